This design comes from an exercise in tuning for small area on the open sky130 flow, not from production work.
At most, simulation tests tie the RTL to the original design; equivalence was not proved.
Runs are listed by start time; runs that overlapped did not see each other's results, and the first one shown may already differ from the original design.
Some runs may be left out. An edit can pass the tests and still lose a function that they never use.
No functional check of the RTL was part of run 12.
No driver is modelled on the clock port, so clocking that relies on it looks cheaper here than on a real chip.
No activity file was given, so power comes from the tool's default toggle rates.

[flow/config.mk]
export PLATFORM = sky130hd
export DESIGN_NAME = URATE
export DESIGN_NICKNAME = URATE
export VERILOG_FILES = /design/flow/design.v
export SDC_FILE = /design/flow/constraint.sdc
export NUM_CORES = 4
export LEC_CHECK = 0
export CAP_MARGIN = 20
export CORE_MARGIN = 2
export CORE_UTILIZATION = 40
export SLEW_MARGIN = 20
[flow/constraint.sdc]
create_clock -name core_clock -period 14.0 [get_ports {clk}]
set_input_delay 2.8000 -clock core_clock [delete_from_list [all_inputs] [get_ports {clk}]]
set_output_delay 2.8000 -clock core_clock [all_outputs]
set_load 0.01 [all_outputs]
[flow/design.v]
module URATE (
    input clk,
    input rst,
    input signed [15:0] in,
    output signed [15:0] out
);
reg [4:0] cnt;
reg [15:0] x0, x1, x2, x3;
reg [30:0] r0;
reg [28:0] r1;
reg [25:0] r2;
reg [22:0] r3;
reg [20:0] r4;
wire smp = (cnt == 5'd19);    
wire [15:0] s3 = smp ? in : x3;    
reg k0d0a;
reg k0d0b;
reg k0d0n;
reg k0d1a;
reg k0d1b;
reg k0d1n;
reg k1d0a;
reg k1d0b;
reg k1d0n;
reg k1d1a;
reg k1d1b;
reg k1d1n;
reg k2d0a;
reg k2d0b;
reg k2d0n;
reg k2d1a;
reg k2d1b;
reg k2d1n;
reg k3d0a;
reg k3d0b;
reg k3d0n;
reg k3d1a;
reg k3d1n;
reg kc0;
reg kc1;
reg kc2;
reg kc3;
always @* begin
	k0d0a = 1'b0;
	k0d0b = 1'b0;
	k0d0n = 1'b0;
	k0d1a = 1'b0;
	k0d1b = 1'b0;
	k0d1n = 1'b0;
	k1d0a = 1'b0;
	k1d0b = 1'b0;
	k1d0n = 1'b0;
	k1d1a = 1'b0;
	k1d1b = 1'b0;
	k1d1n = 1'b0;
	k2d0a = 1'b0;
	k2d0b = 1'b0;
	k2d0n = 1'b0;
	k2d1a = 1'b0;
	k2d1b = 1'b0;
	k2d1n = 1'b0;
	k3d0a = 1'b0;
	k3d0b = 1'b0;
	k3d0n = 1'b0;
	k3d1a = 1'b0;
	k3d1n = 1'b0;
	kc0 = 1'b0;
	kc1 = 1'b0;
	kc2 = 1'b0;
	kc3 = 1'b0;
	case (cnt)
	5'd0: begin
		k0d0a = 1'b1;
		k0d0n = 1'b1;
		k1d0b = 1'b1;
		k1d0n = 1'b1;
		k1d1a = 1'b1;
		k1d1n = 1'b1;
		k2d0a = 1'b1;
		k2d1a = 1'b1;
		k2d1n = 1'b1;
		k3d0b = 1'b1;
		k3d1a = 1'b1;
		kc1 = 1'b1;
		kc3 = 1'b1;
	end
	5'd1: begin
		k1d1a = 1'b1;
		k2d0b = 1'b1;
		k2d0n = 1'b1;
		k3d0a = 1'b1;
		k3d1a = 1'b1;
		k3d1n = 1'b1;
		kc0 = 1'b1;
		kc2 = 1'b1;
	end
	5'd2: begin
		k0d0a = 1'b1;
		k1d0a = 1'b1;
		k2d0a = 1'b1;
		k2d0n = 1'b1;
		k3d0a = 1'b1;
		k3d0n = 1'b1;
		kc1 = 1'b1;
	end
	5'd3: begin
		k0d0a = 1'b1;
		k0d0n = 1'b1;
		k0d1a = 1'b1;
		k1d0b = 1'b1;
		k2d1a = 1'b1;
		k2d1n = 1'b1;
		kc0 = 1'b1;
		kc2 = 1'b1;
	end
	5'd4: begin
		k0d0b = 1'b1;
		k0d0n = 1'b1;
		k0d1a = 1'b1;
		k0d1n = 1'b1;
		k1d0a = 1'b1;
		k1d0n = 1'b1;
		k1d1a = 1'b1;
		k2d0b = 1'b1;
		k2d1a = 1'b1;
		k3d0a = 1'b1;
		kc1 = 1'b1;
		kc2 = 1'b1;
	end
	5'd5: begin
		k0d0a = 1'b1;
		k0d0n = 1'b1;
		k0d1b = 1'b1;
		k1d0b = 1'b1;
		k1d1a = 1'b1;
		k2d1a = 1'b1;
		k2d1n = 1'b1;
		k3d0a = 1'b1;
		k3d0n = 1'b1;
		kc1 = 1'b1;
		kc2 = 1'b1;
	end
	5'd6: begin
		k0d0b = 1'b1;
		k0d0n = 1'b1;
		k1d0a = 1'b1;
		k2d0a = 1'b1;
		k2d0n = 1'b1;
		k2d1a = 1'b1;
		kc1 = 1'b1;
	end
	5'd7: begin
		k0d0a = 1'b1;
		k0d1a = 1'b1;
		k0d1n = 1'b1;
		k1d0a = 1'b1;
		k1d1b = 1'b1;
		k2d1a = 1'b1;
		kc2 = 1'b1;
	end
	5'd8: begin
		k0d0b = 1'b1;
		k0d1a = 1'b1;
		k1d0a = 1'b1;
		k1d1a = 1'b1;
		k1d1n = 1'b1;
		k2d0b = 1'b1;
		k2d0n = 1'b1;
		kc0 = 1'b1;
		kc2 = 1'b1;
	end
	5'd9: begin
		k0d1a = 1'b1;
		k0d1n = 1'b1;
		k1d0a = 1'b1;
		k1d1b = 1'b1;
		k2d0a = 1'b1;
		k2d0n = 1'b1;
		k2d1b = 1'b1;
		kc0 = 1'b1;
		kc2 = 1'b1;
	end
	5'd10: begin
		k1d0a = 1'b1;
		k2d0a = 1'b1;
		k2d1a = 1'b1;
		k2d1n = 1'b1;
		kc2 = 1'b1;
	end
	5'd11: begin
		k0d0a = 1'b1;
		k0d0n = 1'b1;
		k2d0b = 1'b1;
		k2d1a = 1'b1;
		kc0 = 1'b1;
	end
	5'd12: begin
		k0d0a = 1'b1;
		k2d0a = 1'b1;
		k2d0n = 1'b1;
		kc0 = 1'b1;
	end
	5'd13: begin
		k0d0b = 1'b1;
		k0d0n = 1'b1;
		k0d1a = 1'b1;
		k0d1n = 1'b1;
		k2d0a = 1'b1;
		kc0 = 1'b1;
		kc2 = 1'b1;
	end
	5'd14: begin
		k0d0a = 1'b1;
		k0d0n = 1'b1;
		k0d1a = 1'b1;
		k1d0a = 1'b1;
		k1d0n = 1'b1;
		kc1 = 1'b1;
	end
	5'd15: begin
		k0d0a = 1'b1;
		k0d1b = 1'b1;
		k0d1n = 1'b1;
		k1d0a = 1'b1;
		k1d0n = 1'b1;
		k1d1b = 1'b1;
		k1d1n = 1'b1;
		k2d1a = 1'b1;
		kc0 = 1'b1;
		kc3 = 1'b1;
	end
	5'd16: begin
		k0d0b = 1'b1;
		k1d0a = 1'b1;
		k1d0n = 1'b1;
		k1d1a = 1'b1;
		k2d0b = 1'b1;
		k2d0n = 1'b1;
		k2d1a = 1'b1;
		k2d1n = 1'b1;
		kc1 = 1'b1;
		kc2 = 1'b1;
	end
	5'd17: begin
		k0d1a = 1'b1;
		k0d1n = 1'b1;
		k1d0a = 1'b1;
		k1d0n = 1'b1;
		k1d1b = 1'b1;
		k1d1n = 1'b1;
		k2d0a = 1'b1;
		k2d0n = 1'b1;
		k2d1a = 1'b1;
		kc1 = 1'b1;
		kc3 = 1'b1;
	end
	5'd18: begin
		k0d0a = 1'b1;
		k0d1a = 1'b1;
		k0d1n = 1'b1;
		k1d0a = 1'b1;
		k1d0n = 1'b1;
		k2d0b = 1'b1;
		kc0 = 1'b1;
		kc2 = 1'b1;
	end
	5'd19: begin
		k0d1a = 1'b1;
		k1d0b = 1'b1;
		k1d0n = 1'b1;
		k1d1a = 1'b1;
		k1d1n = 1'b1;
		k2d0a = 1'b1;
		k2d1b = 1'b1;
		k2d1n = 1'b1;
		k3d0a = 1'b1;
		kc0 = 1'b1;
		kc3 = 1'b1;
	end
	default: ;
	endcase
end
wire k0d0_0 = ((k0d0a & x0[0])) ^ k0d0n;
wire k0d0_1 = ((k0d0a & x0[1]) | (k0d0b & x0[0])) ^ k0d0n;
wire k0d0_2 = ((k0d0a & x0[2]) | (k0d0b & x0[1])) ^ k0d0n;
wire k0d0_3 = ((k0d0a & x0[3]) | (k0d0b & x0[2])) ^ k0d0n;
wire k0d0_4 = ((k0d0a & x0[4]) | (k0d0b & x0[3])) ^ k0d0n;
wire k0d0_5 = ((k0d0a & x0[5]) | (k0d0b & x0[4])) ^ k0d0n;
wire k0d0_6 = ((k0d0a & x0[6]) | (k0d0b & x0[5])) ^ k0d0n;
wire k0d0_7 = ((k0d0a & x0[7]) | (k0d0b & x0[6])) ^ k0d0n;
wire k0d0_8 = ((k0d0a & x0[8]) | (k0d0b & x0[7])) ^ k0d0n;
wire k0d0_9 = ((k0d0a & x0[9]) | (k0d0b & x0[8])) ^ k0d0n;
wire k0d0_10 = ((k0d0a & x0[10]) | (k0d0b & x0[9])) ^ k0d0n;
wire k0d0_11 = ((k0d0a & x0[11]) | (k0d0b & x0[10])) ^ k0d0n;
wire k0d0_12 = ((k0d0a & x0[12]) | (k0d0b & x0[11])) ^ k0d0n;
wire k0d0_13 = ((k0d0a & x0[13]) | (k0d0b & x0[12])) ^ k0d0n;
wire k0d0_14 = ((k0d0a & x0[14]) | (k0d0b & x0[13])) ^ k0d0n;
wire k0d0_15 = ((k0d0a & x0[15]) | (k0d0b & x0[14])) ^ k0d0n;
wire k0d0_16 = ~(((k0d0a & x0[15]) | (k0d0b & x0[15])) ^ k0d0n);
wire k0d1_0 = ((k0d1a & x0[0])) ^ k0d1n;
wire k0d1_1 = ((k0d1a & x0[1]) | (k0d1b & x0[0])) ^ k0d1n;
wire k0d1_2 = ((k0d1a & x0[2]) | (k0d1b & x0[1])) ^ k0d1n;
wire k0d1_3 = ((k0d1a & x0[3]) | (k0d1b & x0[2])) ^ k0d1n;
wire k0d1_4 = ((k0d1a & x0[4]) | (k0d1b & x0[3])) ^ k0d1n;
wire k0d1_5 = ((k0d1a & x0[5]) | (k0d1b & x0[4])) ^ k0d1n;
wire k0d1_6 = ((k0d1a & x0[6]) | (k0d1b & x0[5])) ^ k0d1n;
wire k0d1_7 = ((k0d1a & x0[7]) | (k0d1b & x0[6])) ^ k0d1n;
wire k0d1_8 = ((k0d1a & x0[8]) | (k0d1b & x0[7])) ^ k0d1n;
wire k0d1_9 = ((k0d1a & x0[9]) | (k0d1b & x0[8])) ^ k0d1n;
wire k0d1_10 = ((k0d1a & x0[10]) | (k0d1b & x0[9])) ^ k0d1n;
wire k0d1_11 = ((k0d1a & x0[11]) | (k0d1b & x0[10])) ^ k0d1n;
wire k0d1_12 = ((k0d1a & x0[12]) | (k0d1b & x0[11])) ^ k0d1n;
wire k0d1_13 = ((k0d1a & x0[13]) | (k0d1b & x0[12])) ^ k0d1n;
wire k0d1_14 = ((k0d1a & x0[14]) | (k0d1b & x0[13])) ^ k0d1n;
wire k0d1_15 = ((k0d1a & x0[15]) | (k0d1b & x0[14])) ^ k0d1n;
wire k0d1_16 = ~(((k0d1a & x0[15]) | (k0d1b & x0[15])) ^ k0d1n);
wire k1d0_0 = ((k1d0a & x1[0])) ^ k1d0n;
wire k1d0_1 = ((k1d0a & x1[1]) | (k1d0b & x1[0])) ^ k1d0n;
wire k1d0_2 = ((k1d0a & x1[2]) | (k1d0b & x1[1])) ^ k1d0n;
wire k1d0_3 = ((k1d0a & x1[3]) | (k1d0b & x1[2])) ^ k1d0n;
wire k1d0_4 = ((k1d0a & x1[4]) | (k1d0b & x1[3])) ^ k1d0n;
wire k1d0_5 = ((k1d0a & x1[5]) | (k1d0b & x1[4])) ^ k1d0n;
wire k1d0_6 = ((k1d0a & x1[6]) | (k1d0b & x1[5])) ^ k1d0n;
wire k1d0_7 = ((k1d0a & x1[7]) | (k1d0b & x1[6])) ^ k1d0n;
wire k1d0_8 = ((k1d0a & x1[8]) | (k1d0b & x1[7])) ^ k1d0n;
wire k1d0_9 = ((k1d0a & x1[9]) | (k1d0b & x1[8])) ^ k1d0n;
wire k1d0_10 = ((k1d0a & x1[10]) | (k1d0b & x1[9])) ^ k1d0n;
wire k1d0_11 = ((k1d0a & x1[11]) | (k1d0b & x1[10])) ^ k1d0n;
wire k1d0_12 = ((k1d0a & x1[12]) | (k1d0b & x1[11])) ^ k1d0n;
wire k1d0_13 = ((k1d0a & x1[13]) | (k1d0b & x1[12])) ^ k1d0n;
wire k1d0_14 = ((k1d0a & x1[14]) | (k1d0b & x1[13])) ^ k1d0n;
wire k1d0_15 = ((k1d0a & x1[15]) | (k1d0b & x1[14])) ^ k1d0n;
wire k1d0_16 = ~(((k1d0a & x1[15]) | (k1d0b & x1[15])) ^ k1d0n);
wire k1d1_0 = ((k1d1a & x1[0])) ^ k1d1n;
wire k1d1_1 = ((k1d1a & x1[1]) | (k1d1b & x1[0])) ^ k1d1n;
wire k1d1_2 = ((k1d1a & x1[2]) | (k1d1b & x1[1])) ^ k1d1n;
wire k1d1_3 = ((k1d1a & x1[3]) | (k1d1b & x1[2])) ^ k1d1n;
wire k1d1_4 = ((k1d1a & x1[4]) | (k1d1b & x1[3])) ^ k1d1n;
wire k1d1_5 = ((k1d1a & x1[5]) | (k1d1b & x1[4])) ^ k1d1n;
wire k1d1_6 = ((k1d1a & x1[6]) | (k1d1b & x1[5])) ^ k1d1n;
wire k1d1_7 = ((k1d1a & x1[7]) | (k1d1b & x1[6])) ^ k1d1n;
wire k1d1_8 = ((k1d1a & x1[8]) | (k1d1b & x1[7])) ^ k1d1n;
wire k1d1_9 = ((k1d1a & x1[9]) | (k1d1b & x1[8])) ^ k1d1n;
wire k1d1_10 = ((k1d1a & x1[10]) | (k1d1b & x1[9])) ^ k1d1n;
wire k1d1_11 = ((k1d1a & x1[11]) | (k1d1b & x1[10])) ^ k1d1n;
wire k1d1_12 = ((k1d1a & x1[12]) | (k1d1b & x1[11])) ^ k1d1n;
wire k1d1_13 = ((k1d1a & x1[13]) | (k1d1b & x1[12])) ^ k1d1n;
wire k1d1_14 = ((k1d1a & x1[14]) | (k1d1b & x1[13])) ^ k1d1n;
wire k1d1_15 = ((k1d1a & x1[15]) | (k1d1b & x1[14])) ^ k1d1n;
wire k1d1_16 = ~(((k1d1a & x1[15]) | (k1d1b & x1[15])) ^ k1d1n);
wire k2d0_0 = ((k2d0a & x2[0])) ^ k2d0n;
wire k2d0_1 = ((k2d0a & x2[1]) | (k2d0b & x2[0])) ^ k2d0n;
wire k2d0_2 = ((k2d0a & x2[2]) | (k2d0b & x2[1])) ^ k2d0n;
wire k2d0_3 = ((k2d0a & x2[3]) | (k2d0b & x2[2])) ^ k2d0n;
wire k2d0_4 = ((k2d0a & x2[4]) | (k2d0b & x2[3])) ^ k2d0n;
wire k2d0_5 = ((k2d0a & x2[5]) | (k2d0b & x2[4])) ^ k2d0n;
wire k2d0_6 = ((k2d0a & x2[6]) | (k2d0b & x2[5])) ^ k2d0n;
wire k2d0_7 = ((k2d0a & x2[7]) | (k2d0b & x2[6])) ^ k2d0n;
wire k2d0_8 = ((k2d0a & x2[8]) | (k2d0b & x2[7])) ^ k2d0n;
wire k2d0_9 = ((k2d0a & x2[9]) | (k2d0b & x2[8])) ^ k2d0n;
wire k2d0_10 = ((k2d0a & x2[10]) | (k2d0b & x2[9])) ^ k2d0n;
wire k2d0_11 = ((k2d0a & x2[11]) | (k2d0b & x2[10])) ^ k2d0n;
wire k2d0_12 = ((k2d0a & x2[12]) | (k2d0b & x2[11])) ^ k2d0n;
wire k2d0_13 = ((k2d0a & x2[13]) | (k2d0b & x2[12])) ^ k2d0n;
wire k2d0_14 = ((k2d0a & x2[14]) | (k2d0b & x2[13])) ^ k2d0n;
wire k2d0_15 = ((k2d0a & x2[15]) | (k2d0b & x2[14])) ^ k2d0n;
wire k2d0_16 = ~(((k2d0a & x2[15]) | (k2d0b & x2[15])) ^ k2d0n);
wire k2d1_0 = ((k2d1a & x2[0])) ^ k2d1n;
wire k2d1_1 = ((k2d1a & x2[1]) | (k2d1b & x2[0])) ^ k2d1n;
wire k2d1_2 = ((k2d1a & x2[2]) | (k2d1b & x2[1])) ^ k2d1n;
wire k2d1_3 = ((k2d1a & x2[3]) | (k2d1b & x2[2])) ^ k2d1n;
wire k2d1_4 = ((k2d1a & x2[4]) | (k2d1b & x2[3])) ^ k2d1n;
wire k2d1_5 = ((k2d1a & x2[5]) | (k2d1b & x2[4])) ^ k2d1n;
wire k2d1_6 = ((k2d1a & x2[6]) | (k2d1b & x2[5])) ^ k2d1n;
wire k2d1_7 = ((k2d1a & x2[7]) | (k2d1b & x2[6])) ^ k2d1n;
wire k2d1_8 = ((k2d1a & x2[8]) | (k2d1b & x2[7])) ^ k2d1n;
wire k2d1_9 = ((k2d1a & x2[9]) | (k2d1b & x2[8])) ^ k2d1n;
wire k2d1_10 = ((k2d1a & x2[10]) | (k2d1b & x2[9])) ^ k2d1n;
wire k2d1_11 = ((k2d1a & x2[11]) | (k2d1b & x2[10])) ^ k2d1n;
wire k2d1_12 = ((k2d1a & x2[12]) | (k2d1b & x2[11])) ^ k2d1n;
wire k2d1_13 = ((k2d1a & x2[13]) | (k2d1b & x2[12])) ^ k2d1n;
wire k2d1_14 = ((k2d1a & x2[14]) | (k2d1b & x2[13])) ^ k2d1n;
wire k2d1_15 = ((k2d1a & x2[15]) | (k2d1b & x2[14])) ^ k2d1n;
wire k2d1_16 = ~(((k2d1a & x2[15]) | (k2d1b & x2[15])) ^ k2d1n);
wire k3d0_0 = ((k3d0a & s3[0])) ^ k3d0n;
wire k3d0_1 = ((k3d0a & s3[1]) | (k3d0b & s3[0])) ^ k3d0n;
wire k3d0_2 = ((k3d0a & s3[2]) | (k3d0b & s3[1])) ^ k3d0n;
wire k3d0_3 = ((k3d0a & s3[3]) | (k3d0b & s3[2])) ^ k3d0n;
wire k3d0_4 = ((k3d0a & s3[4]) | (k3d0b & s3[3])) ^ k3d0n;
wire k3d0_5 = ((k3d0a & s3[5]) | (k3d0b & s3[4])) ^ k3d0n;
wire k3d0_6 = ((k3d0a & s3[6]) | (k3d0b & s3[5])) ^ k3d0n;
wire k3d0_7 = ((k3d0a & s3[7]) | (k3d0b & s3[6])) ^ k3d0n;
wire k3d0_8 = ((k3d0a & s3[8]) | (k3d0b & s3[7])) ^ k3d0n;
wire k3d0_9 = ((k3d0a & s3[9]) | (k3d0b & s3[8])) ^ k3d0n;
wire k3d0_10 = ((k3d0a & s3[10]) | (k3d0b & s3[9])) ^ k3d0n;
wire k3d0_11 = ((k3d0a & s3[11]) | (k3d0b & s3[10])) ^ k3d0n;
wire k3d0_12 = ((k3d0a & s3[12]) | (k3d0b & s3[11])) ^ k3d0n;
wire k3d0_13 = ((k3d0a & s3[13]) | (k3d0b & s3[12])) ^ k3d0n;
wire k3d0_14 = ((k3d0a & s3[14]) | (k3d0b & s3[13])) ^ k3d0n;
wire k3d0_15 = ((k3d0a & s3[15]) | (k3d0b & s3[14])) ^ k3d0n;
wire k3d0_16 = ~(((k3d0a & s3[15]) | (k3d0b & s3[15])) ^ k3d0n);
wire k3d1_0 = ((k3d1a & s3[0])) ^ k3d1n;
wire k3d1_1 = ((k3d1a & s3[1])) ^ k3d1n;
wire k3d1_2 = ((k3d1a & s3[2])) ^ k3d1n;
wire k3d1_3 = ((k3d1a & s3[3])) ^ k3d1n;
wire k3d1_4 = ((k3d1a & s3[4])) ^ k3d1n;
wire k3d1_5 = ((k3d1a & s3[5])) ^ k3d1n;
wire k3d1_6 = ((k3d1a & s3[6])) ^ k3d1n;
wire k3d1_7 = ((k3d1a & s3[7])) ^ k3d1n;
wire k3d1_8 = ((k3d1a & s3[8])) ^ k3d1n;
wire k3d1_9 = ((k3d1a & s3[9])) ^ k3d1n;
wire k3d1_10 = ((k3d1a & s3[10])) ^ k3d1n;
wire k3d1_11 = ((k3d1a & s3[11])) ^ k3d1n;
wire k3d1_12 = ((k3d1a & s3[12])) ^ k3d1n;
wire k3d1_13 = ((k3d1a & s3[13])) ^ k3d1n;
wire k3d1_14 = ((k3d1a & s3[14])) ^ k3d1n;
wire k3d1_15 = ((k3d1a & s3[15])) ^ k3d1n;
wire k3d1_16 = ~(((k3d1a & s3[15])) ^ k3d1n);
wire fs_1 = r4[0] ^ k0d0_0 ^ k1d0_0;
wire fc_2 = (r4[0] & k0d0_0) | (r4[0] & k1d0_0) | (k0d0_0 & k1d0_0);
wire fs_3 = k2d0_0 ^ k3d0_0 ^ kc0;
wire fc_4 = (k2d0_0 & k3d0_0) | (k2d0_0 & kc0) | (k3d0_0 & kc0);
wire fs_5 = r4[1] ^ k0d0_1 ^ k1d0_1;
wire fc_6 = (r4[1] & k0d0_1) | (r4[1] & k1d0_1) | (k0d0_1 & k1d0_1);
wire fs_7 = k2d0_1 ^ k3d0_1 ^ kc1;
wire fc_8 = (k2d0_1 & k3d0_1) | (k2d0_1 & kc1) | (k3d0_1 & kc1);
wire fs_9 = r4[2] ^ k0d0_2 ^ k0d1_0;
wire fc_10 = (r4[2] & k0d0_2) | (r4[2] & k0d1_0) | (k0d0_2 & k0d1_0);
wire fs_11 = k1d0_2 ^ k1d1_0 ^ k2d0_2;
wire fc_12 = (k1d0_2 & k1d1_0) | (k1d0_2 & k2d0_2) | (k1d1_0 & k2d0_2);
wire fs_13 = k2d1_0 ^ k3d0_2 ^ k3d1_0;
wire fc_14 = (k2d1_0 & k3d0_2) | (k2d1_0 & k3d1_0) | (k3d0_2 & k3d1_0);
wire fs_15 = r4[3] ^ k0d0_3 ^ k0d1_1;
wire fc_16 = (r4[3] & k0d0_3) | (r4[3] & k0d1_1) | (k0d0_3 & k0d1_1);
wire fs_17 = k1d0_3 ^ k1d1_1 ^ k2d0_3;
wire fc_18 = (k1d0_3 & k1d1_1) | (k1d0_3 & k2d0_3) | (k1d1_1 & k2d0_3);
wire fs_19 = k2d1_1 ^ k3d0_3 ^ k3d1_1;
wire fc_20 = (k2d1_1 & k3d0_3) | (k2d1_1 & k3d1_1) | (k3d0_3 & k3d1_1);
wire fs_21 = r4[4] ^ k0d0_4 ^ k0d1_2;
wire fc_22 = (r4[4] & k0d0_4) | (r4[4] & k0d1_2) | (k0d0_4 & k0d1_2);
wire fs_23 = k1d0_4 ^ k1d1_2 ^ k2d0_4;
wire fc_24 = (k1d0_4 & k1d1_2) | (k1d0_4 & k2d0_4) | (k1d1_2 & k2d0_4);
wire fs_25 = k2d1_2 ^ k3d0_4 ^ k3d1_2;
wire fc_26 = (k2d1_2 & k3d0_4) | (k2d1_2 & k3d1_2) | (k3d0_4 & k3d1_2);
wire fs_27 = r4[5] ^ k0d0_5 ^ k0d1_3;
wire fc_28 = (r4[5] & k0d0_5) | (r4[5] & k0d1_3) | (k0d0_5 & k0d1_3);
wire fs_29 = k1d0_5 ^ k1d1_3 ^ k2d0_5;
wire fc_30 = (k1d0_5 & k1d1_3) | (k1d0_5 & k2d0_5) | (k1d1_3 & k2d0_5);
wire fs_31 = k2d1_3 ^ k3d0_5 ^ k3d1_3;
wire fc_32 = (k2d1_3 & k3d0_5) | (k2d1_3 & k3d1_3) | (k3d0_5 & k3d1_3);
wire fs_33 = r4[6] ^ k0d0_6 ^ k0d1_4;
wire fc_34 = (r4[6] & k0d0_6) | (r4[6] & k0d1_4) | (k0d0_6 & k0d1_4);
wire fs_35 = k1d0_6 ^ k1d1_4 ^ k2d0_6;
wire fc_36 = (k1d0_6 & k1d1_4) | (k1d0_6 & k2d0_6) | (k1d1_4 & k2d0_6);
wire fs_37 = k2d1_4 ^ k3d0_6 ^ k3d1_4;
wire fc_38 = (k2d1_4 & k3d0_6) | (k2d1_4 & k3d1_4) | (k3d0_6 & k3d1_4);
wire fs_39 = r4[7] ^ k0d0_7 ^ k0d1_5;
wire fc_40 = (r4[7] & k0d0_7) | (r4[7] & k0d1_5) | (k0d0_7 & k0d1_5);
wire fs_41 = k1d0_7 ^ k1d1_5 ^ k2d0_7;
wire fc_42 = (k1d0_7 & k1d1_5) | (k1d0_7 & k2d0_7) | (k1d1_5 & k2d0_7);
wire fs_43 = k2d1_5 ^ k3d0_7 ^ k3d1_5;
wire fc_44 = (k2d1_5 & k3d0_7) | (k2d1_5 & k3d1_5) | (k3d0_7 & k3d1_5);
wire fs_45 = r4[8] ^ k0d0_8 ^ k0d1_6;
wire fc_46 = (r4[8] & k0d0_8) | (r4[8] & k0d1_6) | (k0d0_8 & k0d1_6);
wire fs_47 = k1d0_8 ^ k1d1_6 ^ k2d0_8;
wire fc_48 = (k1d0_8 & k1d1_6) | (k1d0_8 & k2d0_8) | (k1d1_6 & k2d0_8);
wire fs_49 = k2d1_6 ^ k3d0_8 ^ k3d1_6;
wire fc_50 = (k2d1_6 & k3d0_8) | (k2d1_6 & k3d1_6) | (k3d0_8 & k3d1_6);
wire fs_51 = r4[9] ^ k0d0_9 ^ k0d1_7;
wire fc_52 = (r4[9] & k0d0_9) | (r4[9] & k0d1_7) | (k0d0_9 & k0d1_7);
wire fs_53 = k1d0_9 ^ k1d1_7 ^ k2d0_9;
wire fc_54 = (k1d0_9 & k1d1_7) | (k1d0_9 & k2d0_9) | (k1d1_7 & k2d0_9);
wire fs_55 = k2d1_7 ^ k3d0_9 ^ k3d1_7;
wire fc_56 = (k2d1_7 & k3d0_9) | (k2d1_7 & k3d1_7) | (k3d0_9 & k3d1_7);
wire fs_57 = r4[10] ^ k0d0_10 ^ k0d1_8;
wire fc_58 = (r4[10] & k0d0_10) | (r4[10] & k0d1_8) | (k0d0_10 & k0d1_8);
wire fs_59 = k1d0_10 ^ k1d1_8 ^ k2d0_10;
wire fc_60 = (k1d0_10 & k1d1_8) | (k1d0_10 & k2d0_10) | (k1d1_8 & k2d0_10);
wire fs_61 = k2d1_8 ^ k3d0_10 ^ k3d1_8;
wire fc_62 = (k2d1_8 & k3d0_10) | (k2d1_8 & k3d1_8) | (k3d0_10 & k3d1_8);
wire fs_63 = r4[11] ^ k0d0_11 ^ k0d1_9;
wire fc_64 = (r4[11] & k0d0_11) | (r4[11] & k0d1_9) | (k0d0_11 & k0d1_9);
wire fs_65 = k1d0_11 ^ k1d1_9 ^ k2d0_11;
wire fc_66 = (k1d0_11 & k1d1_9) | (k1d0_11 & k2d0_11) | (k1d1_9 & k2d0_11);
wire fs_67 = k2d1_9 ^ k3d0_11 ^ k3d1_9;
wire fc_68 = (k2d1_9 & k3d0_11) | (k2d1_9 & k3d1_9) | (k3d0_11 & k3d1_9);
wire fs_69 = r4[12] ^ k0d0_12 ^ k0d1_10;
wire fc_70 = (r4[12] & k0d0_12) | (r4[12] & k0d1_10) | (k0d0_12 & k0d1_10);
wire fs_71 = k1d0_12 ^ k1d1_10 ^ k2d0_12;
wire fc_72 = (k1d0_12 & k1d1_10) | (k1d0_12 & k2d0_12) | (k1d1_10 & k2d0_12);
wire fs_73 = k2d1_10 ^ k3d0_12 ^ k3d1_10;
wire fc_74 = (k2d1_10 & k3d0_12) | (k2d1_10 & k3d1_10) | (k3d0_12 & k3d1_10);
wire fs_75 = r4[13] ^ k0d0_13 ^ k0d1_11;
wire fc_76 = (r4[13] & k0d0_13) | (r4[13] & k0d1_11) | (k0d0_13 & k0d1_11);
wire fs_77 = k1d0_13 ^ k1d1_11 ^ k2d0_13;
wire fc_78 = (k1d0_13 & k1d1_11) | (k1d0_13 & k2d0_13) | (k1d1_11 & k2d0_13);
wire fs_79 = k2d1_11 ^ k3d0_13 ^ k3d1_11;
wire fc_80 = (k2d1_11 & k3d0_13) | (k2d1_11 & k3d1_11) | (k3d0_13 & k3d1_11);
wire fs_81 = r4[14] ^ k0d0_14 ^ k0d1_12;
wire fc_82 = (r4[14] & k0d0_14) | (r4[14] & k0d1_12) | (k0d0_14 & k0d1_12);
wire fs_83 = k1d0_14 ^ k1d1_12 ^ k2d0_14;
wire fc_84 = (k1d0_14 & k1d1_12) | (k1d0_14 & k2d0_14) | (k1d1_12 & k2d0_14);
wire fs_85 = k2d1_12 ^ k3d0_14 ^ k3d1_12;
wire fc_86 = (k2d1_12 & k3d0_14) | (k2d1_12 & k3d1_12) | (k3d0_14 & k3d1_12);
wire fs_87 = r4[15] ^ k0d0_15 ^ k0d1_13;
wire fc_88 = (r4[15] & k0d0_15) | (r4[15] & k0d1_13) | (k0d0_15 & k0d1_13);
wire fs_89 = k1d0_15 ^ k1d1_13 ^ k2d0_15;
wire fc_90 = (k1d0_15 & k1d1_13) | (k1d0_15 & k2d0_15) | (k1d1_13 & k2d0_15);
wire fs_91 = k2d1_13 ^ k3d0_15 ^ k3d1_13;
wire fc_92 = (k2d1_13 & k3d0_15) | (k2d1_13 & k3d1_13) | (k3d0_15 & k3d1_13);
wire fs_93 = r4[16] ^ k0d0_16 ^ k0d1_14;
wire fc_94 = (r4[16] & k0d0_16) | (r4[16] & k0d1_14) | (k0d0_16 & k0d1_14);
wire fs_95 = k1d0_16 ^ k1d1_14 ^ k2d0_16;
wire fc_96 = (k1d0_16 & k1d1_14) | (k1d0_16 & k2d0_16) | (k1d1_14 & k2d0_16);
wire fs_97 = k2d1_14 ^ k3d0_16 ^ k3d1_14;
wire fc_98 = (k2d1_14 & k3d0_16) | (k2d1_14 & k3d1_14) | (k3d0_16 & k3d1_14);
wire fs_99 = r4[17] ^ k0d1_15 ^ k1d1_15;
wire fc_100 = (r4[17] & k0d1_15) | (r4[17] & k1d1_15) | (k0d1_15 & k1d1_15);
wire fs_101 = r4[18] ^ k0d1_16 ^ k1d1_16;
wire fc_102 = (r4[18] & k0d1_16) | (r4[18] & k1d1_16) | (k0d1_16 & k1d1_16);
wire fs_103 = k2d1_16 ^ k3d1_16 ^ 1'b1;
wire fc_104 = (k2d1_16 & k3d1_16) | (k2d1_16 & 1'b1) | (k3d1_16 & 1'b1);
wire fs_105 = fc_2 ^ fc_4 ^ fs_5;
wire fc_106 = (fc_2 & fc_4) | (fc_2 & fs_5) | (fc_4 & fs_5);
wire fs_107 = fc_6 ^ fc_8 ^ fs_9;
wire fc_108 = (fc_6 & fc_8) | (fc_6 & fs_9) | (fc_8 & fs_9);
wire fs_109 = fs_11 ^ fs_13 ^ kc2;
wire fc_110 = (fs_11 & fs_13) | (fs_11 & kc2) | (fs_13 & kc2);
wire fs_111 = fc_10 ^ fc_12 ^ fc_14;
wire fc_112 = (fc_10 & fc_12) | (fc_10 & fc_14) | (fc_12 & fc_14);
wire fs_113 = fs_15 ^ fs_17 ^ fs_19;
wire fc_114 = (fs_15 & fs_17) | (fs_15 & fs_19) | (fs_17 & fs_19);
wire fs_115 = fc_16 ^ fc_18 ^ fc_20;
wire fc_116 = (fc_16 & fc_18) | (fc_16 & fc_20) | (fc_18 & fc_20);
wire fs_117 = fs_21 ^ fs_23 ^ fs_25;
wire fc_118 = (fs_21 & fs_23) | (fs_21 & fs_25) | (fs_23 & fs_25);
wire fs_119 = fc_22 ^ fc_24 ^ fc_26;
wire fc_120 = (fc_22 & fc_24) | (fc_22 & fc_26) | (fc_24 & fc_26);
wire fs_121 = fs_27 ^ fs_29 ^ fs_31;
wire fc_122 = (fs_27 & fs_29) | (fs_27 & fs_31) | (fs_29 & fs_31);
wire fs_123 = fc_28 ^ fc_30 ^ fc_32;
wire fc_124 = (fc_28 & fc_30) | (fc_28 & fc_32) | (fc_30 & fc_32);
wire fs_125 = fs_33 ^ fs_35 ^ fs_37;
wire fc_126 = (fs_33 & fs_35) | (fs_33 & fs_37) | (fs_35 & fs_37);
wire fs_127 = fc_34 ^ fc_36 ^ fc_38;
wire fc_128 = (fc_34 & fc_36) | (fc_34 & fc_38) | (fc_36 & fc_38);
wire fs_129 = fs_39 ^ fs_41 ^ fs_43;
wire fc_130 = (fs_39 & fs_41) | (fs_39 & fs_43) | (fs_41 & fs_43);
wire fs_131 = fc_40 ^ fc_42 ^ fc_44;
wire fc_132 = (fc_40 & fc_42) | (fc_40 & fc_44) | (fc_42 & fc_44);
wire fs_133 = fs_45 ^ fs_47 ^ fs_49;
wire fc_134 = (fs_45 & fs_47) | (fs_45 & fs_49) | (fs_47 & fs_49);
wire fs_135 = fc_46 ^ fc_48 ^ fc_50;
wire fc_136 = (fc_46 & fc_48) | (fc_46 & fc_50) | (fc_48 & fc_50);
wire fs_137 = fs_51 ^ fs_53 ^ fs_55;
wire fc_138 = (fs_51 & fs_53) | (fs_51 & fs_55) | (fs_53 & fs_55);
wire fs_139 = fc_52 ^ fc_54 ^ fc_56;
wire fc_140 = (fc_52 & fc_54) | (fc_52 & fc_56) | (fc_54 & fc_56);
wire fs_141 = fs_57 ^ fs_59 ^ fs_61;
wire fc_142 = (fs_57 & fs_59) | (fs_57 & fs_61) | (fs_59 & fs_61);
wire fs_143 = fc_58 ^ fc_60 ^ fc_62;
wire fc_144 = (fc_58 & fc_60) | (fc_58 & fc_62) | (fc_60 & fc_62);
wire fs_145 = fs_63 ^ fs_65 ^ fs_67;
wire fc_146 = (fs_63 & fs_65) | (fs_63 & fs_67) | (fs_65 & fs_67);
wire fs_147 = fc_64 ^ fc_66 ^ fc_68;
wire fc_148 = (fc_64 & fc_66) | (fc_64 & fc_68) | (fc_66 & fc_68);
wire fs_149 = fs_69 ^ fs_71 ^ fs_73;
wire fc_150 = (fs_69 & fs_71) | (fs_69 & fs_73) | (fs_71 & fs_73);
wire fs_151 = fc_70 ^ fc_72 ^ fc_74;
wire fc_152 = (fc_70 & fc_72) | (fc_70 & fc_74) | (fc_72 & fc_74);
wire fs_153 = fs_75 ^ fs_77 ^ fs_79;
wire fc_154 = (fs_75 & fs_77) | (fs_75 & fs_79) | (fs_77 & fs_79);
wire fs_155 = fc_76 ^ fc_78 ^ fc_80;
wire fc_156 = (fc_76 & fc_78) | (fc_76 & fc_80) | (fc_78 & fc_80);
wire fs_157 = fs_81 ^ fs_83 ^ fs_85;
wire fc_158 = (fs_81 & fs_83) | (fs_81 & fs_85) | (fs_83 & fs_85);
wire fs_159 = fc_82 ^ fc_84 ^ fc_86;
wire fc_160 = (fc_82 & fc_84) | (fc_82 & fc_86) | (fc_84 & fc_86);
wire fs_161 = fs_87 ^ fs_89 ^ fs_91;
wire fc_162 = (fs_87 & fs_89) | (fs_87 & fs_91) | (fs_89 & fs_91);
wire fs_163 = fc_88 ^ fc_90 ^ fc_92;
wire fc_164 = (fc_88 & fc_90) | (fc_88 & fc_92) | (fc_90 & fc_92);
wire fs_165 = fs_93 ^ fs_95 ^ fs_97;
wire fc_166 = (fs_93 & fs_95) | (fs_93 & fs_97) | (fs_95 & fs_97);
wire fs_167 = fc_94 ^ fc_96 ^ fc_98;
wire fc_168 = (fc_94 & fc_96) | (fc_94 & fc_98) | (fc_96 & fc_98);
wire fs_169 = fs_99 ^ k2d1_15 ^ k3d1_15;
wire fc_170 = (fs_99 & k2d1_15) | (fs_99 & k3d1_15) | (k2d1_15 & k3d1_15);
wire fs_171 = fc_100 ^ fs_101 ^ fs_103;
wire fc_172 = (fc_100 & fs_101) | (fc_100 & fs_103) | (fs_101 & fs_103);
wire fs_173 = fc_102 ^ fc_104 ^ r4[19];
wire fc_174 = (fc_102 & fc_104) | (fc_102 & r4[19]) | (fc_104 & r4[19]);
wire fs_175 = fc_106 ^ fs_107 ^ fs_109;
wire fc_176 = (fc_106 & fs_107) | (fc_106 & fs_109) | (fs_107 & fs_109);
wire fs_177 = fc_108 ^ fc_110 ^ fs_111;
wire fc_178 = (fc_108 & fc_110) | (fc_108 & fs_111) | (fc_110 & fs_111);
wire fs_179 = fc_112 ^ fc_114 ^ fs_115;
wire fc_180 = (fc_112 & fc_114) | (fc_112 & fs_115) | (fc_114 & fs_115);
wire fs_181 = fc_116 ^ fc_118 ^ fs_119;
wire fc_182 = (fc_116 & fc_118) | (fc_116 & fs_119) | (fc_118 & fs_119);
wire fs_183 = fc_120 ^ fc_122 ^ fs_123;
wire fc_184 = (fc_120 & fc_122) | (fc_120 & fs_123) | (fc_122 & fs_123);
wire fs_185 = fc_124 ^ fc_126 ^ fs_127;
wire fc_186 = (fc_124 & fc_126) | (fc_124 & fs_127) | (fc_126 & fs_127);
wire fs_187 = fc_128 ^ fc_130 ^ fs_131;
wire fc_188 = (fc_128 & fc_130) | (fc_128 & fs_131) | (fc_130 & fs_131);
wire fs_189 = fc_132 ^ fc_134 ^ fs_135;
wire fc_190 = (fc_132 & fc_134) | (fc_132 & fs_135) | (fc_134 & fs_135);
wire fs_191 = fc_136 ^ fc_138 ^ fs_139;
wire fc_192 = (fc_136 & fc_138) | (fc_136 & fs_139) | (fc_138 & fs_139);
wire fs_193 = fc_140 ^ fc_142 ^ fs_143;
wire fc_194 = (fc_140 & fc_142) | (fc_140 & fs_143) | (fc_142 & fs_143);
wire fs_195 = fc_144 ^ fc_146 ^ fs_147;
wire fc_196 = (fc_144 & fc_146) | (fc_144 & fs_147) | (fc_146 & fs_147);
wire fs_197 = fc_148 ^ fc_150 ^ fs_151;
wire fc_198 = (fc_148 & fc_150) | (fc_148 & fs_151) | (fc_150 & fs_151);
wire fs_199 = fc_152 ^ fc_154 ^ fs_155;
wire fc_200 = (fc_152 & fc_154) | (fc_152 & fs_155) | (fc_154 & fs_155);
wire fs_201 = fc_156 ^ fc_158 ^ fs_159;
wire fc_202 = (fc_156 & fc_158) | (fc_156 & fs_159) | (fc_158 & fs_159);
wire fs_203 = fc_160 ^ fc_162 ^ fs_163;
wire fc_204 = (fc_160 & fc_162) | (fc_160 & fs_163) | (fc_162 & fs_163);
wire fs_205 = fc_164 ^ fc_166 ^ fs_167;
wire fc_206 = (fc_164 & fc_166) | (fc_164 & fs_167) | (fc_166 & fs_167);
wire fs_207 = fc_168 ^ fc_170 ^ fs_171;
wire fc_208 = (fc_168 & fc_170) | (fc_168 & fs_171) | (fc_170 & fs_171);
wire fs_209 = fc_172 ^ fs_173 ^ 1'b1;
wire fc_210 = (fc_172 & fs_173) | (fc_172 & 1'b1) | (fs_173 & 1'b1);
wire fs_211 = fc_176 ^ fs_177 ^ fs_113;
wire fc_212 = (fc_176 & fs_177) | (fc_176 & fs_113) | (fs_177 & fs_113);
wire fs_213 = fc_178 ^ fs_179 ^ fs_117;
wire fc_214 = (fc_178 & fs_179) | (fc_178 & fs_117) | (fs_179 & fs_117);
wire fs_215 = fc_180 ^ fs_181 ^ fs_121;
wire fc_216 = (fc_180 & fs_181) | (fc_180 & fs_121) | (fs_181 & fs_121);
wire fs_217 = fc_182 ^ fs_183 ^ fs_125;
wire fc_218 = (fc_182 & fs_183) | (fc_182 & fs_125) | (fs_183 & fs_125);
wire fs_219 = fc_184 ^ fs_185 ^ fs_129;
wire fc_220 = (fc_184 & fs_185) | (fc_184 & fs_129) | (fs_185 & fs_129);
wire fs_221 = fc_186 ^ fs_187 ^ fs_133;
wire fc_222 = (fc_186 & fs_187) | (fc_186 & fs_133) | (fs_187 & fs_133);
wire fs_223 = fc_188 ^ fs_189 ^ fs_137;
wire fc_224 = (fc_188 & fs_189) | (fc_188 & fs_137) | (fs_189 & fs_137);
wire fs_225 = fc_190 ^ fs_191 ^ fs_141;
wire fc_226 = (fc_190 & fs_191) | (fc_190 & fs_141) | (fs_191 & fs_141);
wire fs_227 = fc_192 ^ fs_193 ^ fs_145;
wire fc_228 = (fc_192 & fs_193) | (fc_192 & fs_145) | (fs_193 & fs_145);
wire fs_229 = fc_194 ^ fs_195 ^ fs_149;
wire fc_230 = (fc_194 & fs_195) | (fc_194 & fs_149) | (fs_195 & fs_149);
wire fs_231 = fc_196 ^ fs_197 ^ fs_153;
wire fc_232 = (fc_196 & fs_197) | (fc_196 & fs_153) | (fs_197 & fs_153);
wire fs_233 = fc_198 ^ fs_199 ^ fs_157;
wire fc_234 = (fc_198 & fs_199) | (fc_198 & fs_157) | (fs_199 & fs_157);
wire fs_235 = fc_200 ^ fs_201 ^ fs_161;
wire fc_236 = (fc_200 & fs_201) | (fc_200 & fs_161) | (fs_201 & fs_161);
wire fs_237 = fc_202 ^ fs_203 ^ fs_165;
wire fc_238 = (fc_202 & fs_203) | (fc_202 & fs_165) | (fs_203 & fs_165);
wire fs_239 = fc_204 ^ fs_205 ^ fs_169;
wire fc_240 = (fc_204 & fs_205) | (fc_204 & fs_169) | (fs_205 & fs_169);
wire fs_241 = fc_210 ^ fc_174 ^ r4[20];
wire fc_242 = (fc_210 & fc_174) | (fc_210 & r4[20]) | (fc_174 & r4[20]);
wire fs_243 = fc_240 ^ fc_206 ^ fs_207;
wire fc_244 = (fc_240 & fc_206) | (fc_240 & fs_207) | (fc_206 & fs_207);
wire fs_245 = fc_244 ^ fc_208 ^ fs_209;
wire fc_246 = (fc_244 & fc_208) | (fc_244 & fs_209) | (fc_208 & fs_209);
wire fc_247 = fs_1 & fs_3;
wire fc_248 = (fs_105 & fs_7) | (fs_105 & fc_247) | (fs_7 & fc_247);
wire fc_249 = fs_175 & fc_248;
wire fc_250 = (fs_211 & kc3) | (fs_211 & fc_249) | (kc3 & fc_249);
wire fc_251 = (fc_212 & fs_213) | (fc_212 & fc_250) | (fs_213 & fc_250);
wire fc_252 = (fc_214 & fs_215) | (fc_214 & fc_251) | (fs_215 & fc_251);
wire fc_253 = (fc_216 & fs_217) | (fc_216 & fc_252) | (fs_217 & fc_252);
wire fc_254 = (fc_218 & fs_219) | (fc_218 & fc_253) | (fs_219 & fc_253);
wire fc_255 = (fc_220 & fs_221) | (fc_220 & fc_254) | (fs_221 & fc_254);
wire fc_256 = (fc_222 & fs_223) | (fc_222 & fc_255) | (fs_223 & fc_255);
wire fc_257 = (fc_224 & fs_225) | (fc_224 & fc_256) | (fs_225 & fc_256);
wire fc_258 = (fc_226 & fs_227) | (fc_226 & fc_257) | (fs_227 & fc_257);
wire fc_259 = (fc_228 & fs_229) | (fc_228 & fc_258) | (fs_229 & fc_258);
wire fc_260 = (fc_230 & fs_231) | (fc_230 & fc_259) | (fs_231 & fc_259);
wire fc_261 = (fc_232 & fs_233) | (fc_232 & fc_260) | (fs_233 & fc_260);
wire fc_262 = (fc_234 & fs_235) | (fc_234 & fc_261) | (fs_235 & fc_261);
wire fc_263 = (fc_236 & fs_237) | (fc_236 & fc_262) | (fs_237 & fc_262);
wire fc_264 = (fc_238 & fs_239) | (fc_238 & fc_263) | (fs_239 & fc_263);
wire fc_265 = fs_243 & fc_264;
wire fc_266 = fs_245 & fc_265;
wire [20:0] nx4 = {(fc_246 ^ fs_241 ^ fc_266), (fs_245 ^ fc_265), (fs_243 ^ fc_264), (fc_238 ^ fs_239 ^ fc_263), (fc_236 ^ fs_237 ^ fc_262), (fc_234 ^ fs_235 ^ fc_261), (fc_232 ^ fs_233 ^ fc_260), (fc_230 ^ fs_231 ^ fc_259), (fc_228 ^ fs_229 ^ fc_258), (fc_226 ^ fs_227 ^ fc_257), (fc_224 ^ fs_225 ^ fc_256), (fc_222 ^ fs_223 ^ fc_255), (fc_220 ^ fs_221 ^ fc_254), (fc_218 ^ fs_219 ^ fc_253), (fc_216 ^ fs_217 ^ fc_252), (fc_214 ^ fs_215 ^ fc_251), (fc_212 ^ fs_213 ^ fc_250), (fs_211 ^ kc3 ^ fc_249), (fs_175 ^ fc_248), (fs_105 ^ fs_7 ^ fc_247), (fs_1 ^ fs_3)};
wire fc_267 = r0[0] & r1[0];
wire fc_268 = (r0[1] & r1[1]) | (r0[1] & fc_267) | (r1[1] & fc_267);
wire fc_269 = (r0[2] & r1[2]) | (r0[2] & fc_268) | (r1[2] & fc_268);
wire fc_270 = (r0[3] & r1[3]) | (r0[3] & fc_269) | (r1[3] & fc_269);
wire fc_271 = (r0[4] & r1[4]) | (r0[4] & fc_270) | (r1[4] & fc_270);
wire fc_272 = (r0[5] & r1[5]) | (r0[5] & fc_271) | (r1[5] & fc_271);
wire fc_273 = (r0[6] & r1[6]) | (r0[6] & fc_272) | (r1[6] & fc_272);
wire fc_274 = (r0[7] & r1[7]) | (r0[7] & fc_273) | (r1[7] & fc_273);
wire fc_275 = (r0[8] & r1[8]) | (r0[8] & fc_274) | (r1[8] & fc_274);
wire fc_276 = (r0[9] & r1[9]) | (r0[9] & fc_275) | (r1[9] & fc_275);
wire fc_277 = (r0[10] & r1[10]) | (r0[10] & fc_276) | (r1[10] & fc_276);
wire fc_278 = (r0[11] & r1[11]) | (r0[11] & fc_277) | (r1[11] & fc_277);
wire fc_279 = (r0[12] & r1[12]) | (r0[12] & fc_278) | (r1[12] & fc_278);
wire fc_280 = (r0[13] & r1[13]) | (r0[13] & fc_279) | (r1[13] & fc_279);
wire fc_281 = (r0[14] & r1[14]) | (r0[14] & fc_280) | (r1[14] & fc_280);
wire fc_282 = (r0[15] & r1[15]) | (r0[15] & fc_281) | (r1[15] & fc_281);
wire fc_283 = (r0[16] & r1[16]) | (r0[16] & fc_282) | (r1[16] & fc_282);
wire fc_284 = (r0[17] & r1[17]) | (r0[17] & fc_283) | (r1[17] & fc_283);
wire fc_285 = (r0[18] & r1[18]) | (r0[18] & fc_284) | (r1[18] & fc_284);
wire fc_286 = (r0[19] & r1[19]) | (r0[19] & fc_285) | (r1[19] & fc_285);
wire fc_287 = (r0[20] & r1[20]) | (r0[20] & fc_286) | (r1[20] & fc_286);
wire fc_288 = (r0[21] & r1[21]) | (r0[21] & fc_287) | (r1[21] & fc_287);
wire fc_289 = (r0[22] & r1[22]) | (r0[22] & fc_288) | (r1[22] & fc_288);
wire fc_290 = (r0[23] & r1[23]) | (r0[23] & fc_289) | (r1[23] & fc_289);
wire fc_291 = (r0[24] & r1[24]) | (r0[24] & fc_290) | (r1[24] & fc_290);
wire fc_292 = (r0[25] & r1[25]) | (r0[25] & fc_291) | (r1[25] & fc_291);
wire fc_293 = (r0[26] & r1[26]) | (r0[26] & fc_292) | (r1[26] & fc_292);
wire fc_294 = (r0[27] & r1[27]) | (r0[27] & fc_293) | (r1[27] & fc_293);
wire fc_295 = (r0[28] & r1[28]) | (r0[28] & fc_294) | (r1[28] & fc_294);
wire fc_296 = (r0[29] & r1[28]) | (r0[29] & fc_295) | (r1[28] & fc_295);
wire [30:0] nx0 = {(r0[30] ^ r1[28] ^ fc_296), (r0[29] ^ r1[28] ^ fc_295), (r0[28] ^ r1[28] ^ fc_294), (r0[27] ^ r1[27] ^ fc_293), (r0[26] ^ r1[26] ^ fc_292), (r0[25] ^ r1[25] ^ fc_291), (r0[24] ^ r1[24] ^ fc_290), (r0[23] ^ r1[23] ^ fc_289), (r0[22] ^ r1[22] ^ fc_288), (r0[21] ^ r1[21] ^ fc_287), (r0[20] ^ r1[20] ^ fc_286), (r0[19] ^ r1[19] ^ fc_285), (r0[18] ^ r1[18] ^ fc_284), (r0[17] ^ r1[17] ^ fc_283), (r0[16] ^ r1[16] ^ fc_282), (r0[15] ^ r1[15] ^ fc_281), (r0[14] ^ r1[14] ^ fc_280), (r0[13] ^ r1[13] ^ fc_279), (r0[12] ^ r1[12] ^ fc_278), (r0[11] ^ r1[11] ^ fc_277), (r0[10] ^ r1[10] ^ fc_276), (r0[9] ^ r1[9] ^ fc_275), (r0[8] ^ r1[8] ^ fc_274), (r0[7] ^ r1[7] ^ fc_273), (r0[6] ^ r1[6] ^ fc_272), (r0[5] ^ r1[5] ^ fc_271), (r0[4] ^ r1[4] ^ fc_270), (r0[3] ^ r1[3] ^ fc_269), (r0[2] ^ r1[2] ^ fc_268), (r0[1] ^ r1[1] ^ fc_267), (r0[0] ^ r1[0])};
wire fc_297 = r1[0] & r2[0];
wire fc_298 = (r1[1] & r2[1]) | (r1[1] & fc_297) | (r2[1] & fc_297);
wire fc_299 = (r1[2] & r2[2]) | (r1[2] & fc_298) | (r2[2] & fc_298);
wire fc_300 = (r1[3] & r2[3]) | (r1[3] & fc_299) | (r2[3] & fc_299);
wire fc_301 = (r1[4] & r2[4]) | (r1[4] & fc_300) | (r2[4] & fc_300);
wire fc_302 = (r1[5] & r2[5]) | (r1[5] & fc_301) | (r2[5] & fc_301);
wire fc_303 = (r1[6] & r2[6]) | (r1[6] & fc_302) | (r2[6] & fc_302);
wire fc_304 = (r1[7] & r2[7]) | (r1[7] & fc_303) | (r2[7] & fc_303);
wire fc_305 = (r1[8] & r2[8]) | (r1[8] & fc_304) | (r2[8] & fc_304);
wire fc_306 = (r1[9] & r2[9]) | (r1[9] & fc_305) | (r2[9] & fc_305);
wire fc_307 = (r1[10] & r2[10]) | (r1[10] & fc_306) | (r2[10] & fc_306);
wire fc_308 = (r1[11] & r2[11]) | (r1[11] & fc_307) | (r2[11] & fc_307);
wire fc_309 = (r1[12] & r2[12]) | (r1[12] & fc_308) | (r2[12] & fc_308);
wire fc_310 = (r1[13] & r2[13]) | (r1[13] & fc_309) | (r2[13] & fc_309);
wire fc_311 = (r1[14] & r2[14]) | (r1[14] & fc_310) | (r2[14] & fc_310);
wire fc_312 = (r1[15] & r2[15]) | (r1[15] & fc_311) | (r2[15] & fc_311);
wire fc_313 = (r1[16] & r2[16]) | (r1[16] & fc_312) | (r2[16] & fc_312);
wire fc_314 = (r1[17] & r2[17]) | (r1[17] & fc_313) | (r2[17] & fc_313);
wire fc_315 = (r1[18] & r2[18]) | (r1[18] & fc_314) | (r2[18] & fc_314);
wire fc_316 = (r1[19] & r2[19]) | (r1[19] & fc_315) | (r2[19] & fc_315);
wire fc_317 = (r1[20] & r2[20]) | (r1[20] & fc_316) | (r2[20] & fc_316);
wire fc_318 = (r1[21] & r2[21]) | (r1[21] & fc_317) | (r2[21] & fc_317);
wire fc_319 = (r1[22] & r2[22]) | (r1[22] & fc_318) | (r2[22] & fc_318);
wire fc_320 = (r1[23] & r2[23]) | (r1[23] & fc_319) | (r2[23] & fc_319);
wire fc_321 = (r1[24] & r2[24]) | (r1[24] & fc_320) | (r2[24] & fc_320);
wire fc_322 = (r1[25] & r2[25]) | (r1[25] & fc_321) | (r2[25] & fc_321);
wire fc_323 = (r1[26] & r2[25]) | (r1[26] & fc_322) | (r2[25] & fc_322);
wire fc_324 = (r1[27] & r2[25]) | (r1[27] & fc_323) | (r2[25] & fc_323);
wire [28:0] nx1 = {(r1[28] ^ r2[25] ^ fc_324), (r1[27] ^ r2[25] ^ fc_323), (r1[26] ^ r2[25] ^ fc_322), (r1[25] ^ r2[25] ^ fc_321), (r1[24] ^ r2[24] ^ fc_320), (r1[23] ^ r2[23] ^ fc_319), (r1[22] ^ r2[22] ^ fc_318), (r1[21] ^ r2[21] ^ fc_317), (r1[20] ^ r2[20] ^ fc_316), (r1[19] ^ r2[19] ^ fc_315), (r1[18] ^ r2[18] ^ fc_314), (r1[17] ^ r2[17] ^ fc_313), (r1[16] ^ r2[16] ^ fc_312), (r1[15] ^ r2[15] ^ fc_311), (r1[14] ^ r2[14] ^ fc_310), (r1[13] ^ r2[13] ^ fc_309), (r1[12] ^ r2[12] ^ fc_308), (r1[11] ^ r2[11] ^ fc_307), (r1[10] ^ r2[10] ^ fc_306), (r1[9] ^ r2[9] ^ fc_305), (r1[8] ^ r2[8] ^ fc_304), (r1[7] ^ r2[7] ^ fc_303), (r1[6] ^ r2[6] ^ fc_302), (r1[5] ^ r2[5] ^ fc_301), (r1[4] ^ r2[4] ^ fc_300), (r1[3] ^ r2[3] ^ fc_299), (r1[2] ^ r2[2] ^ fc_298), (r1[1] ^ r2[1] ^ fc_297), (r1[0] ^ r2[0])};
wire fc_325 = r2[0] & r3[0];
wire fc_326 = (r2[1] & r3[1]) | (r2[1] & fc_325) | (r3[1] & fc_325);
wire fc_327 = (r2[2] & r3[2]) | (r2[2] & fc_326) | (r3[2] & fc_326);
wire fc_328 = (r2[3] & r3[3]) | (r2[3] & fc_327) | (r3[3] & fc_327);
wire fc_329 = (r2[4] & r3[4]) | (r2[4] & fc_328) | (r3[4] & fc_328);
wire fc_330 = (r2[5] & r3[5]) | (r2[5] & fc_329) | (r3[5] & fc_329);
wire fc_331 = (r2[6] & r3[6]) | (r2[6] & fc_330) | (r3[6] & fc_330);
wire fc_332 = (r2[7] & r3[7]) | (r2[7] & fc_331) | (r3[7] & fc_331);
wire fc_333 = (r2[8] & r3[8]) | (r2[8] & fc_332) | (r3[8] & fc_332);
wire fc_334 = (r2[9] & r3[9]) | (r2[9] & fc_333) | (r3[9] & fc_333);
wire fc_335 = (r2[10] & r3[10]) | (r2[10] & fc_334) | (r3[10] & fc_334);
wire fc_336 = (r2[11] & r3[11]) | (r2[11] & fc_335) | (r3[11] & fc_335);
wire fc_337 = (r2[12] & r3[12]) | (r2[12] & fc_336) | (r3[12] & fc_336);
wire fc_338 = (r2[13] & r3[13]) | (r2[13] & fc_337) | (r3[13] & fc_337);
wire fc_339 = (r2[14] & r3[14]) | (r2[14] & fc_338) | (r3[14] & fc_338);
wire fc_340 = (r2[15] & r3[15]) | (r2[15] & fc_339) | (r3[15] & fc_339);
wire fc_341 = (r2[16] & r3[16]) | (r2[16] & fc_340) | (r3[16] & fc_340);
wire fc_342 = (r2[17] & r3[17]) | (r2[17] & fc_341) | (r3[17] & fc_341);
wire fc_343 = (r2[18] & r3[18]) | (r2[18] & fc_342) | (r3[18] & fc_342);
wire fc_344 = (r2[19] & r3[19]) | (r2[19] & fc_343) | (r3[19] & fc_343);
wire fc_345 = (r2[20] & r3[20]) | (r2[20] & fc_344) | (r3[20] & fc_344);
wire fc_346 = (r2[21] & r3[21]) | (r2[21] & fc_345) | (r3[21] & fc_345);
wire fc_347 = (r2[22] & r3[22]) | (r2[22] & fc_346) | (r3[22] & fc_346);
wire fc_348 = (r2[23] & r3[22]) | (r2[23] & fc_347) | (r3[22] & fc_347);
wire fc_349 = (r2[24] & r3[22]) | (r2[24] & fc_348) | (r3[22] & fc_348);
wire [25:0] nx2 = {(r2[25] ^ r3[22] ^ fc_349), (r2[24] ^ r3[22] ^ fc_348), (r2[23] ^ r3[22] ^ fc_347), (r2[22] ^ r3[22] ^ fc_346), (r2[21] ^ r3[21] ^ fc_345), (r2[20] ^ r3[20] ^ fc_344), (r2[19] ^ r3[19] ^ fc_343), (r2[18] ^ r3[18] ^ fc_342), (r2[17] ^ r3[17] ^ fc_341), (r2[16] ^ r3[16] ^ fc_340), (r2[15] ^ r3[15] ^ fc_339), (r2[14] ^ r3[14] ^ fc_338), (r2[13] ^ r3[13] ^ fc_337), (r2[12] ^ r3[12] ^ fc_336), (r2[11] ^ r3[11] ^ fc_335), (r2[10] ^ r3[10] ^ fc_334), (r2[9] ^ r3[9] ^ fc_333), (r2[8] ^ r3[8] ^ fc_332), (r2[7] ^ r3[7] ^ fc_331), (r2[6] ^ r3[6] ^ fc_330), (r2[5] ^ r3[5] ^ fc_329), (r2[4] ^ r3[4] ^ fc_328), (r2[3] ^ r3[3] ^ fc_327), (r2[2] ^ r3[2] ^ fc_326), (r2[1] ^ r3[1] ^ fc_325), (r2[0] ^ r3[0])};
wire fc_350 = r3[0] & r4[0];
wire fc_351 = (r3[1] & r4[1]) | (r3[1] & fc_350) | (r4[1] & fc_350);
wire fc_352 = (r3[2] & r4[2]) | (r3[2] & fc_351) | (r4[2] & fc_351);
wire fc_353 = (r3[3] & r4[3]) | (r3[3] & fc_352) | (r4[3] & fc_352);
wire fc_354 = (r3[4] & r4[4]) | (r3[4] & fc_353) | (r4[4] & fc_353);
wire fc_355 = (r3[5] & r4[5]) | (r3[5] & fc_354) | (r4[5] & fc_354);
wire fc_356 = (r3[6] & r4[6]) | (r3[6] & fc_355) | (r4[6] & fc_355);
wire fc_357 = (r3[7] & r4[7]) | (r3[7] & fc_356) | (r4[7] & fc_356);
wire fc_358 = (r3[8] & r4[8]) | (r3[8] & fc_357) | (r4[8] & fc_357);
wire fc_359 = (r3[9] & r4[9]) | (r3[9] & fc_358) | (r4[9] & fc_358);
wire fc_360 = (r3[10] & r4[10]) | (r3[10] & fc_359) | (r4[10] & fc_359);
wire fc_361 = (r3[11] & r4[11]) | (r3[11] & fc_360) | (r4[11] & fc_360);
wire fc_362 = (r3[12] & r4[12]) | (r3[12] & fc_361) | (r4[12] & fc_361);
wire fc_363 = (r3[13] & r4[13]) | (r3[13] & fc_362) | (r4[13] & fc_362);
wire fc_364 = (r3[14] & r4[14]) | (r3[14] & fc_363) | (r4[14] & fc_363);
wire fc_365 = (r3[15] & r4[15]) | (r3[15] & fc_364) | (r4[15] & fc_364);
wire fc_366 = (r3[16] & r4[16]) | (r3[16] & fc_365) | (r4[16] & fc_365);
wire fc_367 = (r3[17] & r4[17]) | (r3[17] & fc_366) | (r4[17] & fc_366);
wire fc_368 = (r3[18] & r4[18]) | (r3[18] & fc_367) | (r4[18] & fc_367);
wire fc_369 = (r3[19] & r4[19]) | (r3[19] & fc_368) | (r4[19] & fc_368);
wire fc_370 = (r3[20] & r4[20]) | (r3[20] & fc_369) | (r4[20] & fc_369);
wire fc_371 = (r3[21] & r4[20]) | (r3[21] & fc_370) | (r4[20] & fc_370);
wire [22:0] nx3 = {(r3[22] ^ r4[20] ^ fc_371), (r3[21] ^ r4[20] ^ fc_370), (r3[20] ^ r4[20] ^ fc_369), (r3[19] ^ r4[19] ^ fc_368), (r3[18] ^ r4[18] ^ fc_367), (r3[17] ^ r4[17] ^ fc_366), (r3[16] ^ r4[16] ^ fc_365), (r3[15] ^ r4[15] ^ fc_364), (r3[14] ^ r4[14] ^ fc_363), (r3[13] ^ r4[13] ^ fc_362), (r3[12] ^ r4[12] ^ fc_361), (r3[11] ^ r4[11] ^ fc_360), (r3[10] ^ r4[10] ^ fc_359), (r3[9] ^ r4[9] ^ fc_358), (r3[8] ^ r4[8] ^ fc_357), (r3[7] ^ r4[7] ^ fc_356), (r3[6] ^ r4[6] ^ fc_355), (r3[5] ^ r4[5] ^ fc_354), (r3[4] ^ r4[4] ^ fc_353), (r3[3] ^ r4[3] ^ fc_352), (r3[2] ^ r4[2] ^ fc_351), (r3[1] ^ r4[1] ^ fc_350), (r3[0] ^ r4[0])};
always @(posedge clk or posedge rst) begin
	if (rst) begin
		cnt <= 5'd0;
		r0 <= 31'd0;
		r1 <= 29'd0;
		r2 <= 26'd0;
		r3 <= 23'd0;
		r4 <= 21'd0;
	end else begin
		cnt <= smp ? 5'd0 : cnt + 5'd1;
		r0 <= nx0;
		r1 <= nx1;
		r2 <= nx2;
		r3 <= nx3;
		r4 <= nx4;
	end
end
always @(posedge clk) begin
	if (smp | rst) begin
		x0 <= rst ? 16'd0 : in; x1 <= x0; x2 <= x1; x3 <= x2;
	end
end
assign out = r0[30:15];
endmodule
[flow/run.sh]
#!/bin/bash
# synth_recipe.tcl (not shown) runs the flow's synth.tcl, then flattens the netlist and writes it again
# the make line also repeats each setting of config.mk as NAME=value (left out here)
make -C /OpenROAD-flow-scripts/flow DESIGN_CONFIG=/design/flow/config.mk WORK_HOME=/design/flow/orfs CLKGATE_MAP_FILE= SYNTH_SCRIPT=/design/flow/synth_recipe.tcl finish
==> impl_metrics.csv, run 1 <==
group,metric,value,unit
worst_setup_path,cp.arrival,13480,ps
yosys,ys_ff_latch,199,
worst_hold_path,hp-class,"flop to flop",
power,power_leakage,6.54,nW
clock_tree,cts_resized,0,
sta,drv_slew,0,
grt,grt_usage,16.6,%
floorplan,rows,69,
clock_tree,cts_sinks,199,
yosys,synth_adder_area_share,34.0,%
drt,postRouteAntennaNets,0,
grt,grt_max_degree,74,
power,power_density,210,nW/um2
yosys,synth_compound_area_share,9.56,%
worst_setup_path,critPathBufInv,4,
sta,period_share,93.6,%
drt,via_per_inst,5.08,
sta,rsz0062_at_grt,"false",
cells_and_area,fin_util,44.3,%
cells_and_area,instances_no_fill,1593,
yosys,synth_flop_cell,"dfrtp_1",
clock_tree,htreeDepth,4,
clock_tree,post_cts_buffers,0,
worst_setup_path,cp_common_cell,"fa_1",
power,p_sw,1.35,mW
worst_setup_path,critPathCaptureType,"flop",
placed_design,place_inst,1561,
cells_and_area,nets,1391,
sta,finClkSkew,16.0,ps
sta,fin_tns_setup,0,ps
power,swShare,40.7,%
placed_design,place.gp.congestion,0.857,
grt,grt_antenna_before_repair,0,
clock_tree,cts_tree,"built",
yosys,synth_mux_area_share,1.38,%
yosys,ys_warn_count,1,
cells_and_area,syn2layout_area_growth,8.42,%
yosys,synthCells,1112,
floorplan,core,35700,um2
yosys,synth_top_family_by_area,"adder cells",
clock_tree,clock-root-buffer,"clkbuf_16",
cells_and_area,mostFrequentLayoutCells,"fa_1, inv_1, dfrtp_1",
worst_setup_path,critical_path_required,14370,ps
placed_design,detailed_place_hpwl,22800,um
floorplan,die_x,195,um
floorplan,fp.dieH,195,um
clock_tree,cts_hold_buffers,0,
sta,max_slew_margin,33.7,%
worst_setup_path,path_max_fanout,2,
sta,fin_crit,13100,ps
worst_setup_path,critPathKind,"primary input to flop",
sta,tightestPinTransition,994,ps
run,max-cap-violations,0,
grt,grt_pass1_vias,8609,
yosys,syn_area,14600,um2
clock_tree,numCtsBuffers,17,
floorplan,start_util,40.8,%
placed_design,io_buffers,33,
yosys,synthArstFlopShare,67.8,%
power,pwr-share-comb,50.3,%
power,p_clk_share,15.6,%
sta,max_freq,76.3,MHz
clock_tree,cts_buffer_depth,2,
yosys,synth.avg_cell_area,13.1,um2
drt,drc,0,
drt,postRouteWirelength,29200,um
drt,num_vias,8095,
status,status,"finished clean",
yosys,yosys.area_share.simple,3.52,%
grt,grt_pass1_wl,49500,um
cells_and_area,drive_above_1_share,7.95,%
floorplan,dieArea,38000,um2
yosys,synth_xor_area_share,8.04,%
power,p_int,1.97,mW
yosys,yosys.cell_types.count,52,
drt,dr.first_iter.drc_count,650,
clock_tree,clk_pin_slew,80,ps
drt,wl_per_cell,18.4,um
drt,drtPass1Iterations,8,
yosys,synth-edff-count,64,
cells_and_area,diodes,0,
yosys,yosysSeqAreaShare,36.3,%
worst_setup_path,crit_family,"adder cells",
sta,setup_viol,0,
cells_and_area,layout_commonest_cell,"fa_1",
power,seqPwrFrac,34.0,%
cells_and_area,final.fill_count,3303,
worst_setup_path,slowest_stage,"fa_1",
power,finalPower,3.31,mW
floorplan,io_pins,34,
worst_setup_path,crit_path_max_incr_delay,520,ps
grt,grt_overflow,0,
worst_setup_path,crit_path_start_kind,"primary input",
power,ir_drop,0.0916,mV
sta,report.final.hold_viol_count,0,
clock_tree,clock_latency,460,ps
[per-stage QoR]
step                      hold slack, ps  setup slack (ps)  area [um2]
after global placement               464               423       15200
after global routing                 526               455       15800
after floorplan                      447              1380       14600
final                                493               896       15800
after CTS                            492               833       15800
after detailed placement             476               371       15200
[path summary, 6_finish.rpt]
path | depth (start not counted) | slack [ps] | start | to
min in group asynchronous | 2 | 3320 | rst | r4[4]$_DFF_PP0_
max in group asynchronous | 3 | 9390 | rst | r1[21]$_DFF_PP0_
min | 1 | 490 | r0[0]$_DFF_PP0_ | r0[0]$_DFF_PP0_
min reg2reg | 1 | 490 | r0[0]$_DFF_PP0_ | r0[0]$_DFF_PP0_
max reg2reg | 34 | 1540 | cnt[2]$_DFF_PP0_ | r4[20]$_DFF_PP0_
max | 31 | 900 | in[1] | r4[20]$_DFF_PP0_
[routing by layer]
metal,routed length (um),vias up,track usage [%],part of all wire (%)
met5,0,-,0,0
met4,356,0,4.18,1.2
met3,1170,30,2.73,4.0
met2,13000,184,23.8,44
met1,14800,4265,26.3,50
li1,-,3616,-,-
[flip-flops by register name, indices dropped and copies added, names as in the netlist]
| signal | cells |
|---|---|
| cnt | 5 |
| r0 | 31 |
| r1 | 29 |
| r2 | 26 |
| r3 | 23 |
| r4 | 21 |
| x0 | 16 |
| x1 | 16 |
| x2 | 16 |
| x3 | 16 |
[cell usage after synthesis, types with 10 or more instances]
| cell type | count | share of area, % |
|---|---|---|
| ha_1 | 17 | 1.5 |
| nor2_1 | 10 | 0.26 |
| a22oi_1 | 81 | 4.2 |
| dfrtp_1 | 135 | 23 |
| a22oi_2 | 11 | 0.94 |
| and3_1 | 14 | 0.60 |
| inv_1 | 158 | 4.1 |
| buf_2 | 13 | 0.45 |
| buf_4 | 22 | 1.1 |
| buf_6 | 16 | 1.2 |
| a21oi_1 | 25 | 0.86 |
| clkbuf_1 | 11 | 0.28 |
| fa_1 | 237 | 33 |
| nor2b_1 | 22 | 0.94 |
| mux2i_1 | 19 | 1.3 |
| xnor2_1 | 125 | 7.5 |
| nand2_1 | 20 | 0.51 |
| o21ai_0 | 31 | 1.1 |
| o22ai_1 | 16 | 0.69 |
| edfxtp_1 | 64 | 13 |
[logic make-up after synthesis]
family,Yosys count
AOI/OAI and AO/OA,192
muxes,20
DFF,199
adders and majority gates,254
buffers and inverters,221
and+or+nand+nor,92
xor gates and xnor gates,134
[cell type report]
class | instances | area [um2] | share of cell area, %
inverter | 159 | 602 | 3.80
timing repair buffer | 50 | 458 | 2.90
clock buffer | 17 | 425 | 2.69
clock inverter | 15 | 193 | 1.22
multi-input combinational | 692 | 8260 | 52.2
tap | 461 | 577 | 3.65
sequential | 199 | 5300 | 33.5
[power by group through the flow]
stage	logic (mW)	registers, mW	clock network, mW
after detailed placement	1.72	1.15	0
final	1.67	1.13	0.518
after floorplan	1.28	1.10	0
after global placement	1.62	1.15	0
after global routing	2.02	1.18	0.556
after CTS	1.73	1.14	0.533
==> run 2, diff against run 1 <==
==> flow/design.v (replaced) <==
module URATE (
    input clk,
    input rst,
    input signed [15:0] in,
    output signed [15:0] out
);
reg [4:0] cnt;
reg [15:0] x0, x1, x2, x3;
reg [30:0] r0;
reg [28:0] r1;
reg [25:0] r2;
reg [22:0] r3;
reg [20:0] r4;
wire smp = (cnt == 5'd19);    
wire [15:0] s3 = smp ? in : x3;    
reg k0d0a;
reg k0d0b;
reg k0d0n;
reg k0d1a;
reg k0d1b;
reg k0d1n;
reg k1d0a;
reg k1d0b;
reg k1d0n;
reg k1d1a;
reg k1d1b;
reg k1d1n;
reg k2d0a;
reg k2d0b;
reg k2d0n;
reg k2d1a;
reg k2d1b;
reg k2d1n;
reg k3d0a;
reg k3d0b;
reg k3d0n;
reg k3d1a;
reg k3d1n;
reg kc0;
reg kc1;
reg kc2;
reg kc3;
always @* begin
	k0d0a = 1'b0;
	k0d0b = 1'b0;
	k0d0n = 1'b0;
	k0d1a = 1'b0;
	k0d1b = 1'b0;
	k0d1n = 1'b0;
	k1d0a = 1'b0;
	k1d0b = 1'b0;
	k1d0n = 1'b0;
	k1d1a = 1'b0;
	k1d1b = 1'b0;
	k1d1n = 1'b0;
	k2d0a = 1'b0;
	k2d0b = 1'b0;
	k2d0n = 1'b0;
	k2d1a = 1'b0;
	k2d1b = 1'b0;
	k2d1n = 1'b0;
	k3d0a = 1'b0;
	k3d0b = 1'b0;
	k3d0n = 1'b0;
	k3d1a = 1'b0;
	k3d1n = 1'b0;
	kc0 = 1'b0;
	kc1 = 1'b0;
	kc2 = 1'b0;
	kc3 = 1'b0;
	case (cnt)
	5'd0: begin
		k0d0a = 1'b1;
		k0d0n = 1'b1;
		k1d0b = 1'b1;
		k1d0n = 1'b1;
		k1d1a = 1'b1;
		k1d1n = 1'b1;
		k2d0a = 1'b1;
		k2d1a = 1'b1;
		k2d1n = 1'b1;
		k3d0b = 1'b1;
		k3d1a = 1'b1;
		kc1 = 1'b1;
		kc3 = 1'b1;
	end
	5'd1: begin
		k1d1a = 1'b1;
		k2d0b = 1'b1;
		k2d0n = 1'b1;
		k3d0a = 1'b1;
		k3d1a = 1'b1;
		k3d1n = 1'b1;
		kc0 = 1'b1;
		kc2 = 1'b1;
	end
	5'd2: begin
		k0d0a = 1'b1;
		k1d0a = 1'b1;
		k2d0a = 1'b1;
		k2d0n = 1'b1;
		k3d0a = 1'b1;
		k3d0n = 1'b1;
		kc1 = 1'b1;
	end
	5'd3: begin
		k0d0a = 1'b1;
		k0d0n = 1'b1;
		k0d1a = 1'b1;
		k1d0b = 1'b1;
		k2d1a = 1'b1;
		k2d1n = 1'b1;
		kc0 = 1'b1;
		kc2 = 1'b1;
	end
	5'd4: begin
		k0d0b = 1'b1;
		k0d0n = 1'b1;
		k0d1a = 1'b1;
		k0d1n = 1'b1;
		k1d0a = 1'b1;
		k1d0n = 1'b1;
		k1d1a = 1'b1;
		k2d0b = 1'b1;
		k2d1a = 1'b1;
		k3d0a = 1'b1;
		kc1 = 1'b1;
		kc2 = 1'b1;
	end
	5'd5: begin
		k0d0a = 1'b1;
		k0d0n = 1'b1;
		k0d1b = 1'b1;
		k1d0b = 1'b1;
		k1d1a = 1'b1;
		k2d1a = 1'b1;
		k2d1n = 1'b1;
		k3d0a = 1'b1;
		k3d0n = 1'b1;
		kc1 = 1'b1;
		kc2 = 1'b1;
	end
	5'd6: begin
		k0d0b = 1'b1;
		k0d0n = 1'b1;
		k1d0a = 1'b1;
		k2d0a = 1'b1;
		k2d0n = 1'b1;
		k2d1a = 1'b1;
		kc1 = 1'b1;
	end
	5'd7: begin
		k0d0a = 1'b1;
		k0d1a = 1'b1;
		k0d1n = 1'b1;
		k1d0a = 1'b1;
		k1d1b = 1'b1;
		k2d1a = 1'b1;
		kc2 = 1'b1;
	end
	5'd8: begin
		k0d0b = 1'b1;
		k0d1a = 1'b1;
		k1d0a = 1'b1;
		k1d1a = 1'b1;
		k1d1n = 1'b1;
		k2d0b = 1'b1;
		k2d0n = 1'b1;
		kc0 = 1'b1;
		kc2 = 1'b1;
	end
	5'd9: begin
		k0d1a = 1'b1;
		k0d1n = 1'b1;
		k1d0a = 1'b1;
		k1d1b = 1'b1;
		k2d0a = 1'b1;
		k2d0n = 1'b1;
		k2d1b = 1'b1;
		kc0 = 1'b1;
		kc2 = 1'b1;
	end
	5'd10: begin
		k1d0a = 1'b1;
		k2d0a = 1'b1;
		k2d1a = 1'b1;
		k2d1n = 1'b1;
		kc2 = 1'b1;
	end
	5'd11: begin
		k0d0a = 1'b1;
		k0d0n = 1'b1;
		k2d0b = 1'b1;
		k2d1a = 1'b1;
		kc0 = 1'b1;
	end
	5'd12: begin
		k0d0a = 1'b1;
		k2d0a = 1'b1;
		k2d0n = 1'b1;
		kc0 = 1'b1;
	end
	5'd13: begin
		k0d0b = 1'b1;
		k0d0n = 1'b1;
		k0d1a = 1'b1;
		k0d1n = 1'b1;
		k2d0a = 1'b1;
		kc0 = 1'b1;
		kc2 = 1'b1;
	end
	5'd14: begin
		k0d0a = 1'b1;
		k0d0n = 1'b1;
		k0d1a = 1'b1;
		k1d0a = 1'b1;
		k1d0n = 1'b1;
		kc1 = 1'b1;
	end
	5'd15: begin
		k0d0a = 1'b1;
		k0d1b = 1'b1;
		k0d1n = 1'b1;
		k1d0a = 1'b1;
		k1d0n = 1'b1;
		k1d1b = 1'b1;
		k1d1n = 1'b1;
		k2d1a = 1'b1;
		kc0 = 1'b1;
		kc3 = 1'b1;
	end
	5'd16: begin
		k0d0b = 1'b1;
		k1d0a = 1'b1;
		k1d0n = 1'b1;
		k1d1a = 1'b1;
		k2d0b = 1'b1;
		k2d0n = 1'b1;
		k2d1a = 1'b1;
		k2d1n = 1'b1;
		kc1 = 1'b1;
		kc2 = 1'b1;
	end
	5'd17: begin
		k0d1a = 1'b1;
		k0d1n = 1'b1;
		k1d0a = 1'b1;
		k1d0n = 1'b1;
		k1d1b = 1'b1;
		k1d1n = 1'b1;
		k2d0a = 1'b1;
		k2d0n = 1'b1;
		k2d1a = 1'b1;
		kc1 = 1'b1;
		kc3 = 1'b1;
	end
	5'd18: begin
		k0d0a = 1'b1;
		k0d1a = 1'b1;
		k0d1n = 1'b1;
		k1d0a = 1'b1;
		k1d0n = 1'b1;
		k2d0b = 1'b1;
		kc0 = 1'b1;
		kc2 = 1'b1;
	end
	5'd19: begin
		k0d1a = 1'b1;
		k1d0b = 1'b1;
		k1d0n = 1'b1;
		k1d1a = 1'b1;
		k1d1n = 1'b1;
		k2d0a = 1'b1;
		k2d1b = 1'b1;
		k2d1n = 1'b1;
		k3d0a = 1'b1;
		kc0 = 1'b1;
		kc3 = 1'b1;
	end
	default: ;
	endcase
end
wire k0d0_0 = ((k0d0a & x0[0])) ^ k0d0n;
wire k0d0_1 = ((k0d0a & x0[1]) | (k0d0b & x0[0])) ^ k0d0n;
wire k0d0_2 = ((k0d0a & x0[2]) | (k0d0b & x0[1])) ^ k0d0n;
wire k0d0_3 = ((k0d0a & x0[3]) | (k0d0b & x0[2])) ^ k0d0n;
wire k0d0_4 = ((k0d0a & x0[4]) | (k0d0b & x0[3])) ^ k0d0n;
wire k0d0_5 = ((k0d0a & x0[5]) | (k0d0b & x0[4])) ^ k0d0n;
wire k0d0_6 = ((k0d0a & x0[6]) | (k0d0b & x0[5])) ^ k0d0n;
wire k0d0_7 = ((k0d0a & x0[7]) | (k0d0b & x0[6])) ^ k0d0n;
wire k0d0_8 = ((k0d0a & x0[8]) | (k0d0b & x0[7])) ^ k0d0n;
wire k0d0_9 = ((k0d0a & x0[9]) | (k0d0b & x0[8])) ^ k0d0n;
wire k0d0_10 = ((k0d0a & x0[10]) | (k0d0b & x0[9])) ^ k0d0n;
wire k0d0_11 = ((k0d0a & x0[11]) | (k0d0b & x0[10])) ^ k0d0n;
wire k0d0_12 = ((k0d0a & x0[12]) | (k0d0b & x0[11])) ^ k0d0n;
wire k0d0_13 = ((k0d0a & x0[13]) | (k0d0b & x0[12])) ^ k0d0n;
wire k0d0_14 = ((k0d0a & x0[14]) | (k0d0b & x0[13])) ^ k0d0n;
wire k0d0_15 = ((k0d0a & x0[15]) | (k0d0b & x0[14])) ^ k0d0n;
wire k0d0_16 = ~(((k0d0a & x0[15]) | (k0d0b & x0[15])) ^ k0d0n);
wire k0d1_0 = ((k0d1a & x0[0])) ^ k0d1n;
wire k0d1_1 = ((k0d1a & x0[1]) | (k0d1b & x0[0])) ^ k0d1n;
wire k0d1_2 = ((k0d1a & x0[2]) | (k0d1b & x0[1])) ^ k0d1n;
wire k0d1_3 = ((k0d1a & x0[3]) | (k0d1b & x0[2])) ^ k0d1n;
wire k0d1_4 = ((k0d1a & x0[4]) | (k0d1b & x0[3])) ^ k0d1n;
wire k0d1_5 = ((k0d1a & x0[5]) | (k0d1b & x0[4])) ^ k0d1n;
wire k0d1_6 = ((k0d1a & x0[6]) | (k0d1b & x0[5])) ^ k0d1n;
wire k0d1_7 = ((k0d1a & x0[7]) | (k0d1b & x0[6])) ^ k0d1n;
wire k0d1_8 = ((k0d1a & x0[8]) | (k0d1b & x0[7])) ^ k0d1n;
wire k0d1_9 = ((k0d1a & x0[9]) | (k0d1b & x0[8])) ^ k0d1n;
wire k0d1_10 = ((k0d1a & x0[10]) | (k0d1b & x0[9])) ^ k0d1n;
wire k0d1_11 = ((k0d1a & x0[11]) | (k0d1b & x0[10])) ^ k0d1n;
wire k0d1_12 = ((k0d1a & x0[12]) | (k0d1b & x0[11])) ^ k0d1n;
wire k0d1_13 = ((k0d1a & x0[13]) | (k0d1b & x0[12])) ^ k0d1n;
wire k0d1_14 = ((k0d1a & x0[14]) | (k0d1b & x0[13])) ^ k0d1n;
wire k0d1_15 = ((k0d1a & x0[15]) | (k0d1b & x0[14])) ^ k0d1n;
wire k0d1_16 = ~(((k0d1a & x0[15]) | (k0d1b & x0[15])) ^ k0d1n);
wire k1d0_0 = ((k1d0a & x1[0])) ^ k1d0n;
wire k1d0_1 = ((k1d0a & x1[1]) | (k1d0b & x1[0])) ^ k1d0n;
wire k1d0_2 = ((k1d0a & x1[2]) | (k1d0b & x1[1])) ^ k1d0n;
wire k1d0_3 = ((k1d0a & x1[3]) | (k1d0b & x1[2])) ^ k1d0n;
wire k1d0_4 = ((k1d0a & x1[4]) | (k1d0b & x1[3])) ^ k1d0n;
wire k1d0_5 = ((k1d0a & x1[5]) | (k1d0b & x1[4])) ^ k1d0n;
wire k1d0_6 = ((k1d0a & x1[6]) | (k1d0b & x1[5])) ^ k1d0n;
wire k1d0_7 = ((k1d0a & x1[7]) | (k1d0b & x1[6])) ^ k1d0n;
wire k1d0_8 = ((k1d0a & x1[8]) | (k1d0b & x1[7])) ^ k1d0n;
wire k1d0_9 = ((k1d0a & x1[9]) | (k1d0b & x1[8])) ^ k1d0n;
wire k1d0_10 = ((k1d0a & x1[10]) | (k1d0b & x1[9])) ^ k1d0n;
wire k1d0_11 = ((k1d0a & x1[11]) | (k1d0b & x1[10])) ^ k1d0n;
wire k1d0_12 = ((k1d0a & x1[12]) | (k1d0b & x1[11])) ^ k1d0n;
wire k1d0_13 = ((k1d0a & x1[13]) | (k1d0b & x1[12])) ^ k1d0n;
wire k1d0_14 = ((k1d0a & x1[14]) | (k1d0b & x1[13])) ^ k1d0n;
wire k1d0_15 = ((k1d0a & x1[15]) | (k1d0b & x1[14])) ^ k1d0n;
wire k1d0_16 = ~(((k1d0a & x1[15]) | (k1d0b & x1[15])) ^ k1d0n);
wire k1d1_0 = ((k1d1a & x1[0])) ^ k1d1n;
wire k1d1_1 = ((k1d1a & x1[1]) | (k1d1b & x1[0])) ^ k1d1n;
wire k1d1_2 = ((k1d1a & x1[2]) | (k1d1b & x1[1])) ^ k1d1n;
wire k1d1_3 = ((k1d1a & x1[3]) | (k1d1b & x1[2])) ^ k1d1n;
wire k1d1_4 = ((k1d1a & x1[4]) | (k1d1b & x1[3])) ^ k1d1n;
wire k1d1_5 = ((k1d1a & x1[5]) | (k1d1b & x1[4])) ^ k1d1n;
wire k1d1_6 = ((k1d1a & x1[6]) | (k1d1b & x1[5])) ^ k1d1n;
wire k1d1_7 = ((k1d1a & x1[7]) | (k1d1b & x1[6])) ^ k1d1n;
wire k1d1_8 = ((k1d1a & x1[8]) | (k1d1b & x1[7])) ^ k1d1n;
wire k1d1_9 = ((k1d1a & x1[9]) | (k1d1b & x1[8])) ^ k1d1n;
wire k1d1_10 = ((k1d1a & x1[10]) | (k1d1b & x1[9])) ^ k1d1n;
wire k1d1_11 = ((k1d1a & x1[11]) | (k1d1b & x1[10])) ^ k1d1n;
wire k1d1_12 = ((k1d1a & x1[12]) | (k1d1b & x1[11])) ^ k1d1n;
wire k1d1_13 = ((k1d1a & x1[13]) | (k1d1b & x1[12])) ^ k1d1n;
wire k1d1_14 = ((k1d1a & x1[14]) | (k1d1b & x1[13])) ^ k1d1n;
wire k1d1_15 = ((k1d1a & x1[15]) | (k1d1b & x1[14])) ^ k1d1n;
wire k1d1_16 = ~(((k1d1a & x1[15]) | (k1d1b & x1[15])) ^ k1d1n);
wire k2d0_0 = ((k2d0a & x2[0])) ^ k2d0n;
wire k2d0_1 = ((k2d0a & x2[1]) | (k2d0b & x2[0])) ^ k2d0n;
wire k2d0_2 = ((k2d0a & x2[2]) | (k2d0b & x2[1])) ^ k2d0n;
wire k2d0_3 = ((k2d0a & x2[3]) | (k2d0b & x2[2])) ^ k2d0n;
wire k2d0_4 = ((k2d0a & x2[4]) | (k2d0b & x2[3])) ^ k2d0n;
wire k2d0_5 = ((k2d0a & x2[5]) | (k2d0b & x2[4])) ^ k2d0n;
wire k2d0_6 = ((k2d0a & x2[6]) | (k2d0b & x2[5])) ^ k2d0n;
wire k2d0_7 = ((k2d0a & x2[7]) | (k2d0b & x2[6])) ^ k2d0n;
wire k2d0_8 = ((k2d0a & x2[8]) | (k2d0b & x2[7])) ^ k2d0n;
wire k2d0_9 = ((k2d0a & x2[9]) | (k2d0b & x2[8])) ^ k2d0n;
wire k2d0_10 = ((k2d0a & x2[10]) | (k2d0b & x2[9])) ^ k2d0n;
wire k2d0_11 = ((k2d0a & x2[11]) | (k2d0b & x2[10])) ^ k2d0n;
wire k2d0_12 = ((k2d0a & x2[12]) | (k2d0b & x2[11])) ^ k2d0n;
wire k2d0_13 = ((k2d0a & x2[13]) | (k2d0b & x2[12])) ^ k2d0n;
wire k2d0_14 = ((k2d0a & x2[14]) | (k2d0b & x2[13])) ^ k2d0n;
wire k2d0_15 = ((k2d0a & x2[15]) | (k2d0b & x2[14])) ^ k2d0n;
wire k2d0_16 = ~(((k2d0a & x2[15]) | (k2d0b & x2[15])) ^ k2d0n);
wire k2d1_0 = ((k2d1a & x2[0])) ^ k2d1n;
wire k2d1_1 = ((k2d1a & x2[1]) | (k2d1b & x2[0])) ^ k2d1n;
wire k2d1_2 = ((k2d1a & x2[2]) | (k2d1b & x2[1])) ^ k2d1n;
wire k2d1_3 = ((k2d1a & x2[3]) | (k2d1b & x2[2])) ^ k2d1n;
wire k2d1_4 = ((k2d1a & x2[4]) | (k2d1b & x2[3])) ^ k2d1n;
wire k2d1_5 = ((k2d1a & x2[5]) | (k2d1b & x2[4])) ^ k2d1n;
wire k2d1_6 = ((k2d1a & x2[6]) | (k2d1b & x2[5])) ^ k2d1n;
wire k2d1_7 = ((k2d1a & x2[7]) | (k2d1b & x2[6])) ^ k2d1n;
wire k2d1_8 = ((k2d1a & x2[8]) | (k2d1b & x2[7])) ^ k2d1n;
wire k2d1_9 = ((k2d1a & x2[9]) | (k2d1b & x2[8])) ^ k2d1n;
wire k2d1_10 = ((k2d1a & x2[10]) | (k2d1b & x2[9])) ^ k2d1n;
wire k2d1_11 = ((k2d1a & x2[11]) | (k2d1b & x2[10])) ^ k2d1n;
wire k2d1_12 = ((k2d1a & x2[12]) | (k2d1b & x2[11])) ^ k2d1n;
wire k2d1_13 = ((k2d1a & x2[13]) | (k2d1b & x2[12])) ^ k2d1n;
wire k2d1_14 = ((k2d1a & x2[14]) | (k2d1b & x2[13])) ^ k2d1n;
wire k2d1_15 = ((k2d1a & x2[15]) | (k2d1b & x2[14])) ^ k2d1n;
wire k2d1_16 = ~(((k2d1a & x2[15]) | (k2d1b & x2[15])) ^ k2d1n);
wire k3d0_0 = ((k3d0a & s3[0])) ^ k3d0n;
wire k3d0_1 = ((k3d0a & s3[1]) | (k3d0b & s3[0])) ^ k3d0n;
wire k3d0_2 = ((k3d0a & s3[2]) | (k3d0b & s3[1])) ^ k3d0n;
wire k3d0_3 = ((k3d0a & s3[3]) | (k3d0b & s3[2])) ^ k3d0n;
wire k3d0_4 = ((k3d0a & s3[4]) | (k3d0b & s3[3])) ^ k3d0n;
wire k3d0_5 = ((k3d0a & s3[5]) | (k3d0b & s3[4])) ^ k3d0n;
wire k3d0_6 = ((k3d0a & s3[6]) | (k3d0b & s3[5])) ^ k3d0n;
wire k3d0_7 = ((k3d0a & s3[7]) | (k3d0b & s3[6])) ^ k3d0n;
wire k3d0_8 = ((k3d0a & s3[8]) | (k3d0b & s3[7])) ^ k3d0n;
wire k3d0_9 = ((k3d0a & s3[9]) | (k3d0b & s3[8])) ^ k3d0n;
wire k3d0_10 = ((k3d0a & s3[10]) | (k3d0b & s3[9])) ^ k3d0n;
wire k3d0_11 = ((k3d0a & s3[11]) | (k3d0b & s3[10])) ^ k3d0n;
wire k3d0_12 = ((k3d0a & s3[12]) | (k3d0b & s3[11])) ^ k3d0n;
wire k3d0_13 = ((k3d0a & s3[13]) | (k3d0b & s3[12])) ^ k3d0n;
wire k3d0_14 = ((k3d0a & s3[14]) | (k3d0b & s3[13])) ^ k3d0n;
wire k3d0_15 = ((k3d0a & s3[15]) | (k3d0b & s3[14])) ^ k3d0n;
wire k3d0_16 = ~(((k3d0a & s3[15]) | (k3d0b & s3[15])) ^ k3d0n);
wire k3d1_0 = ((k3d1a & s3[0])) ^ k3d1n;
wire k3d1_1 = ((k3d1a & s3[1])) ^ k3d1n;
wire k3d1_2 = ((k3d1a & s3[2])) ^ k3d1n;
wire k3d1_3 = ((k3d1a & s3[3])) ^ k3d1n;
wire k3d1_4 = ((k3d1a & s3[4])) ^ k3d1n;
wire k3d1_5 = ((k3d1a & s3[5])) ^ k3d1n;
wire k3d1_6 = ((k3d1a & s3[6])) ^ k3d1n;
wire k3d1_7 = ((k3d1a & s3[7])) ^ k3d1n;
wire k3d1_8 = ((k3d1a & s3[8])) ^ k3d1n;
wire k3d1_9 = ((k3d1a & s3[9])) ^ k3d1n;
wire k3d1_10 = ((k3d1a & s3[10])) ^ k3d1n;
wire k3d1_11 = ((k3d1a & s3[11])) ^ k3d1n;
wire k3d1_12 = ((k3d1a & s3[12])) ^ k3d1n;
wire k3d1_13 = ((k3d1a & s3[13])) ^ k3d1n;
wire k3d1_14 = ((k3d1a & s3[14])) ^ k3d1n;
wire k3d1_15 = ((k3d1a & s3[15])) ^ k3d1n;
wire k3d1_16 = ~(((k3d1a & s3[15])) ^ k3d1n);
wire fs_1, fc_2;
FA ufs_1 (.a(r4[0]), .b(k0d0_0), .c(k1d0_0), .s(fs_1), .co(fc_2));
wire fs_3, fc_4;
FA ufs_3 (.a(k2d0_0), .b(k3d0_0), .c(kc0), .s(fs_3), .co(fc_4));
wire fs_5, fc_6;
FA ufs_5 (.a(r4[1]), .b(k0d0_1), .c(k1d0_1), .s(fs_5), .co(fc_6));
wire fs_7, fc_8;
FA ufs_7 (.a(k2d0_1), .b(k3d0_1), .c(kc1), .s(fs_7), .co(fc_8));
wire fs_9, fc_10;
FA ufs_9 (.a(r4[2]), .b(k0d0_2), .c(k0d1_0), .s(fs_9), .co(fc_10));
wire fs_11, fc_12;
FA ufs_11 (.a(k1d0_2), .b(k1d1_0), .c(k2d0_2), .s(fs_11), .co(fc_12));
wire fs_13, fc_14;
FA ufs_13 (.a(k2d1_0), .b(k3d0_2), .c(k3d1_0), .s(fs_13), .co(fc_14));
wire fs_15, fc_16;
FA ufs_15 (.a(r4[3]), .b(k0d0_3), .c(k0d1_1), .s(fs_15), .co(fc_16));
wire fs_17, fc_18;
FA ufs_17 (.a(k1d0_3), .b(k1d1_1), .c(k2d0_3), .s(fs_17), .co(fc_18));
wire fs_19, fc_20;
FA ufs_19 (.a(k2d1_1), .b(k3d0_3), .c(k3d1_1), .s(fs_19), .co(fc_20));
wire fs_21, fc_22;
FA ufs_21 (.a(r4[4]), .b(k0d0_4), .c(k0d1_2), .s(fs_21), .co(fc_22));
wire fs_23, fc_24;
FA ufs_23 (.a(k1d0_4), .b(k1d1_2), .c(k2d0_4), .s(fs_23), .co(fc_24));
wire fs_25, fc_26;
FA ufs_25 (.a(k2d1_2), .b(k3d0_4), .c(k3d1_2), .s(fs_25), .co(fc_26));
wire fs_27, fc_28;
FA ufs_27 (.a(r4[5]), .b(k0d0_5), .c(k0d1_3), .s(fs_27), .co(fc_28));
wire fs_29, fc_30;
FA ufs_29 (.a(k1d0_5), .b(k1d1_3), .c(k2d0_5), .s(fs_29), .co(fc_30));
wire fs_31, fc_32;
FA ufs_31 (.a(k2d1_3), .b(k3d0_5), .c(k3d1_3), .s(fs_31), .co(fc_32));
wire fs_33, fc_34;
FA ufs_33 (.a(r4[6]), .b(k0d0_6), .c(k0d1_4), .s(fs_33), .co(fc_34));
wire fs_35, fc_36;
FA ufs_35 (.a(k1d0_6), .b(k1d1_4), .c(k2d0_6), .s(fs_35), .co(fc_36));
wire fs_37, fc_38;
FA ufs_37 (.a(k2d1_4), .b(k3d0_6), .c(k3d1_4), .s(fs_37), .co(fc_38));
wire fs_39, fc_40;
FA ufs_39 (.a(r4[7]), .b(k0d0_7), .c(k0d1_5), .s(fs_39), .co(fc_40));
wire fs_41, fc_42;
FA ufs_41 (.a(k1d0_7), .b(k1d1_5), .c(k2d0_7), .s(fs_41), .co(fc_42));
wire fs_43, fc_44;
FA ufs_43 (.a(k2d1_5), .b(k3d0_7), .c(k3d1_5), .s(fs_43), .co(fc_44));
wire fs_45, fc_46;
FA ufs_45 (.a(r4[8]), .b(k0d0_8), .c(k0d1_6), .s(fs_45), .co(fc_46));
wire fs_47, fc_48;
FA ufs_47 (.a(k1d0_8), .b(k1d1_6), .c(k2d0_8), .s(fs_47), .co(fc_48));
wire fs_49, fc_50;
FA ufs_49 (.a(k2d1_6), .b(k3d0_8), .c(k3d1_6), .s(fs_49), .co(fc_50));
wire fs_51, fc_52;
FA ufs_51 (.a(r4[9]), .b(k0d0_9), .c(k0d1_7), .s(fs_51), .co(fc_52));
wire fs_53, fc_54;
FA ufs_53 (.a(k1d0_9), .b(k1d1_7), .c(k2d0_9), .s(fs_53), .co(fc_54));
wire fs_55, fc_56;
FA ufs_55 (.a(k2d1_7), .b(k3d0_9), .c(k3d1_7), .s(fs_55), .co(fc_56));
wire fs_57, fc_58;
FA ufs_57 (.a(r4[10]), .b(k0d0_10), .c(k0d1_8), .s(fs_57), .co(fc_58));
wire fs_59, fc_60;
FA ufs_59 (.a(k1d0_10), .b(k1d1_8), .c(k2d0_10), .s(fs_59), .co(fc_60));
wire fs_61, fc_62;
FA ufs_61 (.a(k2d1_8), .b(k3d0_10), .c(k3d1_8), .s(fs_61), .co(fc_62));
wire fs_63, fc_64;
FA ufs_63 (.a(r4[11]), .b(k0d0_11), .c(k0d1_9), .s(fs_63), .co(fc_64));
wire fs_65, fc_66;
FA ufs_65 (.a(k1d0_11), .b(k1d1_9), .c(k2d0_11), .s(fs_65), .co(fc_66));
wire fs_67, fc_68;
FA ufs_67 (.a(k2d1_9), .b(k3d0_11), .c(k3d1_9), .s(fs_67), .co(fc_68));
wire fs_69, fc_70;
FA ufs_69 (.a(r4[12]), .b(k0d0_12), .c(k0d1_10), .s(fs_69), .co(fc_70));
wire fs_71, fc_72;
FA ufs_71 (.a(k1d0_12), .b(k1d1_10), .c(k2d0_12), .s(fs_71), .co(fc_72));
wire fs_73, fc_74;
FA ufs_73 (.a(k2d1_10), .b(k3d0_12), .c(k3d1_10), .s(fs_73), .co(fc_74));
wire fs_75, fc_76;
FA ufs_75 (.a(r4[13]), .b(k0d0_13), .c(k0d1_11), .s(fs_75), .co(fc_76));
wire fs_77, fc_78;
FA ufs_77 (.a(k1d0_13), .b(k1d1_11), .c(k2d0_13), .s(fs_77), .co(fc_78));
wire fs_79, fc_80;
FA ufs_79 (.a(k2d1_11), .b(k3d0_13), .c(k3d1_11), .s(fs_79), .co(fc_80));
wire fs_81, fc_82;
FA ufs_81 (.a(r4[14]), .b(k0d0_14), .c(k0d1_12), .s(fs_81), .co(fc_82));
wire fs_83, fc_84;
FA ufs_83 (.a(k1d0_14), .b(k1d1_12), .c(k2d0_14), .s(fs_83), .co(fc_84));
wire fs_85, fc_86;
FA ufs_85 (.a(k2d1_12), .b(k3d0_14), .c(k3d1_12), .s(fs_85), .co(fc_86));
wire fs_87, fc_88;
FA ufs_87 (.a(r4[15]), .b(k0d0_15), .c(k0d1_13), .s(fs_87), .co(fc_88));
wire fs_89, fc_90;
FA ufs_89 (.a(k1d0_15), .b(k1d1_13), .c(k2d0_15), .s(fs_89), .co(fc_90));
wire fs_91, fc_92;
FA ufs_91 (.a(k2d1_13), .b(k3d0_15), .c(k3d1_13), .s(fs_91), .co(fc_92));
wire fs_93, fc_94;
FA ufs_93 (.a(r4[16]), .b(k0d0_16), .c(k0d1_14), .s(fs_93), .co(fc_94));
wire fs_95, fc_96;
FA ufs_95 (.a(k1d0_16), .b(k1d1_14), .c(k2d0_16), .s(fs_95), .co(fc_96));
wire fs_97, fc_98;
FA ufs_97 (.a(k2d1_14), .b(k3d0_16), .c(k3d1_14), .s(fs_97), .co(fc_98));
wire fs_99, fc_100;
FA ufs_99 (.a(r4[17]), .b(k0d1_15), .c(k1d1_15), .s(fs_99), .co(fc_100));
wire fs_101, fc_102;
FA ufs_101 (.a(r4[18]), .b(k0d1_16), .c(k1d1_16), .s(fs_101), .co(fc_102));
wire fs_103, fc_104;
FA ufs_103 (.a(k2d1_16), .b(k3d1_16), .c(1'b1), .s(fs_103), .co(fc_104));
wire fs_105, fc_106;
FA ufs_105 (.a(fc_2), .b(fc_4), .c(fs_5), .s(fs_105), .co(fc_106));
wire fs_107, fc_108;
FA ufs_107 (.a(fc_6), .b(fc_8), .c(fs_9), .s(fs_107), .co(fc_108));
wire fs_109, fc_110;
FA ufs_109 (.a(fs_11), .b(fs_13), .c(kc2), .s(fs_109), .co(fc_110));
wire fs_111, fc_112;
FA ufs_111 (.a(fc_10), .b(fc_12), .c(fc_14), .s(fs_111), .co(fc_112));
wire fs_113, fc_114;
FA ufs_113 (.a(fs_15), .b(fs_17), .c(fs_19), .s(fs_113), .co(fc_114));
wire fs_115, fc_116;
FA ufs_115 (.a(fc_16), .b(fc_18), .c(fc_20), .s(fs_115), .co(fc_116));
wire fs_117, fc_118;
FA ufs_117 (.a(fs_21), .b(fs_23), .c(fs_25), .s(fs_117), .co(fc_118));
wire fs_119, fc_120;
FA ufs_119 (.a(fc_22), .b(fc_24), .c(fc_26), .s(fs_119), .co(fc_120));
wire fs_121, fc_122;
FA ufs_121 (.a(fs_27), .b(fs_29), .c(fs_31), .s(fs_121), .co(fc_122));
wire fs_123, fc_124;
FA ufs_123 (.a(fc_28), .b(fc_30), .c(fc_32), .s(fs_123), .co(fc_124));
wire fs_125, fc_126;
FA ufs_125 (.a(fs_33), .b(fs_35), .c(fs_37), .s(fs_125), .co(fc_126));
wire fs_127, fc_128;
FA ufs_127 (.a(fc_34), .b(fc_36), .c(fc_38), .s(fs_127), .co(fc_128));
wire fs_129, fc_130;
FA ufs_129 (.a(fs_39), .b(fs_41), .c(fs_43), .s(fs_129), .co(fc_130));
wire fs_131, fc_132;
FA ufs_131 (.a(fc_40), .b(fc_42), .c(fc_44), .s(fs_131), .co(fc_132));
wire fs_133, fc_134;
FA ufs_133 (.a(fs_45), .b(fs_47), .c(fs_49), .s(fs_133), .co(fc_134));
wire fs_135, fc_136;
FA ufs_135 (.a(fc_46), .b(fc_48), .c(fc_50), .s(fs_135), .co(fc_136));
wire fs_137, fc_138;
FA ufs_137 (.a(fs_51), .b(fs_53), .c(fs_55), .s(fs_137), .co(fc_138));
wire fs_139, fc_140;
FA ufs_139 (.a(fc_52), .b(fc_54), .c(fc_56), .s(fs_139), .co(fc_140));
wire fs_141, fc_142;
FA ufs_141 (.a(fs_57), .b(fs_59), .c(fs_61), .s(fs_141), .co(fc_142));
wire fs_143, fc_144;
FA ufs_143 (.a(fc_58), .b(fc_60), .c(fc_62), .s(fs_143), .co(fc_144));
wire fs_145, fc_146;
FA ufs_145 (.a(fs_63), .b(fs_65), .c(fs_67), .s(fs_145), .co(fc_146));
wire fs_147, fc_148;
FA ufs_147 (.a(fc_64), .b(fc_66), .c(fc_68), .s(fs_147), .co(fc_148));
wire fs_149, fc_150;
FA ufs_149 (.a(fs_69), .b(fs_71), .c(fs_73), .s(fs_149), .co(fc_150));
wire fs_151, fc_152;
FA ufs_151 (.a(fc_70), .b(fc_72), .c(fc_74), .s(fs_151), .co(fc_152));
wire fs_153, fc_154;
FA ufs_153 (.a(fs_75), .b(fs_77), .c(fs_79), .s(fs_153), .co(fc_154));
wire fs_155, fc_156;
FA ufs_155 (.a(fc_76), .b(fc_78), .c(fc_80), .s(fs_155), .co(fc_156));
wire fs_157, fc_158;
FA ufs_157 (.a(fs_81), .b(fs_83), .c(fs_85), .s(fs_157), .co(fc_158));
wire fs_159, fc_160;
FA ufs_159 (.a(fc_82), .b(fc_84), .c(fc_86), .s(fs_159), .co(fc_160));
wire fs_161, fc_162;
FA ufs_161 (.a(fs_87), .b(fs_89), .c(fs_91), .s(fs_161), .co(fc_162));
wire fs_163, fc_164;
FA ufs_163 (.a(fc_88), .b(fc_90), .c(fc_92), .s(fs_163), .co(fc_164));
wire fs_165, fc_166;
FA ufs_165 (.a(fs_93), .b(fs_95), .c(fs_97), .s(fs_165), .co(fc_166));
wire fs_167, fc_168;
FA ufs_167 (.a(fc_94), .b(fc_96), .c(fc_98), .s(fs_167), .co(fc_168));
wire fs_169, fc_170;
FA ufs_169 (.a(fs_99), .b(k2d1_15), .c(k3d1_15), .s(fs_169), .co(fc_170));
wire fs_171, fc_172;
FA ufs_171 (.a(fc_100), .b(fs_101), .c(fs_103), .s(fs_171), .co(fc_172));
wire fs_173, fc_174;
FA ufs_173 (.a(fc_102), .b(fc_104), .c(r4[19]), .s(fs_173), .co(fc_174));
wire fs_175, fc_176;
FA ufs_175 (.a(fc_106), .b(fs_107), .c(fs_109), .s(fs_175), .co(fc_176));
wire fs_177, fc_178;
FA ufs_177 (.a(fc_108), .b(fc_110), .c(fs_111), .s(fs_177), .co(fc_178));
wire fs_179, fc_180;
FA ufs_179 (.a(fc_112), .b(fc_114), .c(fs_115), .s(fs_179), .co(fc_180));
wire fs_181, fc_182;
FA ufs_181 (.a(fc_116), .b(fc_118), .c(fs_119), .s(fs_181), .co(fc_182));
wire fs_183, fc_184;
FA ufs_183 (.a(fc_120), .b(fc_122), .c(fs_123), .s(fs_183), .co(fc_184));
wire fs_185, fc_186;
FA ufs_185 (.a(fc_124), .b(fc_126), .c(fs_127), .s(fs_185), .co(fc_186));
wire fs_187, fc_188;
FA ufs_187 (.a(fc_128), .b(fc_130), .c(fs_131), .s(fs_187), .co(fc_188));
wire fs_189, fc_190;
FA ufs_189 (.a(fc_132), .b(fc_134), .c(fs_135), .s(fs_189), .co(fc_190));
wire fs_191, fc_192;
FA ufs_191 (.a(fc_136), .b(fc_138), .c(fs_139), .s(fs_191), .co(fc_192));
wire fs_193, fc_194;
FA ufs_193 (.a(fc_140), .b(fc_142), .c(fs_143), .s(fs_193), .co(fc_194));
wire fs_195, fc_196;
FA ufs_195 (.a(fc_144), .b(fc_146), .c(fs_147), .s(fs_195), .co(fc_196));
wire fs_197, fc_198;
FA ufs_197 (.a(fc_148), .b(fc_150), .c(fs_151), .s(fs_197), .co(fc_198));
wire fs_199, fc_200;
FA ufs_199 (.a(fc_152), .b(fc_154), .c(fs_155), .s(fs_199), .co(fc_200));
wire fs_201, fc_202;
FA ufs_201 (.a(fc_156), .b(fc_158), .c(fs_159), .s(fs_201), .co(fc_202));
wire fs_203, fc_204;
FA ufs_203 (.a(fc_160), .b(fc_162), .c(fs_163), .s(fs_203), .co(fc_204));
wire fs_205, fc_206;
FA ufs_205 (.a(fc_164), .b(fc_166), .c(fs_167), .s(fs_205), .co(fc_206));
wire fs_207, fc_208;
FA ufs_207 (.a(fc_168), .b(fc_170), .c(fs_171), .s(fs_207), .co(fc_208));
wire fs_209, fc_210;
FA ufs_209 (.a(fc_172), .b(fs_173), .c(1'b1), .s(fs_209), .co(fc_210));
wire fs_211, fc_212;
FA ufs_211 (.a(fc_176), .b(fs_177), .c(fs_113), .s(fs_211), .co(fc_212));
wire fs_213, fc_214;
FA ufs_213 (.a(fc_178), .b(fs_179), .c(fs_117), .s(fs_213), .co(fc_214));
wire fs_215, fc_216;
FA ufs_215 (.a(fc_180), .b(fs_181), .c(fs_121), .s(fs_215), .co(fc_216));
wire fs_217, fc_218;
FA ufs_217 (.a(fc_182), .b(fs_183), .c(fs_125), .s(fs_217), .co(fc_218));
wire fs_219, fc_220;
FA ufs_219 (.a(fc_184), .b(fs_185), .c(fs_129), .s(fs_219), .co(fc_220));
wire fs_221, fc_222;
FA ufs_221 (.a(fc_186), .b(fs_187), .c(fs_133), .s(fs_221), .co(fc_222));
wire fs_223, fc_224;
FA ufs_223 (.a(fc_188), .b(fs_189), .c(fs_137), .s(fs_223), .co(fc_224));
wire fs_225, fc_226;
FA ufs_225 (.a(fc_190), .b(fs_191), .c(fs_141), .s(fs_225), .co(fc_226));
wire fs_227, fc_228;
FA ufs_227 (.a(fc_192), .b(fs_193), .c(fs_145), .s(fs_227), .co(fc_228));
wire fs_229, fc_230;
FA ufs_229 (.a(fc_194), .b(fs_195), .c(fs_149), .s(fs_229), .co(fc_230));
wire fs_231, fc_232;
FA ufs_231 (.a(fc_196), .b(fs_197), .c(fs_153), .s(fs_231), .co(fc_232));
wire fs_233, fc_234;
FA ufs_233 (.a(fc_198), .b(fs_199), .c(fs_157), .s(fs_233), .co(fc_234));
wire fs_235, fc_236;
FA ufs_235 (.a(fc_200), .b(fs_201), .c(fs_161), .s(fs_235), .co(fc_236));
wire fs_237, fc_238;
FA ufs_237 (.a(fc_202), .b(fs_203), .c(fs_165), .s(fs_237), .co(fc_238));
wire fs_239, fc_240;
FA ufs_239 (.a(fc_204), .b(fs_205), .c(fs_169), .s(fs_239), .co(fc_240));
wire fs_241, fc_242;
FA ufs_241 (.a(fc_210), .b(fc_174), .c(r4[20]), .s(fs_241), .co(fc_242));
wire fs_243, fc_244;
FA ufs_243 (.a(fc_240), .b(fc_206), .c(fs_207), .s(fs_243), .co(fc_244));
wire fs_245, fc_246;
FA ufs_245 (.a(fc_244), .b(fc_208), .c(fs_209), .s(fs_245), .co(fc_246));
wire fs_247, fc_248;
HA ufs_247 (.a(fs_1), .b(fs_3), .s(fs_247), .co(fc_248));
wire fs_249, fc_250;
FA ufs_249 (.a(fs_105), .b(fs_7), .c(fc_248), .s(fs_249), .co(fc_250));
wire fs_251, fc_252;
HA ufs_251 (.a(fs_175), .b(fc_250), .s(fs_251), .co(fc_252));
wire fs_253, fc_254;
FA ufs_253 (.a(fs_211), .b(kc3), .c(fc_252), .s(fs_253), .co(fc_254));
wire fs_255, fc_256;
FA ufs_255 (.a(fc_212), .b(fs_213), .c(fc_254), .s(fs_255), .co(fc_256));
wire fs_257, fc_258;
FA ufs_257 (.a(fc_214), .b(fs_215), .c(fc_256), .s(fs_257), .co(fc_258));
wire fs_259, fc_260;
FA ufs_259 (.a(fc_216), .b(fs_217), .c(fc_258), .s(fs_259), .co(fc_260));
wire fs_261, fc_262;
FA ufs_261 (.a(fc_218), .b(fs_219), .c(fc_260), .s(fs_261), .co(fc_262));
wire fs_263, fc_264;
FA ufs_263 (.a(fc_220), .b(fs_221), .c(fc_262), .s(fs_263), .co(fc_264));
wire fs_265, fc_266;
FA ufs_265 (.a(fc_222), .b(fs_223), .c(fc_264), .s(fs_265), .co(fc_266));
wire fs_267, fc_268;
FA ufs_267 (.a(fc_224), .b(fs_225), .c(fc_266), .s(fs_267), .co(fc_268));
wire fs_269, fc_270;
FA ufs_269 (.a(fc_226), .b(fs_227), .c(fc_268), .s(fs_269), .co(fc_270));
wire fs_271, fc_272;
FA ufs_271 (.a(fc_228), .b(fs_229), .c(fc_270), .s(fs_271), .co(fc_272));
wire fs_273, fc_274;
FA ufs_273 (.a(fc_230), .b(fs_231), .c(fc_272), .s(fs_273), .co(fc_274));
wire fs_275, fc_276;
FA ufs_275 (.a(fc_232), .b(fs_233), .c(fc_274), .s(fs_275), .co(fc_276));
wire fs_277, fc_278;
FA ufs_277 (.a(fc_234), .b(fs_235), .c(fc_276), .s(fs_277), .co(fc_278));
wire fs_279, fc_280;
FA ufs_279 (.a(fc_236), .b(fs_237), .c(fc_278), .s(fs_279), .co(fc_280));
wire fs_281, fc_282;
FA ufs_281 (.a(fc_238), .b(fs_239), .c(fc_280), .s(fs_281), .co(fc_282));
wire fs_283, fc_284;
HA ufs_283 (.a(fs_243), .b(fc_282), .s(fs_283), .co(fc_284));
wire fs_285, fc_286;
HA ufs_285 (.a(fs_245), .b(fc_284), .s(fs_285), .co(fc_286));
wire [20:0] nx4 = {(fc_246 ^ fs_241 ^ fc_286), fs_285, fs_283, fs_281, fs_279, fs_277, fs_275, fs_273, fs_271, fs_269, fs_267, fs_265, fs_263, fs_261, fs_259, fs_257, fs_255, fs_253, fs_251, fs_249, fs_247};
wire fs_287, fc_288;
HA ufs_287 (.a(r0[0]), .b(r1[0]), .s(fs_287), .co(fc_288));
wire fs_289, fc_290;
FA ufs_289 (.a(r0[1]), .b(r1[1]), .c(fc_288), .s(fs_289), .co(fc_290));
wire fs_291, fc_292;
FA ufs_291 (.a(r0[2]), .b(r1[2]), .c(fc_290), .s(fs_291), .co(fc_292));
wire fs_293, fc_294;
FA ufs_293 (.a(r0[3]), .b(r1[3]), .c(fc_292), .s(fs_293), .co(fc_294));
wire fs_295, fc_296;
FA ufs_295 (.a(r0[4]), .b(r1[4]), .c(fc_294), .s(fs_295), .co(fc_296));
wire fs_297, fc_298;
FA ufs_297 (.a(r0[5]), .b(r1[5]), .c(fc_296), .s(fs_297), .co(fc_298));
wire fs_299, fc_300;
FA ufs_299 (.a(r0[6]), .b(r1[6]), .c(fc_298), .s(fs_299), .co(fc_300));
wire fs_301, fc_302;
FA ufs_301 (.a(r0[7]), .b(r1[7]), .c(fc_300), .s(fs_301), .co(fc_302));
wire fs_303, fc_304;
FA ufs_303 (.a(r0[8]), .b(r1[8]), .c(fc_302), .s(fs_303), .co(fc_304));
wire fs_305, fc_306;
FA ufs_305 (.a(r0[9]), .b(r1[9]), .c(fc_304), .s(fs_305), .co(fc_306));
wire fs_307, fc_308;
FA ufs_307 (.a(r0[10]), .b(r1[10]), .c(fc_306), .s(fs_307), .co(fc_308));
wire fs_309, fc_310;
FA ufs_309 (.a(r0[11]), .b(r1[11]), .c(fc_308), .s(fs_309), .co(fc_310));
wire fs_311, fc_312;
FA ufs_311 (.a(r0[12]), .b(r1[12]), .c(fc_310), .s(fs_311), .co(fc_312));
wire fs_313, fc_314;
FA ufs_313 (.a(r0[13]), .b(r1[13]), .c(fc_312), .s(fs_313), .co(fc_314));
wire fs_315, fc_316;
FA ufs_315 (.a(r0[14]), .b(r1[14]), .c(fc_314), .s(fs_315), .co(fc_316));
wire fs_317, fc_318;
FA ufs_317 (.a(r0[15]), .b(r1[15]), .c(fc_316), .s(fs_317), .co(fc_318));
wire fs_319, fc_320;
FA ufs_319 (.a(r0[16]), .b(r1[16]), .c(fc_318), .s(fs_319), .co(fc_320));
wire fs_321, fc_322;
FA ufs_321 (.a(r0[17]), .b(r1[17]), .c(fc_320), .s(fs_321), .co(fc_322));
wire fs_323, fc_324;
FA ufs_323 (.a(r0[18]), .b(r1[18]), .c(fc_322), .s(fs_323), .co(fc_324));
wire fs_325, fc_326;
FA ufs_325 (.a(r0[19]), .b(r1[19]), .c(fc_324), .s(fs_325), .co(fc_326));
wire fs_327, fc_328;
FA ufs_327 (.a(r0[20]), .b(r1[20]), .c(fc_326), .s(fs_327), .co(fc_328));
wire fs_329, fc_330;
FA ufs_329 (.a(r0[21]), .b(r1[21]), .c(fc_328), .s(fs_329), .co(fc_330));
wire fs_331, fc_332;
FA ufs_331 (.a(r0[22]), .b(r1[22]), .c(fc_330), .s(fs_331), .co(fc_332));
wire fs_333, fc_334;
FA ufs_333 (.a(r0[23]), .b(r1[23]), .c(fc_332), .s(fs_333), .co(fc_334));
wire fs_335, fc_336;
FA ufs_335 (.a(r0[24]), .b(r1[24]), .c(fc_334), .s(fs_335), .co(fc_336));
wire fs_337, fc_338;
FA ufs_337 (.a(r0[25]), .b(r1[25]), .c(fc_336), .s(fs_337), .co(fc_338));
wire fs_339, fc_340;
FA ufs_339 (.a(r0[26]), .b(r1[26]), .c(fc_338), .s(fs_339), .co(fc_340));
wire fs_341, fc_342;
FA ufs_341 (.a(r0[27]), .b(r1[27]), .c(fc_340), .s(fs_341), .co(fc_342));
wire fs_343, fc_344;
FA ufs_343 (.a(r0[28]), .b(r1[28]), .c(fc_342), .s(fs_343), .co(fc_344));
wire fs_345, fc_346;
FA ufs_345 (.a(r0[29]), .b(r1[28]), .c(fc_344), .s(fs_345), .co(fc_346));
wire [30:0] nx0 = {(r0[30] ^ r1[28] ^ fc_346), fs_345, fs_343, fs_341, fs_339, fs_337, fs_335, fs_333, fs_331, fs_329, fs_327, fs_325, fs_323, fs_321, fs_319, fs_317, fs_315, fs_313, fs_311, fs_309, fs_307, fs_305, fs_303, fs_301, fs_299, fs_297, fs_295, fs_293, fs_291, fs_289, fs_287};
wire fs_347, fc_348;
HA ufs_347 (.a(r1[0]), .b(r2[0]), .s(fs_347), .co(fc_348));
wire fs_349, fc_350;
FA ufs_349 (.a(r1[1]), .b(r2[1]), .c(fc_348), .s(fs_349), .co(fc_350));
wire fs_351, fc_352;
FA ufs_351 (.a(r1[2]), .b(r2[2]), .c(fc_350), .s(fs_351), .co(fc_352));
wire fs_353, fc_354;
FA ufs_353 (.a(r1[3]), .b(r2[3]), .c(fc_352), .s(fs_353), .co(fc_354));
wire fs_355, fc_356;
FA ufs_355 (.a(r1[4]), .b(r2[4]), .c(fc_354), .s(fs_355), .co(fc_356));
wire fs_357, fc_358;
FA ufs_357 (.a(r1[5]), .b(r2[5]), .c(fc_356), .s(fs_357), .co(fc_358));
wire fs_359, fc_360;
FA ufs_359 (.a(r1[6]), .b(r2[6]), .c(fc_358), .s(fs_359), .co(fc_360));
wire fs_361, fc_362;
FA ufs_361 (.a(r1[7]), .b(r2[7]), .c(fc_360), .s(fs_361), .co(fc_362));
wire fs_363, fc_364;
FA ufs_363 (.a(r1[8]), .b(r2[8]), .c(fc_362), .s(fs_363), .co(fc_364));
wire fs_365, fc_366;
FA ufs_365 (.a(r1[9]), .b(r2[9]), .c(fc_364), .s(fs_365), .co(fc_366));
wire fs_367, fc_368;
FA ufs_367 (.a(r1[10]), .b(r2[10]), .c(fc_366), .s(fs_367), .co(fc_368));
wire fs_369, fc_370;
FA ufs_369 (.a(r1[11]), .b(r2[11]), .c(fc_368), .s(fs_369), .co(fc_370));
wire fs_371, fc_372;
FA ufs_371 (.a(r1[12]), .b(r2[12]), .c(fc_370), .s(fs_371), .co(fc_372));
wire fs_373, fc_374;
FA ufs_373 (.a(r1[13]), .b(r2[13]), .c(fc_372), .s(fs_373), .co(fc_374));
wire fs_375, fc_376;
FA ufs_375 (.a(r1[14]), .b(r2[14]), .c(fc_374), .s(fs_375), .co(fc_376));
wire fs_377, fc_378;
FA ufs_377 (.a(r1[15]), .b(r2[15]), .c(fc_376), .s(fs_377), .co(fc_378));
wire fs_379, fc_380;
FA ufs_379 (.a(r1[16]), .b(r2[16]), .c(fc_378), .s(fs_379), .co(fc_380));
wire fs_381, fc_382;
FA ufs_381 (.a(r1[17]), .b(r2[17]), .c(fc_380), .s(fs_381), .co(fc_382));
wire fs_383, fc_384;
FA ufs_383 (.a(r1[18]), .b(r2[18]), .c(fc_382), .s(fs_383), .co(fc_384));
wire fs_385, fc_386;
FA ufs_385 (.a(r1[19]), .b(r2[19]), .c(fc_384), .s(fs_385), .co(fc_386));
wire fs_387, fc_388;
FA ufs_387 (.a(r1[20]), .b(r2[20]), .c(fc_386), .s(fs_387), .co(fc_388));
wire fs_389, fc_390;
FA ufs_389 (.a(r1[21]), .b(r2[21]), .c(fc_388), .s(fs_389), .co(fc_390));
wire fs_391, fc_392;
FA ufs_391 (.a(r1[22]), .b(r2[22]), .c(fc_390), .s(fs_391), .co(fc_392));
wire fs_393, fc_394;
FA ufs_393 (.a(r1[23]), .b(r2[23]), .c(fc_392), .s(fs_393), .co(fc_394));
wire fs_395, fc_396;
FA ufs_395 (.a(r1[24]), .b(r2[24]), .c(fc_394), .s(fs_395), .co(fc_396));
wire fs_397, fc_398;
FA ufs_397 (.a(r1[25]), .b(r2[25]), .c(fc_396), .s(fs_397), .co(fc_398));
wire fs_399, fc_400;
FA ufs_399 (.a(r1[26]), .b(r2[25]), .c(fc_398), .s(fs_399), .co(fc_400));
wire fs_401, fc_402;
FA ufs_401 (.a(r1[27]), .b(r2[25]), .c(fc_400), .s(fs_401), .co(fc_402));
wire [28:0] nx1 = {(r1[28] ^ r2[25] ^ fc_402), fs_401, fs_399, fs_397, fs_395, fs_393, fs_391, fs_389, fs_387, fs_385, fs_383, fs_381, fs_379, fs_377, fs_375, fs_373, fs_371, fs_369, fs_367, fs_365, fs_363, fs_361, fs_359, fs_357, fs_355, fs_353, fs_351, fs_349, fs_347};
wire fs_403, fc_404;
HA ufs_403 (.a(r2[0]), .b(r3[0]), .s(fs_403), .co(fc_404));
wire fs_405, fc_406;
FA ufs_405 (.a(r2[1]), .b(r3[1]), .c(fc_404), .s(fs_405), .co(fc_406));
wire fs_407, fc_408;
FA ufs_407 (.a(r2[2]), .b(r3[2]), .c(fc_406), .s(fs_407), .co(fc_408));
wire fs_409, fc_410;
FA ufs_409 (.a(r2[3]), .b(r3[3]), .c(fc_408), .s(fs_409), .co(fc_410));
wire fs_411, fc_412;
FA ufs_411 (.a(r2[4]), .b(r3[4]), .c(fc_410), .s(fs_411), .co(fc_412));
wire fs_413, fc_414;
FA ufs_413 (.a(r2[5]), .b(r3[5]), .c(fc_412), .s(fs_413), .co(fc_414));
wire fs_415, fc_416;
FA ufs_415 (.a(r2[6]), .b(r3[6]), .c(fc_414), .s(fs_415), .co(fc_416));
wire fs_417, fc_418;
FA ufs_417 (.a(r2[7]), .b(r3[7]), .c(fc_416), .s(fs_417), .co(fc_418));
wire fs_419, fc_420;
FA ufs_419 (.a(r2[8]), .b(r3[8]), .c(fc_418), .s(fs_419), .co(fc_420));
wire fs_421, fc_422;
FA ufs_421 (.a(r2[9]), .b(r3[9]), .c(fc_420), .s(fs_421), .co(fc_422));
wire fs_423, fc_424;
FA ufs_423 (.a(r2[10]), .b(r3[10]), .c(fc_422), .s(fs_423), .co(fc_424));
wire fs_425, fc_426;
FA ufs_425 (.a(r2[11]), .b(r3[11]), .c(fc_424), .s(fs_425), .co(fc_426));
wire fs_427, fc_428;
FA ufs_427 (.a(r2[12]), .b(r3[12]), .c(fc_426), .s(fs_427), .co(fc_428));
wire fs_429, fc_430;
FA ufs_429 (.a(r2[13]), .b(r3[13]), .c(fc_428), .s(fs_429), .co(fc_430));
wire fs_431, fc_432;
FA ufs_431 (.a(r2[14]), .b(r3[14]), .c(fc_430), .s(fs_431), .co(fc_432));
wire fs_433, fc_434;
FA ufs_433 (.a(r2[15]), .b(r3[15]), .c(fc_432), .s(fs_433), .co(fc_434));
wire fs_435, fc_436;
FA ufs_435 (.a(r2[16]), .b(r3[16]), .c(fc_434), .s(fs_435), .co(fc_436));
wire fs_437, fc_438;
FA ufs_437 (.a(r2[17]), .b(r3[17]), .c(fc_436), .s(fs_437), .co(fc_438));
wire fs_439, fc_440;
FA ufs_439 (.a(r2[18]), .b(r3[18]), .c(fc_438), .s(fs_439), .co(fc_440));
wire fs_441, fc_442;
FA ufs_441 (.a(r2[19]), .b(r3[19]), .c(fc_440), .s(fs_441), .co(fc_442));
wire fs_443, fc_444;
FA ufs_443 (.a(r2[20]), .b(r3[20]), .c(fc_442), .s(fs_443), .co(fc_444));
wire fs_445, fc_446;
FA ufs_445 (.a(r2[21]), .b(r3[21]), .c(fc_444), .s(fs_445), .co(fc_446));
wire fs_447, fc_448;
FA ufs_447 (.a(r2[22]), .b(r3[22]), .c(fc_446), .s(fs_447), .co(fc_448));
wire fs_449, fc_450;
FA ufs_449 (.a(r2[23]), .b(r3[22]), .c(fc_448), .s(fs_449), .co(fc_450));
wire fs_451, fc_452;
FA ufs_451 (.a(r2[24]), .b(r3[22]), .c(fc_450), .s(fs_451), .co(fc_452));
wire [25:0] nx2 = {(r2[25] ^ r3[22] ^ fc_452), fs_451, fs_449, fs_447, fs_445, fs_443, fs_441, fs_439, fs_437, fs_435, fs_433, fs_431, fs_429, fs_427, fs_425, fs_423, fs_421, fs_419, fs_417, fs_415, fs_413, fs_411, fs_409, fs_407, fs_405, fs_403};
wire fs_453, fc_454;
HA ufs_453 (.a(r3[0]), .b(r4[0]), .s(fs_453), .co(fc_454));
wire fs_455, fc_456;
FA ufs_455 (.a(r3[1]), .b(r4[1]), .c(fc_454), .s(fs_455), .co(fc_456));
wire fs_457, fc_458;
FA ufs_457 (.a(r3[2]), .b(r4[2]), .c(fc_456), .s(fs_457), .co(fc_458));
wire fs_459, fc_460;
FA ufs_459 (.a(r3[3]), .b(r4[3]), .c(fc_458), .s(fs_459), .co(fc_460));
wire fs_461, fc_462;
FA ufs_461 (.a(r3[4]), .b(r4[4]), .c(fc_460), .s(fs_461), .co(fc_462));
wire fs_463, fc_464;
FA ufs_463 (.a(r3[5]), .b(r4[5]), .c(fc_462), .s(fs_463), .co(fc_464));
wire fs_465, fc_466;
FA ufs_465 (.a(r3[6]), .b(r4[6]), .c(fc_464), .s(fs_465), .co(fc_466));
wire fs_467, fc_468;
FA ufs_467 (.a(r3[7]), .b(r4[7]), .c(fc_466), .s(fs_467), .co(fc_468));
wire fs_469, fc_470;
FA ufs_469 (.a(r3[8]), .b(r4[8]), .c(fc_468), .s(fs_469), .co(fc_470));
wire fs_471, fc_472;
FA ufs_471 (.a(r3[9]), .b(r4[9]), .c(fc_470), .s(fs_471), .co(fc_472));
wire fs_473, fc_474;
FA ufs_473 (.a(r3[10]), .b(r4[10]), .c(fc_472), .s(fs_473), .co(fc_474));
wire fs_475, fc_476;
FA ufs_475 (.a(r3[11]), .b(r4[11]), .c(fc_474), .s(fs_475), .co(fc_476));
wire fs_477, fc_478;
FA ufs_477 (.a(r3[12]), .b(r4[12]), .c(fc_476), .s(fs_477), .co(fc_478));
wire fs_479, fc_480;
FA ufs_479 (.a(r3[13]), .b(r4[13]), .c(fc_478), .s(fs_479), .co(fc_480));
wire fs_481, fc_482;
FA ufs_481 (.a(r3[14]), .b(r4[14]), .c(fc_480), .s(fs_481), .co(fc_482));
wire fs_483, fc_484;
FA ufs_483 (.a(r3[15]), .b(r4[15]), .c(fc_482), .s(fs_483), .co(fc_484));
wire fs_485, fc_486;
FA ufs_485 (.a(r3[16]), .b(r4[16]), .c(fc_484), .s(fs_485), .co(fc_486));
wire fs_487, fc_488;
FA ufs_487 (.a(r3[17]), .b(r4[17]), .c(fc_486), .s(fs_487), .co(fc_488));
wire fs_489, fc_490;
FA ufs_489 (.a(r3[18]), .b(r4[18]), .c(fc_488), .s(fs_489), .co(fc_490));
wire fs_491, fc_492;
FA ufs_491 (.a(r3[19]), .b(r4[19]), .c(fc_490), .s(fs_491), .co(fc_492));
wire fs_493, fc_494;
FA ufs_493 (.a(r3[20]), .b(r4[20]), .c(fc_492), .s(fs_493), .co(fc_494));
wire fs_495, fc_496;
FA ufs_495 (.a(r3[21]), .b(r4[20]), .c(fc_494), .s(fs_495), .co(fc_496));
wire [22:0] nx3 = {(r3[22] ^ r4[20] ^ fc_496), fs_495, fs_493, fs_491, fs_489, fs_487, fs_485, fs_483, fs_481, fs_479, fs_477, fs_475, fs_473, fs_471, fs_469, fs_467, fs_465, fs_463, fs_461, fs_459, fs_457, fs_455, fs_453};
always @(posedge clk or posedge rst) begin
	if (rst) begin
		cnt <= 5'd0;
		r0 <= 31'd0;
		r1 <= 29'd0;
		r2 <= 26'd0;
		r3 <= 23'd0;
		r4 <= 21'd0;
	end else begin
		cnt <= smp ? 5'd0 : cnt + 5'd1;
		r0 <= nx0;
		r1 <= nx1;
		r2 <= nx2;
		r3 <= nx3;
		r4 <= nx4;
	end
end
always @(posedge clk) begin
	if (smp | rst) begin
		x0 <= rst ? 16'd0 : in; x1 <= x0; x2 <= x1; x3 <= x2;
	end
end
assign out = r0[30:15];
endmodule
module FA (input a, input b, input c, output s, output co);
assign s = a ^ b ^ c;
assign co = (a & b) | (a & c) | (b & c);
endmodule
module HA (input a, input b, output s, output co);
assign s = a ^ b;
assign co = a & b;
endmodule
--- a/flow/config.mk
+++ b/flow/config.mk
@@ -9,3 +9,5 @@
 export CORE_MARGIN = 2
 export CORE_UTILIZATION = 40
 export SLEW_MARGIN = 20
+export SYNTH_HIERARCHICAL = 1
+export SYNTH_MINIMUM_KEEP_SIZE = 0
==> run 2 against run 1 <==
  * Critical endpoint is now r0[30]$_DFF_PP0_
  * Hold slack worse by 9.7 ps
  * Non-clock buffer count up 5
  * Register-to-register slack better by 140 ps
  * Clock skew down 2.3 ps
  * Highest routed layer unchanged
  * Still clean on timing, DRC and antenna
==> impl_metrics.csv, run 2 <==
group,metric,value,unit
status,status,"finished clean",
power,p_sw,1.24,mW
yosys,yosysMostFrequentCell,"fa_1",
yosys,yosys.area.top_type,"fa_1",
yosys,synthCells,975,
worst_setup_path,slowest_stage,"fa_1",
drt,num_vias,7821,
worst_setup_path,r2r_slack,1680,ps
cells_and_area,syn2layout_area_growth,8.43,%
worst_setup_path,critPathCaptureType,"flop",
placed_design,dp_slack,1410,ps
yosys,synth_mux_area_share,1.44,%
floorplan,core,35300,um2
cells_and_area,reg_top3,"r0: 31 flops, r1: 29 flops, r2: 26 flops",
worst_setup_path,r2r-start,"r1[0]$_DFF_PP0_",
yosys,synth-edff-count,64,
yosys,synth_adder_area_share,35.3,%
worst_setup_path,crit_path_max_incr_delay,420,ps
run,max-cap-violations,0,
cells_and_area,drive_above_1_share,9.65,%
power,ir_drop,0.111,mV
grt,grt_antenna_before_repair,0,
cells_and_area,layout_commonest_cell,"fa_1",
power,pwr-share-comb,48.8,%
sta,report.final.hold_viol_count,0,
grt,grt_overflow,0,
clock_tree,numCtsBuffers,17,
yosys,synth_compound_area_share,10.4,%
power,p_int,1.94,mW
worst_setup_path,startpoint,"r1[0]$_DFF_PP0_",
clock_tree,cts_tree,"built",
clock_tree,cts_hold_buffers,0,
drt,via_per_inst,5.37,
sta,rsz0062_at_grt,"false",
worst_setup_path,critPathKind,"flop to flop",
clock_tree,post_cts_buffers,0,
drt,wl_met2,14500,um
drt,highest_layer,"met4",
floorplan,fp.dieH,193,um
sta,finClkSkew,13.6,ps
sta,setup_viol,0,
drt,dr.first_iter.drc_count,647,
clock_tree,cts_sinks,199,
cells_and_area,mostFrequentLayoutCells,"fa_1, dfrtp_1, xor2_1",
clock_tree,htreeDepth,4,
sta,tightestPinTransition,1030,ps
power,power_leakage,5.97,nW
grt,grt_usage,18.3,%
placed_design,io_buffers,33,
worst_setup_path,critical_path_required,14330,ps
drt,wl_per_cell,21.4,um
worst_hold_path,hp-class,"flop to flop",
floorplan,rows,69,
yosys,synth_top_family_by_area,"adder cells",
worst_hold_path,hold_path.startpoint,"r0[0]$_DFF_PP0_",
floorplan,io_pins,34,
sta,fin_crit,12320,ps
yosys,synth_flop_cell,"dfrtp_1",
worst_setup_path,r2r-end,"r0[30]$_DFF_PP0_",
yosys,yosysSeqAreaShare,37.1,%
drt,wl_met3,1810,um
placed_design,place.gp.congestion,0.875,
yosys,yosys.cell_types.count,65,
power,p_clk_share,15.1,%
grt,grt_pass1_wl,50300,um
grt,grt_max_degree,83,
cells_and_area,nets,1259,
yosys,ys_warn_count,7,
clock_tree,cts_resized,0,
sta,layout_setup_ws,1680,ps
drt,drc,0,
grt,grt_pass1_vias,8427,
yosys,syn_area,14300,um2
yosys,synth_area_leaders,"fa_1, dfrtp_1, edfxtp_1",
yosys,synth_common_cells,"fa_1, dfrtp_1, xor2_1",
sta,max_slew_margin,31.6,%
yosys,yosys.area.top_type_share,33.7,%
floorplan,dieArea,37200,um2
power,seqPwrFrac,36.0,%
drt,postRouteAntennaNets,0,
sta,drv_slew,0,
power,power_density,205,nW/um2
clock_tree,cts_buffer_depth,2,
sta,period_share,88.0,%
clock_tree,clock-root-buffer,"clkbuf_16",
cells_and_area,largest_reg_flops,31,
yosys,ys_ff_latch,199,
yosys,synth_xor_area_share,8.28,%
sta,fin_tns_setup,0,ps
worst_setup_path,cp_common_cell,"fa_1",
cells_and_area,diodes,0,
placed_design,detailed_place_hpwl,22500,um
drt,postRouteWirelength,31100,um
power,swShare,39.1,%
drt,wl_met1,14000,um
worst_setup_path,rr_worst_depth,32,
clock_tree,clock_latency,460,ps
cells_and_area,final.fill_count,3102,
worst_setup_path,crit_path_start_kind,"flop",
worst_setup_path,path_max_fanout,2,
worst_setup_path,critPathCapture,"r0[30]$_DFF_PP0_",
yosys,synth.avg_cell_area,14.6,um2
yosys,yosys.area_share.simple,3.74,%
sta,max_freq,81.2,MHz
worst_setup_path,cp.arrival,12650,ps
yosys,synthArstFlopShare,67.8,%
cells_and_area,regMostFlops,"r0",
floorplan,die_x,193,um
drt,drtPass1Iterations,5,
floorplan,start_util,40.4,%
clock_tree,clk_pin_slew,70,ps
-- run 2: changes by cell type after synthesis, sizes merged, moves of 4 or more --
cell	previous run	this run
inv	159	6
and3	14	2
xor2	9	99
xnor2	125	35
or3	0	15
nand2	22	18
buf	51	60
a21oi	28	35
nand2b	9	5
-- run 2: critical path: cells and delay by family (launching register included) --
family	cells	cell delay, ps
adder cells (fa/ha/maj)	30	11570
flip-flops	1	390
XOR/XNOR	2	260
-- run 2: logic make-up after synthesis --
| family | after synthesis |
|---|---|
| buf+inv | 74 |
| simple gates | 90 |
| compound gates | 198 |
| mux | 20 |
| flops | 199 |
| xor+xnor | 134 |
| other cells | 1 |
| fa+ha+maj | 259 |
-- run 2: layout make-up --
cell class,instances,area [um2],area share [%]
multi-input combinational,703,8500,54.9
sequential,199,5300,34.3
tap,461,577,3.73
timing repair buffer,55,499,3.23
clock buffer,19,433,2.80
clock inverter,13,135,0.873
inverter,6,30.0,0.194
-- run 2: power by group through the flow --
| stage | registers, mW | clock network [mW] | logic [mW] |
|---|---|---|---|
| final | 1.15 | 0.481 | 1.55 |
| after global routing | 1.20 | 0.519 | 1.88 |
| after CTS | 1.16 | 0.499 | 1.62 |
| after detailed placement | 1.17 | 0 | 1.60 |
| after global placement | 1.16 | 0 | 1.51 |
| after floorplan | 1.10 | 0 | 1.21 |
-- run 2: worst min-delay path by stage --
| stage | cells past startpoint | to | slack (ps) |
|---|---|---|---|
| 3_3_place_gp | 1 | r0[0]$_DFF_PP0_ | 470 |
| 5_1_grt | 1 | r0[0]$_DFF_PP0_ | 510 |
| 6_report | 1 | r0[0]$_DFF_PP0_ | 480 |
| 3_5_place_dp | 1 | r0[0]$_DFF_PP0_ | 470 |
| 2_1_floorplan | 1 | r0[0]$_DFF_PP0_ | 460 |
| 4_1_cts | 1 | r0[0]$_DFF_PP0_ | 490 |
-- run 2: metrics by stage --
stage | hold WS, ps | area, um2 | total power, mW | std cells | utilization, %
floorplan | 456 | 14300 | 2.32 | 976 | -
global placement | 465 | 14900 | 2.67 | 1424 | 42.2
detailed placement | 471 | 14900 | 2.77 | 1424 | 42.2
CTS | 490 | 15500 | 3.28 | 1456 | 43.8
global route | 513 | 15500 | 3.60 | 1456 | 43.8
finish | 483 | 15500 | 3.18 | 1456 | 43.8
-- run 2: layer usage --
| metal | vias up | track usage [%] |
|---|---|---|
| li1 | 3364 | - |
| met1 | 4148 | 26.8 |
| met2 | 263 | 27.2 |
| met3 | 46 | 3.75 |
| met4 | 0 | 6.40 |
| met5 | - | 0 |
-- run 2: modules after synthesis (local to each module, per instance) --
module / flops+latches / area [um2]
FA: 0 / 20.0
URATE: 199 / 9370
HA: 0 / 12.5
==> run 3, diff against run 2 <==
--- a/flow/config.mk
+++ b/flow/config.mk
@@ -8,6 +8,8 @@
 export CAP_MARGIN = 20
 export CORE_MARGIN = 2
 export CORE_UTILIZATION = 40
+export CTS_BUF_LIST = sky130_fd_sc_hd__clkbuf_4 sky130_fd_sc_hd__clkbuf_8
+export CTS_CLUSTER_SIZE = 30
 export SLEW_MARGIN = 20
 export SYNTH_HIERARCHICAL = 1
 export SYNTH_MINIMUM_KEEP_SIZE = 0
==> run 3 against run 2 <==
  * Sequential power is essentially flat
  * Critical path depth did not move
  * Wire length decreased by 0.46%
  * Combinational power hardly changed
  * Hold slack better by 6.9 ps
  * Count of clock-buffer cells in the layout did not move
  * Total power fell by 3.9%
  * Non-clock buffer count stayed put
  * First-iteration DRC count increased by 13%
  * Worst setup slack improved by 14 ps
  * Register-to-register slack barely moved
  * Critical path type unchanged
  * Highest routed layer unchanged
==> impl_metrics.csv, run 3 <==
group,metric,value,unit
placed_design,io_buffers,33,
cells_and_area,seq_area,5300,um2
worst_setup_path,rr_worst_depth,32,
worst_setup_path,cp_common_cell,"fa_1",
yosys,ys_ff_latch,199,
sta,fin_crit,12300,ps
clock_tree,numCtsBuffers,17,
cells_and_area,reg_top3,"r0: 31 flops, r1: 29 flops, r2: 26 flops",
yosys,syn_area,14300,um2
cells_and_area,layout_commonest_cell,"fa_1",
yosys,synth_area_leaders,"fa_1, dfrtp_1, edfxtp_1",
worst_hold_path,hp-class,"flop to flop",
grt,grt_max_degree,83,
sta,report.final.hold_viol_count,0,
grt,grt_pass1_wl,50100,um
floorplan,io_pins,34,
drt,postRouteAntennaNets,0,
status,status,"finished clean",
sta,fin_tns_setup,0,ps
power,power_leakage,5.89,nW
clock_tree,cts_resized,0,
run,max-cap-violations,0,
drt,drtPass1Iterations,5,
sta,rsz0062_at_grt,"false",
grt,grt_antenna_before_repair,0,
drt,via_per_inst,5.38,
grt,grt_pass1_vias,8346,
sta,holdWs,490,ps
cells_and_area,finish.instance_area,15300,um2
floorplan,start_util,40.4,%
yosys,yosysMostFrequentCell,"fa_1",
cells_and_area,drive_above_1_share,9.85,%
cells_and_area,mostFrequentLayoutCells,"fa_1, dfrtp_1, xor2_1",
power,ir_drop,0.124,mV
floorplan,die_x,193,um
sta,setup_viol,0,
worst_setup_path,crit_path_max_incr_delay,410,ps
drt,postRouteWirelength,31000,um
sta,max_freq,81.3,MHz
floorplan,rows,69,
sta,max_slew_margin,32.3,%
floorplan,core,35300,um2
sta,drv_slew,0,
placed_design,detailed_place_hpwl,22500,um
drt,dr.first_iter.drc_count,732,
yosys,synth_flop_cell,"dfrtp_1",
floorplan,fp.dieH,193,um
worst_setup_path,critPathCaptureType,"flop",
floorplan,dieArea,37200,um2
drt,drc,0,
yosys,yosys.cell_types.count,65,
clock_tree,clock-root-buffer,"clkbuf_8",
drt,wl_per_cell,21.3,um
sta,period_share,87.9,%
clock_tree,htreeDepth,4,
yosys,synth_common_cells,"fa_1, dfrtp_1, xor2_1",
cells_and_area,multiInputGateArea,8500,um2
sta,tightestPinTransition,1010,ps
yosys,synth-edff-count,64,
cells_and_area,final.fill_count,3128,
worst_setup_path,crit_path_start_kind,"flop",
clock_tree,clk_pin_slew,100,ps
clock_tree,cts_tree,"built",
worst_setup_path,critical_path_required,14390,ps
placed_design,place.gp.congestion,0.875,
clock_tree,post_cts_buffers,0,
yosys,synthCells,975,
grt,grt_usage,18.3,%
worst_setup_path,critPathKind,"flop to flop",
grt,grt_overflow,0,
placed_design,dpl_cell_area,14900,um2
clock_tree,clock_latency,510,ps
cells_and_area,largest_reg_flops,31,
clock_tree,cts_sinks,199,
yosys,ys_warn_count,7,
clock_tree,cts_hold_buffers,0,
worst_hold_path,hold_depth,1,
worst_setup_path,cp.arrival,12690,ps
power,power_density,200,nW/um2
clock_tree,cts_buffer_depth,2,
yosys,yosys.area.top_type_share,33.7,%
worst_setup_path,slowest_stage,"fa_1",
yosys,yosys.area.top_type,"fa_1",
worst_setup_path,path_max_fanout,2,
cells_and_area,nets,1259,
sta,finClkSkew,18.3,ps
yosys,yosysSeqAreaShare,37.1,%
cells_and_area,syn2layout_area_growth,7.14,%
cells_and_area,diodes,0,
yosys,synthArstFlopShare,67.8,%
cells_and_area,regMostFlops,"r0",
yosys,synth.avg_cell_area,14.6,um2
drt,num_vias,7835,
-- run 3: power by group --
| part | internal, mW | total [mW] | switching [mW] |
|---|---|---|---|
| Clock | 0.136 | 0.364 | 0.228 |
| Sequential | 0.898 | 1.15 | 0.247 |
| Combinational | 0.796 | 1.54 | 0.748 |
| Total | 1.83 | 3.05 | 1.22 |
-- run 3: stage by stage --
stage	setup slack [ps]	util, %	power [mW]	cells
global route	1240	43.3	3.47	1456
CTS	1530	43.3	3.15	1456
global placement	1440	42.2	2.67	1424
floorplan	2070	-	2.32	976
detailed placement	1410	42.2	2.77	1424
finish	1700	43.3	3.05	1456
-- run 3: area by class of cell --
class                           instances  share of cell area [%]
Inverter                                6                   0.196
Sequential cell                       199                    34.7
Tap cell                              461                    3.77
Clock buffer                           19                    1.63
Multi-Input combinational cell        703                    55.6
Timing Repair Buffer                   55                    3.27
Clock inverter                         13                   0.884
-- run 3: modules after synthesis, one instance, submodules excluded --
module  cells inside  copies in the design
URATE            727                     1
FA                 1                   240
HA                 1                     8
-- run 3: critical path, delay by kind of cell, from the launching register on --
| family | cells | cell delay (ps) |
|---|---|---|
| adders and majority gates | 30 | 11540 |
| xor gates and xnor gates | 2 | 260 |
| DFF | 1 | 400 |
-- run 3: path summary, 6_finish.rpt --
check / from / endpoint / slack [ps]
setup / recovery: r1[0]$_DFF_PP0_ / r0[30]$_DFF_PP0_ / 1700
hold / removal: r0[0]$_DFF_PP0_ / r0[0]$_DFF_PP0_ / 490
setup reg to reg: r1[0]$_DFF_PP0_ / r0[30]$_DFF_PP0_ / 1700
hold reg to reg: r0[0]$_DFF_PP0_ / r0[0]$_DFF_PP0_ / 490
max in group asynchronous: rst / r4[0]$_DFF_PP0_ / 10030
min in group asynchronous: rst / r4[12]$_DFF_PP0_ / 2890
-- run 3: per-layer routing --
layer	GRT usage (%)	share of wire (%)	vias up
met5	0	0	-
met4	5.46	1.8	0
met3	3.69	5.6	35
met2	27.5	47	240
met1	26.8	45	4199
li1	-	-	3361
-- run 3: cells by family after synthesis --
group | after synthesis | share of synthesized area [%]
adders and majority gates | 259 | 35.3
DFF | 199 | 37.1
AOI/OAI and AO/OA | 198 | 10.4
xor gates and xnor gates | 134 | 8.28
and+or+nand+nor | 90 | 3.74
buffers and inverters | 74 | 3.69
muxes | 20 | 1.44
other | 1 | 0.0263
==> run 4, diff against run 3 <==
--- a/flow/config.mk
+++ b/flow/config.mk
@@ -9,7 +9,8 @@
 export CORE_MARGIN = 2
 export CORE_UTILIZATION = 40
 export CTS_BUF_LIST = sky130_fd_sc_hd__clkbuf_4 sky130_fd_sc_hd__clkbuf_8
-export CTS_CLUSTER_SIZE = 30
+export CTS_CLUSTER_DIAMETER = 200
+export CTS_CLUSTER_SIZE = 50
 export SLEW_MARGIN = 20
 export SYNTH_HIERARCHICAL = 1
 export SYNTH_MINIMUM_KEEP_SIZE = 0
==> run 4 against run 3 <==
  * Sequential power is essentially flat
  * Fmax is the same
  * Flip-flop and latch count is the same
  * Non-clock buffer count is the same
  * Clock skew is the same
  * Worst setup slack is the same
  * First-iteration DRC count is the same
  * Critical path depth is the same
  * Clock power is essentially flat
  * Wire length is the same
  * Hold slack is the same
  * Register-to-register slack is essentially flat
  * Largest cell class unchanged
  * Largest power group unchanged
  * Highest routed layer unchanged
==> impl_metrics.csv, run 4 <==
group,metric,value,unit
yosys,synth_compound_area_share,10.4,%
yosys,synth_area_leaders,"fa_1, dfrtp_1, edfxtp_1",
yosys,yosysMostFrequentCell,"fa_1",
drt,drc,0,
clock_tree,htreeDepth,4,
grt,grt_overflow,0,
yosys,yosysSeqAreaShare,37.1,%
worst_setup_path,crit_family,"adder cells",
worst_setup_path,cp_common_cell,"fa_1",
clock_tree,clock_latency,510,ps
clock_tree,cts_sinks,199,
status,status,"finished clean",
floorplan,die_x,193,um
yosys,synth-edff-count,64,
clock_tree,cts_hold_buffers,0,
grt,met3_usage,3.69,%
yosys,synth_common_cells,"fa_1, dfrtp_1, xor2_1",
grt,grt_usage,18.3,%
cells_and_area,diodes,0,
floorplan,rows,69,
sta,finClkSkew,18.3,ps
sta,fin_tns_setup,0,ps
worst_setup_path,path_max_fanout,2,
drt,drtPass1Iterations,5,
yosys,yosys.cell_types.count,65,
cells_and_area,syn2layout_area_growth,7.14,%
power,power_leakage,5.89,nW
drt,wl_per_cell,21.3,um
sta,tightestPinTransition,1010,ps
yosys,yosys.area.top_type_share,33.7,%
cells_and_area,regMostFlops,"r0",
worst_hold_path,hp-class,"flop to flop",
drt,postRouteWirelength,31000,um
sta,setup_viol,0,
run,max-cap-violations,0,
cells_and_area,largest_reg_flops,31,
yosys,yosys.area_share.simple,3.74,%
yosys,ys_warn_count,7,
power,pwr-share-comb,50.6,%
yosys,yosys.area.top_type,"fa_1",
power,ir_drop,0.124,mV
sta,drv_slew,0,
yosys,synth_xor_area_share,8.28,%
sta,fin_crit,12300,ps
floorplan,io_pins,34,
grt,grt_pass1_wl,50100,um
placed_design,detailed_place_hpwl,22500,um
drt,dr.first_iter.drc_count,732,
yosys,synth.avg_cell_area,14.6,um2
power,finalPower,3.05,mW
cells_and_area,drive_above_1_share,9.85,%
cells_and_area,reg_top3,"r0: 31 flops, r1: 29 flops, r2: 26 flops",
power,seqPwrFrac,37.5,%
yosys,synth_mux_area_share,1.44,%
grt,grt_antenna_before_repair,0,
clock_tree,clk_pin_slew,100,ps
yosys,synth_adder_area_share,35.3,%
sta,report.final.hold_viol_count,0,
yosys,syn_area,14300,um2
worst_setup_path,cp.arrival,12690,ps
grt,grt_pass1_vias,8346,
worst_setup_path,slowest_stage,"fa_1",
drt,via_per_inst,5.38,
sta,max_freq,81.3,MHz
sta,rsz0062_at_grt,"false",
worst_setup_path,crit_path_max_incr_delay,410,ps
yosys,synthArstFlopShare,67.8,%
yosys,ys_ff_latch,199,
clock_tree,clock-root-buffer,"clkbuf_8",
yosys,synthCells,975,
drt,num_vias,7835,
floorplan,dieArea,37200,um2
power,p_clk_share,11.9,%
drt,postRouteAntennaNets,0,
grt,grtUsageMet1,26.8,%
sta,period_share,87.9,%
worst_setup_path,critPathCaptureType,"flop",
clock_tree,post_cts_buffers,0,
worst_setup_path,critical_path_required,14390,ps
cells_and_area,nets,1259,
floorplan,core,35300,um2
placed_design,io_buffers,33,
placed_design,place.gp.congestion,0.875,
grt,use_met2,27.5,%
yosys,synth_flop_cell,"dfrtp_1",
power,power_density,200,nW/um2
power,p_int,1.83,mW
clock_tree,cts_resized,0,
floorplan,start_util,40.4,%
sta,max_slew_margin,32.3,%
worst_setup_path,crit_path_start_kind,"flop",
worst_setup_path,critPathBufInv,0,
clock_tree,cts_buffer_depth,2,
clock_tree,cts_tree,"built",
floorplan,fp.dieH,193,um
clock_tree,numCtsBuffers,17,
grt,grt-busiest-layer,"met2",
cells_and_area,mostFrequentLayoutCells,"fa_1, dfrtp_1, xor2_1",
grt,grt_max_degree,83,
worst_setup_path,critPathKind,"flop to flop",
cells_and_area,layout_commonest_cell,"fa_1",
power,p_sw,1.22,mW
yosys,synth_top_family_by_area,"adder cells",
power,swShare,40.1,%
## run 4: cell counts after synthesis
No cell type changed its count.
## run 4: logic make-up after synthesis
logic type,after synthesis
AOI/OAI and AO/OA,198
and+or+nand+nor,90
buffers and inverters,74
DFF,199
other,1
muxes,20
adders and majority gates,259
xor gates and xnor gates,134
## run 4: routing by layer
metal / share of wire [%] / vias up
met5: 0 / -
met4: 1.8 / 0
met3: 5.6 / 35
met2: 47 / 240
met1: 45 / 4199
li1: - / 3361
## run 4: path summary, 6_finish.rpt
kind,endpoint,cells after the start,from,slack [ps]
worst max-delay path,r0[30]$_DFF_PP0_,32,r1[0]$_DFF_PP0_,1700
worst min-delay path,r0[0]$_DFF_PP0_,1,r0[0]$_DFF_PP0_,490
worst max register to register,r0[30]$_DFF_PP0_,32,r1[0]$_DFF_PP0_,1700
worst min register to register,r0[0]$_DFF_PP0_,1,r0[0]$_DFF_PP0_,490
max in group asynchronous,r4[0]$_DFF_PP0_,4,rst,10030
min in group asynchronous,r4[12]$_DFF_PP0_,3,rst,2890
## run 4: through the flow
step | std cells | worst slack, ps | utilization, % | hold slack (ps) | instance area, um2
after detailed placement | 1424 | 1410 | 42.2 | 471 | 14900
after global placement | 1424 | 1440 | 42.2 | 465 | 14900
final | 1456 | 1700 | 43.3 | 490 | 15300
after global routing | 1456 | 1240 | 43.3 | 522 | 15300
after floorplan | 976 | 2070 | - | 456 | 14300
after CTS | 1456 | 1530 | 43.3 | 497 | 15300
## run 4: area by class of cell
| cell class | count | area, um2 |
|---|---|---|
| Inverter | 6 | 30.0 |
| Tap cell | 461 | 577 |
| Multi-Input combinational cell | 703 | 8500 |
| Timing Repair Buffer | 55 | 499 |
| Fill cell | 3128 | 20000 |
| Clock buffer | 19 | 249 |
| Clock inverter | 13 | 135 |
| Sequential cell | 199 | 5300 |
## run 4: power groups by stage
stage / logic, mW / registers [mW] / clock network (mW)
5_1_grt: 1.87 / 1.20 / 0.402
4_1_cts: 1.61 / 1.16 / 0.383
6_report: 1.54 / 1.15 / 0.364
3_3_place_gp: 1.51 / 1.16 / 0
2_1_floorplan: 1.21 / 1.10 / 0
3_5_place_dp: 1.60 / 1.17 / 0
## run 4: modules after synthesis, one instance, submodules excluded
module / flops+latches / times used / cells
HA: 0 / 8 / 1
URATE: 199 / 1 / 727
FA: 0 / 240 / 1
==> run 5, diff against run 4 <==
==> flow/flow/run.sh (new file) <==
#!/bin/bash
# Own flow: the standard layout (standard.sh, unchanged synthesis), with two changes:
# port buffers use the smallest buffer cell, and clock tree synthesis inserts no dummy loads.
set -euo pipefail
bash standard.sh \
  'BUFFER_PORTS_ARGS=-buffer_cell sky130_fd_sc_hd__buf_1' \
  'CTS_ARGS=-sink_clustering_enable -repair_clock_nets -dont_use_dummy_load -buf_list {sky130_fd_sc_hd__clkbuf_4 sky130_fd_sc_hd__clkbuf_8}' \
  finish > standard_flow.log 2>&1
==> flow/standard.sh (new file) <==
#!/bin/bash
# synth_recipe.tcl (not shown) runs the flow's synth.tcl, then flattens the netlist and writes it again
# the make line also repeats each setting of config.mk as NAME=value (left out here)
make -C /OpenROAD-flow-scripts/flow DESIGN_CONFIG=/design/flow/config.mk WORK_HOME=/design/flow/orfs CLKGATE_MAP_FILE= SYNTH_SCRIPT=/design/flow/synth_recipe.tcl "${@:-finish}"
--- a/flow/config.mk
+++ b/flow/config.mk
@@ -9,8 +9,7 @@
 export CORE_MARGIN = 2
 export CORE_UTILIZATION = 40
 export CTS_BUF_LIST = sky130_fd_sc_hd__clkbuf_4 sky130_fd_sc_hd__clkbuf_8
-export CTS_CLUSTER_DIAMETER = 200
-export CTS_CLUSTER_SIZE = 50
+export CTS_CLUSTER_SIZE = 30
 export SLEW_MARGIN = 20
 export SYNTH_HIERARCHICAL = 1
 export SYNTH_MINIMUM_KEEP_SIZE = 0
removed: flow/run.sh
==> run 5 against run 4 <==
  * Die area did not move
  * Fmax rose by 0.45%
  * Count of clock-buffer cells in the layout fell by 2
  * Largest cell class unchanged
  * Sequential share of layout area rose by 0.87 points
  * Clock skew rose by 24 ps
  * Worst setup slack improved by 55 ps
  * Sequential power barely moved
  * Non-clock buffer count fell by 1
  * Wire length rose by 0.26%
  * Largest power group unchanged
  * Critical path type unchanged
==> impl_metrics.csv, run 5 <==
group,metric,value,unit
cells_and_area,mostFrequentLayoutCells,"fa_1, dfrtp_1, xor2_1",
clock_tree,clock-root-buffer,"clkbuf_8",
sta,drv_slew,0,
sta,rsz0062_at_grt,"false",
placed_design,io_buffers,33,
yosys,synth_flop_cell,"dfrtp_1",
worst_setup_path,slowest_stage,"fa_1",
sta,layout_setup_ws,1750,ps
cells_and_area,drive_above_1_share,8.38,%
cells_and_area,reg_top3,"r0: 31 flops, r1: 29 flops, r2: 26 flops",
power,power_density,197,nW/um2
worst_setup_path,critPathKind,"flop to flop",
clock_tree,cts_tree,"built",
drt,num_vias,7790,
clock_tree,clk_pin_slew,80,ps
clock_tree,clock_latency,500,ps
worst_setup_path,cp_common_cell,"fa_1",
grt,grt_antenna_before_repair,0,
yosys,synthCells,975,
sta,finClkSkew,42.3,ps
worst_setup_path,crit_path_max_incr_delay,400,ps
worst_hold_path,hp-class,"flop to flop",
placed_design,place_inst,1423,
clock_tree,numCtsBuffers,17,
grt,grt_max_degree,82,
grt,grt_overflow,0,
cells_and_area,regMostFlops,"r0",
clock_tree,cts_sinks,199,
cells_and_area,largest_reg_flops,31,
floorplan,fp.dieH,193,um
clock_tree,htreeDepth,4,
worst_setup_path,critPathCaptureType,"flop",
grt,grt_pass1_wl,50000,um
yosys,yosys.area.top_type_share,33.7,%
clock_tree,cts_hold_buffers,0,
placed_design,dpl_cell_area,14700,um2
clock_tree,cts_resized,0,
sta,holdWs,485,ps
yosys,yosys.area.top_type,"fa_1",
sta,fin_crit,12250,ps
sta,tightestPinTransition,1060,ps
cells_and_area,layout_commonest_cell,"fa_1",
drt,postRouteWirelength,31000,um
placed_design,detailed_place_hpwl,22700,um
clock_tree,cts_buffer_depth,2,
worst_setup_path,path_max_fanout,2,
power,power_leakage,5.72,nW
yosys,syn_area,14300,um2
power,finalPower,2.94,mW
drt,postRouteAntennaNets,0,
cells_and_area,syn2layout_area_growth,4.51,%
floorplan,io_pins,34,
power,ir_drop,0.108,mV
worst_setup_path,crit_path_start_kind,"flop",
yosys,ys_warn_count,7,
floorplan,core,35300,um2
cells_and_area,nets,1258,
yosys,synthArstFlopShare,67.8,%
floorplan,start_util,40.4,%
yosys,synth-edff-count,64,
grt,grt_usage,18.3,%
clock_tree,post_cts_buffers,0,
cells_and_area,diodes,0,
run,max-cap-violations,0,
placed_design,dp_slack,1680,ps
status,status,"finished clean",
drt,via_per_inst,5.41,
drt,drtPass1Iterations,5,
drt,dr.first_iter.drc_count,685,
sta,fin_tns_setup,0,ps
worst_setup_path,critical_path_required,14350,ps
cells_and_area,fin_util,42.2,%
yosys,yosysSeqAreaShare,37.1,%
drt,wl_per_cell,21.5,um
floorplan,dieArea,37200,um2
worst_setup_path,cp.arrival,12600,ps
cells_and_area,finish.instance_area,14900,um2
yosys,synth.avg_cell_area,14.6,um2
sta,max_freq,81.6,MHz
grt,grt_pass1_vias,8353,
yosys,synth_common_cells,"fa_1, dfrtp_1, xor2_1",
yosys,yosys.cell_types.count,65,
yosys,ys_ff_latch,199,
sta,period_share,87.5,%
cells_and_area,instances_no_fill,1440,
yosys,synth_area_leaders,"fa_1, dfrtp_1, edfxtp_1",
sta,setup_viol,0,
placed_design,place.gp.congestion,0.871,
drt,drc,0,
sta,report.final.hold_viol_count,0,
yosys,yosysMostFrequentCell,"fa_1",
floorplan,die_x,193,um
floorplan,rows,69,
sta,max_slew_margin,29.5,%
==> run 5: final timing paths <==
check                                start               end  slack [ps]  cells after the start
setup / recovery           r1[0]$_DFF_PP0_  r0[30]$_DFF_PP0_        1750                     32
hold / removal             r0[0]$_DFF_PP0_   r0[0]$_DFF_PP0_         480                      1
setup reg to reg           r1[0]$_DFF_PP0_  r0[30]$_DFF_PP0_        1750                     32
hold reg to reg            r0[0]$_DFF_PP0_   r0[0]$_DFF_PP0_         480                      1
max in group asynchronous              rst  r1[28]$_DFF_PP0_       10330                      4
min in group asynchronous              rst  r4[11]$_DFF_PP0_        2550                      3
==> run 5: kinds of logic (layout without fill, tap and decap cells) <==
| family | after synthesis | in the layout | share of synthesized area (%) |
|---|---|---|---|
| compound gates | 198 | 198 | 10.4 |
| xor+xnor | 134 | 134 | 8.28 |
| fa+ha+maj | 259 | 259 | 35.3 |
| buf+inv | 74 | 77 | 3.69 |
| flops | 199 | 199 | 37.1 |
| mux | 20 | 20 | 1.44 |
| other cells | 1 | 2 | 0.0263 |
| simple gates | 90 | 90 | 3.74 |
==> run 5: power by group <==
group | internal (mW) | total, mW | switching (mW)
clock | 0.108 | 0.293 | 0.186
combinational | 0.758 | 1.50 | 0.742
sequential | 0.899 | 1.14 | 0.246
total | 1.76 | 2.94 | 1.17
==> run 5: cell type report <==
| cell class | instances | area, um2 |
|---|---|---|
| inverter | 6 | 30.0 |
| timing repair buffer | 54 | 285 |
| multi-input combinational | 703 | 8490 |
| sequential | 199 | 5300 |
| fill | 3200 | 20400 |
| clock buffer | 17 | 234 |
| tap | 461 | 577 |
==> run 5: metal layers <==
layer | wire length [um] | vias to the layer above | track usage [%]
met1 | 13900 | 4125 | 26.8
met4 | 678 | 0 | 6.25
met3 | 1980 | 37 | 3.04
met5 | 0 | - | 0
met2 | 14500 | 292 | 27.7
li1 | - | 3336 | -
==> run 5: per-module statistics from Yosys (local to each module, per instance) <==
| module | area, um2 | times used | cells inside | flops+latches |
|---|---|---|---|---|
| FA | 20.0 | 240 | 1 | 0 |
| HA | 12.5 | 8 | 1 | 0 |
| URATE | 9370 | 1 | 727 | 199 |
==> run 5: critical path, delay by kind of cell (launching register included) <==
| kind | cells | cell delay (ps) |
|---|---|---|
| xor+xnor | 2 | 260 |
| fa+ha+maj | 30 | 11440 |
| flops | 1 | 390 |
==> run 6, diff against run 5 <==
==> flow/design.v (replaced) <==
module URATE (
    input clk,
    input rst,
    input signed [15:0] in,
    output signed [15:0] out
);
reg [4:0] cnt;      
reg [15:0] x0, x1, x2, x3;
reg [30:0] r0;
reg [28:0] r1;
reg [25:0] r2;
reg [22:0] r3;
reg [20:0] r4;
wire smp = (cnt == 5'd19);
wire [15:0] s3 = smp ? in : x3;    
reg [4:0] cnt_nx;
reg k0r0_s0;
reg k0r0_s1;
reg k0r0_n;
reg k0r1_s2;
reg k0r1_s3;
reg k0r1_n;
reg k1r0_s0;
reg k1r0_s1;
reg k1r0_n;
reg k1r1_s2;
reg k1r1_s3;
reg k1r1_n;
reg k2r0_s0;
reg k2r0_s1;
reg k2r0_n;
reg k2r1_s2;
reg k2r1_s3;
reg k2r1_n;
reg k3r0_s1;
reg k3r0_s2;
reg k3r1_s0;
reg k3r1_s3;
reg kc0;
reg kc1;
reg kc2;
reg kc3;
always @* begin
	cnt_nx = 5'd0;
	k0r0_s0 = 1'b0;
	k0r0_s1 = 1'b0;
	k0r0_n = 1'b0;
	k0r1_s2 = 1'b0;
	k0r1_s3 = 1'b0;
	k0r1_n = 1'b0;
	k1r0_s0 = 1'b0;
	k1r0_s1 = 1'b0;
	k1r0_n = 1'b0;
	k1r1_s2 = 1'b0;
	k1r1_s3 = 1'b0;
	k1r1_n = 1'b0;
	k2r0_s0 = 1'b0;
	k2r0_s1 = 1'b0;
	k2r0_n = 1'b0;
	k2r1_s2 = 1'b0;
	k2r1_s3 = 1'b0;
	k2r1_n = 1'b0;
	k3r0_s1 = 1'b0;
	k3r0_s2 = 1'b0;
	k3r1_s0 = 1'b0;
	k3r1_s3 = 1'b0;
	kc0 = 1'b0;
	kc1 = 1'b0;
	kc2 = 1'b0;
	kc3 = 1'b0;
	case (cnt)
	5'd0: begin
		cnt_nx = 5'd1;
		k0r0_s0 = 1'b1;
		k0r0_n = 1'b1;
		k1r0_s1 = 1'b1;
		k1r1_s3 = 1'b1;
		k1r1_n = 1'b1;
		k2r0_s0 = 1'b1;
		k2r1_s2 = 1'b1;
		k2r1_n = 1'b1;
		k3r0_s1 = 1'b1;
		k3r1_s3 = 1'b1;
		kc0 = 1'b1;
		kc1 = 1'b1;
		kc3 = 1'b1;
	end
	5'd1: begin
		cnt_nx = 5'd2;
		k1r1_s2 = 1'b1;
		k2r0_s1 = 1'b1;
		k2r0_n = 1'b1;
		k3r0_s2 = 1'b1;
		k3r1_s0 = 1'b1;
		kc0 = 1'b1;
		kc1 = 1'b1;
	end
	5'd2: begin
		cnt_nx = 5'd3;
		k0r0_s0 = 1'b1;
		k1r0_s0 = 1'b1;
		k2r0_s0 = 1'b1;
		k2r0_n = 1'b1;
		k3r0_s1 = 1'b1;
		k3r1_s0 = 1'b1;
		kc0 = 1'b1;
		kc1 = 1'b1;
	end
	5'd3: begin
		cnt_nx = 5'd4;
		k0r0_s0 = 1'b1;
		k0r0_n = 1'b1;
		k0r1_s2 = 1'b1;
		k1r0_s1 = 1'b1;
		k2r1_s2 = 1'b1;
		k2r1_n = 1'b1;
		kc0 = 1'b1;
		kc1 = 1'b1;
		kc2 = 1'b1;
	end
	5'd4: begin
		cnt_nx = 5'd5;
		k0r0_s1 = 1'b1;
		k0r1_s3 = 1'b1;
		k0r1_n = 1'b1;
		k1r0_s0 = 1'b1;
		k1r0_n = 1'b1;
		k1r1_s2 = 1'b1;
		k2r0_s1 = 1'b1;
		k2r1_s2 = 1'b1;
		k3r1_s0 = 1'b1;
		kc0 = 1'b1;
		kc1 = 1'b1;
		kc2 = 1'b1;
	end
	5'd5: begin
		cnt_nx = 5'd6;
		k0r0_s0 = 1'b1;
		k0r0_n = 1'b1;
		k0r1_s3 = 1'b1;
		k1r0_s1 = 1'b1;
		k1r1_s2 = 1'b1;
		k2r1_s2 = 1'b1;
		k2r1_n = 1'b1;
		k3r0_s1 = 1'b1;
		k3r1_s0 = 1'b1;
		kc0 = 1'b1;
		kc1 = 1'b1;
		kc2 = 1'b1;
	end
	5'd6: begin
		cnt_nx = 5'd7;
		k0r0_s1 = 1'b1;
		k0r0_n = 1'b1;
		k1r0_s0 = 1'b1;
		k2r0_s0 = 1'b1;
		k2r0_n = 1'b1;
		k2r1_s2 = 1'b1;
		kc2 = 1'b1;
	end
	5'd7: begin
		cnt_nx = 5'd8;
		k0r0_s0 = 1'b1;
		k0r1_s2 = 1'b1;
		k0r1_n = 1'b1;
		k1r0_s0 = 1'b1;
		k1r1_s3 = 1'b1;
		k2r1_s2 = 1'b1;
		kc1 = 1'b1;
		kc2 = 1'b1;
	end
	5'd8: begin
		cnt_nx = 5'd9;
		k0r0_s1 = 1'b1;
		k0r1_s2 = 1'b1;
		k1r0_s0 = 1'b1;
		k1r1_s2 = 1'b1;
		k1r1_n = 1'b1;
		k2r0_s1 = 1'b1;
		k2r0_n = 1'b1;
		kc0 = 1'b1;
		kc1 = 1'b1;
		kc2 = 1'b1;
	end
	5'd9: begin
		cnt_nx = 5'd10;
		k0r1_s2 = 1'b1;
		k0r1_n = 1'b1;
		k1r0_s0 = 1'b1;
		k1r1_s3 = 1'b1;
		k2r0_s0 = 1'b1;
		k2r0_n = 1'b1;
		k2r1_s3 = 1'b1;
		kc0 = 1'b1;
		kc1 = 1'b1;
		kc2 = 1'b1;
	end
	5'd10: begin
		cnt_nx = 5'd11;
		k1r0_s0 = 1'b1;
		k2r0_s0 = 1'b1;
		k2r1_s2 = 1'b1;
		k2r1_n = 1'b1;
		kc1 = 1'b1;
		kc2 = 1'b1;
	end
	5'd11: begin
		cnt_nx = 5'd12;
		k0r0_s0 = 1'b1;
		k0r0_n = 1'b1;
		k2r0_s1 = 1'b1;
		k2r1_s2 = 1'b1;
		kc0 = 1'b1;
		kc1 = 1'b1;
	end
	5'd12: begin
		cnt_nx = 5'd13;
		k0r0_s0 = 1'b1;
		k2r0_s0 = 1'b1;
		k2r0_n = 1'b1;
		kc0 = 1'b1;
		kc1 = 1'b1;
	end
	5'd13: begin
		cnt_nx = 5'd14;
		k0r0_s1 = 1'b1;
		k0r1_s3 = 1'b1;
		k0r1_n = 1'b1;
		k2r0_s0 = 1'b1;
		kc1 = 1'b1;
		kc2 = 1'b1;
	end
	5'd14: begin
		cnt_nx = 5'd15;
		k0r0_s0 = 1'b1;
		k0r0_n = 1'b1;
		k0r1_s2 = 1'b1;
		k1r0_s0 = 1'b1;
		k1r0_n = 1'b1;
		kc2 = 1'b1;
	end
	5'd15: begin
		cnt_nx = 5'd16;
		k0r0_s0 = 1'b1;
		k0r1_s3 = 1'b1;
		k0r1_n = 1'b1;
		k1r0_s0 = 1'b1;
		k1r0_n = 1'b1;
		k1r1_s3 = 1'b1;
		k1r1_n = 1'b1;
		k2r1_s2 = 1'b1;
		kc0 = 1'b1;
		kc1 = 1'b1;
		kc3 = 1'b1;
	end
	5'd16: begin
		cnt_nx = 5'd17;
		k0r0_s1 = 1'b1;
		k1r0_s0 = 1'b1;
		k1r0_n = 1'b1;
		k1r1_s2 = 1'b1;
		k2r0_s1 = 1'b1;
		k2r1_s3 = 1'b1;
		k2r1_n = 1'b1;
		kc0 = 1'b1;
		kc1 = 1'b1;
		kc2 = 1'b1;
	end
	5'd17: begin
		cnt_nx = 5'd18;
		k0r1_s2 = 1'b1;
		k0r1_n = 1'b1;
		k1r0_s0 = 1'b1;
		k1r0_n = 1'b1;
		k1r1_s3 = 1'b1;
		k1r1_n = 1'b1;
		k2r0_s0 = 1'b1;
		k2r0_n = 1'b1;
		k2r1_s2 = 1'b1;
		kc2 = 1'b1;
		kc3 = 1'b1;
	end
	5'd18: begin
		cnt_nx = 5'd19;
		k0r0_s0 = 1'b1;
		k0r1_s2 = 1'b1;
		k0r1_n = 1'b1;
		k1r0_s0 = 1'b1;
		k1r0_n = 1'b1;
		k2r0_s1 = 1'b1;
		kc0 = 1'b1;
		kc1 = 1'b1;
		kc2 = 1'b1;
	end
	5'd19: begin
		cnt_nx = 5'd0;
		k0r1_s2 = 1'b1;
		k1r0_s1 = 1'b1;
		k1r1_s3 = 1'b1;
		k1r1_n = 1'b1;
		k2r0_s0 = 1'b1;
		k2r1_s3 = 1'b1;
		k2r1_n = 1'b1;
		k3r1_s0 = 1'b1;
		kc1 = 1'b1;
		kc3 = 1'b1;
	end
	default: ;
	endcase
end
wire k0r0_0 = ((k0r0_s0 & x0[0])) ^ k0r0_n;
wire k0r0_1 = ((k0r0_s0 & x0[1]) | (k0r0_s1 & x0[0])) ^ k0r0_n;
wire k0r0_2 = ((k0r0_s0 & x0[2]) | (k0r0_s1 & x0[1])) ^ k0r0_n;
wire k0r0_3 = ((k0r0_s0 & x0[3]) | (k0r0_s1 & x0[2])) ^ k0r0_n;
wire k0r0_4 = ((k0r0_s0 & x0[4]) | (k0r0_s1 & x0[3])) ^ k0r0_n;
wire k0r0_5 = ((k0r0_s0 & x0[5]) | (k0r0_s1 & x0[4])) ^ k0r0_n;
wire k0r0_6 = ((k0r0_s0 & x0[6]) | (k0r0_s1 & x0[5])) ^ k0r0_n;
wire k0r0_7 = ((k0r0_s0 & x0[7]) | (k0r0_s1 & x0[6])) ^ k0r0_n;
wire k0r0_8 = ((k0r0_s0 & x0[8]) | (k0r0_s1 & x0[7])) ^ k0r0_n;
wire k0r0_9 = ((k0r0_s0 & x0[9]) | (k0r0_s1 & x0[8])) ^ k0r0_n;
wire k0r0_10 = ((k0r0_s0 & x0[10]) | (k0r0_s1 & x0[9])) ^ k0r0_n;
wire k0r0_11 = ((k0r0_s0 & x0[11]) | (k0r0_s1 & x0[10])) ^ k0r0_n;
wire k0r0_12 = ((k0r0_s0 & x0[12]) | (k0r0_s1 & x0[11])) ^ k0r0_n;
wire k0r0_13 = ((k0r0_s0 & x0[13]) | (k0r0_s1 & x0[12])) ^ k0r0_n;
wire k0r0_14 = ((k0r0_s0 & x0[14]) | (k0r0_s1 & x0[13])) ^ k0r0_n;
wire k0r0_15 = ((k0r0_s0 & x0[15]) | (k0r0_s1 & x0[14])) ^ k0r0_n;
wire k0r0_16 = ~(((k0r0_s0 & x0[15]) | (k0r0_s1 & x0[15])) ^ k0r0_n);
wire k0r1_2 = ((k0r1_s2 & x0[0])) ^ k0r1_n;
wire k0r1_3 = ((k0r1_s2 & x0[1]) | (k0r1_s3 & x0[0])) ^ k0r1_n;
wire k0r1_4 = ((k0r1_s2 & x0[2]) | (k0r1_s3 & x0[1])) ^ k0r1_n;
wire k0r1_5 = ((k0r1_s2 & x0[3]) | (k0r1_s3 & x0[2])) ^ k0r1_n;
wire k0r1_6 = ((k0r1_s2 & x0[4]) | (k0r1_s3 & x0[3])) ^ k0r1_n;
wire k0r1_7 = ((k0r1_s2 & x0[5]) | (k0r1_s3 & x0[4])) ^ k0r1_n;
wire k0r1_8 = ((k0r1_s2 & x0[6]) | (k0r1_s3 & x0[5])) ^ k0r1_n;
wire k0r1_9 = ((k0r1_s2 & x0[7]) | (k0r1_s3 & x0[6])) ^ k0r1_n;
wire k0r1_10 = ((k0r1_s2 & x0[8]) | (k0r1_s3 & x0[7])) ^ k0r1_n;
wire k0r1_11 = ((k0r1_s2 & x0[9]) | (k0r1_s3 & x0[8])) ^ k0r1_n;
wire k0r1_12 = ((k0r1_s2 & x0[10]) | (k0r1_s3 & x0[9])) ^ k0r1_n;
wire k0r1_13 = ((k0r1_s2 & x0[11]) | (k0r1_s3 & x0[10])) ^ k0r1_n;
wire k0r1_14 = ((k0r1_s2 & x0[12]) | (k0r1_s3 & x0[11])) ^ k0r1_n;
wire k0r1_15 = ((k0r1_s2 & x0[13]) | (k0r1_s3 & x0[12])) ^ k0r1_n;
wire k0r1_16 = ((k0r1_s2 & x0[14]) | (k0r1_s3 & x0[13])) ^ k0r1_n;
wire k0r1_17 = ((k0r1_s2 & x0[15]) | (k0r1_s3 & x0[14])) ^ k0r1_n;
wire k0r1_18 = ~(((k0r1_s2 & x0[15]) | (k0r1_s3 & x0[15])) ^ k0r1_n);
wire k1r0_0 = ((k1r0_s0 & x1[0])) ^ k1r0_n;
wire k1r0_1 = ((k1r0_s0 & x1[1]) | (k1r0_s1 & x1[0])) ^ k1r0_n;
wire k1r0_2 = ((k1r0_s0 & x1[2]) | (k1r0_s1 & x1[1])) ^ k1r0_n;
wire k1r0_3 = ((k1r0_s0 & x1[3]) | (k1r0_s1 & x1[2])) ^ k1r0_n;
wire k1r0_4 = ((k1r0_s0 & x1[4]) | (k1r0_s1 & x1[3])) ^ k1r0_n;
wire k1r0_5 = ((k1r0_s0 & x1[5]) | (k1r0_s1 & x1[4])) ^ k1r0_n;
wire k1r0_6 = ((k1r0_s0 & x1[6]) | (k1r0_s1 & x1[5])) ^ k1r0_n;
wire k1r0_7 = ((k1r0_s0 & x1[7]) | (k1r0_s1 & x1[6])) ^ k1r0_n;
wire k1r0_8 = ((k1r0_s0 & x1[8]) | (k1r0_s1 & x1[7])) ^ k1r0_n;
wire k1r0_9 = ((k1r0_s0 & x1[9]) | (k1r0_s1 & x1[8])) ^ k1r0_n;
wire k1r0_10 = ((k1r0_s0 & x1[10]) | (k1r0_s1 & x1[9])) ^ k1r0_n;
wire k1r0_11 = ((k1r0_s0 & x1[11]) | (k1r0_s1 & x1[10])) ^ k1r0_n;
wire k1r0_12 = ((k1r0_s0 & x1[12]) | (k1r0_s1 & x1[11])) ^ k1r0_n;
wire k1r0_13 = ((k1r0_s0 & x1[13]) | (k1r0_s1 & x1[12])) ^ k1r0_n;
wire k1r0_14 = ((k1r0_s0 & x1[14]) | (k1r0_s1 & x1[13])) ^ k1r0_n;
wire k1r0_15 = ((k1r0_s0 & x1[15]) | (k1r0_s1 & x1[14])) ^ k1r0_n;
wire k1r0_16 = ~(((k1r0_s0 & x1[15]) | (k1r0_s1 & x1[15])) ^ k1r0_n);
wire k1r1_2 = ((k1r1_s2 & x1[0])) ^ k1r1_n;
wire k1r1_3 = ((k1r1_s2 & x1[1]) | (k1r1_s3 & x1[0])) ^ k1r1_n;
wire k1r1_4 = ((k1r1_s2 & x1[2]) | (k1r1_s3 & x1[1])) ^ k1r1_n;
wire k1r1_5 = ((k1r1_s2 & x1[3]) | (k1r1_s3 & x1[2])) ^ k1r1_n;
wire k1r1_6 = ((k1r1_s2 & x1[4]) | (k1r1_s3 & x1[3])) ^ k1r1_n;
wire k1r1_7 = ((k1r1_s2 & x1[5]) | (k1r1_s3 & x1[4])) ^ k1r1_n;
wire k1r1_8 = ((k1r1_s2 & x1[6]) | (k1r1_s3 & x1[5])) ^ k1r1_n;
wire k1r1_9 = ((k1r1_s2 & x1[7]) | (k1r1_s3 & x1[6])) ^ k1r1_n;
wire k1r1_10 = ((k1r1_s2 & x1[8]) | (k1r1_s3 & x1[7])) ^ k1r1_n;
wire k1r1_11 = ((k1r1_s2 & x1[9]) | (k1r1_s3 & x1[8])) ^ k1r1_n;
wire k1r1_12 = ((k1r1_s2 & x1[10]) | (k1r1_s3 & x1[9])) ^ k1r1_n;
wire k1r1_13 = ((k1r1_s2 & x1[11]) | (k1r1_s3 & x1[10])) ^ k1r1_n;
wire k1r1_14 = ((k1r1_s2 & x1[12]) | (k1r1_s3 & x1[11])) ^ k1r1_n;
wire k1r1_15 = ((k1r1_s2 & x1[13]) | (k1r1_s3 & x1[12])) ^ k1r1_n;
wire k1r1_16 = ((k1r1_s2 & x1[14]) | (k1r1_s3 & x1[13])) ^ k1r1_n;
wire k1r1_17 = ((k1r1_s2 & x1[15]) | (k1r1_s3 & x1[14])) ^ k1r1_n;
wire k1r1_18 = ~(((k1r1_s2 & x1[15]) | (k1r1_s3 & x1[15])) ^ k1r1_n);
wire k2r0_0 = ((k2r0_s0 & x2[0])) ^ k2r0_n;
wire k2r0_1 = ((k2r0_s0 & x2[1]) | (k2r0_s1 & x2[0])) ^ k2r0_n;
wire k2r0_2 = ((k2r0_s0 & x2[2]) | (k2r0_s1 & x2[1])) ^ k2r0_n;
wire k2r0_3 = ((k2r0_s0 & x2[3]) | (k2r0_s1 & x2[2])) ^ k2r0_n;
wire k2r0_4 = ((k2r0_s0 & x2[4]) | (k2r0_s1 & x2[3])) ^ k2r0_n;
wire k2r0_5 = ((k2r0_s0 & x2[5]) | (k2r0_s1 & x2[4])) ^ k2r0_n;
wire k2r0_6 = ((k2r0_s0 & x2[6]) | (k2r0_s1 & x2[5])) ^ k2r0_n;
wire k2r0_7 = ((k2r0_s0 & x2[7]) | (k2r0_s1 & x2[6])) ^ k2r0_n;
wire k2r0_8 = ((k2r0_s0 & x2[8]) | (k2r0_s1 & x2[7])) ^ k2r0_n;
wire k2r0_9 = ((k2r0_s0 & x2[9]) | (k2r0_s1 & x2[8])) ^ k2r0_n;
wire k2r0_10 = ((k2r0_s0 & x2[10]) | (k2r0_s1 & x2[9])) ^ k2r0_n;
wire k2r0_11 = ((k2r0_s0 & x2[11]) | (k2r0_s1 & x2[10])) ^ k2r0_n;
wire k2r0_12 = ((k2r0_s0 & x2[12]) | (k2r0_s1 & x2[11])) ^ k2r0_n;
wire k2r0_13 = ((k2r0_s0 & x2[13]) | (k2r0_s1 & x2[12])) ^ k2r0_n;
wire k2r0_14 = ((k2r0_s0 & x2[14]) | (k2r0_s1 & x2[13])) ^ k2r0_n;
wire k2r0_15 = ((k2r0_s0 & x2[15]) | (k2r0_s1 & x2[14])) ^ k2r0_n;
wire k2r0_16 = ~(((k2r0_s0 & x2[15]) | (k2r0_s1 & x2[15])) ^ k2r0_n);
wire k2r1_2 = ((k2r1_s2 & x2[0])) ^ k2r1_n;
wire k2r1_3 = ((k2r1_s2 & x2[1]) | (k2r1_s3 & x2[0])) ^ k2r1_n;
wire k2r1_4 = ((k2r1_s2 & x2[2]) | (k2r1_s3 & x2[1])) ^ k2r1_n;
wire k2r1_5 = ((k2r1_s2 & x2[3]) | (k2r1_s3 & x2[2])) ^ k2r1_n;
wire k2r1_6 = ((k2r1_s2 & x2[4]) | (k2r1_s3 & x2[3])) ^ k2r1_n;
wire k2r1_7 = ((k2r1_s2 & x2[5]) | (k2r1_s3 & x2[4])) ^ k2r1_n;
wire k2r1_8 = ((k2r1_s2 & x2[6]) | (k2r1_s3 & x2[5])) ^ k2r1_n;
wire k2r1_9 = ((k2r1_s2 & x2[7]) | (k2r1_s3 & x2[6])) ^ k2r1_n;
wire k2r1_10 = ((k2r1_s2 & x2[8]) | (k2r1_s3 & x2[7])) ^ k2r1_n;
wire k2r1_11 = ((k2r1_s2 & x2[9]) | (k2r1_s3 & x2[8])) ^ k2r1_n;
wire k2r1_12 = ((k2r1_s2 & x2[10]) | (k2r1_s3 & x2[9])) ^ k2r1_n;
wire k2r1_13 = ((k2r1_s2 & x2[11]) | (k2r1_s3 & x2[10])) ^ k2r1_n;
wire k2r1_14 = ((k2r1_s2 & x2[12]) | (k2r1_s3 & x2[11])) ^ k2r1_n;
wire k2r1_15 = ((k2r1_s2 & x2[13]) | (k2r1_s3 & x2[12])) ^ k2r1_n;
wire k2r1_16 = ((k2r1_s2 & x2[14]) | (k2r1_s3 & x2[13])) ^ k2r1_n;
wire k2r1_17 = ((k2r1_s2 & x2[15]) | (k2r1_s3 & x2[14])) ^ k2r1_n;
wire k2r1_18 = ~(((k2r1_s2 & x2[15]) | (k2r1_s3 & x2[15])) ^ k2r1_n);
wire k3r0_1 = ~((k3r0_s1 & s3[0]));
wire k3r0_2 = ~((k3r0_s1 & s3[1]) | (k3r0_s2 & s3[0]));
wire k3r0_3 = ~((k3r0_s1 & s3[2]) | (k3r0_s2 & s3[1]));
wire k3r0_4 = ~((k3r0_s1 & s3[3]) | (k3r0_s2 & s3[2]));
wire k3r0_5 = ~((k3r0_s1 & s3[4]) | (k3r0_s2 & s3[3]));
wire k3r0_6 = ~((k3r0_s1 & s3[5]) | (k3r0_s2 & s3[4]));
wire k3r0_7 = ~((k3r0_s1 & s3[6]) | (k3r0_s2 & s3[5]));
wire k3r0_8 = ~((k3r0_s1 & s3[7]) | (k3r0_s2 & s3[6]));
wire k3r0_9 = ~((k3r0_s1 & s3[8]) | (k3r0_s2 & s3[7]));
wire k3r0_10 = ~((k3r0_s1 & s3[9]) | (k3r0_s2 & s3[8]));
wire k3r0_11 = ~((k3r0_s1 & s3[10]) | (k3r0_s2 & s3[9]));
wire k3r0_12 = ~((k3r0_s1 & s3[11]) | (k3r0_s2 & s3[10]));
wire k3r0_13 = ~((k3r0_s1 & s3[12]) | (k3r0_s2 & s3[11]));
wire k3r0_14 = ~((k3r0_s1 & s3[13]) | (k3r0_s2 & s3[12]));
wire k3r0_15 = ~((k3r0_s1 & s3[14]) | (k3r0_s2 & s3[13]));
wire k3r0_16 = ~((k3r0_s1 & s3[15]) | (k3r0_s2 & s3[14]));
wire k3r0_17 = (k3r0_s1 & s3[15]) | (k3r0_s2 & s3[15]);
wire k3r1_0 = (k3r1_s0 & s3[0]);
wire k3r1_1 = (k3r1_s0 & s3[1]);
wire k3r1_2 = (k3r1_s0 & s3[2]);
wire k3r1_3 = (k3r1_s0 & s3[3]) | (k3r1_s3 & s3[0]);
wire k3r1_4 = (k3r1_s0 & s3[4]) | (k3r1_s3 & s3[1]);
wire k3r1_5 = (k3r1_s0 & s3[5]) | (k3r1_s3 & s3[2]);
wire k3r1_6 = (k3r1_s0 & s3[6]) | (k3r1_s3 & s3[3]);
wire k3r1_7 = (k3r1_s0 & s3[7]) | (k3r1_s3 & s3[4]);
wire k3r1_8 = (k3r1_s0 & s3[8]) | (k3r1_s3 & s3[5]);
wire k3r1_9 = (k3r1_s0 & s3[9]) | (k3r1_s3 & s3[6]);
wire k3r1_10 = (k3r1_s0 & s3[10]) | (k3r1_s3 & s3[7]);
wire k3r1_11 = (k3r1_s0 & s3[11]) | (k3r1_s3 & s3[8]);
wire k3r1_12 = (k3r1_s0 & s3[12]) | (k3r1_s3 & s3[9]);
wire k3r1_13 = (k3r1_s0 & s3[13]) | (k3r1_s3 & s3[10]);
wire k3r1_14 = (k3r1_s0 & s3[14]) | (k3r1_s3 & s3[11]);
wire k3r1_15 = (k3r1_s0 & s3[15]) | (k3r1_s3 & s3[12]);
wire k3r1_16 = (k3r1_s0 & s3[15]) | (k3r1_s3 & s3[13]);
wire k3r1_17 = (k3r1_s0 & s3[15]) | (k3r1_s3 & s3[14]);
wire k3r1_18 = ~((k3r1_s0 & s3[15]) | (k3r1_s3 & s3[15]));
wire fs1, fc2;
FA ufs1 (.a(r4[0]), .b(k0r0_0), .c(k1r0_0), .s(fs1), .co(fc2));
wire fs3, fc4;
FA ufs3 (.a(k2r0_0), .b(k3r1_0), .c(kc0), .s(fs3), .co(fc4));
wire fs5, fc6;
FA ufs5 (.a(r4[1]), .b(k0r0_1), .c(k1r0_1), .s(fs5), .co(fc6));
wire fs7, fc8;
FA ufs7 (.a(k2r0_1), .b(k3r0_1), .c(k3r1_1), .s(fs7), .co(fc8));
wire fs9, fc10;
FA ufs9 (.a(r4[2]), .b(k0r0_2), .c(k0r1_2), .s(fs9), .co(fc10));
wire fs11, fc12;
FA ufs11 (.a(k1r0_2), .b(k1r1_2), .c(k2r0_2), .s(fs11), .co(fc12));
wire fs13, fc14;
FA ufs13 (.a(k2r1_2), .b(k3r0_2), .c(k3r1_2), .s(fs13), .co(fc14));
wire fs15, fc16;
FA ufs15 (.a(r4[3]), .b(k0r0_3), .c(k0r1_3), .s(fs15), .co(fc16));
wire fs17, fc18;
FA ufs17 (.a(k1r0_3), .b(k1r1_3), .c(k2r0_3), .s(fs17), .co(fc18));
wire fs19, fc20;
FA ufs19 (.a(k2r1_3), .b(k3r0_3), .c(k3r1_3), .s(fs19), .co(fc20));
wire fs21, fc22;
FA ufs21 (.a(r4[4]), .b(k0r0_4), .c(k0r1_4), .s(fs21), .co(fc22));
wire fs23, fc24;
FA ufs23 (.a(k1r0_4), .b(k1r1_4), .c(k2r0_4), .s(fs23), .co(fc24));
wire fs25, fc26;
FA ufs25 (.a(k2r1_4), .b(k3r0_4), .c(k3r1_4), .s(fs25), .co(fc26));
wire fs27, fc28;
FA ufs27 (.a(r4[5]), .b(k0r0_5), .c(k0r1_5), .s(fs27), .co(fc28));
wire fs29, fc30;
FA ufs29 (.a(k1r0_5), .b(k1r1_5), .c(k2r0_5), .s(fs29), .co(fc30));
wire fs31, fc32;
FA ufs31 (.a(k2r1_5), .b(k3r0_5), .c(k3r1_5), .s(fs31), .co(fc32));
wire fs33, fc34;
FA ufs33 (.a(r4[6]), .b(k0r0_6), .c(k0r1_6), .s(fs33), .co(fc34));
wire fs35, fc36;
FA ufs35 (.a(k1r0_6), .b(k1r1_6), .c(k2r0_6), .s(fs35), .co(fc36));
wire fs37, fc38;
FA ufs37 (.a(k2r1_6), .b(k3r0_6), .c(k3r1_6), .s(fs37), .co(fc38));
wire fs39, fc40;
FA ufs39 (.a(r4[7]), .b(k0r0_7), .c(k0r1_7), .s(fs39), .co(fc40));
wire fs41, fc42;
FA ufs41 (.a(k1r0_7), .b(k1r1_7), .c(k2r0_7), .s(fs41), .co(fc42));
wire fs43, fc44;
FA ufs43 (.a(k2r1_7), .b(k3r0_7), .c(k3r1_7), .s(fs43), .co(fc44));
wire fs45, fc46;
FA ufs45 (.a(r4[8]), .b(k0r0_8), .c(k0r1_8), .s(fs45), .co(fc46));
wire fs47, fc48;
FA ufs47 (.a(k1r0_8), .b(k1r1_8), .c(k2r0_8), .s(fs47), .co(fc48));
wire fs49, fc50;
FA ufs49 (.a(k2r1_8), .b(k3r0_8), .c(k3r1_8), .s(fs49), .co(fc50));
wire fs51, fc52;
FA ufs51 (.a(r4[9]), .b(k0r0_9), .c(k0r1_9), .s(fs51), .co(fc52));
wire fs53, fc54;
FA ufs53 (.a(k1r0_9), .b(k1r1_9), .c(k2r0_9), .s(fs53), .co(fc54));
wire fs55, fc56;
FA ufs55 (.a(k2r1_9), .b(k3r0_9), .c(k3r1_9), .s(fs55), .co(fc56));
wire fs57, fc58;
FA ufs57 (.a(r4[10]), .b(k0r0_10), .c(k0r1_10), .s(fs57), .co(fc58));
wire fs59, fc60;
FA ufs59 (.a(k1r0_10), .b(k1r1_10), .c(k2r0_10), .s(fs59), .co(fc60));
wire fs61, fc62;
FA ufs61 (.a(k2r1_10), .b(k3r0_10), .c(k3r1_10), .s(fs61), .co(fc62));
wire fs63, fc64;
FA ufs63 (.a(r4[11]), .b(k0r0_11), .c(k0r1_11), .s(fs63), .co(fc64));
wire fs65, fc66;
FA ufs65 (.a(k1r0_11), .b(k1r1_11), .c(k2r0_11), .s(fs65), .co(fc66));
wire fs67, fc68;
FA ufs67 (.a(k2r1_11), .b(k3r0_11), .c(k3r1_11), .s(fs67), .co(fc68));
wire fs69, fc70;
FA ufs69 (.a(r4[12]), .b(k0r0_12), .c(k0r1_12), .s(fs69), .co(fc70));
wire fs71, fc72;
FA ufs71 (.a(k1r0_12), .b(k1r1_12), .c(k2r0_12), .s(fs71), .co(fc72));
wire fs73, fc74;
FA ufs73 (.a(k2r1_12), .b(k3r0_12), .c(k3r1_12), .s(fs73), .co(fc74));
wire fs75, fc76;
FA ufs75 (.a(r4[13]), .b(k0r0_13), .c(k0r1_13), .s(fs75), .co(fc76));
wire fs77, fc78;
FA ufs77 (.a(k1r0_13), .b(k1r1_13), .c(k2r0_13), .s(fs77), .co(fc78));
wire fs79, fc80;
FA ufs79 (.a(k2r1_13), .b(k3r0_13), .c(k3r1_13), .s(fs79), .co(fc80));
wire fs81, fc82;
FA ufs81 (.a(r4[14]), .b(k0r0_14), .c(k0r1_14), .s(fs81), .co(fc82));
wire fs83, fc84;
FA ufs83 (.a(k1r0_14), .b(k1r1_14), .c(k2r0_14), .s(fs83), .co(fc84));
wire fs85, fc86;
FA ufs85 (.a(k2r1_14), .b(k3r0_14), .c(k3r1_14), .s(fs85), .co(fc86));
wire fs87, fc88;
FA ufs87 (.a(r4[15]), .b(k0r0_15), .c(k0r1_15), .s(fs87), .co(fc88));
wire fs89, fc90;
FA ufs89 (.a(k1r0_15), .b(k1r1_15), .c(k2r0_15), .s(fs89), .co(fc90));
wire fs91, fc92;
FA ufs91 (.a(k2r1_15), .b(k3r0_15), .c(k3r1_15), .s(fs91), .co(fc92));
wire fs93, fc94;
FA ufs93 (.a(r4[16]), .b(k0r0_16), .c(k0r1_16), .s(fs93), .co(fc94));
wire fs95, fc96;
FA ufs95 (.a(k1r0_16), .b(k1r1_16), .c(k2r0_16), .s(fs95), .co(fc96));
wire fs97, fc98;
FA ufs97 (.a(k2r1_16), .b(k3r0_16), .c(k3r1_16), .s(fs97), .co(fc98));
wire fs99, fc100;
FA ufs99 (.a(r4[17]), .b(k0r1_17), .c(k1r1_17), .s(fs99), .co(fc100));
wire fs101, fc102;
FA ufs101 (.a(k2r1_17), .b(k3r0_17), .c(k3r1_17), .s(fs101), .co(fc102));
wire fs103, fc104;
FA ufs103 (.a(r4[18]), .b(k0r1_18), .c(k1r1_18), .s(fs103), .co(fc104));
wire fs105, fc106;
FA ufs105 (.a(fc2), .b(fc4), .c(fs5), .s(fs105), .co(fc106));
wire fs107, fc108;
FA ufs107 (.a(fc6), .b(fc8), .c(fs9), .s(fs107), .co(fc108));
wire fs109, fc110;
FA ufs109 (.a(fs11), .b(fs13), .c(kc2), .s(fs109), .co(fc110));
wire fs111, fc112;
FA ufs111 (.a(fc10), .b(fc12), .c(fc14), .s(fs111), .co(fc112));
wire fs113, fc114;
FA ufs113 (.a(fs15), .b(fs17), .c(fs19), .s(fs113), .co(fc114));
wire fs115, fc116;
FA ufs115 (.a(fc16), .b(fc18), .c(fc20), .s(fs115), .co(fc116));
wire fs117, fc118;
FA ufs117 (.a(fs21), .b(fs23), .c(fs25), .s(fs117), .co(fc118));
wire fs119, fc120;
FA ufs119 (.a(fc22), .b(fc24), .c(fc26), .s(fs119), .co(fc120));
wire fs121, fc122;
FA ufs121 (.a(fs27), .b(fs29), .c(fs31), .s(fs121), .co(fc122));
wire fs123, fc124;
FA ufs123 (.a(fc28), .b(fc30), .c(fc32), .s(fs123), .co(fc124));
wire fs125, fc126;
FA ufs125 (.a(fs33), .b(fs35), .c(fs37), .s(fs125), .co(fc126));
wire fs127, fc128;
FA ufs127 (.a(fc34), .b(fc36), .c(fc38), .s(fs127), .co(fc128));
wire fs129, fc130;
FA ufs129 (.a(fs39), .b(fs41), .c(fs43), .s(fs129), .co(fc130));
wire fs131, fc132;
FA ufs131 (.a(fc40), .b(fc42), .c(fc44), .s(fs131), .co(fc132));
wire fs133, fc134;
FA ufs133 (.a(fs45), .b(fs47), .c(fs49), .s(fs133), .co(fc134));
wire fs135, fc136;
FA ufs135 (.a(fc46), .b(fc48), .c(fc50), .s(fs135), .co(fc136));
wire fs137, fc138;
FA ufs137 (.a(fs51), .b(fs53), .c(fs55), .s(fs137), .co(fc138));
wire fs139, fc140;
FA ufs139 (.a(fc52), .b(fc54), .c(fc56), .s(fs139), .co(fc140));
wire fs141, fc142;
FA ufs141 (.a(fs57), .b(fs59), .c(fs61), .s(fs141), .co(fc142));
wire fs143, fc144;
FA ufs143 (.a(fc58), .b(fc60), .c(fc62), .s(fs143), .co(fc144));
wire fs145, fc146;
FA ufs145 (.a(fs63), .b(fs65), .c(fs67), .s(fs145), .co(fc146));
wire fs147, fc148;
FA ufs147 (.a(fc64), .b(fc66), .c(fc68), .s(fs147), .co(fc148));
wire fs149, fc150;
FA ufs149 (.a(fs69), .b(fs71), .c(fs73), .s(fs149), .co(fc150));
wire fs151, fc152;
FA ufs151 (.a(fc70), .b(fc72), .c(fc74), .s(fs151), .co(fc152));
wire fs153, fc154;
FA ufs153 (.a(fs75), .b(fs77), .c(fs79), .s(fs153), .co(fc154));
wire fs155, fc156;
FA ufs155 (.a(fc76), .b(fc78), .c(fc80), .s(fs155), .co(fc156));
wire fs157, fc158;
FA ufs157 (.a(fs81), .b(fs83), .c(fs85), .s(fs157), .co(fc158));
wire fs159, fc160;
FA ufs159 (.a(fc82), .b(fc84), .c(fc86), .s(fs159), .co(fc160));
wire fs161, fc162;
FA ufs161 (.a(fs87), .b(fs89), .c(fs91), .s(fs161), .co(fc162));
wire fs163, fc164;
FA ufs163 (.a(fc88), .b(fc90), .c(fc92), .s(fs163), .co(fc164));
wire fs165, fc166;
FA ufs165 (.a(fs93), .b(fs95), .c(fs97), .s(fs165), .co(fc166));
wire fs167, fc168;
FA ufs167 (.a(fc94), .b(fc96), .c(fc98), .s(fs167), .co(fc168));
wire fs169, fc170;
FA ufs169 (.a(fs99), .b(fs101), .c(1'b1), .s(fs169), .co(fc170));
wire fs171, fc172;
FA ufs171 (.a(fc100), .b(fc102), .c(fs103), .s(fs171), .co(fc172));
wire fs173, fc174;
FA ufs173 (.a(fc104), .b(r4[19]), .c(1'b1), .s(fs173), .co(fc174));
wire fs175, fc176;
FA ufs175 (.a(fs105), .b(fs7), .c(kc1), .s(fs175), .co(fc176));
wire fs177, fc178;
FA ufs177 (.a(fc106), .b(fs107), .c(fs109), .s(fs177), .co(fc178));
wire fs179, fc180;
FA ufs179 (.a(fc108), .b(fc110), .c(fs111), .s(fs179), .co(fc180));
wire fs181, fc182;
FA ufs181 (.a(fc112), .b(fc114), .c(fs115), .s(fs181), .co(fc182));
wire fs183, fc184;
FA ufs183 (.a(fc116), .b(fc118), .c(fs119), .s(fs183), .co(fc184));
wire fs185, fc186;
FA ufs185 (.a(fc120), .b(fc122), .c(fs123), .s(fs185), .co(fc186));
wire fs187, fc188;
FA ufs187 (.a(fc124), .b(fc126), .c(fs127), .s(fs187), .co(fc188));
wire fs189, fc190;
FA ufs189 (.a(fc128), .b(fc130), .c(fs131), .s(fs189), .co(fc190));
wire fs191, fc192;
FA ufs191 (.a(fc132), .b(fc134), .c(fs135), .s(fs191), .co(fc192));
wire fs193, fc194;
FA ufs193 (.a(fc136), .b(fc138), .c(fs139), .s(fs193), .co(fc194));
wire fs195, fc196;
FA ufs195 (.a(fc140), .b(fc142), .c(fs143), .s(fs195), .co(fc196));
wire fs197, fc198;
FA ufs197 (.a(fc144), .b(fc146), .c(fs147), .s(fs197), .co(fc198));
wire fs199, fc200;
FA ufs199 (.a(fc148), .b(fc150), .c(fs151), .s(fs199), .co(fc200));
wire fs201, fc202;
FA ufs201 (.a(fc152), .b(fc154), .c(fs155), .s(fs201), .co(fc202));
wire fs203, fc204;
FA ufs203 (.a(fc156), .b(fc158), .c(fs159), .s(fs203), .co(fc204));
wire fs205, fc206;
FA ufs205 (.a(fc160), .b(fc162), .c(fs163), .s(fs205), .co(fc206));
wire fs207, fc208;
FA ufs207 (.a(fc164), .b(fc166), .c(fs167), .s(fs207), .co(fc208));
wire fs209, fc210;
FA ufs209 (.a(fc168), .b(fc170), .c(fs171), .s(fs209), .co(fc210));
wire fs211, fc212;
FA ufs211 (.a(fc178), .b(fs179), .c(fs113), .s(fs211), .co(fc212));
wire fs213, fc214;
FA ufs213 (.a(fc180), .b(fs181), .c(fs117), .s(fs213), .co(fc214));
wire fs215, fc216;
FA ufs215 (.a(fc182), .b(fs183), .c(fs121), .s(fs215), .co(fc216));
wire fs217, fc218;
FA ufs217 (.a(fc184), .b(fs185), .c(fs125), .s(fs217), .co(fc218));
wire fs219, fc220;
FA ufs219 (.a(fc186), .b(fs187), .c(fs129), .s(fs219), .co(fc220));
wire fs221, fc222;
FA ufs221 (.a(fc188), .b(fs189), .c(fs133), .s(fs221), .co(fc222));
wire fs223, fc224;
FA ufs223 (.a(fc190), .b(fs191), .c(fs137), .s(fs223), .co(fc224));
wire fs225, fc226;
FA ufs225 (.a(fc192), .b(fs193), .c(fs141), .s(fs225), .co(fc226));
wire fs227, fc228;
FA ufs227 (.a(fc194), .b(fs195), .c(fs145), .s(fs227), .co(fc228));
wire fs229, fc230;
FA ufs229 (.a(fc196), .b(fs197), .c(fs149), .s(fs229), .co(fc230));
wire fs231, fc232;
FA ufs231 (.a(fc198), .b(fs199), .c(fs153), .s(fs231), .co(fc232));
wire fs233, fc234;
FA ufs233 (.a(fc200), .b(fs201), .c(fs157), .s(fs233), .co(fc234));
wire fs235, fc236;
FA ufs235 (.a(fc202), .b(fs203), .c(fs161), .s(fs235), .co(fc236));
wire fs237, fc238;
FA ufs237 (.a(fc204), .b(fs205), .c(fs165), .s(fs237), .co(fc238));
wire fs239, fc240;
FA ufs239 (.a(fc206), .b(fs207), .c(fs169), .s(fs239), .co(fc240));
wire fs241, fc242;
FA ufs241 (.a(fc208), .b(fs209), .c(k2r1_18), .s(fs241), .co(fc242));
wire fs243, fc244;
FA ufs243 (.a(fc210), .b(fc172), .c(fs173), .s(fs243), .co(fc244));
wire fs245, fc246;
FA ufs245 (.a(fc236), .b(fs237), .c(1'b1), .s(fs245), .co(fc246));
wire fs247, fc248;
FA ufs247 (.a(fc240), .b(fs241), .c(k3r1_18), .s(fs247), .co(fc248));
wire fs249, fc250;
FA ufs249 (.a(fc244), .b(fc174), .c(r4[20]), .s(fs249), .co(fc250));
wire fs251, fc252;
FA ufs251 (.a(fc246), .b(fc238), .c(fs239), .s(fs251), .co(fc252));
wire fs253, fc254;
FA ufs253 (.a(fc248), .b(fc242), .c(fs243), .s(fs253), .co(fc254));
wire fs255, fc256;
HA ufs255 (.a(fs1), .b(fs3), .s(fs255), .co(fc256));
wire fs257, fc258;
HA ufs257 (.a(fs175), .b(fc256), .s(fs257), .co(fc258));
wire fs259, fc260;
FA ufs259 (.a(fc176), .b(fs177), .c(fc258), .s(fs259), .co(fc260));
wire fs261, fc262;
FA ufs261 (.a(fs211), .b(kc3), .c(fc260), .s(fs261), .co(fc262));
wire fs263, fc264;
FA ufs263 (.a(fc212), .b(fs213), .c(fc262), .s(fs263), .co(fc264));
wire fs265, fc266;
FA ufs265 (.a(fc214), .b(fs215), .c(fc264), .s(fs265), .co(fc266));
wire fs267, fc268;
FA ufs267 (.a(fc216), .b(fs217), .c(fc266), .s(fs267), .co(fc268));
wire fs269, fc270;
FA ufs269 (.a(fc218), .b(fs219), .c(fc268), .s(fs269), .co(fc270));
wire fs271, fc272;
FA ufs271 (.a(fc220), .b(fs221), .c(fc270), .s(fs271), .co(fc272));
wire fs273, fc274;
FA ufs273 (.a(fc222), .b(fs223), .c(fc272), .s(fs273), .co(fc274));
wire fs275, fc276;
FA ufs275 (.a(fc224), .b(fs225), .c(fc274), .s(fs275), .co(fc276));
wire fs277, fc278;
FA ufs277 (.a(fc226), .b(fs227), .c(fc276), .s(fs277), .co(fc278));
wire fs279, fc280;
FA ufs279 (.a(fc228), .b(fs229), .c(fc278), .s(fs279), .co(fc280));
wire fs281, fc282;
FA ufs281 (.a(fc230), .b(fs231), .c(fc280), .s(fs281), .co(fc282));
wire fs283, fc284;
FA ufs283 (.a(fc232), .b(fs233), .c(fc282), .s(fs283), .co(fc284));
wire fs285, fc286;
FA ufs285 (.a(fc234), .b(fs235), .c(fc284), .s(fs285), .co(fc286));
wire fs287, fc288;
HA ufs287 (.a(fs245), .b(fc286), .s(fs287), .co(fc288));
wire fs289, fc290;
HA ufs289 (.a(fs251), .b(fc288), .s(fs289), .co(fc290));
wire fs291, fc292;
FA ufs291 (.a(fc252), .b(fs247), .c(fc290), .s(fs291), .co(fc292));
wire fs293, fc294;
HA ufs293 (.a(fs253), .b(fc292), .s(fs293), .co(fc294));
wire [20:0] nx4 = {(fc254 ^ fs249 ^ fc294), fs293, fs291, fs289, fs287, fs285, fs283, fs281, fs279, fs277, fs275, fs273, fs271, fs269, fs267, fs265, fs263, fs261, fs259, fs257, fs255};
wire fs295, fc296;
HA ufs295 (.a(r0[0]), .b(r1[0]), .s(fs295), .co(fc296));
wire fs297, fc298;
FA ufs297 (.a(r0[1]), .b(r1[1]), .c(fc296), .s(fs297), .co(fc298));
wire fs299, fc300;
FA ufs299 (.a(r0[2]), .b(r1[2]), .c(fc298), .s(fs299), .co(fc300));
wire fs301, fc302;
FA ufs301 (.a(r0[3]), .b(r1[3]), .c(fc300), .s(fs301), .co(fc302));
wire fs303, fc304;
FA ufs303 (.a(r0[4]), .b(r1[4]), .c(fc302), .s(fs303), .co(fc304));
wire fs305, fc306;
FA ufs305 (.a(r0[5]), .b(r1[5]), .c(fc304), .s(fs305), .co(fc306));
wire fs307, fc308;
FA ufs307 (.a(r0[6]), .b(r1[6]), .c(fc306), .s(fs307), .co(fc308));
wire fs309, fc310;
FA ufs309 (.a(r0[7]), .b(r1[7]), .c(fc308), .s(fs309), .co(fc310));
wire fs311, fc312;
FA ufs311 (.a(r0[8]), .b(r1[8]), .c(fc310), .s(fs311), .co(fc312));
wire fs313, fc314;
FA ufs313 (.a(r0[9]), .b(r1[9]), .c(fc312), .s(fs313), .co(fc314));
wire fs315, fc316;
FA ufs315 (.a(r0[10]), .b(r1[10]), .c(fc314), .s(fs315), .co(fc316));
wire fs317, fc318;
FA ufs317 (.a(r0[11]), .b(r1[11]), .c(fc316), .s(fs317), .co(fc318));
wire fs319, fc320;
FA ufs319 (.a(r0[12]), .b(r1[12]), .c(fc318), .s(fs319), .co(fc320));
wire fs321, fc322;
FA ufs321 (.a(r0[13]), .b(r1[13]), .c(fc320), .s(fs321), .co(fc322));
wire fs323, fc324;
FA ufs323 (.a(r0[14]), .b(r1[14]), .c(fc322), .s(fs323), .co(fc324));
wire fs325, fc326;
FA ufs325 (.a(r0[15]), .b(r1[15]), .c(fc324), .s(fs325), .co(fc326));
wire fs327, fc328;
FA ufs327 (.a(r0[16]), .b(r1[16]), .c(fc326), .s(fs327), .co(fc328));
wire fs329, fc330;
FA ufs329 (.a(r0[17]), .b(r1[17]), .c(fc328), .s(fs329), .co(fc330));
wire fs331, fc332;
FA ufs331 (.a(r0[18]), .b(r1[18]), .c(fc330), .s(fs331), .co(fc332));
wire fs333, fc334;
FA ufs333 (.a(r0[19]), .b(r1[19]), .c(fc332), .s(fs333), .co(fc334));
wire fs335, fc336;
FA ufs335 (.a(r0[20]), .b(r1[20]), .c(fc334), .s(fs335), .co(fc336));
wire fs337, fc338;
FA ufs337 (.a(r0[21]), .b(r1[21]), .c(fc336), .s(fs337), .co(fc338));
wire fs339, fc340;
FA ufs339 (.a(r0[22]), .b(r1[22]), .c(fc338), .s(fs339), .co(fc340));
wire fs341, fc342;
FA ufs341 (.a(r0[23]), .b(r1[23]), .c(fc340), .s(fs341), .co(fc342));
wire fs343, fc344;
FA ufs343 (.a(r0[24]), .b(r1[24]), .c(fc342), .s(fs343), .co(fc344));
wire fs345, fc346;
FA ufs345 (.a(r0[25]), .b(r1[25]), .c(fc344), .s(fs345), .co(fc346));
wire fs347, fc348;
FA ufs347 (.a(r0[26]), .b(r1[26]), .c(fc346), .s(fs347), .co(fc348));
wire fs349, fc350;
FA ufs349 (.a(r0[27]), .b(r1[27]), .c(fc348), .s(fs349), .co(fc350));
wire fs351, fc352;
FA ufs351 (.a(r0[28]), .b(r1[28]), .c(fc350), .s(fs351), .co(fc352));
wire fs353, fc354;
FA ufs353 (.a(r0[29]), .b(r1[28]), .c(fc352), .s(fs353), .co(fc354));
wire [30:0] nx0 = {(r0[30] ^ r1[28] ^ fc354), fs353, fs351, fs349, fs347, fs345, fs343, fs341, fs339, fs337, fs335, fs333, fs331, fs329, fs327, fs325, fs323, fs321, fs319, fs317, fs315, fs313, fs311, fs309, fs307, fs305, fs303, fs301, fs299, fs297, fs295};
wire fs355, fc356;
HA ufs355 (.a(r1[0]), .b(r2[0]), .s(fs355), .co(fc356));
wire fs357, fc358;
FA ufs357 (.a(r1[1]), .b(r2[1]), .c(fc356), .s(fs357), .co(fc358));
wire fs359, fc360;
FA ufs359 (.a(r1[2]), .b(r2[2]), .c(fc358), .s(fs359), .co(fc360));
wire fs361, fc362;
FA ufs361 (.a(r1[3]), .b(r2[3]), .c(fc360), .s(fs361), .co(fc362));
wire fs363, fc364;
FA ufs363 (.a(r1[4]), .b(r2[4]), .c(fc362), .s(fs363), .co(fc364));
wire fs365, fc366;
FA ufs365 (.a(r1[5]), .b(r2[5]), .c(fc364), .s(fs365), .co(fc366));
wire fs367, fc368;
FA ufs367 (.a(r1[6]), .b(r2[6]), .c(fc366), .s(fs367), .co(fc368));
wire fs369, fc370;
FA ufs369 (.a(r1[7]), .b(r2[7]), .c(fc368), .s(fs369), .co(fc370));
wire fs371, fc372;
FA ufs371 (.a(r1[8]), .b(r2[8]), .c(fc370), .s(fs371), .co(fc372));
wire fs373, fc374;
FA ufs373 (.a(r1[9]), .b(r2[9]), .c(fc372), .s(fs373), .co(fc374));
wire fs375, fc376;
FA ufs375 (.a(r1[10]), .b(r2[10]), .c(fc374), .s(fs375), .co(fc376));
wire fs377, fc378;
FA ufs377 (.a(r1[11]), .b(r2[11]), .c(fc376), .s(fs377), .co(fc378));
wire fs379, fc380;
FA ufs379 (.a(r1[12]), .b(r2[12]), .c(fc378), .s(fs379), .co(fc380));
wire fs381, fc382;
FA ufs381 (.a(r1[13]), .b(r2[13]), .c(fc380), .s(fs381), .co(fc382));
wire fs383, fc384;
FA ufs383 (.a(r1[14]), .b(r2[14]), .c(fc382), .s(fs383), .co(fc384));
wire fs385, fc386;
FA ufs385 (.a(r1[15]), .b(r2[15]), .c(fc384), .s(fs385), .co(fc386));
wire fs387, fc388;
FA ufs387 (.a(r1[16]), .b(r2[16]), .c(fc386), .s(fs387), .co(fc388));
wire fs389, fc390;
FA ufs389 (.a(r1[17]), .b(r2[17]), .c(fc388), .s(fs389), .co(fc390));
wire fs391, fc392;
FA ufs391 (.a(r1[18]), .b(r2[18]), .c(fc390), .s(fs391), .co(fc392));
wire fs393, fc394;
FA ufs393 (.a(r1[19]), .b(r2[19]), .c(fc392), .s(fs393), .co(fc394));
wire fs395, fc396;
FA ufs395 (.a(r1[20]), .b(r2[20]), .c(fc394), .s(fs395), .co(fc396));
wire fs397, fc398;
FA ufs397 (.a(r1[21]), .b(r2[21]), .c(fc396), .s(fs397), .co(fc398));
wire fs399, fc400;
FA ufs399 (.a(r1[22]), .b(r2[22]), .c(fc398), .s(fs399), .co(fc400));
wire fs401, fc402;
FA ufs401 (.a(r1[23]), .b(r2[23]), .c(fc400), .s(fs401), .co(fc402));
wire fs403, fc404;
FA ufs403 (.a(r1[24]), .b(r2[24]), .c(fc402), .s(fs403), .co(fc404));
wire fs405, fc406;
FA ufs405 (.a(r1[25]), .b(r2[25]), .c(fc404), .s(fs405), .co(fc406));
wire fs407, fc408;
FA ufs407 (.a(r1[26]), .b(r2[25]), .c(fc406), .s(fs407), .co(fc408));
wire fs409, fc410;
FA ufs409 (.a(r1[27]), .b(r2[25]), .c(fc408), .s(fs409), .co(fc410));
wire [28:0] nx1 = {(r1[28] ^ r2[25] ^ fc410), fs409, fs407, fs405, fs403, fs401, fs399, fs397, fs395, fs393, fs391, fs389, fs387, fs385, fs383, fs381, fs379, fs377, fs375, fs373, fs371, fs369, fs367, fs365, fs363, fs361, fs359, fs357, fs355};
wire fs411, fc412;
HA ufs411 (.a(r2[0]), .b(r3[0]), .s(fs411), .co(fc412));
wire fs413, fc414;
FA ufs413 (.a(r2[1]), .b(r3[1]), .c(fc412), .s(fs413), .co(fc414));
wire fs415, fc416;
FA ufs415 (.a(r2[2]), .b(r3[2]), .c(fc414), .s(fs415), .co(fc416));
wire fs417, fc418;
FA ufs417 (.a(r2[3]), .b(r3[3]), .c(fc416), .s(fs417), .co(fc418));
wire fs419, fc420;
FA ufs419 (.a(r2[4]), .b(r3[4]), .c(fc418), .s(fs419), .co(fc420));
wire fs421, fc422;
FA ufs421 (.a(r2[5]), .b(r3[5]), .c(fc420), .s(fs421), .co(fc422));
wire fs423, fc424;
FA ufs423 (.a(r2[6]), .b(r3[6]), .c(fc422), .s(fs423), .co(fc424));
wire fs425, fc426;
FA ufs425 (.a(r2[7]), .b(r3[7]), .c(fc424), .s(fs425), .co(fc426));
wire fs427, fc428;
FA ufs427 (.a(r2[8]), .b(r3[8]), .c(fc426), .s(fs427), .co(fc428));
wire fs429, fc430;
FA ufs429 (.a(r2[9]), .b(r3[9]), .c(fc428), .s(fs429), .co(fc430));
wire fs431, fc432;
FA ufs431 (.a(r2[10]), .b(r3[10]), .c(fc430), .s(fs431), .co(fc432));
wire fs433, fc434;
FA ufs433 (.a(r2[11]), .b(r3[11]), .c(fc432), .s(fs433), .co(fc434));
wire fs435, fc436;
FA ufs435 (.a(r2[12]), .b(r3[12]), .c(fc434), .s(fs435), .co(fc436));
wire fs437, fc438;
FA ufs437 (.a(r2[13]), .b(r3[13]), .c(fc436), .s(fs437), .co(fc438));
wire fs439, fc440;
FA ufs439 (.a(r2[14]), .b(r3[14]), .c(fc438), .s(fs439), .co(fc440));
wire fs441, fc442;
FA ufs441 (.a(r2[15]), .b(r3[15]), .c(fc440), .s(fs441), .co(fc442));
wire fs443, fc444;
FA ufs443 (.a(r2[16]), .b(r3[16]), .c(fc442), .s(fs443), .co(fc444));
wire fs445, fc446;
FA ufs445 (.a(r2[17]), .b(r3[17]), .c(fc444), .s(fs445), .co(fc446));
wire fs447, fc448;
FA ufs447 (.a(r2[18]), .b(r3[18]), .c(fc446), .s(fs447), .co(fc448));
wire fs449, fc450;
FA ufs449 (.a(r2[19]), .b(r3[19]), .c(fc448), .s(fs449), .co(fc450));
wire fs451, fc452;
FA ufs451 (.a(r2[20]), .b(r3[20]), .c(fc450), .s(fs451), .co(fc452));
wire fs453, fc454;
FA ufs453 (.a(r2[21]), .b(r3[21]), .c(fc452), .s(fs453), .co(fc454));
wire fs455, fc456;
FA ufs455 (.a(r2[22]), .b(r3[22]), .c(fc454), .s(fs455), .co(fc456));
wire fs457, fc458;
FA ufs457 (.a(r2[23]), .b(r3[22]), .c(fc456), .s(fs457), .co(fc458));
wire fs459, fc460;
FA ufs459 (.a(r2[24]), .b(r3[22]), .c(fc458), .s(fs459), .co(fc460));
wire [25:0] nx2 = {(r2[25] ^ r3[22] ^ fc460), fs459, fs457, fs455, fs453, fs451, fs449, fs447, fs445, fs443, fs441, fs439, fs437, fs435, fs433, fs431, fs429, fs427, fs425, fs423, fs421, fs419, fs417, fs415, fs413, fs411};
wire fs461, fc462;
HA ufs461 (.a(r3[0]), .b(r4[0]), .s(fs461), .co(fc462));
wire fs463, fc464;
FA ufs463 (.a(r3[1]), .b(r4[1]), .c(fc462), .s(fs463), .co(fc464));
wire fs465, fc466;
FA ufs465 (.a(r3[2]), .b(r4[2]), .c(fc464), .s(fs465), .co(fc466));
wire fs467, fc468;
FA ufs467 (.a(r3[3]), .b(r4[3]), .c(fc466), .s(fs467), .co(fc468));
wire fs469, fc470;
FA ufs469 (.a(r3[4]), .b(r4[4]), .c(fc468), .s(fs469), .co(fc470));
wire fs471, fc472;
FA ufs471 (.a(r3[5]), .b(r4[5]), .c(fc470), .s(fs471), .co(fc472));
wire fs473, fc474;
FA ufs473 (.a(r3[6]), .b(r4[6]), .c(fc472), .s(fs473), .co(fc474));
wire fs475, fc476;
FA ufs475 (.a(r3[7]), .b(r4[7]), .c(fc474), .s(fs475), .co(fc476));
wire fs477, fc478;
FA ufs477 (.a(r3[8]), .b(r4[8]), .c(fc476), .s(fs477), .co(fc478));
wire fs479, fc480;
FA ufs479 (.a(r3[9]), .b(r4[9]), .c(fc478), .s(fs479), .co(fc480));
wire fs481, fc482;
FA ufs481 (.a(r3[10]), .b(r4[10]), .c(fc480), .s(fs481), .co(fc482));
wire fs483, fc484;
FA ufs483 (.a(r3[11]), .b(r4[11]), .c(fc482), .s(fs483), .co(fc484));
wire fs485, fc486;
FA ufs485 (.a(r3[12]), .b(r4[12]), .c(fc484), .s(fs485), .co(fc486));
wire fs487, fc488;
FA ufs487 (.a(r3[13]), .b(r4[13]), .c(fc486), .s(fs487), .co(fc488));
wire fs489, fc490;
FA ufs489 (.a(r3[14]), .b(r4[14]), .c(fc488), .s(fs489), .co(fc490));
wire fs491, fc492;
FA ufs491 (.a(r3[15]), .b(r4[15]), .c(fc490), .s(fs491), .co(fc492));
wire fs493, fc494;
FA ufs493 (.a(r3[16]), .b(r4[16]), .c(fc492), .s(fs493), .co(fc494));
wire fs495, fc496;
FA ufs495 (.a(r3[17]), .b(r4[17]), .c(fc494), .s(fs495), .co(fc496));
wire fs497, fc498;
FA ufs497 (.a(r3[18]), .b(r4[18]), .c(fc496), .s(fs497), .co(fc498));
wire fs499, fc500;
FA ufs499 (.a(r3[19]), .b(r4[19]), .c(fc498), .s(fs499), .co(fc500));
wire fs501, fc502;
FA ufs501 (.a(r3[20]), .b(r4[20]), .c(fc500), .s(fs501), .co(fc502));
wire fs503, fc504;
FA ufs503 (.a(r3[21]), .b(r4[20]), .c(fc502), .s(fs503), .co(fc504));
wire [22:0] nx3 = {(r3[22] ^ r4[20] ^ fc504), fs503, fs501, fs499, fs497, fs495, fs493, fs491, fs489, fs487, fs485, fs483, fs481, fs479, fs477, fs475, fs473, fs471, fs469, fs467, fs465, fs463, fs461};
always @(posedge clk or posedge rst) begin
	if (rst) begin
		cnt <= 5'd0;
		r0 <= 31'd0;
		r1 <= 29'd0;
		r2 <= 26'd0;
		r3 <= 23'd0;
		r4 <= 21'd0;
	end else begin
		cnt <= cnt_nx;
		r0 <= nx0;
		r1 <= nx1;
		r2 <= nx2;
		r3 <= nx3;
		r4 <= nx4;
	end
end
always @(posedge clk) begin
	if (smp | rst) begin
		x0 <= rst ? 16'd0 : in; x1 <= x0; x2 <= x1; x3 <= x2;
	end
end
assign out = r0[30:15];
endmodule
module FA (input a, input b, input c, output s, output co);
assign s = a ^ b ^ c;
assign co = (a & b) | (a & c) | (b & c);
endmodule
module HA (input a, input b, output s, output co);
assign s = a ^ b;
assign co = a & b;
endmodule
==> run 6 against run 5 <==
  * Worst setup slack got worse by 45 ps
  * Still clean
  * Cell count down 3.6%
  * Sequential share of layout area is 1.0 points higher
==> impl_metrics.csv, run 6 <==
group,metric,value,unit
placed_design,place_inst,1371,
yosys,synthCells,939,
cells_and_area,final.fill_count,3153,
power,ir_drop,0.101,mV
floorplan,start_util,40.5,%
floorplan,core,34400,um2
yosys,synth_compound_area_share,11.3,%
power,power_density,214,nW/um2
yosys,synth_common_cells,"fa_1, dfrtp_1, a22oi_1",
sta,max_slew_margin,29.1,%
sta,max_freq,81.3,MHz
clock_tree,cts_sinks,199,
sta,tightestPinTransition,1060,ps
worst_hold_path,hp-class,"flop to flop",
run,max-cap-violations,0,
cells_and_area,multiInputGateArea,8180,um2
worst_setup_path,crit_path_start_kind,"flop",
worst_setup_path,crit_path_max_incr_delay,400,ps
grt,grt_pass1_vias,8080,
placed_design,place.gp.congestion,0.850,
worst_setup_path,startpoint,"r1[0]$_DFF_PP0_",
yosys,yosys.area_share.simple,3.44,%
grt,grt_max_degree,71,
worst_setup_path,critPathCaptureType,"flop",
clock_tree,clock_latency,480,ps
clock_tree,cts_buffer_depth,2,
sta,period_share,87.8,%
worst_setup_path,rr_worst_depth,32,
drt,postRouteAntennaNets,0,
sta,drv_slew,0,
sta,fin_tns_setup,0,ps
worst_setup_path,cp_common_cell,"fa_1",
cells_and_area,nets,1212,
drt,num_vias,7548,
worst_setup_path,slowest_stage,"fa_1",
floorplan,io_pins,34,
yosys,ys_ff_latch,199,
yosys,synthArstFlopShare,67.8,%
sta,finClkSkew,43.8,ps
clock_tree,numCtsBuffers,17,
yosys,synth_flop_cell,"dfrtp_1",
cells_and_area,reg_top3,"r0: 31 flops, r1: 29 flops, r2: 26 flops",
sta,report.final.hold_viol_count,0,
cells_and_area,fin_util,42.2,%
cells_and_area,seq_area,5300,um2
grt,grt_antenna_before_repair,0,
yosys,synth_adder_area_share,36.4,%
cells_and_area,layout_commonest_cell,"fa_1",
yosys,synth-edff-count,64,
yosys,syn_area,13900,um2
yosys,synth.avg_cell_area,14.8,um2
worst_setup_path,critPathKind,"flop to flop",
clock_tree,cts_hold_buffers,0,
cells_and_area,drive_above_1_share,5.25,%
yosys,yosysMostFrequentCell,"fa_1",
yosys,yosysSeqAreaShare,38.1,%
drt,via_per_inst,5.44,
clock_tree,clock-root-buffer,"clkbuf_8",
floorplan,rows,68,
grt,grt_pass1_wl,46100,um
drt,drtPass1Iterations,5,
yosys,yosys.area.top_type,"fa_1",
drt,drc,0,
worst_hold_path,hold_depth,1,
clock_tree,post_cts_buffers,0,
power,finalPower,3.10,mW
cells_and_area,largest_reg_flops,31,
worst_setup_path,path_max_fanout,2,
sta,rsz0062_at_grt,"false",
yosys,synth_top_family_by_area,"adder cells",
placed_design,io_buffers,33,
yosys,synth_area_leaders,"fa_1, dfrtp_1, edfxtp_1",
drt,dr.first_iter.drc_count,705,
power,power_leakage,5.44,nW
worst_setup_path,critical_path_required,14360,ps
cells_and_area,regMostFlops,"r0",
sta,fin_crit,12290,ps
floorplan,die_x,190,um
status,status,"finished clean",
worst_setup_path,cp.arrival,12650,ps
clock_tree,cts_tree,"built",
sta,setup_viol,0,
cells_and_area,syn2layout_area_growth,4.29,%
cells_and_area,mostFrequentLayoutCells,"fa_1, dfrtp_1, a22oi_1",
placed_design,detailed_place_hpwl,21600,um
grt,grt_overflow,0,
grt,grt_usage,16.5,%
worst_setup_path,r2r-start,"r1[0]$_DFF_PP0_",
floorplan,dieArea,36300,um2
worst_hold_path,hold_path.startpoint,"r0[0]$_DFF_PP0_",
clock_tree,cts_resized,0,
yosys,synth_mux_area_share,1.22,%
yosys,yosys.cell_types.count,62,
floorplan,fp.dieH,190,um
clock_tree,clk_pin_slew,70,ps
yosys,synth_xor_area_share,6.11,%
drt,postRouteWirelength,27400,um
drt,wl_per_cell,19.7,um
yosys,yosys.area.top_type_share,35.0,%
clock_tree,htreeDepth,4,
cells_and_area,instances_no_fill,1388,
sta,holdWs,486,ps
yosys,ys_warn_count,7,
cells_and_area,diodes,0,
-- run 6: cell types whose count changed after synthesis, moves of 5 or more --
cell,change
o21ai_1,-5
xor2_1,-32
a221o_1,+15
or3_1,-14
buf_6,-6
a221oi_1,+14
a22oi_2,-10
nor2_1,+7
buf_2,+8
o21ai_0,-5
a21boi_0,+5
o22a_1,+15
a21oi_1,-12
-- run 6: per-module statistics from Yosys (local to each module, per instance) --
module | cells | flip-flops and latches | area, um2 | copies in the design
URATE | 687 | 199 | 8930 | 1
FA | 1 | 0 | 20.0 | 243
HA | 1 | 0 | 12.5 | 9
-- run 6: through the flow --
stage | instance area, um2 | worst slack [ps]
6_report | 14500 | 1710
3_3_place_gp | 14300 | 1730
2_1_floorplan | 13900 | 1780
4_1_cts | 14500 | 1550
5_1_grt | 14500 | 1320
3_5_place_dp | 14300 | 1590
-- run 6: worst max-delay path, delay by kind of cell (launching register included) --
family	cells	cell delay (ps)
fa+ha+maj	30	11490
xor+xnor	2	320
flops	1	390
-- run 6: per-layer routing --
metal	vias to the layer above	GRT usage, %	share of wire, %
li1	3259	-	-
met1	4042	25.4	47
met2	233	24.6	46
met3	14	2.67	5.5
met4	0	3.52	0.89
met5	-	0	0
-- run 6: final cells by class --
type,instances,share of cell area (%)
Multi-Input combinational cell,669,56.4
Timing Repair Buffer,43,1.37
Sequential cell,199,36.5
Clock buffer,17,1.61
Inverter,5,0.164
Tap cell,455,3.92
-- run 6: path summary, 6_finish.rpt --
kind                                     to  slack, ps
setup / recovery           r0[30]$_DFF_PP0_       1710
hold / removal              r0[0]$_DFF_PP0_        490
setup reg to reg           r0[30]$_DFF_PP0_       1710
hold reg to reg             r0[0]$_DFF_PP0_        490
max in group asynchronous  r0[29]$_DFF_PP0_      10080
min in group asynchronous   r1[2]$_DFF_PP0_       2610
-- run 6: cells by family after synthesis --
kind of cell | Yosys count
compound gates | 206
xor+xnor | 97
fa+ha+maj | 259
buf+inv | 73
flops | 199
mux | 17
other cells | 1
simple gates | 87
-- run 6: power breakdown --
part / switching, mW / internal (mW)
logic: 0.825 / 0.843
clock network: 0.179 / 0.108
registers: 0.239 / 0.906
==> run 7, diff against run 6 <==
==> flow/flow/run.sh (replaced) <==
#!/bin/bash
# Own flow: the standard layout (standard.sh, unchanged synthesis), with two changes:
# port buffers use the smallest buffer cell, and clock tree synthesis inserts no dummy loads.
set -euo pipefail
bash standard.sh \
  'BUFFER_PORTS_ARGS=-buffer_cell sky130_fd_sc_hd__buf_1' \
  'CTS_ARGS=-sink_clustering_enable -repair_clock_nets -dont_use_dummy_load -buf_list {sky130_fd_sc_hd__clkbuf_8} -sink_clustering_size 10' \
  finish > standard_flow.log 2>&1
==> run 7 against run 6 <==
  * Synthesized area stayed put
  * Global-route usage stayed put
  * Hold slack stayed put
  * First-iteration DRC count stayed put
  * Critical path type unchanged
  * Flip-flop and latch count stayed put
  * Register-to-register slack hardly changed
  * Die area stayed put
==> impl_metrics.csv, run 7 <==
group,metric,value,unit
sta,fin_crit,12290,ps
power,power_leakage,5.44,nW
drt,num_vias,7548,
floorplan,fp.dieH,190,um
worst_setup_path,critical_path_required,14360,ps
drt,via_per_inst,5.44,
worst_setup_path,crit_path_start_kind,"flop",
sta,max_freq,81.3,MHz
drt,postRouteWirelength,27400,um
placed_design,place.gp.congestion,0.850,
yosys,yosys.area.top_type,"fa_1",
cells_and_area,largest_reg_flops,31,
cells_and_area,layout_commonest_cell,"fa_1",
sta,rsz0062_at_grt,"false",
worst_setup_path,cp.arrival,12650,ps
yosys,yosys.cell_types.count,62,
status,status,"finished clean",
grt,grt_antenna_before_repair,0,
grt,grt_usage,16.5,%
yosys,synth_flop_cell,"dfrtp_1",
clock_tree,cts_buffer_depth,2,
yosys,ys_ff_latch,199,
clock_tree,numCtsBuffers,17,
cells_and_area,diodes,0,
yosys,yosysMostFrequentCell,"fa_1",
worst_setup_path,critPathKind,"flop to flop",
clock_tree,post_cts_buffers,0,
run,max-cap-violations,0,
sta,tightestPinTransition,1060,ps
worst_setup_path,rr_worst_depth,32,
yosys,syn_area,13900,um2
yosys,synthCells,939,
clock_tree,htreeDepth,4,
clock_tree,cts_resized,0,
cells_and_area,regMostFlops,"r0",
floorplan,start_util,40.5,%
grt,grt_max_degree,71,
sta,drv_slew,0,
worst_hold_path,hp-class,"flop to flop",
sta,fin_tns_setup,0,ps
drt,dr.first_iter.drc_count,705,
placed_design,dpl_cell_area,14300,um2
grt,grt_overflow,0,
floorplan,rows,68,
worst_setup_path,critPathCaptureType,"flop",
sta,finClkSkew,43.8,ps
placed_design,io_buffers,33,
placed_design,detailed_place_hpwl,21600,um
clock_tree,clk_pin_slew,70,ps
grt,grt_pass1_vias,8080,
yosys,yosysSeqAreaShare,38.1,%
power,ir_drop,0.101,mV
cells_and_area,syn2layout_area_growth,4.29,%
worst_setup_path,cp_common_cell,"fa_1",
worst_setup_path,r2r_slack,1710,ps
power,power_density,214,nW/um2
yosys,yosys.area.top_type_share,35.0,%
floorplan,io_pins,34,
worst_setup_path,path_max_fanout,2,
sta,period_share,87.8,%
sta,setup_viol,0,
sta,report.final.hold_viol_count,0,
worst_setup_path,slowest_stage,"fa_1",
yosys,ys_warn_count,7,
yosys,synth_area_leaders,"fa_1, dfrtp_1, edfxtp_1",
drt,drc,0,
sta,max_slew_margin,29.1,%
worst_hold_path,hold_depth,1,
yosys,synthArstFlopShare,67.8,%
clock_tree,cts_tree,"built",
floorplan,dieArea,36300,um2
cells_and_area,mostFrequentLayoutCells,"fa_1, dfrtp_1, a22oi_1",
cells_and_area,reg_top3,"r0: 31 flops, r1: 29 flops, r2: 26 flops",
drt,drtPass1Iterations,5,
cells_and_area,drive_above_1_share,5.25,%
clock_tree,clock-root-buffer,"clkbuf_8",
cells_and_area,nets,1212,
drt,postRouteAntennaNets,0,
worst_setup_path,crit_path_max_incr_delay,400,ps
floorplan,core,34400,um2
yosys,synth-edff-count,64,
clock_tree,clock_latency,480,ps
floorplan,die_x,190,um
drt,wl_per_cell,19.7,um
yosys,synth_common_cells,"fa_1, dfrtp_1, a22oi_1",
clock_tree,cts_hold_buffers,0,
cells_and_area,finish.instance_area,14500,um2
yosys,synth.avg_cell_area,14.8,um2
clock_tree,cts_sinks,199,
grt,grt_pass1_wl,46100,um
## run 7: cell counts in the layout (fill, tap and decap cells not counted)
No cell type changed its count.
## run 7: per-stage QoR
stage | hold slack [ps] | total power, mW | util, % | cells | setup slack (ps)
6_report | 486 | 3.10 | 42.2 | 1388 | 1710
5_1_grt | 518 | 3.57 | 42.2 | 1388 | 1320
4_1_cts | 493 | 3.19 | 42.2 | 1388 | 1550
3_5_place_dp | 475 | 2.90 | 41.5 | 1371 | 1590
3_3_place_gp | 467 | 2.77 | 41.5 | 1371 | 1730
2_1_floorplan | 456 | 2.44 | - | 941 | 1780
## run 7: final cells by class
class | count | area, um2
Clock buffer | 17 | 234
Fill cell | 3153 | 19900
Inverter | 5 | 23.8
Multi-Input combinational cell | 669 | 8180
Sequential cell | 199 | 5300
Tap cell | 455 | 569
Timing Repair Buffer | 43 | 199
## run 7: layer usage
metal / GRT usage, % / wire length (um) / up-vias
li1: - / - / 3259
met1: 25.4 / 13000 / 4042
met2: 24.6 / 12700 / 233
met3: 2.67 / 1500 / 14
met4: 3.52 / 244 / 0
met5: 0 / 0 / -
## run 7: final timing paths
path	from	end
max in group asynchronous	rst	r0[29]$_DFF_PP0_
worst max register to register	r1[0]$_DFF_PP0_	r0[30]$_DFF_PP0_
worst min register to register	r0[0]$_DFF_PP0_	r0[0]$_DFF_PP0_
worst min-delay path	r0[0]$_DFF_PP0_	r0[0]$_DFF_PP0_
worst max-delay path	r1[0]$_DFF_PP0_	r0[30]$_DFF_PP0_
min in group asynchronous	rst	r1[2]$_DFF_PP0_
## run 7: worst max-delay path: cells and delay by family, from the launching register on
family | cells | cell delay, ps
flip-flops | 1 | 390
XOR/XNOR | 2 | 320
adder cells (fa/ha/maj) | 30 | 11490
## run 7: per-module statistics from Yosys (local to each module, per instance)
module	cells inside	times used	area, um2
FA	1	243	20.0
HA	1	9	12.5
URATE	687	1	8930
## run 7: logic make-up after synthesis
kind of cell / count (synthesis) / synth area share, %
flip-flops: 199 / 38.1
AO/OA/AOI/OAI: 206 / 11.3
buffers and inverters: 73 / 3.38
other: 1 / 0.0270
multiplexers: 17 / 1.22
adder cells (fa/ha/maj): 259 / 36.4
XOR/XNOR: 97 / 6.11
AND/OR/NAND/NOR: 87 / 3.44
## run 7: power breakdown
| group | internal, mW | switching (mW) | total (mW) |
|---|---|---|---|
| clock network | 0.108 | 0.179 | 0.287 |
| logic | 0.843 | 0.825 | 1.67 |
| registers | 0.906 | 0.239 | 1.15 |
| total | 1.86 | 1.24 | 3.10 |
==> run 8, diff against run 7 <==
--- a/flow/design.v
+++ b/flow/design.v
@@ -32,10 +32,10 @@
 reg k2r1_s2;
 reg k2r1_s3;
 reg k2r1_n;
-reg k3r0_s1;
-reg k3r0_s2;
-reg k3r1_s0;
-reg k3r1_s3;
+reg k3r0_s1s3;
+reg k3r0_s2s3;
+reg k3r1_s0s3;
+reg k3r1_s3s3;
 reg kc0;
 reg kc1;
 reg kc2;
@@ -60,10 +60,10 @@
 	k2r1_s2 = 1'b0;
 	k2r1_s3 = 1'b0;
 	k2r1_n = 1'b0;
-	k3r0_s1 = 1'b0;
-	k3r0_s2 = 1'b0;
-	k3r1_s0 = 1'b0;
-	k3r1_s3 = 1'b0;
+	k3r0_s1s3 = 1'b0;
+	k3r0_s2s3 = 1'b0;
+	k3r1_s0s3 = 1'b0;
+	k3r1_s3s3 = 1'b0;
 	kc0 = 1'b0;
 	kc1 = 1'b0;
 	kc2 = 1'b0;
@@ -79,8 +79,8 @@
 		k2r0_s0 = 1'b1;
 		k2r1_s2 = 1'b1;
 		k2r1_n = 1'b1;
-		k3r0_s1 = 1'b1;
-		k3r1_s3 = 1'b1;
+		k3r0_s1s3 = 1'b1;
+		k3r1_s3s3 = 1'b1;
 		kc0 = 1'b1;
 		kc1 = 1'b1;
 		kc3 = 1'b1;
@@ -90,8 +90,8 @@
 		k1r1_s2 = 1'b1;
 		k2r0_s1 = 1'b1;
 		k2r0_n = 1'b1;
-		k3r0_s2 = 1'b1;
-		k3r1_s0 = 1'b1;
+		k3r0_s2s3 = 1'b1;
+		k3r1_s0s3 = 1'b1;
 		kc0 = 1'b1;
 		kc1 = 1'b1;
 	end
@@ -101,8 +101,8 @@
 		k1r0_s0 = 1'b1;
 		k2r0_s0 = 1'b1;
 		k2r0_n = 1'b1;
-		k3r0_s1 = 1'b1;
-		k3r1_s0 = 1'b1;
+		k3r0_s1s3 = 1'b1;
+		k3r1_s0s3 = 1'b1;
 		kc0 = 1'b1;
 		kc1 = 1'b1;
 	end
@@ -128,13 +128,13 @@
 		k1r1_s2 = 1'b1;
 		k2r0_s1 = 1'b1;
 		k2r1_s2 = 1'b1;
-		k3r1_s0 = 1'b1;
+		k3r1_s0s3 = 1'b1;
 		kc0 = 1'b1;
 		kc1 = 1'b1;
 		kc2 = 1'b1;
 	end
 	5'd5: begin
-		cnt_nx = 5'd6;
+		cnt_nx = 5'd28;
 		k0r0_s0 = 1'b1;
 		k0r0_n = 1'b1;
 		k0r1_s3 = 1'b1;
@@ -142,13 +142,13 @@
 		k1r1_s2 = 1'b1;
 		k2r1_s2 = 1'b1;
 		k2r1_n = 1'b1;
-		k3r0_s1 = 1'b1;
-		k3r1_s0 = 1'b1;
+		k3r0_s1s3 = 1'b1;
+		k3r1_s0s3 = 1'b1;
 		kc0 = 1'b1;
 		kc1 = 1'b1;
 		kc2 = 1'b1;
 	end
-	5'd6: begin
+	5'd28: begin
 		cnt_nx = 5'd7;
 		k0r0_s1 = 1'b1;
 		k0r0_n = 1'b1;
@@ -301,7 +301,7 @@
 		k2r0_s0 = 1'b1;
 		k2r1_s3 = 1'b1;
 		k2r1_n = 1'b1;
-		k3r1_s0 = 1'b1;
+		k3r1_s0s3 = 1'b1;
 		kc1 = 1'b1;
 		kc3 = 1'b1;
 	end
@@ -410,42 +410,42 @@
 wire k2r1_16 = ((k2r1_s2 & x2[14]) | (k2r1_s3 & x2[13])) ^ k2r1_n;
 wire k2r1_17 = ((k2r1_s2 & x2[15]) | (k2r1_s3 & x2[14])) ^ k2r1_n;
 wire k2r1_18 = ~(((k2r1_s2 & x2[15]) | (k2r1_s3 & x2[15])) ^ k2r1_n);
-wire k3r0_1 = ~((k3r0_s1 & s3[0]));
-wire k3r0_2 = ~((k3r0_s1 & s3[1]) | (k3r0_s2 & s3[0]));
-wire k3r0_3 = ~((k3r0_s1 & s3[2]) | (k3r0_s2 & s3[1]));
-wire k3r0_4 = ~((k3r0_s1 & s3[3]) | (k3r0_s2 & s3[2]));
-wire k3r0_5 = ~((k3r0_s1 & s3[4]) | (k3r0_s2 & s3[3]));
-wire k3r0_6 = ~((k3r0_s1 & s3[5]) | (k3r0_s2 & s3[4]));
-wire k3r0_7 = ~((k3r0_s1 & s3[6]) | (k3r0_s2 & s3[5]));
-wire k3r0_8 = ~((k3r0_s1 & s3[7]) | (k3r0_s2 & s3[6]));
-wire k3r0_9 = ~((k3r0_s1 & s3[8]) | (k3r0_s2 & s3[7]));
-wire k3r0_10 = ~((k3r0_s1 & s3[9]) | (k3r0_s2 & s3[8]));
-wire k3r0_11 = ~((k3r0_s1 & s3[10]) | (k3r0_s2 & s3[9]));
-wire k3r0_12 = ~((k3r0_s1 & s3[11]) | (k3r0_s2 & s3[10]));
-wire k3r0_13 = ~((k3r0_s1 & s3[12]) | (k3r0_s2 & s3[11]));
-wire k3r0_14 = ~((k3r0_s1 & s3[13]) | (k3r0_s2 & s3[12]));
-wire k3r0_15 = ~((k3r0_s1 & s3[14]) | (k3r0_s2 & s3[13]));
-wire k3r0_16 = ~((k3r0_s1 & s3[15]) | (k3r0_s2 & s3[14]));
-wire k3r0_17 = (k3r0_s1 & s3[15]) | (k3r0_s2 & s3[15]);
-wire k3r1_0 = (k3r1_s0 & s3[0]);
-wire k3r1_1 = (k3r1_s0 & s3[1]);
-wire k3r1_2 = (k3r1_s0 & s3[2]);
-wire k3r1_3 = (k3r1_s0 & s3[3]) | (k3r1_s3 & s3[0]);
-wire k3r1_4 = (k3r1_s0 & s3[4]) | (k3r1_s3 & s3[1]);
-wire k3r1_5 = (k3r1_s0 & s3[5]) | (k3r1_s3 & s3[2]);
-wire k3r1_6 = (k3r1_s0 & s3[6]) | (k3r1_s3 & s3[3]);
-wire k3r1_7 = (k3r1_s0 & s3[7]) | (k3r1_s3 & s3[4]);
-wire k3r1_8 = (k3r1_s0 & s3[8]) | (k3r1_s3 & s3[5]);
-wire k3r1_9 = (k3r1_s0 & s3[9]) | (k3r1_s3 & s3[6]);
-wire k3r1_10 = (k3r1_s0 & s3[10]) | (k3r1_s3 & s3[7]);
-wire k3r1_11 = (k3r1_s0 & s3[11]) | (k3r1_s3 & s3[8]);
-wire k3r1_12 = (k3r1_s0 & s3[12]) | (k3r1_s3 & s3[9]);
-wire k3r1_13 = (k3r1_s0 & s3[13]) | (k3r1_s3 & s3[10]);
-wire k3r1_14 = (k3r1_s0 & s3[14]) | (k3r1_s3 & s3[11]);
-wire k3r1_15 = (k3r1_s0 & s3[15]) | (k3r1_s3 & s3[12]);
-wire k3r1_16 = (k3r1_s0 & s3[15]) | (k3r1_s3 & s3[13]);
-wire k3r1_17 = (k3r1_s0 & s3[15]) | (k3r1_s3 & s3[14]);
-wire k3r1_18 = ~((k3r1_s0 & s3[15]) | (k3r1_s3 & s3[15]));
+wire k3r0_1 = ~((k3r0_s1s3 & s3[0]));
+wire k3r0_2 = ~((k3r0_s1s3 & s3[1]) | (k3r0_s2s3 & s3[0]));
+wire k3r0_3 = ~((k3r0_s1s3 & s3[2]) | (k3r0_s2s3 & s3[1]));
+wire k3r0_4 = ~((k3r0_s1s3 & s3[3]) | (k3r0_s2s3 & s3[2]));
+wire k3r0_5 = ~((k3r0_s1s3 & s3[4]) | (k3r0_s2s3 & s3[3]));
+wire k3r0_6 = ~((k3r0_s1s3 & s3[5]) | (k3r0_s2s3 & s3[4]));
+wire k3r0_7 = ~((k3r0_s1s3 & s3[6]) | (k3r0_s2s3 & s3[5]));
+wire k3r0_8 = ~((k3r0_s1s3 & s3[7]) | (k3r0_s2s3 & s3[6]));
+wire k3r0_9 = ~((k3r0_s1s3 & s3[8]) | (k3r0_s2s3 & s3[7]));
+wire k3r0_10 = ~((k3r0_s1s3 & s3[9]) | (k3r0_s2s3 & s3[8]));
+wire k3r0_11 = ~((k3r0_s1s3 & s3[10]) | (k3r0_s2s3 & s3[9]));
+wire k3r0_12 = ~((k3r0_s1s3 & s3[11]) | (k3r0_s2s3 & s3[10]));
+wire k3r0_13 = ~((k3r0_s1s3 & s3[12]) | (k3r0_s2s3 & s3[11]));
+wire k3r0_14 = ~((k3r0_s1s3 & s3[13]) | (k3r0_s2s3 & s3[12]));
+wire k3r0_15 = ~((k3r0_s1s3 & s3[14]) | (k3r0_s2s3 & s3[13]));
+wire k3r0_16 = ~((k3r0_s1s3 & s3[15]) | (k3r0_s2s3 & s3[14]));
+wire k3r0_17 = (k3r0_s1s3 & s3[15]) | (k3r0_s2s3 & s3[15]);
+wire k3r1_0 = (k3r1_s0s3 & s3[0]);
+wire k3r1_1 = (k3r1_s0s3 & s3[1]);
+wire k3r1_2 = (k3r1_s0s3 & s3[2]);
+wire k3r1_3 = (k3r1_s0s3 & s3[3]) | (k3r1_s3s3 & s3[0]);
+wire k3r1_4 = (k3r1_s0s3 & s3[4]) | (k3r1_s3s3 & s3[1]);
+wire k3r1_5 = (k3r1_s0s3 & s3[5]) | (k3r1_s3s3 & s3[2]);
+wire k3r1_6 = (k3r1_s0s3 & s3[6]) | (k3r1_s3s3 & s3[3]);
+wire k3r1_7 = (k3r1_s0s3 & s3[7]) | (k3r1_s3s3 & s3[4]);
+wire k3r1_8 = (k3r1_s0s3 & s3[8]) | (k3r1_s3s3 & s3[5]);
+wire k3r1_9 = (k3r1_s0s3 & s3[9]) | (k3r1_s3s3 & s3[6]);
+wire k3r1_10 = (k3r1_s0s3 & s3[10]) | (k3r1_s3s3 & s3[7]);
+wire k3r1_11 = (k3r1_s0s3 & s3[11]) | (k3r1_s3s3 & s3[8]);
+wire k3r1_12 = (k3r1_s0s3 & s3[12]) | (k3r1_s3s3 & s3[9]);
+wire k3r1_13 = (k3r1_s0s3 & s3[13]) | (k3r1_s3s3 & s3[10]);
+wire k3r1_14 = (k3r1_s0s3 & s3[14]) | (k3r1_s3s3 & s3[11]);
+wire k3r1_15 = (k3r1_s0s3 & s3[15]) | (k3r1_s3s3 & s3[12]);
+wire k3r1_16 = (k3r1_s0s3 & s3[15]) | (k3r1_s3s3 & s3[13]);
+wire k3r1_17 = (k3r1_s0s3 & s3[15]) | (k3r1_s3s3 & s3[14]);
+wire k3r1_18 = ~((k3r1_s0s3 & s3[15]) | (k3r1_s3s3 & s3[15]));
 wire fs1, fc2;
 FA ufs1 (.a(r4[0]), .b(k0r0_0), .c(k1r0_0), .s(fs1), .co(fc2));
 wire fs3, fc4;
==> flow/flow/run.sh (replaced) <==
#!/bin/bash
# Own flow: the standard layout (standard.sh, unchanged synthesis), with two changes:
# port buffers use the smallest buffer cell, and clock tree synthesis inserts no dummy loads.
set -euo pipefail
bash standard.sh \
  'BUFFER_PORTS_ARGS=-buffer_cell sky130_fd_sc_hd__buf_1' \
  'CTS_ARGS=-sink_clustering_enable -repair_clock_nets -dont_use_dummy_load -buf_list {sky130_fd_sc_hd__clkbuf_4 sky130_fd_sc_hd__clkbuf_8}' \
  finish > standard_flow.log 2>&1
==> run 8 against run 7 <==
  * Non-clock buffer count is 8 higher
  * Total power increased by 0.28%
  * Highest routed layer unchanged
  * Core utilization is 0.29 points higher
  * Critical path depth unchanged
  * Still clean
  * Register-to-register slack barely moved
  * Combinational power hardly changed
  * First-iteration DRC count increased by 11%
  * Worst setup slack worse by 7.0 ps
==> impl_metrics.csv, run 8 <==
group,metric,value,unit
worst_hold_path,hp-class,"flop to flop",
yosys,yosys.area.top_type_share,35.2,%
grt,grt_pass1_wl,48500,um
worst_hold_path,hold_end,"r0[0]$_DFF_PP0_",
cells_and_area,regMostFlops,"r0",
clock_tree,cts_hold_buffers,0,
yosys,synth_common_cells,"fa_1, dfrtp_1, a22oi_1",
worst_setup_path,slowest_stage,"fa_1",
power,finalPower,3.11,mW
grt,grt_max_degree,79,
worst_setup_path,r2r-start,"r1[0]$_DFF_PP0_",
grt,grt_overflow,0,
worst_setup_path,path_max_fanout,2,
sta,holdWs,492,ps
grt,grt_antenna_before_repair,0,
yosys,synth_flop_cell,"dfrtp_1",
cells_and_area,multiInputGateArea,8170,um2
drt,postRouteAntennaNets,0,
yosys,yosys.area.top_type,"fa_1",
worst_setup_path,critPathCaptureType,"flop",
cells_and_area,final.fill_count,3064,
cells_and_area,seq_area,5300,um2
placed_design,dp_slack,1550,ps
sta,report.final.hold_viol_count,0,
cells_and_area,diodes,0,
worst_setup_path,r2r-end,"r0[30]$_DFF_PP0_",
yosys,synthCells,933,
drt,via_per_inst,5.48,
drt,dr.first_iter.drc_count,786,
sta,period_share,87.9,%
floorplan,dieArea,36100,um2
drt,num_vias,7645,
run,max-cap-violations,0,
worst_setup_path,cp.arrival,12700,ps
worst_setup_path,r2r_slack,1700,ps
power,power_density,213,nW/um2
sta,tightestPinTransition,1150,ps
yosys,synth.avg_cell_area,14.8,um2
grt,grt_pass1_vias,8190,
worst_setup_path,crit_path_start_kind,"flop",
yosys,ys_warn_count,7,
worst_setup_path,critPathKind,"flop to flop",
worst_setup_path,crit_path_max_incr_delay,410,ps
yosys,synthArstFlopShare,67.8,%
worst_hold_path,hold_path.startpoint,"r0[0]$_DFF_PP0_",
clock_tree,clock-root-buffer,"clkbuf_8",
status,status,"finished clean",
placed_design,io_buffers,33,
power,ir_drop,0.136,mV
floorplan,core,34300,um2
grt,met3_usage,3.19,%
placed_design,place.gp.congestion,0.862,
drt,postRouteWirelength,29400,um
grt,use_met2,26.5,%
cells_and_area,layout_commonest_cell,"fa_1",
grt,grt-busiest-layer,"met1",
yosys,synth_area_leaders,"fa_1, dfrtp_1, edfxtp_1",
yosys,synth-edff-count,64,
drt,drc,0,
sta,rsz0062_at_grt,"false",
cells_and_area,drive_above_1_share,6.70,%
sta,layout_setup_ws,1700,ps
cells_and_area,reg_top3,"r0: 31 flops, r1: 29 flops, r2: 26 flops",
yosys,yosysSeqAreaShare,38.3,%
clock_tree,post_cts_buffers,0,
sta,fin_crit,12300,ps
cells_and_area,largest_reg_flops,31,
clock_tree,numCtsBuffers,17,
cells_and_area,nets,1220,
worst_setup_path,cp_common_cell,"fa_1",
drt,drtPass1Iterations,5,
yosys,syn_area,13800,um2
worst_setup_path,critical_path_required,14390,ps
sta,max_freq,81.3,MHz
yosys,yosysMostFrequentCell,"fa_1",
grt,grtUsageMet1,26.9,%
cells_and_area,syn2layout_area_growth,5.41,%
yosys,ys_ff_latch,199,
sta,drv_slew,0,
clock_tree,cts_resized,0,
sta,finClkSkew,33.8,ps
sta,fin_tns_setup,0,ps
worst_hold_path,hold_depth,1,
power,power_leakage,5.49,nW
drt,wl_per_cell,21.0,um
clock_tree,cts_tree,"built",
clock_tree,clk_pin_slew,80,ps
sta,setup_viol,0,
floorplan,io_pins,34,
clock_tree,cts_buffer_depth,2,
sta,max_slew_margin,23.0,%
clock_tree,clock_latency,500,ps
clock_tree,htreeDepth,4,
floorplan,rows,68,
worst_setup_path,rr_worst_depth,32,
floorplan,die_x,190,um
grt,grt_usage,17.8,%
placed_design,detailed_place_hpwl,21500,um
clock_tree,cts_sinks,199,
floorplan,start_util,40.3,%
floorplan,fp.dieH,190,um
cells_and_area,mostFrequentLayoutCells,"fa_1, dfrtp_1, a22oi_1",
yosys,yosys.cell_types.count,61,
[run 8: cell count changes after synthesis, moves of 5 or more]
| cell | previous run | this run |
|---|---|---|
| clkbuf_1 | 6 | 13 |
| a21boi_0 | 5 | 0 |
| o21ai_0 | 19 | 12 |
| a22oi_2 | 0 | 8 |
| a22oi_1 | 76 | 87 |
| buf_6 | 9 | 1 |
| a221oi_1 | 15 | 0 |
| a21oi_1 | 18 | 8 |
| nor2_1 | 19 | 13 |
| xor2_1 | 66 | 81 |
| a221o_1 | 15 | 0 |
| o21ai_1 | 2 | 13 |
[run 8: modules after synthesis, one instance, submodules excluded]
module,flops+latches,cell area (um2),cells inside,times used
URATE,199,8850,681,1
FA,0,20.0,1,243
HA,0,12.5,1,9
[run 8: kinds of logic (layout without fill, tap and decap cells)]
logic type	after synthesis	after routing	share of synthesized area, %
AOI/OAI and AO/OA	193	193	10.6
other	1	3	0.0271
buffers and inverters	71	76	2.82
and+or+nand+nor	75	75	2.70
adders and majority gates	260	260	36.7
muxes	20	20	1.55
DFF	199	199	38.3
xor gates and xnor gates	114	114	7.22
[run 8: worst max path at each step]
stage	from	to	slack [ps]	cells after the start
floorplan	r1[0]$_DFF_PP0_	r0[30]$_DFF_PP0_	2070	32
global route	r1[0]$_DFF_PP0_	r0[30]$_DFF_PP0_	1260	32
detailed placement	r1[0]$_DFF_PP0_	r0[30]$_DFF_PP0_	1550	32
CTS	r1[0]$_DFF_PP0_	r0[30]$_DFF_PP0_	1530	32
finish	r1[0]$_DFF_PP0_	r0[30]$_DFF_PP0_	1700	32
global placement	r1[0]$_DFF_PP0_	r0[30]$_DFF_PP0_	1680	32
[run 8: routing by layer]
metal / share of wire [%] / wire (um)
met1: 46 / 13500
met2: 46 / 13600
met3: 5.7 / 1690
met4: 1.7 / 495
met5: 0 / 0
[run 8: layout make-up]
| type | instances | share of cell area (%) |
|---|---|---|
| Tap cell | 455 | 3.91 |
| Timing Repair Buffer | 51 | 1.80 |
| Clock buffer | 17 | 1.61 |
| Sequential cell | 199 | 36.4 |
| Inverter | 8 | 0.240 |
| Multi-Input combinational cell | 665 | 56.1 |
[run 8: where the power goes]
group	internal, mW	leakage, nW	switching (mW)
registers	0.906	2.21	0.243
clock network	0.108	0.122	0.186
logic	0.842	3.16	0.824
[run 8: worst max-delay path, delay by kind of cell (launching register included)]
| family | cells | cell delay [ps] |
|---|---|---|
| xor+xnor | 2 | 310 |
| fa+ha+maj | 30 | 11510 |
| flops | 1 | 400 |
[run 8: through the flow]
| stage | cell area [um2] | instances | util, % |
|---|---|---|---|
| floorplan | 13800 | 935 | - |
| global placement | 14300 | 1378 | 41.8 |
| detailed placement | 14300 | 1378 | 41.8 |
| CTS | 14600 | 1395 | 42.5 |
| global route | 14600 | 1395 | 42.5 |
| finish | 14600 | 1395 | 42.5 |
==> run 9, diff against run 8 <==
==> flow/design.v: back to that of run 6 <==
--- a/flow/config.mk
+++ b/flow/config.mk
@@ -7,7 +7,7 @@
 export LEC_CHECK = 0
 export CAP_MARGIN = 20
 export CORE_MARGIN = 2
-export CORE_UTILIZATION = 40
+export CORE_UTILIZATION = 70
 export CTS_BUF_LIST = sky130_fd_sc_hd__clkbuf_4 sky130_fd_sc_hd__clkbuf_8
 export CTS_CLUSTER_SIZE = 30
 export SLEW_MARGIN = 20
==> run 9 against run 8 <==
  * Core utilization rose by 31 points
  * Critical path depth stayed put
  * First-iteration DRC count grew 18%
  * Highest routed layer unchanged
  * Clock skew is 5.7 ps higher
  * Critical endpoint unchanged
  * Sequential power about the same
  * Cell count fell by 14%
  * Final area shrank 2.0%
  * Worst setup slack worse by 110 ps
  * Fmax decreased by 0.88%
  * Combinational power grew 5%
  * Synthesized cell count increased by 0.64%
  * Hold slack got worse by 18 ps
==> impl_metrics.csv, run 9 <==
group,metric,value,unit
status,status,"finished clean",
power,seqPwrFrac,36.2,%
grt,grt_usage,30.8,%
clock_tree,cts_sinks,199,
yosys,synth_flop_cell,"dfrtp_1",
drt,via_per_inst,6.64,
sta,max_slew_margin,30.8,%
cells_and_area,syn2layout_area_growth,2.70,%
worst_setup_path,critPathCaptureType,"flop",
yosys,synth.avg_cell_area,14.8,um2
yosys,yosysMostFrequentCell,"fa_1",
sta,report.final.hold_viol_count,0,
grt,grt_overflow,0,
yosys,yosys.area.top_type,"fa_1",
sta,fin_crit,12410,ps
power,p_int,1.90,mW
sta,tightestPinTransition,1040,ps
placed_design,io_buffers,33,
yosys,syn_area,13900,um2
grt,grt_pass1_vias,8696,
grt,grt_max_degree,86,
clock_tree,numCtsBuffers,17,
sta,finClkSkew,39.5,ps
worst_setup_path,crit_path_max_incr_delay,420,ps
sta,max_freq,80.6,MHz
sta,period_share,88.6,%
yosys,ys_ff_latch,199,
run,max-cap-violations,0,
clock_tree,post_cts_buffers,0,
floorplan,core,19500,um2
placed_design,place_inst,1183,
worst_setup_path,crit_path_start_kind,"flop",
cells_and_area,diodes,0,
cells_and_area,layout_commonest_cell,"fa_1",
floorplan,dieArea,21000,um2
sta,layout_setup_ws,1590,ps
grt,grt_pass1_wl,48900,um
clock_tree,cts_buffer_depth,2,
sta,drv_slew,0,
yosys,synth_area_leaders,"fa_1, dfrtp_1, edfxtp_1",
drt,drc,0,
sta,setup_viol,0,
worst_setup_path,critical_path_required,14400,ps
cells_and_area,nets,1214,
yosys,synth-edff-count,64,
yosys,synthArstFlopShare,67.8,%
yosys,yosys.cell_types.count,62,
drt,num_vias,7973,
yosys,synth_common_cells,"fa_1, dfrtp_1, a22oi_1",
drt,postRouteAntennaNets,0,
placed_design,dp_slack,1480,ps
yosys,yosys.area.top_type_share,35.0,%
power,p_sw,1.31,mW
floorplan,io_pins,34,
worst_setup_path,critPathKind,"flop to flop",
worst_setup_path,slowest_stage,"fa_1",
yosys,yosysSeqAreaShare,38.1,%
clock_tree,cts_resized,0,
clock_tree,clk_pin_slew,120,ps
floorplan,start_util,71.5,%
clock_tree,clock-root-buffer,"clkbuf_8",
grt,grt_antenna_before_repair,0,
worst_setup_path,cp.arrival,12810,ps
yosys,synthCells,939,
drt,postRouteWirelength,29800,um
power,power_leakage,5.43,nW
power,swShare,40.9,%
sta,fin_tns_setup,0,ps
worst_setup_path,cp_common_cell,"fa_1",
sta,rsz0062_at_grt,"false",
cells_and_area,instances_no_fill,1200,
worst_setup_path,path_max_fanout,1,
sta,holdWs,474,ps
clock_tree,cts_hold_buffers,0,
power,power_density,225,nW/um2
floorplan,rows,51,
power,pwr-share-comb,54.8,%
power,finalPower,3.21,mW
cells_and_area,drive_above_1_share,5.45,%
cells_and_area,largest_reg_flops,31,
cells_and_area,mostFrequentLayoutCells,"fa_1, dfrtp_1, a22oi_1",
cells_and_area,reg_top3,"r0: 31 flops, r1: 29 flops, r2: 26 flops",
clock_tree,clock_latency,480,ps
placed_design,place.gp.congestion,0.935,
yosys,ys_warn_count,7,
clock_tree,htreeDepth,4,
placed_design,detailed_place_hpwl,23100,um
floorplan,fp.dieH,145,um
drt,drtPass1Iterations,7,
worst_hold_path,hp-class,"flop to flop",
drt,wl_per_cell,24.8,um
power,p_clk_share,9.0,%
floorplan,die_x,145,um
drt,dr.first_iter.drc_count,924,
power,ir_drop,0.325,mV
cells_and_area,regMostFlops,"r0",
clock_tree,cts_tree,"built",
==> run 9: modules after synthesis (local to each module, per instance) <==
module  area [um2]  flops+latches
FA            20.0              0
HA            12.5              0
URATE         8930            199
==> run 9: per-stage QoR <==
step | utilization, % | area, um2
after floorplan | - | 13900
after global placement | 72.1 | 14000
after detailed placement | 72.1 | 14000
after CTS | 73.3 | 14300
after global routing | 73.4 | 14300
final | 73.4 | 14300
==> run 9: area by class of cell <==
cell class,count,area [um2]
Tap cell,265,332
Multi-Input combinational cell,669,8180
Sequential cell,199,5300
Fill cell,1278,5180
Clock buffer,17,234
Timing Repair Buffer,45,218
Inverter,5,23.8
==> run 9: worst max-delay path: cells and delay by family (launching register included) <==
family | cells | cell delay [ps]
flops | 1 | 390
fa+ha+maj | 30 | 11620
xor+xnor | 2 | 310
==> run 9: logic make-up after synthesis <==
logic type,Yosys count,synth area share (%)
AND/OR/NAND/NOR,87,3.44
buffers and inverters,73,3.38
XOR/XNOR,97,6.11
flip-flops,199,38.1
AO/OA/AOI/OAI,206,11.3
other,1,0.0270
multiplexers,17,1.22
adder cells (fa/ha/maj),259,36.4
==> run 9: layer usage <==
metal  GRT usage (%)  vias up  wire length [um]
met5               0        -                 0
met4            10.2        0              1040
met3            3.71       68              1520
met2            53.4      368             16100
met1            41.5     4282             11100
li1                -     3255                 -
==> run 9: final timing paths <==
| check | from | end | slack (ps) | cells past startpoint |
|---|---|---|---|---|
| worst max-delay path | r0[0]$_DFF_PP0_ | r0[30]$_DFF_PP0_ | 1590 | 32 |
| worst min-delay path | r1[0]$_DFF_PP0_ | r0[0]$_DFF_PP0_ | 470 | 1 |
| worst max register to register | r0[0]$_DFF_PP0_ | r0[30]$_DFF_PP0_ | 1590 | 32 |
| worst min register to register | r1[0]$_DFF_PP0_ | r0[0]$_DFF_PP0_ | 470 | 1 |
| max in group asynchronous | rst | r0[17]$_DFF_PP0_ | 10320 | 4 |
| min in group asynchronous | rst | r3[17]$_DFF_PP0_ | 2570 | 3 |
==> run 9: power by group through the flow <==
stage,logic (mW),clock network (mW),registers (mW)
after floorplan,1.33,0,1.11
after global placement,1.58,0,1.17
after detailed placement,1.82,0,1.19
after CTS,1.83,0.297,1.17
after global routing,2.09,0.316,1.21
final,1.76,0.289,1.16
==> run 10, diff against run 9 <==
--- a/flow/design.v
+++ b/flow/design.v
@@ -12,7 +12,6 @@
 reg [22:0] r3;
 reg [20:0] r4;
 wire smp = (cnt == 5'd19);
-wire [15:0] s3 = smp ? in : x3;    
 reg [4:0] cnt_nx;
 reg k0r0_s0;
 reg k0r0_s1;
@@ -301,7 +300,6 @@
 		k2r0_s0 = 1'b1;
 		k2r1_s3 = 1'b1;
 		k2r1_n = 1'b1;
-		k3r1_s0 = 1'b1;
 		kc1 = 1'b1;
 		kc3 = 1'b1;
 	end
@@ -410,42 +408,42 @@
 wire k2r1_16 = ((k2r1_s2 & x2[14]) | (k2r1_s3 & x2[13])) ^ k2r1_n;
 wire k2r1_17 = ((k2r1_s2 & x2[15]) | (k2r1_s3 & x2[14])) ^ k2r1_n;
 wire k2r1_18 = ~(((k2r1_s2 & x2[15]) | (k2r1_s3 & x2[15])) ^ k2r1_n);
-wire k3r0_1 = ~((k3r0_s1 & s3[0]));
-wire k3r0_2 = ~((k3r0_s1 & s3[1]) | (k3r0_s2 & s3[0]));
-wire k3r0_3 = ~((k3r0_s1 & s3[2]) | (k3r0_s2 & s3[1]));
-wire k3r0_4 = ~((k3r0_s1 & s3[3]) | (k3r0_s2 & s3[2]));
-wire k3r0_5 = ~((k3r0_s1 & s3[4]) | (k3r0_s2 & s3[3]));
-wire k3r0_6 = ~((k3r0_s1 & s3[5]) | (k3r0_s2 & s3[4]));
-wire k3r0_7 = ~((k3r0_s1 & s3[6]) | (k3r0_s2 & s3[5]));
-wire k3r0_8 = ~((k3r0_s1 & s3[7]) | (k3r0_s2 & s3[6]));
-wire k3r0_9 = ~((k3r0_s1 & s3[8]) | (k3r0_s2 & s3[7]));
-wire k3r0_10 = ~((k3r0_s1 & s3[9]) | (k3r0_s2 & s3[8]));
-wire k3r0_11 = ~((k3r0_s1 & s3[10]) | (k3r0_s2 & s3[9]));
-wire k3r0_12 = ~((k3r0_s1 & s3[11]) | (k3r0_s2 & s3[10]));
-wire k3r0_13 = ~((k3r0_s1 & s3[12]) | (k3r0_s2 & s3[11]));
-wire k3r0_14 = ~((k3r0_s1 & s3[13]) | (k3r0_s2 & s3[12]));
-wire k3r0_15 = ~((k3r0_s1 & s3[14]) | (k3r0_s2 & s3[13]));
-wire k3r0_16 = ~((k3r0_s1 & s3[15]) | (k3r0_s2 & s3[14]));
-wire k3r0_17 = (k3r0_s1 & s3[15]) | (k3r0_s2 & s3[15]);
-wire k3r1_0 = (k3r1_s0 & s3[0]);
-wire k3r1_1 = (k3r1_s0 & s3[1]);
-wire k3r1_2 = (k3r1_s0 & s3[2]);
-wire k3r1_3 = (k3r1_s0 & s3[3]) | (k3r1_s3 & s3[0]);
-wire k3r1_4 = (k3r1_s0 & s3[4]) | (k3r1_s3 & s3[1]);
-wire k3r1_5 = (k3r1_s0 & s3[5]) | (k3r1_s3 & s3[2]);
-wire k3r1_6 = (k3r1_s0 & s3[6]) | (k3r1_s3 & s3[3]);
-wire k3r1_7 = (k3r1_s0 & s3[7]) | (k3r1_s3 & s3[4]);
-wire k3r1_8 = (k3r1_s0 & s3[8]) | (k3r1_s3 & s3[5]);
-wire k3r1_9 = (k3r1_s0 & s3[9]) | (k3r1_s3 & s3[6]);
-wire k3r1_10 = (k3r1_s0 & s3[10]) | (k3r1_s3 & s3[7]);
-wire k3r1_11 = (k3r1_s0 & s3[11]) | (k3r1_s3 & s3[8]);
-wire k3r1_12 = (k3r1_s0 & s3[12]) | (k3r1_s3 & s3[9]);
-wire k3r1_13 = (k3r1_s0 & s3[13]) | (k3r1_s3 & s3[10]);
-wire k3r1_14 = (k3r1_s0 & s3[14]) | (k3r1_s3 & s3[11]);
-wire k3r1_15 = (k3r1_s0 & s3[15]) | (k3r1_s3 & s3[12]);
-wire k3r1_16 = (k3r1_s0 & s3[15]) | (k3r1_s3 & s3[13]);
-wire k3r1_17 = (k3r1_s0 & s3[15]) | (k3r1_s3 & s3[14]);
-wire k3r1_18 = ~((k3r1_s0 & s3[15]) | (k3r1_s3 & s3[15]));
+wire k3r0_1 = ~((k3r0_s1 & x3[0]));
+wire k3r0_2 = ~((k3r0_s1 & x3[1]) | (k3r0_s2 & x3[0]));
+wire k3r0_3 = ~((k3r0_s1 & x3[2]) | (k3r0_s2 & x3[1]));
+wire k3r0_4 = ~((k3r0_s1 & x3[3]) | (k3r0_s2 & x3[2]));
+wire k3r0_5 = ~((k3r0_s1 & x3[4]) | (k3r0_s2 & x3[3]));
+wire k3r0_6 = ~((k3r0_s1 & x3[5]) | (k3r0_s2 & x3[4]));
+wire k3r0_7 = ~((k3r0_s1 & x3[6]) | (k3r0_s2 & x3[5]));
+wire k3r0_8 = ~((k3r0_s1 & x3[7]) | (k3r0_s2 & x3[6]));
+wire k3r0_9 = ~((k3r0_s1 & x3[8]) | (k3r0_s2 & x3[7]));
+wire k3r0_10 = ~((k3r0_s1 & x3[9]) | (k3r0_s2 & x3[8]));
+wire k3r0_11 = ~((k3r0_s1 & x3[10]) | (k3r0_s2 & x3[9]));
+wire k3r0_12 = ~((k3r0_s1 & x3[11]) | (k3r0_s2 & x3[10]));
+wire k3r0_13 = ~((k3r0_s1 & x3[12]) | (k3r0_s2 & x3[11]));
+wire k3r0_14 = ~((k3r0_s1 & x3[13]) | (k3r0_s2 & x3[12]));
+wire k3r0_15 = ~((k3r0_s1 & x3[14]) | (k3r0_s2 & x3[13]));
+wire k3r0_16 = ~((k3r0_s1 & x3[15]) | (k3r0_s2 & x3[14]));
+wire k3r0_17 = (k3r0_s1 & x3[15]) | (k3r0_s2 & x3[15]);
+wire k3r1_0 = (smp & in[0]) | (k3r1_s0 & x3[0]);
+wire k3r1_1 = (smp & in[1]) | (k3r1_s0 & x3[1]);
+wire k3r1_2 = (smp & in[2]) | (k3r1_s0 & x3[2]);
+wire k3r1_3 = (smp & in[3]) | (k3r1_s0 & x3[3]) | (k3r1_s3 & x3[0]);
+wire k3r1_4 = (smp & in[4]) | (k3r1_s0 & x3[4]) | (k3r1_s3 & x3[1]);
+wire k3r1_5 = (smp & in[5]) | (k3r1_s0 & x3[5]) | (k3r1_s3 & x3[2]);
+wire k3r1_6 = (smp & in[6]) | (k3r1_s0 & x3[6]) | (k3r1_s3 & x3[3]);
+wire k3r1_7 = (smp & in[7]) | (k3r1_s0 & x3[7]) | (k3r1_s3 & x3[4]);
+wire k3r1_8 = (smp & in[8]) | (k3r1_s0 & x3[8]) | (k3r1_s3 & x3[5]);
+wire k3r1_9 = (smp & in[9]) | (k3r1_s0 & x3[9]) | (k3r1_s3 & x3[6]);
+wire k3r1_10 = (smp & in[10]) | (k3r1_s0 & x3[10]) | (k3r1_s3 & x3[7]);
+wire k3r1_11 = (smp & in[11]) | (k3r1_s0 & x3[11]) | (k3r1_s3 & x3[8]);
+wire k3r1_12 = (smp & in[12]) | (k3r1_s0 & x3[12]) | (k3r1_s3 & x3[9]);
+wire k3r1_13 = (smp & in[13]) | (k3r1_s0 & x3[13]) | (k3r1_s3 & x3[10]);
+wire k3r1_14 = (smp & in[14]) | (k3r1_s0 & x3[14]) | (k3r1_s3 & x3[11]);
+wire k3r1_15 = (smp & in[15]) | (k3r1_s0 & x3[15]) | (k3r1_s3 & x3[12]);
+wire k3r1_16 = (smp & in[15]) | (k3r1_s0 & x3[15]) | (k3r1_s3 & x3[13]);
+wire k3r1_17 = (smp & in[15]) | (k3r1_s0 & x3[15]) | (k3r1_s3 & x3[14]);
+wire k3r1_18 = ~((smp & in[15]) | (k3r1_s0 & x3[15]) | (k3r1_s3 & x3[15]));
 wire fs1, fc2;
 FA ufs1 (.a(r4[0]), .b(k0r0_0), .c(k1r0_0), .s(fs1), .co(fc2));
 wire fs3, fc4;
--- a/flow/config.mk
+++ b/flow/config.mk
@@ -7,7 +7,7 @@
 export LEC_CHECK = 0
 export CAP_MARGIN = 20
 export CORE_MARGIN = 2
-export CORE_UTILIZATION = 70
+export CORE_UTILIZATION = 40
 export CTS_BUF_LIST = sky130_fd_sc_hd__clkbuf_4 sky130_fd_sc_hd__clkbuf_8
 export CTS_CLUSTER_SIZE = 30
 export SLEW_MARGIN = 20
==> run 10 against run 9 <==
  * Clock skew fell by 4.5 ps
  * Critical path depth did not move
  * Count of clock-buffer cells in the layout did not move
  * Critical path type unchanged
  * Critical endpoint unchanged
  * Hold slack improved by 18 ps
  * Synthesized area rose by 0.32%
  * Via count fell by 4.5%
  * Sequential power barely moved
  * Combinational power fell by 6%
  * Synthesized cell count fell by 1.7%
  * Worst setup slack improved by 180 ps
==> impl_metrics.csv, run 10 <==
group,metric,value,unit
status,status,"finished clean",
yosys,ys_ff_latch,199,
run,max-cap-violations,0,
power,power_density,214,nW/um2
sta,fin_tns_setup,0,ps
grt,grt_antenna_before_repair,0,
clock_tree,cts_resized,0,
floorplan,start_util,40.5,%
sta,rsz0062_at_grt,"false",
drt,postRouteWirelength,30000,um
grt,grt_usage,17.9,%
worst_setup_path,r2r-start,"r1[0]$_DFF_PP0_",
power,power_leakage,5.52,nW
worst_setup_path,critPathCaptureType,"flop",
cells_and_area,nets,1199,
cells_and_area,instances_no_fill,1375,
yosys,synth-edff-count,64,
drt,via_per_inst,5.54,
worst_setup_path,slowest_stage,"fa_1",
worst_setup_path,r2r_slack,1770,ps
yosys,synth_common_cells,"fa_1, dfrtp_1, a22oi_1",
yosys,yosys.area.top_type,"fa_1",
drt,dr.first_iter.drc_count,808,
yosys,syn_area,14000,um2
drt,num_vias,7611,
clock_tree,clk_pin_slew,80,ps
drt,drtPass1Iterations,6,
worst_setup_path,cp.arrival,12580,ps
clock_tree,clock-root-buffer,"clkbuf_8",
placed_design,dp_slack,1640,ps
grt,grt_pass1_wl,48900,um
floorplan,die_x,191,um
clock_tree,htreeDepth,4,
yosys,synth_flop_cell,"dfrtp_1",
worst_setup_path,r2r-end,"r0[30]$_DFF_PP0_",
cells_and_area,diodes,0,
floorplan,fp.dieH,191,um
worst_setup_path,cp_common_cell,"fa_1",
floorplan,core,34500,um2
cells_and_area,mostFrequentLayoutCells,"fa_1, dfrtp_1, a22oi_1",
cells_and_area,layout_commonest_cell,"fa_1",
worst_setup_path,path_max_fanout,2,
cells_and_area,reg_top3,"r0: 31 flops, r1: 29 flops, r2: 26 flops",
clock_tree,numCtsBuffers,17,
grt,grt_pass1_vias,8129,
yosys,synth.avg_cell_area,15.1,um2
sta,layout_setup_ws,1770,ps
floorplan,io_pins,34,
yosys,yosysMostFrequentCell,"fa_1",
drt,postRouteAntennaNets,0,
floorplan,rows,68,
cells_and_area,multiInputGateArea,8150,um2
grt,grt_max_degree,79,
sta,holdWs,492,ps
yosys,synthCells,923,
cells_and_area,largest_reg_flops,31,
yosys,ys_warn_count,7,
sta,fin_crit,12230,ps
yosys,yosysSeqAreaShare,38.0,%
clock_tree,cts_sinks,199,
clock_tree,post_cts_buffers,0,
floorplan,dieArea,36400,um2
clock_tree,clock_latency,480,ps
worst_setup_path,crit_path_start_kind,"flop",
yosys,yosys.cell_types.count,60,
sta,period_share,87.4,%
sta,drv_slew,0,
placed_design,dpl_cell_area,14300,um2
clock_tree,cts_buffer_depth,2,
sta,finClkSkew,35.0,ps
cells_and_area,final.fill_count,3137,
cells_and_area,seq_area,5300,um2
clock_tree,cts_hold_buffers,0,
worst_setup_path,rr_worst_depth,32,
sta,tightestPinTransition,1120,ps
placed_design,io_buffers,33,
cells_and_area,fin_util,42.2,%
sta,setup_viol,0,
yosys,yosys.area.top_type_share,34.9,%
yosys,synthArstFlopShare,67.8,%
cells_and_area,syn2layout_area_growth,4.25,%
yosys,synth_area_leaders,"fa_1, dfrtp_1, edfxtp_1",
cells_and_area,regMostFlops,"r0",
cells_and_area,finish.instance_area,14500,um2
worst_setup_path,critPathCapture,"r0[30]$_DFF_PP0_",
drt,drc,0,
worst_setup_path,crit_path_max_incr_delay,400,ps
power,ir_drop,0.130,mV
grt,grt_overflow,0,
worst_setup_path,critPathKind,"flop to flop",
sta,max_freq,81.7,MHz
drt,wl_per_cell,21.8,um
placed_design,detailed_place_hpwl,21900,um
placed_design,place.gp.congestion,0.854,
worst_setup_path,critical_path_required,14350,ps
worst_hold_path,hp-class,"flop to flop",
placed_design,place_inst,1357,
sta,max_slew_margin,25.5,%
clock_tree,cts_tree,"built",
power,finalPower,3.11,mW
cells_and_area,drive_above_1_share,7.72,%
sta,report.final.hold_viol_count,0,
worst_setup_path,startpoint,"r1[0]$_DFF_PP0_",
## run 10: changes by cell type after synthesis, sizes merged, moves of 3 or more
cell and change:
a22oi +15, o22a -14, mux2i -13, a222oi +12
inv +10, nand2 -9, o22ai -9, o21ai -8
nor2b +6, a22o +5, a21boi -4, and2b -3
nand3b +3
## run 10: area by class of cell
cell class                      instances  share of cell area (%)
Inverter                               15                   0.421
Multi-Input combinational cell        644                    56.0
Tap cell                              455                    3.91
Timing Repair Buffer                   45                    1.61
Clock buffer                           17                    1.61
Sequential cell                       199                    36.4
## run 10: worst min-delay path by stage
stage                    startpoint               to  slack (ps)  depth (start not counted)
CTS                 r0[0]$_DFF_PP0_  r0[0]$_DFF_PP0_         500                          1
detailed placement  r0[0]$_DFF_PP0_  r0[0]$_DFF_PP0_         480                          1
global route        r0[0]$_DFF_PP0_  r0[0]$_DFF_PP0_         520                          1
finish              r0[0]$_DFF_PP0_  r0[0]$_DFF_PP0_         490                          1
floorplan           r0[0]$_DFF_PP0_  r0[0]$_DFF_PP0_         460                          1
global placement    r0[0]$_DFF_PP0_  r0[0]$_DFF_PP0_         470                          1
## run 10: per-layer routing
layer	vias to the layer above	GRT usage [%]	wire length (um)
met1	4077	27.8	13900
met4	0	4.71	340
met3	26	3.35	2060
met5	-	0	0
met2	290	25.7	13700
li1	3218	-	-
## run 10: cells by family (layout without fill, tap and decap cells)
| kind of cell | after synthesis | in the layout | synth area share (%) |
|---|---|---|---|
| XOR/XNOR | 98 | 98 | 6.15 |
| adder cells (fa/ha/maj) | 259 | 259 | 36.3 |
| AO/OA/AOI/OAI | 201 | 201 | 12.1 |
| other | 1 | 3 | 0.0269 |
| AND/OR/NAND/NOR | 78 | 78 | 3.13 |
| multiplexers | 5 | 5 | 0.368 |
| flip-flops | 199 | 199 | 38.0 |
| buffers and inverters | 82 | 77 | 3.94 |
## run 10: per-module statistics from Yosys (local to each module, per instance)
| module | times used | area, um2 |
|---|---|---|
| HA | 9 | 12.5 |
| FA | 243 | 20.0 |
| URATE | 1 | 8980 |
## run 10: where the power goes
| group | leakage, nW | internal (mW) | switching (mW) |
|---|---|---|---|
| clock | 0.122 | 0.108 | 0.184 |
| sequential | 2.21 | 0.906 | 0.250 |
| combinational | 3.19 | 0.837 | 0.820 |
## run 10: critical path: cells and delay by family (launching register included)
kind,cells,cell delay (ps)
xor gates and xnor gates,2,260
adders and majority gates,30,11470
DFF,1,390
==> run 11, diff against run 10 <==
==> flow/design.v: back to that of run 6 <==
==> flow/flow/run.sh (replaced) <==
#!/bin/bash
# Own flow: the standard layout (standard.sh, unchanged synthesis), with two changes:
# port buffers use the smallest buffer cell, and clock tree synthesis inserts no dummy loads.
set -euo pipefail
bash standard.sh \
  'BUFFER_PORTS_ARGS=-buffer_cell sky130_fd_sc_hd__buf_1' \
  'CTS_ARGS=-sink_clustering_enable -repair_clock_nets -dont_use_dummy_load -buf_list {sky130_fd_sc_hd__clkbuf_8 sky130_fd_sc_hd__clkbuf_16}' \
  finish > standard_flow.log 2>&1
==> run 11 against run 10 <==
  * Register-to-register slack got worse by 60 ps
  * Core utilization rose by 0.54 points
  * Flip-flop and latch count stayed put
  * Worst setup slack got worse by 57 ps
  * Cell count grew 0.95%
  * Total power increased by 3.9%
==> impl_metrics.csv, run 11 <==
group,metric,value,unit
drt,dr.first_iter.drc_count,652,
sta,rsz0062_at_grt,"false",
yosys,yosys.area.top_type_share,35.0,%
yosys,synthCells,939,
cells_and_area,diodes,0,
floorplan,fp.dieH,190,um
worst_hold_path,hold_depth,1,
worst_setup_path,critical_path_required,14330,ps
worst_setup_path,r2r-end,"r0[30]$_DFF_PP0_",
drt,wl_per_cell,19.8,um
clock_tree,cts_resized,0,
status,status,"finished clean",
placed_design,io_buffers,33,
grt,grt_max_degree,71,
drt,wl_met2,12600,um
drt,postRouteAntennaNets,0,
sta,layout_setup_ws,1710,ps
placed_design,dp_slack,1590,ps
cells_and_area,mostFrequentLayoutCells,"fa_1, dfrtp_1, a22oi_1",
placed_design,detailed_place_hpwl,21600,um
yosys,synth_area_leaders,"fa_1, dfrtp_1, edfxtp_1",
cells_and_area,final.fill_count,3132,
yosys,synth_flop_cell,"dfrtp_1",
yosys,synth.avg_cell_area,14.8,um2
cells_and_area,syn2layout_area_growth,5.67,%
floorplan,dieArea,36300,um2
worst_setup_path,r2r_slack,1710,ps
clock_tree,numCtsBuffers,17,
floorplan,rows,68,
yosys,synth_common_cells,"fa_1, dfrtp_1, a22oi_1",
sta,fin_crit,12290,ps
power,ir_drop,0.103,mV
drt,drtPass1Iterations,5,
sta,fin_tns_setup,0,ps
grt,grt_overflow,0,
clock_tree,cts_sinks,199,
worst_setup_path,crit_path_start_kind,"flop",
clock_tree,post_cts_buffers,0,
sta,report.final.hold_viol_count,0,
yosys,yosys.area.top_type,"fa_1",
cells_and_area,layout_commonest_cell,"fa_1",
worst_setup_path,cp.arrival,12630,ps
yosys,ys_warn_count,7,
grt,grt_antenna_before_repair,0,
yosys,yosys.cell_types.count,62,
power,power_leakage,5.53,nW
cells_and_area,reg_top3,"r0: 31 flops, r1: 29 flops, r2: 26 flops",
clock_tree,clock-root-buffer,"clkbuf_16",
worst_setup_path,r2r-start,"r1[0]$_DFF_PP0_",
clock_tree,cts_buffer_depth,2,
yosys,yosysMostFrequentCell,"fa_1",
sta,setup_viol,0,
drt,highest_layer,"met4",
sta,max_freq,81.4,MHz
floorplan,start_util,40.5,%
sta,finClkSkew,28.8,ps
drt,num_vias,7579,
grt,grt_usage,16.6,%
drt,wl_met1,13000,um
cells_and_area,regMostFlops,"r0",
sta,tightestPinTransition,1080,ps
sta,max_slew_margin,28.3,%
yosys,ys_ff_latch,199,
cells_and_area,drive_above_1_share,5.25,%
grt,grt_pass1_wl,46100,um
worst_hold_path,hp-class,"flop to flop",
placed_design,place.gp.congestion,0.850,
drt,wl_met3,1640,um
floorplan,io_pins,34,
run,max-cap-violations,0,
floorplan,core,34400,um2
sta,period_share,87.8,%
yosys,yosysSeqAreaShare,38.1,%
clock_tree,cts_tree,"built",
worst_setup_path,path_max_fanout,2,
clock_tree,clock_latency,440,ps
cells_and_area,largest_reg_flops,31,
clock_tree,clk_pin_slew,60,ps
worst_setup_path,critPathCaptureType,"flop",
worst_setup_path,crit_path_max_incr_delay,400,ps
worst_setup_path,critPathBufInv,0,
drt,drc,0,
grt,grt_pass1_vias,8087,
worst_setup_path,critPathCapture,"r0[30]$_DFF_PP0_",
worst_setup_path,cp.depth,32,
cells_and_area,nets,1212,
drt,postRouteWirelength,27500,um
yosys,syn_area,13900,um2
clock_tree,cts_hold_buffers,0,
worst_setup_path,startpoint,"r1[0]$_DFF_PP0_",
worst_setup_path,crit_family,"adder cells",
clock_tree,htreeDepth,4,
floorplan,die_x,190,um
yosys,synthArstFlopShare,67.8,%
worst_setup_path,cp_common_cell,"fa_1",
worst_setup_path,critPathKind,"flop to flop",
yosys,synth-edff-count,64,
sta,drv_slew,0,
power,power_density,220,nW/um2
worst_setup_path,rr_worst_depth,32,
worst_setup_path,slowest_stage,"fa_1",
drt,via_per_inst,5.46,
-- run 11: modules after synthesis (local to each module, per instance) --
module	times used	cells inside	area [um2]	flops+latches
FA	243	1	20.0	0
HA	9	1	12.5	0
URATE	1	687	8930	199
-- run 11: final cells by class --
type / count / area (um2) / area share, %
tap: 455 / 569 / 3.87
multi-input combinational: 669 / 8180 / 55.7
inverter: 5 / 23.8 / 0.162
sequential: 199 / 5300 / 36.1
clock buffer: 17 / 425 / 2.89
timing repair buffer: 43 / 199 / 1.35
-- run 11: how the worst min path moves through the flow --
stage | startpoint | end | slack [ps]
global placement | r0[0]$_DFF_PP0_ | r0[0]$_DFF_PP0_ | 470
floorplan | r0[0]$_DFF_PP0_ | r0[0]$_DFF_PP0_ | 460
detailed placement | r0[0]$_DFF_PP0_ | r0[0]$_DFF_PP0_ | 480
global route | r0[0]$_DFF_PP0_ | r0[0]$_DFF_PP0_ | 510
finish | r0[0]$_DFF_PP0_ | r0[0]$_DFF_PP0_ | 480
CTS | r0[0]$_DFF_PP0_ | r0[0]$_DFF_PP0_ | 490
-- run 11: logic make-up (layout without fill, tap and decap cells) --
group / count (synthesis) / count (layout) / share of synthesized area (%)
AO/OA/AOI/OAI: 206 / 206 / 11.3
XOR/XNOR: 97 / 97 / 6.11
adder cells (fa/ha/maj): 259 / 259 / 36.4
buffers and inverters: 73 / 65 / 3.38
flip-flops: 199 / 199 / 38.1
multiplexers: 17 / 17 / 1.22
other: 1 / 3 / 0.0270
AND/OR/NAND/NOR: 87 / 87 / 3.44
-- run 11: per-layer routing --
layer | GRT usage (%) | vias to the layer above
met5 | 0 | -
met4 | 4.08 | 0
met3 | 2.50 | 16
met2 | 24.7 | 254
met1 | 25.5 | 4039
li1 | - | 3270
-- run 11: through the flow --
stage	hold slack, ps	std cells	power, mW	area [um2]	util, %
after global routing	512	1388	3.69	14700	42.8
after floorplan	456	941	2.44	13900	-
after CTS	488	1388	3.32	14700	42.8
final	481	1388	3.23	14700	42.8
after global placement	467	1371	2.77	14300	41.5
after detailed placement	475	1371	2.90	14300	41.5
-- run 11: worst register-to-register path: cells and delay by family (launching register included) --
kind / cells / cell delay [ps]
xor+xnor: 2 / 320
fa+ha+maj: 30 / 11500
flops: 1 / 380
-- run 11: where the power goes --
part,switching [mW],internal [mW],total [mW],leakage [nW]
Combinational,0.828,0.846,1.67,3.11
Clock,0.195,0.212,0.406,0.209
Sequential,0.240,0.908,1.15,2.21
==> run 12, diff against run 11 <==
--- a/flow/design.v
+++ b/flow/design.v
@@ -32,10 +32,10 @@
 reg k2r1_s2;
 reg k2r1_s3;
 reg k2r1_n;
-reg k3r0_s1;
-reg k3r0_s2;
-reg k3r1_s0;
-reg k3r1_s3;
+reg k3r0_m1;
+reg k3r0_m2;
+reg k3r1_p0;
+reg k3r1_p3;
 reg kc0;
 reg kc1;
 reg kc2;
@@ -60,10 +60,10 @@
 	k2r1_s2 = 1'b0;
 	k2r1_s3 = 1'b0;
 	k2r1_n = 1'b0;
-	k3r0_s1 = 1'b0;
-	k3r0_s2 = 1'b0;
-	k3r1_s0 = 1'b0;
-	k3r1_s3 = 1'b0;
+	k3r0_m1 = 1'b0;
+	k3r0_m2 = 1'b0;
+	k3r1_p0 = 1'b0;
+	k3r1_p3 = 1'b0;
 	kc0 = 1'b0;
 	kc1 = 1'b0;
 	kc2 = 1'b0;
@@ -74,37 +74,40 @@
 		k0r0_s0 = 1'b1;
 		k0r0_n = 1'b1;
 		k1r0_s1 = 1'b1;
-		k1r1_s3 = 1'b1;
+		k1r0_n = 1'b1;
+		k1r1_s2 = 1'b1;
 		k1r1_n = 1'b1;
 		k2r0_s0 = 1'b1;
 		k2r1_s2 = 1'b1;
 		k2r1_n = 1'b1;
-		k3r0_s1 = 1'b1;
-		k3r1_s3 = 1'b1;
-		kc0 = 1'b1;
-		kc1 = 1'b1;
+		k3r0_m1 = 1'b1;
+		k3r1_p3 = 1'b1;
+		kc2 = 1'b1;
 		kc3 = 1'b1;
 	end
 	5'd1: begin
 		cnt_nx = 5'd2;
+		k1r0_n = 1'b1;
 		k1r1_s2 = 1'b1;
 		k2r0_s1 = 1'b1;
 		k2r0_n = 1'b1;
-		k3r0_s2 = 1'b1;
-		k3r1_s0 = 1'b1;
-		kc0 = 1'b1;
-		kc1 = 1'b1;
+		k2r1_n = 1'b1;
+		k3r0_m2 = 1'b1;
+		k3r1_p0 = 1'b1;
+		kc3 = 1'b1;
 	end
 	5'd2: begin
 		cnt_nx = 5'd3;
 		k0r0_s0 = 1'b1;
 		k1r0_s0 = 1'b1;
+		k1r1_n = 1'b1;
 		k2r0_s0 = 1'b1;
 		k2r0_n = 1'b1;
-		k3r0_s1 = 1'b1;
-		k3r1_s0 = 1'b1;
+		k3r0_m1 = 1'b1;
+		k3r1_p0 = 1'b1;
 		kc0 = 1'b1;
 		kc1 = 1'b1;
+		kc2 = 1'b1;
 	end
 	5'd3: begin
 		cnt_nx = 5'd4;
@@ -112,26 +115,26 @@
 		k0r0_n = 1'b1;
 		k0r1_s2 = 1'b1;
 		k1r0_s1 = 1'b1;
+		k1r1_n = 1'b1;
 		k2r1_s2 = 1'b1;
 		k2r1_n = 1'b1;
 		kc0 = 1'b1;
 		kc1 = 1'b1;
-		kc2 = 1'b1;
+		kc3 = 1'b1;
 	end
 	5'd4: begin
 		cnt_nx = 5'd5;
 		k0r0_s1 = 1'b1;
-		k0r1_s3 = 1'b1;
+		k0r0_n = 1'b1;
+		k0r1_s2 = 1'b1;
 		k0r1_n = 1'b1;
 		k1r0_s0 = 1'b1;
 		k1r0_n = 1'b1;
 		k1r1_s2 = 1'b1;
 		k2r0_s1 = 1'b1;
 		k2r1_s2 = 1'b1;
-		k3r1_s0 = 1'b1;
-		kc0 = 1'b1;
-		kc1 = 1'b1;
-		kc2 = 1'b1;
+		k3r1_p0 = 1'b1;
+		kc3 = 1'b1;
 	end
 	5'd5: begin
 		cnt_nx = 5'd6;
@@ -139,24 +142,26 @@
 		k0r0_n = 1'b1;
 		k0r1_s3 = 1'b1;
 		k1r0_s1 = 1'b1;
-		k1r1_s2 = 1'b1;
+		k1r0_n = 1'b1;
+		k1r1_s3 = 1'b1;
+		k2r0_n = 1'b1;
 		k2r1_s2 = 1'b1;
 		k2r1_n = 1'b1;
-		k3r0_s1 = 1'b1;
-		k3r1_s0 = 1'b1;
+		k3r0_m1 = 1'b1;
+		k3r1_p0 = 1'b1;
 		kc0 = 1'b1;
-		kc1 = 1'b1;
-		kc2 = 1'b1;
+		kc3 = 1'b1;
 	end
 	5'd6: begin
 		cnt_nx = 5'd7;
 		k0r0_s1 = 1'b1;
 		k0r0_n = 1'b1;
+		k0r1_n = 1'b1;
 		k1r0_s0 = 1'b1;
 		k2r0_s0 = 1'b1;
 		k2r0_n = 1'b1;
 		k2r1_s2 = 1'b1;
-		kc2 = 1'b1;
+		kc3 = 1'b1;
 	end
 	5'd7: begin
 		cnt_nx = 5'd8;
@@ -178,9 +183,10 @@
 		k1r1_n = 1'b1;
 		k2r0_s1 = 1'b1;
 		k2r0_n = 1'b1;
+		k2r1_n = 1'b1;
 		kc0 = 1'b1;
 		kc1 = 1'b1;
-		kc2 = 1'b1;
+		kc3 = 1'b1;
 	end
 	5'd9: begin
 		cnt_nx = 5'd10;
@@ -197,38 +203,52 @@
 	end
 	5'd10: begin
 		cnt_nx = 5'd11;
+		k0r1_n = 1'b1;
 		k1r0_s0 = 1'b1;
+		k1r1_n = 1'b1;
 		k2r0_s0 = 1'b1;
 		k2r1_s2 = 1'b1;
 		k2r1_n = 1'b1;
 		kc1 = 1'b1;
 		kc2 = 1'b1;
+		kc3 = 1'b1;
 	end
 	5'd11: begin
 		cnt_nx = 5'd12;
 		k0r0_s0 = 1'b1;
 		k0r0_n = 1'b1;
+		k0r1_n = 1'b1;
+		k1r1_n = 1'b1;
 		k2r0_s1 = 1'b1;
 		k2r1_s2 = 1'b1;
 		kc0 = 1'b1;
 		kc1 = 1'b1;
+		kc3 = 1'b1;
 	end
 	5'd12: begin
 		cnt_nx = 5'd13;
 		k0r0_s0 = 1'b1;
+		k0r1_n = 1'b1;
+		k1r1_n = 1'b1;
 		k2r0_s0 = 1'b1;
 		k2r0_n = 1'b1;
 		kc0 = 1'b1;
 		kc1 = 1'b1;
+		kc3 = 1'b1;
 	end
 	5'd13: begin
 		cnt_nx = 5'd14;
 		k0r0_s1 = 1'b1;
 		k0r1_s3 = 1'b1;
 		k0r1_n = 1'b1;
+		k1r0_n = 1'b1;
+		k1r1_n = 1'b1;
 		k2r0_s0 = 1'b1;
+		k2r1_n = 1'b1;
+		kc0 = 1'b1;
 		kc1 = 1'b1;
 		kc2 = 1'b1;
+		kc3 = 1'b1;
 	end
 	5'd14: begin
 		cnt_nx = 5'd15;
@@ -237,6 +257,8 @@
 		k0r1_s2 = 1'b1;
 		k1r0_s0 = 1'b1;
 		k1r0_n = 1'b1;
+		k2r0_n = 1'b1;
+		kc0 = 1'b1;
 		kc2 = 1'b1;
 	end
 	5'd15: begin
@@ -248,9 +270,9 @@
 		k1r0_n = 1'b1;
 		k1r1_s3 = 1'b1;
 		k1r1_n = 1'b1;
+		k2r0_n = 1'b1;
 		k2r1_s2 = 1'b1;
-		kc0 = 1'b1;
-		kc1 = 1'b1;
+		kc2 = 1'b1;
 		kc3 = 1'b1;
 	end
 	5'd16: begin
@@ -288,21 +310,24 @@
 		k1r0_s0 = 1'b1;
 		k1r0_n = 1'b1;
 		k2r0_s1 = 1'b1;
+		k2r1_n = 1'b1;
 		kc0 = 1'b1;
 		kc1 = 1'b1;
-		kc2 = 1'b1;
+		kc3 = 1'b1;
 	end
 	5'd19: begin
 		cnt_nx = 5'd0;
+		k0r0_n = 1'b1;
 		k0r1_s2 = 1'b1;
 		k1r0_s1 = 1'b1;
-		k1r1_s3 = 1'b1;
+		k1r0_n = 1'b1;
+		k1r1_s2 = 1'b1;
 		k1r1_n = 1'b1;
 		k2r0_s0 = 1'b1;
 		k2r1_s3 = 1'b1;
 		k2r1_n = 1'b1;
-		k3r1_s0 = 1'b1;
-		kc1 = 1'b1;
+		k3r1_p0 = 1'b1;
+		kc2 = 1'b1;
 		kc3 = 1'b1;
 	end
 	default: ;
@@ -410,42 +435,42 @@
 wire k2r1_16 = ((k2r1_s2 & x2[14]) | (k2r1_s3 & x2[13])) ^ k2r1_n;
 wire k2r1_17 = ((k2r1_s2 & x2[15]) | (k2r1_s3 & x2[14])) ^ k2r1_n;
 wire k2r1_18 = ~(((k2r1_s2 & x2[15]) | (k2r1_s3 & x2[15])) ^ k2r1_n);
-wire k3r0_1 = ~((k3r0_s1 & s3[0]));
-wire k3r0_2 = ~((k3r0_s1 & s3[1]) | (k3r0_s2 & s3[0]));
-wire k3r0_3 = ~((k3r0_s1 & s3[2]) | (k3r0_s2 & s3[1]));
-wire k3r0_4 = ~((k3r0_s1 & s3[3]) | (k3r0_s2 & s3[2]));
-wire k3r0_5 = ~((k3r0_s1 & s3[4]) | (k3r0_s2 & s3[3]));
-wire k3r0_6 = ~((k3r0_s1 & s3[5]) | (k3r0_s2 & s3[4]));
-wire k3r0_7 = ~((k3r0_s1 & s3[6]) | (k3r0_s2 & s3[5]));
-wire k3r0_8 = ~((k3r0_s1 & s3[7]) | (k3r0_s2 & s3[6]));
-wire k3r0_9 = ~((k3r0_s1 & s3[8]) | (k3r0_s2 & s3[7]));
-wire k3r0_10 = ~((k3r0_s1 & s3[9]) | (k3r0_s2 & s3[8]));
-wire k3r0_11 = ~((k3r0_s1 & s3[10]) | (k3r0_s2 & s3[9]));
-wire k3r0_12 = ~((k3r0_s1 & s3[11]) | (k3r0_s2 & s3[10]));
-wire k3r0_13 = ~((k3r0_s1 & s3[12]) | (k3r0_s2 & s3[11]));
-wire k3r0_14 = ~((k3r0_s1 & s3[13]) | (k3r0_s2 & s3[12]));
-wire k3r0_15 = ~((k3r0_s1 & s3[14]) | (k3r0_s2 & s3[13]));
-wire k3r0_16 = ~((k3r0_s1 & s3[15]) | (k3r0_s2 & s3[14]));
-wire k3r0_17 = (k3r0_s1 & s3[15]) | (k3r0_s2 & s3[15]);
-wire k3r1_0 = (k3r1_s0 & s3[0]);
-wire k3r1_1 = (k3r1_s0 & s3[1]);
-wire k3r1_2 = (k3r1_s0 & s3[2]);
-wire k3r1_3 = (k3r1_s0 & s3[3]) | (k3r1_s3 & s3[0]);
-wire k3r1_4 = (k3r1_s0 & s3[4]) | (k3r1_s3 & s3[1]);
-wire k3r1_5 = (k3r1_s0 & s3[5]) | (k3r1_s3 & s3[2]);
-wire k3r1_6 = (k3r1_s0 & s3[6]) | (k3r1_s3 & s3[3]);
-wire k3r1_7 = (k3r1_s0 & s3[7]) | (k3r1_s3 & s3[4]);
-wire k3r1_8 = (k3r1_s0 & s3[8]) | (k3r1_s3 & s3[5]);
-wire k3r1_9 = (k3r1_s0 & s3[9]) | (k3r1_s3 & s3[6]);
-wire k3r1_10 = (k3r1_s0 & s3[10]) | (k3r1_s3 & s3[7]);
-wire k3r1_11 = (k3r1_s0 & s3[11]) | (k3r1_s3 & s3[8]);
-wire k3r1_12 = (k3r1_s0 & s3[12]) | (k3r1_s3 & s3[9]);
-wire k3r1_13 = (k3r1_s0 & s3[13]) | (k3r1_s3 & s3[10]);
-wire k3r1_14 = (k3r1_s0 & s3[14]) | (k3r1_s3 & s3[11]);
-wire k3r1_15 = (k3r1_s0 & s3[15]) | (k3r1_s3 & s3[12]);
-wire k3r1_16 = (k3r1_s0 & s3[15]) | (k3r1_s3 & s3[13]);
-wire k3r1_17 = (k3r1_s0 & s3[15]) | (k3r1_s3 & s3[14]);
-wire k3r1_18 = ~((k3r1_s0 & s3[15]) | (k3r1_s3 & s3[15]));
+wire k3r0_1 = ~((k3r0_m1 & s3[0]));
+wire k3r0_2 = ~((k3r0_m1 & s3[1]) | (k3r0_m2 & s3[0]));
+wire k3r0_3 = ~((k3r0_m1 & s3[2]) | (k3r0_m2 & s3[1]));
+wire k3r0_4 = ~((k3r0_m1 & s3[3]) | (k3r0_m2 & s3[2]));
+wire k3r0_5 = ~((k3r0_m1 & s3[4]) | (k3r0_m2 & s3[3]));
+wire k3r0_6 = ~((k3r0_m1 & s3[5]) | (k3r0_m2 & s3[4]));
+wire k3r0_7 = ~((k3r0_m1 & s3[6]) | (k3r0_m2 & s3[5]));
+wire k3r0_8 = ~((k3r0_m1 & s3[7]) | (k3r0_m2 & s3[6]));
+wire k3r0_9 = ~((k3r0_m1 & s3[8]) | (k3r0_m2 & s3[7]));
+wire k3r0_10 = ~((k3r0_m1 & s3[9]) | (k3r0_m2 & s3[8]));
+wire k3r0_11 = ~((k3r0_m1 & s3[10]) | (k3r0_m2 & s3[9]));
+wire k3r0_12 = ~((k3r0_m1 & s3[11]) | (k3r0_m2 & s3[10]));
+wire k3r0_13 = ~((k3r0_m1 & s3[12]) | (k3r0_m2 & s3[11]));
+wire k3r0_14 = ~((k3r0_m1 & s3[13]) | (k3r0_m2 & s3[12]));
+wire k3r0_15 = ~((k3r0_m1 & s3[14]) | (k3r0_m2 & s3[13]));
+wire k3r0_16 = ~((k3r0_m1 & s3[15]) | (k3r0_m2 & s3[14]));
+wire k3r0_17 = (k3r0_m1 & s3[15]) | (k3r0_m2 & s3[15]);
+wire k3r1_0 = (k3r1_p0 & s3[0]);
+wire k3r1_1 = (k3r1_p0 & s3[1]);
+wire k3r1_2 = (k3r1_p0 & s3[2]);
+wire k3r1_3 = (k3r1_p0 & s3[3]) | (k3r1_p3 & s3[0]);
+wire k3r1_4 = (k3r1_p0 & s3[4]) | (k3r1_p3 & s3[1]);
+wire k3r1_5 = (k3r1_p0 & s3[5]) | (k3r1_p3 & s3[2]);
+wire k3r1_6 = (k3r1_p0 & s3[6]) | (k3r1_p3 & s3[3]);
+wire k3r1_7 = (k3r1_p0 & s3[7]) | (k3r1_p3 & s3[4]);
+wire k3r1_8 = (k3r1_p0 & s3[8]) | (k3r1_p3 & s3[5]);
+wire k3r1_9 = (k3r1_p0 & s3[9]) | (k3r1_p3 & s3[6]);
+wire k3r1_10 = (k3r1_p0 & s3[10]) | (k3r1_p3 & s3[7]);
+wire k3r1_11 = (k3r1_p0 & s3[11]) | (k3r1_p3 & s3[8]);
+wire k3r1_12 = (k3r1_p0 & s3[12]) | (k3r1_p3 & s3[9]);
+wire k3r1_13 = (k3r1_p0 & s3[13]) | (k3r1_p3 & s3[10]);
+wire k3r1_14 = (k3r1_p0 & s3[14]) | (k3r1_p3 & s3[11]);
+wire k3r1_15 = (k3r1_p0 & s3[15]) | (k3r1_p3 & s3[12]);
+wire k3r1_16 = (k3r1_p0 & s3[15]) | (k3r1_p3 & s3[13]);
+wire k3r1_17 = (k3r1_p0 & s3[15]) | (k3r1_p3 & s3[14]);
+wire k3r1_18 = ~((k3r1_p0 & s3[15]) | (k3r1_p3 & s3[15]));
 wire fs1, fc2;
 FA ufs1 (.a(r4[0]), .b(k0r0_0), .c(k1r0_0), .s(fs1), .co(fc2));
 wire fs3, fc4;
==> flow/flow/run.sh (replaced) <==
#!/bin/bash
# Own flow: the standard layout (standard.sh, unchanged synthesis), with two changes:
# port buffers use the smallest buffer cell, and clock tree synthesis inserts no dummy loads.
set -euo pipefail
bash standard.sh \
  'BUFFER_PORTS_ARGS=-buffer_cell sky130_fd_sc_hd__buf_1' \
  'CTS_ARGS=-sink_clustering_enable -repair_clock_nets -dont_use_dummy_load -buf_list {sky130_fd_sc_hd__clkbuf_4 sky130_fd_sc_hd__clkbuf_8}' \
  finish > standard_flow.log 2>&1
==> run 12 against run 11 <==
  * Wire length increased by 4.6%
  * First-iteration DRC count increased by 20%
  * Total power decreased by 5.3%
  * Largest cell class unchanged
  * Largest power group unchanged
  * Highest routed layer unchanged
==> impl_metrics.csv, run 12 <==
group,metric,value,unit
grt,grtUsageMet1,24.9,%
sta,max_freq,82.2,MHz
sta,report.final.hold_viol_count,0,
yosys,yosys.area.top_type,"fa_1",
clock_tree,cts_hold_buffers,0,
run,max-cap-violations,0,
worst_setup_path,crit_path_max_incr_delay,410,ps
drt,postRouteAntennaNets,0,
status,status,"finished clean",
yosys,synth_flop_cell,"dfrtp_1",
clock_tree,cts_tree,"built",
yosys,ys_ff_latch,199,
clock_tree,clock_latency,500,ps
drt,wl_per_cell,20.5,um
yosys,synthArstFlopShare,67.8,%
cells_and_area,mostFrequentLayoutCells,"fa_1, dfrtp_1, a22oi_1",
grt,grt_usage,17.6,%
floorplan,dieArea,36000,um2
yosys,synthCells,938,
sta,fin_tns_setup,0,ps
grt,grt_pass1_vias,8301,
floorplan,rows,68,
floorplan,io_pins,34,
floorplan,fp.dieH,190,um
sta,tightestPinTransition,955,ps
grt,grt_antenna_before_repair,1,
drt,drtPass1Iterations,5,
clock_tree,clk_pin_slew,100,ps
power,ir_drop,0.118,mV
placed_design,detailed_place_hpwl,22200,um
grt,use_met2,27.6,%
yosys,syn_area,13800,um2
placed_design,io_buffers,33,
power,power_density,210,nW/um2
floorplan,start_util,40.3,%
yosys,yosysSeqAreaShare,38.4,%
drt,dr.first_iter.drc_count,781,
cells_and_area,reg_top3,"r0: 31 flops, r1: 29 flops, r2: 26 flops",
worst_setup_path,path_max_fanout,2,
drt,num_vias,7624,
cells_and_area,regMostFlops,"r0",
worst_setup_path,crit_path_start_kind,"flop",
yosys,synth-edff-count,64,
yosys,yosysMostFrequentCell,"fa_1",
yosys,synth_common_cells,"fa_1, dfrtp_1, a22oi_1",
cells_and_area,nets,1228,
yosys,synth.avg_cell_area,14.7,um2
cells_and_area,syn2layout_area_growth,5.34,%
clock_tree,cts_sinks,199,
sta,rsz0062_at_grt,"false",
sta,period_share,86.9,%
clock_tree,numCtsBuffers,17,
worst_setup_path,slowest_stage,"dfrtp_1",
drt,drc,0,
worst_setup_path,critPathCaptureType,"flop",
yosys,yosys.cell_types.count,53,
cells_and_area,drive_above_1_share,6.01,%
grt,grt_overflow,0,
clock_tree,htreeDepth,4,
floorplan,die_x,190,um
placed_design,place.gp.congestion,0.856,
sta,setup_viol,0,
worst_hold_path,hp-class,"flop to flop",
worst_setup_path,cp.arrival,12540,ps
yosys,synth_area_leaders,"fa_1, dfrtp_1, edfxtp_1",
sta,max_slew_margin,36.3,%
cells_and_area,largest_reg_flops,31,
sta,drv_slew,0,
worst_setup_path,critical_path_required,14360,ps
yosys,yosys.area.top_type_share,35.2,%
worst_setup_path,critPathKind,"flop to flop",
floorplan,core,34300,um2
grt,met3_usage,3.28,%
clock_tree,cts_buffer_depth,2,
power,power_leakage,5.42,nW
drt,via_per_inst,5.43,
clock_tree,clock-root-buffer,"clkbuf_8",
clock_tree,cts_resized,0,
grt,grt-busiest-layer,"met2",
drt,postRouteWirelength,28800,um
clock_tree,post_cts_buffers,0,
power,finalPower,3.06,mW
grt,grt_pass1_wl,48300,um
worst_setup_path,cp_common_cell,"fa_1",
cells_and_area,layout_commonest_cell,"fa_1",
sta,finClkSkew,36.9,ps
grt,grt_max_degree,74,
yosys,ys_warn_count,7,
sta,fin_crit,12170,ps
==> run 12: cell count changes after synthesis, moves of 5 or more <==
cell / change
buf_6: -6
nand2_1: +7
o22a_1: -6
a221oi_1: -15
a22oi_1: +16
a221o_1: -15
o21ai_0: -6
xnor2_1: +14
o21ai_1: +5
==> run 12: modules after synthesis (local to each module, per instance) <==
module / cells inside / cell area [um2] / times used
URATE: 686 / 8830 / 1
FA: 1 / 20.0 / 243
HA: 1 / 12.5 / 9
==> run 12: report_power, final <==
part,total [mW],switching [mW],internal (mW)
registers,1.15,0.240,0.906
logic,1.62,0.793,0.825
clock network,0.291,0.184,0.108
==> run 12: final timing paths <==
path | startpoint | to | slack (ps) | cells past startpoint
max | r1[0]$_DFF_PP0_ | r0[30]$_DFF_PP0_ | 1830 | 32
min | r0[0]$_DFF_PP0_ | r0[0]$_DFF_PP0_ | 490 | 1
max reg2reg | r1[0]$_DFF_PP0_ | r0[30]$_DFF_PP0_ | 1830 | 32
min reg2reg | r0[0]$_DFF_PP0_ | r0[0]$_DFF_PP0_ | 490 | 1
max in group asynchronous | rst | r3[20]$_DFF_PP0_ | 10140 | 4
min in group asynchronous | rst | r2[4]$_DFF_PP0_ | 2620 | 3
==> run 12: final cells by class <==
cell class              count  area (um2)
diodes                      1        2.50
clock buffers              17         234
fillers                  3109       19700
inverters                  10        42.5
multi-input cells         671        8140
flip-flops and latches    199        5300
well taps                 455         569
repair buffers             51         259
==> run 12: per-stage QoR <==
step	std cells	utilization [%]	setup slack, ps	hold WS, ps	cell area, um2
3_5_place_dp	1386	41.7	1750	471	14300
3_3_place_gp	1386	41.7	1760	468	14300
2_1_floorplan	940	-	1780	456	13800
6_report	1404	42.4	1830	489	14500
4_1_cts	1403	42.4	1720	495	14500
5_1_grt	1403	42.4	1390	536	14500
==> run 12: metal layers <==
layer / vias to the layer above / share of wire, %
met5: - / 0
met4: 0 / 2.7
met3: 45 / 4.1
met2: 217 / 49
met1: 4128 / 44
li1: 3234 / -
==> run 12: worst max-delay path: cells and delay by family, from the launching register on <==
| kind | cells | cell delay (ps) |
|---|---|---|
| adder cells (fa/ha/maj) | 30 | 11340 |
| flip-flops | 1 | 410 |
| XOR/XNOR | 2 | 260 |
==> run 12: logic make-up (layout without fill, tap and decap cells) <==
kind of cell / Yosys count / after routing / synth area share [%]
and+or+nand+nor: 86 / 86 / 3.05
AOI/OAI and AO/OA: 187 / 187 / 9.89
other: 1 / 4 / 0.0272
muxes: 21 / 21 / 1.64
DFF: 199 / 199 / 38.4
xor gates and xnor gates: 114 / 114 / 7.29
buffers and inverters: 70 / 78 / 2.95
adders and majority gates: 260 / 260 / 36.8
==> run 13, diff against run 12 <==
==> flow/design.v: back to that of run 6 <==
==> flow/flow/run.sh (replaced) <==
#!/bin/bash
# Own flow: the standard layout (standard.sh) with three changes:
#  - synthesis is the standard synthesis script with one difference: the ABC
#    technology-mapping step uses an area-oriented script (flow/abc_area.script)
#    instead of ORFS's speed script; registers, flattening and renaming are unchanged;
#  - port buffers use the smallest buffer cell;
#  - clock tree synthesis inserts no dummy loads.
set -euo pipefail
here=$PWD
# ORFS's synth.tcl with only the ABC script replaced
sed 's|^\(\s*\)log_cmd abc {\*}\$abc_args$|\1set abc_args [lreplace $abc_args 1 1 '"$here"'/flow/abc_area.script]\n\1log_cmd abc {*}$abc_args|' \
  "$FLOW_HOME/scripts/synth.tcl" > "$here/synth_area.tcl"
grep -q 'flow/abc_area.script' "$here/synth_area.tcl"
# The standard flow's synthesis wrapper, sourcing that copy
sed 's|source \$::env(SCRIPTS_DIR)/synth.tcl|source '"$here"'/synth_area.tcl|' synth_recipe.tcl > "$here/synth_own.tcl"
grep -q 'synth_area.tcl' "$here/synth_own.tcl"
bash standard.sh \
  "SYNTH_SCRIPT=$here/synth_own.tcl" \
  'BUFFER_PORTS_ARGS=-buffer_cell sky130_fd_sc_hd__buf_1' \
  'CTS_ARGS=-sink_clustering_enable -repair_clock_nets -dont_use_dummy_load -buf_list {sky130_fd_sc_hd__clkbuf_4 sky130_fd_sc_hd__clkbuf_8}' \
  finish > standard_flow.log 2>&1
==> flow/flow/abc_area.script (new file) <==
&get -n
&st
&dch -f
&nf -a -R 1000
&put
==> run 13 against run 12 <==
  * Critical path depth stayed put
  * Clock power about the same
  * Wire length up 0.80%
  * Register-to-register slack worse by 110 ps
  * Sequential power hardly changed
  * Combinational power barely moved
  * Core utilization increased by 1.4 points
  * Via count fell by 1.4%
  * Synthesized cell count is 6.8% lower
  * Critical endpoint unchanged
  * Still clean
  * Largest cell class unchanged
==> impl_metrics.csv, run 13 <==
group,metric,value,unit
cells_and_area,reg_top3,"r0: 31 flops, r1: 29 flops, r2: 26 flops",
clock_tree,cts_hold_buffers,0,
placed_design,detailed_place_hpwl,20900,um
yosys,syn_area,13300,um2
worst_setup_path,cp.arrival,12640,ps
worst_setup_path,crit_path_max_incr_delay,400,ps
worst_hold_path,hp-class,"flop to flop",
worst_setup_path,slowest_stage,"dfrtp_1",
grt,grt_usage,18.1,%
yosys,yosysSeqAreaShare,39.8,%
drt,dr.first_iter.drc_count,699,
clock_tree,cts_sinks,199,
yosys,synth-edff-count,64,
run,max-cap-violations,0,
yosys,synth.avg_cell_area,15.2,um2
yosys,synthCells,874,
cells_and_area,layout_commonest_cell,"fa_1",
clock_tree,htreeDepth,4,
grt,grt_max_degree,73,
yosys,synth_flop_cell,"dfrtp_1",
cells_and_area,syn2layout_area_growth,7.46,%
grt,grt_overflow,0,
grt,grt_pass1_wl,47900,um
cells_and_area,drive_above_1_share,5.17,%
floorplan,core,32600,um2
floorplan,dieArea,34700,um2
yosys,yosys.area.top_type,"fa_1",
worst_setup_path,critPathCaptureType,"flop",
yosys,ys_warn_count,7,
sta,rsz0062_at_grt,"false",
grt,grt_antenna_before_repair,0,
drt,postRouteWirelength,29000,um
yosys,yosys.cell_types.count,34,
cells_and_area,diodes,0,
yosys,synth_common_cells,"fa_1, dfrtp_1, a22oi_1",
cells_and_area,fin_util,43.8,%
floorplan,die_x,186,um
cells_and_area,regMostFlops,"r0",
sta,max_slew_margin,28.6,%
sta,drv_slew,0,
status,status,"finished clean",
cells_and_area,nets,1207,
drt,drtPass1Iterations,5,
drt,postRouteAntennaNets,0,
yosys,yosys.area.top_type_share,36.6,%
clock_tree,post_cts_buffers,0,
worst_setup_path,path_max_fanout,2,
cells_and_area,mostFrequentLayoutCells,"fa_1, dfrtp_1, a22oi_1",
placed_design,io_buffers,33,
floorplan,fp.dieH,186,um
sta,max_freq,81.4,MHz
sta,period_share,87.7,%
clock_tree,cts_resized,0,
worst_setup_path,critical_path_required,14360,ps
clock_tree,cts_tree,"built",
placed_design,place.gp.congestion,0.834,
floorplan,start_util,40.8,%
clock_tree,clk_pin_slew,90,ps
worst_setup_path,crit_path_start_kind,"flop",
drt,via_per_inst,5.49,
worst_setup_path,critPathBufInv,0,
yosys,synth_area_leaders,"fa_1, dfrtp_1, edfxtp_1",
grt,grt_pass1_vias,8170,
drt,drc,0,
clock_tree,clock-root-buffer,"clkbuf_8",
yosys,ys_ff_latch,199,
power,power_leakage,5.51,nW
sta,fin_crit,12280,ps
power,power_density,216,nW/um2
worst_setup_path,crit_family,"adder cells",
sta,fin_tns_setup,0,ps
worst_setup_path,critPathKind,"flop to flop",
drt,num_vias,7521,
cells_and_area,largest_reg_flops,31,
sta,report.final.hold_viol_count,0,
yosys,yosysMostFrequentCell,"fa_1",
clock_tree,clock_latency,500,ps
clock_tree,cts_buffer_depth,2,
drt,wl_per_cell,21.2,um
sta,setup_viol,0,
clock_tree,numCtsBuffers,17,
floorplan,rows,66,
floorplan,io_pins,34,
sta,finClkSkew,39.1,ps
worst_setup_path,cp_common_cell,"fa_1",
yosys,synthArstFlopShare,67.8,%
sta,tightestPinTransition,1070,ps
power,ir_drop,0.171,mV
-- run 13: changes by cell type after synthesis, moves of 5 or more --
| cell | previous run | this run |
|---|---|---|
| nand2_1 | 28 | 34 |
| clkbuf_1 | 7 | 0 |
| o21ai_0 | 13 | 23 |
| o21ai_1 | 7 | 0 |
| xor2_1 | 68 | 81 |
| clkinv_1 | 0 | 6 |
| xnor2_1 | 45 | 31 |
| o22a_1 | 10 | 15 |
| inv_1 | 6 | 0 |
| buf_4 | 24 | 16 |
| buf_2 | 26 | 0 |
-- run 13: cell families (layout without fill, tap and decap cells) --
family	count (synthesis)	in the layout	synth area share, %
adder cells (fa/ha/maj)	259	259	38.1
flip-flops	199	199	39.8
AO/OA/AOI/OAI	181	181	9.48
XOR/XNOR	112	112	7.37
AND/OR/NAND/NOR	84	84	2.93
buffers and inverters	22	74	1.07
multiplexers	16	16	1.20
other	1	3	0.0282
-- run 13: metrics by stage --
| step | instances | setup WS, ps | hold slack [ps] | total power [mW] | area [um2] |
|---|---|---|---|---|---|
| 2_1_floorplan | 876 | 2070 | 447 | 2.44 | 13300 |
| 3_3_place_gp | 1352 | 1720 | 470 | 2.76 | 14100 |
| 3_5_place_dp | 1352 | 1570 | 462 | 2.89 | 14100 |
| 4_1_cts | 1369 | 1550 | 477 | 3.19 | 14300 |
| 5_1_grt | 1370 | 1180 | 505 | 3.53 | 14300 |
| 6_report | 1370 | 1720 | 478 | 3.08 | 14300 |
-- run 13: cell type report --
class | count | area, um2
Sequential cell | 199 | 5300
Timing Repair Buffer | 51 | 263
Multi-Input combinational cell | 655 | 7920
Tap cell | 442 | 553
Fill cell | 2943 | 18300
Inverter | 6 | 27.5
Clock buffer | 17 | 234
-- run 13: path summary, 6_finish.rpt --
path                                        from                to  slack (ps)  cells after the start
max in group asynchronous                    rst  r4[20]$_DFF_PP0_       10000                      4
worst min-delay path            r0[30]$_DFF_PP0_  r0[30]$_DFF_PP0_         480                      1
min in group asynchronous                    rst  r0[28]$_DFF_PP0_        2640                      3
worst max-delay path             r1[0]$_DFF_PP0_  r0[30]$_DFF_PP0_        1720                     32
worst min register to register  r0[30]$_DFF_PP0_  r0[30]$_DFF_PP0_         480                      1
worst max register to register   r1[0]$_DFF_PP0_  r0[30]$_DFF_PP0_        1720                     32
-- run 13: routing by layer --
layer  wire length (um)  track usage (%)  up-vias
met5                  0                0        -
met4                435             4.83        0
met3               1880             3.57       29
met2              13500             27.0      288
met1              13200             27.3     4060
li1                   -                -     3144
-- run 13: modules after synthesis, one instance, submodules excluded --
module  cells inside  copies in the design  flip-flops and latches  area (um2)
HA                 1                     9                       0        12.5
URATE            622                     1                     199        8330
FA                 1                   243                       0        20.0
-- run 13: where the power goes --
group | switching, mW | internal (mW)
Clock | 0.186 | 0.108
Sequential | 0.243 | 0.906
Combinational | 0.809 | 0.831
==> run 14, diff against run 13 <==
--- a/flow/config.mk
+++ b/flow/config.mk
@@ -5,11 +5,11 @@
 export SDC_FILE = /design/flow/constraint.sdc
 export NUM_CORES = 4
 export LEC_CHECK = 0
-export CAP_MARGIN = 20
+export CAP_MARGIN = 0
 export CORE_MARGIN = 2
 export CORE_UTILIZATION = 40
 export CTS_BUF_LIST = sky130_fd_sc_hd__clkbuf_4 sky130_fd_sc_hd__clkbuf_8
 export CTS_CLUSTER_SIZE = 30
-export SLEW_MARGIN = 20
+export SLEW_MARGIN = 0
 export SYNTH_HIERARCHICAL = 1
 export SYNTH_MINIMUM_KEEP_SIZE = 0
==> run 14 against run 13 <==
  * Critical path type unchanged
  * Sequential power is essentially flat
  * Worst setup slack lost 4.3 ps
  * Critical path depth is the same
  * Largest cell class unchanged
  * Count of clock-buffer cells in the layout is the same
  * Critical endpoint unchanged
  * Cell count is essentially flat
  * Total power is essentially flat
  * Register-to-register slack is essentially flat
  * Largest power group unchanged
  * Fmax is essentially flat
  * Core utilization is essentially flat
  * Non-clock buffer count shrank 1
  * Hold slack is essentially flat
  * Final area is essentially flat
  * Still clean on timing, DRC and antenna
==> impl_metrics.csv, run 14 <==
group,metric,value,unit
clock_tree,cts_sinks,199,
yosys,yosys.area.top_type,"fa_1",
cells_and_area,finish.instance_area,14300,um2
worst_setup_path,startpoint,"r1[0]$_DFF_PP0_",
grt,grt_usage,18.1,%
grt,grt_overflow,0,
placed_design,io_buffers,33,
worst_setup_path,r2r_slack,1710,ps
drt,drc,0,
sta,setup_viol,0,
power,ir_drop,0.171,mV
placed_design,place_inst,1352,
clock_tree,cts_buffer_depth,2,
yosys,ys_ff_latch,199,
drt,dr.first_iter.drc_count,717,
worst_setup_path,r2r-start,"r1[0]$_DFF_PP0_",
cells_and_area,syn2layout_area_growth,7.37,%
grt,grt_max_degree,73,
status,status,"finished clean",
grt,grt_pass1_wl,47900,um
yosys,synth_common_cells,"fa_1, dfrtp_1, a22oi_1",
clock_tree,cts_tree,"built",
floorplan,start_util,40.8,%
yosys,synth_flop_cell,"dfrtp_1",
yosys,synth_area_leaders,"fa_1, dfrtp_1, edfxtp_1",
drt,postRouteWirelength,29100,um
worst_setup_path,r2r-end,"r0[30]$_DFF_PP0_",
drt,num_vias,7535,
run,max-cap-violations,0,
clock_tree,clk_pin_slew,90,ps
placed_design,place.gp.congestion,0.834,
sta,max_slew_margin,22.0,%
floorplan,dieArea,34700,um2
drt,postRouteAntennaNets,0,
clock_tree,cts_hold_buffers,0,
sta,max_freq,81.4,MHz
yosys,ys_warn_count,7,
clock_tree,post_cts_buffers,0,
grt,grt_pass1_vias,8170,
yosys,synthCells,874,
cells_and_area,diodes,0,
worst_setup_path,cp.arrival,12640,ps
worst_setup_path,slowest_stage,"dfrtp_1",
worst_setup_path,crit_path_start_kind,"flop",
sta,tightestPinTransition,1170,ps
cells_and_area,nets,1206,
yosys,yosys.area.top_type_share,36.6,%
drt,drtPass1Iterations,6,
cells_and_area,drive_above_1_share,5.07,%
worst_setup_path,critical_path_required,14360,ps
sta,drv_slew,0,
cells_and_area,layout_commonest_cell,"fa_1",
grt,grt_antenna_before_repair,0,
clock_tree,numCtsBuffers,17,
worst_setup_path,crit_path_max_incr_delay,400,ps
cells_and_area,regMostFlops,"r0",
floorplan,core,32600,um2
sta,report.final.hold_viol_count,0,
clock_tree,clock_latency,500,ps
placed_design,detailed_place_hpwl,20900,um
placed_design,dpl_cell_area,14100,um2
sta,period_share,87.8,%
sta,finClkSkew,38.1,ps
sta,rsz0062_at_grt,"false",
worst_setup_path,critPathKind,"flop to flop",
yosys,synth.avg_cell_area,15.2,um2
floorplan,fp.dieH,186,um
yosys,synthArstFlopShare,67.8,%
clock_tree,cts_resized,0,
power,power_leakage,5.50,nW
floorplan,io_pins,34,
sta,fin_tns_setup,0,ps
clock_tree,clock-root-buffer,"clkbuf_8",
floorplan,rows,66,
cells_and_area,instances_no_fill,1369,
yosys,synth-edff-count,64,
floorplan,die_x,186,um
sta,fin_crit,12290,ps
yosys,yosysSeqAreaShare,39.8,%
worst_setup_path,critPathCaptureType,"flop",
power,power_density,216,nW/um2
drt,wl_per_cell,21.2,um
drt,via_per_inst,5.50,
cells_and_area,mostFrequentLayoutCells,"fa_1, dfrtp_1, a22oi_1",
cells_and_area,reg_top3,"r0: 31 flops, r1: 29 flops, r2: 26 flops",
worst_setup_path,cp_common_cell,"fa_1",
yosys,yosys.cell_types.count,34,
worst_hold_path,hp-class,"flop to flop",
yosys,yosysMostFrequentCell,"fa_1",
worst_setup_path,rr_worst_depth,32,
clock_tree,htreeDepth,4,
yosys,syn_area,13300,um2
cells_and_area,largest_reg_flops,31,
worst_setup_path,critPathCapture,"r0[30]$_DFF_PP0_",
worst_setup_path,path_max_fanout,2,
[run 14: where the power goes]
| group | internal [mW] | switching, mW | leakage (nW) |
|---|---|---|---|
| logic | 0.832 | 0.809 | 3.17 |
| registers | 0.906 | 0.244 | 2.21 |
| clock network | 0.108 | 0.187 | 0.122 |
| total | 1.85 | 1.24 | 5.50 |
[run 14: cell type report]
class	instances	area, um2
fill	2944	18300
multi-input combinational	655	7920
sequential	199	5300
tap	442	553
timing repair buffer	50	251
clock buffer	17	234
inverter	6	27.5
[run 14: cells by family after synthesis]
group | share of synthesized area [%]
and+or+nand+nor | 2.93
muxes | 1.20
xor gates and xnor gates | 7.37
adders and majority gates | 38.1
DFF | 39.8
other | 0.0282
buffers and inverters | 1.07
AOI/OAI and AO/OA | 9.48
[run 14: worst min path at each step]
| stage | startpoint | endpoint | slack [ps] | depth (start not counted) |
|---|---|---|---|---|
| 6_report | r0[30]$_DFF_PP0_ | r0[30]$_DFF_PP0_ | 480 | 1 |
| 5_1_grt | r0[30]$_DFF_PP0_ | r0[30]$_DFF_PP0_ | 500 | 1 |
| 4_1_cts | r0[30]$_DFF_PP0_ | r0[30]$_DFF_PP0_ | 480 | 1 |
| 3_5_place_dp | r0[30]$_DFF_PP0_ | r0[30]$_DFF_PP0_ | 460 | 1 |
| 3_3_place_gp | r0[30]$_DFF_PP0_ | r0[30]$_DFF_PP0_ | 470 | 1 |
| 2_1_floorplan | r0[30]$_DFF_PP0_ | r0[30]$_DFF_PP0_ | 450 | 1 |
[run 14: per-stage QoR]
stage	setup WS (ps)	util (%)	hold WS [ps]	total power, mW
after CTS	1550	43.8	477	3.19
after floorplan	2070	-	447	2.44
after global placement	1720	43.1	470	2.76
final	1710	43.8	478	3.08
after detailed placement	1570	43.1	462	2.89
after global routing	1180	43.8	505	3.53
[run 14: modules after synthesis, one instance, submodules excluded]
module | flops+latches | area [um2] | copies in the design | cells inside
HA | 0 | 12.5 | 9 | 1
URATE | 199 | 8330 | 1 | 622
FA | 0 | 20.0 | 243 | 1
[run 14: metal layers]
layer  track usage (%)  part of all wire, %
met5                 0                    0
met4              4.83                  1.5
met3              3.57                  6.9
met2              27.0                   46
met1              27.3                   45
[run 14: critical path, delay by kind of cell, from the launching register on]
family                   cells  cell delay (ps)
flip-flops                   1              400
adder cells (fa/ha/maj)     30            11490
XOR/XNOR                     2              270
==> run 15, diff against run 14 <==
==> flow/design.v: back to that of run 10 <==
--- a/flow/config.mk
+++ b/flow/config.mk
@@ -5,11 +5,11 @@
 export SDC_FILE = /design/flow/constraint.sdc
 export NUM_CORES = 4
 export LEC_CHECK = 0
-export CAP_MARGIN = 0
+export CAP_MARGIN = 20
 export CORE_MARGIN = 2
 export CORE_UTILIZATION = 40
 export CTS_BUF_LIST = sky130_fd_sc_hd__clkbuf_4 sky130_fd_sc_hd__clkbuf_8
 export CTS_CLUSTER_SIZE = 30
-export SLEW_MARGIN = 0
+export SLEW_MARGIN = 20
 export SYNTH_HIERARCHICAL = 1
 export SYNTH_MINIMUM_KEEP_SIZE = 0
==> run 15 against run 14 <==
  * Core utilization about the same
  * Final area decreased by 0.22%
  * Flip-flop and latch count unchanged
  * Synthesized cell count increased by 1.1%
  * Die area decreased by 0.43%
  * Count of clock-buffer cells in the layout unchanged
  * Fmax about the same
  * Global-route usage decreased by 0.39 points
  * Total power decreased by 1.1%
  * Worst setup slack got worse by 9.8 ps
  * Non-clock buffer count increased by 2
  * Critical path type unchanged
==> impl_metrics.csv, run 15 <==
group,metric,value,unit
grt,grt_usage,17.7,%
sta,period_share,87.8,%
placed_design,detailed_place_hpwl,20900,um
yosys,yosys.area.top_type,"fa_1",
drt,wl_met2,13200,um
cells_and_area,diodes,0,
placed_design,io_buffers,33,
power,ir_drop,0.134,mV
sta,holdWs,480,ps
worst_hold_path,hold_end,"r0[30]$_DFF_PP0_",
worst_setup_path,path_max_fanout,2,
yosys,yosys.area_share.simple,3.56,%
sta,rsz0062_at_grt,"false",
worst_setup_path,cp.arrival,12670,ps
worst_setup_path,crit_path_max_incr_delay,410,ps
drt,highest_layer,"met4",
drt,num_vias,7400,
clock_tree,cts_buffer_depth,2,
yosys,syn_area,13200,um2
cells_and_area,layout_commonest_cell,"fa_1",
yosys,ys_ff_latch,199,
worst_setup_path,slowest_stage,"fa_1",
worst_setup_path,critical_path_required,14370,ps
yosys,yosys.area.top_type_share,36.7,%
power,power_density,214,nW/um2
drt,via_per_inst,5.36,
cells_and_area,instances_no_fill,1381,
cells_and_area,finish.instance_area,14300,um2
run,max-cap-violations,0,
worst_hold_path,hp-class,"flop to flop",
grt,grt_pass1_wl,45400,um
grt,grt_overflow,0,
drt,dr.first_iter.drc_count,768,
cells_and_area,final.fill_count,3004,
drt,wl_per_cell,20.2,um
drt,postRouteWirelength,27900,um
placed_design,place_inst,1364,
worst_setup_path,cp_common_cell,"fa_1",
yosys,synth_adder_area_share,38.2,%
clock_tree,clock_latency,500,ps
clock_tree,clk_pin_slew,90,ps
drt,drtPass1Iterations,6,
worst_setup_path,critPathKind,"flop to flop",
yosys,synthCells,884,
yosys,synth_area_leaders,"fa_1, dfrtp_1, edfxtp_1",
cells_and_area,regMostFlops,"r0",
placed_design,dpl_cell_area,14000,um2
sta,max_freq,81.3,MHz
worst_setup_path,rr_worst_depth,32,
yosys,synth.avg_cell_area,15.0,um2
cells_and_area,nets,1218,
worst_setup_path,crit_family,"adder cells",
sta,fin_tns_setup,0,ps
cells_and_area,drive_above_1_share,5.01,%
worst_setup_path,r2r_slack,1700,ps
cells_and_area,syn2layout_area_growth,7.61,%
yosys,ys_warn_count,7,
floorplan,core,32500,um2
clock_tree,htreeDepth,4,
sta,fin_crit,12300,ps
worst_hold_path,hold_path.startpoint,"r0[30]$_DFF_PP0_",
yosys,yosysSeqAreaShare,40.0,%
grt,grt_pass1_vias,7859,
worst_setup_path,crit_path_start_kind,"flop",
worst_setup_path,critPathBufInv,0,
cells_and_area,seq_area,5300,um2
cells_and_area,mostFrequentLayoutCells,"fa_1, dfrtp_1, a22oi_1",
sta,max_slew_margin,28.6,%
drt,drc,0,
floorplan,dieArea,34600,um2
power,power_leakage,5.46,nW
sta,setup_viol,0,
cells_and_area,reg_top3,"r0: 31 flops, r1: 29 flops, r2: 26 flops",
clock_tree,cts_sinks,199,
drt,wl_met3,1600,um
status,status,"finished clean",
grt,grt_max_degree,74,
yosys,synth_xor_area_share,7.41,%
yosys,synth_top_family_by_area,"adder cells",
worst_setup_path,r2r-end,"r0[30]$_DFF_PP0_",
yosys,synthArstFlopShare,67.8,%
sta,finClkSkew,42.5,ps
cells_and_area,largest_reg_flops,31,
floorplan,io_pins,34,
floorplan,die_x,186,um
clock_tree,numCtsBuffers,17,
clock_tree,cts_hold_buffers,0,
grt,grt_antenna_before_repair,0,
sta,tightestPinTransition,1070,ps
drt,wl_met1,12700,um
clock_tree,cts_resized,0,
yosys,yosys.cell_types.count,31,
worst_setup_path,r2r-start,"r1[0]$_DFF_PP0_",
yosys,synth_compound_area_share,9.70,%
yosys,synth_common_cells,"fa_1, dfrtp_1, a22oi_1",
worst_setup_path,critPathCaptureType,"flop",
cells_and_area,multiInputGateArea,7880,um2
clock_tree,cts_tree,"built",
clock_tree,clock-root-buffer,"clkbuf_8",
floorplan,fp.dieH,186,um
yosys,yosysMostFrequentCell,"fa_1",
placed_design,place.gp.congestion,0.882,
yosys,synth_flop_cell,"dfrtp_1",
floorplan,rows,66,
worst_hold_path,hold_depth,1,
yosys,synth-edff-count,64,
yosys,synth_mux_area_share,0,%
sta,drv_slew,0,
drt,postRouteAntennaNets,0,
clock_tree,post_cts_buffers,0,
floorplan,start_util,40.7,%
sta,report.final.hold_viol_count,0,
-- run 15: Yosys stat by module (local to each module, per instance) --
module	cells	flops+latches	cell area (um2)	copies in the design
FA	1	0	20.0	243
HA	1	0	12.5	9
URATE	632	199	8270	1
-- run 15: logic make-up after synthesis --
family | Yosys count
adder cells (fa/ha/maj) | 259
flip-flops | 199
AO/OA/AOI/OAI | 185
XOR/XNOR | 112
AND/OR/NAND/NOR | 107
buffers and inverters | 21
other | 1
-- run 15: stage by stage --
stage	util (%)	power, mW	worst slack (ps)
after floorplan	-	2.44	2070
after global placement	43.0	2.74	1730
after detailed placement	43.1	2.87	1550
after CTS	43.8	3.17	1560
after global routing	43.8	3.50	1300
final	43.8	3.05	1700
-- run 15: power by group --
| part | switching, mW | internal (mW) |
|---|---|---|
| clock | 0.181 | 0.108 |
| sequential | 0.243 | 0.906 |
| combinational | 0.787 | 0.826 |
| total | 1.21 | 1.84 |
-- run 15: worst max path at each step --
stage / start / endpoint / slack [ps] / cells after the start
global placement: r1[0]$_DFF_PP0_ / r0[30]$_DFF_PP0_ / 1730 / 32
global route: r1[0]$_DFF_PP0_ / r0[30]$_DFF_PP0_ / 1300 / 32
detailed placement: r1[0]$_DFF_PP0_ / r0[30]$_DFF_PP0_ / 1550 / 32
finish: r1[0]$_DFF_PP0_ / r0[30]$_DFF_PP0_ / 1700 / 32
CTS: r1[0]$_DFF_PP0_ / r0[30]$_DFF_PP0_ / 1560 / 32
floorplan: r1[0]$_DFF_PP0_ / r0[30]$_DFF_PP0_ / 2070 / 32
-- run 15: layout make-up --
| class | instances | area share (%) |
|---|---|---|
| timing repair buffer | 52 | 1.87 |
| tap | 442 | 3.88 |
| clock buffer | 17 | 1.64 |
| multi-input combinational | 666 | 55.3 |
| sequential | 199 | 37.2 |
| inverter | 5 | 0.167 |
-- run 15: per-layer routing --
metal	up-vias	GRT usage, %
li1	3164	-
met1	3995	26.4
met2	217	26.9
met3	24	3.11
met4	0	4.94
met5	-	0
==> run 16, diff against run 15 <==
--- a/flow/flow/run.sh
+++ b/flow/flow/run.sh
@@ -17,5 +17,5 @@
 bash standard.sh \
   "SYNTH_SCRIPT=$here/synth_own.tcl" \
   'BUFFER_PORTS_ARGS=-buffer_cell sky130_fd_sc_hd__buf_1' \
-  'CTS_ARGS=-sink_clustering_enable -repair_clock_nets -dont_use_dummy_load -buf_list {sky130_fd_sc_hd__clkbuf_4 sky130_fd_sc_hd__clkbuf_8}' \
+  'CTS_ARGS=-sink_clustering_enable -repair_clock_nets -dont_use_dummy_load -buf_list {sky130_fd_sc_hd__clkbuf_4 sky130_fd_sc_hd__clkbuf_8} -sink_buffer_max_cap_derate 0.5' \
   finish > standard_flow.log 2>&1
==> run 16 against run 15 <==
  * Critical path type unchanged
  * Cell count hardly changed
  * Hold slack hardly changed
  * Non-clock buffer count stayed put
  * Count of clock-buffer cells in the layout stayed put
==> impl_metrics.csv, run 16 <==
group,metric,value,unit
placed_design,dp_slack,1550,ps
yosys,syn_area,13200,um2
cells_and_area,largest_reg_flops,31,
cells_and_area,layout_commonest_cell,"fa_1",
placed_design,place_inst,1364,
placed_design,detailed_place_hpwl,20900,um
drt,wl_per_cell,20.2,um
worst_setup_path,r2r_slack,1700,ps
worst_setup_path,slowest_stage,"fa_1",
drt,via_per_inst,5.38,
worst_hold_path,hold_depth,1,
yosys,synthCells,884,
sta,tightestPinTransition,1070,ps
power,power_leakage,5.45,nW
drt,postRouteAntennaNets,0,
grt,use_met2,26.8,%
yosys,synth_flop_cell,"dfrtp_1",
worst_setup_path,startpoint,"r1[0]$_DFF_PP0_",
floorplan,dieArea,34600,um2
worst_setup_path,critPathKind,"flop to flop",
sta,period_share,87.8,%
worst_setup_path,crit_path_max_incr_delay,410,ps
cells_and_area,mostFrequentLayoutCells,"fa_1, dfrtp_1, a22oi_1",
grt,grt_pass1_vias,7861,
worst_setup_path,r2r-end,"r0[30]$_DFF_PP0_",
worst_hold_path,hold_end,"r0[30]$_DFF_PP0_",
sta,max_freq,81.3,MHz
sta,finClkSkew,44.1,ps
worst_setup_path,critical_path_required,14530,ps
worst_setup_path,r2r-start,"r1[0]$_DFF_PP0_",
drt,postRouteWirelength,28000,um
grt,grt_overflow,0,
clock_tree,clk_pin_slew,90,ps
worst_setup_path,rr_worst_depth,32,
worst_hold_path,hp-class,"flop to flop",
power,power_density,214,nW/um2
sta,layout_setup_ws,1700,ps
worst_hold_path,hold_path.startpoint,"r0[30]$_DFF_PP0_",
clock_tree,clock_latency,660,ps
cells_and_area,finish.instance_area,14200,um2
power,finalPower,3.05,mW
grt,grt_pass1_wl,45400,um
yosys,synth.avg_cell_area,15.0,um2
grt,met3_usage,3.11,%
cells_and_area,syn2layout_area_growth,7.59,%
floorplan,start_util,40.7,%
clock_tree,numCtsBuffers,17,
yosys,synth_area_leaders,"fa_1, dfrtp_1, edfxtp_1",
sta,drv_slew,0,
yosys,synth-edff-count,64,
drt,dr.first_iter.drc_count,711,
clock_tree,cts_resized,0,
grt,grt-busiest-layer,"met2",
cells_and_area,regMostFlops,"r0",
yosys,yosys.cell_types.count,31,
floorplan,rows,66,
status,status,"finished clean",
drt,drtPass1Iterations,5,
cells_and_area,nets,1218,
yosys,synthArstFlopShare,67.8,%
clock_tree,clock-root-buffer,"clkbuf_4",
power,ir_drop,0.134,mV
clock_tree,htreeDepth,4,
floorplan,io_pins,34,
cells_and_area,drive_above_1_share,5.01,%
clock_tree,cts_tree,"built",
cells_and_area,reg_top3,"r0: 31 flops, r1: 29 flops, r2: 26 flops",
placed_design,dpl_cell_area,14000,um2
sta,fin_tns_setup,0,ps
grt,grtUsageMet1,26.4,%
worst_setup_path,cp_common_cell,"fa_1",
yosys,ys_ff_latch,199,
cells_and_area,instances_no_fill,1382,
yosys,yosysSeqAreaShare,40.0,%
sta,fin_crit,12300,ps
worst_setup_path,critPathCaptureType,"flop",
floorplan,core,32500,um2
drt,num_vias,7429,
sta,holdWs,480,ps
sta,max_slew_margin,28.7,%
yosys,synth_common_cells,"fa_1, dfrtp_1, a22oi_1",
floorplan,die_x,186,um
sta,report.final.hold_viol_count,0,
drt,drc,0,
worst_setup_path,cp.arrival,12830,ps
sta,rsz0062_at_grt,"false",
yosys,yosys.area.top_type,"fa_1",
yosys,yosysMostFrequentCell,"fa_1",
sta,setup_viol,0,
yosys,yosys.area.top_type_share,36.7,%
clock_tree,cts_buffer_depth,2,
worst_setup_path,crit_path_start_kind,"flop",
grt,grt_antenna_before_repair,1,
placed_design,io_buffers,33,
yosys,ys_warn_count,7,
clock_tree,post_cts_buffers,0,
worst_setup_path,path_max_fanout,2,
grt,grt_max_degree,74,
grt,grt_usage,17.7,%
clock_tree,cts_sinks,199,
floorplan,fp.dieH,186,um
clock_tree,cts_hold_buffers,0,
cells_and_area,fin_util,43.8,%
run,max-cap-violations,0,
placed_design,place.gp.congestion,0.882,
==> run 16: cell counts after synthesis <==
No cell type changed its count.
==> run 16: how the worst max path moves through the flow <==
stage / cells past startpoint / to / slack, ps
5_1_grt: 32 / r0[30]$_DFF_PP0_ / 1300
3_3_place_gp: 32 / r0[30]$_DFF_PP0_ / 1730
6_report: 32 / r0[30]$_DFF_PP0_ / 1700
4_1_cts: 32 / r0[30]$_DFF_PP0_ / 1560
2_1_floorplan: 32 / r0[30]$_DFF_PP0_ / 2070
3_5_place_dp: 32 / r0[30]$_DFF_PP0_ / 1550
==> run 16: logic make-up after synthesis <==
| logic type | synth area share [%] |
|---|---|
| buf+inv | 1.05 |
| compound gates | 9.70 |
| xor+xnor | 7.41 |
| fa+ha+maj | 38.2 |
| simple gates | 3.56 |
| flops | 40.0 |
| other cells | 0.0283 |
==> run 16: metal layers <==
layer  vias up  wire length [um]  part of all wire [%]
li1       3169                 -                     -
met1      4005             12900                    46
met2       229             13200                    47
met3        26              1420                   5.1
met4         0               466                   1.7
met5         -                 0                     0
==> run 16: report_power, final <==
| group | total, mW | internal [mW] | switching [mW] |
|---|---|---|---|
| Sequential | 1.15 | 0.906 | 0.243 |
| Combinational | 1.61 | 0.825 | 0.787 |
| Clock | 0.287 | 0.104 | 0.183 |
| Total | 3.05 | 1.84 | 1.21 |
==> run 16: area by class of cell <==
type	instances	area (um2)
inverter	5	23.8
sequential	199	5300
multi-input combinational	666	7880
fill	3004	18300
tap	442	553
antenna	1	2.50
clock buffer	17	228
timing repair buffer	52	267
==> run 16: Yosys stat by module (local to each module, per instance) <==
module  copies in the design  flops+latches
FA                       243              0
HA                         9              0
URATE                      1            199
==> run 16: worst max-delay path, delay by kind of cell, from the launching register on <==
kind                       cells  cell delay (ps)
xor gates and xnor gates       2              280
adders and majority gates     30            11500
DFF                            1              390
==> run 17, diff against run 16 <==
--- a/flow/design.v
+++ b/flow/design.v
@@ -195,7 +195,7 @@
 		kc2 = 1'b1;
 	end
 	5'd10: begin
-		cnt_nx = 5'd11;
+		cnt_nx = 5'd13;
 		k1r0_s0 = 1'b1;
 		k2r0_s0 = 1'b1;
 		k2r1_s2 = 1'b1;
@@ -203,8 +203,8 @@
 		kc1 = 1'b1;
 		kc2 = 1'b1;
 	end
-	5'd11: begin
-		cnt_nx = 5'd12;
+	5'd13: begin
+		cnt_nx = 5'd18;
 		k0r0_s0 = 1'b1;
 		k0r0_n = 1'b1;
 		k2r0_s1 = 1'b1;
@@ -212,15 +212,15 @@
 		kc0 = 1'b1;
 		kc1 = 1'b1;
 	end
-	5'd12: begin
-		cnt_nx = 5'd13;
+	5'd18: begin
+		cnt_nx = 5'd16;
 		k0r0_s0 = 1'b1;
 		k2r0_s0 = 1'b1;
 		k2r0_n = 1'b1;
 		kc0 = 1'b1;
 		kc1 = 1'b1;
 	end
-	5'd13: begin
+	5'd16: begin
 		cnt_nx = 5'd14;
 		k0r0_s1 = 1'b1;
 		k0r1_s3 = 1'b1;
@@ -239,7 +239,7 @@
 		kc2 = 1'b1;
 	end
 	5'd15: begin
-		cnt_nx = 5'd16;
+		cnt_nx = 5'd11;
 		k0r0_s0 = 1'b1;
 		k0r1_s3 = 1'b1;
 		k0r1_n = 1'b1;
@@ -252,8 +252,8 @@
 		kc1 = 1'b1;
 		kc3 = 1'b1;
 	end
-	5'd16: begin
-		cnt_nx = 5'd17;
+	5'd11: begin
+		cnt_nx = 5'd25;
 		k0r0_s1 = 1'b1;
 		k1r0_s0 = 1'b1;
 		k1r0_n = 1'b1;
@@ -265,8 +265,8 @@
 		kc1 = 1'b1;
 		kc2 = 1'b1;
 	end
-	5'd17: begin
-		cnt_nx = 5'd18;
+	5'd25: begin
+		cnt_nx = 5'd12;
 		k0r1_s2 = 1'b1;
 		k0r1_n = 1'b1;
 		k1r0_s0 = 1'b1;
@@ -279,7 +279,7 @@
 		kc2 = 1'b1;
 		kc3 = 1'b1;
 	end
-	5'd18: begin
+	5'd12: begin
 		cnt_nx = 5'd19;
 		k0r0_s0 = 1'b1;
 		k0r1_s2 = 1'b1;
--- a/flow/flow/run.sh
+++ b/flow/flow/run.sh
@@ -4,7 +4,8 @@
 #    technology-mapping step uses an area-oriented script (flow/abc_area.script)
 #    instead of ORFS's speed script; registers, flattening and renaming are unchanged;
 #  - port buffers use the smallest buffer cell;
-#  - clock tree synthesis inserts no dummy loads.
+#  - clock tree synthesis inserts no dummy loads, and clock buffers that drive many
+#    flip-flops are then upsized (flow/post_cts.tcl).
 set -euo pipefail
 here=$PWD
 # ORFS's synth.tcl with only the ABC script replaced
@@ -16,6 +17,7 @@
 grep -q 'synth_area.tcl' "$here/synth_own.tcl"
 bash standard.sh \
   "SYNTH_SCRIPT=$here/synth_own.tcl" \
+  "POST_CTS_TCL=$here/flow/post_cts.tcl" \
   'BUFFER_PORTS_ARGS=-buffer_cell sky130_fd_sc_hd__buf_1' \
-  'CTS_ARGS=-sink_clustering_enable -repair_clock_nets -dont_use_dummy_load -buf_list {sky130_fd_sc_hd__clkbuf_4 sky130_fd_sc_hd__clkbuf_8} -sink_buffer_max_cap_derate 0.5' \
+  'CTS_ARGS=-sink_clustering_enable -repair_clock_nets -dont_use_dummy_load -buf_list {sky130_fd_sc_hd__clkbuf_4 sky130_fd_sc_hd__clkbuf_8}' \
   finish > standard_flow.log 2>&1
==> flow/flow/post_cts.tcl (new file) <==
set block [ord::get_db_block]
set n 0
foreach inst [$block getInsts] {
  if {[[$inst getMaster] getName] ne "sky130_fd_sc_hd__clkbuf_8"} { continue }
  set it [$inst findITerm X]
  if {$it eq "NULL"} { continue }
  set net [$it getNet]
  if {$net eq "NULL"} { continue }
  if {[$net getSigType] ne "CLOCK" && ![string match "clknet_*" [$net getName]]} { continue }
  set fo [expr {[llength [$net getITerms]] - 1}]
  if {$fo >= 14} {
    puts "post_cts: [$inst getName] drives $fo pins, now clkbuf_16"
    replace_cell [$inst getName] sky130_fd_sc_hd__clkbuf_16
    incr n
  }
}
puts "post_cts: upsized $n clock buffers"
if {$n > 0} {
  detailed_placement
  check_placement -verbose
}
==> run 17 against run 16 <==
  * Still clean
  * Combinational power grew 4%
  * Core utilization hardly changed
  * Register-to-register slack better by 160 ps
  * Via count fell by 0.65%
  * Critical path type unchanged
==> impl_metrics.csv, run 17 <==
group,metric,value,unit
yosys,synth_flop_cell,"dfrtp_1",
sta,period_share,86.7,%
sta,drv_slew,0,
cells_and_area,regMostFlops,"r0",
floorplan,io_pins,34,
yosys,synth.avg_cell_area,15.4,um2
drt,postRouteAntennaNets,0,
floorplan,start_util,40.5,%
grt,grt_pass1_vias,8043,
cells_and_area,layout_commonest_cell,"fa_1",
drt,drtPass1Iterations,6,
worst_setup_path,cp.arrival,12450,ps
worst_hold_path,hold_depth,1,
grt,grt_antenna_before_repair,0,
sta,finClkSkew,29.8,ps
yosys,yosysSeqAreaShare,40.3,%
yosys,synth-edff-count,64,
clock_tree,clock_latency,420,ps
placed_design,detailed_place_hpwl,21600,um
yosys,synth_common_cells,"fa_1, dfrtp_1, a22oi_1",
power,p_int,1.91,mW
worst_setup_path,critical_path_required,14310,ps
yosys,yosysMostFrequentCell,"fa_1",
worst_hold_path,hold_end,"r0[30]$_DFF_PP0_",
sta,fin_tns_setup,0,ps
worst_hold_path,hp-class,"flop to flop",
power,pwr-share-comb,52.7,%
drt,drc,0,
power,ir_drop,0.132,mV
floorplan,die_x,185,um
power,power_leakage,5.33,nW
grt,grt_usage,18.5,%
worst_setup_path,r2r-start,"r1[0]$_DFF_PP0_",
yosys,yosys.area.top_type_share,37.0,%
placed_design,io_buffers,33,
cells_and_area,multiInputGateArea,7730,um2
yosys,yosys.area.top_type,"fa_1",
worst_setup_path,startpoint,"r1[0]$_DFF_PP0_",
sta,holdWs,483,ps
yosys,syn_area,13100,um2
sta,fin_crit,12140,ps
sta,layout_setup_ws,1860,ps
sta,tightestPinTransition,1250,ps
sta,max_slew_margin,16.9,%
worst_setup_path,rr_worst_depth,32,
worst_hold_path,hold_path.startpoint,"r0[30]$_DFF_PP0_",
yosys,yosys.cell_types.count,38,
cells_and_area,largest_reg_flops,31,
sta,rsz0062_at_grt,"false",
placed_design,place.gp.congestion,0.854,
floorplan,core,32500,um2
worst_setup_path,slowest_stage,"fa_1",
drt,dr.first_iter.drc_count,747,
power,power_density,223,nW/um2
cells_and_area,mostFrequentLayoutCells,"fa_1, dfrtp_1, a22oi_1",
yosys,synthArstFlopShare,67.8,%
grt,grt_pass1_wl,46900,um
grt,grt_overflow,0,
yosys,synth_area_leaders,"fa_1, dfrtp_1, edfxtp_1",
worst_setup_path,critPathKind,"flop to flop",
power,p_clk_share,10.8,%
drt,postRouteWirelength,28800,um
floorplan,rows,66,
floorplan,dieArea,34300,um2
cells_and_area,syn2layout_area_growth,8.05,%
worst_setup_path,crit_path_start_kind,"flop",
drt,wl_per_cell,21.3,um
clock_tree,cts_sinks,199,
clock_tree,clk_pin_slew,90,ps
yosys,ys_ff_latch,199,
power,p_sw,1.25,mW
yosys,ys_warn_count,7,
cells_and_area,fin_util,43.8,%
power,seqPwrFrac,36.5,%
cells_and_area,reg_top3,"r0: 31 flops, r1: 29 flops, r2: 26 flops",
worst_setup_path,crit_path_max_incr_delay,400,ps
clock_tree,cts_tree,"built",
worst_setup_path,path_max_fanout,2,
floorplan,fp.dieH,185,um
grt,grt_max_degree,83,
cells_and_area,nets,1185,
cells_and_area,diodes,0,
worst_setup_path,r2r-end,"r0[30]$_DFF_PP0_",
worst_setup_path,critPathCaptureType,"flop",
yosys,synthCells,856,
cells_and_area,final.fill_count,2937,
drt,num_vias,7381,
sta,setup_viol,0,
run,max-cap-violations,0,
status,status,"finished clean",
sta,report.final.hold_viol_count,0,
cells_and_area,seq_area,5300,um2
placed_design,dp_slack,1660,ps
worst_setup_path,r2r_slack,1860,ps
cells_and_area,drive_above_1_share,5.07,%
drt,via_per_inst,5.47,
sta,max_freq,82.4,MHz
worst_setup_path,cp_common_cell,"fa_1",
power,swShare,39.7,%
## run 17: changes by cell type in the layout (fill, tap and decap cells not counted), sizes merged, moves of 3 or more
cell	change
xor2	-15
xnor2	+15
buf	-4
or2	-3
a31oi	-5
a222oi	+12
a22oi	-12
nand2	-31
clkinv	+12
a21oi	-6
## run 17: how the worst max path moves through the flow
| stage | end | slack, ps | depth (start not counted) |
|---|---|---|---|
| floorplan | r4[20]$_DFF_PP0_ | 1910 | 29 |
| global placement | r0[30]$_DFF_PP0_ | 1850 | 32 |
| detailed placement | r0[30]$_DFF_PP0_ | 1660 | 32 |
| global route | r0[30]$_DFF_PP0_ | 1340 | 32 |
| finish | r0[30]$_DFF_PP0_ | 1860 | 32 |
## run 17: logic make-up (layout without fill, tap and decap cells)
kind of cell	Yosys count	count (layout)	share of synthesized area, %
fa+ha+maj	258	258	38.4
flops	199	199	40.3
compound gates	174	174	9.57
xor+xnor	112	112	7.46
simple gates	79	79	2.80
buf+inv	33	82	1.40
other cells	1	3	0.0285
## run 17: layout make-up
type | count | share of cell area [%]
flip-flops and latches | 199 | 37.3
well taps | 442 | 3.89
inverters | 17 | 0.484
repair buffers | 48 | 1.66
clock buffers | 17 | 2.20
multi-input cells | 626 | 54.4
## run 17: layer usage
metal	up-vias	share of wire [%]	global-route usage, %
met2	261	51	29.9
li1	3080	-	-
met5	-	0	0
met1	3996	41	25.8
met4	0	2.1	5.56
met3	44	5.3	3.17
## run 17: Yosys stat by module (local to each module, per instance)
module	cell area (um2)	copies in the design	cells inside
FA	20.0	243	1
HA	12.5	9	1
URATE	8170	1	604
## run 17: per-stage QoR
step	area, um2	total power, mW	cells
global placement	13900	2.78	1332
global route	14200	3.63	1349
floorplan	13200	2.44	858
finish	14200	3.16	1349
detailed placement	13900	2.93	1332
## run 17: worst max-delay path, delay by kind of cell (launching register included)
kind       cells  cell delay [ps]
xor+xnor       2              270
fa+ha+maj     30            11370
flops          1              390
## run 17: power groups by stage
stage | combinational (mW) | sequential [mW] | clock, mW
finish | 1.67 | 1.15 | 0.341
detailed placement | 1.76 | 1.18 | 0
global placement | 1.60 | 1.18 | 0
floorplan | 1.33 | 1.11 | 0
global route | 2.05 | 1.21 | 0.377
==> run 18, diff against run 17 <==
--- a/flow/flow/run.sh
+++ b/flow/flow/run.sh
@@ -1,5 +1,5 @@
 #!/bin/bash
-# Own flow: the standard layout (standard.sh) with three changes:
+# Own flow: the standard layout (standard.sh) with these changes:
 #  - synthesis is the standard synthesis script with one difference: the ABC
 #    technology-mapping step uses an area-oriented script (flow/abc_area.script)
 #    instead of ORFS's speed script; registers, flattening and renaming are unchanged;
==> run 18 against run 17 <==
  * Still clean on timing, DRC and antenna
  * Synthesized cell count did not move
  * Clock skew did not move
  * Final area unchanged
  * Critical endpoint unchanged
  * Fmax unchanged
  * Core utilization unchanged
  * Total power unchanged
==> impl_metrics.csv, run 18 <==
group,metric,value,unit
grt,grt_usage,18.5,%
sta,tightestPinTransition,1250,ps
sta,max_slew_margin,16.9,%
drt,dr.first_iter.drc_count,747,
floorplan,io_pins,34,
floorplan,die_x,185,um
yosys,synthArstFlopShare,67.8,%
yosys,ys_warn_count,7,
yosys,synth.avg_cell_area,15.4,um2
yosys,yosysSeqAreaShare,40.3,%
worst_setup_path,crit_path_start_kind,"flop",
power,ir_drop,0.132,mV
worst_setup_path,crit_path_max_incr_delay,400,ps
floorplan,start_util,40.5,%
placed_design,io_buffers,33,
status,status,"finished clean",
yosys,synth-edff-count,64,
cells_and_area,syn2layout_area_growth,8.05,%
run,max-cap-violations,0,
worst_hold_path,hp-class,"flop to flop",
placed_design,dp_slack,1660,ps
cells_and_area,finish.instance_area,14200,um2
power,p_sw,1.25,mW
yosys,ys_ff_latch,199,
cells_and_area,final.fill_count,2937,
yosys,synth_flop_cell,"dfrtp_1",
floorplan,rows,66,
worst_setup_path,r2r-end,"r0[30]$_DFF_PP0_",
yosys,yosys.area.top_type,"fa_1",
floorplan,fp.dieH,185,um
power,swShare,39.7,%
grt,grt_max_degree,83,
cells_and_area,regMostFlops,"r0",
placed_design,place.gp.congestion,0.854,
worst_setup_path,r2r-start,"r1[0]$_DFF_PP0_",
clock_tree,cts_tree,"built",
grt,grt_overflow,0,
worst_hold_path,hold_depth,1,
clock_tree,clk_pin_slew,90,ps
sta,setup_viol,0,
worst_setup_path,critPathBufInv,0,
cells_and_area,fin_util,43.8,%
floorplan,core,32500,um2
sta,finClkSkew,29.8,ps
worst_setup_path,critPathKind,"flop to flop",
drt,postRouteAntennaNets,0,
yosys,yosys.cell_types.count,38,
grt,grt_pass1_wl,46900,um
grt,grt_pass1_vias,8043,
sta,rsz0062_at_grt,"false",
sta,period_share,86.7,%
cells_and_area,reg_top3,"r0: 31 flops, r1: 29 flops, r2: 26 flops",
placed_design,place_inst,1332,
cells_and_area,largest_reg_flops,31,
placed_design,dpl_cell_area,13900,um2
floorplan,dieArea,34300,um2
clock_tree,cts_sinks,199,
power,finalPower,3.16,mW
cells_and_area,instances_no_fill,1349,
sta,report.final.hold_viol_count,0,
power,power_leakage,5.33,nW
drt,postRouteWirelength,28800,um
placed_design,detailed_place_hpwl,21600,um
yosys,yosys.area.top_type_share,37.0,%
worst_setup_path,slowest_stage,"fa_1",
worst_setup_path,r2r_slack,1860,ps
yosys,yosysMostFrequentCell,"fa_1",
worst_setup_path,critical_path_required,14310,ps
sta,max_freq,82.4,MHz
power,p_int,1.91,mW
cells_and_area,mostFrequentLayoutCells,"fa_1, dfrtp_1, a22oi_1",
sta,drv_slew,0,
worst_setup_path,cp.arrival,12450,ps
power,power_density,223,nW/um2
sta,fin_tns_setup,0,ps
power,pwr-share-comb,52.7,%
worst_setup_path,path_max_fanout,2,
drt,drc,0,
drt,num_vias,7381,
sta,layout_setup_ws,1860,ps
power,p_clk_share,10.8,%
worst_setup_path,rr_worst_depth,32,
worst_setup_path,cp_common_cell,"fa_1",
clock_tree,clock_latency,420,ps
worst_hold_path,hold_path.startpoint,"r0[30]$_DFF_PP0_",
cells_and_area,layout_commonest_cell,"fa_1",
yosys,syn_area,13100,um2
sta,fin_crit,12140,ps
grt,grt_antenna_before_repair,0,
yosys,synth_common_cells,"fa_1, dfrtp_1, a22oi_1",
yosys,synth_area_leaders,"fa_1, dfrtp_1, edfxtp_1",
cells_and_area,diodes,0,
worst_setup_path,crit_family,"adder cells",
cells_and_area,nets,1185,
power,seqPwrFrac,36.5,%
yosys,synthCells,856,
drt,drtPass1Iterations,6,
worst_setup_path,critPathCaptureType,"flop",
cells_and_area,drive_above_1_share,5.07,%
drt,wl_per_cell,21.3,um
worst_hold_path,hold_end,"r0[30]$_DFF_PP0_",
sta,holdWs,483,ps
drt,via_per_inst,5.47,
run 18: cell counts in the layout (fill, tap and decap cells not counted):
No cell type changed its count.
run 18: per-module statistics from Yosys, one instance, submodules excluded:
| module | flip-flops and latches | copies in the design | area [um2] |
|---|---|---|---|
| HA | 0 | 9 | 12.5 |
| FA | 0 | 243 | 20.0 |
| URATE | 199 | 1 | 8170 |
run 18: how the worst max path moves through the flow:
stage	start	end	slack, ps	cells after the start
final	r1[0]$_DFF_PP0_	r0[30]$_DFF_PP0_	1860	32
after global routing	r1[0]$_DFF_PP0_	r0[30]$_DFF_PP0_	1340	32
after detailed placement	r1[0]$_DFF_PP0_	r0[30]$_DFF_PP0_	1660	32
after global placement	r1[0]$_DFF_PP0_	r0[30]$_DFF_PP0_	1850	32
after floorplan	cnt[0]$_DFF_PP0_	r4[20]$_DFF_PP0_	1910	29
run 18: final cells by class:
class	instances	area, um2	area share [%]
Clock buffer	17	313	2.20
Timing Repair Buffer	48	236	1.66
Inverter	17	68.8	0.484
Sequential cell	199	5300	37.3
Tap cell	442	553	3.89
Multi-Input combinational cell	626	7730	54.4
run 18: kinds of logic after synthesis:
| group | Yosys count | share of synthesized area (%) |
|---|---|---|
| simple gates | 79 | 2.80 |
| fa+ha+maj | 258 | 38.4 |
| flops | 199 | 40.3 |
| other cells | 1 | 0.0285 |
| buf+inv | 33 | 1.40 |
| compound gates | 174 | 9.57 |
| xor+xnor | 112 | 7.46 |
run 18: routing by layer:
metal  vias up  GRT usage (%)  share of wire [%]
li1       3080              -                  -
met3        44           3.17                5.3
met1      3996           25.8                 41
met5         -              0                  0
met4         0           5.56                2.1
met2       261           29.9                 51
run 18: power by group through the flow:
stage               sequential (mW)  combinational [mW]  clock (mW)
finish                         1.15                1.67       0.341
global route                   1.21                2.05       0.377
detailed placement             1.18                1.76           0
global placement               1.18                1.60           0
floorplan                      1.11                1.33           0
run 18: worst reg2reg max path, delay by kind of cell, from the launching register on:
kind	cells	cell delay, ps
adders and majority gates	30	11370
DFF	1	390
xor gates and xnor gates	2	270

## afterwards: timing with drivers on the ports
How much do the figures lean on ideal ports? The routed layouts below were timed once more, with nothing changed but the port constraints. Step 1, drivers: a clkbuf_16 drives clk and a buf_2 each remaining input, both assumed. Step 2 moves the port delays by t, midway between the first and last clock arrival at a register: inputs arrive t later, outputs are due t later. That takes back most of the time a late clock gives input paths. Three values: ideal ports, drivers, drivers and shift; two values: the first two.
run	shift t [ns]	slack for setup (ns)	latest minus earliest clock arrival (ns)	pins driven straight from the clock port
run 1	0.495	0.896 / 0.917 / 0.421	0.019 / 0.019	1
run 2	0.499	1.682 / 1.682 / 1.431	0.014 / 0.014	1
run 3	0.546	1.696 / 1.696 / 1.437	0.020 / 0.021	1
run 4	0.546	1.696 / 1.696 / 1.437	0.020 / 0.021	1
run 5	0.528	1.751 / 1.751 / 1.751	0.043 / 0.043	1
run 6	0.496	1.706 / 1.706 / 1.706	0.044 / 0.045	1
run 7	0.496	1.706 / 1.706 / 1.706	0.044 / 0.045	1
run 8	0.529	1.699 / 1.699 / 1.699	0.034 / 0.034	1
run 9	0.500	1.590 / 1.590 / 1.590	0.048 / 0.048	1
run 10	0.508	1.766 / 1.766 / 1.766	0.035 / 0.035	1
run 11	0.478	1.708 / 1.708 / 1.708	0.029 / 0.029	1
run 12	0.524	1.829 / 1.829 / 1.829	0.038 / 0.037	1
run 13	0.533	1.718 / 1.718 / 1.718	0.040 / 0.040	1
run 14	0.532	1.714 / 1.714 / 1.714	0.039 / 0.039	1
run 15	0.526	1.704 / 1.704 / 1.704	0.045 / 0.045	1
run 16	0.688	1.703 / 1.703 / 1.703	0.047 / 0.047	1
run 17	0.447	1.863 / 1.863 / 1.863	0.030 / 0.031	1
run 18	0.447	1.863 / 1.863 / 1.863	0.030 / 0.031	1
After both steps setup and hold are still met in every run listed. For run 1, which loses most, drivers alone change the setup slack by +0.021 ns; drivers and shift together by -0.475 ns.
